This design comes from an exercise in tuning for small area, a short achievable clock period and few clock cycles per item on the open sky130 flow, not from production work. RTL that was checked went through simulation tests only; none was proved equivalent to the original. Runs are listed by start time; runs that overlapped did not see each other's results, and the first one shown may already differ from the original design. Not every run is shown, and edits may drop behaviour that the tests do not exercise. No functional check of the RTL was part of runs 9 to 11 and 16.

## design.v

```verilog
module RSA_IP #(parameter WIDTH = 3) (
    IN_P, IN_Q, IN_E,
    OUT_N, OUT_D
);
input  [WIDTH-1:0]   IN_P, IN_Q;
input  [WIDTH*2-1:0] IN_E;
output [WIDTH*2-1:0] OUT_N, OUT_D;
reg [WIDTH*2-1:0] N;
reg [WIDTH*2-1:0] Euler;
reg signed [WIDTH*2-1:0] r[0:8];
reg signed [WIDTH*2-1:0] t[0:8];
reg signed [WIDTH*2-1:0] q[0:7];
reg signed [WIDTH*2-1:0] ans;
always@(*)begin
N = IN_P*IN_Q;
Euler = (N-IN_P)-(IN_Q-1);
r[0] = Euler;
r[1] = IN_E;
t[0] = 0;
t[1] = 1;
end
genvar i;
generate
	for(i=2;i<9;i=i+1)begin
		always@(*) begin
				q[i-2] = r[i-2]/r[i-1];
				r[i]   = r[i-2]%r[i-1];
				t[i]   = t[i-2]-q[i-2]*t[i-1];
		end
	end
endgenerate
always@(*)begin
	if(r[2]==0) ans = t[1];
	else if(r[3]==0) ans = t[2];
	else if(r[4]==0) ans = t[3];
	else if(r[5]==0) ans = t[4];
	else if(r[6]==0) ans = t[5];
	else if(r[7]==0) ans = t[6];
	else  ans = t[7];
end
assign OUT_D = (ans<0)? ans+Euler:(ans>Euler)? ans-Euler:ans;
assign OUT_N = N;
endmodule
module rsa_key #(parameter WIDTH = 6) (
    input                    clk,
    input                    rst_n,
    input                    in_valid,
    output                   in_ready,
    input  [WIDTH-1:0]       IN_P,
    input  [WIDTH-1:0]       IN_Q,
    input  [WIDTH*2-1:0]     IN_E,
    output reg               out_valid,
    output reg [WIDTH*2-1:0] OUT_N,
    output reg [WIDTH*2-1:0] OUT_D
);
reg               v_q;
reg [WIDTH-1:0]   p_q, q_q;
reg [WIDTH*2-1:0] e_q;
wire [WIDTH*2-1:0] n_w, d_w;
assign in_ready = 1'b1;
always @(posedge clk or negedge rst_n) begin
    if (~rst_n) begin
        v_q       <= 1'b0;
        out_valid <= 1'b0;
    end else begin
        v_q       <= in_valid;
        out_valid <= v_q;
    end
end
always @(posedge clk) begin
    if (in_valid) begin
        p_q <= IN_P;
        q_q <= IN_Q;
        e_q <= IN_E;
    end
    if (v_q) begin
        OUT_N <= n_w;
        OUT_D <= d_w;
    end
end
RSA_IP #(.WIDTH(WIDTH)) RSA_IP1 (
    .IN_P(p_q), .IN_Q(q_q), .IN_E(e_q),
    .OUT_N(n_w), .OUT_D(d_w)
);
endmodule
```

## config.mk

```make
export PLATFORM = sky130hd
export DESIGN_NAME = rsa_key
export DESIGN_NICKNAME = rsa_key
export VERILOG_FILES = /design/flow/design.v
export SDC_FILE = /design/flow/constraint.sdc
export NUM_CORES = 4
export LEC_CHECK = 0
export CAP_MARGIN = 20
export CORE_MARGIN = 2
export CORE_UTILIZATION = 40
export SLEW_MARGIN = 20
```

## run.sh

```bash
#!/bin/bash
# synth_recipe.tcl (not shown) runs the flow's synth.tcl, then flattens the netlist and writes it again
# the make line also repeats each setting of config.mk as NAME=value (left out here)
make -C /OpenROAD-flow-scripts/flow DESIGN_CONFIG=/design/flow/config.mk WORK_HOME=/design/flow/orfs CLKGATE_MAP_FILE= SYNTH_SCRIPT=/design/flow/synth_recipe.tcl finish
```

## constraint.sdc

```tcl
create_clock -name core_clock -period 210.0 [get_ports {clk}]
set_input_delay 42.0000 -clock core_clock [delete_from_list [all_inputs] [get_ports {clk}]]
set_output_delay 42.0000 -clock core_clock [all_outputs]
set_load 0.01 [all_outputs]
```

==> impl_metrics.ini, run 1 <==
[global_route]
grt_max_degree = 44
grt_pass1_vias = 53800
grt_first_pass_wirelength_mm = 315
overflow = 0
antenna_found_initial = 2
grt_use_total_pct = 28.7

[worst_setup_path]
slowest_delay_ps = 770
crit_top_cell = a21oi_1
path_buf_inv = 103
cp-endpoint = OUT_D[1]
reg2reg_to = OUT_D[1]
path_class = reg2reg
crit_arrival_ps = 194170
rr_worst_depth = 923
timing.rr.start = q_q[2]
cp-start-kind = flip-flop
cp_top_family = compound AO/OA/AOI/OAI gates
crit_fanout = 32
end_kind = flip-flop
rrSetupSlack_ps = 15950
cp.depth = 883
cp.required_ps = 210120
critical_path.startpoint = q_q[2]
slowest_stage = or4_1

[worst_hold_path]
hold_class = reg2reg
holdCritStartpoint = v_q
hold_depth = 0
min_to = out_valid

[drt]
ant_nets = 0
drt_iter0_drc = 5659
wl_per_cell_um = 22.2
drt_first_pass_iters = 6
vias = 56300
wirelength_mm = 204
drc_errors = 0
via_per_inst = 6.15

[cells_and_area]
n_fill_cell = 13800
stdcell_count = 9161
multi_input_area_um2 = 49400
final_common_cell = nor2_1
syn2layout_area_growth_pct = 6.91
layout.nets = 8418
seq_area_um2 = 1490
final_cell_mix = nor2_1 (780), ha_1 (746), nand2_1 (657)
layout-drive-gt1-share_pct = 7.81

[synth]
synth_edf_count = 48
yosysWarnings = 5
ys_ff_latch = 50
seq_area_frac_synth_pct = 2.77
postSynthAreaPerCell_um2 = 7.27
async_flop_share_pct = 4.00
synthTopCellsByArea = ha_1 (17%), fa_1 (9.4%), xnor2_1 (7.0%)
syn_inst = 7407
synth_area_leader_cell = ha_1
yosys.area.top_type_share_pct = 17.3
synth_ff_type = edfxtp_1
synth_area_um2 = 53800
synth_cell_types = 149

[clock_network]
cts_sinks = 50
cts.clk_slew.worst_paths_ps = 70
tritoncts = built
htree_levels = 2
cts_buffers = 5
clock_latency_ps = 320
clockRootBuffer = clkbuf_16
cts_hold_buf = 0
cts_buffer_depth = 2

[placement]
dp_cells = 9125
dp_hpwl_mm = 167
gp_congestion = 1.01
portBuffers = 51

[die]
die_h_um = 371
initial_utilization_pct = 40.3
rows = 134
die_area_um2 = 138000
coreArea_um2 = 133000
die_w_um = 371
ios = 53

[timing]
setup_viol_count_final = 0
max-slew-margin-rel_pct = 21.2
finalClockSkew_ps = 9.76
clock.fmax_mhz = 5.15
post-route-period-util_pct = 92.4
hold_viol = 0
worstMarginPinSlew_ps = 1170
finalCriticalPeriod_ps = 194050
tns_ps = 0
slew_violations = 0

[run_status]
status = timing/DRC/antenna clean

[job]
maxCapViolCount = 0
repair_timing:
action | in CTS | in global routing
resized for setup | 0 | 94
buffers inserted | 0 | 26
setup endpoints to repair | 0 | 12
cells by family after synthesis:
| logic type | count (synthesis) | synth area share (%) |
|---|---|---|
| simple gates | 2649 | 23.9 |
| compound gates | 2024 | 26.6 |
| fa+ha+maj | 1000 | 26.8 |
| buf+inv | 902 | 6.52 |
| xor+xnor | 635 | 10.5 |
| mux | 146 | 2.91 |
| flops | 50 | 2.77 |
| other cells | 1 | 0.00697 |
area by class of cell:
type                       count  share of cell area (%)
antenna                        1                 0.00435
clock buffer                   8                   0.289
inverter                     655                    4.31
multi-input combinational   6455                    85.8
sequential                    50                    2.59
tap                         1768                    3.84
timing repair buffer         224                    3.14
per-stage QoR:
step           setup WS (ps)  hold WS [ps]  utilization [%]  instance area [µm²]
2_1_floorplan          39550           615                -                53800
5_1_grt                 -165           562             43.1                57600
4_1_cts                 6840           553             42.6                56900
3_3_place_gp           11050           546             42.5                56700
3_5_place_dp            7620           542             42.5                56700
6_report               15950           554             43.1                57600
Yosys cell counts, types with 21 or more instances:
master and number:
nor2_1 787, ha_1 746, nand2_1 660, inv_1 642, a21oi_1 473, xnor2_1 433
o21ai_0 274, fa_1 254, nor3_1 253, xor2_1 192, a21o_1 176, clkbuf_1 161
nand3_1 152, o21a_1 144, and2_1 133, nand2b_1 101, a31oi_1 88, nor2b_1 86
or3_1 85, o21bai_1 83, nand4_1 77, mux2i_1 75, a211oi_1 74, o211ai_1 66
mux2_2 64, nor4_1 61, o31ai_1 58, or2_2 54, and3_1 50, buf_2 49
edfxtp_1 48, o21ai_1 43, a22oi_1 32, o22ai_1 29, a211o_1 27, o2111ai_1 27
or4_1 24, buf_1 23, a311oi_1 21
registers in the layout, summed over array words and instances (netlist names):
name       count
OUT_N         12
p_q            6
e_q           12
OUT_D         12
out_valid      1
v_q            1
q_q            6
per-layer routing:
| metal | up-vias | global-route usage (%) | part of all wire [%] |
|---|---|---|---|
| li1 | 26600 | - | - |
| met1 | 27200 | 39.2 | 44 |
| met2 | 2173 | 47.4 | 45 |
| met3 | 374 | 2.80 | 6.9 |
| met4 | 0 | 9.29 | 3.8 |
| met5 | - | 0 | 0 |
Testbench counts, summed over its fixed seeds: cycles 2,416, items 2,400.
Power of run 1 is not shown: the default activity estimate is doubtful for this run.
==> inputs of run 2 (changes only) <==
==> design.v (replaced) <==
module rsa_row #(parameter K = 0, parameter W = 12) (
    input  [W-1:0]  R, B,
    input  [11:0]   X, TB,
    input           en,
    output [W-1:0]  RO,
    output [11:0]   XO,
    output          qo
);
    localparam WR = W - K;
    localparam WX = 12 - K;
    wire [WR:0]   c;
    wire [WR-1:0] d;
    wire [WX:0]   cx;
    wire [WX-1:0] sx;
    assign c[0]  = 1'b1;
    assign cx[0] = 1'b0;
    genvar j;
    generate for (j = 0; j < WR; j = j + 1) begin : bt
        wire x = R[K+j];
        wire y = ~B[j];
        assign d[j]   = x ^ y ^ c[j];
        assign c[j+1] = (x & y) | (x & c[j]) | (y & c[j]);
    end endgenerate
    wire q = en & c[WR];
    wire [WX-1:0] tb = TB[WX-1:0] & {WX{q}};
    generate for (j = 0; j < WX; j = j + 1) begin : bx
        wire x = X[K+j];
        wire y = tb[j];
        assign sx[j]   = x ^ y ^ cx[j];
        assign cx[j+1] = (x & y) | (x & cx[j]) | (y & cx[j]);
    end endgenerate
    assign qo = q;
    generate if (K == 0) begin : k0
        assign RO = q ? d : R;
        assign XO = sx;
    end else begin : kn
        assign RO = {q ? d : R[W-1:K], R[K-1:0]};
        assign XO = {sx, X[K-1:0]};
    end endgenerate
endmodule
module rsa_key #(parameter WIDTH = 6) (
    input                    clk,
    input                    rst_n,
    input                    in_valid,
    output                   in_ready,
    input  [WIDTH-1:0]       IN_P,
    input  [WIDTH-1:0]       IN_Q,
    input  [WIDTH*2-1:0]     IN_E,
    output reg               out_valid,
    output reg [WIDTH*2-1:0] OUT_N,
    output reg [WIDTH*2-1:0] OUT_D
);
assign in_ready = 1'b1;
reg v0;
reg [5:0] p0, q0;
reg [11:0] e0;
always @(posedge clk or negedge rst_n)
    if (~rst_n) v0 <= 1'b0; else v0 <= in_valid;
always @(posedge clk) begin p0 <= IN_P; q0 <= IN_Q; e0 <= IN_E; end
wire [11:0] c_N  = p0 * q0;
wire [11:0] c_Eu = (c_N - {6'd0, p0}) - ({6'd0, q0} - 12'd1);
wire [11:0] c_A0 = c_Eu[11] ? -c_Eu : c_Eu;
wire [11:0] c_B0 = e0[11] ? -e0 : e0;
wire        c_sp0 = ~(c_Eu[11] ^ e0[11]);
reg v1;
always @(posedge clk or negedge rst_n)
    if (~rst_n) v1 <= 1'b0; else v1 <= v0;
reg [11:0] s1_A;
always @(posedge clk) s1_A <= c_A0;
reg [11:0] s1_B;
always @(posedge clk) s1_B <= c_B0;
reg s1_sp;
always @(posedge clk) s1_sp <= c_sp0;
reg [11:0] s1_Eu;
always @(posedge clk) s1_Eu <= c_Eu;
reg [11:0] s1_N;
always @(posedge clk) s1_N <= c_N;
wire [11:0] c1_Bw = s1_B;
wire [11:0] c2_A;
wire [11:0] c3_X;
rsa_row #(.K(11), .W(12)) u_d0_k11 (.R(s1_A), .B(c1_Bw), .X(12'd0), .TB(12'd1), .en((|s1_B & ~|c1_Bw[11:1])), .RO(c2_A), .XO(c3_X), .qo());
wire [11:0] c4_A;
wire [11:0] c5_X;
rsa_row #(.K(10), .W(12)) u_d0_k10 (.R(c2_A), .B(c1_Bw), .X(c3_X), .TB(12'd1), .en((|s1_B & ~|c1_Bw[11:2])), .RO(c4_A), .XO(c5_X), .qo());
wire [11:0] c6_A;
wire [11:0] c7_X;
rsa_row #(.K(9), .W(12)) u_d0_k9 (.R(c4_A), .B(c1_Bw), .X(c5_X), .TB(12'd1), .en((|s1_B & ~|c1_Bw[11:3])), .RO(c6_A), .XO(c7_X), .qo());
wire [11:0] c8_A;
wire [11:0] c9_X;
rsa_row #(.K(8), .W(12)) u_d0_k8 (.R(c6_A), .B(c1_Bw), .X(c7_X), .TB(12'd1), .en((|s1_B & ~|c1_Bw[11:4])), .RO(c8_A), .XO(c9_X), .qo());
wire [11:0] c10_A;
wire [11:0] c11_X;
rsa_row #(.K(7), .W(12)) u_d0_k7 (.R(c8_A), .B(c1_Bw), .X(c9_X), .TB(12'd1), .en((|s1_B & ~|c1_Bw[11:5])), .RO(c10_A), .XO(c11_X), .qo());
wire [11:0] c12_A;
wire [11:0] c13_X;
rsa_row #(.K(6), .W(12)) u_d0_k6 (.R(c10_A), .B(c1_Bw), .X(c11_X), .TB(12'd1), .en((|s1_B & ~|c1_Bw[11:6])), .RO(c12_A), .XO(c13_X), .qo());
wire [11:0] c14_A;
wire [11:0] c15_X;
rsa_row #(.K(5), .W(12)) u_d0_k5 (.R(c12_A), .B(c1_Bw), .X(c13_X), .TB(12'd1), .en((|s1_B & ~|c1_Bw[11:7])), .RO(c14_A), .XO(c15_X), .qo());
wire [11:0] c16_A;
wire [11:0] c17_X;
rsa_row #(.K(4), .W(12)) u_d0_k4 (.R(c14_A), .B(c1_Bw), .X(c15_X), .TB(12'd1), .en((|s1_B & ~|c1_Bw[11:8])), .RO(c16_A), .XO(c17_X), .qo());
wire [11:0] c18_A;
wire [11:0] c19_X;
rsa_row #(.K(3), .W(12)) u_d0_k3 (.R(c16_A), .B(c1_Bw), .X(c17_X), .TB(12'd1), .en((|s1_B & ~|c1_Bw[11:9])), .RO(c18_A), .XO(c19_X), .qo());
wire [11:0] c20_A;
wire [11:0] c21_X;
rsa_row #(.K(2), .W(12)) u_d0_k2 (.R(c18_A), .B(c1_Bw), .X(c19_X), .TB(12'd1), .en((|s1_B & ~|c1_Bw[11:10])), .RO(c20_A), .XO(c21_X), .qo());
wire [11:0] c22_A;
wire [11:0] c23_X;
rsa_row #(.K(1), .W(12)) u_d0_k1 (.R(c20_A), .B(c1_Bw), .X(c21_X), .TB(12'd1), .en((|s1_B & ~|c1_Bw[11:11])), .RO(c22_A), .XO(c23_X), .qo());
wire [11:0] c24_A;
wire [11:0] c25_X;
rsa_row #(.K(0), .W(12)) u_d0_k0 (.R(c22_A), .B(c1_Bw), .X(c23_X), .TB(12'd1), .en((|s1_B)), .RO(c24_A), .XO(c25_X), .qo());
wire c26_bnz = |s1_B;
wire [11:0] c27_A = s1_B;
wire [10:0] c28_B = c26_bnz ? c24_A[10:0] : 11'd0;
wire [11:0] c29_X = c26_bnz ? 12'd1 : c25_X;
wire [11:0] c30_TB = c25_X;
wire c31_par = c26_bnz ? ~1'b0 : 1'b0;
reg v2;
always @(posedge clk or negedge rst_n)
    if (~rst_n) v2 <= 1'b0; else v2 <= v1;
reg [11:0] s2_A;
always @(posedge clk) s2_A <= c27_A;
reg [10:0] s2_B;
always @(posedge clk) s2_B <= c28_B;
reg [11:0] s2_X;
always @(posedge clk) s2_X <= c29_X;
reg [11:0] s2_TB;
always @(posedge clk) s2_TB <= c30_TB;
reg s2_par;
always @(posedge clk) s2_par <= c31_par;
reg s2_sp;
always @(posedge clk) s2_sp <= s1_sp;
reg [11:0] s2_Eu;
always @(posedge clk) s2_Eu <= s1_Eu;
reg [11:0] s2_N;
always @(posedge clk) s2_N <= s1_N;
wire [11:0] c32_Bw = s2_B;
wire [11:0] c33_A;
wire [11:0] c34_X;
rsa_row #(.K(11), .W(12)) u_d1_k11 (.R(s2_A), .B(c32_Bw), .X(s2_X), .TB(s2_TB), .en((|s2_B & ~|c32_Bw[11:1])), .RO(c33_A), .XO(c34_X), .qo());
wire [11:0] c35_A;
wire [11:0] c36_X;
rsa_row #(.K(10), .W(12)) u_d1_k10 (.R(c33_A), .B(c32_Bw), .X(c34_X), .TB(s2_TB), .en((|s2_B & ~|c32_Bw[11:2])), .RO(c35_A), .XO(c36_X), .qo());
wire [11:0] c37_A;
wire [11:0] c38_X;
rsa_row #(.K(9), .W(12)) u_d1_k9 (.R(c35_A), .B(c32_Bw), .X(c36_X), .TB(s2_TB), .en((|s2_B & ~|c32_Bw[11:3])), .RO(c37_A), .XO(c38_X), .qo());
wire [11:0] c39_A;
wire [11:0] c40_X;
rsa_row #(.K(8), .W(12)) u_d1_k8 (.R(c37_A), .B(c32_Bw), .X(c38_X), .TB(s2_TB), .en((|s2_B & ~|c32_Bw[11:4])), .RO(c39_A), .XO(c40_X), .qo());
wire [11:0] c41_A;
wire [11:0] c42_X;
rsa_row #(.K(7), .W(12)) u_d1_k7 (.R(c39_A), .B(c32_Bw), .X(c40_X), .TB(s2_TB), .en((|s2_B & ~|c32_Bw[11:5])), .RO(c41_A), .XO(c42_X), .qo());
wire [11:0] c43_A;
wire [11:0] c44_X;
rsa_row #(.K(6), .W(12)) u_d1_k6 (.R(c41_A), .B(c32_Bw), .X(c42_X), .TB(s2_TB), .en((|s2_B & ~|c32_Bw[11:6])), .RO(c43_A), .XO(c44_X), .qo());
wire [11:0] c45_A;
wire [11:0] c46_X;
rsa_row #(.K(5), .W(12)) u_d1_k5 (.R(c43_A), .B(c32_Bw), .X(c44_X), .TB(s2_TB), .en((|s2_B & ~|c32_Bw[11:7])), .RO(c45_A), .XO(c46_X), .qo());
wire [11:0] c47_A;
wire [11:0] c48_X;
rsa_row #(.K(4), .W(12)) u_d1_k4 (.R(c45_A), .B(c32_Bw), .X(c46_X), .TB(s2_TB), .en((|s2_B & ~|c32_Bw[11:8])), .RO(c47_A), .XO(c48_X), .qo());
wire [11:0] c49_A;
wire [11:0] c50_X;
rsa_row #(.K(3), .W(12)) u_d1_k3 (.R(c47_A), .B(c32_Bw), .X(c48_X), .TB(s2_TB), .en((|s2_B & ~|c32_Bw[11:9])), .RO(c49_A), .XO(c50_X), .qo());
wire [11:0] c51_A;
wire [11:0] c52_X;
rsa_row #(.K(2), .W(12)) u_d1_k2 (.R(c49_A), .B(c32_Bw), .X(c50_X), .TB(s2_TB), .en((|s2_B & ~|c32_Bw[11:10])), .RO(c51_A), .XO(c52_X), .qo());
wire [11:0] c53_A;
wire [11:0] c54_X;
rsa_row #(.K(1), .W(12)) u_d1_k1 (.R(c51_A), .B(c32_Bw), .X(c52_X), .TB(s2_TB), .en((|s2_B & ~|c32_Bw[11:11])), .RO(c53_A), .XO(c54_X), .qo());
wire [11:0] c55_A;
wire [11:0] c56_X;
rsa_row #(.K(0), .W(12)) u_d1_k0 (.R(c53_A), .B(c32_Bw), .X(c54_X), .TB(s2_TB), .en((|s2_B)), .RO(c55_A), .XO(c56_X), .qo());
wire c57_bnz = |s2_B;
wire [10:0] c58_A = s2_B;
wire [9:0] c59_B = c57_bnz ? c55_A[9:0] : 10'd0;
wire [11:0] c60_X = c57_bnz ? s2_TB : c56_X;
wire [11:0] c61_TB = c56_X;
wire c62_par = c57_bnz ? ~s2_par : s2_par;
reg v3;
always @(posedge clk or negedge rst_n)
    if (~rst_n) v3 <= 1'b0; else v3 <= v2;
reg [10:0] s3_A;
always @(posedge clk) s3_A <= c58_A;
reg [9:0] s3_B;
always @(posedge clk) s3_B <= c59_B;
reg [11:0] s3_X;
always @(posedge clk) s3_X <= c60_X;
reg [11:0] s3_TB;
always @(posedge clk) s3_TB <= c61_TB;
reg s3_par;
always @(posedge clk) s3_par <= c62_par;
reg s3_sp;
always @(posedge clk) s3_sp <= s2_sp;
reg [11:0] s3_Eu;
always @(posedge clk) s3_Eu <= s2_Eu;
reg [11:0] s3_N;
always @(posedge clk) s3_N <= s2_N;
wire [10:0] c63_Bw = s3_B;
wire [10:0] c64_A;
wire [11:0] c65_X;
rsa_row #(.K(10), .W(11)) u_d2_k10 (.R(s3_A), .B(c63_Bw), .X(s3_X), .TB(s3_TB), .en((|s3_B & ~|c63_Bw[10:1])), .RO(c64_A), .XO(c65_X), .qo());
wire [10:0] c66_A;
wire [11:0] c67_X;
rsa_row #(.K(9), .W(11)) u_d2_k9 (.R(c64_A), .B(c63_Bw), .X(c65_X), .TB(s3_TB), .en((|s3_B & ~|c63_Bw[10:2])), .RO(c66_A), .XO(c67_X), .qo());
wire [10:0] c68_A;
wire [11:0] c69_X;
rsa_row #(.K(8), .W(11)) u_d2_k8 (.R(c66_A), .B(c63_Bw), .X(c67_X), .TB(s3_TB), .en((|s3_B & ~|c63_Bw[10:3])), .RO(c68_A), .XO(c69_X), .qo());
wire [10:0] c70_A;
wire [11:0] c71_X;
rsa_row #(.K(7), .W(11)) u_d2_k7 (.R(c68_A), .B(c63_Bw), .X(c69_X), .TB(s3_TB), .en((|s3_B & ~|c63_Bw[10:4])), .RO(c70_A), .XO(c71_X), .qo());
wire [10:0] c72_A;
wire [11:0] c73_X;
rsa_row #(.K(6), .W(11)) u_d2_k6 (.R(c70_A), .B(c63_Bw), .X(c71_X), .TB(s3_TB), .en((|s3_B & ~|c63_Bw[10:5])), .RO(c72_A), .XO(c73_X), .qo());
wire [10:0] c74_A;
wire [11:0] c75_X;
rsa_row #(.K(5), .W(11)) u_d2_k5 (.R(c72_A), .B(c63_Bw), .X(c73_X), .TB(s3_TB), .en((|s3_B & ~|c63_Bw[10:6])), .RO(c74_A), .XO(c75_X), .qo());
wire [10:0] c76_A;
wire [11:0] c77_X;
rsa_row #(.K(4), .W(11)) u_d2_k4 (.R(c74_A), .B(c63_Bw), .X(c75_X), .TB(s3_TB), .en((|s3_B & ~|c63_Bw[10:7])), .RO(c76_A), .XO(c77_X), .qo());
wire [10:0] c78_A;
wire [11:0] c79_X;
rsa_row #(.K(3), .W(11)) u_d2_k3 (.R(c76_A), .B(c63_Bw), .X(c77_X), .TB(s3_TB), .en((|s3_B & ~|c63_Bw[10:8])), .RO(c78_A), .XO(c79_X), .qo());
wire [10:0] c80_A;
wire [11:0] c81_X;
rsa_row #(.K(2), .W(11)) u_d2_k2 (.R(c78_A), .B(c63_Bw), .X(c79_X), .TB(s3_TB), .en((|s3_B & ~|c63_Bw[10:9])), .RO(c80_A), .XO(c81_X), .qo());
wire [10:0] c82_A;
wire [11:0] c83_X;
rsa_row #(.K(1), .W(11)) u_d2_k1 (.R(c80_A), .B(c63_Bw), .X(c81_X), .TB(s3_TB), .en((|s3_B & ~|c63_Bw[10:10])), .RO(c82_A), .XO(c83_X), .qo());
wire [10:0] c84_A;
wire [11:0] c85_X;
rsa_row #(.K(0), .W(11)) u_d2_k0 (.R(c82_A), .B(c63_Bw), .X(c83_X), .TB(s3_TB), .en((|s3_B)), .RO(c84_A), .XO(c85_X), .qo());
wire c86_bnz = |s3_B;
wire [9:0] c87_A = s3_B;
wire [9:0] c88_B = c86_bnz ? c84_A[9:0] : 10'd0;
wire [11:0] c89_X = c86_bnz ? s3_TB : c85_X;
wire [11:0] c90_TB = c85_X;
wire c91_par = c86_bnz ? ~s3_par : s3_par;
reg v4;
always @(posedge clk or negedge rst_n)
    if (~rst_n) v4 <= 1'b0; else v4 <= v3;
reg [9:0] s4_A;
always @(posedge clk) s4_A <= c87_A;
reg [9:0] s4_B;
always @(posedge clk) s4_B <= c88_B;
reg [11:0] s4_X;
always @(posedge clk) s4_X <= c89_X;
reg [11:0] s4_TB;
always @(posedge clk) s4_TB <= c90_TB;
reg s4_par;
always @(posedge clk) s4_par <= c91_par;
reg s4_sp;
always @(posedge clk) s4_sp <= s3_sp;
reg [11:0] s4_Eu;
always @(posedge clk) s4_Eu <= s3_Eu;
reg [11:0] s4_N;
always @(posedge clk) s4_N <= s3_N;
wire [9:0] c92_Bw = s4_B;
wire [9:0] c93_A;
wire [11:0] c94_X;
rsa_row #(.K(9), .W(10)) u_d3_k9 (.R(s4_A), .B(c92_Bw), .X(s4_X), .TB(s4_TB), .en((|s4_B & ~|c92_Bw[9:1])), .RO(c93_A), .XO(c94_X), .qo());
wire [9:0] c95_A;
wire [11:0] c96_X;
rsa_row #(.K(8), .W(10)) u_d3_k8 (.R(c93_A), .B(c92_Bw), .X(c94_X), .TB(s4_TB), .en((|s4_B & ~|c92_Bw[9:2])), .RO(c95_A), .XO(c96_X), .qo());
wire [9:0] c97_A;
wire [11:0] c98_X;
rsa_row #(.K(7), .W(10)) u_d3_k7 (.R(c95_A), .B(c92_Bw), .X(c96_X), .TB(s4_TB), .en((|s4_B & ~|c92_Bw[9:3])), .RO(c97_A), .XO(c98_X), .qo());
wire [9:0] c99_A;
wire [11:0] c100_X;
rsa_row #(.K(6), .W(10)) u_d3_k6 (.R(c97_A), .B(c92_Bw), .X(c98_X), .TB(s4_TB), .en((|s4_B & ~|c92_Bw[9:4])), .RO(c99_A), .XO(c100_X), .qo());
wire [9:0] c101_A;
wire [11:0] c102_X;
rsa_row #(.K(5), .W(10)) u_d3_k5 (.R(c99_A), .B(c92_Bw), .X(c100_X), .TB(s4_TB), .en((|s4_B & ~|c92_Bw[9:5])), .RO(c101_A), .XO(c102_X), .qo());
wire [9:0] c103_A;
wire [11:0] c104_X;
rsa_row #(.K(4), .W(10)) u_d3_k4 (.R(c101_A), .B(c92_Bw), .X(c102_X), .TB(s4_TB), .en((|s4_B & ~|c92_Bw[9:6])), .RO(c103_A), .XO(c104_X), .qo());
wire [9:0] c105_A;
wire [11:0] c106_X;
rsa_row #(.K(3), .W(10)) u_d3_k3 (.R(c103_A), .B(c92_Bw), .X(c104_X), .TB(s4_TB), .en((|s4_B & ~|c92_Bw[9:7])), .RO(c105_A), .XO(c106_X), .qo());
wire [9:0] c107_A;
wire [11:0] c108_X;
rsa_row #(.K(2), .W(10)) u_d3_k2 (.R(c105_A), .B(c92_Bw), .X(c106_X), .TB(s4_TB), .en((|s4_B & ~|c92_Bw[9:8])), .RO(c107_A), .XO(c108_X), .qo());
wire [9:0] c109_A;
wire [11:0] c110_X;
rsa_row #(.K(1), .W(10)) u_d3_k1 (.R(c107_A), .B(c92_Bw), .X(c108_X), .TB(s4_TB), .en((|s4_B & ~|c92_Bw[9:9])), .RO(c109_A), .XO(c110_X), .qo());
wire [9:0] c111_A;
wire [11:0] c112_X;
rsa_row #(.K(0), .W(10)) u_d3_k0 (.R(c109_A), .B(c92_Bw), .X(c110_X), .TB(s4_TB), .en((|s4_B)), .RO(c111_A), .XO(c112_X), .qo());
wire c113_bnz = |s4_B;
wire [9:0] c114_A = s4_B;
wire [8:0] c115_B = c113_bnz ? c111_A[8:0] : 9'd0;
wire [11:0] c116_X = c113_bnz ? s4_TB : c112_X;
wire [11:0] c117_TB = c112_X;
wire c118_par = c113_bnz ? ~s4_par : s4_par;
reg v5;
always @(posedge clk or negedge rst_n)
    if (~rst_n) v5 <= 1'b0; else v5 <= v4;
reg [9:0] s5_A;
always @(posedge clk) s5_A <= c114_A;
reg [8:0] s5_B;
always @(posedge clk) s5_B <= c115_B;
reg [11:0] s5_X;
always @(posedge clk) s5_X <= c116_X;
reg [11:0] s5_TB;
always @(posedge clk) s5_TB <= c117_TB;
reg s5_par;
always @(posedge clk) s5_par <= c118_par;
reg s5_sp;
always @(posedge clk) s5_sp <= s4_sp;
reg [11:0] s5_Eu;
always @(posedge clk) s5_Eu <= s4_Eu;
reg [11:0] s5_N;
always @(posedge clk) s5_N <= s4_N;
wire [9:0] c119_Bw = s5_B;
wire [9:0] c120_A;
wire [11:0] c121_X;
rsa_row #(.K(9), .W(10)) u_d4_k9 (.R(s5_A), .B(c119_Bw), .X(s5_X), .TB(s5_TB), .en((|s5_B & ~|c119_Bw[9:1])), .RO(c120_A), .XO(c121_X), .qo());
wire [9:0] c122_A;
wire [11:0] c123_X;
rsa_row #(.K(8), .W(10)) u_d4_k8 (.R(c120_A), .B(c119_Bw), .X(c121_X), .TB(s5_TB), .en((|s5_B & ~|c119_Bw[9:2])), .RO(c122_A), .XO(c123_X), .qo());
wire [9:0] c124_A;
wire [11:0] c125_X;
rsa_row #(.K(7), .W(10)) u_d4_k7 (.R(c122_A), .B(c119_Bw), .X(c123_X), .TB(s5_TB), .en((|s5_B & ~|c119_Bw[9:3])), .RO(c124_A), .XO(c125_X), .qo());
wire [9:0] c126_A;
wire [11:0] c127_X;
rsa_row #(.K(6), .W(10)) u_d4_k6 (.R(c124_A), .B(c119_Bw), .X(c125_X), .TB(s5_TB), .en((|s5_B & ~|c119_Bw[9:4])), .RO(c126_A), .XO(c127_X), .qo());
wire [9:0] c128_A;
wire [11:0] c129_X;
rsa_row #(.K(5), .W(10)) u_d4_k5 (.R(c126_A), .B(c119_Bw), .X(c127_X), .TB(s5_TB), .en((|s5_B & ~|c119_Bw[9:5])), .RO(c128_A), .XO(c129_X), .qo());
wire [9:0] c130_A;
wire [11:0] c131_X;
rsa_row #(.K(4), .W(10)) u_d4_k4 (.R(c128_A), .B(c119_Bw), .X(c129_X), .TB(s5_TB), .en((|s5_B & ~|c119_Bw[9:6])), .RO(c130_A), .XO(c131_X), .qo());
wire [9:0] c132_A;
wire [11:0] c133_X;
rsa_row #(.K(3), .W(10)) u_d4_k3 (.R(c130_A), .B(c119_Bw), .X(c131_X), .TB(s5_TB), .en((|s5_B & ~|c119_Bw[9:7])), .RO(c132_A), .XO(c133_X), .qo());
wire [9:0] c134_A;
wire [11:0] c135_X;
rsa_row #(.K(2), .W(10)) u_d4_k2 (.R(c132_A), .B(c119_Bw), .X(c133_X), .TB(s5_TB), .en((|s5_B & ~|c119_Bw[9:8])), .RO(c134_A), .XO(c135_X), .qo());
wire [9:0] c136_A;
wire [11:0] c137_X;
rsa_row #(.K(1), .W(10)) u_d4_k1 (.R(c134_A), .B(c119_Bw), .X(c135_X), .TB(s5_TB), .en((|s5_B & ~|c119_Bw[9:9])), .RO(c136_A), .XO(c137_X), .qo());
wire [9:0] c138_A;
wire [11:0] c139_X;
rsa_row #(.K(0), .W(10)) u_d4_k0 (.R(c136_A), .B(c119_Bw), .X(c137_X), .TB(s5_TB), .en((|s5_B)), .RO(c138_A), .XO(c139_X), .qo());
wire c140_bnz = |s5_B;
wire [8:0] c141_A = s5_B;
wire [8:0] c142_B = c140_bnz ? c138_A[8:0] : 9'd0;
wire [11:0] c143_X = c140_bnz ? s5_TB : c139_X;
wire [11:0] c144_TB = c139_X;
wire c145_par = c140_bnz ? ~s5_par : s5_par;
reg v6;
always @(posedge clk or negedge rst_n)
    if (~rst_n) v6 <= 1'b0; else v6 <= v5;
reg [8:0] s6_A;
always @(posedge clk) s6_A <= c141_A;
reg [8:0] s6_B;
always @(posedge clk) s6_B <= c142_B;
reg [11:0] s6_X;
always @(posedge clk) s6_X <= c143_X;
reg [11:0] s6_TB;
always @(posedge clk) s6_TB <= c144_TB;
reg s6_par;
always @(posedge clk) s6_par <= c145_par;
reg s6_sp;
always @(posedge clk) s6_sp <= s5_sp;
reg [11:0] s6_Eu;
always @(posedge clk) s6_Eu <= s5_Eu;
reg [11:0] s6_N;
always @(posedge clk) s6_N <= s5_N;
wire [8:0] c146_Bw = s6_B;
wire [8:0] c147_A;
wire [11:0] c148_X;
rsa_row #(.K(8), .W(9)) u_d5_k8 (.R(s6_A), .B(c146_Bw), .X(s6_X), .TB(s6_TB), .en((|s6_B & ~|c146_Bw[8:1])), .RO(c147_A), .XO(c148_X), .qo());
wire [8:0] c149_A;
wire [11:0] c150_X;
rsa_row #(.K(7), .W(9)) u_d5_k7 (.R(c147_A), .B(c146_Bw), .X(c148_X), .TB(s6_TB), .en((|s6_B & ~|c146_Bw[8:2])), .RO(c149_A), .XO(c150_X), .qo());
wire [8:0] c151_A;
wire [11:0] c152_X;
rsa_row #(.K(6), .W(9)) u_d5_k6 (.R(c149_A), .B(c146_Bw), .X(c150_X), .TB(s6_TB), .en((|s6_B & ~|c146_Bw[8:3])), .RO(c151_A), .XO(c152_X), .qo());
wire [8:0] c153_A;
wire [11:0] c154_X;
rsa_row #(.K(5), .W(9)) u_d5_k5 (.R(c151_A), .B(c146_Bw), .X(c152_X), .TB(s6_TB), .en((|s6_B & ~|c146_Bw[8:4])), .RO(c153_A), .XO(c154_X), .qo());
wire [8:0] c155_A;
wire [11:0] c156_X;
rsa_row #(.K(4), .W(9)) u_d5_k4 (.R(c153_A), .B(c146_Bw), .X(c154_X), .TB(s6_TB), .en((|s6_B & ~|c146_Bw[8:5])), .RO(c155_A), .XO(c156_X), .qo());
wire [8:0] c157_A;
wire [11:0] c158_X;
rsa_row #(.K(3), .W(9)) u_d5_k3 (.R(c155_A), .B(c146_Bw), .X(c156_X), .TB(s6_TB), .en((|s6_B & ~|c146_Bw[8:6])), .RO(c157_A), .XO(c158_X), .qo());
wire [8:0] c159_A;
wire [11:0] c160_X;
rsa_row #(.K(2), .W(9)) u_d5_k2 (.R(c157_A), .B(c146_Bw), .X(c158_X), .TB(s6_TB), .en((|s6_B & ~|c146_Bw[8:7])), .RO(c159_A), .XO(c160_X), .qo());
wire [8:0] c161_A;
wire [11:0] c162_X;
rsa_row #(.K(1), .W(9)) u_d5_k1 (.R(c159_A), .B(c146_Bw), .X(c160_X), .TB(s6_TB), .en((|s6_B & ~|c146_Bw[8:8])), .RO(c161_A), .XO(c162_X), .qo());
wire [8:0] c163_A;
wire [11:0] c164_X;
rsa_row #(.K(0), .W(9)) u_d5_k0 (.R(c161_A), .B(c146_Bw), .X(c162_X), .TB(s6_TB), .en((|s6_B)), .RO(c163_A), .XO(c164_X), .qo());
wire c165_bnz = |s6_B;
wire [8:0] c166_A = s6_B;
wire [7:0] c167_B = c165_bnz ? c163_A[7:0] : 8'd0;
wire [11:0] c168_X = c165_bnz ? s6_TB : c164_X;
wire [11:0] c169_TB = c164_X;
wire c170_par = c165_bnz ? ~s6_par : s6_par;
reg v7;
always @(posedge clk or negedge rst_n)
    if (~rst_n) v7 <= 1'b0; else v7 <= v6;
reg [8:0] s7_A;
always @(posedge clk) s7_A <= c166_A;
reg [7:0] s7_B;
always @(posedge clk) s7_B <= c167_B;
reg [11:0] s7_X;
always @(posedge clk) s7_X <= c168_X;
reg [11:0] s7_TB;
always @(posedge clk) s7_TB <= c169_TB;
reg s7_par;
always @(posedge clk) s7_par <= c170_par;
reg s7_sp;
always @(posedge clk) s7_sp <= s6_sp;
reg [11:0] s7_Eu;
always @(posedge clk) s7_Eu <= s6_Eu;
reg [11:0] s7_N;
always @(posedge clk) s7_N <= s6_N;
wire f_z = ~|s7_B;
wire [11:0] f_u = f_z ? s7_X : s7_TB;
wire f_neg = s7_sp & ~(f_z ? s7_par : ~s7_par);
wire [11:0] f_ans = f_neg ? -f_u : f_u;
wire [11:0] f_Eu = s7_Eu;
wire [11:0] f_D = f_ans[11] ? f_ans + f_Eu : (f_ans > f_Eu) ? f_ans - f_Eu : f_ans;
always @(posedge clk or negedge rst_n)
    if (~rst_n) out_valid <= 1'b0; else out_valid <= v7;
always @(posedge clk) begin OUT_N <= s7_N; OUT_D <= f_D; end
endmodule
==> run 2 against run 1 <==
Against the previous run:
- still clean on timing, DRC and antenna
- clock skew grew 56 ps
- register-to-register slack gained 150000 ps
- non-clock buffer count down 116
- critical path depth fell by 882
- core utilization is 1.1 points higher
- die area down 25%
- synthesized cell count fell by 45%
- largest cell class unchanged
- highest routed layer unchanged
==> impl_metrics.ini, run 2 <==
[run_status]
status = timing/DRC/antenna clean

[clock_network]
clock_latency_ps = 670
htree_levels = 2
cts_sinks = 514
cts.clk_slew.worst_paths_ps = 60
cts_buffers = 56
post_cts_buffers = 0
cts_buffer_depth = 3
cts_hold_buf = 0
ctsResizeCount = 0
clockRootBuffer = clkbuf_16
tritoncts = built

[drt]
wl_met3_mm = 2.38
drt_iter0_drc = 1207
ant_nets = 0
via_per_inst = 5.00
wirelength_mm = 89.2
drc_errors = 0
met1_length_mm = 40.0
route.met2.wl_mm = 45.1
drt_first_pass_iters = 5
vias = 27200
wl_per_cell_um = 16.4
dr.max_layer_used = met4

[synth]
synth.top_cells.by_count = fa_1 (601), inv_1 (592), dfxtp_1 (505), nand2_1 (393), nor2_1 (236)
synth_cell_types = 95
synth.most_common_cell = fa_1
yosysWarnings = 1
synth_area_leader_cell = fa_1
yosys.area.top_type_share_pct = 30.0
seq_area_frac_synth_pct = 25.7
synth_area_um2 = 40100
ys_ff_latch = 514
synth_edf_count = 0
async_flop_share_pct = 1.75
synthTopCellsByArea = fa_1 (30%), dfxtp_1 (25%), ha_1 (5.6%)
synth_ff_type = dfxtp_1
syn_inst = 4073
postSynthAreaPerCell_um2 = 9.86

[timing]
worstMarginPinSlew_ps = 1120
tns_ps = 0
max-slew-margin-rel_pct = 24.7
grt_setup_unrepaired = false
finalClockSkew_ps = 66.1
post-route-period-util_pct = 20.7
hold_viol = 0
finalCriticalPeriod_ps = 43530
clock.fmax_mhz = 23.0
setup_viol_count_final = 0
slew_violations = 0

[global_route]
antenna_found_initial = 2
overflow = 0
grt_max_degree = 64
grt_pass1_vias = 28200
grt_use_total_pct = 18.0
grt_first_pass_wirelength_mm = 150

[worst_setup_path]
path_cells = clkdlybuf4s50_1
critical_path.startpoint = OUT_N[7]
cp_top_family = buffers and inverters
end_kind = output pin
path_buf_inv = 1
timing.rr.start = s2_B[7]
path_class = reg2out
slowest_delay_ps = 550
cp.required_ps = 168000
cp-start-kind = flip-flop
crit_arrival_ps = 1530
slowest_stage = clkdlybuf4s50_1
crit_fanout = 1

[die]
die_area_um2 = 103000
rows = 116
initial_utilization_pct = 40.2
coreArea_um2 = 99900
die_w_um = 321
die_h_um = 321
ios = 53

[worst_hold_path]
hold_class = reg2reg
holdCritStartpoint = s5_Eu[9]

[cells_and_area]
antennaDiodeCount = 0
final_cell_mix = fa_1 (601), inv_1 (592), dfxtp_1 (503)
layout.nets = 4918
final_common_cell = fa_1
syn2layout_area_growth_pct = 9.98
layout-drive-gt1-share_pct = 7.08

[placement]
portBuffers = 51
gp_congestion = 0.854
dp_hpwl_mm = 71.8

[job]
maxCapViolCount = 0
-- run 2: cell types whose count changed in the layout (fill, tap and decap cells not counted), moves of 142 or more --
cell,delta
a21o_1,-154
a21oi_1,-325
dfxtp_1,+503
fa_1,+347
ha_1,-565
nand2_1,-264
nor2_1,-545
nor3_1,-181
o21ai_0,-142
xnor2_1,-303
xor2_1,-150
-- run 2: logic make-up after synthesis --
logic type               count (synthesis)  share of synthesized area (%)
AO/OA/AOI/OAI                          532                           9.05
buffers and inverters                  734                           7.01
flip-flops                             514                           25.7
AND/OR/NAND/NOR                       1189                           14.8
adder cells (fa/ha/maj)                782                           35.6
other                                    2                         0.0187
multiplexers                           158                           4.23
XOR/XNOR                               162                           3.53
-- run 2: layout make-up --
cell class,instances,area (µm²)
Multi-Input combinational cell,2835,27100
Clock buffer,71,1520
Fill cell,9587,55700
Clock inverter,32,417
Timing Repair Buffer,108,938
Tap cell,1298,1620
Sequential cell,514,10300
Inverter,594,2230
-- run 2: metrics by stage --
| stage | util, % | setup WS, ps | hold slack, ps | cell area, µm² | std cells |
|---|---|---|---|---|---|
| floorplan | - | 167620 | 310 | 40200 | 4083 |
| global placement | 42.3 | 167170 | 310 | 42200 | 5349 |
| detailed placement | 42.3 | 167170 | 312 | 42200 | 5349 |
| CTS | 44.2 | 166400 | 280 | 44100 | 5452 |
| global route | 44.2 | 166410 | 298 | 44200 | 5452 |
| finish | 44.2 | 166470 | 296 | 44200 | 5452 |
-- run 2: worst paths after layout --
path | end | slack (ps) | cells after the start
max | OUT_N[7] | 166470 | 1
min | s6_Eu[9] | 300 | 0
max reg2reg | s3_X[11] | 169090 | 127
min reg2reg | s6_Eu[9] | 300 | 0
max in group asynchronous | out_valid | 168060 | 1
min in group asynchronous | v4 | 41660 | 1
-- run 2: routing by layer --
| metal | up-vias | track usage [%] |
|---|---|---|
| met1 | 13600 | 23.6 |
| li1 | 13200 | - |
| met5 | - | 0 |
| met3 | 108 | 1.99 |
| met2 | 363 | 31.9 |
| met4 | 0 | 4.11 |
Testbench counts for the RTL of run 2, summed over its fixed seeds: cycles 2,472, items 2,400.
Power of run 2 is left out: the tool's default activity adds up to more than one toggle a clock period on the data nets, which glitch-free logic cannot reach.
==> inputs of run 3 (changes only) <==
==> design.v (replaced) <==
module rsa_row #(parameter K = 0, parameter W = 12) (
    input  [W-1:0]  R, B,
    input  [11:0]   X, TB,
    input           en,
    output [W-1:0]  RO,
    output [11:0]   XO,
    output          qo
);
    localparam WR = W - K;
    localparam WX = 12 - K;
    wire [WR:0]   c;
    wire [WR-1:0] d;
    wire [WX:0]   cx;
    wire [WX-1:0] sx;
    assign c[0]  = 1'b1;
    assign cx[0] = 1'b0;
    genvar j;
    generate for (j = 0; j < WR; j = j + 1) begin : bt
        wire x = R[K+j];
        wire y = ~B[j];
        assign d[j]   = x ^ y ^ c[j];
        assign c[j+1] = (x & y) | (x & c[j]) | (y & c[j]);
    end endgenerate
    wire q = en & c[WR];
    wire [WX-1:0] tb = TB[WX-1:0] & {WX{q}};
    generate for (j = 0; j < WX; j = j + 1) begin : bx
        wire x = X[K+j];
        wire y = tb[j];
        assign sx[j]   = x ^ y ^ cx[j];
        assign cx[j+1] = (x & y) | (x & cx[j]) | (y & cx[j]);
    end endgenerate
    assign qo = q;
    generate if (K == 0) begin : k0
        assign RO = q ? d : R;
        assign XO = sx;
    end else begin : kn
        assign RO = {q ? d : R[W-1:K], R[K-1:0]};
        assign XO = {sx, X[K-1:0]};
    end endgenerate
endmodule
module rsa_key #(parameter WIDTH = 6) (
    input                    clk,
    input                    rst_n,
    input                    in_valid,
    output                   in_ready,
    input  [WIDTH-1:0]       IN_P,
    input  [WIDTH-1:0]       IN_Q,
    input  [WIDTH*2-1:0]     IN_E,
    output reg               out_valid,
    output reg [WIDTH*2-1:0] OUT_N,
    output reg [WIDTH*2-1:0] OUT_D
);
assign in_ready = 1'b1;
reg v0;
reg [5:0] p0, q0;
reg [11:0] e0;
always @(posedge clk or negedge rst_n)
    if (~rst_n) v0 <= 1'b0; else v0 <= in_valid;
always @(posedge clk) begin p0 <= IN_P; q0 <= IN_Q; e0 <= IN_E; end
wire [11:0] c_N  = p0 * q0;
wire [11:0] c_Eu = (c_N - {6'd0, p0}) - ({6'd0, q0} - 12'd1);
wire [11:0] c_A0 = c_Eu[11] ? -c_Eu : c_Eu;
wire [11:0] c_B0 = e0[11] ? -e0 : e0;
wire        c_sp0 = ~(c_Eu[11] ^ e0[11]);
wire [11:0] c1_Bw = c_B0;
wire [11:0] c2_A;
wire [11:0] c3_X;
rsa_row #(.K(11), .W(12)) u_d0_k11 (.R(c_A0), .B(c1_Bw), .X(12'd0), .TB(12'd1), .en((|c_B0 & ~|c1_Bw[11:1])), .RO(c2_A), .XO(c3_X), .qo());
wire [11:0] c4_Bw = c_B0;
wire [11:0] c5_A;
wire [11:0] c6_X;
rsa_row #(.K(10), .W(12)) u_d0_k10 (.R(c2_A), .B(c4_Bw), .X(c3_X), .TB(12'd1), .en((|c_B0 & ~|c4_Bw[11:2])), .RO(c5_A), .XO(c6_X), .qo());
wire [11:0] c7_Bw = c_B0;
wire [11:0] c8_A;
wire [11:0] c9_X;
rsa_row #(.K(9), .W(12)) u_d0_k9 (.R(c5_A), .B(c7_Bw), .X(c6_X), .TB(12'd1), .en((|c_B0 & ~|c7_Bw[11:3])), .RO(c8_A), .XO(c9_X), .qo());
wire [11:0] c10_Bw = c_B0;
wire [11:0] c11_A;
wire [11:0] c12_X;
rsa_row #(.K(8), .W(12)) u_d0_k8 (.R(c8_A), .B(c10_Bw), .X(c9_X), .TB(12'd1), .en((|c_B0 & ~|c10_Bw[11:4])), .RO(c11_A), .XO(c12_X), .qo());
wire [11:0] c13_Bw = c_B0;
wire [11:0] c14_A;
wire [11:0] c15_X;
rsa_row #(.K(7), .W(12)) u_d0_k7 (.R(c11_A), .B(c13_Bw), .X(c12_X), .TB(12'd1), .en((|c_B0 & ~|c13_Bw[11:5])), .RO(c14_A), .XO(c15_X), .qo());
wire [11:0] c16_Bw = c_B0;
wire [11:0] c17_A;
wire [11:0] c18_X;
rsa_row #(.K(6), .W(12)) u_d0_k6 (.R(c14_A), .B(c16_Bw), .X(c15_X), .TB(12'd1), .en((|c_B0 & ~|c16_Bw[11:6])), .RO(c17_A), .XO(c18_X), .qo());
wire [11:0] c19_Bw = c_B0;
wire [11:0] c20_A;
wire [11:0] c21_X;
rsa_row #(.K(5), .W(12)) u_d0_k5 (.R(c17_A), .B(c19_Bw), .X(c18_X), .TB(12'd1), .en((|c_B0 & ~|c19_Bw[11:7])), .RO(c20_A), .XO(c21_X), .qo());
wire [11:0] c22_Bw = c_B0;
wire [11:0] c23_A;
wire [11:0] c24_X;
rsa_row #(.K(4), .W(12)) u_d0_k4 (.R(c20_A), .B(c22_Bw), .X(c21_X), .TB(12'd1), .en((|c_B0 & ~|c22_Bw[11:8])), .RO(c23_A), .XO(c24_X), .qo());
wire [11:0] c25_Bw = c_B0;
wire [11:0] c26_A;
wire [11:0] c27_X;
rsa_row #(.K(3), .W(12)) u_d0_k3 (.R(c23_A), .B(c25_Bw), .X(c24_X), .TB(12'd1), .en((|c_B0 & ~|c25_Bw[11:9])), .RO(c26_A), .XO(c27_X), .qo());
wire [11:0] c28_Bw = c_B0;
wire [11:0] c29_A;
wire [11:0] c30_X;
rsa_row #(.K(2), .W(12)) u_d0_k2 (.R(c26_A), .B(c28_Bw), .X(c27_X), .TB(12'd1), .en((|c_B0 & ~|c28_Bw[11:10])), .RO(c29_A), .XO(c30_X), .qo());
wire [11:0] c31_Bw = c_B0;
wire [11:0] c32_A;
wire [11:0] c33_X;
rsa_row #(.K(1), .W(12)) u_d0_k1 (.R(c29_A), .B(c31_Bw), .X(c30_X), .TB(12'd1), .en((|c_B0 & ~|c31_Bw[11:11])), .RO(c32_A), .XO(c33_X), .qo());
wire [11:0] c34_Bw = c_B0;
wire [11:0] c35_A;
wire [11:0] c36_X;
rsa_row #(.K(0), .W(12)) u_d0_k0 (.R(c32_A), .B(c34_Bw), .X(c33_X), .TB(12'd1), .en((|c_B0)), .RO(c35_A), .XO(c36_X), .qo());
wire c37_bnz = |c_B0;
wire [11:0] c38_A = c_B0;
wire [10:0] c39_B = c37_bnz ? c35_A[10:0] : 11'd0;
wire [11:0] c40_X = c37_bnz ? 12'd1 : c36_X;
wire [11:0] c41_TB = c36_X;
wire c42_par = c37_bnz ? ~1'b0 : 1'b0;
reg v1;
always @(posedge clk or negedge rst_n)
    if (~rst_n) v1 <= 1'b0; else v1 <= v0;
reg [11:0] s1_A;
always @(posedge clk) s1_A <= c38_A;
reg [10:0] s1_B;
always @(posedge clk) s1_B <= c39_B;
reg [11:0] s1_X;
always @(posedge clk) s1_X <= c40_X;
reg [11:0] s1_TB;
always @(posedge clk) s1_TB <= c41_TB;
reg s1_par;
always @(posedge clk) s1_par <= c42_par;
reg s1_sp;
always @(posedge clk) s1_sp <= c_sp0;
reg [11:0] s1_Eu;
always @(posedge clk) s1_Eu <= c_Eu;
reg [11:0] s1_N;
always @(posedge clk) s1_N <= c_N;
wire [11:0] c43_Bw = s1_B;
wire [11:0] c44_A;
wire [11:0] c45_X;
rsa_row #(.K(11), .W(12)) u_d1_k11 (.R(s1_A), .B(c43_Bw), .X(s1_X), .TB(s1_TB), .en((|s1_B & ~|c43_Bw[11:1])), .RO(c44_A), .XO(c45_X), .qo());
wire [11:0] c46_Bw = s1_B;
wire [11:0] c47_A;
wire [11:0] c48_X;
rsa_row #(.K(10), .W(12)) u_d1_k10 (.R(c44_A), .B(c46_Bw), .X(c45_X), .TB(s1_TB), .en((|s1_B & ~|c46_Bw[11:2])), .RO(c47_A), .XO(c48_X), .qo());
wire [11:0] c49_Bw = s1_B;
wire [11:0] c50_A;
wire [11:0] c51_X;
rsa_row #(.K(9), .W(12)) u_d1_k9 (.R(c47_A), .B(c49_Bw), .X(c48_X), .TB(s1_TB), .en((|s1_B & ~|c49_Bw[11:3])), .RO(c50_A), .XO(c51_X), .qo());
wire [11:0] c52_Bw = s1_B;
wire [11:0] c53_A;
wire [11:0] c54_X;
rsa_row #(.K(8), .W(12)) u_d1_k8 (.R(c50_A), .B(c52_Bw), .X(c51_X), .TB(s1_TB), .en((|s1_B & ~|c52_Bw[11:4])), .RO(c53_A), .XO(c54_X), .qo());
wire [11:0] c55_Bw = s1_B;
wire [11:0] c56_A;
wire [11:0] c57_X;
rsa_row #(.K(7), .W(12)) u_d1_k7 (.R(c53_A), .B(c55_Bw), .X(c54_X), .TB(s1_TB), .en((|s1_B & ~|c55_Bw[11:5])), .RO(c56_A), .XO(c57_X), .qo());
wire [11:0] c58_Bw = s1_B;
wire [11:0] c59_A;
wire [11:0] c60_X;
rsa_row #(.K(6), .W(12)) u_d1_k6 (.R(c56_A), .B(c58_Bw), .X(c57_X), .TB(s1_TB), .en((|s1_B & ~|c58_Bw[11:6])), .RO(c59_A), .XO(c60_X), .qo());
wire [11:0] c61_Bw = s1_B;
wire [11:0] c62_A;
wire [11:0] c63_X;
rsa_row #(.K(5), .W(12)) u_d1_k5 (.R(c59_A), .B(c61_Bw), .X(c60_X), .TB(s1_TB), .en((|s1_B & ~|c61_Bw[11:7])), .RO(c62_A), .XO(c63_X), .qo());
wire [11:0] c64_Bw = s1_B;
wire [11:0] c65_A;
wire [11:0] c66_X;
rsa_row #(.K(4), .W(12)) u_d1_k4 (.R(c62_A), .B(c64_Bw), .X(c63_X), .TB(s1_TB), .en((|s1_B & ~|c64_Bw[11:8])), .RO(c65_A), .XO(c66_X), .qo());
wire [11:0] c67_Bw = s1_B;
wire [11:0] c68_A;
wire [11:0] c69_X;
rsa_row #(.K(3), .W(12)) u_d1_k3 (.R(c65_A), .B(c67_Bw), .X(c66_X), .TB(s1_TB), .en((|s1_B & ~|c67_Bw[11:9])), .RO(c68_A), .XO(c69_X), .qo());
wire [11:0] c70_Bw = s1_B;
wire [11:0] c71_A;
wire [11:0] c72_X;
rsa_row #(.K(2), .W(12)) u_d1_k2 (.R(c68_A), .B(c70_Bw), .X(c69_X), .TB(s1_TB), .en((|s1_B & ~|c70_Bw[11:10])), .RO(c71_A), .XO(c72_X), .qo());
wire [11:0] c73_Bw = s1_B;
wire [11:0] c74_A;
wire [11:0] c75_X;
rsa_row #(.K(1), .W(12)) u_d1_k1 (.R(c71_A), .B(c73_Bw), .X(c72_X), .TB(s1_TB), .en((|s1_B & ~|c73_Bw[11:11])), .RO(c74_A), .XO(c75_X), .qo());
wire [11:0] c76_Bw = s1_B;
wire [11:0] c77_A;
wire [11:0] c78_X;
rsa_row #(.K(0), .W(12)) u_d1_k0 (.R(c74_A), .B(c76_Bw), .X(c75_X), .TB(s1_TB), .en((|s1_B)), .RO(c77_A), .XO(c78_X), .qo());
wire c79_bnz = |s1_B;
wire [10:0] c80_A = s1_B;
wire [9:0] c81_B = c79_bnz ? c77_A[9:0] : 10'd0;
wire [11:0] c82_X = c79_bnz ? s1_TB : c78_X;
wire [11:0] c83_TB = c78_X;
wire c84_par = c79_bnz ? ~s1_par : s1_par;
reg v2;
always @(posedge clk or negedge rst_n)
    if (~rst_n) v2 <= 1'b0; else v2 <= v1;
reg [10:0] s2_A;
always @(posedge clk) s2_A <= c80_A;
reg [9:0] s2_B;
always @(posedge clk) s2_B <= c81_B;
reg [11:0] s2_X;
always @(posedge clk) s2_X <= c82_X;
reg [11:0] s2_TB;
always @(posedge clk) s2_TB <= c83_TB;
reg s2_par;
always @(posedge clk) s2_par <= c84_par;
reg s2_sp;
always @(posedge clk) s2_sp <= s1_sp;
reg [11:0] s2_Eu;
always @(posedge clk) s2_Eu <= s1_Eu;
reg [11:0] s2_N;
always @(posedge clk) s2_N <= s1_N;
wire [10:0] c85_Bw = s2_B;
wire [10:0] c86_A;
wire [11:0] c87_X;
rsa_row #(.K(10), .W(11)) u_d2_k10 (.R(s2_A), .B(c85_Bw), .X(s2_X), .TB(s2_TB), .en((|s2_B & ~|c85_Bw[10:1])), .RO(c86_A), .XO(c87_X), .qo());
wire [10:0] c88_Bw = s2_B;
wire [10:0] c89_A;
wire [11:0] c90_X;
rsa_row #(.K(9), .W(11)) u_d2_k9 (.R(c86_A), .B(c88_Bw), .X(c87_X), .TB(s2_TB), .en((|s2_B & ~|c88_Bw[10:2])), .RO(c89_A), .XO(c90_X), .qo());
wire [10:0] c91_Bw = s2_B;
wire [10:0] c92_A;
wire [11:0] c93_X;
rsa_row #(.K(8), .W(11)) u_d2_k8 (.R(c89_A), .B(c91_Bw), .X(c90_X), .TB(s2_TB), .en((|s2_B & ~|c91_Bw[10:3])), .RO(c92_A), .XO(c93_X), .qo());
wire [10:0] c94_Bw = s2_B;
wire [10:0] c95_A;
wire [11:0] c96_X;
rsa_row #(.K(7), .W(11)) u_d2_k7 (.R(c92_A), .B(c94_Bw), .X(c93_X), .TB(s2_TB), .en((|s2_B & ~|c94_Bw[10:4])), .RO(c95_A), .XO(c96_X), .qo());
wire [10:0] c97_Bw = s2_B;
wire [10:0] c98_A;
wire [11:0] c99_X;
rsa_row #(.K(6), .W(11)) u_d2_k6 (.R(c95_A), .B(c97_Bw), .X(c96_X), .TB(s2_TB), .en((|s2_B & ~|c97_Bw[10:5])), .RO(c98_A), .XO(c99_X), .qo());
wire [10:0] c100_Bw = s2_B;
wire [10:0] c101_A;
wire [11:0] c102_X;
rsa_row #(.K(5), .W(11)) u_d2_k5 (.R(c98_A), .B(c100_Bw), .X(c99_X), .TB(s2_TB), .en((|s2_B & ~|c100_Bw[10:6])), .RO(c101_A), .XO(c102_X), .qo());
wire [10:0] c103_Bw = s2_B;
wire [10:0] c104_A;
wire [11:0] c105_X;
rsa_row #(.K(4), .W(11)) u_d2_k4 (.R(c101_A), .B(c103_Bw), .X(c102_X), .TB(s2_TB), .en((|s2_B & ~|c103_Bw[10:7])), .RO(c104_A), .XO(c105_X), .qo());
wire [10:0] c106_Bw = s2_B;
wire [10:0] c107_A;
wire [11:0] c108_X;
rsa_row #(.K(3), .W(11)) u_d2_k3 (.R(c104_A), .B(c106_Bw), .X(c105_X), .TB(s2_TB), .en((|s2_B & ~|c106_Bw[10:8])), .RO(c107_A), .XO(c108_X), .qo());
wire [10:0] c109_Bw = s2_B;
wire [10:0] c110_A;
wire [11:0] c111_X;
rsa_row #(.K(2), .W(11)) u_d2_k2 (.R(c107_A), .B(c109_Bw), .X(c108_X), .TB(s2_TB), .en((|s2_B & ~|c109_Bw[10:9])), .RO(c110_A), .XO(c111_X), .qo());
wire [10:0] c112_Bw = s2_B;
wire [10:0] c113_A;
wire [11:0] c114_X;
rsa_row #(.K(1), .W(11)) u_d2_k1 (.R(c110_A), .B(c112_Bw), .X(c111_X), .TB(s2_TB), .en((|s2_B & ~|c112_Bw[10:10])), .RO(c113_A), .XO(c114_X), .qo());
wire [10:0] c115_Bw = s2_B;
wire [10:0] c116_A;
wire [11:0] c117_X;
rsa_row #(.K(0), .W(11)) u_d2_k0 (.R(c113_A), .B(c115_Bw), .X(c114_X), .TB(s2_TB), .en((|s2_B)), .RO(c116_A), .XO(c117_X), .qo());
wire c118_bnz = |s2_B;
wire [9:0] c119_A = s2_B;
wire [9:0] c120_B = c118_bnz ? c116_A[9:0] : 10'd0;
wire [11:0] c121_X = c118_bnz ? s2_TB : c117_X;
wire [11:0] c122_TB = c117_X;
wire c123_par = c118_bnz ? ~s2_par : s2_par;
wire [9:0] c124_Bw = c120_B;
wire [9:0] c125_A;
wire [11:0] c126_X;
rsa_row #(.K(9), .W(10)) u_d3_k9 (.R(c119_A), .B(c124_Bw), .X(c121_X), .TB(c122_TB), .en((|c120_B & ~|c124_Bw[9:1])), .RO(c125_A), .XO(c126_X), .qo());
wire [9:0] c127_Bw = c120_B;
wire [9:0] c128_A;
wire [11:0] c129_X;
rsa_row #(.K(8), .W(10)) u_d3_k8 (.R(c125_A), .B(c127_Bw), .X(c126_X), .TB(c122_TB), .en((|c120_B & ~|c127_Bw[9:2])), .RO(c128_A), .XO(c129_X), .qo());
wire [9:0] c130_Bw = c120_B;
wire [9:0] c131_A;
wire [11:0] c132_X;
rsa_row #(.K(7), .W(10)) u_d3_k7 (.R(c128_A), .B(c130_Bw), .X(c129_X), .TB(c122_TB), .en((|c120_B & ~|c130_Bw[9:3])), .RO(c131_A), .XO(c132_X), .qo());
reg v3;
always @(posedge clk or negedge rst_n)
    if (~rst_n) v3 <= 1'b0; else v3 <= v2;
reg [9:0] s3_A;
always @(posedge clk) s3_A <= c131_A;
reg [9:0] s3_B;
always @(posedge clk) s3_B <= c120_B;
reg [11:0] s3_X;
always @(posedge clk) s3_X <= c132_X;
reg [11:0] s3_TB;
always @(posedge clk) s3_TB <= c122_TB;
reg s3_par;
always @(posedge clk) s3_par <= c123_par;
reg s3_sp;
always @(posedge clk) s3_sp <= s2_sp;
reg [11:0] s3_Eu;
always @(posedge clk) s3_Eu <= s2_Eu;
reg [11:0] s3_N;
always @(posedge clk) s3_N <= s2_N;
wire [9:0] c133_Bw = s3_B;
wire [9:0] c134_A;
wire [11:0] c135_X;
rsa_row #(.K(6), .W(10)) u_d3_k6 (.R(s3_A), .B(c133_Bw), .X(s3_X), .TB(s3_TB), .en((|s3_B & ~|c133_Bw[9:4])), .RO(c134_A), .XO(c135_X), .qo());
wire [9:0] c136_Bw = s3_B;
wire [9:0] c137_A;
wire [11:0] c138_X;
rsa_row #(.K(5), .W(10)) u_d3_k5 (.R(c134_A), .B(c136_Bw), .X(c135_X), .TB(s3_TB), .en((|s3_B & ~|c136_Bw[9:5])), .RO(c137_A), .XO(c138_X), .qo());
wire [9:0] c139_Bw = s3_B;
wire [9:0] c140_A;
wire [11:0] c141_X;
rsa_row #(.K(4), .W(10)) u_d3_k4 (.R(c137_A), .B(c139_Bw), .X(c138_X), .TB(s3_TB), .en((|s3_B & ~|c139_Bw[9:6])), .RO(c140_A), .XO(c141_X), .qo());
wire [9:0] c142_Bw = s3_B;
wire [9:0] c143_A;
wire [11:0] c144_X;
rsa_row #(.K(3), .W(10)) u_d3_k3 (.R(c140_A), .B(c142_Bw), .X(c141_X), .TB(s3_TB), .en((|s3_B & ~|c142_Bw[9:7])), .RO(c143_A), .XO(c144_X), .qo());
wire [9:0] c145_Bw = s3_B;
wire [9:0] c146_A;
wire [11:0] c147_X;
rsa_row #(.K(2), .W(10)) u_d3_k2 (.R(c143_A), .B(c145_Bw), .X(c144_X), .TB(s3_TB), .en((|s3_B & ~|c145_Bw[9:8])), .RO(c146_A), .XO(c147_X), .qo());
wire [9:0] c148_Bw = s3_B;
wire [9:0] c149_A;
wire [11:0] c150_X;
rsa_row #(.K(1), .W(10)) u_d3_k1 (.R(c146_A), .B(c148_Bw), .X(c147_X), .TB(s3_TB), .en((|s3_B & ~|c148_Bw[9:9])), .RO(c149_A), .XO(c150_X), .qo());
wire [9:0] c151_Bw = s3_B;
wire [9:0] c152_A;
wire [11:0] c153_X;
rsa_row #(.K(0), .W(10)) u_d3_k0 (.R(c149_A), .B(c151_Bw), .X(c150_X), .TB(s3_TB), .en((|s3_B)), .RO(c152_A), .XO(c153_X), .qo());
wire c154_bnz = |s3_B;
wire [9:0] c155_A = s3_B;
wire [8:0] c156_B = c154_bnz ? c152_A[8:0] : 9'd0;
wire [11:0] c157_X = c154_bnz ? s3_TB : c153_X;
wire [11:0] c158_TB = c153_X;
wire c159_par = c154_bnz ? ~s3_par : s3_par;
wire [9:0] c160_Bw = c156_B;
wire [9:0] c161_A;
wire [11:0] c162_X;
rsa_row #(.K(9), .W(10)) u_d4_k9 (.R(c155_A), .B(c160_Bw), .X(c157_X), .TB(c158_TB), .en((|c156_B & ~|c160_Bw[9:1])), .RO(c161_A), .XO(c162_X), .qo());
wire [9:0] c163_Bw = c156_B;
wire [9:0] c164_A;
wire [11:0] c165_X;
rsa_row #(.K(8), .W(10)) u_d4_k8 (.R(c161_A), .B(c163_Bw), .X(c162_X), .TB(c158_TB), .en((|c156_B & ~|c163_Bw[9:2])), .RO(c164_A), .XO(c165_X), .qo());
wire [9:0] c166_Bw = c156_B;
wire [9:0] c167_A;
wire [11:0] c168_X;
rsa_row #(.K(7), .W(10)) u_d4_k7 (.R(c164_A), .B(c166_Bw), .X(c165_X), .TB(c158_TB), .en((|c156_B & ~|c166_Bw[9:3])), .RO(c167_A), .XO(c168_X), .qo());
wire [9:0] c169_Bw = c156_B;
wire [9:0] c170_A;
wire [11:0] c171_X;
rsa_row #(.K(6), .W(10)) u_d4_k6 (.R(c167_A), .B(c169_Bw), .X(c168_X), .TB(c158_TB), .en((|c156_B & ~|c169_Bw[9:4])), .RO(c170_A), .XO(c171_X), .qo());
wire [9:0] c172_Bw = c156_B;
wire [9:0] c173_A;
wire [11:0] c174_X;
rsa_row #(.K(5), .W(10)) u_d4_k5 (.R(c170_A), .B(c172_Bw), .X(c171_X), .TB(c158_TB), .en((|c156_B & ~|c172_Bw[9:5])), .RO(c173_A), .XO(c174_X), .qo());
wire [9:0] c175_Bw = c156_B;
wire [9:0] c176_A;
wire [11:0] c177_X;
rsa_row #(.K(4), .W(10)) u_d4_k4 (.R(c173_A), .B(c175_Bw), .X(c174_X), .TB(c158_TB), .en((|c156_B & ~|c175_Bw[9:6])), .RO(c176_A), .XO(c177_X), .qo());
wire [9:0] c178_Bw = c156_B;
wire [9:0] c179_A;
wire [11:0] c180_X;
rsa_row #(.K(3), .W(10)) u_d4_k3 (.R(c176_A), .B(c178_Bw), .X(c177_X), .TB(c158_TB), .en((|c156_B & ~|c178_Bw[9:7])), .RO(c179_A), .XO(c180_X), .qo());
reg v4;
always @(posedge clk or negedge rst_n)
    if (~rst_n) v4 <= 1'b0; else v4 <= v3;
reg [9:0] s4_A;
always @(posedge clk) s4_A <= c179_A;
reg [8:0] s4_B;
always @(posedge clk) s4_B <= c156_B;
reg [11:0] s4_X;
always @(posedge clk) s4_X <= c180_X;
reg [11:0] s4_TB;
always @(posedge clk) s4_TB <= c158_TB;
reg s4_par;
always @(posedge clk) s4_par <= c159_par;
reg s4_sp;
always @(posedge clk) s4_sp <= s3_sp;
reg [11:0] s4_Eu;
always @(posedge clk) s4_Eu <= s3_Eu;
reg [11:0] s4_N;
always @(posedge clk) s4_N <= s3_N;
wire [9:0] c181_Bw = s4_B;
wire [9:0] c182_A;
wire [11:0] c183_X;
rsa_row #(.K(2), .W(10)) u_d4_k2 (.R(s4_A), .B(c181_Bw), .X(s4_X), .TB(s4_TB), .en((|s4_B & ~|c181_Bw[9:8])), .RO(c182_A), .XO(c183_X), .qo());
wire [9:0] c184_Bw = s4_B;
wire [9:0] c185_A;
wire [11:0] c186_X;
rsa_row #(.K(1), .W(10)) u_d4_k1 (.R(c182_A), .B(c184_Bw), .X(c183_X), .TB(s4_TB), .en((|s4_B & ~|c184_Bw[9:9])), .RO(c185_A), .XO(c186_X), .qo());
wire [9:0] c187_Bw = s4_B;
wire [9:0] c188_A;
wire [11:0] c189_X;
rsa_row #(.K(0), .W(10)) u_d4_k0 (.R(c185_A), .B(c187_Bw), .X(c186_X), .TB(s4_TB), .en((|s4_B)), .RO(c188_A), .XO(c189_X), .qo());
wire c190_bnz = |s4_B;
wire [8:0] c191_A = s4_B;
wire [8:0] c192_B = c190_bnz ? c188_A[8:0] : 9'd0;
wire [11:0] c193_X = c190_bnz ? s4_TB : c189_X;
wire [11:0] c194_TB = c189_X;
wire c195_par = c190_bnz ? ~s4_par : s4_par;
wire [8:0] c196_Bw = c192_B;
wire [8:0] c197_A;
wire [11:0] c198_X;
rsa_row #(.K(8), .W(9)) u_d5_k8 (.R(c191_A), .B(c196_Bw), .X(c193_X), .TB(c194_TB), .en((|c192_B & ~|c196_Bw[8:1])), .RO(c197_A), .XO(c198_X), .qo());
wire [8:0] c199_Bw = c192_B;
wire [8:0] c200_A;
wire [11:0] c201_X;
rsa_row #(.K(7), .W(9)) u_d5_k7 (.R(c197_A), .B(c199_Bw), .X(c198_X), .TB(c194_TB), .en((|c192_B & ~|c199_Bw[8:2])), .RO(c200_A), .XO(c201_X), .qo());
wire [8:0] c202_Bw = c192_B;
wire [8:0] c203_A;
wire [11:0] c204_X;
rsa_row #(.K(6), .W(9)) u_d5_k6 (.R(c200_A), .B(c202_Bw), .X(c201_X), .TB(c194_TB), .en((|c192_B & ~|c202_Bw[8:3])), .RO(c203_A), .XO(c204_X), .qo());
wire [8:0] c205_Bw = c192_B;
wire [8:0] c206_A;
wire [11:0] c207_X;
rsa_row #(.K(5), .W(9)) u_d5_k5 (.R(c203_A), .B(c205_Bw), .X(c204_X), .TB(c194_TB), .en((|c192_B & ~|c205_Bw[8:4])), .RO(c206_A), .XO(c207_X), .qo());
wire [8:0] c208_Bw = c192_B;
wire [8:0] c209_A;
wire [11:0] c210_X;
rsa_row #(.K(4), .W(9)) u_d5_k4 (.R(c206_A), .B(c208_Bw), .X(c207_X), .TB(c194_TB), .en((|c192_B & ~|c208_Bw[8:5])), .RO(c209_A), .XO(c210_X), .qo());
wire [8:0] c211_Bw = c192_B;
wire [8:0] c212_A;
wire [11:0] c213_X;
rsa_row #(.K(3), .W(9)) u_d5_k3 (.R(c209_A), .B(c211_Bw), .X(c210_X), .TB(c194_TB), .en((|c192_B & ~|c211_Bw[8:6])), .RO(c212_A), .XO(c213_X), .qo());
wire [8:0] c214_Bw = c192_B;
wire [8:0] c215_A;
wire [11:0] c216_X;
rsa_row #(.K(2), .W(9)) u_d5_k2 (.R(c212_A), .B(c214_Bw), .X(c213_X), .TB(c194_TB), .en((|c192_B & ~|c214_Bw[8:7])), .RO(c215_A), .XO(c216_X), .qo());
wire [8:0] c217_Bw = c192_B;
wire [8:0] c218_A;
wire [11:0] c219_X;
rsa_row #(.K(1), .W(9)) u_d5_k1 (.R(c215_A), .B(c217_Bw), .X(c216_X), .TB(c194_TB), .en((|c192_B & ~|c217_Bw[8:8])), .RO(c218_A), .XO(c219_X), .qo());
wire [8:0] c220_Bw = c192_B;
wire [8:0] c221_A;
wire [11:0] c222_X;
rsa_row #(.K(0), .W(9)) u_d5_k0 (.R(c218_A), .B(c220_Bw), .X(c219_X), .TB(c194_TB), .en((|c192_B)), .RO(c221_A), .XO(c222_X), .qo());
wire c223_bnz = |c192_B;
wire [8:0] c224_A = c192_B;
wire [7:0] c225_B = c223_bnz ? c221_A[7:0] : 8'd0;
wire [11:0] c226_X = c223_bnz ? c194_TB : c222_X;
wire [11:0] c227_TB = c222_X;
wire c228_par = c223_bnz ? ~c195_par : c195_par;
wire f_z = ~|c225_B;
wire [11:0] f_u = f_z ? c226_X : c227_TB;
wire f_neg = s4_sp & ~(f_z ? c228_par : ~c228_par);
wire [11:0] f_ans = f_neg ? -f_u : f_u;
wire [11:0] f_Eu = s4_Eu;
wire [11:0] f_D = f_ans[11] ? f_ans + f_Eu : (f_ans > f_Eu) ? f_ans - f_Eu : f_ans;
always @(posedge clk or negedge rst_n)
    if (~rst_n) out_valid <= 1'b0; else out_valid <= v4;
always @(posedge clk) begin OUT_N <= s4_N; OUT_D <= f_D; end
endmodule
==> run 3 against run 2 <==
Against the previous run:
- still clean
- critical endpoint is now OUT_D[10]
- clock-buffer cell count down 26
- worst hold slack improved by 12 ps
- clock skew is 23 ps lower
==> impl_metrics.ini, run 3 <==
[die]
coreArea_um2 = 90000
die_w_um = 306
initial_utilization_pct = 40.4
rows = 110
ios = 53
die_h_um = 306
die_area_um2 = 93300

[worst_setup_path]
slowest_delay_ps = 540
slowest_stage = clkdlybuf4s50_1
path_buf_inv = 1
crit_arrival_ps = 1420
path_class = reg2out
crit_fanout = 1
rr_worst_depth = 134
cp.required_ps = 168000
cp-start-kind = flip-flop
cp.depth = 1
path_cells = clkdlybuf4s50_1
cp_top_family = buffers and inverters
end_kind = output pin

[clock_network]
clockRootBuffer = clkbuf_16
ctsResizeCount = 0
cts_hold_buf = 0
cts_sinks = 337
tritoncts = built
htree_levels = 2
cts_buffer_depth = 3
cts_buffers = 39
post_cts_buffers = 0
clock_latency_ps = 580
cts.clk_slew.worst_paths_ps = 60

[cells_and_area]
syn2layout_area_growth_pct = 9.20
final_cell_mix = fa_1 (601), inv_1 (540), nand2_1 (376)
layout.nets = 4676
layout-drive-gt1-share_pct = 7.27
stdcell_count = 5069
antennaDiodeCount = 0
final_common_cell = fa_1

[placement]
post-place-ws_ps = 167160
dp_cells = 5002
gp_congestion = 0.905
dp_hpwl_mm = 71.2
portBuffers = 51

[drt]
vias = 25900
ant_nets = 0
via_per_inst = 5.10
drc_errors = 0
wl_per_cell_um = 17.1
drt_iter0_drc = 1576
wirelength_mm = 86.5
drt_first_pass_iters = 5

[synth]
yosysWarnings = 1
synth.top_cells.by_count = fa_1 (601), inv_1 (540), nand2_1 (376), dfxtp_1 (331), nor2_1 (266)
synth_area_um2 = 36400
synth_cell_types = 103
yosys.area.top_type_share_pct = 33.1
synth_edf_count = 0
synth_ff_type = dfxtp_1
ys_ff_latch = 337
seq_area_frac_synth_pct = 18.6
async_flop_share_pct = 1.78
syn_inst = 3841
synth_area_leader_cell = fa_1
postSynthAreaPerCell_um2 = 9.47
synth.most_common_cell = fa_1
synthTopCellsByArea = fa_1 (33%), dfxtp_1 (18%), ha_1 (6.2%)

[timing]
holdWs_ps = 308
slew_violations = 0
post-route-period-util_pct = 20.7
setup_viol_count_final = 0
worstMarginPinSlew_ps = 1090
clock.fmax_mhz = 23.0
finalClockSkew_ps = 43.1
grt_setup_unrepaired = false
hold_viol = 0
finalCriticalPeriod_ps = 43420
max-slew-margin-rel_pct = 26.9
tns_ps = 0
fin_ws_ps = 166580

[job]
maxCapViolCount = 0

[run_status]
status = timing/DRC/antenna clean

[global_route]
use_met3_pct = 2.63
antenna_found_initial = 3
overflow = 0
grt_max_degree = 42
met1_usage_pct = 25.8
grt.busiest_layer = met2
grt_pass1_vias = 26600
grt_use_total_pct = 19.1
grt_use_met2_pct = 31.9
grt_first_pass_wirelength_mm = 144

[worst_hold_path]
hold_depth = 0
hold_class = reg2reg
[run 3: changes by cell type in the layout (fill, tap and decap cells not counted), sizes merged, moves of 13 or more]
cell / previous run / this run
nand2b: 27 / 40
a21oi: 135 / 114
mux2: 68 / 92
dfxtp: 505 / 331
clkbuf: 71 / 45
nor2: 236 / 267
inv: 600 / 545
nand2: 393 / 376
or2: 13 / 29
o21ai: 137 / 95
[run 3: layout make-up]
| type | count | area, µm² |
|---|---|---|
| clock buffer | 45 | 1040 |
| clock inverter | 22 | 312 |
| fill | 8809 | 50300 |
| inverter | 547 | 2050 |
| multi-input combinational | 2838 | 27200 |
| sequential | 337 | 6780 |
| tap | 1176 | 1470 |
| timing repair buffer | 104 | 908 |
[run 3: kinds of logic (layout without fill, tap and decap cells)]
| family | count (synthesis) | in the layout | share of synthesized area [%] |
|---|---|---|---|
| compound gates | 499 | 499 | 9.43 |
| xor+xnor | 164 | 164 | 4.03 |
| fa+ha+maj | 782 | 782 | 39.3 |
| buf+inv | 676 | 718 | 7.01 |
| flops | 337 | 337 | 18.6 |
| mux | 171 | 171 | 5.04 |
| other cells | 2 | 12 | 0.0207 |
| simple gates | 1210 | 1210 | 16.5 |
[run 3: per-layer routing]
layer	wire [µm]	part of all wire, %
met5	0	0
met4	2820	3.3
met3	3420	3.9
met2	41100	48
met1	39200	45
[run 3: worst paths after layout]
check                           from   endpoint  slack [ps]
max reg2reg                  s4_B[0]   OUT_D[9]      167490
max                        OUT_D[10]  OUT_D[10]      166580
min in group asynchronous      rst_n         v3       41670
max in group asynchronous      rst_n         v0      168100
min reg2reg                 s3_Eu[3]   s4_Eu[3]         310
min                         s3_Eu[3]   s4_Eu[3]         310
[run 3: through the flow]
step / cell area [µm²] / util [%]
6_report: 39700 / 44.1
5_1_grt: 39700 / 44.1
4_1_cts: 39700 / 44.1
3_5_place_dp: 38300 / 42.6
3_3_place_gp: 38300 / 42.6
2_1_floorplan: 36400 / -
Testbench counts for the RTL of run 3, summed over its fixed seeds: cycles 2,448, items 2,400.
Power of run 3 is left out for the same reason.
==> inputs of run 4 (changes only) <==
--- a/config.mk
+++ b/config.mk
@@ -5,6 +5,7 @@
 export SDC_FILE = /design/flow/constraint.sdc
 export NUM_CORES = 4
 export LEC_CHECK = 0
+export ABC_AREA = 1
 export CAP_MARGIN = 20
 export CORE_MARGIN = 2
 export CORE_UTILIZATION = 40
==> run 4 against run 3 <==
Against the previous run:
- design area fell by 4.8%
- wire length decreased by 12%
- setup slack better by 12 ps
- sequential share of layout area up 0.86 points
- synthesized area fell by 4.3%
- die area is 4.2% lower
- flip-flop and latch count is the same
- critical path type unchanged
==> impl_metrics.ini, run 4 <==
[run_status]
status = timing/DRC/antenna clean

[clock_network]
cts.clk_slew.worst_paths_ps = 60
htree_levels = 2
clockRootBuffer = clkbuf_16
cts_sinks = 337
cts_buffer_depth = 3
post_cts_buffers = 0
cts_buffers = 38
tritoncts = built
ctsResizeCount = 0
cts_hold_buf = 0
clock_latency_ps = 570

[placement]
place_area_um2 = 36500
gp_congestion = 0.848
portBuffers = 51
dp_hpwl_mm = 65.0

[global_route]
grt_max_degree = 41
antenna_found_initial = 1
grt_use_total_pct = 18.2
grt_pass1_vias = 26300
overflow = 0
grt_first_pass_wirelength_mm = 133

[die]
die_area_um2 = 89400
ios = 53
die_w_um = 299
initial_utilization_pct = 40.3
die_h_um = 299
rows = 108
coreArea_um2 = 86500

[worst_setup_path]
crit_arrival_ps = 1410
slowest_stage = clkdlybuf4s50_1
path_cells = clkdlybuf4s50_1
end_kind = output pin
timing.rr.start = s1_B[4]
cp.required_ps = 168000
slowest_delay_ps = 530
path_buf_inv = 1
cp-start-kind = flip-flop
critical_path.startpoint = OUT_D[9]
rr_worst_depth = 126
path_class = reg2out
crit_fanout = 1
cp.depth = 1
cp_top_family = buffers and inverters

[synth]
synth_area_leader_cell = fa_1
synth.top_cells.by_count = nand2_1 (870), inv_1 (740), fa_1 (601), nor2_1 (449), dfxtp_1 (331)
synth_ff_type = dfxtp_1
yosys.area.top_type_share_pct = 34.6
yosysWarnings = 1
synth_area_um2 = 34800
async_flop_share_pct = 1.78
synth_edf_count = 0
postSynthAreaPerCell_um2 = 8.45
syn_inst = 4121
synth.most_common_cell = nand2_1
ys_ff_latch = 337
synth_cell_types = 60
seq_area_frac_synth_pct = 19.5
synthTopCellsByArea = fa_1 (35%), dfxtp_1 (19%), nand2_1 (9.4%)

[cells_and_area]
antennaDiodeCount = 0
final_common_cell = nand2_1
layout-drive-gt1-share_pct = 4.80
syn2layout_area_growth_pct = 8.60
layout.nets = 4965
final_area_um2 = 37800
final_cell_mix = nand2_1 (870), inv_1 (740), fa_1 (601)

[timing]
clock.fmax_mhz = 23.0
tns_ps = 0
hold_viol = 0
finalCriticalPeriod_ps = 43410
finalClockSkew_ps = 29.3
slew_violations = 0
setup_viol_count_final = 0
max-slew-margin-rel_pct = 36.0
worstMarginPinSlew_ps = 959
grt_setup_unrepaired = false
holdWs_ps = 320
post-route-period-util_pct = 20.7

[drt]
drc_errors = 0
wl_per_cell_um = 14.3
wirelength_mm = 76.5
drt_first_pass_iters = 5
via_per_inst = 4.71
ant_nets = 0
vias = 25200
drt_iter0_drc = 1146

[job]
maxCapViolCount = 0

[worst_hold_path]
hold_class = reg2reg
holdCritStartpoint = s3_Eu[9]
hold_depth = 0
-- run 4: metrics by stage --
step | util, % | instances | setup slack, ps
after floorplan | - | 4131 | 167620
after global placement | 42.3 | 5271 | 167170
after detailed placement | 42.3 | 5271 | 167170
after CTS | 43.7 | 5340 | 166550
after global routing | 43.7 | 5340 | 166470
final | 43.7 | 5340 | 166590
-- run 4: logic make-up after synthesis --
logic type | Yosys count | share of synthesized area, %
simple gates | 1676 | 20.5
buf+inv | 858 | 9.49
fa+ha+maj | 782 | 41.1
flops | 337 | 19.5
compound gates | 278 | 4.56
xor+xnor | 157 | 3.97
mux | 31 | 0.891
other cells | 2 | 0.0216
-- run 4: layer usage --
| layer | track usage (%) | vias up | wire length, µm | part of all wire (%) |
|---|---|---|---|---|
| li1 | - | 12500 | - | - |
| met1 | 24.7 | 12200 | 34900 | 46 |
| met2 | 31.3 | 320 | 37400 | 49 |
| met3 | 1.87 | 88 | 2550 | 3.3 |
| met4 | 4.10 | 0 | 1580 | 2.1 |
| met5 | 0 | - | 0 | 0 |
-- run 4: area by class of cell --
class,instances,area (µm²)
clock buffer,49,1040
multi-input combinational,2936,24800
tap,1155,1450
sequential,337,6780
clock inverter,20,211
fill,8627,48700
inverter,773,2910
timing repair buffer,70,653
-- run 4: final timing paths --
path | endpoint | slack (ps)
worst min-delay path | s4_Eu[9] | 320
min in group asynchronous | v1 | 41680
max in group asynchronous | v0 | 168120
worst min register to register | s4_Eu[9] | 320
worst max-delay path | OUT_D[9] | 166590
worst max register to register | s2_TB[11] | 169200
Power of run 4 is left out for the same reason.
==> inputs of run 5 (changes only) <==
--- a/config.mk
+++ b/config.mk
@@ -9,4 +9,6 @@
 export CAP_MARGIN = 20
 export CORE_MARGIN = 2
 export CORE_UTILIZATION = 40
+export CTS_BUF_LIST = sky130_fd_sc_hd__clkbuf_4
+export CTS_CLUSTER_SIZE = 50
 export SLEW_MARGIN = 20
==> run 5 against run 4 <==
Against the previous run:
- setup slack lost 300 ps
- cell count grew 1.8%
- die area is the same
- sequential share of layout area is essentially flat
- first-iteration DRC count shrank 6.0%
==> impl_metrics.ini, run 5 <==
[run_status]
status = timing/DRC/antenna clean

[cells_and_area]
n_fill_cell = 8703
layout-drive-gt1-share_pct = 6.50
syn2layout_area_growth_pct = 8.47
stdcell_count = 5435
final_area_um2 = 37800
final_cell_mix = nand2_1 (870), inv_1 (740), fa_1 (601)
layout.nets = 5016
final_common_cell = nand2_1

[placement]
place_area_um2 = 36500
dp_hpwl_mm = 65.0
dp_cells = 5271
gp_congestion = 0.848
portBuffers = 51

[synth]
synth-xor-area-share_pct = 3.97
synth_cell_types = 60
async_flop_share_pct = 1.78
synth_edf_count = 0
synth_area_um2 = 34800
postSynthAreaPerCell_um2 = 8.45
synthMuxAreaShare_pct = 0.891
yosys.area.top_type_share_pct = 34.6
synth-compound-area-share_pct = 4.56
synth-simple-area-share_pct = 20.5
synth_top_family_by_area = adder cells
synthAdderAreaFrac_pct = 41.1
synth_ff_type = dfxtp_1
seq_area_frac_synth_pct = 19.5
syn_inst = 4121
ys_ff_latch = 337
yosysWarnings = 1
synth.most_common_cell = nand2_1
synth.top_cells.by_count = nand2_1 (870), inv_1 (740), fa_1 (601), nor2_1 (449), dfxtp_1 (331)
synth_area_leader_cell = fa_1
synthTopCellsByArea = fa_1 (35%), dfxtp_1 (19%), nand2_1 (9.4%)

[worst_hold_path]
hold_class = reg2reg

[worst_setup_path]
path_cells = clkdlybuf4s50_1
slowest_stage = clkdlybuf4s50_1
cp_top_family = buffers and inverters
path_buf_inv = 1
path_class = reg2out
rrSetupSlack_ps = 169080
crit_fanout = 1
cp-start-kind = flip-flop
slowest_delay_ps = 530
end_kind = output pin
cp.required_ps = 168000
crit_arrival_ps = 1710

[die]
initial_utilization_pct = 40.3
die_w_um = 299
ios = 53
coreArea_um2 = 86500
die_area_um2 = 89400
die_h_um = 299
rows = 108

[clock_network]
ctsResizeCount = 0
cts_buffer_depth = 3
clockRootBuffer = clkbuf_4
post_cts_buffers = 0
cts_hold_buf = 0
tritoncts = built
cts_sinks = 337
clock_latency_ps = 890
htree_levels = 3
cts.clk_slew.worst_paths_ps = 60
cts_buffers = 89

[timing]
setup_viol_count_final = 0
hold_viol = 0
finalCriticalPeriod_ps = 43710
clock.fmax_mhz = 22.9
finalClockSkew_ps = 74.5
holdWs_ps = 301
max-slew-margin-rel_pct = 36.7
worstMarginPinSlew_ps = 949
slew_violations = 0
tns_ps = 0
post-route-period-util_pct = 20.8
grt_setup_unrepaired = false

[drt]
drt_first_pass_iters = 5
via_per_inst = 4.70
drc_errors = 0
drt_iter0_drc = 1077
vias = 25500
wirelength_mm = 77.0
ant_nets = 0
wl_per_cell_um = 14.2

[global_route]
grt_max_degree = 41
grt_first_pass_wirelength_mm = 134
overflow = 0
antenna_found_initial = 2
grt_use_total_pct = 18.4
grt_pass1_vias = 26800

[job]
maxCapViolCount = 0
run 5: cell counts after synthesis:
Identical to the previous run, type by type.
run 5: logic make-up (layout without fill, tap and decap cells):
kind of cell / after synthesis / count (layout)
buffers and inverters: 858 / 1006
XOR/XNOR: 157 / 157
adder cells (fa/ha/maj): 782 / 782
flip-flops: 337 / 337
AO/OA/AOI/OAI: 278 / 278
AND/OR/NAND/NOR: 1676 / 1676
other: 2 / 13
multiplexers: 31 / 31
run 5: worst paths after layout:
kind                       cells past startpoint  startpoint        end
max                                            1    OUT_D[1]   OUT_D[1]
min                                            0     s4_N[8]   OUT_N[8]
max reg2reg                                  126     s1_B[4]   s2_X[11]
min reg2reg                                    0     s4_N[8]   OUT_N[8]
max in group asynchronous                      1       rst_n  out_valid
min in group asynchronous                      1       rst_n         v1
run 5: metal layers:
layer / track usage [%] / vias up / wire length [µm]
met5: 0 / - / 0
met4: 5.14 / 0 / 1750
met3: 2.46 / 105 / 2810
met2: 31.3 / 376 / 37700
met1: 24.4 / 12400 / 34800
li1: - / 12700 / -
run 5: layout make-up:
cell class                 count  area (µm²)  share of cell area, %
multi-input combinational   2936       24800                   65.6
sequential                   337        6780                   17.9
inverter                     773        2910                   7.69
tap                         1155        1450                   3.83
clock buffer                 122         916                   2.43
timing repair buffer          70         653                   1.73
clock inverter                41         290                  0.769
antenna                        1        2.50                0.00663
run 5: metrics by stage:
stage,setup WS (ps),utilization [%]
detailed placement,167170,42.3
CTS,166120,43.7
global placement,167170,42.3
finish,166290,43.7
floorplan,167620,-
global route,166160,43.7
Power of run 5 is left out for the same reason.
==> inputs of run 6 (changes only) <==
==> design.v (replaced) <==
module rsa_row #(parameter K = 0, parameter W = 12) (
    input  [W-1:0]  R, B,
    input  [11:0]   X, TB,
    input           en,
    output [W-1:0]  RO,
    output [11:0]   XO,
    output          qo
);
    localparam WR = W - K;
    localparam WX = 12 - K;
    wire [WR:0]   c;
    wire [WR-1:0] d;
    wire [WX:0]   cx;
    wire [WX-1:0] sx;
    assign c[0]  = 1'b1;
    assign cx[0] = 1'b0;
    genvar j;
    generate for (j = 0; j < WR; j = j + 1) begin : bt
        wire x = R[K+j];
        wire y = ~B[j];
        assign d[j]   = x ^ y ^ c[j];
        assign c[j+1] = (x & y) | (x & c[j]) | (y & c[j]);
    end endgenerate
    wire q = en & c[WR];
    wire [WX-1:0] tb = TB[WX-1:0] & {WX{q}};
    generate for (j = 0; j < WX; j = j + 1) begin : bx
        wire x = X[K+j];
        wire y = tb[j];
        assign sx[j]   = x ^ y ^ cx[j];
        assign cx[j+1] = (x & y) | (x & cx[j]) | (y & cx[j]);
    end endgenerate
    assign qo = q;
    generate if (K == 0) begin : k0
        assign RO = q ? d : R;
        assign XO = sx;
    end else begin : kn
        assign RO = {q ? d : R[W-1:K], R[K-1:0]};
        assign XO = {sx, X[K-1:0]};
    end endgenerate
endmodule
module rsa_add #(parameter W = 12) (
    input  [W-1:0] a, b,
    input          ci,
    output [W-1:0] s,
    output         co
);
    wire [W:0] c;
    assign c[0] = ci;
    genvar j;
    generate for (j = 0; j < W; j = j + 1) begin : bt
        assign s[j]   = a[j] ^ b[j] ^ c[j];
        assign c[j+1] = (a[j] & b[j]) | (a[j] & c[j]) | (b[j] & c[j]);
    end endgenerate
    assign co = c[W];
endmodule
module rsa_cneg #(parameter W = 12) (
    input  [W-1:0] x,
    input          n,
    output [W-1:0] y
);
    wire [W-1:0] xi = x ^ {W{n}};
    wire [W:0]   c;
    assign c[0] = n;
    genvar j;
    generate for (j = 0; j < W; j = j + 1) begin : bt
        assign y[j]   = xi[j] ^ c[j];
        assign c[j+1] = xi[j] & c[j];
    end endgenerate
endmodule
module rsa_prep (
    input  [5:0]  p, q,
    output [11:0] N, Eu
);
    wire [11:0] acc [0:5];
    assign acc[0] = {6'd0, p & {6{q[0]}}};
    genvar i;
    generate for (i = 1; i < 6; i = i + 1) begin : mr
        wire [6:0] s;
        wire       co;
        rsa_add #(.W(6)) u_a (.a(acc[i-1][i+5:i]), .b(p & {6{q[i]}}), .ci(1'b0), .s(s[5:0]), .co(co));
        assign s[6] = co;
        if (i < 5) begin : lo
            assign acc[i] = {{(5-i){1'b0}}, s, acc[i-1][i-1:0]};
        end else begin : hi
            assign acc[i] = {s[6:0], acc[i-1][4:0]};
        end
    end endgenerate
    assign N = acc[5];
    wire [11:0] np = {6'h3f, ~p};
    wire [11:0] nq;
    rsa_cneg #(.W(12)) u_nq (.x({6'd0, q}), .n(1'b1), .y(nq));
    wire [11:0] cs = N ^ np ^ nq;
    wire [11:0] cc = (N & np) | (N & nq) | (np & nq);
    wire        co2;
    rsa_add #(.W(12)) u_e (.a(cs), .b({cc[10:0], 1'b1}), .ci(1'b1), .s(Eu), .co(co2));
endmodule
module rsa_key #(parameter WIDTH = 6) (
    input                    clk,
    input                    rst_n,
    input                    in_valid,
    output                   in_ready,
    input  [WIDTH-1:0]       IN_P,
    input  [WIDTH-1:0]       IN_Q,
    input  [WIDTH*2-1:0]     IN_E,
    output reg               out_valid,
    output reg [WIDTH*2-1:0] OUT_N,
    output reg [WIDTH*2-1:0] OUT_D
);
assign in_ready = 1'b1;
reg v0;
reg [5:0] p0, q0;
reg [11:0] e0;
always @(posedge clk or negedge rst_n)
    if (~rst_n) v0 <= 1'b0; else v0 <= in_valid;
always @(posedge clk) begin p0 <= IN_P; q0 <= IN_Q; e0 <= IN_E; end
wire [11:0] c_N, c_Eu, c_A0, c_B0;
rsa_prep u_prep (.p(p0), .q(q0), .N(c_N), .Eu(c_Eu));
rsa_cneg #(.W(12)) u_na (.x(c_Eu), .n(c_Eu[11]), .y(c_A0));
rsa_cneg #(.W(12)) u_nb (.x(e0), .n(e0[11]), .y(c_B0));
wire        c_sp0 = ~(c_Eu[11] ^ e0[11]);
wire [11:0] c1_Bw = c_B0;
wire [11:0] c2_A;
wire [11:0] c3_X;
rsa_row #(.K(11), .W(12)) u_d0_k11 (.R(c_A0), .B(c1_Bw), .X(12'd0), .TB(12'd1), .en((|c_B0 & ~|c1_Bw[11:1])), .RO(c2_A), .XO(c3_X), .qo());
wire [11:0] c4_Bw = c_B0;
wire [11:0] c5_A;
wire [11:0] c6_X;
rsa_row #(.K(10), .W(12)) u_d0_k10 (.R(c2_A), .B(c4_Bw), .X(c3_X), .TB(12'd1), .en((|c_B0 & ~|c4_Bw[11:2])), .RO(c5_A), .XO(c6_X), .qo());
wire [11:0] c7_Bw = c_B0;
wire [11:0] c8_A;
wire [11:0] c9_X;
rsa_row #(.K(9), .W(12)) u_d0_k9 (.R(c5_A), .B(c7_Bw), .X(c6_X), .TB(12'd1), .en((|c_B0 & ~|c7_Bw[11:3])), .RO(c8_A), .XO(c9_X), .qo());
wire [11:0] c10_Bw = c_B0;
wire [11:0] c11_A;
wire [11:0] c12_X;
rsa_row #(.K(8), .W(12)) u_d0_k8 (.R(c8_A), .B(c10_Bw), .X(c9_X), .TB(12'd1), .en((|c_B0 & ~|c10_Bw[11:4])), .RO(c11_A), .XO(c12_X), .qo());
wire [11:0] c13_Bw = c_B0;
wire [11:0] c14_A;
wire [11:0] c15_X;
rsa_row #(.K(7), .W(12)) u_d0_k7 (.R(c11_A), .B(c13_Bw), .X(c12_X), .TB(12'd1), .en((|c_B0 & ~|c13_Bw[11:5])), .RO(c14_A), .XO(c15_X), .qo());
wire [11:0] c16_Bw = c_B0;
wire [11:0] c17_A;
wire [11:0] c18_X;
rsa_row #(.K(6), .W(12)) u_d0_k6 (.R(c14_A), .B(c16_Bw), .X(c15_X), .TB(12'd1), .en((|c_B0 & ~|c16_Bw[11:6])), .RO(c17_A), .XO(c18_X), .qo());
wire [11:0] c19_Bw = c_B0;
wire [11:0] c20_A;
wire [11:0] c21_X;
rsa_row #(.K(5), .W(12)) u_d0_k5 (.R(c17_A), .B(c19_Bw), .X(c18_X), .TB(12'd1), .en((|c_B0 & ~|c19_Bw[11:7])), .RO(c20_A), .XO(c21_X), .qo());
wire [11:0] c22_Bw = c_B0;
wire [11:0] c23_A;
wire [11:0] c24_X;
rsa_row #(.K(4), .W(12)) u_d0_k4 (.R(c20_A), .B(c22_Bw), .X(c21_X), .TB(12'd1), .en((|c_B0 & ~|c22_Bw[11:8])), .RO(c23_A), .XO(c24_X), .qo());
wire [11:0] c25_Bw = c_B0;
wire [11:0] c26_A;
wire [11:0] c27_X;
rsa_row #(.K(3), .W(12)) u_d0_k3 (.R(c23_A), .B(c25_Bw), .X(c24_X), .TB(12'd1), .en((|c_B0 & ~|c25_Bw[11:9])), .RO(c26_A), .XO(c27_X), .qo());
wire [11:0] c28_Bw = c_B0;
wire [11:0] c29_A;
wire [11:0] c30_X;
rsa_row #(.K(2), .W(12)) u_d0_k2 (.R(c26_A), .B(c28_Bw), .X(c27_X), .TB(12'd1), .en((|c_B0 & ~|c28_Bw[11:10])), .RO(c29_A), .XO(c30_X), .qo());
wire [11:0] c31_Bw = c_B0;
wire [11:0] c32_A;
wire [11:0] c33_X;
rsa_row #(.K(1), .W(12)) u_d0_k1 (.R(c29_A), .B(c31_Bw), .X(c30_X), .TB(12'd1), .en((|c_B0 & ~|c31_Bw[11:11])), .RO(c32_A), .XO(c33_X), .qo());
reg v1;
always @(posedge clk or negedge rst_n)
    if (~rst_n) v1 <= 1'b0; else v1 <= v0;
reg [11:0] s1_A;
always @(posedge clk) s1_A <= c32_A;
reg [11:0] s1_B;
always @(posedge clk) s1_B <= c_B0;
reg [11:0] s1_X;
always @(posedge clk) s1_X <= c33_X;
reg s1_sp;
always @(posedge clk) s1_sp <= c_sp0;
reg [11:0] s1_Eu;
always @(posedge clk) s1_Eu <= c_Eu;
reg [11:0] s1_N;
always @(posedge clk) s1_N <= c_N;
wire [11:0] c34_Bw = s1_B;
wire [11:0] c35_A;
wire [11:0] c36_X;
rsa_row #(.K(0), .W(12)) u_d0_k0 (.R(s1_A), .B(c34_Bw), .X(s1_X), .TB(12'd1), .en((|s1_B)), .RO(c35_A), .XO(c36_X), .qo());
wire c37_bnz = |s1_B;
wire [11:0] c38_A = s1_B;
wire [10:0] c39_B = c37_bnz ? c35_A[10:0] : 11'd0;
wire [11:0] c40_X = 12'd1;
wire [11:0] c41_TB = c36_X;
wire c42_par = c37_bnz ? ~1'b0 : 1'b0;
wire c43_sw = c37_bnz ? 1'b0 : ~1'b0;
wire [11:0] c44_Bw = c39_B;
wire [11:0] c45_A;
wire [11:0] c46_X;
rsa_row #(.K(11), .W(12)) u_d1_k11 (.R(c38_A), .B(c44_Bw), .X(c40_X), .TB(c41_TB), .en((|c39_B & ~|c44_Bw[11:1])), .RO(c45_A), .XO(c46_X), .qo());
wire [11:0] c47_Bw = c39_B;
wire [11:0] c48_A;
wire [11:0] c49_X;
rsa_row #(.K(10), .W(12)) u_d1_k10 (.R(c45_A), .B(c47_Bw), .X(c46_X), .TB(c41_TB), .en((|c39_B & ~|c47_Bw[11:2])), .RO(c48_A), .XO(c49_X), .qo());
wire [11:0] c50_Bw = c39_B;
wire [11:0] c51_A;
wire [11:0] c52_X;
rsa_row #(.K(9), .W(12)) u_d1_k9 (.R(c48_A), .B(c50_Bw), .X(c49_X), .TB(c41_TB), .en((|c39_B & ~|c50_Bw[11:3])), .RO(c51_A), .XO(c52_X), .qo());
wire [11:0] c53_Bw = c39_B;
wire [11:0] c54_A;
wire [11:0] c55_X;
rsa_row #(.K(8), .W(12)) u_d1_k8 (.R(c51_A), .B(c53_Bw), .X(c52_X), .TB(c41_TB), .en((|c39_B & ~|c53_Bw[11:4])), .RO(c54_A), .XO(c55_X), .qo());
wire [11:0] c56_Bw = c39_B;
wire [11:0] c57_A;
wire [11:0] c58_X;
rsa_row #(.K(7), .W(12)) u_d1_k7 (.R(c54_A), .B(c56_Bw), .X(c55_X), .TB(c41_TB), .en((|c39_B & ~|c56_Bw[11:5])), .RO(c57_A), .XO(c58_X), .qo());
wire [11:0] c59_Bw = c39_B;
wire [11:0] c60_A;
wire [11:0] c61_X;
rsa_row #(.K(6), .W(12)) u_d1_k6 (.R(c57_A), .B(c59_Bw), .X(c58_X), .TB(c41_TB), .en((|c39_B & ~|c59_Bw[11:6])), .RO(c60_A), .XO(c61_X), .qo());
wire [11:0] c62_Bw = c39_B;
wire [11:0] c63_A;
wire [11:0] c64_X;
rsa_row #(.K(5), .W(12)) u_d1_k5 (.R(c60_A), .B(c62_Bw), .X(c61_X), .TB(c41_TB), .en((|c39_B & ~|c62_Bw[11:7])), .RO(c63_A), .XO(c64_X), .qo());
wire [11:0] c65_Bw = c39_B;
wire [11:0] c66_A;
wire [11:0] c67_X;
rsa_row #(.K(4), .W(12)) u_d1_k4 (.R(c63_A), .B(c65_Bw), .X(c64_X), .TB(c41_TB), .en((|c39_B & ~|c65_Bw[11:8])), .RO(c66_A), .XO(c67_X), .qo());
wire [11:0] c68_Bw = c39_B;
wire [11:0] c69_A;
wire [11:0] c70_X;
rsa_row #(.K(3), .W(12)) u_d1_k3 (.R(c66_A), .B(c68_Bw), .X(c67_X), .TB(c41_TB), .en((|c39_B & ~|c68_Bw[11:9])), .RO(c69_A), .XO(c70_X), .qo());
wire [11:0] c71_Bw = c39_B;
wire [11:0] c72_A;
wire [11:0] c73_X;
rsa_row #(.K(2), .W(12)) u_d1_k2 (.R(c69_A), .B(c71_Bw), .X(c70_X), .TB(c41_TB), .en((|c39_B & ~|c71_Bw[11:10])), .RO(c72_A), .XO(c73_X), .qo());
wire [11:0] c74_Bw = c39_B;
wire [11:0] c75_A;
wire [11:0] c76_X;
rsa_row #(.K(1), .W(12)) u_d1_k1 (.R(c72_A), .B(c74_Bw), .X(c73_X), .TB(c41_TB), .en((|c39_B & ~|c74_Bw[11:11])), .RO(c75_A), .XO(c76_X), .qo());
reg v2;
always @(posedge clk or negedge rst_n)
    if (~rst_n) v2 <= 1'b0; else v2 <= v1;
reg [11:0] s2_A;
always @(posedge clk) s2_A <= c75_A;
reg [10:0] s2_B;
always @(posedge clk) s2_B <= c39_B;
reg [11:0] s2_X;
always @(posedge clk) s2_X <= c76_X;
reg [11:0] s2_TB;
always @(posedge clk) s2_TB <= c41_TB;
reg s2_par;
always @(posedge clk) s2_par <= c42_par;
reg s2_sw;
always @(posedge clk) s2_sw <= c43_sw;
reg s2_sp;
always @(posedge clk) s2_sp <= s1_sp;
reg [11:0] s2_Eu;
always @(posedge clk) s2_Eu <= s1_Eu;
reg [11:0] s2_N;
always @(posedge clk) s2_N <= s1_N;
wire [11:0] c77_Bw = s2_B;
wire [11:0] c78_A;
wire [11:0] c79_X;
rsa_row #(.K(0), .W(12)) u_d1_k0 (.R(s2_A), .B(c77_Bw), .X(s2_X), .TB(s2_TB), .en((|s2_B)), .RO(c78_A), .XO(c79_X), .qo());
wire c80_bnz = |s2_B;
wire [10:0] c81_A = s2_B;
wire [9:0] c82_B = c80_bnz ? c78_A[9:0] : 10'd0;
wire [11:0] c83_X = s2_TB;
wire [11:0] c84_TB = c79_X;
wire c85_par = c80_bnz ? ~s2_par : s2_par;
wire c86_sw = c80_bnz ? s2_sw : ~s2_sw;
wire [10:0] c87_Bw = c82_B;
wire [10:0] c88_A;
wire [11:0] c89_X;
rsa_row #(.K(10), .W(11)) u_d2_k10 (.R(c81_A), .B(c87_Bw), .X(c83_X), .TB(c84_TB), .en((|c82_B & ~|c87_Bw[10:1])), .RO(c88_A), .XO(c89_X), .qo());
wire [10:0] c90_Bw = c82_B;
wire [10:0] c91_A;
wire [11:0] c92_X;
rsa_row #(.K(9), .W(11)) u_d2_k9 (.R(c88_A), .B(c90_Bw), .X(c89_X), .TB(c84_TB), .en((|c82_B & ~|c90_Bw[10:2])), .RO(c91_A), .XO(c92_X), .qo());
wire [10:0] c93_Bw = c82_B;
wire [10:0] c94_A;
wire [11:0] c95_X;
rsa_row #(.K(8), .W(11)) u_d2_k8 (.R(c91_A), .B(c93_Bw), .X(c92_X), .TB(c84_TB), .en((|c82_B & ~|c93_Bw[10:3])), .RO(c94_A), .XO(c95_X), .qo());
wire [10:0] c96_Bw = c82_B;
wire [10:0] c97_A;
wire [11:0] c98_X;
rsa_row #(.K(7), .W(11)) u_d2_k7 (.R(c94_A), .B(c96_Bw), .X(c95_X), .TB(c84_TB), .en((|c82_B & ~|c96_Bw[10:4])), .RO(c97_A), .XO(c98_X), .qo());
wire [10:0] c99_Bw = c82_B;
wire [10:0] c100_A;
wire [11:0] c101_X;
rsa_row #(.K(6), .W(11)) u_d2_k6 (.R(c97_A), .B(c99_Bw), .X(c98_X), .TB(c84_TB), .en((|c82_B & ~|c99_Bw[10:5])), .RO(c100_A), .XO(c101_X), .qo());
wire [10:0] c102_Bw = c82_B;
wire [10:0] c103_A;
wire [11:0] c104_X;
rsa_row #(.K(5), .W(11)) u_d2_k5 (.R(c100_A), .B(c102_Bw), .X(c101_X), .TB(c84_TB), .en((|c82_B & ~|c102_Bw[10:6])), .RO(c103_A), .XO(c104_X), .qo());
wire [10:0] c105_Bw = c82_B;
wire [10:0] c106_A;
wire [11:0] c107_X;
rsa_row #(.K(4), .W(11)) u_d2_k4 (.R(c103_A), .B(c105_Bw), .X(c104_X), .TB(c84_TB), .en((|c82_B & ~|c105_Bw[10:7])), .RO(c106_A), .XO(c107_X), .qo());
wire [10:0] c108_Bw = c82_B;
wire [10:0] c109_A;
wire [11:0] c110_X;
rsa_row #(.K(3), .W(11)) u_d2_k3 (.R(c106_A), .B(c108_Bw), .X(c107_X), .TB(c84_TB), .en((|c82_B & ~|c108_Bw[10:8])), .RO(c109_A), .XO(c110_X), .qo());
wire [10:0] c111_Bw = c82_B;
wire [10:0] c112_A;
wire [11:0] c113_X;
rsa_row #(.K(2), .W(11)) u_d2_k2 (.R(c109_A), .B(c111_Bw), .X(c110_X), .TB(c84_TB), .en((|c82_B & ~|c111_Bw[10:9])), .RO(c112_A), .XO(c113_X), .qo());
wire [10:0] c114_Bw = c82_B;
wire [10:0] c115_A;
wire [11:0] c116_X;
rsa_row #(.K(1), .W(11)) u_d2_k1 (.R(c112_A), .B(c114_Bw), .X(c113_X), .TB(c84_TB), .en((|c82_B & ~|c114_Bw[10:10])), .RO(c115_A), .XO(c116_X), .qo());
wire [10:0] c117_Bw = c82_B;
wire [10:0] c118_A;
wire [11:0] c119_X;
rsa_row #(.K(0), .W(11)) u_d2_k0 (.R(c115_A), .B(c117_Bw), .X(c116_X), .TB(c84_TB), .en((|c82_B)), .RO(c118_A), .XO(c119_X), .qo());
wire c120_bnz = |c82_B;
wire [9:0] c121_A = c82_B;
wire [9:0] c122_B = c120_bnz ? c118_A[9:0] : 10'd0;
wire [11:0] c123_X = c84_TB;
wire [11:0] c124_TB = c119_X;
wire c125_par = c120_bnz ? ~c85_par : c85_par;
wire c126_sw = c120_bnz ? c86_sw : ~c86_sw;
wire [9:0] c127_Bw = c122_B;
wire [9:0] c128_A;
wire [11:0] c129_X;
rsa_row #(.K(9), .W(10)) u_d3_k9 (.R(c121_A), .B(c127_Bw), .X(c123_X), .TB(c124_TB), .en((|c122_B & ~|c127_Bw[9:1])), .RO(c128_A), .XO(c129_X), .qo());
reg v3;
always @(posedge clk or negedge rst_n)
    if (~rst_n) v3 <= 1'b0; else v3 <= v2;
reg [9:0] s3_A;
always @(posedge clk) s3_A <= c128_A;
reg [9:0] s3_B;
always @(posedge clk) s3_B <= c122_B;
reg [11:0] s3_X;
always @(posedge clk) s3_X <= c129_X;
reg [11:0] s3_TB;
always @(posedge clk) s3_TB <= c124_TB;
reg s3_par;
always @(posedge clk) s3_par <= c125_par;
reg s3_sw;
always @(posedge clk) s3_sw <= c126_sw;
reg s3_sp;
always @(posedge clk) s3_sp <= s2_sp;
reg [11:0] s3_Eu;
always @(posedge clk) s3_Eu <= s2_Eu;
reg [11:0] s3_N;
always @(posedge clk) s3_N <= s2_N;
wire [9:0] c130_Bw = s3_B;
wire [9:0] c131_A;
wire [11:0] c132_X;
rsa_row #(.K(8), .W(10)) u_d3_k8 (.R(s3_A), .B(c130_Bw), .X(s3_X), .TB(s3_TB), .en((|s3_B & ~|c130_Bw[9:2])), .RO(c131_A), .XO(c132_X), .qo());
wire [9:0] c133_Bw = s3_B;
wire [9:0] c134_A;
wire [11:0] c135_X;
rsa_row #(.K(7), .W(10)) u_d3_k7 (.R(c131_A), .B(c133_Bw), .X(c132_X), .TB(s3_TB), .en((|s3_B & ~|c133_Bw[9:3])), .RO(c134_A), .XO(c135_X), .qo());
wire [9:0] c136_Bw = s3_B;
wire [9:0] c137_A;
wire [11:0] c138_X;
rsa_row #(.K(6), .W(10)) u_d3_k6 (.R(c134_A), .B(c136_Bw), .X(c135_X), .TB(s3_TB), .en((|s3_B & ~|c136_Bw[9:4])), .RO(c137_A), .XO(c138_X), .qo());
wire [9:0] c139_Bw = s3_B;
wire [9:0] c140_A;
wire [11:0] c141_X;
rsa_row #(.K(5), .W(10)) u_d3_k5 (.R(c137_A), .B(c139_Bw), .X(c138_X), .TB(s3_TB), .en((|s3_B & ~|c139_Bw[9:5])), .RO(c140_A), .XO(c141_X), .qo());
wire [9:0] c142_Bw = s3_B;
wire [9:0] c143_A;
wire [11:0] c144_X;
rsa_row #(.K(4), .W(10)) u_d3_k4 (.R(c140_A), .B(c142_Bw), .X(c141_X), .TB(s3_TB), .en((|s3_B & ~|c142_Bw[9:6])), .RO(c143_A), .XO(c144_X), .qo());
wire [9:0] c145_Bw = s3_B;
wire [9:0] c146_A;
wire [11:0] c147_X;
rsa_row #(.K(3), .W(10)) u_d3_k3 (.R(c143_A), .B(c145_Bw), .X(c144_X), .TB(s3_TB), .en((|s3_B & ~|c145_Bw[9:7])), .RO(c146_A), .XO(c147_X), .qo());
wire [9:0] c148_Bw = s3_B;
wire [9:0] c149_A;
wire [11:0] c150_X;
rsa_row #(.K(2), .W(10)) u_d3_k2 (.R(c146_A), .B(c148_Bw), .X(c147_X), .TB(s3_TB), .en((|s3_B & ~|c148_Bw[9:8])), .RO(c149_A), .XO(c150_X), .qo());
wire [9:0] c151_Bw = s3_B;
wire [9:0] c152_A;
wire [11:0] c153_X;
rsa_row #(.K(1), .W(10)) u_d3_k1 (.R(c149_A), .B(c151_Bw), .X(c150_X), .TB(s3_TB), .en((|s3_B & ~|c151_Bw[9:9])), .RO(c152_A), .XO(c153_X), .qo());
wire [9:0] c154_Bw = s3_B;
wire [9:0] c155_A;
wire [11:0] c156_X;
rsa_row #(.K(0), .W(10)) u_d3_k0 (.R(c152_A), .B(c154_Bw), .X(c153_X), .TB(s3_TB), .en((|s3_B)), .RO(c155_A), .XO(c156_X), .qo());
wire c157_bnz = |s3_B;
wire [9:0] c158_A = s3_B;
wire [8:0] c159_B = c157_bnz ? c155_A[8:0] : 9'd0;
wire [11:0] c160_X = s3_TB;
wire [11:0] c161_TB = c156_X;
wire c162_par = c157_bnz ? ~s3_par : s3_par;
wire c163_sw = c157_bnz ? s3_sw : ~s3_sw;
wire [9:0] c164_Bw = c159_B;
wire [9:0] c165_A;
wire [11:0] c166_X;
rsa_row #(.K(9), .W(10)) u_d4_k9 (.R(c158_A), .B(c164_Bw), .X(c160_X), .TB(c161_TB), .en((|c159_B & ~|c164_Bw[9:1])), .RO(c165_A), .XO(c166_X), .qo());
wire [9:0] c167_Bw = c159_B;
wire [9:0] c168_A;
wire [11:0] c169_X;
rsa_row #(.K(8), .W(10)) u_d4_k8 (.R(c165_A), .B(c167_Bw), .X(c166_X), .TB(c161_TB), .en((|c159_B & ~|c167_Bw[9:2])), .RO(c168_A), .XO(c169_X), .qo());
wire [9:0] c170_Bw = c159_B;
wire [9:0] c171_A;
wire [11:0] c172_X;
rsa_row #(.K(7), .W(10)) u_d4_k7 (.R(c168_A), .B(c170_Bw), .X(c169_X), .TB(c161_TB), .en((|c159_B & ~|c170_Bw[9:3])), .RO(c171_A), .XO(c172_X), .qo());
wire [9:0] c173_Bw = c159_B;
wire [9:0] c174_A;
wire [11:0] c175_X;
rsa_row #(.K(6), .W(10)) u_d4_k6 (.R(c171_A), .B(c173_Bw), .X(c172_X), .TB(c161_TB), .en((|c159_B & ~|c173_Bw[9:4])), .RO(c174_A), .XO(c175_X), .qo());
wire [9:0] c176_Bw = c159_B;
wire [9:0] c177_A;
wire [11:0] c178_X;
rsa_row #(.K(5), .W(10)) u_d4_k5 (.R(c174_A), .B(c176_Bw), .X(c175_X), .TB(c161_TB), .en((|c159_B & ~|c176_Bw[9:5])), .RO(c177_A), .XO(c178_X), .qo());
wire [9:0] c179_Bw = c159_B;
wire [9:0] c180_A;
wire [11:0] c181_X;
rsa_row #(.K(4), .W(10)) u_d4_k4 (.R(c177_A), .B(c179_Bw), .X(c178_X), .TB(c161_TB), .en((|c159_B & ~|c179_Bw[9:6])), .RO(c180_A), .XO(c181_X), .qo());
reg v4;
always @(posedge clk or negedge rst_n)
    if (~rst_n) v4 <= 1'b0; else v4 <= v3;
reg [9:0] s4_A;
always @(posedge clk) s4_A <= c180_A;
reg [8:0] s4_B;
always @(posedge clk) s4_B <= c159_B;
reg [11:0] s4_X;
always @(posedge clk) s4_X <= c181_X;
reg [11:0] s4_TB;
always @(posedge clk) s4_TB <= c161_TB;
reg s4_par;
always @(posedge clk) s4_par <= c162_par;
reg s4_sw;
always @(posedge clk) s4_sw <= c163_sw;
reg s4_sp;
always @(posedge clk) s4_sp <= s3_sp;
reg [11:0] s4_Eu;
always @(posedge clk) s4_Eu <= s3_Eu;
reg [11:0] s4_N;
always @(posedge clk) s4_N <= s3_N;
wire [9:0] c182_Bw = s4_B;
wire [9:0] c183_A;
wire [11:0] c184_X;
rsa_row #(.K(3), .W(10)) u_d4_k3 (.R(s4_A), .B(c182_Bw), .X(s4_X), .TB(s4_TB), .en((|s4_B & ~|c182_Bw[9:7])), .RO(c183_A), .XO(c184_X), .qo());
wire [9:0] c185_Bw = s4_B;
wire [9:0] c186_A;
wire [11:0] c187_X;
rsa_row #(.K(2), .W(10)) u_d4_k2 (.R(c183_A), .B(c185_Bw), .X(c184_X), .TB(s4_TB), .en((|s4_B & ~|c185_Bw[9:8])), .RO(c186_A), .XO(c187_X), .qo());
wire [9:0] c188_Bw = s4_B;
wire [9:0] c189_A;
wire [11:0] c190_X;
rsa_row #(.K(1), .W(10)) u_d4_k1 (.R(c186_A), .B(c188_Bw), .X(c187_X), .TB(s4_TB), .en((|s4_B & ~|c188_Bw[9:9])), .RO(c189_A), .XO(c190_X), .qo());
wire [9:0] c191_Bw = s4_B;
wire [9:0] c192_A;
wire [11:0] c193_X;
rsa_row #(.K(0), .W(10)) u_d4_k0 (.R(c189_A), .B(c191_Bw), .X(c190_X), .TB(s4_TB), .en((|s4_B)), .RO(c192_A), .XO(c193_X), .qo());
wire c194_bnz = |s4_B;
wire [8:0] c195_A = s4_B;
wire [8:0] c196_B = c194_bnz ? c192_A[8:0] : 9'd0;
wire [11:0] c197_X = s4_TB;
wire [11:0] c198_TB = c193_X;
wire c199_par = c194_bnz ? ~s4_par : s4_par;
wire c200_sw = c194_bnz ? s4_sw : ~s4_sw;
wire [8:0] c201_Bw = c196_B;
wire [8:0] c202_A;
wire [11:0] c203_X;
rsa_row #(.K(8), .W(9)) u_d5_k8 (.R(c195_A), .B(c201_Bw), .X(c197_X), .TB(c198_TB), .en((|c196_B & ~|c201_Bw[8:1])), .RO(c202_A), .XO(c203_X), .qo());
wire [8:0] c204_Bw = c196_B;
wire [8:0] c205_A;
wire [11:0] c206_X;
rsa_row #(.K(7), .W(9)) u_d5_k7 (.R(c202_A), .B(c204_Bw), .X(c203_X), .TB(c198_TB), .en((|c196_B & ~|c204_Bw[8:2])), .RO(c205_A), .XO(c206_X), .qo());
wire [8:0] c207_Bw = c196_B;
wire [8:0] c208_A;
wire [11:0] c209_X;
rsa_row #(.K(6), .W(9)) u_d5_k6 (.R(c205_A), .B(c207_Bw), .X(c206_X), .TB(c198_TB), .en((|c196_B & ~|c207_Bw[8:3])), .RO(c208_A), .XO(c209_X), .qo());
wire [8:0] c210_Bw = c196_B;
wire [8:0] c211_A;
wire [11:0] c212_X;
rsa_row #(.K(5), .W(9)) u_d5_k5 (.R(c208_A), .B(c210_Bw), .X(c209_X), .TB(c198_TB), .en((|c196_B & ~|c210_Bw[8:4])), .RO(c211_A), .XO(c212_X), .qo());
wire [8:0] c213_Bw = c196_B;
wire [8:0] c214_A;
wire [11:0] c215_X;
rsa_row #(.K(4), .W(9)) u_d5_k4 (.R(c211_A), .B(c213_Bw), .X(c212_X), .TB(c198_TB), .en((|c196_B & ~|c213_Bw[8:5])), .RO(c214_A), .XO(c215_X), .qo());
wire [8:0] c216_Bw = c196_B;
wire [8:0] c217_A;
wire [11:0] c218_X;
rsa_row #(.K(3), .W(9)) u_d5_k3 (.R(c214_A), .B(c216_Bw), .X(c215_X), .TB(c198_TB), .en((|c196_B & ~|c216_Bw[8:6])), .RO(c217_A), .XO(c218_X), .qo());
wire [8:0] c219_Bw = c196_B;
wire [8:0] c220_A;
wire [11:0] c221_X;
rsa_row #(.K(2), .W(9)) u_d5_k2 (.R(c217_A), .B(c219_Bw), .X(c218_X), .TB(c198_TB), .en((|c196_B & ~|c219_Bw[8:7])), .RO(c220_A), .XO(c221_X), .qo());
wire [8:0] c222_Bw = c196_B;
wire [8:0] c223_A;
wire [11:0] c224_X;
rsa_row #(.K(1), .W(9)) u_d5_k1 (.R(c220_A), .B(c222_Bw), .X(c221_X), .TB(c198_TB), .en((|c196_B & ~|c222_Bw[8:8])), .RO(c223_A), .XO(c224_X), .qo());
wire [8:0] c225_Bw = c196_B;
wire [8:0] c226_A;
wire [11:0] c227_X;
rsa_row #(.K(0), .W(9)) u_d5_k0 (.R(c223_A), .B(c225_Bw), .X(c224_X), .TB(c198_TB), .en((|c196_B)), .RO(c226_A), .XO(c227_X), .qo());
wire c228_bnz = |c196_B;
wire [8:0] c229_A = c196_B;
wire [7:0] c230_B = c228_bnz ? c226_A[7:0] : 8'd0;
wire [11:0] c231_X = c198_TB;
wire [11:0] c232_TB = c227_X;
wire c233_par = c228_bnz ? ~c199_par : c199_par;
wire c234_sw = c228_bnz ? c200_sw : ~c200_sw;
wire f_z = ~|c230_B;
wire [11:0] f_u = (f_z & ~c234_sw) ? c231_X : c232_TB;
wire f_neg = s4_sp & ~(f_z ? c233_par : ~c233_par);
wire [11:0] f_Eu = s4_Eu;
wire f_m = (f_neg & |f_u) | f_u[11];   
wire [11:0] f_df, f_ndf;
wire f_ge;
rsa_add #(.W(12)) u_df (.a(f_u), .b(~f_Eu), .ci(1'b1), .s(f_df), .co(f_ge));
rsa_cneg #(.W(12)) u_nd (.x(f_df), .n(1'b1), .y(f_ndf));
wire f_gt = f_ge & |f_df;
wire [11:0] f_D = f_m ? f_ndf : f_gt ? f_df : f_u;
always @(posedge clk or negedge rst_n)
    if (~rst_n) out_valid <= 1'b0; else out_valid <= v4;
always @(posedge clk) begin OUT_N <= s4_N; OUT_D <= f_D; end
endmodule
--- a/config.mk
+++ b/config.mk
@@ -9,6 +9,4 @@
 export CAP_MARGIN = 20
 export CORE_MARGIN = 2
 export CORE_UTILIZATION = 40
-export CTS_BUF_LIST = sky130_fd_sc_hd__clkbuf_4
-export CTS_CLUSTER_SIZE = 50
 export SLEW_MARGIN = 20
==> run 6 against run 5 <==
Against the previous run:
- still clean
- first-iteration DRC count shrank 4.0%
- clock-buffer cell count down 74
- wire length down 7.2%
- synthesized area down 5.4%
- worst hold slack better by 17 ps
- critical path depth stayed put
- flip-flop and latch count down 10
- clock skew shrank 44 ps
- critical endpoint is now OUT_D[10]
- largest cell class unchanged
==> impl_metrics.ini, run 6 <==
[run_status]
status = timing/DRC/antenna clean

[timing]
slew_violations = 0
tns_ps = 0
hold_viol = 0
post-route-period-util_pct = 20.7
finalClockSkew_ps = 30.7
max-slew-margin-rel_pct = 42.5
holdWs_ps = 318
grt_setup_unrepaired = false
worstMarginPinSlew_ps = 854
clock.fmax_mhz = 23.0
finalCriticalPeriod_ps = 43400
setup_viol_count_final = 0

[worst_hold_path]
hold_depth = 0
hold_class = reg2reg

[drt]
ant_nets = 0
via_per_inst = 4.67
drt_first_pass_iters = 5
wirelength_mm = 71.5
wl_per_cell_um = 14.9
vias = 22400
drc_errors = 0
drt_iter0_drc = 1034

[clock_network]
tritoncts = built
cts.clk_slew.worst_paths_ps = 60
htree_levels = 2
cts_buffer_depth = 3
clock_latency_ps = 570
clockRootBuffer = clkbuf_16
cts_hold_buf = 0
post_cts_buffers = 0
ctsResizeCount = 0
cts_sinks = 327
cts_buffers = 37

[synth]
synth.top_cells.by_count = nand2_1 (777), inv_1 (687), fa_1 (617), nor2_1 (388), dfxtp_1 (321)
postSynthAreaPerCell_um2 = 8.95
seq_area_frac_synth_pct = 20.0
synth_ff_type = dfxtp_1
async_flop_share_pct = 1.83
synth_cell_types = 62
syn_inst = 3677
synth_area_um2 = 32900
synthTopCellsByArea = fa_1 (38%), dfxtp_1 (20%), nand2_1 (8.9%)
yosysWarnings = 2
yosys.area.top_type_share_pct = 37.5
ys_ff_latch = 327
synth.most_common_cell = nand2_1
synth_edf_count = 0
synth_area_leader_cell = fa_1

[cells_and_area]
final_common_cell = nand2_1
antennaDiodeCount = 0
syn2layout_area_growth_pct = 8.52
layout-drive-gt1-share_pct = 5.06
final_cell_mix = nand2_1 (777), inv_1 (687), fa_1 (617)
layout.nets = 4516

[worst_setup_path]
cp_top_family = buffers and inverters
end_kind = output pin
path_cells = clkdlybuf4s50_1
cp.required_ps = 168000
slowest_stage = clkdlybuf4s50_1
cp-start-kind = flip-flop
path_buf_inv = 1
path_class = reg2out
crit_fanout = 1
crit_arrival_ps = 1400
slowest_delay_ps = 550
rr_worst_depth = 134
cp.depth = 1

[die]
die_area_um2 = 84600
rows = 105
ios = 53
initial_utilization_pct = 40.2
die_h_um = 291
die_w_um = 291
coreArea_um2 = 81800

[global_route]
grt_pass1_vias = 23200
grt_use_total_pct = 17.8
overflow = 0
grt_first_pass_wirelength_mm = 122
grt_max_degree = 24
antenna_found_initial = 0

[placement]
portBuffers = 51
gp_congestion = 0.863
dp_hpwl_mm = 60.7

[job]
maxCapViolCount = 0
## run 6: cell count changes after synthesis, moves of 16 or more
cell,delta
nand2_1,-93
nand3_1,-80
nor2_1,-61
inv_1,-53
o21ai_0,-46
a21oi_1,-41
xor2_1,-39
or2_2,-22
and2_1,-18
clkbuf_1,-17
fa_1,+16
ha_1,-16
## run 6: layout make-up
type / instances / area [µm²]
well taps: 1070 / 1340
multi-input cells: 2557 / 23200
clock buffers: 48 / 1040
repair buffers: 63 / 601
fillers: 8085 / 46100
inverters: 721 / 2710
clock inverters: 16 / 235
flip-flops and latches: 327 / 6580
## run 6: cells by family (layout without fill, tap and decap cells)
group | after synthesis | in the layout | share of synthesized area [%]
multiplexers | 42 | 42 | 1.28
XOR/XNOR | 129 | 129 | 3.43
buffers and inverters | 793 | 848 | 9.47
other | 1 | 1 | 0.0114
AND/OR/NAND/NOR | 1423 | 1423 | 18.7
AO/OA/AOI/OAI | 180 | 180 | 3.33
adder cells (fa/ha/maj) | 782 | 782 | 43.8
flip-flops | 327 | 327 | 20.0
## run 6: final timing paths
check                           from   endpoint  slack (ps)
max                        OUT_D[10]  OUT_D[10]      166600
min                        s3_Eu[11]  s4_Eu[11]         320
max reg2reg                  s2_B[0]  s3_TB[11]      167090
min reg2reg                s3_Eu[11]  s4_Eu[11]         320
max in group asynchronous      rst_n  out_valid      168090
min in group asynchronous      rst_n         v3       41700
## run 6: metal layers
metal	track usage [%]	wire length (µm)
met1	24.7	33100
met2	29.9	34400
met3	1.98	2300
met4	4.54	1710
met5	0	0
## run 6: through the flow
step	area [µm²]	util (%)	setup slack [ps]	cells
floorplan	32900	-	167620	3677
global placement	34500	42.1	167160	4738
global route	35700	43.7	164320	4802
detailed placement	34500	42.1	167150	4738
CTS	35700	43.7	166560	4802
finish	35700	43.7	166600	4802
Testbench counts for the RTL of run 6, summed over its fixed seeds: cycles 2,448, items 2,400.
Power of run 6 is left out for the same reason.
==> run 7: too many edits to list; what changed since run 6 <==
design.v: 511 -> 653 lines; modules unchanged: 4
  rsa_rrow: new, 25 lines
  rsa_tb4: new, 28 lines
  rsa_key: edited, 415 -> 504 lines, shown in part
==> module rsa_rrow as of run 7 <==
module rsa_rrow #(parameter K = 0, parameter W = 12) (
    input  [W-1:0]  R, B,
    input           en,
    output [W-1:0]  RO,
    output          qo
);
    localparam WR = W - K;
    wire [WR:0]   c;
    wire [WR-1:0] d;
    assign c[0] = 1'b1;
    genvar j;
    generate for (j = 0; j < WR; j = j + 1) begin : bt
        wire x = R[K+j];
        wire y = ~B[j];
        assign d[j]   = x ^ y ^ c[j];
        assign c[j+1] = (x & y) | (x & c[j]) | (y & c[j]);
    end endgenerate
    wire q = en & c[WR];
    assign qo = q;
    generate if (K == 0) begin : k0
        assign RO = q ? d : R;
    end else begin : kn
        assign RO = {q ? d : R[W-1:K], R[K-1:0]};
    end endgenerate
endmodule
==> module rsa_tb4 as of run 7 <==
module rsa_tb4 #(parameter I = 0) (
    input  [11:0] X, TB,
    input         q2, q1, q0,
    output [11:0] XO
);
    localparam WX = 12 - 2 * I;
    wire one = q1 ^ q0;
    wire two = (q2 & ~q1 & ~q0) | (~q2 & q1 & q0);
    wire neg = q2;
    wire [WX-1:0] tb  = TB[WX-1:0];
    wire [WX-1:0] tb2 = {TB[WX-2:0], 1'b0};
    wire [WX-1:0] pp  = ((tb & {WX{one}}) | (tb2 & {WX{two}})) ^ {WX{neg}};
    wire [WX:0]   c;
    wire [WX-1:0] s;
    assign c[0] = neg;
    genvar j;
    generate for (j = 0; j < WX; j = j + 1) begin : bt
        wire x = X[2*I+j];
        wire y = pp[j];
        assign s[j]   = x ^ y ^ c[j];
        assign c[j+1] = (x & y) | (x & c[j]) | (y & c[j]);
    end endgenerate
    generate if (I == 0) begin : i0
        assign XO = s;
    end else begin : in
        assign XO = {s, X[2*I-1:0]};
    end endgenerate
endmodule
==> module rsa_key, changes in run 7, first 35 of 757 lines <==
@@ -24,48 +24,48 @@
 wire        c_sp0 = ~(c_Eu[11] ^ e0[11]);
 wire [11:0] c1_Bw = c_B0;
 wire [11:0] c2_A;
-wire [11:0] c3_X;
-rsa_row #(.K(11), .W(12)) u_d0_k11 (.R(c_A0), .B(c1_Bw), .X(12'd0), .TB(12'd1), .en((|c_B0 & ~|c1_Bw[11:1])), .RO(c2_A), .XO(c3_X), .qo());
+wire c3_q;
+rsa_rrow #(.K(11), .W(12)) u_d0_k11 (.R(c_A0), .B(c1_Bw), .en((|c_B0 & ~|c1_Bw[11:1])), .RO(c2_A), .qo(c3_q));
 wire [11:0] c4_Bw = c_B0;
 wire [11:0] c5_A;
-wire [11:0] c6_X;
-rsa_row #(.K(10), .W(12)) u_d0_k10 (.R(c2_A), .B(c4_Bw), .X(c3_X), .TB(12'd1), .en((|c_B0 & ~|c4_Bw[11:2])), .RO(c5_A), .XO(c6_X), .qo());
+wire c6_q;
+rsa_rrow #(.K(10), .W(12)) u_d0_k10 (.R(c2_A), .B(c4_Bw), .en((|c_B0 & ~|c4_Bw[11:2])), .RO(c5_A), .qo(c6_q));
 wire [11:0] c7_Bw = c_B0;
 wire [11:0] c8_A;
-wire [11:0] c9_X;
-rsa_row #(.K(9), .W(12)) u_d0_k9 (.R(c5_A), .B(c7_Bw), .X(c6_X), .TB(12'd1), .en((|c_B0 & ~|c7_Bw[11:3])), .RO(c8_A), .XO(c9_X), .qo());
+wire c9_q;
+rsa_rrow #(.K(9), .W(12)) u_d0_k9 (.R(c5_A), .B(c7_Bw), .en((|c_B0 & ~|c7_Bw[11:3])), .RO(c8_A), .qo(c9_q));
 wire [11:0] c10_Bw = c_B0;
 wire [11:0] c11_A;
-wire [11:0] c12_X;
-rsa_row #(.K(8), .W(12)) u_d0_k8 (.R(c8_A), .B(c10_Bw), .X(c9_X), .TB(12'd1), .en((|c_B0 & ~|c10_Bw[11:4])), .RO(c11_A), .XO(c12_X), .qo());
+wire c12_q;
+rsa_rrow #(.K(8), .W(12)) u_d0_k8 (.R(c8_A), .B(c10_Bw), .en((|c_B0 & ~|c10_Bw[11:4])), .RO(c11_A), .qo(c12_q));
 wire [11:0] c13_Bw = c_B0;
 wire [11:0] c14_A;
-wire [11:0] c15_X;
-rsa_row #(.K(7), .W(12)) u_d0_k7 (.R(c11_A), .B(c13_Bw), .X(c12_X), .TB(12'd1), .en((|c_B0 & ~|c13_Bw[11:5])), .RO(c14_A), .XO(c15_X), .qo());
+wire c15_q;
+rsa_rrow #(.K(7), .W(12)) u_d0_k7 (.R(c11_A), .B(c13_Bw), .en((|c_B0 & ~|c13_Bw[11:5])), .RO(c14_A), .qo(c15_q));
 wire [11:0] c16_Bw = c_B0;
 wire [11:0] c17_A;
-wire [11:0] c18_X;
--- a/config.mk
+++ b/config.mk
@@ -8,5 +8,5 @@
 export ABC_AREA = 1
 export CAP_MARGIN = 20
 export CORE_MARGIN = 2
-export CORE_UTILIZATION = 40
+export CORE_UTILIZATION = 65
 export SLEW_MARGIN = 20
==> run 7 against run 6 <==
Against the previous run:
- sequential share of layout area is 1.2 points higher
- register-to-register slack worse by 200 ps
- worst hold slack improved by 4.3 ps
- setup slack got worse by 24 ps
- cell count fell by 11%
==> impl_metrics.ini, run 7 <==
[drt]
ant_nets = 0
drt_first_pass_iters = 6
wirelength_mm = 71.2
drt_iter0_drc = 1426
drc_errors = 0
wl_per_cell_um = 16.6
via_per_inst = 5.56
vias = 23800

[timing]
tns_ps = 0
post-route-period-util_pct = 20.7
clock.fmax_mhz = 23.0
grt_setup_unrepaired = false
slew_violations = 0
finalClockSkew_ps = 17.9
max-slew-margin-rel_pct = 33.7
finalCriticalPeriod_ps = 43420
worstMarginPinSlew_ps = 990
hold_viol = 0
setup_viol_count_final = 0

[cells_and_area]
final_common_cell = nand2_1
antennaDiodeCount = 0
syn2layout_area_growth_pct = 7.36
final_util_pct = 70.7
final_cell_mix = nand2_1 (776), inv_1 (614), fa_1 (497)
layout.nets = 4293
final_area_um2 = 33800
layout-drive-gt1-share_pct = 4.56

[clock_network]
cts.clk_slew.worst_paths_ps = 60
ctsResizeCount = 0
cts_buffers = 36
cts_hold_buf = 0
cts_sinks = 329
clock_latency_ps = 560
cts_buffer_depth = 3
htree_levels = 2
tritoncts = built
clockRootBuffer = clkbuf_16
post_cts_buffers = 0

[synth]
synth.most_common_cell = nand2_1
synth_ff_type = dfxtp_1
async_flop_share_pct = 1.82
synth.top_cells.by_count = nand2_1 (776), inv_1 (614), fa_1 (497), dfxtp_1 (323), xor2_1 (232)
yosysWarnings = 2
postSynthAreaPerCell_um2 = 8.69
synth_edf_count = 0
synth_cell_types = 53
ys_ff_latch = 329
seq_area_frac_synth_pct = 21.0
synthTopCellsByArea = fa_1 (32%), dfxtp_1 (21%), nand2_1 (9.3%)
syn_inst = 3619
synth_area_um2 = 31400
yosys.area.top_type_share_pct = 31.6
synth_area_leader_cell = fa_1

[worst_setup_path]
cp-start-kind = flip-flop
slowest_delay_ps = 540
end_kind = output pin
cp.required_ps = 168000
path_cells = clkdlybuf4s50_1
crit_fanout = 1
cp_top_family = buffers and inverters
path_buf_inv = 1
path_class = reg2out
crit_arrival_ps = 1420
slowest_stage = clkdlybuf4s50_1

[die]
ios = 53
initial_utilization_pct = 65.9
coreArea_um2 = 47700
die_w_um = 224
rows = 80
die_h_um = 224
die_area_um2 = 50200

[global_route]
grt_max_degree = 22
grt_use_total_pct = 30.0
antenna_found_initial = 0
overflow = 0
grt_pass1_vias = 24700
grt_first_pass_wirelength_mm = 121

[job]
maxCapViolCount = 0

[worst_hold_path]
hold_class = reg2reg

[placement]
gp_congestion = 0.935
portBuffers = 51
place_area_um2 = 32400
dp_hpwl_mm = 59.0

[run_status]
status = timing/DRC/antenna clean
## run 7: layer usage
metal	vias to the layer above	share of wire (%)	global-route usage [%]
li1	11300	-	-
met1	11700	42	38.3
met2	629	50	52.3
met3	137	4.9	4.38
met4	0	3.3	10.7
met5	-	0	0
## run 7: final timing paths
kind / from / cells past startpoint / slack [ps] / to
hold reg to reg: s1_Eu[8] / 0 / 320 / s2_Eu[8]
max in group asynchronous: rst_n / 1 / 168120 / v4
setup / recovery: OUT_N[5] / 1 / 166580 / OUT_N[5]
hold / removal: s1_Eu[8] / 0 / 320 / s2_Eu[8]
min in group asynchronous: rst_n / 1 / 41670 / v0
setup reg to reg: s1_B[0] / 140 / 166890 / s2_A[6]
## run 7: final cells by class
cell class              count  area (µm²)
fillers                  3822       14000
well taps                 615         769
multi-input cells        2554       22000
repair buffers             65         616
flip-flops and latches    329        6620
clock buffers              49        1040
inverters                 651        2450
clock inverters            16         262
## run 7: metrics by stage
stage          hold WS (ps)  cells  setup WS (ps)
6_report                322   4279         166580
5_1_grt                 330   4279         163820
4_1_cts                 317   4279         166530
3_5_place_dp            312   4214         166860
3_3_place_gp            310   4214         167180
2_1_floorplan           310   3619         167620
## run 7: logic make-up (layout without fill, tap and decap cells)
kind of cell,count (synthesis),count (layout),synth area share (%)
AO/OA/AOI/OAI,400,400,7.49
other,1,1,0.0119
AND/OR/NAND/NOR,1203,1203,16.4
multiplexers,52,52,1.66
flip-flops,329,329,21.0
XOR/XNOR,269,269,7.49
buffers and inverters,736,781,9.02
adder cells (fa/ha/maj),629,629,36.9
Testbench counts for the RTL of run 7, summed over its fixed seeds: cycles 2,448, items 2,400.
Power of run 7 is left out for the same reason.
==> inputs of run 8 (changes only) <==
--- a/config.mk
+++ b/config.mk
@@ -8,5 +8,5 @@
 export ABC_AREA = 1
 export CAP_MARGIN = 20
 export CORE_MARGIN = 2
-export CORE_UTILIZATION = 65
+export CORE_UTILIZATION = 40
 export SLEW_MARGIN = 20
==> run 8 against run 7 <==
Against the previous run:
- sequential share of layout area decreased by 0.21 points
- register-to-register slack gained 470 ps
- clock-buffer cell count shrank 1
- maximum frequency about the same
- critical path depth stayed put
- die area grew 61%
- core utilization fell by 27 points
- critical endpoint is now OUT_D[6]
==> impl_metrics.ini, run 8 <==
[worst_hold_path]
hold_class = reg2reg

[timing]
post-route-period-util_pct = 20.7
slew_violations = 0
hold_viol = 0
clock.fmax_mhz = 23.1
tns_ps = 0
finalClockSkew_ps = 30.9
finalCriticalPeriod_ps = 43380
setup_viol_count_final = 0
worstMarginPinSlew_ps = 894
max-slew-margin-rel_pct = 40.1
grt_setup_unrepaired = false
holdWs_ps = 321

[synth]
yosys.area.top_type_share_pct = 31.6
syn_inst = 3619
synthTopCellsByArea = fa_1 (32%), dfxtp_1 (21%), nand2_1 (9.3%)
seq_area_frac_synth_pct = 21.0
async_flop_share_pct = 1.82
yosysWarnings = 2
synth.top_cells.by_count = nand2_1 (776), inv_1 (614), fa_1 (497), dfxtp_1 (323), xor2_1 (232)
synth_cell_types = 53
synth_area_leader_cell = fa_1
synth_ff_type = dfxtp_1
synth_area_um2 = 31400
ys_ff_latch = 329
postSynthAreaPerCell_um2 = 8.69
synth_edf_count = 0
synth.most_common_cell = nand2_1

[clock_network]
clockRootBuffer = clkbuf_16
cts_sinks = 329
cts.clk_slew.worst_paths_ps = 60
htree_levels = 2
cts_hold_buf = 0
cts_buffer_depth = 3
tritoncts = built
clock_latency_ps = 550
ctsResizeCount = 0
post_cts_buffers = 0
cts_buffers = 35

[cells_and_area]
syn2layout_area_growth_pct = 8.51
final_cell_mix = nand2_1 (776), inv_1 (614), fa_1 (497)
seq_area_um2 = 6620
layout-drive-gt1-share_pct = 4.45
multi_input_area_um2 = 22000
final_util_pct = 44.0
layout.nets = 4296
final_common_cell = nand2_1
n_fill_cell = 7851

[worst_setup_path]
path_buf_inv = 1
crit_fanout = 1
slowest_delay_ps = 540
crit_arrival_ps = 1380
slowest_stage = clkdlybuf4s50_1
cp.required_ps = 168000
end_kind = output pin
path_cells = clkdlybuf4s50_1
cp-start-kind = flip-flop
path_class = reg2out
cp_top_family = buffers and inverters

[global_route]
antenna_found_initial = 0
overflow = 0
grt_use_total_pct = 18.1
grt_max_degree = 23
grt_first_pass_wirelength_mm = 120
grt_pass1_vias = 23300

[drt]
vias = 22900
drc_errors = 0
via_per_inst = 4.88
ant_nets = 0
drt_iter0_drc = 1392
wirelength_mm = 70.9
wl_per_cell_um = 15.1
drt_first_pass_iters = 5

[die]
initial_utilization_pct = 40.5
die_h_um = 284
coreArea_um2 = 77600
die_area_um2 = 80900
rows = 102
die_w_um = 284
ios = 53

[run_status]
status = timing/DRC/antenna clean

[placement]
portBuffers = 51
dp_hpwl_mm = 59.7
gp_congestion = 0.869

[job]
maxCapViolCount = 0
-- run 8: area by class of cell --
cell class	instances	area share [%]
Timing Repair Buffer	69	1.89
Antenna cell	1	0.00733
Clock inverter	11	0.282
Sequential cell	329	19.4
Inverter	651	7.17
Clock buffer	48	2.94
Tap cell	1040	3.81
Multi-Input combinational cell	2554	64.5
-- run 8: worst paths after layout --
check                      cells past startpoint  slack (ps)     start         to
hold reg to reg                                0         320  s3_Eu[2]   s4_Eu[2]
max in group asynchronous                      1      168080     rst_n  out_valid
setup / recovery                               1      166620  OUT_D[6]   OUT_D[6]
min in group asynchronous                      1       41710     rst_n         v3
hold / removal                                 0         320  s3_Eu[2]   s4_Eu[2]
setup reg to reg                             143      167360   s1_B[0]    s2_A[4]
-- run 8: cells by family after synthesis --
family | after synthesis | synth area share (%)
and+or+nand+nor | 1203 | 16.4
buffers and inverters | 736 | 9.02
adders and majority gates | 629 | 36.9
AOI/OAI and AO/OA | 400 | 7.49
DFF | 329 | 21.0
xor gates and xnor gates | 269 | 7.49
muxes | 52 | 1.66
other | 1 | 0.0119
-- run 8: routing by layer --
layer  global-route usage (%)  vias up  share of wire [%]
met5                        0        -                  0
met4                     3.95        0                1.9
met3                     1.98       88                2.9
met2                     31.7      356                 50
met1                     24.1    11200                 46
li1                         -    11300                  -
-- run 8: stage by stage --
step	instances	cell area [µm²]	worst slack (ps)
after floorplan	3619	31400	167620
after global placement	4643	33000	167170
after detailed placement	4643	33000	167140
after CTS	4702	34100	166570
after global routing	4702	34100	164400
final	4703	34100	166620
Power of run 8 is left out for the same reason.
==> inputs of run 9 (changes only) <==
==> design.v (replaced) <==
module rsa_row #(parameter K = 0, parameter W = 12) (
    input  [W-1:0]  R, B,
    input  [11:0]   X, TB,
    input           en,
    output [W-1:0]  RO,
    output [11:0]   XO,
    output          qo
);
    localparam WR = W - K;
    localparam WX = 12 - K;
    wire [WR:0]   c;
    wire [WR-1:0] d;
    wire [WX:0]   cx;
    wire [WX-1:0] sx;
    assign c[0]  = 1'b1;
    assign cx[0] = 1'b0;
    genvar j;
    generate for (j = 0; j < WR; j = j + 1) begin : bt
        wire x = R[K+j];
        wire y = ~B[j];
        assign d[j]   = x ^ y ^ c[j];
        assign c[j+1] = (x & y) | (x & c[j]) | (y & c[j]);
    end endgenerate
    wire q = en & c[WR];
    wire [WX-1:0] tb = TB[WX-1:0] & {WX{q}};
    generate for (j = 0; j < WX; j = j + 1) begin : bx
        wire x = X[K+j];
        wire y = tb[j];
        assign sx[j]   = x ^ y ^ cx[j];
        assign cx[j+1] = (x & y) | (x & cx[j]) | (y & cx[j]);
    end endgenerate
    assign qo = q;
    generate if (K == 0) begin : k0
        assign RO = q ? d : R;
        assign XO = sx;
    end else begin : kn
        assign RO = {q ? d : R[W-1:K], R[K-1:0]};
        assign XO = {sx, X[K-1:0]};
    end endgenerate
endmodule
module rsa_add #(parameter W = 12) (
    input  [W-1:0] a, b,
    input          ci,
    output [W-1:0] s,
    output         co
);
    wire [W:0] c;
    assign c[0] = ci;
    genvar j;
    generate for (j = 0; j < W; j = j + 1) begin : bt
        assign s[j]   = a[j] ^ b[j] ^ c[j];
        assign c[j+1] = (a[j] & b[j]) | (a[j] & c[j]) | (b[j] & c[j]);
    end endgenerate
    assign co = c[W];
endmodule
module rsa_cneg #(parameter W = 12) (
    input  [W-1:0] x,
    input          n,
    output [W-1:0] y
);
    wire [W-1:0] xi = x ^ {W{n}};
    wire [W:0]   c;
    assign c[0] = n;
    genvar j;
    generate for (j = 0; j < W; j = j + 1) begin : bt
        assign y[j]   = xi[j] ^ c[j];
        assign c[j+1] = xi[j] & c[j];
    end endgenerate
endmodule
module rsa_prep (
    input  [5:0]  p, q,
    output [11:0] N, Eu
);
    wire [11:0] acc [0:5];
    assign acc[0] = {6'd0, p & {6{q[0]}}};
    genvar i;
    generate for (i = 1; i < 6; i = i + 1) begin : mr
        wire [6:0] s;
        wire       co;
        rsa_add #(.W(6)) u_a (.a(acc[i-1][i+5:i]), .b(p & {6{q[i]}}), .ci(1'b0), .s(s[5:0]), .co(co));
        assign s[6] = co;
        if (i < 5) begin : lo
            assign acc[i] = {{(5-i){1'b0}}, s, acc[i-1][i-1:0]};
        end else begin : hi
            assign acc[i] = {s[6:0], acc[i-1][4:0]};
        end
    end endgenerate
    assign N = acc[5];
    wire [11:0] np = {6'h3f, ~p};
    wire [11:0] nq;
    rsa_cneg #(.W(12)) u_nq (.x({6'd0, q}), .n(1'b1), .y(nq));
    wire [11:0] cs = N ^ np ^ nq;
    wire [11:0] cc = (N & np) | (N & nq) | (np & nq);
    wire        co2;
    rsa_add #(.W(12)) u_e (.a(cs), .b({cc[10:0], 1'b1}), .ci(1'b1), .s(Eu), .co(co2));
endmodule
module rsa_rrow #(parameter K = 0, parameter W = 12) (
    input  [W-1:0]  R, B,
    input           en,
    output [W-1:0]  RO,
    output          qo
);
    localparam WR = W - K;
    wire [WR:0]   c;
    wire [WR-1:0] d;
    assign c[0] = 1'b1;
    genvar j;
    generate for (j = 0; j < WR; j = j + 1) begin : bt
        wire x = R[K+j];
        wire y = ~B[j];
        assign d[j]   = x ^ y ^ c[j];
        assign c[j+1] = (x & y) | (x & c[j]) | (y & c[j]);
    end endgenerate
    wire q = en & c[WR];
    assign qo = q;
    generate if (K == 0) begin : k0
        assign RO = q ? d : R;
    end else begin : kn
        assign RO = {q ? d : R[W-1:K], R[K-1:0]};
    end endgenerate
endmodule
module rsa_tb4 #(parameter I = 0) (
    input  [11:0] X, TB,
    input         q2, q1, q0,
    output [11:0] XO
);
    localparam WX = 12 - 2 * I;
    wire one = q1 ^ q0;
    wire two = (q2 & ~q1 & ~q0) | (~q2 & q1 & q0);
    wire neg = q2;
    wire [WX-1:0] tb  = TB[WX-1:0];
    wire [WX-1:0] tb2 = {TB[WX-2:0], 1'b0};
    wire [WX-1:0] pp  = ((tb & {WX{one}}) | (tb2 & {WX{two}})) ^ {WX{neg}};
    wire [WX:0]   c;
    wire [WX-1:0] s;
    assign c[0] = neg;
    genvar j;
    generate for (j = 0; j < WX; j = j + 1) begin : bt
        wire x = X[2*I+j];
        wire y = pp[j];
        assign s[j]   = x ^ y ^ c[j];
        assign c[j+1] = (x & y) | (x & c[j]) | (y & c[j]);
    end endgenerate
    generate if (I == 0) begin : i0
        assign XO = s;
    end else begin : in
        assign XO = {s, X[2*I-1:0]};
    end endgenerate
endmodule
module rsa_key #(parameter WIDTH = 6) (
    input                    clk,
    input                    rst_n,
    input                    in_valid,
    output                   in_ready,
    input  [WIDTH-1:0]       IN_P,
    input  [WIDTH-1:0]       IN_Q,
    input  [WIDTH*2-1:0]     IN_E,
    output reg               out_valid,
    output reg [WIDTH*2-1:0] OUT_N,
    output reg [WIDTH*2-1:0] OUT_D
);
assign in_ready = 1'b1;
reg v0;
reg [5:0] p0, q0;
reg [11:0] e0;
always @(posedge clk or negedge rst_n)
    if (~rst_n) v0 <= 1'b0; else v0 <= in_valid;
always @(posedge clk) begin p0 <= IN_P; q0 <= IN_Q; e0 <= IN_E; end
wire [11:0] c_N, c_Eu, c_A0, c_B0;
rsa_prep u_prep (.p(p0), .q(q0), .N(c_N), .Eu(c_Eu));
rsa_cneg #(.W(12)) u_na (.x(c_Eu), .n(c_Eu[11]), .y(c_A0));
rsa_cneg #(.W(12)) u_nb (.x(e0), .n(e0[11]), .y(c_B0));
wire        c_sp0 = ~(c_Eu[11] ^ e0[11]);
wire [10:0] c1_Bw = c_B0;
wire [10:0] c2_A;
wire c3_q;
rsa_rrow #(.K(10), .W(11)) u_d0_k10 (.R(c_A0), .B(c1_Bw), .en((|c_B0 & ~|c_B0[11:1])), .RO(c2_A), .qo(c3_q));
wire [10:0] c4_Bw = c_B0;
wire [10:0] c5_A;
wire c6_q;
rsa_rrow #(.K(9), .W(11)) u_d0_k9 (.R(c2_A), .B(c4_Bw), .en((|c_B0 & ~|c_B0[11:2])), .RO(c5_A), .qo(c6_q));
wire [10:0] c7_Bw = c_B0;
wire [10:0] c8_A;
wire c9_q;
rsa_rrow #(.K(8), .W(11)) u_d0_k8 (.R(c5_A), .B(c7_Bw), .en((|c_B0 & ~|c_B0[11:3])), .RO(c8_A), .qo(c9_q));
wire [10:0] c10_Bw = c_B0;
wire [10:0] c11_A;
wire c12_q;
rsa_rrow #(.K(7), .W(11)) u_d0_k7 (.R(c8_A), .B(c10_Bw), .en((|c_B0 & ~|c_B0[11:4])), .RO(c11_A), .qo(c12_q));
wire [10:0] c13_Bw = c_B0;
wire [10:0] c14_A;
wire c15_q;
rsa_rrow #(.K(6), .W(11)) u_d0_k6 (.R(c11_A), .B(c13_Bw), .en((|c_B0 & ~|c_B0[11:5])), .RO(c14_A), .qo(c15_q));
wire [10:0] c16_Bw = c_B0;
wire [10:0] c17_A;
wire c18_q;
rsa_rrow #(.K(5), .W(11)) u_d0_k5 (.R(c14_A), .B(c16_Bw), .en((|c_B0 & ~|c_B0[11:6])), .RO(c17_A), .qo(c18_q));
wire [10:0] c19_Bw = c_B0;
wire [10:0] c20_A;
wire c21_q;
rsa_rrow #(.K(4), .W(11)) u_d0_k4 (.R(c17_A), .B(c19_Bw), .en((|c_B0 & ~|c_B0[11:7])), .RO(c20_A), .qo(c21_q));
wire [10:0] c22_Bw = c_B0;
wire [10:0] c23_A;
wire c24_q;
rsa_rrow #(.K(3), .W(11)) u_d0_k3 (.R(c20_A), .B(c22_Bw), .en((|c_B0 & ~|c_B0[11:8])), .RO(c23_A), .qo(c24_q));
wire [10:0] c25_Bw = c_B0;
wire [10:0] c26_A;
wire c27_q;
rsa_rrow #(.K(2), .W(11)) u_d0_k2 (.R(c23_A), .B(c25_Bw), .en((|c_B0 & ~|c_B0[11:9])), .RO(c26_A), .qo(c27_q));
wire [10:0] c28_Bw = c_B0;
wire [10:0] c29_A;
wire c30_q;
rsa_rrow #(.K(1), .W(11)) u_d0_k1 (.R(c26_A), .B(c28_Bw), .en((|c_B0 & ~|c_B0[11:10])), .RO(c29_A), .qo(c30_q));
wire [10:0] c31_Bw = c_B0;
wire [10:0] c32_A;
wire c33_q;
rsa_rrow #(.K(0), .W(11)) u_d0_k0 (.R(c29_A), .B(c31_Bw), .en((|c_B0 & ~|c_B0[11:11])), .RO(c32_A), .qo(c33_q));
reg v1;
always @(posedge clk or negedge rst_n)
    if (~rst_n) v1 <= 1'b0; else v1 <= v0;
reg [10:0] s1_A;
always @(posedge clk) s1_A <= c32_A;
reg [11:0] s1_B;
always @(posedge clk) s1_B <= c_B0;
reg s1_sp;
always @(posedge clk) s1_sp <= c_sp0;
reg [11:0] s1_Eu;
always @(posedge clk) s1_Eu <= c_Eu;
reg [11:0] s1_N;
always @(posedge clk) s1_N <= c_N;
reg s1_q10;
always @(posedge clk) s1_q10 <= c3_q;
reg s1_q9;
always @(posedge clk) s1_q9 <= c6_q;
reg s1_q8;
always @(posedge clk) s1_q8 <= c9_q;
reg s1_q7;
always @(posedge clk) s1_q7 <= c12_q;
reg s1_q6;
always @(posedge clk) s1_q6 <= c15_q;
reg s1_q5;
always @(posedge clk) s1_q5 <= c18_q;
reg s1_q4;
always @(posedge clk) s1_q4 <= c21_q;
reg s1_q3;
always @(posedge clk) s1_q3 <= c24_q;
reg s1_q2;
always @(posedge clk) s1_q2 <= c27_q;
reg s1_q1;
always @(posedge clk) s1_q1 <= c30_q;
reg s1_q0;
always @(posedge clk) s1_q0 <= c33_q;
wire [11:0] c34_Q = {1'b0, s1_q10, s1_q9, s1_q8, s1_q7, s1_q6, s1_q5, s1_q4, s1_q3, s1_q2, s1_q1, s1_q0};
wire c35_bnz = |s1_B;
wire [11:0] c36_A = s1_B;
wire [10:0] c37_B = c35_bnz ? s1_A[10:0] : 11'd0;
wire [11:0] c38_X = 12'd1;
wire [11:0] c39_TB = c34_Q;
wire c40_par = c35_bnz ? ~1'b0 : 1'b0;
wire c41_sw = c35_bnz ? 1'b0 : ~1'b0;
wire [11:0] c42_Bw = c37_B;
wire [11:0] c43_A;
wire c44_q;
rsa_rrow #(.K(11), .W(12)) u_d1_k11 (.R(c36_A), .B(c42_Bw), .en((|c37_B & ~|c37_B[10:1])), .RO(c43_A), .qo(c44_q));
wire [11:0] c45_Bw = c37_B;
wire [11:0] c46_A;
wire c47_q;
rsa_rrow #(.K(10), .W(12)) u_d1_k10 (.R(c43_A), .B(c45_Bw), .en((|c37_B & ~|c37_B[10:2])), .RO(c46_A), .qo(c47_q));
wire [11:0] c48_Bw = c37_B;
wire [11:0] c49_A;
wire c50_q;
rsa_rrow #(.K(9), .W(12)) u_d1_k9 (.R(c46_A), .B(c48_Bw), .en((|c37_B & ~|c37_B[10:3])), .RO(c49_A), .qo(c50_q));
wire [11:0] c51_X;
rsa_tb4 #(.I(5)) u_t1_i5 (.X(c38_X), .TB(c39_TB), .q2(c44_q), .q1(c47_q), .q0(c50_q), .XO(c51_X));
wire [11:0] c52_Bw = c37_B;
wire [11:0] c53_A;
wire c54_q;
rsa_rrow #(.K(8), .W(12)) u_d1_k8 (.R(c49_A), .B(c52_Bw), .en((|c37_B & ~|c37_B[10:4])), .RO(c53_A), .qo(c54_q));
wire [11:0] c55_Bw = c37_B;
wire [11:0] c56_A;
wire c57_q;
rsa_rrow #(.K(7), .W(12)) u_d1_k7 (.R(c53_A), .B(c55_Bw), .en((|c37_B & ~|c37_B[10:5])), .RO(c56_A), .qo(c57_q));
wire [11:0] c58_X;
rsa_tb4 #(.I(4)) u_t1_i4 (.X(c51_X), .TB(c39_TB), .q2(c50_q), .q1(c54_q), .q0(c57_q), .XO(c58_X));
wire [11:0] c59_Bw = c37_B;
wire [11:0] c60_A;
wire c61_q;
rsa_rrow #(.K(6), .W(12)) u_d1_k6 (.R(c56_A), .B(c59_Bw), .en((|c37_B & ~|c37_B[10:6])), .RO(c60_A), .qo(c61_q));
wire [11:0] c62_Bw = c37_B;
wire [11:0] c63_A;
wire c64_q;
rsa_rrow #(.K(5), .W(12)) u_d1_k5 (.R(c60_A), .B(c62_Bw), .en((|c37_B & ~|c37_B[10:7])), .RO(c63_A), .qo(c64_q));
wire [11:0] c65_X;
rsa_tb4 #(.I(3)) u_t1_i3 (.X(c58_X), .TB(c39_TB), .q2(c57_q), .q1(c61_q), .q0(c64_q), .XO(c65_X));
wire [11:0] c66_Bw = c37_B;
wire [11:0] c67_A;
wire c68_q;
rsa_rrow #(.K(4), .W(12)) u_d1_k4 (.R(c63_A), .B(c66_Bw), .en((|c37_B & ~|c37_B[10:8])), .RO(c67_A), .qo(c68_q));
wire [11:0] c69_Bw = c37_B;
wire [11:0] c70_A;
wire c71_q;
rsa_rrow #(.K(3), .W(12)) u_d1_k3 (.R(c67_A), .B(c69_Bw), .en((|c37_B & ~|c37_B[10:9])), .RO(c70_A), .qo(c71_q));
wire [11:0] c72_X;
rsa_tb4 #(.I(2)) u_t1_i2 (.X(c65_X), .TB(c39_TB), .q2(c64_q), .q1(c68_q), .q0(c71_q), .XO(c72_X));
wire [11:0] c73_Bw = c37_B;
wire [11:0] c74_A;
wire c75_q;
rsa_rrow #(.K(2), .W(12)) u_d1_k2 (.R(c70_A), .B(c73_Bw), .en((|c37_B & ~|c37_B[10:10])), .RO(c74_A), .qo(c75_q));
wire [11:0] c76_Bw = c37_B;
wire [11:0] c77_A;
wire c78_q;
rsa_rrow #(.K(1), .W(12)) u_d1_k1 (.R(c74_A), .B(c76_Bw), .en((|c37_B)), .RO(c77_A), .qo(c78_q));
wire [11:0] c79_X;
rsa_tb4 #(.I(1)) u_t1_i1 (.X(c72_X), .TB(c39_TB), .q2(c71_q), .q1(c75_q), .q0(c78_q), .XO(c79_X));
wire [11:0] c80_Bw = c37_B;
wire [11:0] c81_A;
wire c82_q;
rsa_rrow #(.K(0), .W(12)) u_d1_k0 (.R(c77_A), .B(c80_Bw), .en((|c37_B)), .RO(c81_A), .qo(c82_q));
reg v2;
always @(posedge clk or negedge rst_n)
    if (~rst_n) v2 <= 1'b0; else v2 <= v1;
reg [11:0] s2_A;
always @(posedge clk) s2_A <= c81_A;
reg [10:0] s2_B;
always @(posedge clk) s2_B <= c37_B;
reg [11:0] s2_X;
always @(posedge clk) s2_X <= c79_X;
reg [11:0] s2_TB;
always @(posedge clk) s2_TB <= c39_TB;
reg s2_par;
always @(posedge clk) s2_par <= c40_par;
reg s2_sw;
always @(posedge clk) s2_sw <= c41_sw;
reg s2_sp;
always @(posedge clk) s2_sp <= s1_sp;
reg [11:0] s2_Eu;
always @(posedge clk) s2_Eu <= s1_Eu;
reg [11:0] s2_N;
always @(posedge clk) s2_N <= s1_N;
reg s2_q1;
always @(posedge clk) s2_q1 <= c78_q;
reg s2_q0;
always @(posedge clk) s2_q0 <= c82_q;
wire [11:0] c83_X;
rsa_tb4 #(.I(0)) u_t1_i0 (.X(s2_X), .TB(s2_TB), .q2(s2_q1), .q1(s2_q0), .q0(1'b0), .XO(c83_X));
wire c84_bnz = |s2_B;
wire [10:0] c85_A = s2_B;
wire [9:0] c86_B = c84_bnz ? s2_A[9:0] : 10'd0;
wire [11:0] c87_X = s2_TB;
wire [11:0] c88_TB = c83_X;
wire c89_par = c84_bnz ? ~s2_par : s2_par;
wire c90_sw = c84_bnz ? s2_sw : ~s2_sw;
wire [10:0] c91_Bw = c86_B;
wire [10:0] c92_A;
wire c93_q;
rsa_rrow #(.K(10), .W(11)) u_d2_k10 (.R(c85_A), .B(c91_Bw), .en((|c86_B & ~|c86_B[9:1])), .RO(c92_A), .qo(c93_q));
wire [10:0] c94_Bw = c86_B;
wire [10:0] c95_A;
wire c96_q;
rsa_rrow #(.K(9), .W(11)) u_d2_k9 (.R(c92_A), .B(c94_Bw), .en((|c86_B & ~|c86_B[9:2])), .RO(c95_A), .qo(c96_q));
wire [11:0] c97_X;
rsa_tb4 #(.I(5)) u_t2_i5 (.X(c87_X), .TB(c88_TB), .q2(1'b0), .q1(c93_q), .q0(c96_q), .XO(c97_X));
wire [10:0] c98_Bw = c86_B;
wire [10:0] c99_A;
wire c100_q;
rsa_rrow #(.K(8), .W(11)) u_d2_k8 (.R(c95_A), .B(c98_Bw), .en((|c86_B & ~|c86_B[9:3])), .RO(c99_A), .qo(c100_q));
wire [10:0] c101_Bw = c86_B;
wire [10:0] c102_A;
wire c103_q;
rsa_rrow #(.K(7), .W(11)) u_d2_k7 (.R(c99_A), .B(c101_Bw), .en((|c86_B & ~|c86_B[9:4])), .RO(c102_A), .qo(c103_q));
wire [11:0] c104_X;
rsa_tb4 #(.I(4)) u_t2_i4 (.X(c97_X), .TB(c88_TB), .q2(c96_q), .q1(c100_q), .q0(c103_q), .XO(c104_X));
wire [10:0] c105_Bw = c86_B;
wire [10:0] c106_A;
wire c107_q;
rsa_rrow #(.K(6), .W(11)) u_d2_k6 (.R(c102_A), .B(c105_Bw), .en((|c86_B & ~|c86_B[9:5])), .RO(c106_A), .qo(c107_q));
wire [10:0] c108_Bw = c86_B;
wire [10:0] c109_A;
wire c110_q;
rsa_rrow #(.K(5), .W(11)) u_d2_k5 (.R(c106_A), .B(c108_Bw), .en((|c86_B & ~|c86_B[9:6])), .RO(c109_A), .qo(c110_q));
wire [11:0] c111_X;
rsa_tb4 #(.I(3)) u_t2_i3 (.X(c104_X), .TB(c88_TB), .q2(c103_q), .q1(c107_q), .q0(c110_q), .XO(c111_X));
wire [10:0] c112_Bw = c86_B;
wire [10:0] c113_A;
wire c114_q;
rsa_rrow #(.K(4), .W(11)) u_d2_k4 (.R(c109_A), .B(c112_Bw), .en((|c86_B & ~|c86_B[9:7])), .RO(c113_A), .qo(c114_q));
wire [10:0] c115_Bw = c86_B;
wire [10:0] c116_A;
wire c117_q;
rsa_rrow #(.K(3), .W(11)) u_d2_k3 (.R(c113_A), .B(c115_Bw), .en((|c86_B & ~|c86_B[9:8])), .RO(c116_A), .qo(c117_q));
wire [11:0] c118_X;
rsa_tb4 #(.I(2)) u_t2_i2 (.X(c111_X), .TB(c88_TB), .q2(c110_q), .q1(c114_q), .q0(c117_q), .XO(c118_X));
wire [10:0] c119_Bw = c86_B;
wire [10:0] c120_A;
wire c121_q;
rsa_rrow #(.K(2), .W(11)) u_d2_k2 (.R(c116_A), .B(c119_Bw), .en((|c86_B & ~|c86_B[9:9])), .RO(c120_A), .qo(c121_q));
wire [10:0] c122_Bw = c86_B;
wire [10:0] c123_A;
wire c124_q;
rsa_rrow #(.K(1), .W(11)) u_d2_k1 (.R(c120_A), .B(c122_Bw), .en((|c86_B)), .RO(c123_A), .qo(c124_q));
wire [11:0] c125_X;
rsa_tb4 #(.I(1)) u_t2_i1 (.X(c118_X), .TB(c88_TB), .q2(c117_q), .q1(c121_q), .q0(c124_q), .XO(c125_X));
wire [10:0] c126_Bw = c86_B;
wire [10:0] c127_A;
wire c128_q;
rsa_rrow #(.K(0), .W(11)) u_d2_k0 (.R(c123_A), .B(c126_Bw), .en((|c86_B)), .RO(c127_A), .qo(c128_q));
wire [11:0] c129_X;
rsa_tb4 #(.I(0)) u_t2_i0 (.X(c125_X), .TB(c88_TB), .q2(c124_q), .q1(c128_q), .q0(1'b0), .XO(c129_X));
wire c130_bnz = |c86_B;
wire [9:0] c131_A = c86_B;
wire [9:0] c132_B = c130_bnz ? c127_A[9:0] : 10'd0;
wire [11:0] c133_X = c88_TB;
wire [11:0] c134_TB = c129_X;
wire c135_par = c130_bnz ? ~c89_par : c89_par;
wire c136_sw = c130_bnz ? c90_sw : ~c90_sw;
wire [9:0] c137_Bw = c132_B;
wire [9:0] c138_A;
wire c139_q;
rsa_rrow #(.K(9), .W(10)) u_d3_k9 (.R(c131_A), .B(c137_Bw), .en((|c132_B & ~|c132_B[9:1])), .RO(c138_A), .qo(c139_q));
wire [11:0] c140_X;
rsa_tb4 #(.I(5)) u_t3_i5 (.X(c133_X), .TB(c134_TB), .q2(1'b0), .q1(1'b0), .q0(c139_q), .XO(c140_X));
reg v3;
always @(posedge clk or negedge rst_n)
    if (~rst_n) v3 <= 1'b0; else v3 <= v2;
reg [9:0] s3_A;
always @(posedge clk) s3_A <= c138_A;
reg [9:0] s3_B;
always @(posedge clk) s3_B <= c132_B;
reg [11:0] s3_X;
always @(posedge clk) s3_X <= c140_X;
reg [11:0] s3_TB;
always @(posedge clk) s3_TB <= c134_TB;
reg s3_par;
always @(posedge clk) s3_par <= c135_par;
reg s3_sw;
always @(posedge clk) s3_sw <= c136_sw;
reg s3_sp;
always @(posedge clk) s3_sp <= s2_sp;
reg [11:0] s3_Eu;
always @(posedge clk) s3_Eu <= s2_Eu;
reg [11:0] s3_N;
always @(posedge clk) s3_N <= s2_N;
reg s3_q9;
always @(posedge clk) s3_q9 <= c139_q;
wire [9:0] c141_Bw = s3_B;
wire [9:0] c142_A;
wire c143_q;
rsa_rrow #(.K(8), .W(10)) u_d3_k8 (.R(s3_A), .B(c141_Bw), .en((|s3_B & ~|s3_B[9:2])), .RO(c142_A), .qo(c143_q));
wire [9:0] c144_Bw = s3_B;
wire [9:0] c145_A;
wire c146_q;
rsa_rrow #(.K(7), .W(10)) u_d3_k7 (.R(c142_A), .B(c144_Bw), .en((|s3_B & ~|s3_B[9:3])), .RO(c145_A), .qo(c146_q));
wire [11:0] c147_X;
rsa_tb4 #(.I(4)) u_t3_i4 (.X(s3_X), .TB(s3_TB), .q2(s3_q9), .q1(c143_q), .q0(c146_q), .XO(c147_X));
wire [9:0] c148_Bw = s3_B;
wire [9:0] c149_A;
wire c150_q;
rsa_rrow #(.K(6), .W(10)) u_d3_k6 (.R(c145_A), .B(c148_Bw), .en((|s3_B & ~|s3_B[9:4])), .RO(c149_A), .qo(c150_q));
wire [9:0] c151_Bw = s3_B;
wire [9:0] c152_A;
wire c153_q;
rsa_rrow #(.K(5), .W(10)) u_d3_k5 (.R(c149_A), .B(c151_Bw), .en((|s3_B & ~|s3_B[9:5])), .RO(c152_A), .qo(c153_q));
wire [11:0] c154_X;
rsa_tb4 #(.I(3)) u_t3_i3 (.X(c147_X), .TB(s3_TB), .q2(c146_q), .q1(c150_q), .q0(c153_q), .XO(c154_X));
wire [9:0] c155_Bw = s3_B;
wire [9:0] c156_A;
wire c157_q;
rsa_rrow #(.K(4), .W(10)) u_d3_k4 (.R(c152_A), .B(c155_Bw), .en((|s3_B & ~|s3_B[9:6])), .RO(c156_A), .qo(c157_q));
wire [9:0] c158_Bw = s3_B;
wire [9:0] c159_A;
wire c160_q;
rsa_rrow #(.K(3), .W(10)) u_d3_k3 (.R(c156_A), .B(c158_Bw), .en((|s3_B & ~|s3_B[9:7])), .RO(c159_A), .qo(c160_q));
wire [11:0] c161_X;
rsa_tb4 #(.I(2)) u_t3_i2 (.X(c154_X), .TB(s3_TB), .q2(c153_q), .q1(c157_q), .q0(c160_q), .XO(c161_X));
wire [9:0] c162_Bw = s3_B;
wire [9:0] c163_A;
wire c164_q;
rsa_rrow #(.K(2), .W(10)) u_d3_k2 (.R(c159_A), .B(c162_Bw), .en((|s3_B & ~|s3_B[9:8])), .RO(c163_A), .qo(c164_q));
wire [9:0] c165_Bw = s3_B;
wire [9:0] c166_A;
wire c167_q;
rsa_rrow #(.K(1), .W(10)) u_d3_k1 (.R(c163_A), .B(c165_Bw), .en((|s3_B & ~|s3_B[9:9])), .RO(c166_A), .qo(c167_q));
wire [11:0] c168_X;
rsa_tb4 #(.I(1)) u_t3_i1 (.X(c161_X), .TB(s3_TB), .q2(c160_q), .q1(c164_q), .q0(c167_q), .XO(c168_X));
wire [9:0] c169_Bw = s3_B;
wire [9:0] c170_A;
wire c171_q;
rsa_rrow #(.K(0), .W(10)) u_d3_k0 (.R(c166_A), .B(c169_Bw), .en((|s3_B)), .RO(c170_A), .qo(c171_q));
wire [11:0] c172_X;
rsa_tb4 #(.I(0)) u_t3_i0 (.X(c168_X), .TB(s3_TB), .q2(c167_q), .q1(c171_q), .q0(1'b0), .XO(c172_X));
wire c173_bnz = |s3_B;
wire [9:0] c174_A = s3_B;
wire [8:0] c175_B = c173_bnz ? c170_A[8:0] : 9'd0;
wire [11:0] c176_X = s3_TB;
wire [11:0] c177_TB = c172_X;
wire c178_par = c173_bnz ? ~s3_par : s3_par;
wire c179_sw = c173_bnz ? s3_sw : ~s3_sw;
wire [9:0] c180_Bw = c175_B;
wire [9:0] c181_A;
wire c182_q;
rsa_rrow #(.K(9), .W(10)) u_d4_k9 (.R(c174_A), .B(c180_Bw), .en((|c175_B & ~|c175_B[8:1])), .RO(c181_A), .qo(c182_q));
wire [11:0] c183_X;
rsa_tb4 #(.I(5)) u_t4_i5 (.X(c176_X), .TB(c177_TB), .q2(1'b0), .q1(1'b0), .q0(c182_q), .XO(c183_X));
wire [9:0] c184_Bw = c175_B;
wire [9:0] c185_A;
wire c186_q;
rsa_rrow #(.K(8), .W(10)) u_d4_k8 (.R(c181_A), .B(c184_Bw), .en((|c175_B & ~|c175_B[8:2])), .RO(c185_A), .qo(c186_q));
wire [9:0] c187_Bw = c175_B;
wire [9:0] c188_A;
wire c189_q;
rsa_rrow #(.K(7), .W(10)) u_d4_k7 (.R(c185_A), .B(c187_Bw), .en((|c175_B & ~|c175_B[8:3])), .RO(c188_A), .qo(c189_q));
wire [11:0] c190_X;
rsa_tb4 #(.I(4)) u_t4_i4 (.X(c183_X), .TB(c177_TB), .q2(c182_q), .q1(c186_q), .q0(c189_q), .XO(c190_X));
wire [9:0] c191_Bw = c175_B;
wire [9:0] c192_A;
wire c193_q;
rsa_rrow #(.K(6), .W(10)) u_d4_k6 (.R(c188_A), .B(c191_Bw), .en((|c175_B & ~|c175_B[8:4])), .RO(c192_A), .qo(c193_q));
wire [9:0] c194_Bw = c175_B;
wire [9:0] c195_A;
wire c196_q;
rsa_rrow #(.K(5), .W(10)) u_d4_k5 (.R(c192_A), .B(c194_Bw), .en((|c175_B & ~|c175_B[8:5])), .RO(c195_A), .qo(c196_q));
wire [11:0] c197_X;
rsa_tb4 #(.I(3)) u_t4_i3 (.X(c190_X), .TB(c177_TB), .q2(c189_q), .q1(c193_q), .q0(c196_q), .XO(c197_X));
wire [9:0] c198_Bw = c175_B;
wire [9:0] c199_A;
wire c200_q;
rsa_rrow #(.K(4), .W(10)) u_d4_k4 (.R(c195_A), .B(c198_Bw), .en((|c175_B & ~|c175_B[8:6])), .RO(c199_A), .qo(c200_q));
reg v4;
always @(posedge clk or negedge rst_n)
    if (~rst_n) v4 <= 1'b0; else v4 <= v3;
reg [9:0] s4_A;
always @(posedge clk) s4_A <= c199_A;
reg [8:0] s4_B;
always @(posedge clk) s4_B <= c175_B;
reg [11:0] s4_X;
always @(posedge clk) s4_X <= c197_X;
reg [11:0] s4_TB;
always @(posedge clk) s4_TB <= c177_TB;
reg s4_par;
always @(posedge clk) s4_par <= c178_par;
reg s4_sw;
always @(posedge clk) s4_sw <= c179_sw;
reg s4_sp;
always @(posedge clk) s4_sp <= s3_sp;
reg [11:0] s4_Eu;
always @(posedge clk) s4_Eu <= s3_Eu;
reg [11:0] s4_N;
always @(posedge clk) s4_N <= s3_N;
reg s4_q5;
always @(posedge clk) s4_q5 <= c196_q;
reg s4_q4;
always @(posedge clk) s4_q4 <= c200_q;
wire [9:0] c201_Bw = s4_B;
wire [9:0] c202_A;
wire c203_q;
rsa_rrow #(.K(3), .W(10)) u_d4_k3 (.R(s4_A), .B(c201_Bw), .en((|s4_B & ~|s4_B[8:7])), .RO(c202_A), .qo(c203_q));
wire [11:0] c204_X;
rsa_tb4 #(.I(2)) u_t4_i2 (.X(s4_X), .TB(s4_TB), .q2(s4_q5), .q1(s4_q4), .q0(c203_q), .XO(c204_X));
wire [9:0] c205_Bw = s4_B;
wire [9:0] c206_A;
wire c207_q;
rsa_rrow #(.K(2), .W(10)) u_d4_k2 (.R(c202_A), .B(c205_Bw), .en((|s4_B & ~|s4_B[8:8])), .RO(c206_A), .qo(c207_q));
wire [9:0] c208_Bw = s4_B;
wire [9:0] c209_A;
wire c210_q;
rsa_rrow #(.K(1), .W(10)) u_d4_k1 (.R(c206_A), .B(c208_Bw), .en((|s4_B)), .RO(c209_A), .qo(c210_q));
wire [11:0] c211_X;
rsa_tb4 #(.I(1)) u_t4_i1 (.X(c204_X), .TB(s4_TB), .q2(c203_q), .q1(c207_q), .q0(c210_q), .XO(c211_X));
wire [9:0] c212_Bw = s4_B;
wire [9:0] c213_A;
wire c214_q;
rsa_rrow #(.K(0), .W(10)) u_d4_k0 (.R(c209_A), .B(c212_Bw), .en((|s4_B)), .RO(c213_A), .qo(c214_q));
wire [11:0] c215_X;
rsa_tb4 #(.I(0)) u_t4_i0 (.X(c211_X), .TB(s4_TB), .q2(c210_q), .q1(c214_q), .q0(1'b0), .XO(c215_X));
wire c216_bnz = |s4_B;
wire [8:0] c217_A = s4_B;
wire [8:0] c218_B = c216_bnz ? c213_A[8:0] : 9'd0;
wire [11:0] c219_X = s4_TB;
wire [11:0] c220_TB = c215_X;
wire c221_par = c216_bnz ? ~s4_par : s4_par;
wire c222_sw = c216_bnz ? s4_sw : ~s4_sw;
wire [8:0] c223_Bw = c218_B;
wire [8:0] c224_A;
wire c225_q;
rsa_rrow #(.K(8), .W(9)) u_d5_k8 (.R(c217_A), .B(c223_Bw), .en((|c218_B & ~|c218_B[8:1])), .RO(c224_A), .qo(c225_q));
wire [8:0] c226_Bw = c218_B;
wire [8:0] c227_A;
wire c228_q;
rsa_rrow #(.K(7), .W(9)) u_d5_k7 (.R(c224_A), .B(c226_Bw), .en((|c218_B & ~|c218_B[8:2])), .RO(c227_A), .qo(c228_q));
wire [11:0] c229_X;
rsa_tb4 #(.I(4)) u_t5_i4 (.X(c219_X), .TB(c220_TB), .q2(1'b0), .q1(c225_q), .q0(c228_q), .XO(c229_X));
wire [8:0] c230_Bw = c218_B;
wire [8:0] c231_A;
wire c232_q;
rsa_rrow #(.K(6), .W(9)) u_d5_k6 (.R(c227_A), .B(c230_Bw), .en((|c218_B & ~|c218_B[8:3])), .RO(c231_A), .qo(c232_q));
wire [8:0] c233_Bw = c218_B;
wire [8:0] c234_A;
wire c235_q;
rsa_rrow #(.K(5), .W(9)) u_d5_k5 (.R(c231_A), .B(c233_Bw), .en((|c218_B & ~|c218_B[8:4])), .RO(c234_A), .qo(c235_q));
wire [11:0] c236_X;
rsa_tb4 #(.I(3)) u_t5_i3 (.X(c229_X), .TB(c220_TB), .q2(c228_q), .q1(c232_q), .q0(c235_q), .XO(c236_X));
wire [8:0] c237_Bw = c218_B;
wire [8:0] c238_A;
wire c239_q;
rsa_rrow #(.K(4), .W(9)) u_d5_k4 (.R(c234_A), .B(c237_Bw), .en((|c218_B & ~|c218_B[8:5])), .RO(c238_A), .qo(c239_q));
wire [8:0] c240_Bw = c218_B;
wire [8:0] c241_A;
wire c242_q;
rsa_rrow #(.K(3), .W(9)) u_d5_k3 (.R(c238_A), .B(c240_Bw), .en((|c218_B & ~|c218_B[8:6])), .RO(c241_A), .qo(c242_q));
wire [11:0] c243_X;
rsa_tb4 #(.I(2)) u_t5_i2 (.X(c236_X), .TB(c220_TB), .q2(c235_q), .q1(c239_q), .q0(c242_q), .XO(c243_X));
wire [8:0] c244_Bw = c218_B;
wire [8:0] c245_A;
wire c246_q;
rsa_rrow #(.K(2), .W(9)) u_d5_k2 (.R(c241_A), .B(c244_Bw), .en((|c218_B & ~|c218_B[8:7])), .RO(c245_A), .qo(c246_q));
wire [8:0] c247_Bw = c218_B;
wire [8:0] c248_A;
wire c249_q;
rsa_rrow #(.K(1), .W(9)) u_d5_k1 (.R(c245_A), .B(c247_Bw), .en((|c218_B & ~|c218_B[8:8])), .RO(c248_A), .qo(c249_q));
wire [11:0] c250_X;
rsa_tb4 #(.I(1)) u_t5_i1 (.X(c243_X), .TB(c220_TB), .q2(c242_q), .q1(c246_q), .q0(c249_q), .XO(c250_X));
wire [8:0] c251_Bw = c218_B;
wire [8:0] c252_A;
wire c253_q;
rsa_rrow #(.K(0), .W(9)) u_d5_k0 (.R(c248_A), .B(c251_Bw), .en((|c218_B)), .RO(c252_A), .qo(c253_q));
wire [11:0] c254_X;
rsa_tb4 #(.I(0)) u_t5_i0 (.X(c250_X), .TB(c220_TB), .q2(c249_q), .q1(c253_q), .q0(1'b0), .XO(c254_X));
wire c255_bnz = |c218_B;
wire [8:0] c256_A = c218_B;
wire [7:0] c257_B = c255_bnz ? c252_A[7:0] : 8'd0;
wire [11:0] c258_X = c220_TB;
wire [11:0] c259_TB = c254_X;
wire c260_par = c255_bnz ? ~c221_par : c221_par;
wire c261_sw = c255_bnz ? c222_sw : ~c222_sw;
wire f_z = ~|c257_B;
wire [11:0] f_u = (f_z & ~c261_sw) ? c258_X : c259_TB;
wire f_neg = s4_sp & ~(f_z ? c260_par : ~c260_par);
wire [11:0] f_Eu = s4_Eu;
wire f_m = (f_neg & |f_u) | f_u[11];   
wire [11:0] f_df, f_ndf;
wire f_ge;
rsa_add #(.W(12)) u_df (.a(f_u), .b(~f_Eu), .ci(1'b1), .s(f_df), .co(f_ge));
rsa_cneg #(.W(12)) u_nd (.x(f_df), .n(1'b1), .y(f_ndf));
wire f_gt = f_ge & |f_df;
wire [11:0] f_D = f_m ? f_ndf : f_gt ? f_df : f_u;
always @(posedge clk or negedge rst_n)
    if (~rst_n) out_valid <= 1'b0; else out_valid <= v4;
always @(posedge clk) begin OUT_N <= s4_N; OUT_D <= f_D; end
endmodule
==> run 9 against run 8 <==
Against the previous run:
- sequential share of layout area about the same
- critical path depth unchanged
- maximum frequency about the same
- largest cell class unchanged
- non-clock buffer count increased by 4
- first-iteration DRC count decreased by 22%
==> impl_metrics.ini, run 9 <==
[run_status]
status = timing/DRC/antenna clean

[drt]
drc_errors = 0
wl_per_cell_um = 14.7
via_per_inst = 4.82
drt_iter0_drc = 1091
vias = 22600
ant_nets = 0
drt_first_pass_iters = 6
wirelength_mm = 68.9

[worst_setup_path]
path_class = reg2out
path_buf_inv = 1
crit_fanout = 1
cp-start-kind = flip-flop
path_cells = clkdlybuf4s50_1
end_kind = output pin
rrSetupSlack_ps = 169040
critical_path.startpoint = OUT_D[2]
slowest_stage = clkdlybuf4s50_1
timing.rr.start = s4_B[0]
slowest_delay_ps = 540
cp_top_family = buffers and inverters
crit_arrival_ps = 1400
cp.required_ps = 168000

[placement]
gp_congestion = 0.857
dp_hpwl_mm = 57.7
place_area_um2 = 32700
portBuffers = 51

[clock_network]
tritoncts = built
cts_hold_buf = 0
htree_levels = 2
post_cts_buffers = 0
cts_buffers = 36
ctsResizeCount = 0
cts_buffer_depth = 3
cts_sinks = 328
clock_latency_ps = 560
clockRootBuffer = clkbuf_16
cts.clk_slew.worst_paths_ps = 60

[global_route]
grt_use_total_pct = 18.2
overflow = 0
grt_first_pass_wirelength_mm = 118
grt_pass1_vias = 23100
antenna_found_initial = 1
grt_max_degree = 22

[die]
ios = 53
initial_utilization_pct = 40.3
die_w_um = 283
die_area_um2 = 79900
die_h_um = 283
rows = 102
coreArea_um2 = 77200

[timing]
hold_viol = 0
max-slew-margin-rel_pct = 41.7
clock.fmax_mhz = 23.0
worstMarginPinSlew_ps = 871
tns_ps = 0
slew_violations = 0
post-route-period-util_pct = 20.7
finalCriticalPeriod_ps = 43400
grt_setup_unrepaired = false
finalClockSkew_ps = 22.6
setup_viol_count_final = 0
holdWs_ps = 314

[synth]
seq_area_frac_synth_pct = 21.2
synth_area_um2 = 31100
yosys.area.top_type_share_pct = 31.4
synth_edf_count = 0
syn_inst = 3569
synth_area_leader_cell = fa_1
yosysWarnings = 3
synth.top_cells.by_count = nand2_1 (739), inv_1 (613), fa_1 (487), dfxtp_1 (322), xor2_1 (225)
ys_ff_latch = 328
synthTopCellsByArea = fa_1 (31%), dfxtp_1 (21%), nand2_1 (8.9%)
synth_ff_type = dfxtp_1
async_flop_share_pct = 1.83
postSynthAreaPerCell_um2 = 8.71
synth_cell_types = 58
synth.most_common_cell = nand2_1

[cells_and_area]
final_cell_mix = nand2_1 (739), inv_1 (613), fa_1 (487)
syn2layout_area_growth_pct = 9.42
layout-drive-gt1-share_pct = 5.06
multi_input_area_um2 = 21700
n_fill_cell = 7621
layout.nets = 4254
final_common_cell = nand2_1
final_area_um2 = 34000
seq_area_um2 = 6600

[worst_hold_path]
hold_class = reg2reg
holdCritStartpoint = s2_Eu[11]

[job]
maxCapViolCount = 0
run 9: changes by cell type in the layout (fill, tap and decap cells not counted), sizes merged, moves of 8 or more:
cell | previous run | this run
o22ai | 159 | 150
nor2 | 176 | 196
nand2 | 798 | 755
fa | 497 | 487
nor3 | 33 | 22
nand3 | 135 | 127
clkinv | 21 | 34
o21ai | 145 | 153
run 9: cell families after synthesis:
family / share of synthesized area (%)
other: 0.0121
AO/OA/AOI/OAI: 7.59
flip-flops: 21.2
multiplexers: 1.55
AND/OR/NAND/NOR: 16.5
adder cells (fa/ha/maj): 36.6
buffers and inverters: 9.05
XOR/XNOR: 7.47
run 9: area by class of cell:
class,instances,area share (%)
clock inverter,22,0.835
clock buffer,42,2.90
tap,1040,3.83
inverter,658,7.28
multi-input combinational,2512,63.8
timing repair buffer,73,1.99
antenna,1,0.00736
sequential,328,19.4
run 9: per-layer routing:
metal	track usage [%]	vias to the layer above	part of all wire (%)
met4	4.79	0	2.5
met5	0	-	0
li1	-	11200	-
met2	31.9	322	49
met3	2.32	97	3.3
met1	23.7	10900	45
run 9: path summary, 6_finish.rpt:
path	endpoint	cells after the start
worst min-delay path	s3_Eu[11]	0
worst min register to register	s3_Eu[11]	0
min in group asynchronous	v0	1
worst max-delay path	OUT_D[2]	1
worst max register to register	OUT_D[3]	148
max in group asynchronous	v4	1
run 9: through the flow:
step | utilization [%] | worst slack [ps] | instances
finish | 44.0 | 166600 | 4676
global route | 44.0 | 166460 | 4675
CTS | 44.0 | 166560 | 4675
detailed placement | 42.4 | 167160 | 4611
global placement | 42.4 | 167170 | 4611
floorplan | - | 167620 | 3569
run 9: worst register-to-register path: cells and delay by family (launching register included):
family | cells | cell delay (ps)
fa+ha+maj | 73 | 28610
simple gates | 44 | 7090
buf+inv | 16 | 2210
compound gates | 9 | 1360
xor+xnor | 6 | 1020
flops | 1 | 480
Power of run 9 is left out for the same reason.
==> inputs of run 10 (changes only) <==
--- a/config.mk
+++ b/config.mk
@@ -9,4 +9,6 @@
 export CAP_MARGIN = 20
 export CORE_MARGIN = 2
 export CORE_UTILIZATION = 40
+export CTS_CLUSTER_DIAMETER = 60
+export CTS_CLUSTER_SIZE = 40
 export SLEW_MARGIN = 20
==> run 10 against run 9 <==
Against the previous run:
- clock-buffer cell count is 16 lower
- maximum frequency hardly changed
- flip-flop and latch count stayed put
- first-iteration DRC count is 3.4% higher
- setup slack worse by 41 ps
- synthesized area stayed put
- sequential share of layout area is 0.14 points higher
- cell count is 0.43% lower
- critical path type unchanged
- critical endpoint unchanged
==> impl_metrics.ini, run 10 <==
[worst_setup_path]
timing.rr.start = s4_B[0]
slowest_stage = clkdlybuf4s50_1
path_class = reg2out
path_buf_inv = 1
reg2reg_to = OUT_D[3]
path_cells = clkdlybuf4s50_1
crit_fanout = 1
cp_top_family = buffers and inverters
slowest_delay_ps = 540
end_kind = output pin
rrSetupSlack_ps = 169020
cp-start-kind = flip-flop
cp.required_ps = 168000
crit_arrival_ps = 1440
rr_worst_depth = 148

[run_status]
status = timing/DRC/antenna clean

[clock_network]
clockRootBuffer = clkbuf_16
clock_latency_ps = 580
cts_buffer_depth = 3
post_cts_buffers = 0
cts.clk_slew.worst_paths_ps = 130
cts_hold_buf = 0
cts_sinks = 328
htree_levels = 1
ctsResizeCount = 0
tritoncts = built
cts_buffers = 25

[worst_hold_path]
holdCritStartpoint = s3_N[4]
hold_class = reg2reg
hold_depth = 0
min_to = s4_N[4]

[global_route]
met1_usage_pct = 23.6
antenna_found_initial = 1
grt_use_total_pct = 18.0
grt_use_met2_pct = 31.5
use_met3_pct = 1.96
grt_first_pass_wirelength_mm = 117
grt_pass1_vias = 22900
grt.busiest_layer = met2
grt_max_degree = 41
overflow = 0

[synth]
syn_inst = 3569
synth.top_cells.by_count = nand2_1 (739), inv_1 (613), fa_1 (487), dfxtp_1 (322), xor2_1 (225)
yosys.area.top_type_share_pct = 31.4
async_flop_share_pct = 1.83
yosysWarnings = 3
ys_ff_latch = 328
synth_ff_type = dfxtp_1
postSynthAreaPerCell_um2 = 8.71
synth_edf_count = 0
synth_area_um2 = 31100
synth_area_leader_cell = fa_1
seq_area_frac_synth_pct = 21.2
synth_cell_types = 58
synth.most_common_cell = nand2_1
synthTopCellsByArea = fa_1 (31%), dfxtp_1 (21%), nand2_1 (8.9%)

[drt]
drt_first_pass_iters = 6
vias = 22400
ant_nets = 0
wl_per_cell_um = 14.7
drc_errors = 0
via_per_inst = 4.82
wirelength_mm = 68.5
drt_iter0_drc = 1128

[die]
coreArea_um2 = 77200
die_w_um = 283
initial_utilization_pct = 40.3
rows = 102
die_h_um = 283
die_area_um2 = 79900
ios = 53

[cells_and_area]
final_common_cell = nand2_1
final_cell_mix = nand2_1 (739), inv_1 (613), fa_1 (487)
layout.nets = 4243
layout-drive-gt1-share_pct = 4.56
syn2layout_area_growth_pct = 8.65
final_util_pct = 43.7
antennaDiodeCount = 0

[timing]
hold_viol = 0
setup_viol_count_final = 0
clock.fmax_mhz = 23.0
max-slew-margin-rel_pct = 41.7
finalClockSkew_ps = 44.7
finalCriticalPeriod_ps = 43440
post-route-period-util_pct = 20.7
tns_ps = 0
worstMarginPinSlew_ps = 871
slew_violations = 0
grt_setup_unrepaired = false

[job]
maxCapViolCount = 0

[placement]
portBuffers = 51
dp_hpwl_mm = 57.7
gp_congestion = 0.857
[run 10: cell counts after synthesis]
No cell type changed its count.
[run 10: layout make-up]
class,count,area [µm²]
well taps,1040,1300
multi-input cells,2512,21700
clock buffers,26,629
fillers,7653,43400
clock inverters,19,404
flip-flops and latches,328,6600
repair buffers,73,676
inverters,658,2480
[run 10: routing by layer]
metal / part of all wire [%] / routed length (µm) / up-vias
li1: - / - / 11200
met1: 45 / 31100 / 10900
met2: 49 / 33400 / 287
met3: 2.9 / 1960 / 104
met4: 2.9 / 1950 / 0
met5: 0 / 0 / -
[run 10: worst max path at each step]
stage | start | to | slack (ps) | depth (start not counted)
after floorplan | out_valid | out_valid | 167620 | 0
after global placement | OUT_N[10] | OUT_N[10] | 167170 | 1
after detailed placement | OUT_D[7] | OUT_D[7] | 167160 | 1
after CTS | OUT_N[6] | OUT_N[6] | 166520 | 1
after global routing | s4_B[0] | OUT_D[3] | 166470 | 148
final | OUT_D[2] | OUT_D[2] | 166560 | 1
[run 10: cells by family after synthesis]
kind of cell	synth area share [%]
muxes	1.55
and+or+nand+nor	16.5
xor gates and xnor gates	7.47
DFF	21.2
adders and majority gates	36.6
other	0.0121
AOI/OAI and AO/OA	7.59
buffers and inverters	9.05
[run 10: worst register-to-register path: cells and delay by family (launching register included)]
family                   cells  cell delay (ps)
AO/OA/AOI/OAI                9             1370
XOR/XNOR                     6             1020
adder cells (fa/ha/maj)     73            28650
buffers and inverters       16             2240
flip-flops                   1              490
AND/OR/NAND/NOR             44             7080
[run 10: through the flow]
stage / worst slack (ps) / hold slack, ps / instance area, µm² / cells
2_1_floorplan: 167620 / 310 / 31100 / 3569
3_3_place_gp: 167170 / 311 / 32700 / 4611
3_5_place_dp: 167160 / 312 / 32700 / 4611
4_1_cts: 166520 / 335 / 33800 / 4656
5_1_grt: 166470 / 333 / 33800 / 4656
6_report: 166560 / 330 / 33800 / 4656
Power of run 10 is left out for the same reason.
==> inputs of run 11 (changes only) <==
--- a/config.mk
+++ b/config.mk
@@ -9,6 +9,6 @@
 export CAP_MARGIN = 20
 export CORE_MARGIN = 2
 export CORE_UTILIZATION = 40
-export CTS_CLUSTER_DIAMETER = 60
-export CTS_CLUSTER_SIZE = 40
+export CTS_CLUSTER_DIAMETER = 80
+export CTS_CLUSTER_SIZE = 30
 export SLEW_MARGIN = 20
==> run 11 against run 10 <==
Against the previous run:
- still clean
- synthesized cell count unchanged
- register-to-register slack about the same
- critical endpoint is now OUT_N[6]
- die area is the same
==> impl_metrics.ini, run 11 <==
[synth]
ys_ff_latch = 328
synth_area_um2 = 31100
async_flop_share_pct = 1.83
synthTopCellsByArea = fa_1 (31%), dfxtp_1 (21%), nand2_1 (8.9%)
syn_inst = 3569
postSynthAreaPerCell_um2 = 8.71
synth_edf_count = 0
synth.most_common_cell = nand2_1
synth_area_leader_cell = fa_1
synth_ff_type = dfxtp_1
synth_cell_types = 58
seq_area_frac_synth_pct = 21.2
yosysWarnings = 3
yosys.area.top_type_share_pct = 31.4
synth.top_cells.by_count = nand2_1 (739), inv_1 (613), fa_1 (487), dfxtp_1 (322), xor2_1 (225)

[job]
maxCapViolCount = 0

[timing]
hold_viol = 0
worstMarginPinSlew_ps = 873
slew_violations = 0
post-route-period-util_pct = 20.7
tns_ps = 0
max-slew-margin-rel_pct = 41.6
grt_setup_unrepaired = false
setup_viol_count_final = 0
finalClockSkew_ps = 32.3
clock.fmax_mhz = 23.0
finalCriticalPeriod_ps = 43400

[worst_setup_path]
crit_arrival_ps = 1400
cp.required_ps = 168000
path_cells = clkdlybuf4s50_1
path_class = reg2out
end_kind = output pin
slowest_stage = clkdlybuf4s50_1
cp_top_family = buffers and inverters
path_buf_inv = 1
crit_fanout = 1
slowest_delay_ps = 540
cp-start-kind = flip-flop

[global_route]
grt_pass1_vias = 22900
antenna_found_initial = 1
grt_use_total_pct = 17.9
overflow = 0
grt_max_degree = 31
grt_first_pass_wirelength_mm = 117

[placement]
gp_congestion = 0.857
dp_hpwl_mm = 57.7
dp_cells = 4611
portBuffers = 51

[cells_and_area]
stdcell_count = 4645
final_cell_mix = nand2_1 (739), inv_1 (613), fa_1 (487)
layout.nets = 4239
layout-drive-gt1-share_pct = 4.30
antennaDiodeCount = 0
n_fill_cell = 7690
final_common_cell = nand2_1
syn2layout_area_growth_pct = 7.66

[die]
die_area_um2 = 79900
rows = 102
die_w_um = 283
coreArea_um2 = 77200
initial_utilization_pct = 40.3
die_h_um = 283
ios = 53

[drt]
via_per_inst = 4.82
drt_iter0_drc = 1132
vias = 22400
drc_errors = 0
ant_nets = 0
wl_per_cell_um = 14.7
drt_first_pass_iters = 7
wirelength_mm = 68.2

[clock_network]
ctsResizeCount = 0
tritoncts = built
cts.clk_slew.worst_paths_ps = 100
cts_sinks = 328
post_cts_buffers = 0
htree_levels = 1
clockRootBuffer = clkbuf_16
cts_buffer_depth = 3
clock_latency_ps = 560
cts_hold_buf = 0
cts_buffers = 21

[worst_hold_path]
hold_class = reg2reg

[run_status]
status = timing/DRC/antenna clean
-- run 11: cell count changes in the layout (fill, tap and decap cells not counted), sizes merged --
cell,previous run,this run
clkbuf,26,21
clkinv,33,28
bufinv,2,0
inv,641,643
clkinvlp,1,0
-- run 11: layout make-up --
cell class / count / area, µm² / share of cell area [%]
Timing Repair Buffer: 73 / 676 / 2.02
Multi-Input combinational cell: 2512 / 21700 / 64.8
Clock buffer: 21 / 526 / 1.57
Sequential cell: 328 / 6600 / 19.7
Clock inverter: 13 / 200 / 0.598
Inverter: 658 / 2480 / 7.40
Tap cell: 1040 / 1300 / 3.89
-- run 11: routing by layer --
metal / track usage (%) / share of wire [%]
met3: 1.88 / 3.0
met4: 3.99 / 2.3
met1: 23.7 / 45
met2: 31.7 / 49
met5: 0 / 0
-- run 11: kinds of logic (layout without fill, tap and decap cells) --
group | after synthesis | in the layout | share of synthesized area [%]
AOI/OAI and AO/OA | 404 | 404 | 7.59
other | 1 | 1 | 0.0121
xor gates and xnor gates | 265 | 265 | 7.47
buffers and inverters | 729 | 765 | 9.05
adders and majority gates | 618 | 618 | 36.6
muxes | 48 | 48 | 1.55
and+or+nand+nor | 1176 | 1176 | 16.5
DFF | 328 | 328 | 21.2
-- run 11: path summary, 6_finish.rpt --
path / start / end / slack, ps / cells after the start
max: OUT_N[6] / OUT_N[6] / 166600 / 1
min: s2_sp / s3_sp / 330 / 0
max reg2reg: s4_B[0] / OUT_D[3] / 169030 / 148
min reg2reg: s2_sp / s3_sp / 330 / 0
max in group asynchronous: rst_n / v4 / 168090 / 1
min in group asynchronous: rst_n / v0 / 41700 / 1
-- run 11: stage by stage --
step                setup WS, ps  area [µm²]  utilization (%)  hold WS [ps]
finish                    166600       33500             43.3           333
CTS                       166550       33500             43.3           335
floorplan                 167620       31100                -           310
global placement          167170       32700             42.4           311
detailed placement        167160       32700             42.4           312
global route              166470       33500             43.3           339
-- run 11: worst register-to-register path: cells and delay by family (launching register included) --
family	cells	cell delay [ps]
fa+ha+maj	73	28640
buf+inv	16	2240
compound gates	9	1350
xor+xnor	6	1020
simple gates	44	7050
flops	1	490
Power of run 11 is left out for the same reason.
==> inputs of run 12 (changes only) <==
==> design.v (replaced) <==
module rsa_row #(parameter K = 0, parameter W = 12) (
    input  [W-1:0]  R, B,
    input  [11:0]   X, TB,
    input           en,
    output [W-1:0]  RO,
    output [11:0]   XO,
    output          qo
);
    localparam WR = W - K;
    localparam WX = 12 - K;
    wire [WR:0]   c;
    wire [WR-1:0] d;
    wire [WX:0]   cx;
    wire [WX-1:0] sx;
    assign c[0]  = 1'b1;
    assign cx[0] = 1'b0;
    genvar j;
    generate for (j = 0; j < WR; j = j + 1) begin : bt
        wire x = R[K+j];
        wire y = ~B[j];
        assign d[j]   = x ^ y ^ c[j];
        assign c[j+1] = (x & y) | (x & c[j]) | (y & c[j]);
    end endgenerate
    wire q = en & c[WR];
    wire [WX-1:0] tb = TB[WX-1:0] & {WX{q}};
    generate for (j = 0; j < WX; j = j + 1) begin : bx
        wire x = X[K+j];
        wire y = tb[j];
        assign sx[j]   = x ^ y ^ cx[j];
        assign cx[j+1] = (x & y) | (x & cx[j]) | (y & cx[j]);
    end endgenerate
    assign qo = q;
    generate if (K == 0) begin : k0
        assign RO = q ? d : R;
        assign XO = sx;
    end else begin : kn
        assign RO = {q ? d : R[W-1:K], R[K-1:0]};
        assign XO = {sx, X[K-1:0]};
    end endgenerate
endmodule
module rsa_add #(parameter W = 12) (
    input  [W-1:0] a, b,
    input          ci,
    output [W-1:0] s,
    output         co
);
    wire [W:0] c;
    assign c[0] = ci;
    genvar j;
    generate for (j = 0; j < W; j = j + 1) begin : bt
        assign s[j]   = a[j] ^ b[j] ^ c[j];
        assign c[j+1] = (a[j] & b[j]) | (a[j] & c[j]) | (b[j] & c[j]);
    end endgenerate
    assign co = c[W];
endmodule
module rsa_cneg #(parameter W = 12) (
    input  [W-1:0] x,
    input          n,
    output [W-1:0] y
);
    wire [W-1:0] xi = x ^ {W{n}};
    wire [W:0]   c;
    assign c[0] = n;
    genvar j;
    generate for (j = 0; j < W; j = j + 1) begin : bt
        assign y[j]   = xi[j] ^ c[j];
        assign c[j+1] = xi[j] & c[j];
    end endgenerate
endmodule
module rsa_prep (
    input  [5:0]  p, q,
    output [11:0] N, Eu
);
    wire [11:0] acc [0:5];
    assign acc[0] = {6'd0, p & {6{q[0]}}};
    genvar i;
    generate for (i = 1; i < 6; i = i + 1) begin : mr
        wire [6:0] s;
        wire       co;
        rsa_add #(.W(6)) u_a (.a(acc[i-1][i+5:i]), .b(p & {6{q[i]}}), .ci(1'b0), .s(s[5:0]), .co(co));
        assign s[6] = co;
        if (i < 5) begin : lo
            assign acc[i] = {{(5-i){1'b0}}, s, acc[i-1][i-1:0]};
        end else begin : hi
            assign acc[i] = {s[6:0], acc[i-1][4:0]};
        end
    end endgenerate
    assign N = acc[5];
    wire [11:0] np = {6'h3f, ~p};
    wire [11:0] nq;
    rsa_cneg #(.W(12)) u_nq (.x({6'd0, q}), .n(1'b1), .y(nq));
    wire [11:0] cs = N ^ np ^ nq;
    wire [11:0] cc = (N & np) | (N & nq) | (np & nq);
    wire        co2;
    rsa_add #(.W(12)) u_e (.a(cs), .b({cc[10:0], 1'b1}), .ci(1'b1), .s(Eu), .co(co2));
endmodule
module rsa_rrow #(parameter K = 0, parameter W = 12) (
    input  [W-1:0]  R, B,
    input           en,
    output [W-1:0]  RO,
    output          qo
);
    localparam WR = W - K;
    wire [WR:0]   c;
    wire [WR-1:0] d;
    assign c[0] = 1'b1;
    genvar j;
    generate for (j = 0; j < WR; j = j + 1) begin : bt
        wire x = R[K+j];
        wire y = ~B[j];
        assign d[j]   = x ^ y ^ c[j];
        assign c[j+1] = (x & y) | (x & c[j]) | (y & c[j]);
    end endgenerate
    wire q = en & c[WR];
    assign qo = q;
    generate if (K == 0) begin : k0
        assign RO = q ? d : R;
    end else begin : kn
        assign RO = {q ? d : R[W-1:K], R[K-1:0]};
    end endgenerate
endmodule
module rsa_tb4 #(parameter I = 0) (
    input  [11:0] X, TB,
    input         q2, q1, q0,
    output [11:0] XO
);
    localparam WX = 12 - 2 * I;
    wire one = q1 ^ q0;
    wire two = (q2 & ~q1 & ~q0) | (~q2 & q1 & q0);
    wire neg = q2;
    wire [WX-1:0] tb  = TB[WX-1:0];
    wire [WX-1:0] tb2 = {TB[WX-2:0], 1'b0};
    wire [WX-1:0] pp  = ((tb & {WX{one}}) | (tb2 & {WX{two}})) ^ {WX{neg}};
    wire [WX:0]   c;
    wire [WX-1:0] s;
    assign c[0] = neg;
    genvar j;
    generate for (j = 0; j < WX; j = j + 1) begin : bt
        wire x = X[2*I+j];
        wire y = pp[j];
        assign s[j]   = x ^ y ^ c[j];
        assign c[j+1] = (x & y) | (x & c[j]) | (y & c[j]);
    end endgenerate
    generate if (I == 0) begin : i0
        assign XO = s;
    end else begin : in
        assign XO = {s, X[2*I-1:0]};
    end endgenerate
endmodule
module rsa_key #(parameter WIDTH = 6) (
    input                    clk,
    input                    rst_n,
    input                    in_valid,
    output                   in_ready,
    input  [WIDTH-1:0]       IN_P,
    input  [WIDTH-1:0]       IN_Q,
    input  [WIDTH*2-1:0]     IN_E,
    output reg               out_valid,
    output reg [WIDTH*2-1:0] OUT_N,
    output reg [WIDTH*2-1:0] OUT_D
);
assign in_ready = 1'b1;
reg v0;
reg [5:0] p0, q0;
reg [11:0] e0;
always @(posedge clk or negedge rst_n)
    if (~rst_n) v0 <= 1'b0; else v0 <= in_valid;
always @(posedge clk) begin p0 <= IN_P; q0 <= IN_Q; e0 <= IN_E; end
wire [11:0] c_N, c_Eu, c_A0, c_B0;
rsa_prep u_prep (.p(p0), .q(q0), .N(c_N), .Eu(c_Eu));
rsa_cneg #(.W(12)) u_na (.x(c_Eu), .n(c_Eu[11]), .y(c_A0));
rsa_cneg #(.W(12)) u_nb (.x(e0), .n(e0[11]), .y(c_B0));
wire        c_sp0 = ~(c_Eu[11] ^ e0[11]);
wire [10:0] c1_Bw = c_B0;
wire [10:0] c2_A;
wire c3_q;
rsa_rrow #(.K(10), .W(11)) u_d0_k10 (.R(c_A0), .B(c1_Bw), .en((|c_B0 & ~|c_B0[11:1])), .RO(c2_A), .qo(c3_q));
wire [10:0] c4_Bw = c_B0;
wire [10:0] c5_A;
wire c6_q;
rsa_rrow #(.K(9), .W(11)) u_d0_k9 (.R(c2_A), .B(c4_Bw), .en((|c_B0 & ~|c_B0[11:2])), .RO(c5_A), .qo(c6_q));
wire [10:0] c7_Bw = c_B0;
wire [10:0] c8_A;
wire c9_q;
rsa_rrow #(.K(8), .W(11)) u_d0_k8 (.R(c5_A), .B(c7_Bw), .en((|c_B0 & ~|c_B0[11:3])), .RO(c8_A), .qo(c9_q));
wire [10:0] c10_Bw = c_B0;
wire [10:0] c11_A;
wire c12_q;
rsa_rrow #(.K(7), .W(11)) u_d0_k7 (.R(c8_A), .B(c10_Bw), .en((|c_B0 & ~|c_B0[11:4])), .RO(c11_A), .qo(c12_q));
wire [10:0] c13_Bw = c_B0;
wire [10:0] c14_A;
wire c15_q;
rsa_rrow #(.K(6), .W(11)) u_d0_k6 (.R(c11_A), .B(c13_Bw), .en((|c_B0 & ~|c_B0[11:5])), .RO(c14_A), .qo(c15_q));
wire [10:0] c16_Bw = c_B0;
wire [10:0] c17_A;
wire c18_q;
rsa_rrow #(.K(5), .W(11)) u_d0_k5 (.R(c14_A), .B(c16_Bw), .en((|c_B0 & ~|c_B0[11:6])), .RO(c17_A), .qo(c18_q));
wire [10:0] c19_Bw = c_B0;
wire [10:0] c20_A;
wire c21_q;
rsa_rrow #(.K(4), .W(11)) u_d0_k4 (.R(c17_A), .B(c19_Bw), .en((|c_B0 & ~|c_B0[11:7])), .RO(c20_A), .qo(c21_q));
wire [10:0] c22_Bw = c_B0;
wire [10:0] c23_A;
wire c24_q;
rsa_rrow #(.K(3), .W(11)) u_d0_k3 (.R(c20_A), .B(c22_Bw), .en((|c_B0 & ~|c_B0[11:8])), .RO(c23_A), .qo(c24_q));
wire [10:0] c25_Bw = c_B0;
wire [10:0] c26_A;
wire c27_q;
rsa_rrow #(.K(2), .W(11)) u_d0_k2 (.R(c23_A), .B(c25_Bw), .en((|c_B0 & ~|c_B0[11:9])), .RO(c26_A), .qo(c27_q));
wire [10:0] c28_Bw = c_B0;
wire [10:0] c29_A;
wire c30_q;
rsa_rrow #(.K(1), .W(11)) u_d0_k1 (.R(c26_A), .B(c28_Bw), .en((|c_B0 & ~|c_B0[11:10])), .RO(c29_A), .qo(c30_q));
wire [10:0] c31_Bw = c_B0;
wire [10:0] c32_A;
wire c33_q;
rsa_rrow #(.K(0), .W(11)) u_d0_k0 (.R(c29_A), .B(c31_Bw), .en((|c_B0 & ~|c_B0[11:11])), .RO(c32_A), .qo(c33_q));
reg v1;
always @(posedge clk or negedge rst_n)
    if (~rst_n) v1 <= 1'b0; else v1 <= v0;
reg [10:0] s1_A;
always @(posedge clk) s1_A <= c32_A;
reg [11:0] s1_B;
always @(posedge clk) s1_B <= c_B0;
reg s1_sp;
always @(posedge clk) s1_sp <= c_sp0;
reg [11:0] s1_Eu;
always @(posedge clk) s1_Eu <= c_Eu;
reg [11:0] s1_N;
always @(posedge clk) s1_N <= c_N;
reg s1_q10;
always @(posedge clk) s1_q10 <= c3_q;
reg s1_q9;
always @(posedge clk) s1_q9 <= c6_q;
reg s1_q8;
always @(posedge clk) s1_q8 <= c9_q;
reg s1_q7;
always @(posedge clk) s1_q7 <= c12_q;
reg s1_q6;
always @(posedge clk) s1_q6 <= c15_q;
reg s1_q5;
always @(posedge clk) s1_q5 <= c18_q;
reg s1_q4;
always @(posedge clk) s1_q4 <= c21_q;
reg s1_q3;
always @(posedge clk) s1_q3 <= c24_q;
reg s1_q2;
always @(posedge clk) s1_q2 <= c27_q;
reg s1_q1;
always @(posedge clk) s1_q1 <= c30_q;
reg s1_q0;
always @(posedge clk) s1_q0 <= c33_q;
wire [11:0] c34_Q = {1'b0, s1_q10, s1_q9, s1_q8, s1_q7, s1_q6, s1_q5, s1_q4, s1_q3, s1_q2, s1_q1, s1_q0};
wire c35_bnz = |s1_B;
wire [11:0] c36_A = s1_B;
wire [10:0] c37_B = c35_bnz ? s1_A[10:0] : 11'd0;
wire [11:0] c38_X = 12'd1;
wire [11:0] c39_TB = c34_Q;
wire c40_par = c35_bnz ? ~1'b0 : 1'b0;
wire [11:0] c41_Bw = c37_B;
wire [11:0] c42_A;
wire c43_q;
rsa_rrow #(.K(11), .W(12)) u_d1_k11 (.R(c36_A), .B(c41_Bw), .en((|c37_B & ~|c37_B[10:1])), .RO(c42_A), .qo(c43_q));
wire [11:0] c44_Bw = c37_B;
wire [11:0] c45_A;
wire c46_q;
rsa_rrow #(.K(10), .W(12)) u_d1_k10 (.R(c42_A), .B(c44_Bw), .en((|c37_B & ~|c37_B[10:2])), .RO(c45_A), .qo(c46_q));
wire [11:0] c47_Bw = c37_B;
wire [11:0] c48_A;
wire c49_q;
rsa_rrow #(.K(9), .W(12)) u_d1_k9 (.R(c45_A), .B(c47_Bw), .en((|c37_B & ~|c37_B[10:3])), .RO(c48_A), .qo(c49_q));
wire [11:0] c50_X;
rsa_tb4 #(.I(5)) u_t1_i5 (.X(c38_X), .TB(c39_TB), .q2(c43_q), .q1(c46_q), .q0(c49_q), .XO(c50_X));
wire [11:0] c51_Bw = c37_B;
wire [11:0] c52_A;
wire c53_q;
rsa_rrow #(.K(8), .W(12)) u_d1_k8 (.R(c48_A), .B(c51_Bw), .en((|c37_B & ~|c37_B[10:4])), .RO(c52_A), .qo(c53_q));
wire [11:0] c54_Bw = c37_B;
wire [11:0] c55_A;
wire c56_q;
rsa_rrow #(.K(7), .W(12)) u_d1_k7 (.R(c52_A), .B(c54_Bw), .en((|c37_B & ~|c37_B[10:5])), .RO(c55_A), .qo(c56_q));
wire [11:0] c57_X;
rsa_tb4 #(.I(4)) u_t1_i4 (.X(c50_X), .TB(c39_TB), .q2(c49_q), .q1(c53_q), .q0(c56_q), .XO(c57_X));
wire [11:0] c58_Bw = c37_B;
wire [11:0] c59_A;
wire c60_q;
rsa_rrow #(.K(6), .W(12)) u_d1_k6 (.R(c55_A), .B(c58_Bw), .en((|c37_B & ~|c37_B[10:6])), .RO(c59_A), .qo(c60_q));
wire [11:0] c61_Bw = c37_B;
wire [11:0] c62_A;
wire c63_q;
rsa_rrow #(.K(5), .W(12)) u_d1_k5 (.R(c59_A), .B(c61_Bw), .en((|c37_B & ~|c37_B[10:7])), .RO(c62_A), .qo(c63_q));
wire [11:0] c64_X;
rsa_tb4 #(.I(3)) u_t1_i3 (.X(c57_X), .TB(c39_TB), .q2(c56_q), .q1(c60_q), .q0(c63_q), .XO(c64_X));
wire [11:0] c65_Bw = c37_B;
wire [11:0] c66_A;
wire c67_q;
rsa_rrow #(.K(4), .W(12)) u_d1_k4 (.R(c62_A), .B(c65_Bw), .en((|c37_B & ~|c37_B[10:8])), .RO(c66_A), .qo(c67_q));
wire [11:0] c68_Bw = c37_B;
wire [11:0] c69_A;
wire c70_q;
rsa_rrow #(.K(3), .W(12)) u_d1_k3 (.R(c66_A), .B(c68_Bw), .en((|c37_B & ~|c37_B[10:9])), .RO(c69_A), .qo(c70_q));
wire [11:0] c71_X;
rsa_tb4 #(.I(2)) u_t1_i2 (.X(c64_X), .TB(c39_TB), .q2(c63_q), .q1(c67_q), .q0(c70_q), .XO(c71_X));
wire [11:0] c72_Bw = c37_B;
wire [11:0] c73_A;
wire c74_q;
rsa_rrow #(.K(2), .W(12)) u_d1_k2 (.R(c69_A), .B(c72_Bw), .en((|c37_B & ~|c37_B[10:10])), .RO(c73_A), .qo(c74_q));
wire [11:0] c75_Bw = c37_B;
wire [11:0] c76_A;
wire c77_q;
rsa_rrow #(.K(1), .W(12)) u_d1_k1 (.R(c73_A), .B(c75_Bw), .en((|c37_B)), .RO(c76_A), .qo(c77_q));
wire [11:0] c78_X;
rsa_tb4 #(.I(1)) u_t1_i1 (.X(c71_X), .TB(c39_TB), .q2(c70_q), .q1(c74_q), .q0(c77_q), .XO(c78_X));
wire [11:0] c79_Bw = c37_B;
wire [11:0] c80_A;
wire c81_q;
rsa_rrow #(.K(0), .W(12)) u_d1_k0 (.R(c76_A), .B(c79_Bw), .en((|c37_B)), .RO(c80_A), .qo(c81_q));
reg v2;
always @(posedge clk or negedge rst_n)
    if (~rst_n) v2 <= 1'b0; else v2 <= v1;
reg [11:0] s2_A;
always @(posedge clk) s2_A <= c80_A;
reg [10:0] s2_B;
always @(posedge clk) s2_B <= c37_B;
reg [11:0] s2_X;
always @(posedge clk) s2_X <= c78_X;
reg [11:0] s2_TB;
always @(posedge clk) s2_TB <= c39_TB;
reg s2_par;
always @(posedge clk) s2_par <= c40_par;
reg s2_sp;
always @(posedge clk) s2_sp <= s1_sp;
reg [11:0] s2_Eu;
always @(posedge clk) s2_Eu <= s1_Eu;
reg [11:0] s2_N;
always @(posedge clk) s2_N <= s1_N;
reg s2_q1;
always @(posedge clk) s2_q1 <= c77_q;
reg s2_q0;
always @(posedge clk) s2_q0 <= c81_q;
wire [11:0] c82_X;
rsa_tb4 #(.I(0)) u_t1_i0 (.X(s2_X), .TB(s2_TB), .q2(s2_q1), .q1(s2_q0), .q0(1'b0), .XO(c82_X));
wire c83_bnz = |s2_B;
wire [10:0] c84_A = s2_B;
wire [9:0] c85_B = c83_bnz ? s2_A[9:0] : 10'd0;
wire [11:0] c86_X = s2_TB;
wire [11:0] c87_TB = c82_X;
wire c88_par = c83_bnz ? ~s2_par : s2_par;
wire [10:0] c89_Bw = c85_B;
wire [10:0] c90_A;
wire c91_q;
rsa_rrow #(.K(10), .W(11)) u_d2_k10 (.R(c84_A), .B(c89_Bw), .en((|c85_B & ~|c85_B[9:1])), .RO(c90_A), .qo(c91_q));
wire [10:0] c92_Bw = c85_B;
wire [10:0] c93_A;
wire c94_q;
rsa_rrow #(.K(9), .W(11)) u_d2_k9 (.R(c90_A), .B(c92_Bw), .en((|c85_B & ~|c85_B[9:2])), .RO(c93_A), .qo(c94_q));
wire [11:0] c95_X;
rsa_tb4 #(.I(5)) u_t2_i5 (.X(c86_X), .TB(c87_TB), .q2(1'b0), .q1(c91_q), .q0(c94_q), .XO(c95_X));
wire [10:0] c96_Bw = c85_B;
wire [10:0] c97_A;
wire c98_q;
rsa_rrow #(.K(8), .W(11)) u_d2_k8 (.R(c93_A), .B(c96_Bw), .en((|c85_B & ~|c85_B[9:3])), .RO(c97_A), .qo(c98_q));
wire [10:0] c99_Bw = c85_B;
wire [10:0] c100_A;
wire c101_q;
rsa_rrow #(.K(7), .W(11)) u_d2_k7 (.R(c97_A), .B(c99_Bw), .en((|c85_B & ~|c85_B[9:4])), .RO(c100_A), .qo(c101_q));
wire [11:0] c102_X;
rsa_tb4 #(.I(4)) u_t2_i4 (.X(c95_X), .TB(c87_TB), .q2(c94_q), .q1(c98_q), .q0(c101_q), .XO(c102_X));
wire [10:0] c103_Bw = c85_B;
wire [10:0] c104_A;
wire c105_q;
rsa_rrow #(.K(6), .W(11)) u_d2_k6 (.R(c100_A), .B(c103_Bw), .en((|c85_B & ~|c85_B[9:5])), .RO(c104_A), .qo(c105_q));
wire [10:0] c106_Bw = c85_B;
wire [10:0] c107_A;
wire c108_q;
rsa_rrow #(.K(5), .W(11)) u_d2_k5 (.R(c104_A), .B(c106_Bw), .en((|c85_B & ~|c85_B[9:6])), .RO(c107_A), .qo(c108_q));
wire [11:0] c109_X;
rsa_tb4 #(.I(3)) u_t2_i3 (.X(c102_X), .TB(c87_TB), .q2(c101_q), .q1(c105_q), .q0(c108_q), .XO(c109_X));
wire [10:0] c110_Bw = c85_B;
wire [10:0] c111_A;
wire c112_q;
rsa_rrow #(.K(4), .W(11)) u_d2_k4 (.R(c107_A), .B(c110_Bw), .en((|c85_B & ~|c85_B[9:7])), .RO(c111_A), .qo(c112_q));
wire [10:0] c113_Bw = c85_B;
wire [10:0] c114_A;
wire c115_q;
rsa_rrow #(.K(3), .W(11)) u_d2_k3 (.R(c111_A), .B(c113_Bw), .en((|c85_B & ~|c85_B[9:8])), .RO(c114_A), .qo(c115_q));
wire [11:0] c116_X;
rsa_tb4 #(.I(2)) u_t2_i2 (.X(c109_X), .TB(c87_TB), .q2(c108_q), .q1(c112_q), .q0(c115_q), .XO(c116_X));
wire [10:0] c117_Bw = c85_B;
wire [10:0] c118_A;
wire c119_q;
rsa_rrow #(.K(2), .W(11)) u_d2_k2 (.R(c114_A), .B(c117_Bw), .en((|c85_B & ~|c85_B[9:9])), .RO(c118_A), .qo(c119_q));
wire [10:0] c120_Bw = c85_B;
wire [10:0] c121_A;
wire c122_q;
rsa_rrow #(.K(1), .W(11)) u_d2_k1 (.R(c118_A), .B(c120_Bw), .en((|c85_B)), .RO(c121_A), .qo(c122_q));
wire [11:0] c123_X;
rsa_tb4 #(.I(1)) u_t2_i1 (.X(c116_X), .TB(c87_TB), .q2(c115_q), .q1(c119_q), .q0(c122_q), .XO(c123_X));
wire [10:0] c124_Bw = c85_B;
wire [10:0] c125_A;
wire c126_q;
rsa_rrow #(.K(0), .W(11)) u_d2_k0 (.R(c121_A), .B(c124_Bw), .en((|c85_B)), .RO(c125_A), .qo(c126_q));
wire [11:0] c127_X;
rsa_tb4 #(.I(0)) u_t2_i0 (.X(c123_X), .TB(c87_TB), .q2(c122_q), .q1(c126_q), .q0(1'b0), .XO(c127_X));
wire c128_bnz = |c85_B;
wire [9:0] c129_A = c85_B;
wire [9:0] c130_B = c128_bnz ? c125_A[9:0] : 10'd0;
wire [11:0] c131_X = c87_TB;
wire [11:0] c132_TB = c127_X;
wire c133_par = c128_bnz ? ~c88_par : c88_par;
wire [9:0] c134_Bw = c130_B;
wire [9:0] c135_A;
wire c136_q;
rsa_rrow #(.K(9), .W(10)) u_d3_k9 (.R(c129_A), .B(c134_Bw), .en((|c130_B & ~|c130_B[9:1])), .RO(c135_A), .qo(c136_q));
wire [11:0] c137_X;
rsa_tb4 #(.I(5)) u_t3_i5 (.X(c131_X), .TB(c132_TB), .q2(1'b0), .q1(1'b0), .q0(c136_q), .XO(c137_X));
reg v3;
always @(posedge clk or negedge rst_n)
    if (~rst_n) v3 <= 1'b0; else v3 <= v2;
reg [9:0] s3_A;
always @(posedge clk) s3_A <= c135_A;
reg [9:0] s3_B;
always @(posedge clk) s3_B <= c130_B;
reg [11:0] s3_X;
always @(posedge clk) s3_X <= c137_X;
reg [11:0] s3_TB;
always @(posedge clk) s3_TB <= c132_TB;
reg s3_par;
always @(posedge clk) s3_par <= c133_par;
reg s3_sp;
always @(posedge clk) s3_sp <= s2_sp;
reg [11:0] s3_Eu;
always @(posedge clk) s3_Eu <= s2_Eu;
reg [11:0] s3_N;
always @(posedge clk) s3_N <= s2_N;
reg s3_q9;
always @(posedge clk) s3_q9 <= c136_q;
wire [9:0] c138_Bw = s3_B;
wire [9:0] c139_A;
wire c140_q;
rsa_rrow #(.K(8), .W(10)) u_d3_k8 (.R(s3_A), .B(c138_Bw), .en((|s3_B & ~|s3_B[9:2])), .RO(c139_A), .qo(c140_q));
wire [9:0] c141_Bw = s3_B;
wire [9:0] c142_A;
wire c143_q;
rsa_rrow #(.K(7), .W(10)) u_d3_k7 (.R(c139_A), .B(c141_Bw), .en((|s3_B & ~|s3_B[9:3])), .RO(c142_A), .qo(c143_q));
wire [11:0] c144_X;
rsa_tb4 #(.I(4)) u_t3_i4 (.X(s3_X), .TB(s3_TB), .q2(s3_q9), .q1(c140_q), .q0(c143_q), .XO(c144_X));
wire [9:0] c145_Bw = s3_B;
wire [9:0] c146_A;
wire c147_q;
rsa_rrow #(.K(6), .W(10)) u_d3_k6 (.R(c142_A), .B(c145_Bw), .en((|s3_B & ~|s3_B[9:4])), .RO(c146_A), .qo(c147_q));
wire [9:0] c148_Bw = s3_B;
wire [9:0] c149_A;
wire c150_q;
rsa_rrow #(.K(5), .W(10)) u_d3_k5 (.R(c146_A), .B(c148_Bw), .en((|s3_B & ~|s3_B[9:5])), .RO(c149_A), .qo(c150_q));
wire [11:0] c151_X;
rsa_tb4 #(.I(3)) u_t3_i3 (.X(c144_X), .TB(s3_TB), .q2(c143_q), .q1(c147_q), .q0(c150_q), .XO(c151_X));
wire [9:0] c152_Bw = s3_B;
wire [9:0] c153_A;
wire c154_q;
rsa_rrow #(.K(4), .W(10)) u_d3_k4 (.R(c149_A), .B(c152_Bw), .en((|s3_B & ~|s3_B[9:6])), .RO(c153_A), .qo(c154_q));
wire [9:0] c155_Bw = s3_B;
wire [9:0] c156_A;
wire c157_q;
rsa_rrow #(.K(3), .W(10)) u_d3_k3 (.R(c153_A), .B(c155_Bw), .en((|s3_B & ~|s3_B[9:7])), .RO(c156_A), .qo(c157_q));
wire [11:0] c158_X;
rsa_tb4 #(.I(2)) u_t3_i2 (.X(c151_X), .TB(s3_TB), .q2(c150_q), .q1(c154_q), .q0(c157_q), .XO(c158_X));
wire [9:0] c159_Bw = s3_B;
wire [9:0] c160_A;
wire c161_q;
rsa_rrow #(.K(2), .W(10)) u_d3_k2 (.R(c156_A), .B(c159_Bw), .en((|s3_B & ~|s3_B[9:8])), .RO(c160_A), .qo(c161_q));
wire [9:0] c162_Bw = s3_B;
wire [9:0] c163_A;
wire c164_q;
rsa_rrow #(.K(1), .W(10)) u_d3_k1 (.R(c160_A), .B(c162_Bw), .en((|s3_B & ~|s3_B[9:9])), .RO(c163_A), .qo(c164_q));
wire [11:0] c165_X;
rsa_tb4 #(.I(1)) u_t3_i1 (.X(c158_X), .TB(s3_TB), .q2(c157_q), .q1(c161_q), .q0(c164_q), .XO(c165_X));
wire [9:0] c166_Bw = s3_B;
wire [9:0] c167_A;
wire c168_q;
rsa_rrow #(.K(0), .W(10)) u_d3_k0 (.R(c163_A), .B(c166_Bw), .en((|s3_B)), .RO(c167_A), .qo(c168_q));
wire [11:0] c169_X;
rsa_tb4 #(.I(0)) u_t3_i0 (.X(c165_X), .TB(s3_TB), .q2(c164_q), .q1(c168_q), .q0(1'b0), .XO(c169_X));
wire c170_bnz = |s3_B;
wire [9:0] c171_A = s3_B;
wire [8:0] c172_B = c170_bnz ? c167_A[8:0] : 9'd0;
wire [11:0] c173_X = s3_TB;
wire [11:0] c174_TB = c169_X;
wire c175_par = c170_bnz ? ~s3_par : s3_par;
wire [9:0] c176_Bw = c172_B;
wire [9:0] c177_A;
wire c178_q;
rsa_rrow #(.K(9), .W(10)) u_d4_k9 (.R(c171_A), .B(c176_Bw), .en((|c172_B & ~|c172_B[8:1])), .RO(c177_A), .qo(c178_q));
wire [11:0] c179_X;
rsa_tb4 #(.I(5)) u_t4_i5 (.X(c173_X), .TB(c174_TB), .q2(1'b0), .q1(1'b0), .q0(c178_q), .XO(c179_X));
wire [9:0] c180_Bw = c172_B;
wire [9:0] c181_A;
wire c182_q;
rsa_rrow #(.K(8), .W(10)) u_d4_k8 (.R(c177_A), .B(c180_Bw), .en((|c172_B & ~|c172_B[8:2])), .RO(c181_A), .qo(c182_q));
wire [9:0] c183_Bw = c172_B;
wire [9:0] c184_A;
wire c185_q;
rsa_rrow #(.K(7), .W(10)) u_d4_k7 (.R(c181_A), .B(c183_Bw), .en((|c172_B & ~|c172_B[8:3])), .RO(c184_A), .qo(c185_q));
wire [11:0] c186_X;
rsa_tb4 #(.I(4)) u_t4_i4 (.X(c179_X), .TB(c174_TB), .q2(c178_q), .q1(c182_q), .q0(c185_q), .XO(c186_X));
wire [9:0] c187_Bw = c172_B;
wire [9:0] c188_A;
wire c189_q;
rsa_rrow #(.K(6), .W(10)) u_d4_k6 (.R(c184_A), .B(c187_Bw), .en((|c172_B & ~|c172_B[8:4])), .RO(c188_A), .qo(c189_q));
wire [9:0] c190_Bw = c172_B;
wire [9:0] c191_A;
wire c192_q;
rsa_rrow #(.K(5), .W(10)) u_d4_k5 (.R(c188_A), .B(c190_Bw), .en((|c172_B & ~|c172_B[8:5])), .RO(c191_A), .qo(c192_q));
wire [11:0] c193_X;
rsa_tb4 #(.I(3)) u_t4_i3 (.X(c186_X), .TB(c174_TB), .q2(c185_q), .q1(c189_q), .q0(c192_q), .XO(c193_X));
wire [9:0] c194_Bw = c172_B;
wire [9:0] c195_A;
wire c196_q;
rsa_rrow #(.K(4), .W(10)) u_d4_k4 (.R(c191_A), .B(c194_Bw), .en((|c172_B & ~|c172_B[8:6])), .RO(c195_A), .qo(c196_q));
reg v4;
always @(posedge clk or negedge rst_n)
    if (~rst_n) v4 <= 1'b0; else v4 <= v3;
reg [9:0] s4_A;
always @(posedge clk) s4_A <= c195_A;
reg [8:0] s4_B;
always @(posedge clk) s4_B <= c172_B;
reg [11:0] s4_X;
always @(posedge clk) s4_X <= c193_X;
reg [11:0] s4_TB;
always @(posedge clk) s4_TB <= c174_TB;
reg s4_par;
always @(posedge clk) s4_par <= c175_par;
reg s4_sp;
always @(posedge clk) s4_sp <= s3_sp;
reg [11:0] s4_Eu;
always @(posedge clk) s4_Eu <= s3_Eu;
reg [11:0] s4_N;
always @(posedge clk) s4_N <= s3_N;
reg s4_q5;
always @(posedge clk) s4_q5 <= c192_q;
reg s4_q4;
always @(posedge clk) s4_q4 <= c196_q;
wire [9:0] c197_Bw = s4_B;
wire [9:0] c198_A;
wire c199_q;
rsa_rrow #(.K(3), .W(10)) u_d4_k3 (.R(s4_A), .B(c197_Bw), .en((|s4_B & ~|s4_B[8:7])), .RO(c198_A), .qo(c199_q));
wire [11:0] c200_X;
rsa_tb4 #(.I(2)) u_t4_i2 (.X(s4_X), .TB(s4_TB), .q2(s4_q5), .q1(s4_q4), .q0(c199_q), .XO(c200_X));
wire [9:0] c201_Bw = s4_B;
wire [9:0] c202_A;
wire c203_q;
rsa_rrow #(.K(2), .W(10)) u_d4_k2 (.R(c198_A), .B(c201_Bw), .en((|s4_B & ~|s4_B[8:8])), .RO(c202_A), .qo(c203_q));
wire [9:0] c204_Bw = s4_B;
wire [9:0] c205_A;
wire c206_q;
rsa_rrow #(.K(1), .W(10)) u_d4_k1 (.R(c202_A), .B(c204_Bw), .en((|s4_B)), .RO(c205_A), .qo(c206_q));
wire [11:0] c207_X;
rsa_tb4 #(.I(1)) u_t4_i1 (.X(c200_X), .TB(s4_TB), .q2(c199_q), .q1(c203_q), .q0(c206_q), .XO(c207_X));
wire [9:0] c208_Bw = s4_B;
wire [9:0] c209_A;
wire c210_q;
rsa_rrow #(.K(0), .W(10)) u_d4_k0 (.R(c205_A), .B(c208_Bw), .en((|s4_B)), .RO(c209_A), .qo(c210_q));
wire [11:0] c211_X;
rsa_tb4 #(.I(0)) u_t4_i0 (.X(c207_X), .TB(s4_TB), .q2(c206_q), .q1(c210_q), .q0(1'b0), .XO(c211_X));
wire c212_bnz = |s4_B;
wire [8:0] c213_A = s4_B;
wire [8:0] c214_B = c212_bnz ? c209_A[8:0] : 9'd0;
wire [11:0] c215_X = s4_TB;
wire [11:0] c216_TB = c211_X;
wire c217_par = c212_bnz ? ~s4_par : s4_par;
wire [8:0] c218_Bw = c214_B;
wire [8:0] c219_A;
wire c220_q;
rsa_rrow #(.K(8), .W(9)) u_d5_k8 (.R(c213_A), .B(c218_Bw), .en((|c214_B & ~|c214_B[8:1])), .RO(c219_A), .qo(c220_q));
wire [8:0] c221_Bw = c214_B;
wire [8:0] c222_A;
wire c223_q;
rsa_rrow #(.K(7), .W(9)) u_d5_k7 (.R(c219_A), .B(c221_Bw), .en((|c214_B & ~|c214_B[8:2])), .RO(c222_A), .qo(c223_q));
wire [11:0] c224_X;
rsa_tb4 #(.I(4)) u_t5_i4 (.X(c215_X), .TB(c216_TB), .q2(1'b0), .q1(c220_q), .q0(c223_q), .XO(c224_X));
wire [8:0] c225_Bw = c214_B;
wire [8:0] c226_A;
wire c227_q;
rsa_rrow #(.K(6), .W(9)) u_d5_k6 (.R(c222_A), .B(c225_Bw), .en((|c214_B & ~|c214_B[8:3])), .RO(c226_A), .qo(c227_q));
wire [8:0] c228_Bw = c214_B;
wire [8:0] c229_A;
wire c230_q;
rsa_rrow #(.K(5), .W(9)) u_d5_k5 (.R(c226_A), .B(c228_Bw), .en((|c214_B & ~|c214_B[8:4])), .RO(c229_A), .qo(c230_q));
wire [11:0] c231_X;
rsa_tb4 #(.I(3)) u_t5_i3 (.X(c224_X), .TB(c216_TB), .q2(c223_q), .q1(c227_q), .q0(c230_q), .XO(c231_X));
wire [8:0] c232_Bw = c214_B;
wire [8:0] c233_A;
wire c234_q;
rsa_rrow #(.K(4), .W(9)) u_d5_k4 (.R(c229_A), .B(c232_Bw), .en((|c214_B & ~|c214_B[8:5])), .RO(c233_A), .qo(c234_q));
wire [8:0] c235_Bw = c214_B;
wire [8:0] c236_A;
wire c237_q;
rsa_rrow #(.K(3), .W(9)) u_d5_k3 (.R(c233_A), .B(c235_Bw), .en((|c214_B & ~|c214_B[8:6])), .RO(c236_A), .qo(c237_q));
wire [11:0] c238_X;
rsa_tb4 #(.I(2)) u_t5_i2 (.X(c231_X), .TB(c216_TB), .q2(c230_q), .q1(c234_q), .q0(c237_q), .XO(c238_X));
wire [8:0] c239_Bw = c214_B;
wire [8:0] c240_A;
wire c241_q;
rsa_rrow #(.K(2), .W(9)) u_d5_k2 (.R(c236_A), .B(c239_Bw), .en((|c214_B & ~|c214_B[8:7])), .RO(c240_A), .qo(c241_q));
wire [8:0] c242_Bw = c214_B;
wire [8:0] c243_A;
wire c244_q;
rsa_rrow #(.K(1), .W(9)) u_d5_k1 (.R(c240_A), .B(c242_Bw), .en((|c214_B & ~|c214_B[8:8])), .RO(c243_A), .qo(c244_q));
wire [11:0] c245_X;
rsa_tb4 #(.I(1)) u_t5_i1 (.X(c238_X), .TB(c216_TB), .q2(c237_q), .q1(c241_q), .q0(c244_q), .XO(c245_X));
wire [8:0] c246_Bw = c214_B;
wire [8:0] c247_A;
wire c248_q;
rsa_rrow #(.K(0), .W(9)) u_d5_k0 (.R(c243_A), .B(c246_Bw), .en((|c214_B)), .RO(c247_A), .qo(c248_q));
wire [11:0] c249_X;
rsa_tb4 #(.I(0)) u_t5_i0 (.X(c245_X), .TB(c216_TB), .q2(c244_q), .q1(c248_q), .q0(1'b0), .XO(c249_X));
wire c250_bnz = |c214_B;
wire [8:0] c251_A = c214_B;
wire [7:0] c252_B = c250_bnz ? c247_A[7:0] : 8'd0;
wire [11:0] c253_X = c216_TB;
wire [11:0] c254_TB = c249_X;
wire c255_par = c250_bnz ? ~c217_par : c217_par;
wire f_z = ~|c252_B;
wire [11:0] f_u = (f_z & ~c255_par) ? c253_X : c254_TB;
wire f_neg = s4_sp & ~(f_z ? c255_par : ~c255_par);
wire [11:0] f_Eu = s4_Eu;
wire f_m = (f_neg & |f_u) | f_u[11];   
wire [11:0] f_df, f_ndf;
wire f_ge;
rsa_add #(.W(12)) u_df (.a(f_u), .b(~f_Eu), .ci(1'b1), .s(f_df), .co(f_ge));
rsa_cneg #(.W(12)) u_nd (.x(f_df), .n(1'b1), .y(f_ndf));
wire f_gt = f_ge & |f_df;
wire [11:0] f_D = f_m ? f_ndf : f_gt ? f_df : f_u;
always @(posedge clk or negedge rst_n)
    if (~rst_n) out_valid <= 1'b0; else out_valid <= v4;
always @(posedge clk) begin OUT_N <= s4_N; OUT_D <= f_D; end
endmodule
==> run 12 against run 11 <==
Against the previous run:
- setup slack got worse by 52 ps
- clock-buffer cell count increased by 3
- largest cell class unchanged
- highest routed layer unchanged
- wire length grew 0.97%
- maximum frequency shrank 0.12%
- first-iteration DRC count decreased by 0.35%
- still clean on timing, DRC and antenna
==> impl_metrics.ini, run 12 <==
[synth]
async_flop_share_pct = 1.85
synth.top_cells.by_count = nand2_1 (686), inv_1 (617), fa_1 (487), dfxtp_1 (319), xor2_1 (222)
yosysWarnings = 3
postSynthAreaPerCell_um2 = 8.77
synthTopCellsByArea = fa_1 (31%), dfxtp_1 (20%), nand2_1 (8.2%)
synth.most_common_cell = nand2_1
ys_ff_latch = 325
synth_area_um2 = 31400
synth_edf_count = 0
yosys.area.top_type_share_pct = 31.0
synth_area_leader_cell = fa_1
synth_ff_type = dfxtp_1
synth_cell_types = 63
seq_area_frac_synth_pct = 20.8
syn_inst = 3583

[drt]
ant_nets = 0
drt_first_pass_iters = 5
wl_per_cell_um = 14.8
wirelength_mm = 68.9
via_per_inst = 4.85
drc_errors = 0
drt_iter0_drc = 1128
vias = 22600

[clock_network]
htree_levels = 1
cts_buffers = 24
tritoncts = built
cts_hold_buf = 0
clock_latency_ps = 600
clockRootBuffer = clkbuf_16
cts_buffer_depth = 3
cts_sinks = 325
cts.clk_slew.worst_paths_ps = 100
ctsResizeCount = 0
post_cts_buffers = 0

[timing]
max-slew-margin-rel_pct = 29.3
slew_violations = 0
setup_viol_count_final = 0
post-route-period-util_pct = 20.7
finalClockSkew_ps = 39.4
grt_setup_unrepaired = false
clock.fmax_mhz = 23.0
worstMarginPinSlew_ps = 1060
tns_ps = 0
hold_viol = 0
finalCriticalPeriod_ps = 43460

[worst_setup_path]
timing.rr.start = s4_B[0]
slowest_stage = clkdlybuf4s50_1
path_class = reg2out
crit_arrival_ps = 1450
path_cells = clkdlybuf4s50_1
crit_fanout = 1
cp.required_ps = 168000
end_kind = output pin
cp_top_family = buffers and inverters
cp-start-kind = flip-flop
slowest_delay_ps = 530
path_buf_inv = 1
critical_path.startpoint = OUT_N[0]

[cells_and_area]
antennaDiodeCount = 0
layout-drive-gt1-share_pct = 7.08
layout.nets = 4249
final_area_um2 = 33900
final_common_cell = nand2_1
n_fill_cell = 7776
final_cell_mix = nand2_1 (686), inv_1 (617), fa_1 (487)
seq_area_um2 = 6540
syn2layout_area_growth_pct = 8.01
multi_input_area_um2 = 22000

[placement]
gp_congestion = 0.851
portBuffers = 51
place_area_um2 = 33000
dp_hpwl_mm = 57.9

[die]
die_h_um = 284
coreArea_um2 = 77600
initial_utilization_pct = 40.5
die_area_um2 = 80800
rows = 102
die_w_um = 284
ios = 53

[global_route]
overflow = 0
grt_first_pass_wirelength_mm = 119
grt_pass1_vias = 23100
grt_use_total_pct = 17.8
grt_max_degree = 31
antenna_found_initial = 0

[worst_hold_path]
holdCritStartpoint = s2_N[0]
hold_class = reg2reg

[run_status]
status = timing/DRC/antenna clean

[job]
maxCapViolCount = 0
run 12: cell families after synthesis:
| group | after synthesis | synth area share [%] |
|---|---|---|
| adders and majority gates | 619 | 36.3 |
| muxes | 48 | 1.53 |
| xor gates and xnor gates | 256 | 7.14 |
| DFF | 325 | 20.8 |
| and+or+nand+nor | 1190 | 17.4 |
| other | 1 | 0.0119 |
| AOI/OAI and AO/OA | 396 | 7.62 |
| buffers and inverters | 748 | 9.25 |
run 12: final timing paths:
check / end / slack (ps) / cells past startpoint
max in group asynchronous: v4 / 168130 / 1
worst min register to register: s3_N[0] / 330 / 0
min in group asynchronous: v2 / 41670 / 1
worst max register to register: OUT_D[0] / 168690 / 147
worst min-delay path: s3_N[0] / 330 / 0
worst max-delay path: OUT_N[0] / 166550 / 1
run 12: per-layer routing:
metal | up-vias | wire length, µm | part of all wire (%) | track usage [%]
li1 | 11200 | - | - | -
met1 | 11000 | 31400 | 46 | 23.8
met2 | 291 | 33900 | 49 | 31.0
met3 | 84 | 1950 | 2.8 | 1.63
met4 | 0 | 1640 | 2.4 | 4.57
met5 | - | 0 | 0 | 0
run 12: layout make-up:
cell class                 count  area share (%)
clock inverter                17           0.940
clock buffer                  24            1.77
multi-input combinational   2510            64.8
tap                         1040            3.83
sequential                   325            19.3
inverter                     669            7.42
timing repair buffer          73            1.99
run 12: stage by stage:
step                      hold slack, ps  setup WS, ps  util (%)  std cells
after global placement               310        167170      42.5       4617
after global routing                 340        166020      43.7       4658
after CTS                            333        166490      43.7       4658
after detailed placement             312        167160      42.5       4617
final                                333        166550      43.7       4658
after floorplan                      310        167620         -       3583
Testbench counts for the RTL of run 12, summed over its fixed seeds: cycles 2,448, items 2,400.
Power of run 12 is left out for the same reason.
==> inputs of run 13 (changes only) <==
--- a/design.v
+++ b/design.v
@@ -119,20 +119,25 @@
         assign RO = {q ? d : R[W-1:K], R[K-1:0]};
     end endgenerate
 endmodule
-module rsa_tb4 #(parameter I = 0) (
-    input  [11:0] X, TB,
-    input         q2, q1, q0,
-    output [11:0] XO
+module rsa_tb4 #(parameter I = 0, parameter TW = 12) (
+    input  [TW-1:0] X, TB,
+    input           q2, q1, q0,
+    output [TW-1:0] XO
 );
-    localparam WX = 12 - 2 * I;
+    localparam WX = TW - 2 * I;
     wire one = q1 ^ q0;
     wire two = (q2 & ~q1 & ~q0) | (~q2 & q1 & q0);
     wire neg = q2;
     wire [WX-1:0] tb  = TB[WX-1:0];
-    wire [WX-1:0] tb2 = {TB[WX-2:0], 1'b0};
-    wire [WX-1:0] pp  = ((tb & {WX{one}}) | (tb2 & {WX{two}})) ^ {WX{neg}};
+    wire [WX-1:0] tb2;
     wire [WX:0]   c;
     wire [WX-1:0] s;
+    generate if (WX > 1) begin : t2
+        assign tb2 = {TB[WX-2:0], 1'b0};
+    end else begin : t1
+        assign tb2 = 1'b0;
+    end endgenerate
+    wire [WX-1:0] pp  = ((tb & {WX{one}}) | (tb2 & {WX{two}})) ^ {WX{neg}};
     assign c[0] = neg;
     genvar j;
     generate for (j = 0; j < WX; j = j + 1) begin : bt
@@ -250,12 +255,12 @@
 always @(posedge clk) s1_q1 <= c30_q;
 reg s1_q0;
 always @(posedge clk) s1_q0 <= c33_q;
-wire [11:0] c34_Q = {1'b0, s1_q10, s1_q9, s1_q8, s1_q7, s1_q6, s1_q5, s1_q4, s1_q3, s1_q2, s1_q1, s1_q0};
+wire [10:0] c34_Q = {s1_q10, s1_q9, s1_q8, s1_q7, s1_q6, s1_q5, s1_q4, s1_q3, s1_q2, s1_q1, s1_q0};
 wire c35_bnz = |s1_B;
 wire [11:0] c36_A = s1_B;
 wire [10:0] c37_B = c35_bnz ? s1_A[10:0] : 11'd0;
-wire [11:0] c38_X = 12'd1;
-wire [11:0] c39_TB = c34_Q;
+wire [10:0] c38_X = 11'd1;
+wire [10:0] c39_TB = c34_Q;
 wire c40_par = c35_bnz ? ~1'b0 : 1'b0;
 wire [11:0] c41_Bw = c37_B;
 wire [11:0] c42_A;
@@ -269,8 +274,8 @@
 wire [11:0] c48_A;
 wire c49_q;
 rsa_rrow #(.K(9), .W(12)) u_d1_k9 (.R(c45_A), .B(c47_Bw), .en((|c37_B & ~|c37_B[10:3])), .RO(c48_A), .qo(c49_q));
-wire [11:0] c50_X;
-rsa_tb4 #(.I(5)) u_t1_i5 (.X(c38_X), .TB(c39_TB), .q2(c43_q), .q1(c46_q), .q0(c49_q), .XO(c50_X));
+wire [10:0] c50_X;
+rsa_tb4 #(.I(5), .TW(11)) u_t1_i5 (.X(c38_X), .TB(c39_TB), .q2(c43_q), .q1(c46_q), .q0(c49_q), .XO(c50_X));
 wire [11:0] c51_Bw = c37_B;
 wire [11:0] c52_A;
 wire c53_q;
@@ -279,8 +284,8 @@
 wire [11:0] c55_A;
 wire c56_q;
 rsa_rrow #(.K(7), .W(12)) u_d1_k7 (.R(c52_A), .B(c54_Bw), .en((|c37_B & ~|c37_B[10:5])), .RO(c55_A), .qo(c56_q));
-wire [11:0] c57_X;
-rsa_tb4 #(.I(4)) u_t1_i4 (.X(c50_X), .TB(c39_TB), .q2(c49_q), .q1(c53_q), .q0(c56_q), .XO(c57_X));
+wire [10:0] c57_X;
+rsa_tb4 #(.I(4), .TW(11)) u_t1_i4 (.X(c50_X), .TB(c39_TB), .q2(c49_q), .q1(c53_q), .q0(c56_q), .XO(c57_X));
 wire [11:0] c58_Bw = c37_B;
 wire [11:0] c59_A;
 wire c60_q;
@@ -289,8 +294,8 @@
 wire [11:0] c62_A;
 wire c63_q;
 rsa_rrow #(.K(5), .W(12)) u_d1_k5 (.R(c59_A), .B(c61_Bw), .en((|c37_B & ~|c37_B[10:7])), .RO(c62_A), .qo(c63_q));
-wire [11:0] c64_X;
-rsa_tb4 #(.I(3)) u_t1_i3 (.X(c57_X), .TB(c39_TB), .q2(c56_q), .q1(c60_q), .q0(c63_q), .XO(c64_X));
+wire [10:0] c64_X;
+rsa_tb4 #(.I(3), .TW(11)) u_t1_i3 (.X(c57_X), .TB(c39_TB), .q2(c56_q), .q1(c60_q), .q0(c63_q), .XO(c64_X));
 wire [11:0] c65_Bw = c37_B;
 wire [11:0] c66_A;
 wire c67_q;
@@ -299,8 +304,8 @@
 wire [11:0] c69_A;
 wire c70_q;
 rsa_rrow #(.K(3), .W(12)) u_d1_k3 (.R(c66_A), .B(c68_Bw), .en((|c37_B & ~|c37_B[10:9])), .RO(c69_A), .qo(c70_q));
-wire [11:0] c71_X;
-rsa_tb4 #(.I(2)) u_t1_i2 (.X(c64_X), .TB(c39_TB), .q2(c63_q), .q1(c67_q), .q0(c70_q), .XO(c71_X));
+wire [10:0] c71_X;
+rsa_tb4 #(.I(2), .TW(11)) u_t1_i2 (.X(c64_X), .TB(c39_TB), .q2(c63_q), .q1(c67_q), .q0(c70_q), .XO(c71_X));
 wire [11:0] c72_Bw = c37_B;
 wire [11:0] c73_A;
 wire c74_q;
@@ -309,8 +314,8 @@
 wire [11:0] c76_A;
 wire c77_q;
 rsa_rrow #(.K(1), .W(12)) u_d1_k1 (.R(c73_A), .B(c75_Bw), .en((|c37_B)), .RO(c76_A), .qo(c77_q));
-wire [11:0] c78_X;
-rsa_tb4 #(.I(1)) u_t1_i1 (.X(c71_X), .TB(c39_TB), .q2(c70_q), .q1(c74_q), .q0(c77_q), .XO(c78_X));
+wire [10:0] c78_X;
+rsa_tb4 #(.I(1), .TW(11)) u_t1_i1 (.X(c71_X), .TB(c39_TB), .q2(c70_q), .q1(c74_q), .q0(c77_q), .XO(c78_X));
 wire [11:0] c79_Bw = c37_B;
 wire [11:0] c80_A;
 wire c81_q;
@@ -322,9 +327,9 @@
 always @(posedge clk) s2_A <= c80_A;
 reg [10:0] s2_B;
 always @(posedge clk) s2_B <= c37_B;
-reg [11:0] s2_X;
+reg [10:0] s2_X;
 always @(posedge clk) s2_X <= c78_X;
-reg [11:0] s2_TB;
+reg [10:0] s2_TB;
 always @(posedge clk) s2_TB <= c39_TB;
 reg s2_par;
 always @(posedge clk) s2_par <= c40_par;
@@ -338,13 +343,13 @@
 always @(posedge clk) s2_q1 <= c77_q;
 reg s2_q0;
 always @(posedge clk) s2_q0 <= c81_q;
-wire [11:0] c82_X;
-rsa_tb4 #(.I(0)) u_t1_i0 (.X(s2_X), .TB(s2_TB), .q2(s2_q1), .q1(s2_q0), .q0(1'b0), .XO(c82_X));
+wire [10:0] c82_X;
+rsa_tb4 #(.I(0), .TW(11)) u_t1_i0 (.X(s2_X), .TB(s2_TB), .q2(s2_q1), .q1(s2_q0), .q0(1'b0), .XO(c82_X));
 wire c83_bnz = |s2_B;
 wire [10:0] c84_A = s2_B;
 wire [9:0] c85_B = c83_bnz ? s2_A[9:0] : 10'd0;
-wire [11:0] c86_X = s2_TB;
-wire [11:0] c87_TB = c82_X;
+wire [10:0] c86_X = s2_TB;
+wire [10:0] c87_TB = c82_X;
 wire c88_par = c83_bnz ? ~s2_par : s2_par;
 wire [10:0] c89_Bw = c85_B;
 wire [10:0] c90_A;
@@ -354,8 +359,8 @@
 wire [10:0] c93_A;
 wire c94_q;
 rsa_rrow #(.K(9), .W(11)) u_d2_k9 (.R(c90_A), .B(c92_Bw), .en((|c85_B & ~|c85_B[9:2])), .RO(c93_A), .qo(c94_q));
-wire [11:0] c95_X;
-rsa_tb4 #(.I(5)) u_t2_i5 (.X(c86_X), .TB(c87_TB), .q2(1'b0), .q1(c91_q), .q0(c94_q), .XO(c95_X));
+wire [10:0] c95_X;
+rsa_tb4 #(.I(5), .TW(11)) u_t2_i5 (.X(c86_X), .TB(c87_TB), .q2(1'b0), .q1(c91_q), .q0(c94_q), .XO(c95_X));
 wire [10:0] c96_Bw = c85_B;
 wire [10:0] c97_A;
 wire c98_q;
@@ -364,8 +369,8 @@
 wire [10:0] c100_A;
 wire c101_q;
 rsa_rrow #(.K(7), .W(11)) u_d2_k7 (.R(c97_A), .B(c99_Bw), .en((|c85_B & ~|c85_B[9:4])), .RO(c100_A), .qo(c101_q));
-wire [11:0] c102_X;
-rsa_tb4 #(.I(4)) u_t2_i4 (.X(c95_X), .TB(c87_TB), .q2(c94_q), .q1(c98_q), .q0(c101_q), .XO(c102_X));
+wire [10:0] c102_X;
+rsa_tb4 #(.I(4), .TW(11)) u_t2_i4 (.X(c95_X), .TB(c87_TB), .q2(c94_q), .q1(c98_q), .q0(c101_q), .XO(c102_X));
 wire [10:0] c103_Bw = c85_B;
 wire [10:0] c104_A;
 wire c105_q;
@@ -374,8 +379,8 @@
 wire [10:0] c107_A;
 wire c108_q;
 rsa_rrow #(.K(5), .W(11)) u_d2_k5 (.R(c104_A), .B(c106_Bw), .en((|c85_B & ~|c85_B[9:6])), .RO(c107_A), .qo(c108_q));
-wire [11:0] c109_X;
-rsa_tb4 #(.I(3)) u_t2_i3 (.X(c102_X), .TB(c87_TB), .q2(c101_q), .q1(c105_q), .q0(c108_q), .XO(c109_X));
+wire [10:0] c109_X;
+rsa_tb4 #(.I(3), .TW(11)) u_t2_i3 (.X(c102_X), .TB(c87_TB), .q2(c101_q), .q1(c105_q), .q0(c108_q), .XO(c109_X));
 wire [10:0] c110_Bw = c85_B;
 wire [10:0] c111_A;
 wire c112_q;
@@ -384,8 +389,8 @@
 wire [10:0] c114_A;
 wire c115_q;
 rsa_rrow #(.K(3), .W(11)) u_d2_k3 (.R(c111_A), .B(c113_Bw), .en((|c85_B & ~|c85_B[9:8])), .RO(c114_A), .qo(c115_q));
-wire [11:0] c116_X;
-rsa_tb4 #(.I(2)) u_t2_i2 (.X(c109_X), .TB(c87_TB), .q2(c108_q), .q1(c112_q), .q0(c115_q), .XO(c116_X));
+wire [10:0] c116_X;
+rsa_tb4 #(.I(2), .TW(11)) u_t2_i2 (.X(c109_X), .TB(c87_TB), .q2(c108_q), .q1(c112_q), .q0(c115_q), .XO(c116_X));
 wire [10:0] c117_Bw = c85_B;
 wire [10:0] c118_A;
 wire c119_q;
@@ -394,26 +399,26 @@
 wire [10:0] c121_A;
 wire c122_q;
 rsa_rrow #(.K(1), .W(11)) u_d2_k1 (.R(c118_A), .B(c120_Bw), .en((|c85_B)), .RO(c121_A), .qo(c122_q));
-wire [11:0] c123_X;
-rsa_tb4 #(.I(1)) u_t2_i1 (.X(c116_X), .TB(c87_TB), .q2(c115_q), .q1(c119_q), .q0(c122_q), .XO(c123_X));
+wire [10:0] c123_X;
+rsa_tb4 #(.I(1), .TW(11)) u_t2_i1 (.X(c116_X), .TB(c87_TB), .q2(c115_q), .q1(c119_q), .q0(c122_q), .XO(c123_X));
 wire [10:0] c124_Bw = c85_B;
 wire [10:0] c125_A;
 wire c126_q;
 rsa_rrow #(.K(0), .W(11)) u_d2_k0 (.R(c121_A), .B(c124_Bw), .en((|c85_B)), .RO(c125_A), .qo(c126_q));
-wire [11:0] c127_X;
-rsa_tb4 #(.I(0)) u_t2_i0 (.X(c123_X), .TB(c87_TB), .q2(c122_q), .q1(c126_q), .q0(1'b0), .XO(c127_X));
+wire [10:0] c127_X;
+rsa_tb4 #(.I(0), .TW(11)) u_t2_i0 (.X(c123_X), .TB(c87_TB), .q2(c122_q), .q1(c126_q), .q0(1'b0), .XO(c127_X));
 wire c128_bnz = |c85_B;
 wire [9:0] c129_A = c85_B;
 wire [9:0] c130_B = c128_bnz ? c125_A[9:0] : 10'd0;
-wire [11:0] c131_X = c87_TB;
-wire [11:0] c132_TB = c127_X;
+wire [10:0] c131_X = c87_TB;
+wire [10:0] c132_TB = c127_X;
 wire c133_par = c128_bnz ? ~c88_par : c88_par;
 wire [9:0] c134_Bw = c130_B;
 wire [9:0] c135_A;
 wire c136_q;
 rsa_rrow #(.K(9), .W(10)) u_d3_k9 (.R(c129_A), .B(c134_Bw), .en((|c130_B & ~|c130_B[9:1])), .RO(c135_A), .qo(c136_q));
-wire [11:0] c137_X;
-rsa_tb4 #(.I(5)) u_t3_i5 (.X(c131_X), .TB(c132_TB), .q2(1'b0), .q1(1'b0), .q0(c136_q), .XO(c137_X));
+wire [10:0] c137_X;
+rsa_tb4 #(.I(5), .TW(11)) u_t3_i5 (.X(c131_X), .TB(c132_TB), .q2(1'b0), .q1(1'b0), .q0(c136_q), .XO(c137_X));
 reg v3;
 always @(posedge clk or negedge rst_n)
     if (~rst_n) v3 <= 1'b0; else v3 <= v2;
@@ -421,9 +426,9 @@
 always @(posedge clk) s3_A <= c135_A;
 reg [9:0] s3_B;
 always @(posedge clk) s3_B <= c130_B;
-reg [11:0] s3_X;
+reg [10:0] s3_X;
 always @(posedge clk) s3_X <= c137_X;
-reg [11:0] s3_TB;
+reg [10:0] s3_TB;
 always @(posedge clk) s3_TB <= c132_TB;
 reg s3_par;
 always @(posedge clk) s3_par <= c133_par;
@@ -443,8 +448,8 @@
 wire [9:0] c142_A;
 wire c143_q;
 rsa_rrow #(.K(7), .W(10)) u_d3_k7 (.R(c139_A), .B(c141_Bw), .en((|s3_B & ~|s3_B[9:3])), .RO(c142_A), .qo(c143_q));
-wire [11:0] c144_X;
-rsa_tb4 #(.I(4)) u_t3_i4 (.X(s3_X), .TB(s3_TB), .q2(s3_q9), .q1(c140_q), .q0(c143_q), .XO(c144_X));
+wire [10:0] c144_X;
+rsa_tb4 #(.I(4), .TW(11)) u_t3_i4 (.X(s3_X), .TB(s3_TB), .q2(s3_q9), .q1(c140_q), .q0(c143_q), .XO(c144_X));
 wire [9:0] c145_Bw = s3_B;
 wire [9:0] c146_A;
 wire c147_q;
@@ -453,8 +458,8 @@
 wire [9:0] c149_A;
 wire c150_q;
 rsa_rrow #(.K(5), .W(10)) u_d3_k5 (.R(c146_A), .B(c148_Bw), .en((|s3_B & ~|s3_B[9:5])), .RO(c149_A), .qo(c150_q));
-wire [11:0] c151_X;
-rsa_tb4 #(.I(3)) u_t3_i3 (.X(c144_X), .TB(s3_TB), .q2(c143_q), .q1(c147_q), .q0(c150_q), .XO(c151_X));
+wire [10:0] c151_X;
+rsa_tb4 #(.I(3), .TW(11)) u_t3_i3 (.X(c144_X), .TB(s3_TB), .q2(c143_q), .q1(c147_q), .q0(c150_q), .XO(c151_X));
 wire [9:0] c152_Bw = s3_B;
 wire [9:0] c153_A;
 wire c154_q;
@@ -463,8 +468,8 @@
 wire [9:0] c156_A;
 wire c157_q;
 rsa_rrow #(.K(3), .W(10)) u_d3_k3 (.R(c153_A), .B(c155_Bw), .en((|s3_B & ~|s3_B[9:7])), .RO(c156_A), .qo(c157_q));
-wire [11:0] c158_X;
-rsa_tb4 #(.I(2)) u_t3_i2 (.X(c151_X), .TB(s3_TB), .q2(c150_q), .q1(c154_q), .q0(c157_q), .XO(c158_X));
+wire [10:0] c158_X;
+rsa_tb4 #(.I(2), .TW(11)) u_t3_i2 (.X(c151_X), .TB(s3_TB), .q2(c150_q), .q1(c154_q), .q0(c157_q), .XO(c158_X));
 wire [9:0] c159_Bw = s3_B;
 wire [9:0] c160_A;
 wire c161_q;
@@ -473,26 +478,26 @@
 wire [9:0] c163_A;
 wire c164_q;
 rsa_rrow #(.K(1), .W(10)) u_d3_k1 (.R(c160_A), .B(c162_Bw), .en((|s3_B & ~|s3_B[9:9])), .RO(c163_A), .qo(c164_q));
-wire [11:0] c165_X;
-rsa_tb4 #(.I(1)) u_t3_i1 (.X(c158_X), .TB(s3_TB), .q2(c157_q), .q1(c161_q), .q0(c164_q), .XO(c165_X));
+wire [10:0] c165_X;
+rsa_tb4 #(.I(1), .TW(11)) u_t3_i1 (.X(c158_X), .TB(s3_TB), .q2(c157_q), .q1(c161_q), .q0(c164_q), .XO(c165_X));
 wire [9:0] c166_Bw = s3_B;
 wire [9:0] c167_A;
 wire c168_q;
 rsa_rrow #(.K(0), .W(10)) u_d3_k0 (.R(c163_A), .B(c166_Bw), .en((|s3_B)), .RO(c167_A), .qo(c168_q));
-wire [11:0] c169_X;
-rsa_tb4 #(.I(0)) u_t3_i0 (.X(c165_X), .TB(s3_TB), .q2(c164_q), .q1(c168_q), .q0(1'b0), .XO(c169_X));
+wire [10:0] c169_X;
+rsa_tb4 #(.I(0), .TW(11)) u_t3_i0 (.X(c165_X), .TB(s3_TB), .q2(c164_q), .q1(c168_q), .q0(1'b0), .XO(c169_X));
 wire c170_bnz = |s3_B;
 wire [9:0] c171_A = s3_B;
 wire [8:0] c172_B = c170_bnz ? c167_A[8:0] : 9'd0;
-wire [11:0] c173_X = s3_TB;
-wire [11:0] c174_TB = c169_X;
+wire [10:0] c173_X = s3_TB;
+wire [10:0] c174_TB = c169_X;
 wire c175_par = c170_bnz ? ~s3_par : s3_par;
 wire [9:0] c176_Bw = c172_B;
 wire [9:0] c177_A;
 wire c178_q;
 rsa_rrow #(.K(9), .W(10)) u_d4_k9 (.R(c171_A), .B(c176_Bw), .en((|c172_B & ~|c172_B[8:1])), .RO(c177_A), .qo(c178_q));
-wire [11:0] c179_X;
-rsa_tb4 #(.I(5)) u_t4_i5 (.X(c173_X), .TB(c174_TB), .q2(1'b0), .q1(1'b0), .q0(c178_q), .XO(c179_X));
+wire [10:0] c179_X;
+rsa_tb4 #(.I(5), .TW(11)) u_t4_i5 (.X(c173_X), .TB(c174_TB), .q2(1'b0), .q1(1'b0), .q0(c178_q), .XO(c179_X));
 wire [9:0] c180_Bw = c172_B;
 wire [9:0] c181_A;
 wire c182_q;
@@ -501,8 +506,8 @@
 wire [9:0] c184_A;
 wire c185_q;
 rsa_rrow #(.K(7), .W(10)) u_d4_k7 (.R(c181_A), .B(c183_Bw), .en((|c172_B & ~|c172_B[8:3])), .RO(c184_A), .qo(c185_q));
-wire [11:0] c186_X;
-rsa_tb4 #(.I(4)) u_t4_i4 (.X(c179_X), .TB(c174_TB), .q2(c178_q), .q1(c182_q), .q0(c185_q), .XO(c186_X));
+wire [10:0] c186_X;
+rsa_tb4 #(.I(4), .TW(11)) u_t4_i4 (.X(c179_X), .TB(c174_TB), .q2(c178_q), .q1(c182_q), .q0(c185_q), .XO(c186_X));
 wire [9:0] c187_Bw = c172_B;
 wire [9:0] c188_A;
 wire c189_q;
@@ -511,8 +516,8 @@
 wire [9:0] c191_A;
 wire c192_q;
 rsa_rrow #(.K(5), .W(10)) u_d4_k5 (.R(c188_A), .B(c190_Bw), .en((|c172_B & ~|c172_B[8:5])), .RO(c191_A), .qo(c192_q));
-wire [11:0] c193_X;
-rsa_tb4 #(.I(3)) u_t4_i3 (.X(c186_X), .TB(c174_TB), .q2(c185_q), .q1(c189_q), .q0(c192_q), .XO(c193_X));
+wire [10:0] c193_X;
+rsa_tb4 #(.I(3), .TW(11)) u_t4_i3 (.X(c186_X), .TB(c174_TB), .q2(c185_q), .q1(c189_q), .q0(c192_q), .XO(c193_X));
 wire [9:0] c194_Bw = c172_B;
 wire [9:0] c195_A;
 wire c196_q;
@@ -524,9 +529,9 @@
 always @(posedge clk) s4_A <= c195_A;
 reg [8:0] s4_B;
 always @(posedge clk) s4_B <= c172_B;
-reg [11:0] s4_X;
+reg [10:0] s4_X;
 always @(posedge clk) s4_X <= c193_X;
-reg [11:0] s4_TB;
+reg [10:0] s4_TB;
 always @(posedge clk) s4_TB <= c174_TB;
 reg s4_par;
 always @(posedge clk) s4_par <= c175_par;
@@ -544,8 +549,8 @@
 wire [9:0] c198_A;
 wire c199_q;
 rsa_rrow #(.K(3), .W(10)) u_d4_k3 (.R(s4_A), .B(c197_Bw), .en((|s4_B & ~|s4_B[8:7])), .RO(c198_A), .qo(c199_q));
-wire [11:0] c200_X;
-rsa_tb4 #(.I(2)) u_t4_i2 (.X(s4_X), .TB(s4_TB), .q2(s4_q5), .q1(s4_q4), .q0(c199_q), .XO(c200_X));
+wire [10:0] c200_X;
+rsa_tb4 #(.I(2), .TW(11)) u_t4_i2 (.X(s4_X), .TB(s4_TB), .q2(s4_q5), .q1(s4_q4), .q0(c199_q), .XO(c200_X));
 wire [9:0] c201_Bw = s4_B;
 wire [9:0] c202_A;
 wire c203_q;
@@ -554,74 +559,75 @@
 wire [9:0] c205_A;
 wire c206_q;
 rsa_rrow #(.K(1), .W(10)) u_d4_k1 (.R(c202_A), .B(c204_Bw), .en((|s4_B)), .RO(c205_A), .qo(c206_q));
-wire [11:0] c207_X;
-rsa_tb4 #(.I(1)) u_t4_i1 (.X(c200_X), .TB(s4_TB), .q2(c199_q), .q1(c203_q), .q0(c206_q), .XO(c207_X));
+wire [10:0] c207_X;
+rsa_tb4 #(.I(1), .TW(11)) u_t4_i1 (.X(c200_X), .TB(s4_TB), .q2(c199_q), .q1(c203_q), .q0(c206_q), .XO(c207_X));
 wire [9:0] c208_Bw = s4_B;
 wire [9:0] c209_A;
 wire c210_q;
 rsa_rrow #(.K(0), .W(10)) u_d4_k0 (.R(c205_A), .B(c208_Bw), .en((|s4_B)), .RO(c209_A), .qo(c210_q));
-wire [11:0] c211_X;
-rsa_tb4 #(.I(0)) u_t4_i0 (.X(c207_X), .TB(s4_TB), .q2(c206_q), .q1(c210_q), .q0(1'b0), .XO(c211_X));
+wire [10:0] c211_X;
+rsa_tb4 #(.I(0), .TW(11)) u_t4_i0 (.X(c207_X), .TB(s4_TB), .q2(c206_q), .q1(c210_q), .q0(1'b0), .XO(c211_X));
 wire c212_bnz = |s4_B;
 wire [8:0] c213_A = s4_B;
-wire [8:0] c214_B = c212_bnz ? c209_A[8:0] : 9'd0;
-wire [11:0] c215_X = s4_TB;
-wire [11:0] c216_TB = c211_X;
+wire [7:0] c214_B = c212_bnz ? c209_A[7:0] : 8'd0;
+wire [10:0] c215_X = s4_TB;
+wire [10:0] c216_TB = c211_X;
 wire c217_par = c212_bnz ? ~s4_par : s4_par;
 wire [8:0] c218_Bw = c214_B;
 wire [8:0] c219_A;
 wire c220_q;
-rsa_rrow #(.K(8), .W(9)) u_d5_k8 (.R(c213_A), .B(c218_Bw), .en((|c214_B & ~|c214_B[8:1])), .RO(c219_A), .qo(c220_q));
+rsa_rrow #(.K(8), .W(9)) u_d5_k8 (.R(c213_A), .B(c218_Bw), .en((|c214_B & ~|c214_B[7:1])), .RO(c219_A), .qo(c220_q));
 wire [8:0] c221_Bw = c214_B;
 wire [8:0] c222_A;
 wire c223_q;
-rsa_rrow #(.K(7), .W(9)) u_d5_k7 (.R(c219_A), .B(c221_Bw), .en((|c214_B & ~|c214_B[8:2])), .RO(c222_A), .qo(c223_q));
-wire [11:0] c224_X;
-rsa_tb4 #(.I(4)) u_t5_i4 (.X(c215_X), .TB(c216_TB), .q2(1'b0), .q1(c220_q), .q0(c223_q), .XO(c224_X));
+rsa_rrow #(.K(7), .W(9)) u_d5_k7 (.R(c219_A), .B(c221_Bw), .en((|c214_B & ~|c214_B[7:2])), .RO(c222_A), .qo(c223_q));
+wire [10:0] c224_X;
+rsa_tb4 #(.I(4), .TW(11)) u_t5_i4 (.X(c215_X), .TB(c216_TB), .q2(1'b0), .q1(c220_q), .q0(c223_q), .XO(c224_X));
 wire [8:0] c225_Bw = c214_B;
 wire [8:0] c226_A;
 wire c227_q;
-rsa_rrow #(.K(6), .W(9)) u_d5_k6 (.R(c222_A), .B(c225_Bw), .en((|c214_B & ~|c214_B[8:3])), .RO(c226_A), .qo(c227_q));
+rsa_rrow #(.K(6), .W(9)) u_d5_k6 (.R(c222_A), .B(c225_Bw), .en((|c214_B & ~|c214_B[7:3])), .RO(c226_A), .qo(c227_q));
 wire [8:0] c228_Bw = c214_B;
 wire [8:0] c229_A;
 wire c230_q;
-rsa_rrow #(.K(5), .W(9)) u_d5_k5 (.R(c226_A), .B(c228_Bw), .en((|c214_B & ~|c214_B[8:4])), .RO(c229_A), .qo(c230_q));
-wire [11:0] c231_X;
-rsa_tb4 #(.I(3)) u_t5_i3 (.X(c224_X), .TB(c216_TB), .q2(c223_q), .q1(c227_q), .q0(c230_q), .XO(c231_X));
+rsa_rrow #(.K(5), .W(9)) u_d5_k5 (.R(c226_A), .B(c228_Bw), .en((|c214_B & ~|c214_B[7:4])), .RO(c229_A), .qo(c230_q));
+wire [10:0] c231_X;
+rsa_tb4 #(.I(3), .TW(11)) u_t5_i3 (.X(c224_X), .TB(c216_TB), .q2(c223_q), .q1(c227_q), .q0(c230_q), .XO(c231_X));
 wire [8:0] c232_Bw = c214_B;
 wire [8:0] c233_A;
 wire c234_q;
-rsa_rrow #(.K(4), .W(9)) u_d5_k4 (.R(c229_A), .B(c232_Bw), .en((|c214_B & ~|c214_B[8:5])), .RO(c233_A), .qo(c234_q));
+rsa_rrow #(.K(4), .W(9)) u_d5_k4 (.R(c229_A), .B(c232_Bw), .en((|c214_B & ~|c214_B[7:5])), .RO(c233_A), .qo(c234_q));
 wire [8:0] c235_Bw = c214_B;
 wire [8:0] c236_A;
 wire c237_q;
-rsa_rrow #(.K(3), .W(9)) u_d5_k3 (.R(c233_A), .B(c235_Bw), .en((|c214_B & ~|c214_B[8:6])), .RO(c236_A), .qo(c237_q));
-wire [11:0] c238_X;
-rsa_tb4 #(.I(2)) u_t5_i2 (.X(c231_X), .TB(c216_TB), .q2(c230_q), .q1(c234_q), .q0(c237_q), .XO(c238_X));
+rsa_rrow #(.K(3), .W(9)) u_d5_k3 (.R(c233_A), .B(c235_Bw), .en((|c214_B & ~|c214_B[7:6])), .RO(c236_A), .qo(c237_q));
+wire [10:0] c238_X;
+rsa_tb4 #(.I(2), .TW(11)) u_t5_i2 (.X(c231_X), .TB(c216_TB), .q2(c230_q), .q1(c234_q), .q0(c237_q), .XO(c238_X));
 wire [8:0] c239_Bw = c214_B;
 wire [8:0] c240_A;
 wire c241_q;
-rsa_rrow #(.K(2), .W(9)) u_d5_k2 (.R(c236_A), .B(c239_Bw), .en((|c214_B & ~|c214_B[8:7])), .RO(c240_A), .qo(c241_q));
+rsa_rrow #(.K(2), .W(9)) u_d5_k2 (.R(c236_A), .B(c239_Bw), .en((|c214_B & ~|c214_B[7:7])), .RO(c240_A), .qo(c241_q));
 wire [8:0] c242_Bw = c214_B;
 wire [8:0] c243_A;
 wire c244_q;
-rsa_rrow #(.K(1), .W(9)) u_d5_k1 (.R(c240_A), .B(c242_Bw), .en((|c214_B & ~|c214_B[8:8])), .RO(c243_A), .qo(c244_q));
-wire [11:0] c245_X;
-rsa_tb4 #(.I(1)) u_t5_i1 (.X(c238_X), .TB(c216_TB), .q2(c237_q), .q1(c241_q), .q0(c244_q), .XO(c245_X));
+rsa_rrow #(.K(1), .W(9)) u_d5_k1 (.R(c240_A), .B(c242_Bw), .en((|c214_B)), .RO(c243_A), .qo(c244_q));
+wire [10:0] c245_X;
+rsa_tb4 #(.I(1), .TW(11)) u_t5_i1 (.X(c238_X), .TB(c216_TB), .q2(c237_q), .q1(c241_q), .q0(c244_q), .XO(c245_X));
 wire [8:0] c246_Bw = c214_B;
 wire [8:0] c247_A;
 wire c248_q;
 rsa_rrow #(.K(0), .W(9)) u_d5_k0 (.R(c243_A), .B(c246_Bw), .en((|c214_B)), .RO(c247_A), .qo(c248_q));
-wire [11:0] c249_X;
-rsa_tb4 #(.I(0)) u_t5_i0 (.X(c245_X), .TB(c216_TB), .q2(c244_q), .q1(c248_q), .q0(1'b0), .XO(c249_X));
+wire [10:0] c249_X;
+rsa_tb4 #(.I(0), .TW(11)) u_t5_i0 (.X(c245_X), .TB(c216_TB), .q2(c244_q), .q1(c248_q), .q0(1'b0), .XO(c249_X));
 wire c250_bnz = |c214_B;
-wire [8:0] c251_A = c214_B;
+wire [7:0] c251_A = c214_B;
 wire [7:0] c252_B = c250_bnz ? c247_A[7:0] : 8'd0;
-wire [11:0] c253_X = c216_TB;
-wire [11:0] c254_TB = c249_X;
+wire [10:0] c253_X = c216_TB;
+wire [10:0] c254_TB = c249_X;
 wire c255_par = c250_bnz ? ~c217_par : c217_par;
 wire f_z = ~|c252_B;
-wire [11:0] f_u = (f_z & ~c255_par) ? c253_X : c254_TB;
+wire [10:0] f_uw = (f_z & ~c255_par) ? c253_X : c254_TB;
+wire [11:0] f_u = f_uw;
 wire f_neg = s4_sp & ~(f_z ? c255_par : ~c255_par);
 wire [11:0] f_Eu = s4_Eu;
 wire f_m = (f_neg & |f_u) | f_u[11];   
==> run 13 against run 12 <==
Against the previous run:
- still clean on timing, DRC and antenna
- die area decreased by 3.3%
- worst hold slack improved by 0.95 ps
- maximum frequency hardly changed
- clock-buffer cell count shrank 1
- critical path type unchanged
- critical endpoint is now OUT_N[1]
==> impl_metrics.ini, run 13 <==
[global_route]
antenna_found_initial = 0
overflow = 0
grt_pass1_vias = 21700
grt_use_total_pct = 17.2
grt_first_pass_wirelength_mm = 111
grt_max_degree = 31

[worst_setup_path]
path_class = reg2out
cp.required_ps = 168000
path_cells = clkdlybuf4s50_1
slowest_delay_ps = 540
end_kind = output pin
path_buf_inv = 1
crit_arrival_ps = 1440
cp_top_family = buffers and inverters
cp-start-kind = flip-flop
crit_fanout = 1
slowest_stage = clkdlybuf4s50_1

[synth]
yosys.area.top_type_share_pct = 30.5
syn_inst = 3523
synth_area_leader_cell = fa_1
synth_cell_types = 59
synth_area_um2 = 30400
synth.top_cells.by_count = nand2_1 (697), inv_1 (631), fa_1 (462), dfxtp_1 (314), xor2_1 (198)
synthTopCellsByArea = fa_1 (30%), dfxtp_1 (21%), nand2_1 (8.6%)
seq_area_frac_synth_pct = 21.2
yosysWarnings = 3
synth_ff_type = dfxtp_1
synth_edf_count = 0
postSynthAreaPerCell_um2 = 8.62
async_flop_share_pct = 1.88
ys_ff_latch = 320
synth.most_common_cell = nand2_1

[timing]
clock.fmax_mhz = 23.0
post-route-period-util_pct = 20.7
hold_viol = 0
slew_violations = 0
max-slew-margin-rel_pct = 34.6
tns_ps = 0
finalCriticalPeriod_ps = 43440
worstMarginPinSlew_ps = 978
finalClockSkew_ps = 31.7
setup_viol_count_final = 0
grt_setup_unrepaired = false

[worst_hold_path]
hold_class = reg2reg

[cells_and_area]
layout-drive-gt1-share_pct = 5.49
antennaDiodeCount = 0
final_common_cell = nand2_1
final_cell_mix = nand2_1 (697), inv_1 (631), fa_1 (462)
layout.nets = 4157
seq_area_um2 = 6440
syn2layout_area_growth_pct = 7.33
multi_input_area_um2 = 21100
n_fill_cell = 7492

[die]
ios = 53
rows = 101
die_w_um = 280
die_h_um = 280
coreArea_um2 = 75600
die_area_um2 = 78100
initial_utilization_pct = 40.2

[clock_network]
cts.clk_slew.worst_paths_ps = 100
ctsResizeCount = 0
cts_buffers = 21
tritoncts = built
cts_hold_buf = 0
htree_levels = 1
clock_latency_ps = 560
clockRootBuffer = clkbuf_16
cts_sinks = 320
cts_buffer_depth = 3
post_cts_buffers = 0

[drt]
wl_per_cell_um = 14.4
vias = 21800
wirelength_mm = 65.1
drc_errors = 0
via_per_inst = 4.81
drt_iter0_drc = 1053
ant_nets = 0
drt_first_pass_iters = 5

[run_status]
status = timing/DRC/antenna clean

[placement]
gp_congestion = 0.853
portBuffers = 51
dp_hpwl_mm = 55.2

[job]
maxCapViolCount = 0
==> run 13: cell count changes in the layout (fill, tap and decap cells not counted), moves of 14 or more <==
cell	change
a31oi_1	-15
fa_1	-25
inv_1	+14
inv_2	-15
nand2_2	-20
nand3_1	+77
nor2_1	-22
o22ai_1	-33
xor2_1	-24
==> run 13: cell type report <==
| class | count | share of cell area [%] |
|---|---|---|
| Clock buffer | 23 | 1.67 |
| Multi-Input combinational cell | 2463 | 64.6 |
| Clock inverter | 11 | 0.526 |
| Inverter | 667 | 7.70 |
| Timing Repair Buffer | 69 | 1.98 |
| Sequential cell | 320 | 19.7 |
| Tap cell | 978 | 3.75 |
==> run 13: worst paths after layout <==
path,startpoint,cells past startpoint,slack [ps],to
worst max register to register,s4_B[0],143,169940,OUT_D[10]
worst min-delay path,s3_Eu[9],0,330,s4_Eu[9]
max in group asynchronous,rst_n,1,168090,out_valid
worst max-delay path,OUT_N[1],1,166570,OUT_N[1]
worst min register to register,s3_Eu[9],0,330,s4_Eu[9]
min in group asynchronous,rst_n,1,41700,v0
==> run 13: routing by layer <==
| metal | GRT usage (%) | vias to the layer above | share of wire (%) |
|---|---|---|---|
| met5 | 0 | - | 0 |
| met4 | 3.11 | 0 | 1.7 |
| met3 | 1.38 | 56 | 2.4 |
| met2 | 30.2 | 223 | 49 |
| met1 | 23.6 | 10500 | 47 |
| li1 | - | 11000 | - |
==> run 13: kinds of logic (layout without fill, tap and decap cells) <==
family                   Yosys count  after routing  share of synthesized area (%)
AO/OA/AOI/OAI                    353            353                           6.83
adder cells (fa/ha/maj)          588            588                           35.6
other                              1              1                         0.0123
XOR/XNOR                         234            234                           6.75
AND/OR/NAND/NOR                 1245           1245                           18.7
buffers and inverters            740            770                           9.49
multiplexers                      42             42                           1.38
flip-flops                       320            320                           21.2
==> run 13: through the flow <==
step | hold WS [ps] | area [µm²] | std cells | utilization, % | worst slack, ps
6_report | 334 | 32600 | 4531 | 43.1 | 166570
3_3_place_gp | 310 | 31900 | 4497 | 42.2 | 167170
4_1_cts | 333 | 32600 | 4531 | 43.1 | 166520
3_5_place_dp | 312 | 31900 | 4497 | 42.2 | 167150
5_1_grt | 340 | 32600 | 4531 | 43.1 | 166490
2_1_floorplan | 310 | 30400 | 3523 | - | 167620
Testbench counts for the RTL of run 13, summed over its fixed seeds: cycles 2,448, items 2,400.
Power of run 13 is left out for the same reason.
==> inputs of run 14 (changes only) <==
==> flow/run.sh (new file) <==
#!/bin/bash
set -o pipefail
export BUFFER_PORTS_ARGS="-buffer_cell sky130_fd_sc_hd__buf_2"
export SYNTH_ARGS="-noabc"
bash standard.sh > standard.log 2>&1
status=$?
tail -20 standard.log
exit $status
==> standard.sh (new file) <==
#!/bin/bash
# synth_recipe.tcl (not shown) runs the flow's synth.tcl, then flattens the netlist and writes it again
# the make line also repeats each setting of config.mk as NAME=value (left out here)
make -C /OpenROAD-flow-scripts/flow DESIGN_CONFIG=/design/flow/config.mk WORK_HOME=/design/flow/orfs CLKGATE_MAP_FILE= SYNTH_SCRIPT=/design/flow/synth_recipe.tcl "${@:-finish}"
removed: run.sh
==> run 14 against run 13 <==
Against the previous run:
- non-clock buffer count rose by 9
- die area fell by 1.7%
- critical path depth did not move
- sequential share of layout area rose by 0.32 points
- largest cell class unchanged
==> impl_metrics.ini, run 14 <==
[timing]
post-route-period-util_pct = 20.5
worstMarginPinSlew_ps = 1010
tns_ps = 0
clock.fmax_mhz = 23.2
hold_viol = 0
finalCriticalPeriod_ps = 43040
setup_viol_count_final = 0
slew_violations = 0
finalClockSkew_ps = 38.3
grt_setup_unrepaired = false
fin_ws_ps = 166960
max-slew-margin-rel_pct = 32.3

[placement]
portBuffers = 51
post-place-ws_ps = 167540
gp_congestion = 0.871
dp_hpwl_mm = 53.9

[drt]
drc_errors = 0
drt_first_pass_iters = 5
ant_nets = 0
via_per_inst = 4.87
vias = 21100
wl_per_cell_um = 14.9
wirelength_mm = 64.3
drt_iter0_drc = 1096

[cells_and_area]
final_cell_mix = nand2_1 (728), fa_1 (483), inv_1 (426)
layout-drive-gt1-share_pct = 7.27
layout.nets = 4021
syn2layout_area_growth_pct = 7.41
final_common_cell = nand2_1
antennaDiodeCount = 0
n_fill_cell = 7350

[clock_network]
cts_buffer_depth = 3
post_cts_buffers = 0
cts_sinks = 320
tritoncts = built
cts_hold_buf = 0
htree_levels = 1
clockRootBuffer = clkbuf_16
ctsResizeCount = 0
cts.clk_slew.worst_paths_ps = 100
clock_latency_ps = 590
cts_buffers = 22

[worst_setup_path]
cp_top_family = flip-flops
slowest_stage = dfrtp_1
slowest_delay_ps = 360
reg2reg_to = OUT_D[9]
cp.required_ps = 168000
path_class = reg2out
timing.rr.start = s4_B[0]
rrSetupSlack_ps = 168120
rr_worst_depth = 149
crit_arrival_ps = 1040
cp-start-kind = flip-flop
path_buf_inv = 1
path_cells = buf_2
crit_fanout = 1
critical_path.startpoint = out_valid
end_kind = output pin

[synth]
yosysWarnings = 3
synthMuxAreaShare_pct = 0.415
synth-compound-area-share_pct = 7.26
syn_inst = 3305
synth-xor-area-share_pct = 6.48
seq_area_frac_synth_pct = 21.6
synth_ff_type = dfxtp_1
synth_area_leader_cell = fa_1
yosys.area.top_type_share_pct = 32.4
synthAdderAreaFrac_pct = 39.5
postSynthAreaPerCell_um2 = 9.03
synth-simple-area-share_pct = 17.7
synth_area_um2 = 29900
synthTopCellsByArea = fa_1 (32%), dfxtp_1 (21%), nand2_1 (9.2%)
synth_top_family_by_area = adder cells
synth_cell_types = 55
ys_ff_latch = 320
async_flop_share_pct = 1.88
synth_edf_count = 0
synth.most_common_cell = nand2_1
synth.top_cells.by_count = nand2_1 (728), fa_1 (483), inv_1 (426), dfxtp_1 (314), xor2_1 (185)

[die]
die_w_um = 277
rows = 100
ios = 53
initial_utilization_pct = 40.2
die_area_um2 = 76900
coreArea_um2 = 74200
die_h_um = 277

[worst_hold_path]
hold_class = reg2reg
hold_depth = 0
holdCritStartpoint = s2_N[7]
min_to = s3_N[7]

[global_route]
grt_pass1_vias = 21800
antenna_found_initial = 0
overflow = 0
grt_first_pass_wirelength_mm = 111
grt_max_degree = 31
grt_use_total_pct = 17.5

[run_status]
status = timing/DRC/antenna clean

[job]
maxCapViolCount = 0
-- run 14: stage by stage --
stage / cell area, µm² / hold WS, ps / cells / util, %
global placement: 31200 / 310 / 4285 / 42.0
finish: 32100 / 331 / 4325 / 43.2
detailed placement: 31200 / 312 / 4285 / 42.0
floorplan: 29900 / 310 / 3305 / -
global route: 32100 / 340 / 4325 / 43.2
CTS: 32100 / 335 / 4325 / 43.2
-- run 14: worst max-delay path by stage --
stage,end,cells past startpoint
after floorplan,out_valid,0
after global placement,out_valid,1
after detailed placement,out_valid,1
after CTS,out_valid,1
after global routing,OUT_D[0],150
final,out_valid,1
-- run 14: cell families (layout without fill, tap and decap cells) --
kind of cell / after synthesis / count (layout)
buffers and inverters: 530 / 581
other: 1 / 1
AND/OR/NAND/NOR: 1199 / 1199
multiplexers: 12 / 12
adder cells (fa/ha/maj): 654 / 654
AO/OA/AOI/OAI: 368 / 368
flip-flops: 320 / 320
XOR/XNOR: 221 / 221
-- run 14: routing by layer --
metal / share of wire [%] / vias up / track usage [%]
met5: 0 / - / 0
met4: 2.1 / 0 / 3.60
met3: 2.9 / 78 / 1.61
li1: - / 10500 / -
met1: 45 / 10200 / 23.1
met2: 50 / 294 / 31.1
-- run 14: layout make-up --
cell class | instances | area (µm²) | area share, %
multi-input combinational | 2455 | 21300 | 66.5
tap | 969 | 1210 | 3.78
timing repair buffer | 78 | 458 | 1.43
inverter | 463 | 1750 | 5.45
sequential | 320 | 6440 | 20.1
clock inverter | 18 | 338 | 1.05
clock buffer | 22 | 551 | 1.72
Power of run 14 is left out for the same reason.
==> inputs of run 15 (changes only) <==
==> flow/run.sh (replaced) <==
#!/bin/bash
set -o pipefail
export BUFFER_PORTS_ARGS="-buffer_cell sky130_fd_sc_hd__buf_2"
export SYNTH_ARGS="-noabc"
export DONT_USE_CELLS="sky130_fd_sc_hd__ha_1 sky130_fd_sc_hd__ha_2 sky130_fd_sc_hd__ha_4"
bash standard.sh > standard.log 2>&1
status=$?
tail -20 standard.log
exit $status
==> run 15 against run 14 <==
Against the previous run:
- still clean
- sequential share of layout area stayed put
- first-iteration DRC count stayed put
- core utilization is the same
- clock skew is the same
- setup slack unchanged
- largest cell class unchanged
- critical path type unchanged
==> impl_metrics.ini, run 15 <==
[run_status]
status = timing/DRC/antenna clean

[worst_setup_path]
reg2reg_to = OUT_D[9]
cp.required_ps = 168000
path_cells = buf_2
path_buf_inv = 1
slowest_stage = dfrtp_1
crit_arrival_ps = 1040
timing.rr.start = s4_B[0]
cp-start-kind = flip-flop
rrSetupSlack_ps = 168120
crit_fanout = 1
rr_worst_depth = 149
end_kind = output pin
cp_top_family = flip-flops
path_class = reg2out
slowest_delay_ps = 360

[timing]
setup_viol_count_final = 0
slew_violations = 0
tns_ps = 0
finalCriticalPeriod_ps = 43040
holdWs_ps = 331
finalClockSkew_ps = 38.3
clock.fmax_mhz = 23.2
post-route-period-util_pct = 20.5
grt_setup_unrepaired = false
worstMarginPinSlew_ps = 1010
max-slew-margin-rel_pct = 32.3
hold_viol = 0

[synth]
synth_area_um2 = 29900
ys_ff_latch = 320
synth.top_cells.by_count = nand2_1 (728), fa_1 (483), inv_1 (426), dfxtp_1 (314), xor2_1 (185)
yosys.area.top_type_share_pct = 32.4
synth_area_leader_cell = fa_1
synth.most_common_cell = nand2_1
synth_edf_count = 0
synthTopCellsByArea = fa_1 (32%), dfxtp_1 (21%), nand2_1 (9.2%)
postSynthAreaPerCell_um2 = 9.03
seq_area_frac_synth_pct = 21.6
synth_cell_types = 55
syn_inst = 3305
yosysWarnings = 3
async_flop_share_pct = 1.88
synth_ff_type = dfxtp_1

[drt]
wl_per_cell_um = 14.9
drc_errors = 0
wirelength_mm = 64.3
ant_nets = 0
vias = 21100
drt_iter0_drc = 1096
drt_first_pass_iters = 5
via_per_inst = 4.87

[clock_network]
cts_sinks = 320
tritoncts = built
clock_latency_ps = 590
cts_hold_buf = 0
cts.clk_slew.worst_paths_ps = 100
htree_levels = 1
ctsResizeCount = 0
post_cts_buffers = 0
cts_buffer_depth = 3
clockRootBuffer = clkbuf_16
cts_buffers = 22

[global_route]
grt_pass1_vias = 21800
grt_first_pass_wirelength_mm = 111
overflow = 0
antenna_found_initial = 0
grt_max_degree = 31
grt_use_total_pct = 17.5

[cells_and_area]
final_common_cell = nand2_1
final_util_pct = 43.2
stdcell_count = 4325
final_cell_mix = nand2_1 (728), fa_1 (483), inv_1 (426)
antennaDiodeCount = 0
n_fill_cell = 7350
layout.nets = 4021
syn2layout_area_growth_pct = 7.41
layout-drive-gt1-share_pct = 7.27
seq_area_um2 = 6440
multi_input_area_um2 = 21300

[die]
rows = 100
ios = 53
initial_utilization_pct = 40.2
coreArea_um2 = 74200
die_area_um2 = 76900
die_w_um = 277
die_h_um = 277

[worst_hold_path]
hold_class = reg2reg
holdCritStartpoint = s2_N[7]
min_to = s3_N[7]
hold_depth = 0

[placement]
dp_cells = 4285
dp_hpwl_mm = 53.9
portBuffers = 51
gp_congestion = 0.871

[job]
maxCapViolCount = 0
-- run 15: cell counts after synthesis --
Identical to the previous run, type by type.
-- run 15: area by class of cell --
cell class | count | area share (%)
Inverter | 463 | 5.45
Sequential cell | 320 | 20.1
Timing Repair Buffer | 78 | 1.43
Clock inverter | 18 | 1.05
Multi-Input combinational cell | 2455 | 66.5
Tap cell | 969 | 3.78
Clock buffer | 22 | 1.72
-- run 15: logic make-up (layout without fill, tap and decap cells) --
kind of cell             Yosys count  after routing  share of synthesized area (%)
AO/OA/AOI/OAI                    368            368                           7.26
XOR/XNOR                         221            221                           6.48
adder cells (fa/ha/maj)          654            654                           39.5
buffers and inverters            530            581                           7.06
flip-flops                       320            320                           21.6
multiplexers                      12             12                          0.415
other                              1              1                         0.0126
AND/OR/NAND/NOR                 1199           1199                           17.7
-- run 15: worst max-delay path by stage --
stage	slack, ps	to	cells past startpoint	startpoint
after floorplan	167620	out_valid	0	out_valid
final	166960	out_valid	1	out_valid
after CTS	166930	out_valid	1	out_valid
after detailed placement	167540	out_valid	1	out_valid
after global placement	167540	out_valid	1	out_valid
after global routing	165540	OUT_D[0]	150	s4_B[0]
-- run 15: metrics by stage --
step / worst slack, ps / area (µm²)
after floorplan: 167620 / 29900
after detailed placement: 167540 / 31200
final: 166960 / 32100
after global routing: 165540 / 32100
after global placement: 167540 / 31200
after CTS: 166930 / 32100
-- run 15: layer usage --
metal | routed length [µm] | vias up | GRT usage, % | share of wire [%]
met5 | 0 | - | 0 | 0
li1 | - | 10500 | - | -
met3 | 1880 | 78 | 1.61 | 2.9
met2 | 32200 | 294 | 31.1 | 50
met4 | 1380 | 0 | 3.60 | 2.1
met1 | 28900 | 10200 | 23.1 | 45
Power of run 15 is left out for the same reason.
## Run 16: large edit since run 15, in outline
design.v: 643 -> 624 lines; modules unchanged: 6
  rsa_rrowx: new, 25 lines
  rsa_key: edited, 489 -> 445 lines, shown in part
==> module rsa_rrowx as of run 16 <==
module rsa_rrowx #(parameter K = 0, parameter W = 12) (
    input  [W-1:0]  R, B,
    input           en,
    output [W-1:0]  RO,
    output          qo
);
    localparam WR = W - K;
    wire [WR:0]   c;
    wire [WR-1:0] t;
    assign c[0] = 1'b1;
    genvar j;
    generate for (j = 0; j < WR; j = j + 1) begin : bt
        wire x = R[K+j];
        wire y = ~B[j];
        assign t[j]   = y ^ c[j];
        assign c[j+1] = (x & y) | (x & c[j]) | (y & c[j]);
    end endgenerate
    wire q = en & c[WR];
    assign qo = q;
    generate if (K == 0) begin : k0
        assign RO = R ^ (t & {WR{q}});
    end else begin : kn
        assign RO = {R[W-1:K] ^ (t & {WR{q}}), R[K-1:0]};
    end endgenerate
endmodule
==> module rsa_key, changes in run 16, first 34 of 554 lines <==
@@ -25,47 +25,47 @@
 wire [10:0] c1_Bw = c_B0;
 wire [10:0] c2_A;
 wire c3_q;
-rsa_rrow #(.K(10), .W(11)) u_d0_k10 (.R(c_A0), .B(c1_Bw), .en((|c_B0 & ~|c_B0[11:1])), .RO(c2_A), .qo(c3_q));
+rsa_rrowx #(.K(10), .W(11)) u_d0_k10 (.R(c_A0), .B(c1_Bw), .en((|c_B0 & ~|c_B0[11:1])), .RO(c2_A), .qo(c3_q));
 wire [10:0] c4_Bw = c_B0;
 wire [10:0] c5_A;
 wire c6_q;
-rsa_rrow #(.K(9), .W(11)) u_d0_k9 (.R(c2_A), .B(c4_Bw), .en((|c_B0 & ~|c_B0[11:2])), .RO(c5_A), .qo(c6_q));
+rsa_rrowx #(.K(9), .W(11)) u_d0_k9 (.R(c2_A), .B(c4_Bw), .en((|c_B0 & ~|c_B0[11:2])), .RO(c5_A), .qo(c6_q));
 wire [10:0] c7_Bw = c_B0;
 wire [10:0] c8_A;
 wire c9_q;
-rsa_rrow #(.K(8), .W(11)) u_d0_k8 (.R(c5_A), .B(c7_Bw), .en((|c_B0 & ~|c_B0[11:3])), .RO(c8_A), .qo(c9_q));
+rsa_rrowx #(.K(8), .W(11)) u_d0_k8 (.R(c5_A), .B(c7_Bw), .en((|c_B0 & ~|c_B0[11:3])), .RO(c8_A), .qo(c9_q));
 wire [10:0] c10_Bw = c_B0;
 wire [10:0] c11_A;
 wire c12_q;
-rsa_rrow #(.K(7), .W(11)) u_d0_k7 (.R(c8_A), .B(c10_Bw), .en((|c_B0 & ~|c_B0[11:4])), .RO(c11_A), .qo(c12_q));
+rsa_rrowx #(.K(7), .W(11)) u_d0_k7 (.R(c8_A), .B(c10_Bw), .en((|c_B0 & ~|c_B0[11:4])), .RO(c11_A), .qo(c12_q));
 wire [10:0] c13_Bw = c_B0;
 wire [10:0] c14_A;
 wire c15_q;
-rsa_rrow #(.K(6), .W(11)) u_d0_k6 (.R(c11_A), .B(c13_Bw), .en((|c_B0 & ~|c_B0[11:5])), .RO(c14_A), .qo(c15_q));
+rsa_rrowx #(.K(6), .W(11)) u_d0_k6 (.R(c11_A), .B(c13_Bw), .en((|c_B0 & ~|c_B0[11:5])), .RO(c14_A), .qo(c15_q));
 wire [10:0] c16_Bw = c_B0;
 wire [10:0] c17_A;
 wire c18_q;
-rsa_rrow #(.K(5), .W(11)) u_d0_k5 (.R(c14_A), .B(c16_Bw), .en((|c_B0 & ~|c_B0[11:6])), .RO(c17_A), .qo(c18_q));
+rsa_rrowx #(.K(5), .W(11)) u_d0_k5 (.R(c14_A), .B(c16_Bw), .en((|c_B0 & ~|c_B0[11:6])), .RO(c17_A), .qo(c18_q));
 wire [10:0] c19_Bw = c_B0;
 wire [10:0] c20_A;
 wire c21_q;
==> flow/run.sh (replaced) <==
#!/bin/bash
set -o pipefail
export BUFFER_PORTS_ARGS="-buffer_cell sky130_fd_sc_hd__buf_2"
export SYNTH_ARGS="-noabc"
plat=$(make -s -C "$FLOW_HOME" DESIGN_CONFIG="$PWD/config.mk" WORK_HOME="$PWD/orfs" print-DONT_USE_CELLS 2>print_dont_use.log | sed -n 's/^DONT_USE_CELLS: //p')
if [ -z "$plat" ]; then echo "could not read the platform's DONT_USE_CELLS" >&2; exit 1; fi
dont_use="$plat sky130_fd_sc_hd__ha_1 sky130_fd_sc_hd__ha_2 sky130_fd_sc_hd__ha_4"
echo "DONT_USE_CELLS=$dont_use" > dont_use.txt
bash standard.sh "DONT_USE_CELLS=$dont_use" finish > standard.log 2>&1
status=$?
tail -20 standard.log
exit $status
==> run 16 against run 15 <==
Against the previous run:
- still clean
- maximum frequency grew 0.23%
- core utilization decreased by 0.52 points
- global-route usage increased by 4.0 points
- worst hold slack lost 6.0 ps
- synthesized cell count is 28% higher
- wire length rose by 17%
- via count increased by 25%
- cell count up 18%
- first-iteration DRC count is 62% higher
- register-to-register slack worse by 810 ps
==> impl_metrics.ini, run 16 <==
[clock_network]
clock_latency_ps = 450
tritoncts = built
cts_buffers = 17
htree_levels = 4
cts_hold_buf = 0
cts_sinks = 181
clockRootBuffer = clkbuf_16
cts.clk_slew.worst_paths_ps = 80
post_cts_buffers = 0
ctsResizeCount = 0
cts_buffer_depth = 2

[synth]
async_flop_share_pct = 2.21
ys_ff_latch = 181
synth_area_um2 = 27300
synth.top_cells.by_count = nand2_1 (1,168), nand3_1 (548), inv_1 (499), xor2_1 (363), nor2_1 (238)
syn_inst = 4223
synth.most_common_cell = nand2_1
synth_area_leader_cell = nand2_1
yosys.area.top_type_share_pct = 16.0
seq_area_frac_synth_pct = 13.3
yosysWarnings = 3
synth_ff_type = dfxtp_1
synthTopCellsByArea = nand2_1 (16%), fa_1 (14%), dfxtp_1 (13%)
synth_cell_types = 70
postSynthAreaPerCell_um2 = 6.47
synth_edf_count = 0

[worst_hold_path]
hold_depth = 0
hold_class = reg2reg
holdCritStartpoint = s1_Eu[1]

[worst_setup_path]
cp.depth = 1
rrSetupSlack_ps = 167310
cp_top_family = flip-flops
timing.rr.start = s2_B[0]
cp.required_ps = 168000
path_cells = buf_2
path_class = reg2out
crit_arrival_ps = 940
crit_fanout = 1
end_kind = output pin
slowest_stage = dfxtp_1
path_buf_inv = 1
rr_worst_depth = 314
critical_path.startpoint = OUT_D[0]
slowest_delay_ps = 350
cp-start-kind = flip-flop

[placement]
place_area_um2 = 28100
dp_hpwl_mm = 60.5
gp_congestion = 0.871
portBuffers = 51

[global_route]
grt_pass1_vias = 24600
grt_use_total_pct = 21.4
grt_first_pass_wirelength_mm = 124
grt_max_degree = 34
overflow = 0
antenna_found_initial = 0

[die]
rows = 95
ios = 53
die_area_um2 = 70400
die_h_um = 265
die_w_um = 265
coreArea_um2 = 67400
initial_utilization_pct = 40.5

[cells_and_area]
antennaDiodeCount = 0
layout-drive-gt1-share_pct = 8.74
final_area_um2 = 28800
n_fill_cell = 7088
syn2layout_area_growth_pct = 5.36
final_cell_mix = nand2_1 (1,168), nand3_1 (548), inv_1 (499)
final_util_pct = 42.7
layout.nets = 4412
final_common_cell = nand2_1

[timing]
grt_setup_unrepaired = false
post-route-period-util_pct = 20.4
finalCriticalPeriod_ps = 42940
worstMarginPinSlew_ps = 1060
finalClockSkew_ps = 14.2
slew_violations = 0
max-slew-margin-rel_pct = 29.1
clock.fmax_mhz = 23.3
setup_viol_count_final = 0
tns_ps = 0
hold_viol = 0

[drt]
ant_nets = 0
wl_per_cell_um = 14.9
vias = 26300
drc_errors = 0
drt_first_pass_iters = 7
drt_iter0_drc = 1774
wirelength_mm = 75.5
via_per_inst = 5.17

[job]
maxCapViolCount = 0

[run_status]
status = timing/DRC/antenna clean
run 16: cell count changes in the layout (fill, tap and decap cells not counted), moves of 58 or more:
cell / previous run / this run
nand2_1: 728 / 1168
nand3_1: 151 / 548
fa_1: 483 / 188
xor2_1: 185 / 362
ha_1: 171 / 0
dfxtp_1: 314 / 177
nand4_1: 16 / 106
nor2_1: 150 / 238
inv_1: 426 / 499
a31oi_1: 60 / 2
xnor2_1: 36 / 94
run 16: final cells by class:
cell class	count	area [µm²]	share of cell area, %
tap	873	1090	3.79
inverter	597	2270	7.88
timing repair buffer	66	368	1.28
multi-input combinational	3334	20800	72.2
clock buffer	18	429	1.49
sequential	181	3640	12.7
clock inverter	14	203	0.704
run 16: layer usage:
metal	vias to the layer above	global-route usage (%)	share of wire, %
li1	13400	-	-
met1	12200	29.2	47
met2	630	36.7	47
met3	100	1.81	4.5
met4	0	5.34	1.9
met5	-	0	0
run 16: kinds of logic after synthesis:
family / synth area share, %
xor gates and xnor gates: 14.8
and+or+nand+nor: 38.5
buffers and inverters: 10.6
AOI/OAI and AO/OA: 8.83
adders and majority gates: 13.8
other: 0.0137
DFF: 13.3
run 16: path summary, 6_finish.rpt:
check	end
max	OUT_D[0]
min	s2_Eu[1]
max reg2reg	OUT_D[4]
min reg2reg	s2_Eu[1]
max in group asynchronous	v2
min in group asynchronous	v1
run 16: per-stage QoR:
stage | hold WS, ps | cells | setup slack [ps]
final | 325 | 5083 | 167060
after detailed placement | 312 | 5051 | 167520
after CTS | 326 | 5083 | 167020
after global placement | 310 | 5051 | 167520
after floorplan | 310 | 4223 | 167620
after global routing | 330 | 5083 | 161720
Power of run 16 is left out for the same reason.
==> run 17: too many edits to list; what changed since run 16 <==
design.v: 624 -> 668 lines; modules unchanged: 6
  rsa_rrowx: edited, 25 -> 25 lines
  rsa_key: edited, 445 -> 489 lines, shown in part
==> module rsa_rrowx as of run 17 <==
module rsa_rrowx #(parameter K = 0, parameter W = 12) (
    input  [W-1:0]  R, B,
    input           en,
    output [W-1:0]  RO,
    output          qo
);
    localparam WR = W - K;
    wire [WR:0]   c;
    wire [WR-1:0] ro;
    assign c[0] = 1'b1;
    wire q = en & c[WR];
    assign qo = q;
    genvar j;
    generate for (j = 0; j < WR; j = j + 1) begin : bt
        wire x = R[K+j];
        wire y = ~B[j];
        assign c[j+1] = (x ^ y) ? c[j] : x;
        assign ro[j]  = x ^ (q & (y ^ c[j]));
    end endgenerate
    generate if (K == 0) begin : k0
        assign RO = ro;
    end else begin : kn
        assign RO = {ro, R[K-1:0]};
    end endgenerate
endmodule
==> module rsa_key, changes in run 17, first 34 of 554 lines <==
@@ -25,47 +25,47 @@
 wire [10:0] c1_Bw = c_B0;
 wire [10:0] c2_A;
 wire c3_q;
-rsa_rrowx #(.K(10), .W(11)) u_d0_k10 (.R(c_A0), .B(c1_Bw), .en((|c_B0 & ~|c_B0[11:1])), .RO(c2_A), .qo(c3_q));
+rsa_rrow #(.K(10), .W(11)) u_d0_k10 (.R(c_A0), .B(c1_Bw), .en((|c_B0 & ~|c_B0[11:1])), .RO(c2_A), .qo(c3_q));
 wire [10:0] c4_Bw = c_B0;
 wire [10:0] c5_A;
 wire c6_q;
-rsa_rrowx #(.K(9), .W(11)) u_d0_k9 (.R(c2_A), .B(c4_Bw), .en((|c_B0 & ~|c_B0[11:2])), .RO(c5_A), .qo(c6_q));
+rsa_rrow #(.K(9), .W(11)) u_d0_k9 (.R(c2_A), .B(c4_Bw), .en((|c_B0 & ~|c_B0[11:2])), .RO(c5_A), .qo(c6_q));
 wire [10:0] c7_Bw = c_B0;
 wire [10:0] c8_A;
 wire c9_q;
-rsa_rrowx #(.K(8), .W(11)) u_d0_k8 (.R(c5_A), .B(c7_Bw), .en((|c_B0 & ~|c_B0[11:3])), .RO(c8_A), .qo(c9_q));
+rsa_rrow #(.K(8), .W(11)) u_d0_k8 (.R(c5_A), .B(c7_Bw), .en((|c_B0 & ~|c_B0[11:3])), .RO(c8_A), .qo(c9_q));
 wire [10:0] c10_Bw = c_B0;
 wire [10:0] c11_A;
 wire c12_q;
-rsa_rrowx #(.K(7), .W(11)) u_d0_k7 (.R(c8_A), .B(c10_Bw), .en((|c_B0 & ~|c_B0[11:4])), .RO(c11_A), .qo(c12_q));
+rsa_rrow #(.K(7), .W(11)) u_d0_k7 (.R(c8_A), .B(c10_Bw), .en((|c_B0 & ~|c_B0[11:4])), .RO(c11_A), .qo(c12_q));
 wire [10:0] c13_Bw = c_B0;
 wire [10:0] c14_A;
 wire c15_q;
-rsa_rrowx #(.K(6), .W(11)) u_d0_k6 (.R(c11_A), .B(c13_Bw), .en((|c_B0 & ~|c_B0[11:5])), .RO(c14_A), .qo(c15_q));
+rsa_rrow #(.K(6), .W(11)) u_d0_k6 (.R(c11_A), .B(c13_Bw), .en((|c_B0 & ~|c_B0[11:5])), .RO(c14_A), .qo(c15_q));
 wire [10:0] c16_Bw = c_B0;
 wire [10:0] c17_A;
 wire c18_q;
-rsa_rrowx #(.K(5), .W(11)) u_d0_k5 (.R(c14_A), .B(c16_Bw), .en((|c_B0 & ~|c_B0[11:6])), .RO(c17_A), .qo(c18_q));
+rsa_rrow #(.K(5), .W(11)) u_d0_k5 (.R(c14_A), .B(c16_Bw), .en((|c_B0 & ~|c_B0[11:6])), .RO(c17_A), .qo(c18_q));
 wire [10:0] c19_Bw = c_B0;
 wire [10:0] c20_A;
 wire c21_q;
==> run 17 against run 16 <==
Against the previous run:
- synthesized cell count fell by 21%
- wire length decreased by 15%
- setup slack lost 77 ps
==> impl_metrics.ini, run 17 <==
[worst_setup_path]
end_kind = output pin
path_buf_inv = 1
crit_fanout = 1
cp.required_ps = 168000
slowest_delay_ps = 350
reg2reg_to = OUT_D[2]
timing.rr.start = s4_B[0]
rr_worst_depth = 156
cp-start-kind = flip-flop
rrSetupSlack_ps = 168060
cp_top_family = flip-flops
path_cells = buf_2
crit_arrival_ps = 1020
path_class = reg2out
slowest_stage = dfrtp_1

[drt]
vias = 21200
drc_errors = 0
wl_met3_mm = 1.96
route.met2.wl_mm = 31.3
via_per_inst = 4.90
drt_first_pass_iters = 5
wl_per_cell_um = 14.8
wirelength_mm = 64.2
drt_iter0_drc = 1161
ant_nets = 0
dr.max_layer_used = met4
met1_length_mm = 29.7

[clock_network]
ctsResizeCount = 0
cts_sinks = 320
tritoncts = built
cts_buffer_depth = 3
cts.clk_slew.worst_paths_ps = 100
post_cts_buffers = 0
cts_buffers = 21
cts_hold_buf = 0
clock_latency_ps = 570
clockRootBuffer = clkbuf_16
htree_levels = 1

[synth]
synth_area_leader_cell = fa_1
synthTopCellsByArea = fa_1 (34%), dfxtp_1 (22%), nand2_1 (9.9%)
yosysWarnings = 3
async_flop_share_pct = 1.88
synth_edf_count = 0
synth.most_common_cell = nand2_1
syn_inst = 3342
seq_area_frac_synth_pct = 22.3
synth_area_um2 = 28800
yosys.area.top_type_share_pct = 33.6
synth.top_cells.by_count = nand2_1 (761), fa_1 (483), inv_1 (403), dfxtp_1 (314), nor2_1 (264)
ys_ff_latch = 320
synth_ff_type = dfxtp_1
postSynthAreaPerCell_um2 = 8.62
synth_cell_types = 57

[placement]
dp_hpwl_mm = 53.6
gp_congestion = 0.860
portBuffers = 51

[global_route]
overflow = 0
grt_max_degree = 31
grt_use_total_pct = 17.9
grt_first_pass_wirelength_mm = 109
antenna_found_initial = 1
grt_pass1_vias = 21300

[cells_and_area]
antennaDiodeCount = 0
layout.nets = 3875
n_fill_cell = 7165
syn2layout_area_growth_pct = 7.26
layout-drive-gt1-share_pct = 7.37
final_cell_mix = nand2_1 (761), fa_1 (483), inv_1 (403)
final_common_cell = nand2_1

[timing]
holdWs_ps = 328
finalClockSkew_ps = 26.4
tns_ps = 0
clock.fmax_mhz = 23.2
slew_violations = 0
grt_setup_unrepaired = false
max-slew-margin-rel_pct = 29.2
worstMarginPinSlew_ps = 1050
hold_viol = 0
post-route-period-util_pct = 20.5
setup_viol_count_final = 0
finalCriticalPeriod_ps = 43020

[die]
initial_utilization_pct = 40.4
die_h_um = 272
rows = 98
die_w_um = 272
die_area_um2 = 74200
coreArea_um2 = 71400
ios = 53

[worst_hold_path]
min_to = s3_Eu[10]
holdCritStartpoint = s2_Eu[10]
hold_class = reg2reg
hold_depth = 0

[run_status]
status = timing/DRC/antenna clean

[job]
maxCapViolCount = 0
[run 17: changes by cell type in the layout (fill, tap and decap cells not counted), moves of 96 or more]
cell / previous run / this run
dfxtp_1: 177 / 314
fa_1: 188 / 483
inv_1: 499 / 403
nand2_1: 1168 / 761
nand3_1: 548 / 147
xor2_1: 362 / 232
[run 17: routing by layer]
| metal | vias to the layer above | global-route usage, % |
|---|---|---|
| met3 | 64 | 1.99 |
| met5 | - | 0 |
| met1 | 10300 | 24.3 |
| li1 | 10500 | - |
| met2 | 301 | 30.9 |
| met4 | 0 | 3.41 |
[run 17: worst max path at each step]
| stage | from | endpoint | slack [ps] | depth (start not counted) |
|---|---|---|---|---|
| floorplan | out_valid | out_valid | 167620 | 0 |
| global placement | out_valid | out_valid | 167540 | 1 |
| detailed placement | out_valid | out_valid | 167540 | 1 |
| CTS | OUT_D[4] | OUT_D[4] | 166940 | 1 |
| global route | s4_B[0] | OUT_D[2] | 165580 | 156 |
| finish | out_valid | out_valid | 166980 | 1 |
[run 17: worst reg2reg max path, delay by kind of cell (launching register included)]
kind	cells	cell delay (ps)
buf+inv	24	3180
compound gates	8	1560
simple gates	50	8020
fa+ha+maj	71	28010
flops	1	410
xor+xnor	3	530
[run 17: per-stage QoR]
stage / cells / area (µm²) / utilization (%) / worst slack (ps)
3_3_place_gp: 4291 / 30100 / 42.2 / 167540
5_1_grt: 4329 / 30900 / 43.3 / 165580
6_report: 4329 / 30900 / 43.3 / 166980
2_1_floorplan: 3342 / 28800 / - / 167620
3_5_place_dp: 4292 / 30100 / 42.2 / 167540
4_1_cts: 4329 / 30900 / 43.3 / 166940
[run 17: area by class of cell]
type / count / area, µm² / area share (%)
repair buffers: 80 / 473 / 1.53
clock buffers: 23 / 543 / 1.76
well taps: 950 / 1190 / 3.85
inverters: 442 / 1670 / 5.41
clock inverters: 14 / 233 / 0.753
flip-flops and latches: 320 / 6440 / 20.8
multi-input cells: 2500 / 20400 / 65.9
[run 17: logic make-up after synthesis]
logic type / synth area share (%)
AOI/OAI and AO/OA: 7.79
muxes: 0.573
adders and majority gates: 33.6
xor gates and xnor gates: 8.42
DFF: 22.3
buffers and inverters: 7.11
other: 0.0130
and+or+nand+nor: 20.2
Testbench counts for the RTL of run 17, summed over its fixed seeds: cycles 2,448, items 2,400.
Power of run 17 is left out for the same reason.
==> inputs of run 18 (changes only) <==
==> design.v (replaced) <==
module rsa_row #(parameter K = 0, parameter W = 12) (
    input  [W-1:0]  R, B,
    input  [11:0]   X, TB,
    input           en,
    output [W-1:0]  RO,
    output [11:0]   XO,
    output          qo
);
    localparam WR = W - K;
    localparam WX = 12 - K;
    wire [WR:0]   c;
    wire [WR-1:0] d;
    wire [WX:0]   cx;
    wire [WX-1:0] sx;
    assign c[0]  = 1'b1;
    assign cx[0] = 1'b0;
    genvar j;
    generate for (j = 0; j < WR; j = j + 1) begin : bt
        wire x = R[K+j];
        wire y = ~B[j];
        assign d[j]   = x ^ y ^ c[j];
        assign c[j+1] = (x & y) | (x & c[j]) | (y & c[j]);
    end endgenerate
    wire q = en & c[WR];
    wire [WX-1:0] tb = TB[WX-1:0] & {WX{q}};
    generate for (j = 0; j < WX; j = j + 1) begin : bx
        wire x = X[K+j];
        wire y = tb[j];
        assign sx[j]   = x ^ y ^ cx[j];
        assign cx[j+1] = (x & y) | (x & cx[j]) | (y & cx[j]);
    end endgenerate
    assign qo = q;
    generate if (K == 0) begin : k0
        assign RO = q ? d : R;
        assign XO = sx;
    end else begin : kn
        assign RO = {q ? d : R[W-1:K], R[K-1:0]};
        assign XO = {sx, X[K-1:0]};
    end endgenerate
endmodule
module rsa_add #(parameter W = 12) (
    input  [W-1:0] a, b,
    input          ci,
    output [W-1:0] s,
    output         co
);
    wire [W:0] c;
    assign c[0] = ci;
    genvar j;
    generate for (j = 0; j < W; j = j + 1) begin : bt
        assign s[j]   = a[j] ^ b[j] ^ c[j];
        assign c[j+1] = (a[j] & b[j]) | (a[j] & c[j]) | (b[j] & c[j]);
    end endgenerate
    assign co = c[W];
endmodule
module rsa_cneg #(parameter W = 12) (
    input  [W-1:0] x,
    input          n,
    output [W-1:0] y
);
    wire [W-1:0] xi = x ^ {W{n}};
    wire [W:0]   c;
    assign c[0] = n;
    genvar j;
    generate for (j = 0; j < W; j = j + 1) begin : bt
        assign y[j]   = xi[j] ^ c[j];
        assign c[j+1] = xi[j] & c[j];
    end endgenerate
endmodule
module rsa_prep (
    input  [5:0]  p, q,
    output [11:0] N, Eu
);
    wire [11:0] acc [0:5];
    assign acc[0] = {6'd0, p & {6{q[0]}}};
    genvar i;
    generate for (i = 1; i < 6; i = i + 1) begin : mr
        wire [6:0] s;
        wire       co;
        rsa_add #(.W(6)) u_a (.a(acc[i-1][i+5:i]), .b(p & {6{q[i]}}), .ci(1'b0), .s(s[5:0]), .co(co));
        assign s[6] = co;
        if (i < 5) begin : lo
            assign acc[i] = {{(5-i){1'b0}}, s, acc[i-1][i-1:0]};
        end else begin : hi
            assign acc[i] = {s[6:0], acc[i-1][4:0]};
        end
    end endgenerate
    assign N = acc[5];
    wire [11:0] np = {6'h3f, ~p};
    wire [11:0] nq;
    rsa_cneg #(.W(12)) u_nq (.x({6'd0, q}), .n(1'b1), .y(nq));
    wire [11:0] cs = N ^ np ^ nq;
    wire [11:0] cc = (N & np) | (N & nq) | (np & nq);
    wire        co2;
    rsa_add #(.W(12)) u_e (.a(cs), .b({cc[10:0], 1'b1}), .ci(1'b1), .s(Eu), .co(co2));
endmodule
module rsa_rrow #(parameter K = 0, parameter W = 12) (
    input  [W-1:0]  R, B,
    input           en,
    output [W-1:0]  RO,
    output          qo
);
    localparam WR = W - K;
    wire [WR:0]   c;
    wire [WR-1:0] d;
    assign c[0] = 1'b1;
    genvar j;
    generate for (j = 0; j < WR; j = j + 1) begin : bt
        wire x = R[K+j];
        wire y = ~B[j];
        assign d[j]   = x ^ y ^ c[j];
        assign c[j+1] = (x & y) | (x & c[j]) | (y & c[j]);
    end endgenerate
    wire q = en & c[WR];
    assign qo = q;
    generate if (K == 0) begin : k0
        assign RO = q ? d : R;
    end else begin : kn
        assign RO = {q ? d : R[W-1:K], R[K-1:0]};
    end endgenerate
endmodule
module rsa_tb4 #(parameter I = 0, parameter TW = 12) (
    input  [TW-1:0] X, TB,
    input           q2, q1, q0,
    output [TW-1:0] XO
);
    localparam WX = TW - 2 * I;
    wire one = q1 ^ q0;
    wire two = (q2 & ~q1 & ~q0) | (~q2 & q1 & q0);
    wire neg = q2;
    wire [WX-1:0] tb  = TB[WX-1:0];
    wire [WX-1:0] tb2;
    wire [WX:0]   c;
    wire [WX-1:0] s;
    generate if (WX > 1) begin : t2
        assign tb2 = {TB[WX-2:0], 1'b0};
    end else begin : t1
        assign tb2 = 1'b0;
    end endgenerate
    wire [WX-1:0] pp  = ((tb & {WX{one}}) | (tb2 & {WX{two}})) ^ {WX{neg}};
    assign c[0] = neg;
    genvar j;
    generate for (j = 0; j < WX; j = j + 1) begin : bt
        wire x = X[2*I+j];
        wire y = pp[j];
        assign s[j]   = x ^ y ^ c[j];
        assign c[j+1] = (x & y) | (x & c[j]) | (y & c[j]);
    end endgenerate
    generate if (I == 0) begin : i0
        assign XO = s;
    end else begin : in
        assign XO = {s, X[2*I-1:0]};
    end endgenerate
endmodule
module rsa_rrowx #(parameter K = 0, parameter W = 12) (
    input  [W-1:0]  R, B,
    input           en,
    output [W-1:0]  RO,
    output          qo
);
    localparam WR = W - K;
    wire [WR:0]   c;
    wire [WR-1:0] t;
    assign c[0] = 1'b1;
    genvar j;
    generate for (j = 0; j < WR; j = j + 1) begin : bt
        wire x = R[K+j];
        wire y = ~B[j];
        assign t[j]   = y ^ c[j];
        assign c[j+1] = (x & y) | (x & c[j]) | (y & c[j]);
    end endgenerate
    wire q = en & c[WR];
    assign qo = q;
    generate if (K == 0) begin : k0
        assign RO = R ^ (t & {WR{q}});
    end else begin : kn
        assign RO = {R[W-1:K] ^ (t & {WR{q}}), R[K-1:0]};
    end endgenerate
endmodule
module rsa_key #(parameter WIDTH = 6) (
    input                    clk,
    input                    rst_n,
    input                    in_valid,
    output                   in_ready,
    input  [WIDTH-1:0]       IN_P,
    input  [WIDTH-1:0]       IN_Q,
    input  [WIDTH*2-1:0]     IN_E,
    output reg               out_valid,
    output reg [WIDTH*2-1:0] OUT_N,
    output reg [WIDTH*2-1:0] OUT_D
);
assign in_ready = 1'b1;
reg v0;
reg [5:0] p0, q0;
reg [11:0] e0;
always @(posedge clk or negedge rst_n)
    if (~rst_n) v0 <= 1'b0; else v0 <= in_valid;
always @(posedge clk) begin p0 <= IN_P; q0 <= IN_Q; e0 <= IN_E; end
wire [11:0] c_N, c_Eu, c_A0, c_B0;
rsa_prep u_prep (.p(p0), .q(q0), .N(c_N), .Eu(c_Eu));
rsa_cneg #(.W(12)) u_na (.x(c_Eu), .n(c_Eu[11]), .y(c_A0));
rsa_cneg #(.W(12)) u_nb (.x(e0), .n(e0[11]), .y(c_B0));
wire        c_sp0 = ~(c_Eu[11] ^ e0[11]);
wire [10:0] c1_Bw = c_B0;
wire [10:0] c2_A;
wire c3_q;
rsa_rrow #(.K(10), .W(11)) u_d0_k10 (.R(c_A0), .B(c1_Bw), .en((|c_B0 & ~|c_B0[11:1])), .RO(c2_A), .qo(c3_q));
wire [10:0] c4_Bw = c_B0;
wire [10:0] c5_A;
wire c6_q;
rsa_rrow #(.K(9), .W(11)) u_d0_k9 (.R(c2_A), .B(c4_Bw), .en((|c_B0 & ~|c_B0[11:2])), .RO(c5_A), .qo(c6_q));
wire [10:0] c7_Bw = c_B0;
wire [10:0] c8_A;
wire c9_q;
rsa_rrow #(.K(8), .W(11)) u_d0_k8 (.R(c5_A), .B(c7_Bw), .en((|c_B0 & ~|c_B0[11:3])), .RO(c8_A), .qo(c9_q));
wire [10:0] c10_Bw = c_B0;
wire [10:0] c11_A;
wire c12_q;
rsa_rrow #(.K(7), .W(11)) u_d0_k7 (.R(c8_A), .B(c10_Bw), .en((|c_B0 & ~|c_B0[11:4])), .RO(c11_A), .qo(c12_q));
wire [10:0] c13_Bw = c_B0;
wire [10:0] c14_A;
wire c15_q;
rsa_rrow #(.K(6), .W(11)) u_d0_k6 (.R(c11_A), .B(c13_Bw), .en((|c_B0 & ~|c_B0[11:5])), .RO(c14_A), .qo(c15_q));
wire [10:0] c16_Bw = c_B0;
wire [10:0] c17_A;
wire c18_q;
rsa_rrow #(.K(5), .W(11)) u_d0_k5 (.R(c14_A), .B(c16_Bw), .en((|c_B0 & ~|c_B0[11:6])), .RO(c17_A), .qo(c18_q));
wire [10:0] c19_Bw = c_B0;
wire [10:0] c20_A;
wire c21_q;
rsa_rrow #(.K(4), .W(11)) u_d0_k4 (.R(c17_A), .B(c19_Bw), .en((|c_B0 & ~|c_B0[11:7])), .RO(c20_A), .qo(c21_q));
wire [10:0] c22_Bw = c_B0;
wire [10:0] c23_A;
wire c24_q;
rsa_rrow #(.K(3), .W(11)) u_d0_k3 (.R(c20_A), .B(c22_Bw), .en((|c_B0 & ~|c_B0[11:8])), .RO(c23_A), .qo(c24_q));
wire [10:0] c25_Bw = c_B0;
wire [10:0] c26_A;
wire c27_q;
rsa_rrow #(.K(2), .W(11)) u_d0_k2 (.R(c23_A), .B(c25_Bw), .en((|c_B0 & ~|c_B0[11:9])), .RO(c26_A), .qo(c27_q));
wire [10:0] c28_Bw = c_B0;
wire [10:0] c29_A;
wire c30_q;
rsa_rrow #(.K(1), .W(11)) u_d0_k1 (.R(c26_A), .B(c28_Bw), .en((|c_B0 & ~|c_B0[11:10])), .RO(c29_A), .qo(c30_q));
wire [10:0] c31_Bw = c_B0;
wire [10:0] c32_A;
wire c33_q;
rsa_rrow #(.K(0), .W(11)) u_d0_k0 (.R(c29_A), .B(c31_Bw), .en((|c_B0 & ~|c_B0[11:11])), .RO(c32_A), .qo(c33_q));
wire [10:0] c34_Q = {c3_q, c6_q, c9_q, c12_q, c15_q, c18_q, c21_q, c24_q, c27_q, c30_q, c33_q};
wire c35_bnz = |c_B0;
wire [11:0] c36_A = c_B0;
wire [10:0] c37_B = c35_bnz ? c32_A[10:0] : 11'd0;
wire [10:0] c38_X = 11'd1;
wire [10:0] c39_TB = c34_Q;
wire c40_par = c35_bnz ? ~1'b0 : 1'b0;
reg v1;
always @(posedge clk or negedge rst_n)
    if (~rst_n) v1 <= 1'b0; else v1 <= v0;
reg [11:0] s1_A;
always @(posedge clk) s1_A <= c36_A;
reg [10:0] s1_B;
always @(posedge clk) s1_B <= c37_B;
reg [10:0] s1_X;
always @(posedge clk) s1_X <= c38_X;
reg [10:0] s1_TB;
always @(posedge clk) s1_TB <= c39_TB;
reg s1_par;
always @(posedge clk) s1_par <= c40_par;
reg s1_sp;
always @(posedge clk) s1_sp <= c_sp0;
reg [11:0] s1_Eu;
always @(posedge clk) s1_Eu <= c_Eu;
reg [11:0] s1_N;
always @(posedge clk) s1_N <= c_N;
wire [11:0] c41_Bw = s1_B;
wire [11:0] c42_A;
wire c43_q;
rsa_rrowx #(.K(11), .W(12)) u_d1_k11 (.R(s1_A), .B(c41_Bw), .en((|s1_B & ~|s1_B[10:1])), .RO(c42_A), .qo(c43_q));
wire [11:0] c44_Bw = s1_B;
wire [11:0] c45_A;
wire c46_q;
rsa_rrowx #(.K(10), .W(12)) u_d1_k10 (.R(c42_A), .B(c44_Bw), .en((|s1_B & ~|s1_B[10:2])), .RO(c45_A), .qo(c46_q));
wire [11:0] c47_Bw = s1_B;
wire [11:0] c48_A;
wire c49_q;
rsa_rrowx #(.K(9), .W(12)) u_d1_k9 (.R(c45_A), .B(c47_Bw), .en((|s1_B & ~|s1_B[10:3])), .RO(c48_A), .qo(c49_q));
wire [10:0] c50_X;
rsa_tb4 #(.I(5), .TW(11)) u_t1_i5 (.X(s1_X), .TB(s1_TB), .q2(c43_q), .q1(c46_q), .q0(c49_q), .XO(c50_X));
wire [11:0] c51_Bw = s1_B;
wire [11:0] c52_A;
wire c53_q;
rsa_rrowx #(.K(8), .W(12)) u_d1_k8 (.R(c48_A), .B(c51_Bw), .en((|s1_B & ~|s1_B[10:4])), .RO(c52_A), .qo(c53_q));
wire [11:0] c54_Bw = s1_B;
wire [11:0] c55_A;
wire c56_q;
rsa_rrowx #(.K(7), .W(12)) u_d1_k7 (.R(c52_A), .B(c54_Bw), .en((|s1_B & ~|s1_B[10:5])), .RO(c55_A), .qo(c56_q));
wire [10:0] c57_X;
rsa_tb4 #(.I(4), .TW(11)) u_t1_i4 (.X(c50_X), .TB(s1_TB), .q2(c49_q), .q1(c53_q), .q0(c56_q), .XO(c57_X));
wire [11:0] c58_Bw = s1_B;
wire [11:0] c59_A;
wire c60_q;
rsa_rrowx #(.K(6), .W(12)) u_d1_k6 (.R(c55_A), .B(c58_Bw), .en((|s1_B & ~|s1_B[10:6])), .RO(c59_A), .qo(c60_q));
wire [11:0] c61_Bw = s1_B;
wire [11:0] c62_A;
wire c63_q;
rsa_rrowx #(.K(5), .W(12)) u_d1_k5 (.R(c59_A), .B(c61_Bw), .en((|s1_B & ~|s1_B[10:7])), .RO(c62_A), .qo(c63_q));
wire [10:0] c64_X;
rsa_tb4 #(.I(3), .TW(11)) u_t1_i3 (.X(c57_X), .TB(s1_TB), .q2(c56_q), .q1(c60_q), .q0(c63_q), .XO(c64_X));
wire [11:0] c65_Bw = s1_B;
wire [11:0] c66_A;
wire c67_q;
rsa_rrowx #(.K(4), .W(12)) u_d1_k4 (.R(c62_A), .B(c65_Bw), .en((|s1_B & ~|s1_B[10:8])), .RO(c66_A), .qo(c67_q));
wire [11:0] c68_Bw = s1_B;
wire [11:0] c69_A;
wire c70_q;
rsa_rrowx #(.K(3), .W(12)) u_d1_k3 (.R(c66_A), .B(c68_Bw), .en((|s1_B & ~|s1_B[10:9])), .RO(c69_A), .qo(c70_q));
wire [10:0] c71_X;
rsa_tb4 #(.I(2), .TW(11)) u_t1_i2 (.X(c64_X), .TB(s1_TB), .q2(c63_q), .q1(c67_q), .q0(c70_q), .XO(c71_X));
wire [11:0] c72_Bw = s1_B;
wire [11:0] c73_A;
wire c74_q;
rsa_rrowx #(.K(2), .W(12)) u_d1_k2 (.R(c69_A), .B(c72_Bw), .en((|s1_B & ~|s1_B[10:10])), .RO(c73_A), .qo(c74_q));
wire [11:0] c75_Bw = s1_B;
wire [11:0] c76_A;
wire c77_q;
rsa_rrowx #(.K(1), .W(12)) u_d1_k1 (.R(c73_A), .B(c75_Bw), .en((|s1_B)), .RO(c76_A), .qo(c77_q));
wire [10:0] c78_X;
rsa_tb4 #(.I(1), .TW(11)) u_t1_i1 (.X(c71_X), .TB(s1_TB), .q2(c70_q), .q1(c74_q), .q0(c77_q), .XO(c78_X));
wire [11:0] c79_Bw = s1_B;
wire [11:0] c80_A;
wire c81_q;
rsa_rrowx #(.K(0), .W(12)) u_d1_k0 (.R(c76_A), .B(c79_Bw), .en((|s1_B)), .RO(c80_A), .qo(c81_q));
wire [10:0] c82_X;
rsa_tb4 #(.I(0), .TW(11)) u_t1_i0 (.X(c78_X), .TB(s1_TB), .q2(c77_q), .q1(c81_q), .q0(1'b0), .XO(c82_X));
wire c83_bnz = |s1_B;
wire [10:0] c84_A = s1_B;
wire [9:0] c85_B = c83_bnz ? c80_A[9:0] : 10'd0;
wire [10:0] c86_X = s1_TB;
wire [10:0] c87_TB = c82_X;
wire c88_par = c83_bnz ? ~s1_par : s1_par;
wire [10:0] c89_Bw = c85_B;
wire [10:0] c90_A;
wire c91_q;
rsa_rrowx #(.K(10), .W(11)) u_d2_k10 (.R(c84_A), .B(c89_Bw), .en((|c85_B & ~|c85_B[9:1])), .RO(c90_A), .qo(c91_q));
wire [10:0] c92_Bw = c85_B;
wire [10:0] c93_A;
wire c94_q;
rsa_rrowx #(.K(9), .W(11)) u_d2_k9 (.R(c90_A), .B(c92_Bw), .en((|c85_B & ~|c85_B[9:2])), .RO(c93_A), .qo(c94_q));
wire [10:0] c95_X;
rsa_tb4 #(.I(5), .TW(11)) u_t2_i5 (.X(c86_X), .TB(c87_TB), .q2(1'b0), .q1(c91_q), .q0(c94_q), .XO(c95_X));
wire [10:0] c96_Bw = c85_B;
wire [10:0] c97_A;
wire c98_q;
rsa_rrowx #(.K(8), .W(11)) u_d2_k8 (.R(c93_A), .B(c96_Bw), .en((|c85_B & ~|c85_B[9:3])), .RO(c97_A), .qo(c98_q));
wire [10:0] c99_Bw = c85_B;
wire [10:0] c100_A;
wire c101_q;
rsa_rrowx #(.K(7), .W(11)) u_d2_k7 (.R(c97_A), .B(c99_Bw), .en((|c85_B & ~|c85_B[9:4])), .RO(c100_A), .qo(c101_q));
wire [10:0] c102_X;
rsa_tb4 #(.I(4), .TW(11)) u_t2_i4 (.X(c95_X), .TB(c87_TB), .q2(c94_q), .q1(c98_q), .q0(c101_q), .XO(c102_X));
wire [10:0] c103_Bw = c85_B;
wire [10:0] c104_A;
wire c105_q;
rsa_rrowx #(.K(6), .W(11)) u_d2_k6 (.R(c100_A), .B(c103_Bw), .en((|c85_B & ~|c85_B[9:5])), .RO(c104_A), .qo(c105_q));
wire [10:0] c106_Bw = c85_B;
wire [10:0] c107_A;
wire c108_q;
rsa_rrowx #(.K(5), .W(11)) u_d2_k5 (.R(c104_A), .B(c106_Bw), .en((|c85_B & ~|c85_B[9:6])), .RO(c107_A), .qo(c108_q));
wire [10:0] c109_X;
rsa_tb4 #(.I(3), .TW(11)) u_t2_i3 (.X(c102_X), .TB(c87_TB), .q2(c101_q), .q1(c105_q), .q0(c108_q), .XO(c109_X));
wire [10:0] c110_Bw = c85_B;
wire [10:0] c111_A;
wire c112_q;
rsa_rrowx #(.K(4), .W(11)) u_d2_k4 (.R(c107_A), .B(c110_Bw), .en((|c85_B & ~|c85_B[9:7])), .RO(c111_A), .qo(c112_q));
wire [10:0] c113_Bw = c85_B;
wire [10:0] c114_A;
wire c115_q;
rsa_rrowx #(.K(3), .W(11)) u_d2_k3 (.R(c111_A), .B(c113_Bw), .en((|c85_B & ~|c85_B[9:8])), .RO(c114_A), .qo(c115_q));
wire [10:0] c116_X;
rsa_tb4 #(.I(2), .TW(11)) u_t2_i2 (.X(c109_X), .TB(c87_TB), .q2(c108_q), .q1(c112_q), .q0(c115_q), .XO(c116_X));
wire [10:0] c117_Bw = c85_B;
wire [10:0] c118_A;
wire c119_q;
rsa_rrowx #(.K(2), .W(11)) u_d2_k2 (.R(c114_A), .B(c117_Bw), .en((|c85_B & ~|c85_B[9:9])), .RO(c118_A), .qo(c119_q));
wire [10:0] c120_Bw = c85_B;
wire [10:0] c121_A;
wire c122_q;
rsa_rrowx #(.K(1), .W(11)) u_d2_k1 (.R(c118_A), .B(c120_Bw), .en((|c85_B)), .RO(c121_A), .qo(c122_q));
wire [10:0] c123_X;
rsa_tb4 #(.I(1), .TW(11)) u_t2_i1 (.X(c116_X), .TB(c87_TB), .q2(c115_q), .q1(c119_q), .q0(c122_q), .XO(c123_X));
wire [10:0] c124_Bw = c85_B;
wire [10:0] c125_A;
wire c126_q;
rsa_rrowx #(.K(0), .W(11)) u_d2_k0 (.R(c121_A), .B(c124_Bw), .en((|c85_B)), .RO(c125_A), .qo(c126_q));
wire [10:0] c127_X;
rsa_tb4 #(.I(0), .TW(11)) u_t2_i0 (.X(c123_X), .TB(c87_TB), .q2(c122_q), .q1(c126_q), .q0(1'b0), .XO(c127_X));
wire c128_bnz = |c85_B;
wire [9:0] c129_A = c85_B;
wire [9:0] c130_B = c128_bnz ? c125_A[9:0] : 10'd0;
wire [10:0] c131_X = c87_TB;
wire [10:0] c132_TB = c127_X;
wire c133_par = c128_bnz ? ~c88_par : c88_par;
reg v2;
always @(posedge clk or negedge rst_n)
    if (~rst_n) v2 <= 1'b0; else v2 <= v1;
reg [9:0] s2_A;
always @(posedge clk) s2_A <= c129_A;
reg [9:0] s2_B;
always @(posedge clk) s2_B <= c130_B;
reg [10:0] s2_X;
always @(posedge clk) s2_X <= c131_X;
reg [10:0] s2_TB;
always @(posedge clk) s2_TB <= c132_TB;
reg s2_par;
always @(posedge clk) s2_par <= c133_par;
reg s2_sp;
always @(posedge clk) s2_sp <= s1_sp;
reg [11:0] s2_Eu;
always @(posedge clk) s2_Eu <= s1_Eu;
reg [11:0] s2_N;
always @(posedge clk) s2_N <= s1_N;
wire [9:0] c134_Bw = s2_B;
wire [9:0] c135_A;
wire c136_q;
rsa_rrowx #(.K(9), .W(10)) u_d3_k9 (.R(s2_A), .B(c134_Bw), .en((|s2_B & ~|s2_B[9:1])), .RO(c135_A), .qo(c136_q));
wire [10:0] c137_X;
rsa_tb4 #(.I(5), .TW(11)) u_t3_i5 (.X(s2_X), .TB(s2_TB), .q2(1'b0), .q1(1'b0), .q0(c136_q), .XO(c137_X));
wire [9:0] c138_Bw = s2_B;
wire [9:0] c139_A;
wire c140_q;
rsa_rrowx #(.K(8), .W(10)) u_d3_k8 (.R(c135_A), .B(c138_Bw), .en((|s2_B & ~|s2_B[9:2])), .RO(c139_A), .qo(c140_q));
wire [9:0] c141_Bw = s2_B;
wire [9:0] c142_A;
wire c143_q;
rsa_rrowx #(.K(7), .W(10)) u_d3_k7 (.R(c139_A), .B(c141_Bw), .en((|s2_B & ~|s2_B[9:3])), .RO(c142_A), .qo(c143_q));
wire [10:0] c144_X;
rsa_tb4 #(.I(4), .TW(11)) u_t3_i4 (.X(c137_X), .TB(s2_TB), .q2(c136_q), .q1(c140_q), .q0(c143_q), .XO(c144_X));
wire [9:0] c145_Bw = s2_B;
wire [9:0] c146_A;
wire c147_q;
rsa_rrowx #(.K(6), .W(10)) u_d3_k6 (.R(c142_A), .B(c145_Bw), .en((|s2_B & ~|s2_B[9:4])), .RO(c146_A), .qo(c147_q));
wire [9:0] c148_Bw = s2_B;
wire [9:0] c149_A;
wire c150_q;
rsa_rrowx #(.K(5), .W(10)) u_d3_k5 (.R(c146_A), .B(c148_Bw), .en((|s2_B & ~|s2_B[9:5])), .RO(c149_A), .qo(c150_q));
wire [10:0] c151_X;
rsa_tb4 #(.I(3), .TW(11)) u_t3_i3 (.X(c144_X), .TB(s2_TB), .q2(c143_q), .q1(c147_q), .q0(c150_q), .XO(c151_X));
wire [9:0] c152_Bw = s2_B;
wire [9:0] c153_A;
wire c154_q;
rsa_rrowx #(.K(4), .W(10)) u_d3_k4 (.R(c149_A), .B(c152_Bw), .en((|s2_B & ~|s2_B[9:6])), .RO(c153_A), .qo(c154_q));
wire [9:0] c155_Bw = s2_B;
wire [9:0] c156_A;
wire c157_q;
rsa_rrowx #(.K(3), .W(10)) u_d3_k3 (.R(c153_A), .B(c155_Bw), .en((|s2_B & ~|s2_B[9:7])), .RO(c156_A), .qo(c157_q));
wire [10:0] c158_X;
rsa_tb4 #(.I(2), .TW(11)) u_t3_i2 (.X(c151_X), .TB(s2_TB), .q2(c150_q), .q1(c154_q), .q0(c157_q), .XO(c158_X));
wire [9:0] c159_Bw = s2_B;
wire [9:0] c160_A;
wire c161_q;
rsa_rrowx #(.K(2), .W(10)) u_d3_k2 (.R(c156_A), .B(c159_Bw), .en((|s2_B & ~|s2_B[9:8])), .RO(c160_A), .qo(c161_q));
wire [9:0] c162_Bw = s2_B;
wire [9:0] c163_A;
wire c164_q;
rsa_rrowx #(.K(1), .W(10)) u_d3_k1 (.R(c160_A), .B(c162_Bw), .en((|s2_B & ~|s2_B[9:9])), .RO(c163_A), .qo(c164_q));
wire [10:0] c165_X;
rsa_tb4 #(.I(1), .TW(11)) u_t3_i1 (.X(c158_X), .TB(s2_TB), .q2(c157_q), .q1(c161_q), .q0(c164_q), .XO(c165_X));
wire [9:0] c166_Bw = s2_B;
wire [9:0] c167_A;
wire c168_q;
rsa_rrowx #(.K(0), .W(10)) u_d3_k0 (.R(c163_A), .B(c166_Bw), .en((|s2_B)), .RO(c167_A), .qo(c168_q));
wire [10:0] c169_X;
rsa_tb4 #(.I(0), .TW(11)) u_t3_i0 (.X(c165_X), .TB(s2_TB), .q2(c164_q), .q1(c168_q), .q0(1'b0), .XO(c169_X));
wire c170_bnz = |s2_B;
wire [9:0] c171_A = s2_B;
wire [8:0] c172_B = c170_bnz ? c167_A[8:0] : 9'd0;
wire [10:0] c173_X = s2_TB;
wire [10:0] c174_TB = c169_X;
wire c175_par = c170_bnz ? ~s2_par : s2_par;
wire [9:0] c176_Bw = c172_B;
wire [9:0] c177_A;
wire c178_q;
rsa_rrowx #(.K(9), .W(10)) u_d4_k9 (.R(c171_A), .B(c176_Bw), .en((|c172_B & ~|c172_B[8:1])), .RO(c177_A), .qo(c178_q));
wire [10:0] c179_X;
rsa_tb4 #(.I(5), .TW(11)) u_t4_i5 (.X(c173_X), .TB(c174_TB), .q2(1'b0), .q1(1'b0), .q0(c178_q), .XO(c179_X));
wire [9:0] c180_Bw = c172_B;
wire [9:0] c181_A;
wire c182_q;
rsa_rrowx #(.K(8), .W(10)) u_d4_k8 (.R(c177_A), .B(c180_Bw), .en((|c172_B & ~|c172_B[8:2])), .RO(c181_A), .qo(c182_q));
wire [9:0] c183_Bw = c172_B;
wire [9:0] c184_A;
wire c185_q;
rsa_rrowx #(.K(7), .W(10)) u_d4_k7 (.R(c181_A), .B(c183_Bw), .en((|c172_B & ~|c172_B[8:3])), .RO(c184_A), .qo(c185_q));
wire [10:0] c186_X;
rsa_tb4 #(.I(4), .TW(11)) u_t4_i4 (.X(c179_X), .TB(c174_TB), .q2(c178_q), .q1(c182_q), .q0(c185_q), .XO(c186_X));
wire [9:0] c187_Bw = c172_B;
wire [9:0] c188_A;
wire c189_q;
rsa_rrowx #(.K(6), .W(10)) u_d4_k6 (.R(c184_A), .B(c187_Bw), .en((|c172_B & ~|c172_B[8:4])), .RO(c188_A), .qo(c189_q));
wire [9:0] c190_Bw = c172_B;
wire [9:0] c191_A;
wire c192_q;
rsa_rrowx #(.K(5), .W(10)) u_d4_k5 (.R(c188_A), .B(c190_Bw), .en((|c172_B & ~|c172_B[8:5])), .RO(c191_A), .qo(c192_q));
wire [10:0] c193_X;
rsa_tb4 #(.I(3), .TW(11)) u_t4_i3 (.X(c186_X), .TB(c174_TB), .q2(c185_q), .q1(c189_q), .q0(c192_q), .XO(c193_X));
wire [9:0] c194_Bw = c172_B;
wire [9:0] c195_A;
wire c196_q;
rsa_rrowx #(.K(4), .W(10)) u_d4_k4 (.R(c191_A), .B(c194_Bw), .en((|c172_B & ~|c172_B[8:6])), .RO(c195_A), .qo(c196_q));
wire [9:0] c197_Bw = c172_B;
wire [9:0] c198_A;
wire c199_q;
rsa_rrowx #(.K(3), .W(10)) u_d4_k3 (.R(c195_A), .B(c197_Bw), .en((|c172_B & ~|c172_B[8:7])), .RO(c198_A), .qo(c199_q));
wire [10:0] c200_X;
rsa_tb4 #(.I(2), .TW(11)) u_t4_i2 (.X(c193_X), .TB(c174_TB), .q2(c192_q), .q1(c196_q), .q0(c199_q), .XO(c200_X));
wire [9:0] c201_Bw = c172_B;
wire [9:0] c202_A;
wire c203_q;
rsa_rrowx #(.K(2), .W(10)) u_d4_k2 (.R(c198_A), .B(c201_Bw), .en((|c172_B & ~|c172_B[8:8])), .RO(c202_A), .qo(c203_q));
wire [9:0] c204_Bw = c172_B;
wire [9:0] c205_A;
wire c206_q;
rsa_rrowx #(.K(1), .W(10)) u_d4_k1 (.R(c202_A), .B(c204_Bw), .en((|c172_B)), .RO(c205_A), .qo(c206_q));
wire [10:0] c207_X;
rsa_tb4 #(.I(1), .TW(11)) u_t4_i1 (.X(c200_X), .TB(c174_TB), .q2(c199_q), .q1(c203_q), .q0(c206_q), .XO(c207_X));
wire [9:0] c208_Bw = c172_B;
wire [9:0] c209_A;
wire c210_q;
rsa_rrowx #(.K(0), .W(10)) u_d4_k0 (.R(c205_A), .B(c208_Bw), .en((|c172_B)), .RO(c209_A), .qo(c210_q));
wire [10:0] c211_X;
rsa_tb4 #(.I(0), .TW(11)) u_t4_i0 (.X(c207_X), .TB(c174_TB), .q2(c206_q), .q1(c210_q), .q0(1'b0), .XO(c211_X));
wire c212_bnz = |c172_B;
wire [8:0] c213_A = c172_B;
wire [7:0] c214_B = c212_bnz ? c209_A[7:0] : 8'd0;
wire [10:0] c215_X = c174_TB;
wire [10:0] c216_TB = c211_X;
wire c217_par = c212_bnz ? ~c175_par : c175_par;
wire [8:0] c218_Bw = c214_B;
wire [8:0] c219_A;
wire c220_q;
rsa_rrowx #(.K(8), .W(9)) u_d5_k8 (.R(c213_A), .B(c218_Bw), .en((|c214_B & ~|c214_B[7:1])), .RO(c219_A), .qo(c220_q));
wire [8:0] c221_Bw = c214_B;
wire [8:0] c222_A;
wire c223_q;
rsa_rrowx #(.K(7), .W(9)) u_d5_k7 (.R(c219_A), .B(c221_Bw), .en((|c214_B & ~|c214_B[7:2])), .RO(c222_A), .qo(c223_q));
wire [10:0] c224_X;
rsa_tb4 #(.I(4), .TW(11)) u_t5_i4 (.X(c215_X), .TB(c216_TB), .q2(1'b0), .q1(c220_q), .q0(c223_q), .XO(c224_X));
wire [8:0] c225_Bw = c214_B;
wire [8:0] c226_A;
wire c227_q;
rsa_rrowx #(.K(6), .W(9)) u_d5_k6 (.R(c222_A), .B(c225_Bw), .en((|c214_B & ~|c214_B[7:3])), .RO(c226_A), .qo(c227_q));
wire [8:0] c228_Bw = c214_B;
wire [8:0] c229_A;
wire c230_q;
rsa_rrowx #(.K(5), .W(9)) u_d5_k5 (.R(c226_A), .B(c228_Bw), .en((|c214_B & ~|c214_B[7:4])), .RO(c229_A), .qo(c230_q));
wire [10:0] c231_X;
rsa_tb4 #(.I(3), .TW(11)) u_t5_i3 (.X(c224_X), .TB(c216_TB), .q2(c223_q), .q1(c227_q), .q0(c230_q), .XO(c231_X));
wire [8:0] c232_Bw = c214_B;
wire [8:0] c233_A;
wire c234_q;
rsa_rrowx #(.K(4), .W(9)) u_d5_k4 (.R(c229_A), .B(c232_Bw), .en((|c214_B & ~|c214_B[7:5])), .RO(c233_A), .qo(c234_q));
wire [8:0] c235_Bw = c214_B;
wire [8:0] c236_A;
wire c237_q;
rsa_rrowx #(.K(3), .W(9)) u_d5_k3 (.R(c233_A), .B(c235_Bw), .en((|c214_B & ~|c214_B[7:6])), .RO(c236_A), .qo(c237_q));
wire [10:0] c238_X;
rsa_tb4 #(.I(2), .TW(11)) u_t5_i2 (.X(c231_X), .TB(c216_TB), .q2(c230_q), .q1(c234_q), .q0(c237_q), .XO(c238_X));
wire [8:0] c239_Bw = c214_B;
wire [8:0] c240_A;
wire c241_q;
rsa_rrowx #(.K(2), .W(9)) u_d5_k2 (.R(c236_A), .B(c239_Bw), .en((|c214_B & ~|c214_B[7:7])), .RO(c240_A), .qo(c241_q));
wire [8:0] c242_Bw = c214_B;
wire [8:0] c243_A;
wire c244_q;
rsa_rrowx #(.K(1), .W(9)) u_d5_k1 (.R(c240_A), .B(c242_Bw), .en((|c214_B)), .RO(c243_A), .qo(c244_q));
wire [10:0] c245_X;
rsa_tb4 #(.I(1), .TW(11)) u_t5_i1 (.X(c238_X), .TB(c216_TB), .q2(c237_q), .q1(c241_q), .q0(c244_q), .XO(c245_X));
wire [8:0] c246_Bw = c214_B;
wire [8:0] c247_A;
wire c248_q;
rsa_rrowx #(.K(0), .W(9)) u_d5_k0 (.R(c243_A), .B(c246_Bw), .en((|c214_B)), .RO(c247_A), .qo(c248_q));
wire [10:0] c249_X;
rsa_tb4 #(.I(0), .TW(11)) u_t5_i0 (.X(c245_X), .TB(c216_TB), .q2(c244_q), .q1(c248_q), .q0(1'b0), .XO(c249_X));
wire c250_bnz = |c214_B;
wire [7:0] c251_A = c214_B;
wire [7:0] c252_B = c250_bnz ? c247_A[7:0] : 8'd0;
wire [10:0] c253_X = c216_TB;
wire [10:0] c254_TB = c249_X;
wire c255_par = c250_bnz ? ~c217_par : c217_par;
wire f_z = ~|c252_B;
wire [10:0] f_uw = (f_z & ~c255_par) ? c253_X : c254_TB;
wire [11:0] f_u = f_uw;
wire f_neg = s2_sp & ~(f_z ? c255_par : ~c255_par);
wire [11:0] f_Eu = s2_Eu;
wire f_m = (f_neg & |f_u) | f_u[11];   
wire [11:0] f_df, f_ndf;
wire f_ge;
rsa_add #(.W(12)) u_df (.a(f_u), .b(~f_Eu), .ci(1'b1), .s(f_df), .co(f_ge));
rsa_cneg #(.W(12)) u_nd (.x(f_df), .n(1'b1), .y(f_ndf));
wire f_gt = f_ge & |f_df;
wire [11:0] f_D = f_m ? f_ndf : f_gt ? f_df : f_u;
always @(posedge clk or negedge rst_n)
    if (~rst_n) out_valid <= 1'b0; else out_valid <= v2;
always @(posedge clk) begin OUT_N <= s2_N; OUT_D <= f_D; end
endmodule
==> run 18 against run 17 <==
Against the previous run:
- wire length up 16%
- non-clock buffer count down 13
- via count up 21%
- clock skew down 8.9 ps
- register-to-register slack worse by 880 ps
- critical endpoint unchanged
- largest cell class unchanged
- worst hold slack worse by 5.3 ps
- critical path depth unchanged
- synthesized area down 3.4%
- still clean on timing, DRC and antenna
- cell count up 17%
- flip-flop and latch count down 140
==> impl_metrics.ini, run 18 <==
[run_status]
status = timing/DRC/antenna clean

[job]
maxCapViolCount = 0

[cells_and_area]
syn2layout_area_growth_pct = 4.74
layout-drive-gt1-share_pct = 9.74
n_fill_cell = 7308
final_cell_mix = nand2_1 (1,116), inv_1 (537), nand3_1 (472)
antennaDiodeCount = 0
layout.nets = 4395
final_common_cell = nand2_1
seq_area_um2 = 3620
multi_input_area_um2 = 20900

[clock_network]
cts_buffers = 17
ctsResizeCount = 0
cts_sinks = 180
htree_levels = 4
tritoncts = built
post_cts_buffers = 0
clockRootBuffer = clkbuf_16
clock_latency_ps = 470
cts.clk_slew.worst_paths_ps = 90
cts_buffer_depth = 2
cts_hold_buf = 0

[die]
die_area_um2 = 71700
die_h_um = 268
coreArea_um2 = 68700
die_w_um = 268
rows = 96
initial_utilization_pct = 40.5
ios = 53

[worst_setup_path]
crit_fanout = 1
rrSetupSlack_ps = 167180
cp_top_family = flip-flops
cp-endpoint = out_valid
critical_path.startpoint = out_valid
cp.required_ps = 168000
reg2reg_to = OUT_D[2]
slowest_stage = dfrtp_1
crit_arrival_ps = 960
rr_worst_depth = 317
cp.depth = 1
cp-start-kind = flip-flop
path_cells = buf_2
end_kind = output pin
path_buf_inv = 1
slowest_delay_ps = 370
timing.rr.start = s2_B[3]
path_class = reg2out

[synth]
seq_area_frac_synth_pct = 13.0
yosysWarnings = 3
postSynthAreaPerCell_um2 = 6.71
synth_top_family_by_area = simple AND/OR/NAND/NOR gates
synthTopCellsByArea = fa_1 (17%), nand2_1 (15%), dfxtp_1 (13%)
synth_edf_count = 0
synthMuxAreaShare_pct = 0.0404
synth.most_common_cell = nand2_1
synth-xor-area-share_pct = 12.5
yosys.area.top_type_share_pct = 17.5
syn_inst = 4151
synth_cell_types = 73
ys_ff_latch = 180
async_flop_share_pct = 2.22
synth_area_um2 = 27800
synth.top_cells.by_count = nand2_1 (1,116), inv_1 (537), nand3_1 (472), xor2_1 (337), nor2_1 (273)
synth-compound-area-share_pct = 8.26
synth-simple-area-share_pct = 36.5
synth_ff_type = dfxtp_1
synthAdderAreaFrac_pct = 17.5
synth_area_leader_cell = fa_1

[global_route]
grt_use_total_pct = 21.1
grt_max_degree = 36
overflow = 0
grt_pass1_vias = 24300
grt_first_pass_wirelength_mm = 123
antenna_found_initial = 0

[timing]
grt_setup_unrepaired = false
worstMarginPinSlew_ps = 927
hold_viol = 0
post-route-period-util_pct = 20.5
finalClockSkew_ps = 17.5
slew_violations = 0
clock.fmax_mhz = 23.3
max-slew-margin-rel_pct = 38.0
setup_viol_count_final = 0
tns_ps = 0
finalCriticalPeriod_ps = 42960

[worst_hold_path]
hold_class = reg2reg

[drt]
vias = 25600
wl_per_cell_um = 14.7
drc_errors = 0
drt_iter0_drc = 1598
wirelength_mm = 74.3
drt_first_pass_iters = 7
ant_nets = 0
via_per_inst = 5.06

[placement]
dp_hpwl_mm = 60.5
portBuffers = 51
gp_congestion = 0.896
-- run 18: layout make-up --
| type | count | area share (%) |
|---|---|---|
| timing repair buffer | 67 | 1.29 |
| tap | 931 | 3.99 |
| sequential | 180 | 12.4 |
| multi-input combinational | 3223 | 71.5 |
| clock inverter | 15 | 0.721 |
| clock buffer | 17 | 1.46 |
| inverter | 636 | 8.61 |
-- run 18: metrics by stage --
step	cell area, µm²	instances	utilization (%)	setup WS (ps)	hold WS, ps
final	29200	5069	42.4	167040	323
after global placement	28500	5037	41.5	167520	310
after CTS	29200	5069	42.4	167010	329
after global routing	29200	5069	42.4	161260	325
after floorplan	27800	4151	-	167620	310
after detailed placement	28500	5037	41.5	167520	312
-- run 18: routing by layer --
metal	track usage, %	vias up	share of wire, %
met5	0	-	0
met4	6.12	0	2.3
met3	2.03	103	3.4
met2	35.6	502	47
met1	28.6	12000	47
li1	-	13100	-
-- run 18: cell families after synthesis --
logic type	Yosys count
buf+inv	748
simple gates	2212
fa+ha+maj	244
compound gates	369
xor+xnor	396
other cells	1
mux	1
flops	180
-- run 18: worst min path at each step --
| stage | startpoint | end | cells after the start |
|---|---|---|---|
| after detailed placement | s2_N[4] | OUT_N[4] | 0 |
| after global placement | s1_N[7] | s2_N[7] | 0 |
| after CTS | s1_sp | s2_sp | 0 |
| final | s1_sp | s2_sp | 0 |
| after floorplan | s2_N[0] | OUT_N[0] | 0 |
| after global routing | s1_sp | s2_sp | 0 |
-- run 18: worst register-to-register path, delay by kind of cell (launching register included) --
| family | cells | cell delay (ps) |
|---|---|---|
| fa+ha+maj | 11 | 4320 |
| simple gates | 242 | 28600 |
| compound gates | 14 | 2760 |
| flops | 1 | 310 |
| xor+xnor | 16 | 3110 |
| buf+inv | 34 | 3530 |
Testbench counts for the RTL of run 18, summed over its fixed seeds: cycles 2,432, items 2,400.
Power of run 18 is left out for the same reason.
==> inputs of run 19 (changes only) <==
--- a/design.v
+++ b/design.v
@@ -252,11 +252,19 @@
 wire [10:0] c38_X = 11'd1;
 wire [10:0] c39_TB = c34_Q;
 wire c40_par = c35_bnz ? ~1'b0 : 1'b0;
+wire [11:0] c41_Bw = c37_B;
+wire [11:0] c42_A;
+wire c43_q;
+rsa_rrowx #(.K(11), .W(12)) u_d1_k11 (.R(c36_A), .B(c41_Bw), .en((|c37_B & ~|c37_B[10:1])), .RO(c42_A), .qo(c43_q));
+wire [11:0] c44_Bw = c37_B;
+wire [11:0] c45_A;
+wire c46_q;
+rsa_rrowx #(.K(10), .W(12)) u_d1_k10 (.R(c42_A), .B(c44_Bw), .en((|c37_B & ~|c37_B[10:2])), .RO(c45_A), .qo(c46_q));
 reg v1;
 always @(posedge clk or negedge rst_n)
     if (~rst_n) v1 <= 1'b0; else v1 <= v0;
 reg [11:0] s1_A;
-always @(posedge clk) s1_A <= c36_A;
+always @(posedge clk) s1_A <= c45_A;
 reg [10:0] s1_B;
 always @(posedge clk) s1_B <= c37_B;
 reg [10:0] s1_X;
@@ -271,20 +279,16 @@
 always @(posedge clk) s1_Eu <= c_Eu;
 reg [11:0] s1_N;
 always @(posedge clk) s1_N <= c_N;
-wire [11:0] c41_Bw = s1_B;
-wire [11:0] c42_A;
-wire c43_q;
-rsa_rrowx #(.K(11), .W(12)) u_d1_k11 (.R(s1_A), .B(c41_Bw), .en((|s1_B & ~|s1_B[10:1])), .RO(c42_A), .qo(c43_q));
-wire [11:0] c44_Bw = s1_B;
-wire [11:0] c45_A;
-wire c46_q;
-rsa_rrowx #(.K(10), .W(12)) u_d1_k10 (.R(c42_A), .B(c44_Bw), .en((|s1_B & ~|s1_B[10:2])), .RO(c45_A), .qo(c46_q));
+reg s1_q11;
+always @(posedge clk) s1_q11 <= c43_q;
+reg s1_q10;
+always @(posedge clk) s1_q10 <= c46_q;
 wire [11:0] c47_Bw = s1_B;
 wire [11:0] c48_A;
 wire c49_q;
-rsa_rrowx #(.K(9), .W(12)) u_d1_k9 (.R(c45_A), .B(c47_Bw), .en((|s1_B & ~|s1_B[10:3])), .RO(c48_A), .qo(c49_q));
+rsa_rrowx #(.K(9), .W(12)) u_d1_k9 (.R(s1_A), .B(c47_Bw), .en((|s1_B & ~|s1_B[10:3])), .RO(c48_A), .qo(c49_q));
 wire [10:0] c50_X;
-rsa_tb4 #(.I(5), .TW(11)) u_t1_i5 (.X(s1_X), .TB(s1_TB), .q2(c43_q), .q1(c46_q), .q0(c49_q), .XO(c50_X));
+rsa_tb4 #(.I(5), .TW(11)) u_t1_i5 (.X(s1_X), .TB(s1_TB), .q2(s1_q11), .q1(s1_q10), .q0(c49_q), .XO(c50_X));
 wire [11:0] c51_Bw = s1_B;
 wire [11:0] c52_A;
 wire c53_q;
@@ -399,15 +403,21 @@
 wire [10:0] c131_X = c87_TB;
 wire [10:0] c132_TB = c127_X;
 wire c133_par = c128_bnz ? ~c88_par : c88_par;
+wire [9:0] c134_Bw = c130_B;
+wire [9:0] c135_A;
+wire c136_q;
+rsa_rrowx #(.K(9), .W(10)) u_d3_k9 (.R(c129_A), .B(c134_Bw), .en((|c130_B & ~|c130_B[9:1])), .RO(c135_A), .qo(c136_q));
+wire [10:0] c137_X;
+rsa_tb4 #(.I(5), .TW(11)) u_t3_i5 (.X(c131_X), .TB(c132_TB), .q2(1'b0), .q1(1'b0), .q0(c136_q), .XO(c137_X));
 reg v2;
 always @(posedge clk or negedge rst_n)
     if (~rst_n) v2 <= 1'b0; else v2 <= v1;
 reg [9:0] s2_A;
-always @(posedge clk) s2_A <= c129_A;
+always @(posedge clk) s2_A <= c135_A;
 reg [9:0] s2_B;
 always @(posedge clk) s2_B <= c130_B;
 reg [10:0] s2_X;
-always @(posedge clk) s2_X <= c131_X;
+always @(posedge clk) s2_X <= c137_X;
 reg [10:0] s2_TB;
 always @(posedge clk) s2_TB <= c132_TB;
 reg s2_par;
@@ -418,22 +428,18 @@
 always @(posedge clk) s2_Eu <= s1_Eu;
 reg [11:0] s2_N;
 always @(posedge clk) s2_N <= s1_N;
-wire [9:0] c134_Bw = s2_B;
-wire [9:0] c135_A;
-wire c136_q;
-rsa_rrowx #(.K(9), .W(10)) u_d3_k9 (.R(s2_A), .B(c134_Bw), .en((|s2_B & ~|s2_B[9:1])), .RO(c135_A), .qo(c136_q));
-wire [10:0] c137_X;
-rsa_tb4 #(.I(5), .TW(11)) u_t3_i5 (.X(s2_X), .TB(s2_TB), .q2(1'b0), .q1(1'b0), .q0(c136_q), .XO(c137_X));
+reg s2_q9;
+always @(posedge clk) s2_q9 <= c136_q;
 wire [9:0] c138_Bw = s2_B;
 wire [9:0] c139_A;
 wire c140_q;
-rsa_rrowx #(.K(8), .W(10)) u_d3_k8 (.R(c135_A), .B(c138_Bw), .en((|s2_B & ~|s2_B[9:2])), .RO(c139_A), .qo(c140_q));
+rsa_rrowx #(.K(8), .W(10)) u_d3_k8 (.R(s2_A), .B(c138_Bw), .en((|s2_B & ~|s2_B[9:2])), .RO(c139_A), .qo(c140_q));
 wire [9:0] c141_Bw = s2_B;
 wire [9:0] c142_A;
 wire c143_q;
 rsa_rrowx #(.K(7), .W(10)) u_d3_k7 (.R(c139_A), .B(c141_Bw), .en((|s2_B & ~|s2_B[9:3])), .RO(c142_A), .qo(c143_q));
 wire [10:0] c144_X;
-rsa_tb4 #(.I(4), .TW(11)) u_t3_i4 (.X(c137_X), .TB(s2_TB), .q2(c136_q), .q1(c140_q), .q0(c143_q), .XO(c144_X));
+rsa_tb4 #(.I(4), .TW(11)) u_t3_i4 (.X(s2_X), .TB(s2_TB), .q2(s2_q9), .q1(c140_q), .q0(c143_q), .XO(c144_X));
 wire [9:0] c145_Bw = s2_B;
 wire [9:0] c146_A;
 wire c147_q;
==> run 19 against run 18 <==
Against the previous run:
- synthesized cell count down 0.14%
- via count down 0.53%
- clock skew is 6.2 ps lower
- critical endpoint unchanged
- wire length shrank 2.1%
- register-to-register slack gained 700 ps
- clock-buffer cell count is 1 higher
- setup slack better by 9.0 ps
- die area grew 0.80%
- critical path depth did not move
- flip-flop and latch count increased by 2
- synthesized area grew 0.81%
==> impl_metrics.ini, run 19 <==
[run_status]
status = timing/DRC/antenna clean

[synth]
synth_ff_type = dfxtp_1
yosys.area.top_type_share_pct = 17.3
synthAdderAreaFrac_pct = 17.3
synth_cell_types = 74
synth-simple-area-share_pct = 36.7
synth_edf_count = 0
postSynthAreaPerCell_um2 = 6.77
synth_area_leader_cell = fa_1
synth-compound-area-share_pct = 8.21
synth_top_family_by_area = simple AND/OR/NAND/NOR gates
synthMuxAreaShare_pct = 0.0802
seq_area_frac_synth_pct = 13.0
yosysWarnings = 3
ys_ff_latch = 182
syn_inst = 4145
synth-xor-area-share_pct = 12.6
synthTopCellsByArea = fa_1 (17%), nand2_1 (15%), dfxtp_1 (13%)
synth.top_cells.by_count = nand2_1 (1,129), inv_1 (509), nand3_1 (497), xor2_1 (340), nor2_1 (255)
synth.most_common_cell = nand2_1
async_flop_share_pct = 2.20
synth_area_um2 = 28100

[worst_setup_path]
cp.required_ps = 168000
rrSetupSlack_ps = 167880
cp_top_family = flip-flops
cp-start-kind = flip-flop
path_class = reg2out
path_buf_inv = 1
end_kind = output pin
path_cells = buf_2
slowest_stage = dfrtp_1
crit_arrival_ps = 950
crit_fanout = 1
slowest_delay_ps = 360

[cells_and_area]
final_common_cell = nand2_1
n_fill_cell = 7426
layout-drive-gt1-share_pct = 9.80
layout.nets = 4391
final_cell_mix = nand2_1 (1,129), inv_1 (509), nand3_1 (497)
antennaDiodeCount = 0
final_area_um2 = 29400
syn2layout_area_growth_pct = 4.63

[timing]
finalCriticalPeriod_ps = 42950
hold_viol = 0
holdWs_ps = 328
max-slew-margin-rel_pct = 33.0
tns_ps = 0
clock.fmax_mhz = 23.3
worstMarginPinSlew_ps = 998
finalClockSkew_ps = 11.3
setup_viol_count_final = 0
grt_setup_unrepaired = false
post-route-period-util_pct = 20.5
slew_violations = 0

[clock_network]
ctsResizeCount = 0
cts.clk_slew.worst_paths_ps = 80
cts_buffer_depth = 2
htree_levels = 4
cts_sinks = 182
clockRootBuffer = clkbuf_16
tritoncts = built
post_cts_buffers = 0
clock_latency_ps = 460
cts_buffers = 17
cts_hold_buf = 0

[worst_hold_path]
hold_class = reg2reg

[die]
die_area_um2 = 72300
initial_utilization_pct = 40.2
ios = 53
rows = 97
die_w_um = 269
coreArea_um2 = 69800
die_h_um = 269

[global_route]
antenna_found_initial = 0
grt_max_degree = 32
grt_pass1_vias = 24000
grt_first_pass_wirelength_mm = 122
overflow = 0
grt_use_total_pct = 20.6

[drt]
via_per_inst = 5.03
drt_first_pass_iters = 5
wirelength_mm = 72.7
drt_iter0_drc = 1768
wl_per_cell_um = 14.3
ant_nets = 0
vias = 25500
drc_errors = 0

[placement]
gp_congestion = 0.871
dp_hpwl_mm = 59.3
portBuffers = 51
place_area_um2 = 28800

[job]
maxCapViolCount = 0
==> run 19: cell count changes in the layout (fill, tap and decap cells not counted), moves of 9 or more <==
| cell | delta |
|---|---|
| nand3_2 | -9 |
| clkinv_1 | -9 |
| a22o_1 | +41 |
| nand2_1 | +13 |
| inv_1 | -28 |
| nor2_1 | -19 |
| nand3_1 | +25 |
| o22ai_1 | -48 |
==> run 19: layer usage <==
layer / GRT usage, % / share of wire, %
met5: 0 / 0
met4: 5.47 / 2.1
met2: 34.7 / 47
met3: 1.71 / 2.8
met1: 28.2 / 48
==> run 19: logic make-up (layout without fill, tap and decap cells) <==
logic type,count (synthesis),in the layout
other,1,1
multiplexers,2,2
buffers and inverters,719,708
XOR/XNOR,403,403
adder cells (fa/ha/maj),243,243
flip-flops,182,182
AO/OA/AOI/OAI,355,355
AND/OR/NAND/NOR,2240,2240
==> run 19: stage by stage <==
step                      worst slack [ps]  util [%]  cells
final                               167050      42.1   5074
after global routing                162100      42.1   5074
after CTS                           167020      42.1   5074
after detailed placement            167530      41.2   5042
after global placement              167530      41.2   5042
after floorplan                     167620         -   4145
==> run 19: cell type report <==
cell class | instances | area [µm²] | share of cell area, %
Inverter | 606 | 2480 | 8.45
Clock inverter | 14 | 188 | 0.639
Clock buffer | 18 | 429 | 1.46
Timing Repair Buffer | 70 | 398 | 1.35
Sequential cell | 182 | 3660 | 12.5
Tap cell | 940 | 1180 | 4.00
Multi-Input combinational cell | 3244 | 21000 | 71.6
==> run 19: path summary, 6_finish.rpt <==
path                            from         to  depth (start not counted)
setup / recovery           out_valid  out_valid                          1
hold / removal              s1_N[11]   s2_N[11]                          0
setup reg to reg               p0[0]   s1_A[10]                        129
hold reg to reg             s1_N[11]   s2_N[11]                          0
max in group asynchronous      rst_n         v0                          1
min in group asynchronous      rst_n  out_valid                          1
Testbench counts for the RTL of run 19, summed over its fixed seeds: cycles 2,432, items 2,400.
Power of run 19 is left out for the same reason.
==> inputs of run 20 (changes only) <==
--- a/config.mk
+++ b/config.mk
@@ -8,7 +8,7 @@
 export ABC_AREA = 1
 export CAP_MARGIN = 20
 export CORE_MARGIN = 2
-export CORE_UTILIZATION = 40
+export CORE_UTILIZATION = 60
 export CTS_CLUSTER_DIAMETER = 80
 export CTS_CLUSTER_SIZE = 30
 export SLEW_MARGIN = 20
==> run 20 against run 19 <==
Against the previous run:
- worst hold slack worse by 5.2 ps
- first-iteration DRC count is 0.28% lower
- critical path depth unchanged
- die area shrank 33%
- core utilization increased by 20 points
- flip-flop and latch count unchanged
- synthesized area did not move
- global-route usage up 9.1 points
- largest cell class unchanged
==> impl_metrics.ini, run 20 <==
[run_status]
status = timing/DRC/antenna clean

[clock_network]
cts_sinks = 182
cts_hold_buf = 0
cts_buffer_depth = 2
clock_latency_ps = 460
tritoncts = built
cts.clk_slew.worst_paths_ps = 70
cts_buffers = 17
clockRootBuffer = clkbuf_16
htree_levels = 4
ctsResizeCount = 0
post_cts_buffers = 0

[global_route]
grt_pass1_vias = 23700
overflow = 0
grt_use_total_pct = 29.7
antenna_found_initial = 0
grt_max_degree = 32
grt_first_pass_wirelength_mm = 117

[synth]
seq_area_frac_synth_pct = 13.0
ys_ff_latch = 182
synth_area_um2 = 28100
postSynthAreaPerCell_um2 = 6.77
synth_ff_type = dfxtp_1
synth_area_leader_cell = fa_1
yosysWarnings = 3
async_flop_share_pct = 2.20
synth_cell_types = 74
yosys.area.top_type_share_pct = 17.3
synth.top_cells.by_count = nand2_1 (1,129), inv_1 (509), nand3_1 (497), xor2_1 (340), nor2_1 (255)
syn_inst = 4145
synthTopCellsByArea = fa_1 (17%), nand2_1 (15%), dfxtp_1 (13%)
synth.most_common_cell = nand2_1
synth_edf_count = 0

[worst_setup_path]
slowest_stage = dfrtp_1
reg2reg_to = OUT_D[0]
rr_worst_depth = 312
cp_top_family = flip-flops
rrSetupSlack_ps = 168060
crit_arrival_ps = 940
end_kind = output pin
timing.rr.start = s2_B[0]
slowest_delay_ps = 360
cp.required_ps = 168000
cp.depth = 1
cp-start-kind = flip-flop
path_cells = buf_2
crit_fanout = 1
path_buf_inv = 1
critical_path.startpoint = out_valid
path_class = reg2out

[die]
die_h_um = 220
ios = 53
rows = 79
initial_utilization_pct = 60.6
coreArea_um2 = 46400
die_area_um2 = 48500
die_w_um = 220

[placement]
post-place-ws_ps = 167540
portBuffers = 51
dp_hpwl_mm = 56.6
gp_congestion = 0.908

[worst_hold_path]
hold_depth = 0
holdCritStartpoint = s1_Eu[4]
hold_class = reg2reg
min_to = s2_Eu[4]

[drt]
ant_nets = 0
drt_first_pass_iters = 6
vias = 25500
drc_errors = 0
via_per_inst = 5.37
wirelength_mm = 70.1
drt_iter0_drc = 1763
wl_per_cell_um = 14.8

[timing]
grt_setup_unrepaired = false
worstMarginPinSlew_ps = 926
holdWs_ps = 322
clock.fmax_mhz = 23.3
fin_ws_ps = 167060
finalCriticalPeriod_ps = 42940
max-slew-margin-rel_pct = 37.8
tns_ps = 0
slew_violations = 0
finalClockSkew_ps = 11.9
hold_viol = 0
post-route-period-util_pct = 20.4
setup_viol_count_final = 0

[cells_and_area]
final_util_pct = 62.4
antennaDiodeCount = 0
final_cell_mix = nand2_1 (1,129), inv_1 (509), nand3_1 (497)
final_common_cell = nand2_1
layout-drive-gt1-share_pct = 9.76
layout.nets = 4389
syn2layout_area_growth_pct = 3.01

[job]
maxCapViolCount = 0
## run 20: area by class of cell
class | count | area, µm²
multi-input cells | 3244 | 21000
flip-flops and latches | 182 | 3660
inverters | 606 | 2480
repair buffers | 68 | 383
clock inverters | 13 | 155
well taps | 607 | 759
clock buffers | 18 | 439
fillers | 4528 | 17400
## run 20: metrics by stage
step | area [µm²] | instances
2_1_floorplan | 28100 | 4145
3_3_place_gp | 28300 | 4707
3_5_place_dp | 28300 | 4707
4_1_cts | 28900 | 4738
5_1_grt | 28900 | 4738
6_report | 28900 | 4738
## run 20: per-layer routing
metal | wire (µm) | up-vias | share of wire [%] | global-route usage, %
li1 | - | 13100 | - | -
met1 | 32400 | 11800 | 46 | 39.6
met2 | 33600 | 503 | 48 | 51.1
met3 | 2360 | 107 | 3.4 | 2.86
met4 | 1770 | 0 | 2.5 | 8.84
met5 | 0 | - | 0 | 0
## run 20: kinds of logic after synthesis
group	count (synthesis)	synth area share, %
muxes	2	0.0802
other	1	0.0134
DFF	182	13.0
and+or+nand+nor	2240	36.7
buffers and inverters	719	12.1
xor gates and xnor gates	403	12.6
AOI/OAI and AO/OA	355	8.21
adders and majority gates	243	17.3
## run 20: worst max-delay path by stage
| stage | end | slack, ps |
|---|---|---|
| finish | out_valid | 167060 |
| global placement | out_valid | 167540 |
| global route | OUT_D[0] | 162910 |
| floorplan | out_valid | 167620 |
| detailed placement | out_valid | 167540 |
| CTS | out_valid | 167040 |
Power of run 20 is left out for the same reason.
==> inputs of run 21 (changes only) <==
--- a/config.mk
+++ b/config.mk
@@ -9,6 +9,6 @@
 export CAP_MARGIN = 20
 export CORE_MARGIN = 2
 export CORE_UTILIZATION = 60
-export CTS_CLUSTER_DIAMETER = 80
-export CTS_CLUSTER_SIZE = 30
+export CTS_CLUSTER_DIAMETER = 90
+export CTS_CLUSTER_SIZE = 35
 export SLEW_MARGIN = 20
==> run 21 against run 20 <==
Against the previous run:
- clock-buffer cell count is the same
- worst hold slack is the same
- still clean
- critical path type unchanged
- first-iteration DRC count is the same
- critical endpoint unchanged
- highest routed layer unchanged
- via count is the same
==> impl_metrics.ini, run 21 <==
[worst_setup_path]
crit_arrival_ps = 940
end_kind = output pin
crit_fanout = 1
path_buf_inv = 1
cp.required_ps = 168000
slowest_delay_ps = 360
slowest_stage = dfrtp_1
path_class = reg2out
cp_top_family = flip-flops
path_cells = buf_2
cp-start-kind = flip-flop

[cells_and_area]
final_common_cell = nand2_1
final_area_um2 = 28900
syn2layout_area_growth_pct = 3.01
n_fill_cell = 4528
antennaDiodeCount = 0
layout.nets = 4389
layout-drive-gt1-share_pct = 9.76
final_cell_mix = nand2_1 (1,129), inv_1 (509), nand3_1 (497)

[placement]
dp_hpwl_mm = 56.6
portBuffers = 51
post-place-ws_ps = 167540
place_area_um2 = 28300
gp_congestion = 0.908

[die]
die_h_um = 220
die_w_um = 220
ios = 53
die_area_um2 = 48500
rows = 79
initial_utilization_pct = 60.6
coreArea_um2 = 46400

[timing]
post-route-period-util_pct = 20.4
max-slew-margin-rel_pct = 37.8
finalCriticalPeriod_ps = 42940
hold_viol = 0
tns_ps = 0
setup_viol_count_final = 0
fin_ws_ps = 167060
worstMarginPinSlew_ps = 926
clock.fmax_mhz = 23.3
grt_setup_unrepaired = false
finalClockSkew_ps = 11.9
slew_violations = 0

[worst_hold_path]
hold_class = reg2reg

[drt]
wl_per_cell_um = 14.8
ant_nets = 0
drt_iter0_drc = 1763
wirelength_mm = 70.1
drt_first_pass_iters = 6
vias = 25500
drc_errors = 0
via_per_inst = 5.37

[global_route]
antenna_found_initial = 0
overflow = 0
grt_max_degree = 32
grt_first_pass_wirelength_mm = 117
grt_use_total_pct = 29.7
grt_pass1_vias = 23700

[run_status]
status = timing/DRC/antenna clean

[synth]
synth_area_leader_cell = fa_1
synth_cell_types = 74
ys_ff_latch = 182
synth_ff_type = dfxtp_1
synth_area_um2 = 28100
postSynthAreaPerCell_um2 = 6.77
yosysWarnings = 3
async_flop_share_pct = 2.20
seq_area_frac_synth_pct = 13.0
synth_edf_count = 0
syn_inst = 4145
synth.top_cells.by_count = nand2_1 (1,129), inv_1 (509), nand3_1 (497), xor2_1 (340), nor2_1 (255)
yosys.area.top_type_share_pct = 17.3
synth.most_common_cell = nand2_1
synthTopCellsByArea = fa_1 (17%), nand2_1 (15%), dfxtp_1 (13%)

[clock_network]
tritoncts = built
cts_buffer_depth = 2
ctsResizeCount = 0
cts_hold_buf = 0
clockRootBuffer = clkbuf_16
clock_latency_ps = 460
cts.clk_slew.worst_paths_ps = 70
htree_levels = 4
cts_sinks = 182
post_cts_buffers = 0
cts_buffers = 17

[job]
maxCapViolCount = 0
[run 21: metal layers]
metal	part of all wire [%]	GRT usage (%)
met5	0	0
met4	2.5	8.84
met3	3.4	2.86
met2	48	51.1
met1	46	39.6
[run 21: cell families after synthesis]
family / synth area share (%)
AO/OA/AOI/OAI: 8.21
AND/OR/NAND/NOR: 36.7
buffers and inverters: 12.1
XOR/XNOR: 12.6
other: 0.0134
adder cells (fa/ha/maj): 17.3
multiplexers: 0.0802
flip-flops: 13.0
[run 21: final cells by class]
cell class                      instances  area [µm²]  area share [%]
Clock buffer                           18         439            1.52
Clock inverter                         13         155           0.536
Inverter                              606        2480            8.58
Multi-Input combinational cell       3244       21000            72.7
Sequential cell                       182        3660            12.7
Tap cell                              607         759            2.63
Timing Repair Buffer                   68         383            1.32
[run 21: path summary, 6_finish.rpt]
check | depth (start not counted) | slack (ps) | end | start
hold / removal | 0 | 320 | s2_Eu[4] | s1_Eu[4]
setup reg to reg | 312 | 168060 | OUT_D[0] | s2_B[0]
min in group asynchronous | 1 | 41330 | v2 | rst_n
max in group asynchronous | 1 | 168540 | v0 | rst_n
hold reg to reg | 0 | 320 | s2_Eu[4] | s1_Eu[4]
setup / recovery | 1 | 167060 | out_valid | out_valid
[run 21: stage by stage]
step	hold WS, ps	utilization, %	instances
4_1_cts	327	62.4	4738
5_1_grt	333	62.4	4738
6_report	322	62.4	4738
3_3_place_gp	310	61.1	4707
2_1_floorplan	310	-	4145
3_5_place_dp	312	61.1	4707
Power of run 21 is left out for the same reason.
==> inputs of run 22 (changes only) <==
--- a/config.mk
+++ b/config.mk
@@ -9,6 +9,6 @@
 export CAP_MARGIN = 20
 export CORE_MARGIN = 2
 export CORE_UTILIZATION = 60
-export CTS_CLUSTER_DIAMETER = 90
-export CTS_CLUSTER_SIZE = 35
+export CTS_CLUSTER_DIAMETER = 100
+export CTS_CLUSTER_SIZE = 45
 export SLEW_MARGIN = 20
==> run 22 against run 21 <==
Against the previous run:
- synthesized cell count is the same
- design area unchanged
- critical path depth unchanged
==> impl_metrics.ini, run 22 <==
[clock_network]
post_cts_buffers = 0
cts_hold_buf = 0
tritoncts = built
cts_buffers = 17
clock_latency_ps = 460
htree_levels = 4
cts.clk_slew.worst_paths_ps = 70
ctsResizeCount = 0
clockRootBuffer = clkbuf_16
cts_buffer_depth = 2
cts_sinks = 182

[cells_and_area]
final_cell_mix = nand2_1 (1,129), inv_1 (509), nand3_1 (497)
stdcell_count = 4738
layout.nets = 4389
final_area_um2 = 28900
final_common_cell = nand2_1
layout-drive-gt1-share_pct = 9.76
antennaDiodeCount = 0
syn2layout_area_growth_pct = 3.01

[worst_setup_path]
rrSetupSlack_ps = 168060
path_class = reg2out
reg2reg_to = OUT_D[0]
timing.rr.start = s2_B[0]
cp_top_family = flip-flops
cp-endpoint = out_valid
cp-start-kind = flip-flop
path_buf_inv = 1
crit_arrival_ps = 940
cp.required_ps = 168000
path_cells = buf_2
rr_worst_depth = 312
crit_fanout = 1
end_kind = output pin
cp.depth = 1
slowest_stage = dfrtp_1
critical_path.startpoint = out_valid
slowest_delay_ps = 360

[timing]
setup_viol_count_final = 0
finalCriticalPeriod_ps = 42940
slew_violations = 0
worstMarginPinSlew_ps = 926
finalClockSkew_ps = 11.9
clock.fmax_mhz = 23.3
post-route-period-util_pct = 20.4
hold_viol = 0
grt_setup_unrepaired = false
max-slew-margin-rel_pct = 37.8
tns_ps = 0

[synth]
synth.top_cells.by_count = nand2_1 (1,129), inv_1 (509), nand3_1 (497), xor2_1 (340), nor2_1 (255)
seq_area_frac_synth_pct = 13.0
synthTopCellsByArea = fa_1 (17%), nand2_1 (15%), dfxtp_1 (13%)
synth-simple-area-share_pct = 36.7
yosys.area.top_type_share_pct = 17.3
synth_top_family_by_area = simple AND/OR/NAND/NOR gates
synthAdderAreaFrac_pct = 17.3
synth-compound-area-share_pct = 8.21
ys_ff_latch = 182
synth_edf_count = 0
synthMuxAreaShare_pct = 0.0802
synth-xor-area-share_pct = 12.6
synth_cell_types = 74
postSynthAreaPerCell_um2 = 6.77
synth_ff_type = dfxtp_1
synth_area_leader_cell = fa_1
synth.most_common_cell = nand2_1
syn_inst = 4145
synth_area_um2 = 28100
async_flop_share_pct = 2.20
yosysWarnings = 3

[placement]
portBuffers = 51
gp_congestion = 0.908
place_area_um2 = 28300
dp_cells = 4707
dp_hpwl_mm = 56.6

[die]
initial_utilization_pct = 60.6
coreArea_um2 = 46400
ios = 53
die_area_um2 = 48500
die_h_um = 220
die_w_um = 220
rows = 79

[global_route]
overflow = 0
grt_first_pass_wirelength_mm = 117
grt_use_total_pct = 29.7
grt_max_degree = 32
grt_pass1_vias = 23700
antenna_found_initial = 0

[worst_hold_path]
hold_class = reg2reg

[drt]
ant_nets = 0
wl_per_cell_um = 14.8
vias = 25500
drt_first_pass_iters = 6
drc_errors = 0
wirelength_mm = 70.1
via_per_inst = 5.37
drt_iter0_drc = 1763

[run_status]
status = timing/DRC/antenna clean

[job]
maxCapViolCount = 0
## run 22: how the worst min path moves through the flow
stage | start | end | slack [ps] | cells past startpoint
after floorplan | s2_N[0] | OUT_N[0] | 310 | 0
after global placement | s1_Eu[2] | s2_Eu[2] | 310 | 0
after detailed placement | s1_Eu[0] | s2_Eu[0] | 310 | 0
after CTS | s1_Eu[4] | s2_Eu[4] | 330 | 0
after global routing | s1_Eu[2] | s2_Eu[2] | 330 | 0
final | s1_Eu[4] | s2_Eu[4] | 320 | 0
## run 22: metrics by stage
step                      util, %  setup slack [ps]  hold slack, ps
after floorplan                 -            167620             310
after global placement       61.1            167540             310
after detailed placement     61.1            167540             312
after CTS                    62.4            167040             327
after global routing         62.4            162910             333
final                        62.4            167060             322
## run 22: kinds of logic (layout without fill, tap and decap cells)
| kind of cell | count (synthesis) | count (layout) |
|---|---|---|
| other cells | 1 | 1 |
| xor+xnor | 403 | 403 |
| mux | 2 | 2 |
| simple gates | 2240 | 2240 |
| flops | 182 | 182 |
| compound gates | 355 | 355 |
| fa+ha+maj | 243 | 243 |
| buf+inv | 719 | 705 |
## run 22: per-layer routing
layer	vias to the layer above	global-route usage (%)	part of all wire [%]
li1	13100	-	-
met4	0	8.84	2.5
met3	107	2.86	3.4
met2	503	51.1	48
met1	11800	39.6	46
met5	-	0	0
## run 22: final cells by class
| cell class | instances | area [µm²] |
|---|---|---|
| timing repair buffer | 68 | 383 |
| multi-input combinational | 3244 | 21000 |
| clock inverter | 13 | 155 |
| sequential | 182 | 3660 |
| fill | 4528 | 17400 |
| tap | 607 | 759 |
| clock buffer | 18 | 439 |
| inverter | 606 | 2480 |
## run 22: worst register-to-register path, delay by kind of cell (launching register included)
family	cells	cell delay, ps
AO/OA/AOI/OAI	19	3990
XOR/XNOR	13	2490
adder cells (fa/ha/maj)	11	4450
buffers and inverters	32	3630
flip-flops	1	830
AND/OR/NAND/NOR	237	26430
Power of run 22 is left out for the same reason.

[port drivers added, routing unchanged]
No port has a modelled driver above. Below, the same layouts with a new extraction and two added sets of constraints.
Step 1, drivers: a clkbuf_16 drives clk and a buf_2 each remaining input, both assumed.
Step 2 adds t to the input delays and takes it off the output delays; t is the mean of the earliest and latest rising clock arrival at the registers after step 1. Input paths then give back, and output paths get back, about the clock's delay inside the block.
Three values: ideal, step 1, step 2; two values: the first two.
run | shift t [ns] | setup WS [ns] | hold slack, ns | latest minus earliest clock arrival (ns) | worst data-port slew with drivers (ns)
run 1 | 0.360 | 15.947 / 15.947 / 15.947 | 0.554 / 0.554 / 0.554 | 0.010 / 0.010 | 0.04
run 2 | 0.704 | 166.474 / 166.410 / 167.114 | 0.296 / 0.296 / 0.296 | 0.074 / 0.074 | 0.04
run 3 | 0.627 | 166.577 / 166.512 / 167.139 | 0.308 / 0.308 / 0.308 | 0.043 / 0.043 | 0.03
run 4 | 0.617 | 166.589 / 166.530 / 167.147 | 0.320 / 0.320 / 0.320 | 0.030 / 0.030 | 0.04
run 5 | 0.904 | 166.290 / 166.232 / 167.136 | 0.301 / 0.301 / 0.301 | 0.090 / 0.089 | 0.04
run 6 | 0.610 | 166.602 / 166.542 / 167.090 | 0.318 / 0.318 / 0.318 | 0.034 / 0.034 | 0.04
run 7 | 0.609 | 166.578 / 166.520 / 166.892 | 0.322 / 0.322 / 0.322 | 0.019 / 0.018 | 0.04
run 8 | 0.599 | 166.618 / 166.556 / 167.154 | 0.321 / 0.321 / 0.321 | 0.033 / 0.033 | 0.03
run 9 | 0.609 | 166.601 / 166.540 / 167.149 | 0.314 / 0.314 / 0.314 | 0.023 / 0.023 | 0.03
run 10 | 0.615 | 166.560 / 166.502 / 167.118 | 0.330 / 0.330 / 0.330 | 0.050 / 0.051 | 0.03
run 11 | 0.603 | 166.597 / 166.538 / 167.140 | 0.333 / 0.333 / 0.333 | 0.033 / 0.033 | 0.03
run 12 | 0.643 | 166.545 / 166.481 / 167.124 | 0.333 / 0.333 / 0.333 | 0.041 / 0.042 | 0.03
run 13 | 0.613 | 166.565 / 166.498 / 167.111 | 0.334 / 0.334 / 0.334 | 0.036 / 0.035 | 0.03
run 14 | 0.633 | 166.960 / 166.900 / 167.532 | 0.331 / 0.331 / 0.331 | 0.042 / 0.043 | 0.03
run 15 | 0.633 | 166.960 / 166.900 / 167.532 | 0.331 / 0.331 / 0.331 | 0.042 / 0.043 | 0.03
run 16 | 0.500 | 167.057 / 167.003 / 167.307 | 0.325 / 0.325 / 0.325 | 0.015 / 0.015 | 0.04
run 17 | 0.612 | 166.980 / 166.920 / 167.532 | 0.328 / 0.328 / 0.328 | 0.034 / 0.034 | 0.03
run 18 | 0.512 | 167.040 / 166.986 / 167.184 | 0.323 / 0.323 / 0.323 | 0.018 / 0.018 | 0.04
run 19 | 0.504 | 167.049 / 166.997 / 167.501 | 0.328 / 0.328 / 0.328 | 0.014 / 0.013 | 0.03
run 20 | 0.508 | 167.058 / 167.004 / 167.512 | 0.322 / 0.322 / 0.322 | 0.012 / 0.013 | 0.03
run 21 | 0.508 | 167.058 / 167.004 / 167.512 | 0.322 / 0.322 / 0.322 | 0.012 / 0.013 | 0.03
run 22 | 0.508 | 167.058 / 167.004 / 167.512 | 0.322 / 0.322 / 0.322 | 0.012 / 0.013 | 0.03
After both steps every run listed still meets setup and hold.
